This is an optimization exercise on Yosys and OpenROAD, whose aim is small area and a short achievable clock period, not a production implementation.
RTL that was checked went through simulation tests only; none was proved equivalent to the original.
Order is by start time. A run may have started before the one above it ended, and the first run may already hold edits.
Not every run is shown, and edits may drop behaviour that the tests do not exercise.
The RTL of runs 20, 21, 25, 26 and 30 was laid out without a check of its function.

### design.v
module SegmentDriver( Display, Number);
output[6:0] Display;
input[3:0] Number;
reg[6:0] Display;
always @*
case( Number )
	0: Display = 7'b1000000;
	1: Display = 7'b1111001;
	2: Display = 7'b0100100;
	3: Display = 7'b0110000;
	4: Display = 7'b0011001;
	5: Display = 7'b0010010;
	6: Display = 7'b0000011;
	7: Display = 7'b1111000;
	8: Display = 7'b0000000;
	9: Display = 7'b0011000;
	default: Display = 7'b0000110;
endcase
endmodule
module Keyboard(KeyData, kyClk, kyData, clk, rst);
input kyClk, kyData, clk, rst;
output[7:0] KeyData;
reg[7:0] KeyData;
reg[7:0] tempdata;
reg[31:0] cycles;
reg gotStart;
reg newKbClk;
reg [20:0] countKb;
reg[10:0] element;
reg keyup;
reg oldKbClk;
 always@(posedge clk)
 begin
	oldKbClk = newKbClk;
	if( rst )
	begin
		countKb = 0;
		newKbClk = 0;
		tempdata = 0;
		cycles = 0;
		gotStart = 0;
		element = 0;
		KeyData <= 0;
		keyup = 0;
	end
	else
	begin
	countKb = {countKb[19:0], kyClk};  
	if(countKb == 21'h00000f)  
	begin
		newKbClk = 1;
	end
	else
	if(countKb == 21'h000000)
		newKbClk = 0;
	else
		newKbClk = newKbClk;
	if( oldKbClk == 1 && newKbClk == 0 )
	begin
		if( (kyData == 0) )
		begin 
			 gotStart = 1;
		end
	   if ( (gotStart == 1) && (cycles < 9) && (cycles > 0))
		begin
			tempdata[element] = kyData;
			element = element +1;
		end
		if(cycles >= 10 )
		begin		
			cycles = 0;
			element = 0;
			if( gotStart == 1 )
			begin
				if( tempdata == 8'b11110000 )
				begin
					keyup = 1;
					KeyData <= 8'b11110000;
				end
				else if( keyup == 0 && tempdata != 8'b11110000 )
				begin
					KeyData <= tempdata;
				end
				else
				begin
					KeyData <= 8'b11110000;
					keyup = 0;
				end
			end
			gotStart = 0;
		end
		else
			cycles = cycles + 1;
	end
	end
 end
endmodule
module VGADriver(R, G, B, Vsync, Hsync, sysclk,curnum0, curnum1, curnum2, curnum3, KeyData, rst);
parameter PADDLE_STEP = 30*30*100;
parameter BALL_STEP = 30*30*75;
parameter WIN_TIME = 9000000;
parameter GOAL_STEP = 5;
input sysclk, rst;
input[7:0] KeyData;
output[3:0] curnum0, curnum1, curnum2, curnum3;
reg[3:0] curnum0, curnum1, curnum2, curnum3;
output[3:0] R, G, B;
reg[3:0] R, G, B;
output Vsync, Hsync;
reg Vsync, Hsync;
reg iclk;
reg[31:0] Vcount;
reg[31:0] Hcount;
reg aclk;
reg[31:0] count;
reg[31:0]  dx;
reg[31:0]  dy;
reg[31:0] X_top;
reg[31:0] Y_top;
localparam [31:0] X_width = 30;
localparam [31:0] Y_width = 30;
reg[31:0] A_inc;
reg[31:0] dxb;
reg[31:0] dyb;
reg[31:0] X_topb;
reg[31:0] Y_topb;
localparam [31:0] X_widthb = 30;
localparam [31:0] Y_widthb = 30;
reg[31:0] A_incb;
localparam [31:0] timeb = 75;
localparam [31:0] gravityb = 5;
reg [31:0] X_toplg;
localparam [31:0] X_widthg = 10;
localparam [31:0] Y_widthg = 30;
reg[31:0] X_toprg;
localparam [31:0] Y_topg = 0;
localparam [31:0] X_topc = 220;
localparam [31:0] X_widthc = 200;
localparam [31:0] Y_topc = 180;
localparam [31:0] Y_widthc = 20;
reg win;
reg[31:0] displaycount;
localparam [31:0] displaywin=WIN_TIME;  
always@(posedge sysclk)
begin
	if( rst )
		iclk <= 0;
	else
		iclk <= ~iclk;
end
always@(posedge sysclk)
begin
	if( rst )
	begin
		count = 0;
		aclk = 0;
	end
	else
	if( count > 20000 )
	begin
		aclk = ~aclk;
	end
	else
		count = count +1;
end
always@(posedge sysclk )
begin
	if( rst )
	begin
		Vcount = 0;
		Hcount = 0;
		Vsync = 0;
		Hsync = 0;
		R <= 0;
		G <= 0;
		B <= 0;
		dx = 0;
		dy = 0;
		X_top = 304;
		Y_top = 445;
		A_inc = 0;
		dxb = 1;
		dyb = 0;
		X_topb = 304;
		Y_topb = 300;
		A_incb = 0;
		X_toplg = 0;
		X_toprg = 630;
		win = 0;
		displaycount = 0;
		curnum0 = 0;
		curnum1 = 0;
		curnum2 = 0;
		curnum3 = 0;
	end
	else
	if( iclk == 0 )
	begin
	if( Vcount < 480 && Hcount < 640 )
		begin
		if( win == 0 )
		begin
			if( KeyData == 8'b00011100)  
				dx = -1;
			if( KeyData == 8'b00100011)  
				dx = 1;
			if( KeyData == 8'b00011101)  
				dy = -1;
			if( KeyData == 8'b00011011)  
				dy = 1;
			if( KeyData == 8'b11110000)  
			begin
				dx = 0;
				dy = 0;
			end
			if( ((X_top + X_width + dx) >= 639 || (X_top+dx <= 0)) )  
					dx = 0;
			if( ((Y_top + Y_width + dy) >= 479 || (Y_top+dy <= 0)) )  
					dy = 0;
			if( ((X_topb + X_widthb + dxb) >= 639 || (X_topb+dxb <= 0)) )  
					dxb = dxb*-1;
			if( ((Y_topb + Y_widthb + dyb) >= 479 || (Y_topb+dyb <= 0)) )  
					dyb = dyb*-1;
			if( (Y_topb + Y_widthb +dyb < 5)||(Y_topb +dyb > 475)|| (X_topb + X_widthb +dxb < 5)|| (X_topb+dxb > 635 ) )
			begin
					X_topb = 304;
					Y_topb = 400;
					dxb = -1;
			end
			if( (Y_topb > Y_topg) && (Y_topb < Y_topg+Y_widthg/10))
			begin
				if( (X_topb > X_toplg+X_widthg) && (X_topb+X_widthb < X_toprg) )
				begin
					X_toplg = X_toplg + GOAL_STEP;
					X_toprg = X_toprg - GOAL_STEP;
						X_top = 304;
						Y_top = 445;
						X_topb = 304;
						Y_topb = 300;
						dy = 0;
						dx = 0;
						dyb = 0;
						dxb = -1;
						curnum0 = curnum0 +1;
						if( curnum0 >= 10)	
							begin 
								curnum0 = 0;
								curnum1 = curnum1 +1;
							end
						if(curnum1 >= 10)
							begin
								curnum1 = 0;
								curnum2 = curnum2 +1;
							end
						if( curnum2 >= 10)
							begin
								curnum2 = 0;
								curnum3 = curnum3 + 1;
							end
						if( curnum3 >= 10 )
							begin
								curnum3 = 0;
						end
						if( (X_widthb+10) > ( X_toprg - (X_toplg + X_width)))
						begin
							win = 1;
						end
				end
			end
			if( ((Y_topb +dyb >= Y_top && Y_topb+dyb <= (Y_top+Y_width) )) ||
						((Y_topb+Y_width+dyb) >= Y_top) && ((Y_topb+Y_width +dyb <= Y_top+Y_width)) )  
			begin
					if( ((X_topb+dxb >= X_top && X_topb+dxb <= (X_top+X_width) )) ||
						((X_topb+X_width+dxb) >= X_top) && ((X_topb+X_width+dxb <= X_top+X_width)) )
						begin
							if( dyb == 0)
								dyb = dy;
							else
								dyb = dyb*-1;
								end
			end		
			if( ((X_topb+dxb >= X_top && X_topb+dxb <= (X_top+X_width) )) ||
						((X_topb+X_width+dxb) >= X_top) && ((X_topb+X_width+dxb <= X_top+X_width)) )	 
			begin
					if( ((Y_topb +dyb >= Y_top && Y_topb+dyb <= (Y_top+Y_width) )) ||
						((Y_topb+Y_width+dyb) >= Y_top) && ((Y_topb+Y_width +dyb <= Y_top+Y_width)) )
						begin
							if( dxb == 0)
								dxb = dx;
							else
								dxb = dxb*-1;
						end
			end
			if( ((Y_topb +dyb >= Y_topg && Y_topb+dyb <= (Y_topg+Y_widthg) )) ||
						((Y_topb+Y_width+dyb) >= Y_topg) && ((Y_topb+Y_width +dyb <= Y_topg+Y_widthg)) )  
			begin
					if( ((X_topb+dxb >= X_toplg && X_topb+dxb <= (X_toplg+X_widthg) )) ||
						((X_topb+X_width+dxb) >= X_toplg) && ((X_topb+X_width+dxb <= X_toplg+X_widthg)) )
						begin
							dyb = dyb*-1;
						end
			end
			if( ((X_topb+dxb >= X_toplg && X_topb+dxb <= (X_toplg+X_widthg) )) ||
						((X_topb+X_width+dxb) >= X_toplg) && ((X_topb+X_width+dxb <= X_toplg+X_widthg)) )	 
			begin
					if( ((Y_topb +dyb >= Y_topg && Y_topb+dyb <= (Y_topg+Y_widthg) )) ||
						((Y_topb+Y_width+dyb) >= Y_topg) && ((Y_topb+Y_width +dyb <= Y_topg+Y_widthg)) )
						begin
							dxb = dxb*-1;
						end
			end
			if( ((Y_topb +dyb >= Y_topg && Y_topb+dyb <= (Y_topg+Y_widthg) )) ||
						((Y_topb+Y_width+dyb) >= Y_topg) && ((Y_topb+Y_width +dyb <= Y_topg+Y_widthg)) )  
			begin
					if( ((X_topb+dxb >= X_toprg && X_topb+dxb <= (X_toprg+X_widthg) )) ||
						((X_topb+X_width+dxb) >= X_toprg) && ((X_topb+X_width+dxb <= X_toprg+X_widthg)) )
						begin
							dyb = dyb*-1;
						end
			end
			if( ((X_topb+dxb >= X_toprg && X_topb+dxb <= (X_toprg+X_widthg) )) ||
						((X_topb+X_width+dxb) >= X_toprg) && ((X_topb+X_width+dxb <= X_toprg+X_widthg)) )	 
			begin
					if( ((Y_topb +dyb >= Y_topg && Y_topb+dyb <= (Y_topg+Y_widthg) )) ||
						((Y_topb+Y_width+dyb) >= Y_topg) && ((Y_topb+Y_width +dyb <= Y_topg+Y_widthg)) )
						begin
							dxb = dxb*-1;
						end
			end
			if( ((Y_topb +dyb >= Y_topc && Y_topb+dyb <= (Y_topc+Y_widthc) )) ||
						((Y_topb+Y_width+dyb) >= Y_topc) && ((Y_topb+Y_width +dyb <= Y_topc+Y_widthc)) )  
			begin
					if( ((X_topb+dxb >= X_topc && X_topb+dxb <= (X_topc+X_widthc) )) ||
						((X_topb+X_width+dxb) >= X_topc) && ((X_topb+X_width+dxb <= X_topc+X_widthc)) )
						begin
							dyb = dyb *-1;
							dxb = dxb *-1;
						end
			end		
			if( ((X_topb+dxb >= X_topc && X_topb+dxb <= (X_topc+X_widthc) )) ||
						((X_topb+X_width+dxb) >= X_topc) && ((X_topb+X_width+dxb <= X_topc+X_widthc)) )	 
			begin
					if( ((Y_topb +dyb >= Y_topc && Y_topb+dyb <= (Y_topc+Y_widthc) )) ||
						((Y_topb+Y_width+dyb) >= Y_topc) && ((Y_topb+Y_width +dyb <= Y_topc+Y_widthc)) )
						begin
								dxb = dxb *-1;
								dyb = dyb *-1;
						end
			end
				if( A_inc >= PADDLE_STEP)
					begin
						X_top = X_top + dx;
						Y_top = Y_top + dy;
						A_inc = 0; 
					end
				else	
					A_inc = A_inc + 1;
				if( A_incb >= BALL_STEP)
					begin
						X_topb = X_topb + dxb;
						Y_topb = Y_topb + dyb;
						A_incb = 0; 
					end
				else	
					A_incb = A_incb + 1;
			R <= 4'b1100;
			G <= 4'b1100;
			B <= 4'b1100;
			if(Hcount >= 0 && Hcount < 5)
				begin
						R <= 4'b1001;
						G <= 4'b1100;
						B <= 4'b1111;
				end
			if( Hcount > 635 && Hcount < 640 )
			begin
						R <= 4'b1001;
						G <= 4'b1100;
						B <= 4'b1111;
			end
			if( Vcount >= 0 && Vcount < 5)
				begin
						R <= 4'b1001;
						G <= 4'b1100;
						B <= 4'b1111;
				end
			if( Vcount > 475 && Vcount < 480)
				begin
						R <= 4'b1001;
						G <= 4'b1100;
						B <= 4'b1111;
				end
			if( Hcount > X_toplg && Hcount < X_toplg + X_widthg )
			begin
				if( Vcount > Y_topg && Vcount < Y_topg + Y_widthg )
				begin
						R <= 4'b1111;
						G <= 4'b1111;
						B <= 4'b0000;
				end
			end
				if( Hcount > X_toprg && Hcount < X_toprg + X_widthg )
				begin
					if( Vcount > Y_topg && Vcount < Y_topg + Y_widthg )
					begin
						R <= 4'b1111;
						G <= 4'b1111;
						B <= 4'b0000;
					end
			end
			if( (Vcount > Y_topc && Vcount < (Y_widthc + Y_topc) ) && (Hcount > X_topc && Hcount < (X_widthc + X_topc) ) )
			begin
					R <= 4'b1111;
					G <= 4'b0000;
					B <= 4'b0000;
			end
			if( (Vcount > Y_top && Vcount < (Y_width + Y_top) ) && (Hcount > X_top && Hcount < (X_width + X_top) ) )
				begin
						R <= 4'b1001;
						G <= 4'b1111;
						B <= 4'b1111;
				end
			if( (Vcount > Y_topb && Vcount < (Y_widthb + Y_topb) ) && (Hcount > X_topb && Hcount < (X_widthb + X_topb) ) )
				begin
						R <= 4'b1111;
						G <= 4'b0110;
						B <= 4'b0000;
				end
		end	 
		else  
			begin
				if( displaycount > displaywin)
				begin
						win = 0;
						displaycount =0;
						X_toplg = 0;
						X_toprg = 630;
						X_top = 304;
						Y_top = 445;
						X_topb = 304;
						Y_topb = 300;
						dy = 0;
						dx = 0;
						dyb = 0;
						dxb = 1;
						curnum0 = 4'b0000;
						curnum1 = 4'b0000;
						curnum2 = 4'b0000;
						curnum3 = 4'b0000;
				end
				else
				begin
					displaycount = displaycount +1;
					R <= 4'b1111;
					G <= 4'b1111;
					B <= 4'b1111;
				end
			end  
		end
	else 	 
		begin
			R <= 4'b0000;
			G <= 4'b0000;
			B <= 4'b0000;
		end
	if( Hcount > 655 && Hcount < 752 )
	begin
		 Hsync = 0;
	end
	else
		Hsync = 1;
	if( Hcount >= 800 )
	begin
		Hcount = 0;
		Vcount = Vcount + 1;
	end
	if( Vcount > 490 && Vcount < 492)
	begin
		 Vsync = 0;
	end
	else  
		Vsync = 1;
	if( Vcount >= 525)
	begin
		Vcount = 0;
	end
	Hcount = Hcount + 1;
	end
end
endmodule
module MyMain( R, G, B,Vsync, Hsync,Display0, Display1, Display2, Display3, kyClk, kyData, clk,kd, c0, c1, c2, c3, rst);
output[3:0] R, G, B;
output Vsync, Hsync;
input kyClk, kyData, clk;
input rst;  
output[7:0] kd;
wire[7:0] KeyData;
output[ 6:0 ] Display0, Display1, Display2,Display3;
wire[3:0] curnum0, curnum1, curnum2, curnum3;
output[3:0] c0, c1, c2, c3;
assign kd = KeyData;
assign  c0 = curnum0;
assign c1 = curnum1;
assign c2 = curnum2;
assign c3 = curnum3;
SegmentDriver SegmD0(Display0, curnum0);
SegmentDriver SegmD1(Display1, curnum1);
SegmentDriver SegmD2(Display2, curnum2);
SegmentDriver SegmD3(Display3, curnum3);
Keyboard KBD(KeyData, kyClk, kyData, clk, rst);
VGADriver #(.PADDLE_STEP(63), .BALL_STEP(3), .WIN_TIME(20000), .GOAL_STEP(25))
            VGAD( R, G, B, Vsync, Hsync, clk, curnum0, curnum1, curnum2, curnum3, KeyData, rst);
endmodule
### run.sh
#!/bin/bash
# synth_recipe.tcl (not shown) runs the flow's synth.tcl, then flattens the netlist and writes it again
# the make line also repeats each setting of config.mk as NAME=value (left out here)
make -C /OpenROAD-flow-scripts/flow DESIGN_CONFIG=/design/flow/config.mk WORK_HOME=/design/flow/orfs CLKGATE_MAP_FILE= SYNTH_SCRIPT=/design/flow/synth_recipe.tcl finish
### config.mk
export PLATFORM = sky130hd
export DESIGN_NAME = MyMain
export DESIGN_NICKNAME = MyMain
export VERILOG_FILES = /design/flow/design.v
export SDC_FILE = /design/flow/constraint.sdc
export NUM_CORES = 4
export LEC_CHECK = 0
export CAP_MARGIN = 20
export CORE_MARGIN = 2
export CORE_UTILIZATION = 40
export SLEW_MARGIN = 20
### constraint.sdc
create_clock -name core_clock -period 125.0 [get_ports {clk}]
set_input_delay 25.0000 -clock core_clock [delete_from_list [all_inputs] [get_ports {clk}]]
set_output_delay 25.0000 -clock core_clock [all_outputs]
set_load 0.01 [all_outputs]
==> flow_metrics.py, run 1 <==
metrics = {
    "status": {
        "status": "no timing/DRC/antenna violations",
    },
    "placement": {
        "place_hpwl_mm": 557.3,
        "gp_congestion": 1.108,
        "dp_slack_ns": 32.16,
        "io_buffers": 69,
    },
    "route": {
        "drt_pass1_iterations": 7,
        "viasPerCell": 6.314,
        "ant_nets": 0,
        "wl_per_cell_um": 29.70,
        "routed_wl_mm": 679.5,
        "drt_iter0_drc": 16810,
        "vias": 144500,
        "drcViolationCount": 0,
    },
    "timing": {
        "fmax_mhz": 10.34,
        "maxSlewHeadroom": 0.05241,
        "period_needed_ns": 96.73,
        "worst_slack_ns": 28.27,
        "setup_tns_ns": 0,
        "slew_viol_final": 0,
        "fin_crit_sh": 0.7738,
        "final-hold-violation-count": 0,
        "tightestPinTransition_ns": 1.407,
        "final-setup-viol-count": 0,
        "skew_ns": 0.09113,
        "rsz0062_at_grt": "false",
    },
    "synth": {
        "yosys.cell_types.count": 135,
        "ys_ff_latch": 620,
        "yosys_warnings": 3,
        "yosys.area.top_type": "ha_1",
        "synthFlopType": "dfxtp_1",
        "ys_top_cells_by_count": "2294 x ha_1, 1994 x nor2_1, 1514 x a21oi_1",
        "ys_seq_area_frac": 0.09477,
        "synth.avg_cell_area_um2": 7.161,
        "synthArstFlopShare": 0,
        "yosys.cell_count.top_type": "ha_1",
        "yosysTopAreaCellShare": 0.2192,
        "netlist_top_cells_area": "ha_1 22%, dfxtp_1 9.5%, xnor2_1 6.6%",
        "syn_area_um2": 131000,
        "syn_inst": 18290,
        "synth_edf_count": 0,
    },
    "global_route": {
        "grt_pass1_wl_mm": 955.9,
        "grt_pass1_vias": 133500,
        "grt_max_degree": 109,
        "overflow": 0,
        "antenna_found_initial": 59,
        "grt.total_usage": 0.3928,
    },
    "clocking": {
        "cts_root_buf": "clkbuf_16",
        "post_cts_resized": 0,
        "cts_hold_buf": 0,
        "post_cts_buffers": 0,
        "cts_buffers": 89,
        "h-tree-depth": 3,
        "cts.sinks": 620,
        "clk_latency_ns": 0.87,
        "cts_tree": "done",
        "cts_buffer_depth": 4,
        "path_clk_slew_ns": 0.06,
    },
    "worst_setup_path": {
        "cp_max_fo": 50,
        "end_kind": "flip-flop",
        "r2r_slack_ns": 28.27,
        "start_kind": "flip-flop",
        "required_ns": 125.70,
        "critPathSlowestCell": "dfxtp_1",
        "arrival_ns": 97.43,
        "critPathMaxStageDelay_ns": 1.12,
        "critPathKind": "flip-flop to flip-flop",
        "cpMostUsedCell": "o21ai_0",
    },
    "finish": {
        "nets": 20810,
        "drive_gt1_frac": 0.05732,
        "utilization": 0.4367,
        "areaGrowthSynthToFinish_pct": 8.917,
    },
    "floorplan": {
        "start_util": 0.4010,
        "num_rows": 210,
        "core-area_um2": 326600,
        "io_pins": 70,
        "dieArea_um2": 332000,
        "die_y_um": 576.2,
        "die_width_um": 576.2,
    },
    "job": {
        "maxCapViolCount": 0,
    },
    "hold_path": {
        "holdCritPathClass": "flip-flop to flip-flop",
    },
}
## layout make-up
cell class                 count  area (um2)
antenna                       38       95.09
clock buffer                 122        2532
clock inverter                37       466.7
fill                       33990      184000
inverter                    1224        4594
multi-input combinational  15880      112300
sequential                   620       12410
tap                         4346        5438
timing repair buffer         614        4800
## stage by stage
step           hold slack (ns)  cells  area [um2]
5_1_grt                 0.4699  22840      142600
6_report                0.4641  22880      142600
3_3_place_gp            0.4434  22680      139500
3_5_place_dp            0.4588  22680      139500
4_1_cts                 0.4647  22840      142500
2_1_floorplan           0.4298  18290      131000
## logic make-up (layout without fill, tap and decap cells)
family / Yosys count / count (layout) / synth area share
mux: 142 / 142 / 0.01132
fa+ha+maj: 2382 / 2382 / 0.2325
other cells: 0 / 38 / 0
buf+inv: 1793 / 1997 / 0.05250
simple gates: 6507 / 6507 / 0.2474
compound gates: 5354 / 5354 / 0.2604
flops: 620 / 620 / 0.09477
xor+xnor: 1491 / 1491 / 0.1011
## layout by cell type, fill, tap and decap left out, types with 159 or more instances in the layout
cell      instances
nor4_1          215
ha_1           2294
o21ai_0        1199
o21bai_1        159
nand4_1         359
xnor2_1         966
nor3_1          506
nand2_1        1228
a31oi_1         184
a21oi_1        1511
nor2b_1         348
nand2b_1        343
and3_1          215
a21o_1          573
xor2_1          487
a22oi_1         194
or3_1           168
and2_1          230
buf_4           544
dfxtp_1         619
nand3_1         415
nor2_1         1972
o21a_1          229
inv_1          1217
## routing by layer
| layer | vias to the layer above | routed length (um) | part of all wire | track usage |
|---|---|---|---|---|
| li1 | 66900 | - | - | - |
| met1 | 68230 | 265700 | 0.39 | 0.4747 |
| met2 | 7322 | 286500 | 0.42 | 0.6065 |
| met3 | 1967 | 61310 | 0.090 | 0.07591 |
| met4 | 32 | 65770 | 0.097 | 0.3181 |
| met5 | - | 207 | 0.00030 | 0 |
## worst paths after layout
check	from	end	cells after the start
worst max register to register	VGAD.X_topb[9]	VGAD.G[0]	396
worst min-delay path	KBD.countKb[17]	KBD.countKb[18]	1
worst min register to register	KBD.countKb[17]	KBD.countKb[18]	1
worst max-delay path	VGAD.X_topb[9]	VGAD.G[0]	396
## worst max-delay path, delay by kind of cell, from the launching register on
family / cells / cell delay (ns)
AOI/OAI and AO/OA: 230 / 51.33
xor gates and xnor gates: 13 / 4.04
adders and majority gates: 21 / 7.60
buffers and inverters: 20 / 6.00
DFF: 1 / 1.12
muxes: 4 / 1.19
and+or+nand+nor: 108 / 24.54
Power of run 1 is not shown: the default activity estimate is doubtful for this run.
==> run 2, diff against run 1 <==
==> design.v (replaced) <==
module SegmentDriver( Display, Number);
output[6:0] Display;
input[3:0] Number;
reg[6:0] Display;
always @*
case( Number )
	0: Display = 7'b1000000;
	1: Display = 7'b1111001;
	2: Display = 7'b0100100;
	3: Display = 7'b0110000;
	4: Display = 7'b0011001;
	5: Display = 7'b0010010;
	6: Display = 7'b0000011;
	7: Display = 7'b1111000;
	8: Display = 7'b0000000;
	9: Display = 7'b0011000;
	default: Display = 7'b0000110;
endcase
endmodule
module Keyboard(KeyData, kyClk, kyData, clk, rst);
input kyClk, kyData, clk, rst;
output reg [7:0] KeyData;
reg [4:0] q;
reg       newKbClk;
reg [7:0] tempdata;
reg [3:0] cycles;      
reg [2:0] element;     
reg       gotStart;
reg       keyup;
reg [4:0] qn;
always @* begin
	if (!kyClk)
		qn = (q >= 5'd22) ? 5'd1 : (q == 5'd21) ? 5'd21 : q + 5'd1;
	else if (q < 5'd22)
		qn = (q >= 5'd17) ? 5'd24 : 5'd28;
	else
		qn = (q == 5'd28) ? 5'd28 : q + 5'd1;
end
wire fall = newKbClk && (qn == 5'd21);
wire gs = gotStart || !kyData;
always @(posedge clk) begin
	if (rst) begin
		q <= 5'd21;
		newKbClk <= 1'b0;
		tempdata <= 8'd0;
		cycles <= 4'd0;
		element <= 3'd0;
		gotStart <= 1'b0;
		KeyData <= 8'd0;
		keyup <= 1'b0;
	end else begin
		q <= qn;
		if (qn == 5'd27)
			newKbClk <= 1'b1;
		else if (qn == 5'd21)
			newKbClk <= 1'b0;
		if (fall) begin
			if (gs && cycles != 4'd0 && cycles < 4'd9) begin
				tempdata[element] <= kyData;
				element <= element + 3'd1;
			end
			if (cycles >= 4'd10) begin
				cycles <= 4'd0;
				element <= 3'd0;
				gotStart <= 1'b0;
				if (gs) begin
					if (tempdata == 8'hf0) begin
						keyup <= 1'b1;
						KeyData <= 8'hf0;
					end else if (!keyup)
						KeyData <= tempdata;
					else begin
						KeyData <= 8'hf0;
						keyup <= 1'b0;
					end
				end
			end else begin
				cycles <= cycles + 4'd1;
				gotStart <= gs;
			end
		end
	end
end
endmodule
module VGADriver(R, G, B, Vsync, Hsync, sysclk, curnum0, curnum1, curnum2, curnum3, KeyData, rst);
input sysclk, rst;
input [7:0] KeyData;
output [3:0] curnum0, curnum1, curnum2, curnum3;
output reg [3:0] R, G, B;
output reg Vsync, Hsync;
reg        iclk;
reg [9:0]  Hcount;       
reg [9:0]  Vcount;       
reg [1:0]  dx, dy;       
reg [9:0]  X_top;        
reg [8:0]  Y_top;        
reg [5:0]  A_inc;        
reg [1:0]  A_incb;       
reg [1:0]  dxb, dyb;
reg signed [10:0] X_topb;    
reg signed [9:0]  Y_topb;    
reg [3:0]  n;            
reg [8:0]  lg;           
reg        win;
reg [14:0] displaycount;     
assign curnum0 = (n >= 4'd10) ? n - 4'd10 : n;
assign curnum1 = {3'b000, n >= 4'd10};
assign curnum2 = 4'd0;
assign curnum3 = 4'd0;
function [1:0] neg2;
	input [1:0] d;
	neg2 = 2'b00 - d;
endfunction
function sel;
	input [1:0] d;
	input pm, p0, pp;
	sel = (d == 2'b01) ? pp : (d == 2'b11) ? pm : p0;
endfunction
wire draw = (Vcount < 10'd480) && (Hcount < 10'd640);
wire signed [1:0] sdxb = dxb, sdyb = dyb;
wire signed [11:0] slg = {3'b000, lg};
wire signed [11:0] e1 = X_topb + sdxb;
wire signed [10:0] f1 = Y_topb + sdyb;
wire flipx = (e1 >= 609) || (e1 == 0);
wire flipy = (f1 >= 449) || (f1 == 0);
wire [1:0] dxb1 = flipx ? neg2(dxb) : dxb;
wire [1:0] dyb1 = flipy ? neg2(dyb) : dyb;
wire signed [1:0] sdxb1 = dxb1, sdyb1 = dyb1;
wire signed [11:0] e2 = X_topb + sdxb1;
wire signed [10:0] f2 = Y_topb + sdyb1;
wire pushout = (e2 > 635) || (e2 < 0) || (f2 > 475) || (f2 < 0);
wire signed [10:0] X2 = pushout ? 11'sd304 : X_topb;    
wire signed [9:0]  Y2 = pushout ? 10'sd400 : Y_topb;    
wire [1:0] dxb2 = pushout ? 2'b11 : dxb1;
wire signed [11:0] XmL = X2 - slg;
wire signed [11:0] XpL = X2 + slg;
wire goalhit = (Y2 == 1 || Y2 == 2) && (XmL > 10) && (XpL < 600);
reg [1:0] kdx, kdy;
always @* begin
	kdx = dx;
	kdy = dy;
	if (KeyData == 8'h1c) kdx = 2'b11;
	if (KeyData == 8'h23) kdx = 2'b01;
	if (KeyData == 8'h1d) kdy = 2'b11;
	if (KeyData == 8'h1b) kdy = 2'b01;
	if (KeyData == 8'hf0) begin kdx = 2'b00; kdy = 2'b00; end
	if ((kdx == 2'b01 && X_top == 10'd608) || (kdx == 2'b11 && X_top == 10'd1)) kdx = 2'b00;
	if ((kdy == 2'b01 && Y_top == 9'd448) || (kdy == 2'b11 && Y_top == 9'd1)) kdy = 2'b00;
end
wire signed [10:0] X3 = goalhit ? 11'sd304 : X2;
wire signed [9:0]  Y3 = goalhit ? 10'sd300 : Y2;
wire [9:0] Xp3 = goalhit ? 10'd304 : X_top;
wire [8:0] Yp3 = goalhit ? 9'd445 : Y_top;
wire [8:0] lg3 = goalhit ? lg + 9'd25 : lg;
wire [1:0] dx3 = goalhit ? 2'b00 : kdx;
wire [1:0] dy3 = goalhit ? 2'b00 : kdy;
wire [1:0] dxb3 = goalhit ? 2'b11 : dxb2;
wire [1:0] dyb3 = goalhit ? 2'b00 : dyb1;
wire signed [11:0] sXp3 = {2'b00, Xp3};
wire signed [10:0] sYp3 = {2'b00, Yp3};
wire signed [11:0] slg3 = {3'b000, lg3};
wire signed [11:0] Dpx = X3 - sXp3;
wire signed [10:0] Dpy = Y3 - sYp3;
wire signed [11:0] Dlx = X3 - slg3;
wire signed [11:0] Drx = X3 + slg3 - 12'sd630;
wire px_m = (Dpx >= -29) && (Dpx <= 31);
wire px_0 = (Dpx >= -30) && (Dpx <= 30);
wire px_p = (Dpx >= -31) && (Dpx <= 29);
wire py_m = (Dpy >= -29) && (Dpy <= 31);
wire py_0 = (Dpy >= -30) && (Dpy <= 30);
wire py_p = (Dpy >= -31) && (Dpy <= 29);
wire lx_m = (Dlx >= 1 && Dlx <= 11) || (Dlx >= -29 && Dlx <= -19);
wire lx_0 = (Dlx >= 0 && Dlx <= 10) || (Dlx >= -30 && Dlx <= -20);
wire lx_p = (Dlx >= -1 && Dlx <= 9) || (Dlx >= -31 && Dlx <= -21);
wire rx_m = (Drx >= 1 && Drx <= 11) || (Drx >= -29 && Drx <= -19);
wire rx_0 = (Drx >= 0 && Drx <= 10) || (Drx >= -30 && Drx <= -20);
wire rx_p = (Drx >= -1 && Drx <= 9) || (Drx >= -31 && Drx <= -21);
wire gy_m = (Y3 <= 31);
wire gy_0 = (Y3 <= 30);
wire gy_p = (Y3 <= 29);
wire cx_m = (X3 >= 191) && (X3 <= 421);
wire cx_0 = (X3 >= 190) && (X3 <= 420);
wire cx_p = (X3 >= 189) && (X3 <= 419);
wire cy_m = (Y3 >= 151 && Y3 <= 171) || (Y3 >= 181 && Y3 <= 201);
wire cy_0 = (Y3 >= 150 && Y3 <= 170) || (Y3 >= 180 && Y3 <= 200);
wire cy_p = (Y3 >= 149 && Y3 <= 169) || (Y3 >= 179 && Y3 <= 199);
reg [1:0] cdxb, cdyb;
always @* begin
	cdxb = dxb3;
	cdyb = dyb3;
	if (sel(cdyb, py_m, py_0, py_p) && sel(cdxb, px_m, px_0, px_p))
		cdyb = (cdyb == 2'b00) ? dy3 : neg2(cdyb);
	if (sel(cdxb, px_m, px_0, px_p) && sel(cdyb, py_m, py_0, py_p))
		cdxb = (cdxb == 2'b00) ? dx3 : neg2(cdxb);
	if (sel(cdyb, gy_m, gy_0, gy_p) && sel(cdxb, lx_m, lx_0, lx_p))
		cdyb = neg2(cdyb);
	if (sel(cdxb, lx_m, lx_0, lx_p) && sel(cdyb, gy_m, gy_0, gy_p))
		cdxb = neg2(cdxb);
	if (sel(cdyb, gy_m, gy_0, gy_p) && sel(cdxb, rx_m, rx_0, rx_p))
		cdyb = neg2(cdyb);
	if (sel(cdxb, rx_m, rx_0, rx_p) && sel(cdyb, gy_m, gy_0, gy_p))
		cdxb = neg2(cdxb);
	if (sel(cdyb, cy_m, cy_0, cy_p) && sel(cdxb, cx_m, cx_0, cx_p)) begin
		cdyb = neg2(cdyb);
		cdxb = neg2(cdxb);
	end
	if (sel(cdxb, cx_m, cx_0, cx_p) && sel(cdyb, cy_m, cy_0, cy_p)) begin
		cdxb = neg2(cdxb);
		cdyb = neg2(cdyb);
	end
end
wire pmove = (A_inc == 6'd63);
wire bmove = (A_incb == 2'd3);
wire [9:0] Xp4 = pmove ? Xp3 + {{8{dx3[1]}}, dx3} : Xp3;
wire [8:0] Yp4 = pmove ? Yp3 + {{7{dy3[1]}}, dy3} : Yp3;
wire signed [10:0] X4 = bmove ? X3 + {{9{cdxb[1]}}, cdxb} : X3;
wire signed [9:0]  Y4 = bmove ? Y3 + {{8{cdyb[1]}}, cdyb} : Y3;
wire [9:0] Hc = Hcount;
wire [9:0] Vc = Vcount;
wire signed [11:0] sHc = {2'b00, Hc};
wire signed [10:0] sVc = {1'b0, Vc};
wire signed [11:0] hb = sHc - X4;
wire signed [10:0] vb = sVc - Y4;
wire ball_on = !X4[10] && !Y4[9] && hb >= 1 && hb <= 29 && vb >= 1 && vb <= 29;
wire [10:0] hp = {1'b0, Hc} - {1'b0, Xp4};
wire [9:0]  vp = {1'b0, Vc} - {1'b0, Yp4};
wire player_on = (Hc > Xp4) && (hp <= 29) && (Vc > {1'b0, Yp4}) && (vp <= 29);
wire center_on = (Vc > 180) && (Vc < 200) && (Hc > 220) && (Hc < 420);
wire [10:0] hl = {1'b0, Hc} - {2'b00, lg3};
wire [10:0] hr = {1'b0, Hc} + {2'b00, lg3};
wire post_on = (Vc > 0) && (Vc < 30) &&
	((Hc > lg3 && hl <= 9) || (hr > 630 && hr < 640));
wire border_on = (Hc < 5) || (Hc > 635 && Hc < 640) || (Vc < 5) || (Vc > 475 && Vc < 480);
always @(posedge sysclk) begin
	if (rst)
		iclk <= 1'b0;
	else
		iclk <= ~iclk;
end
always @(posedge sysclk) begin
	if (rst) begin
		Hcount <= 0;
		Vcount <= 0;
		dx <= 0;
		dy <= 0;
		X_top <= 304;
		Y_top <= 445;
		A_inc <= 0;
		A_incb <= 0;
		dxb <= 2'b01;
		dyb <= 0;
		X_topb <= 304;
		Y_topb <= 300;
		n <= 0;
		lg <= 0;
		win <= 0;
		displaycount <= 0;
	end else if (!iclk) begin
		if (draw) begin
			if (!win) begin
				dx <= dx3;
				dy <= dy3;
				dxb <= cdxb;
				dyb <= cdyb;
				X_top <= Xp4;
				Y_top <= Yp4;
				X_topb <= X4;
				Y_topb <= Y4;
				lg <= lg3;
				A_inc <= A_inc + 1'b1;
				A_incb <= A_incb + 1'b1;
				if (goalhit) begin
					n <= n + 1'b1;
					if (n == 4'd11) win <= 1'b1;
				end
			end else if (displaycount > 15'd20000) begin
				win <= 0;
				displaycount <= 0;
				lg <= 0;
				X_top <= 304;
				Y_top <= 445;
				X_topb <= 304;
				Y_topb <= 300;
				dx <= 0;
				dy <= 0;
				dyb <= 0;
				dxb <= 2'b01;
				n <= 0;
			end else
				displaycount <= displaycount + 1'b1;
		end
		if (Hcount >= 10'd800) begin
			Hcount <= 10'd1;
			Vcount <= (Vcount >= 10'd524) ? 10'd0 : Vcount + 1'b1;
		end else
			Hcount <= Hcount + 1'b1;
	end
end
always @(posedge sysclk) begin
	if (rst) begin
		Hsync <= 0; Vsync <= 0;
		R <= 0; G <= 0; B <= 0;
	end else if (!iclk) begin
		Hsync <= !(Hcount > 655 && Hcount < 752);
		Vsync <= !((Hcount >= 10'd800) ? (Vcount == 10'd490) : (Vcount == 10'd491));
		if (!draw) begin
			R <= 4'b0000; G <= 4'b0000; B <= 4'b0000;
		end else if (win) begin
			if (!(displaycount > 15'd20000)) begin
				R <= 4'b1111; G <= 4'b1111; B <= 4'b1111;
			end
		end else if (ball_on) begin
			R <= 4'b1111; G <= 4'b0110; B <= 4'b0000;
		end else if (player_on) begin
			R <= 4'b1001; G <= 4'b1111; B <= 4'b1111;
		end else if (center_on) begin
			R <= 4'b1111; G <= 4'b0000; B <= 4'b0000;
		end else if (post_on) begin
			R <= 4'b1111; G <= 4'b1111; B <= 4'b0000;
		end else if (border_on) begin
			R <= 4'b1001; G <= 4'b1100; B <= 4'b1111;
		end else begin
			R <= 4'b1100; G <= 4'b1100; B <= 4'b1100;
		end
	end
end
endmodule
module MyMain( R, G, B,Vsync, Hsync,Display0, Display1, Display2, Display3, kyClk, kyData, clk,kd, c0, c1, c2, c3, rst);
output[3:0] R, G, B;
output Vsync, Hsync;
input kyClk, kyData, clk;
input rst;  
output[7:0] kd;
wire[7:0] KeyData;
output[ 6:0 ] Display0, Display1, Display2,Display3;
wire[3:0] curnum0, curnum1, curnum2, curnum3;
output[3:0] c0, c1, c2, c3;
assign kd = KeyData;
assign c0 = curnum0;
assign c1 = curnum1;
assign c2 = curnum2;
assign c3 = curnum3;
SegmentDriver SegmD0(Display0, curnum0);
SegmentDriver SegmD1(Display1, curnum1);
SegmentDriver SegmD2(Display2, curnum2);
SegmentDriver SegmD3(Display3, curnum3);
Keyboard KBD(KeyData, kyClk, kyData, clk, rst);
VGADriver VGAD( R, G, B, Vsync, Hsync, clk, curnum0, curnum1, curnum2, curnum3, KeyData, rst);
endmodule
==> run 2 against run 1 <==
Net effect: still clean on timing, DRC and antenna; global-route usage shrank 14 points; first-iteration DRC count shrank 89%; area after synthesis shrank 85%; cell count shrank 85%; maximum frequency grew to 3.4 times the previous value; wire length shrank 90%; utilization shrank 0.34 points; sequential share of layout area grew 5.4 points; critical path type unchanged; critical endpoint is now VGAD.G[3]; largest cell class unchanged.
==> flow_metrics.py, run 2 <==
metrics = {
    "global_route": {
        "antenna_found_initial": 1,
        "grt_max_degree": 87,
        "grt_pass1_vias": 18820,
        "overflow": 0,
        "grt.total_usage": 0.2540,
        "grt_pass1_wl_mm": 103.0,
    },
    "finish": {
        "nets": 2948,
        "top_register": "VGAD.displaycount",
        "areaGrowthSynthToFinish_pct": 7.448,
        "drive_gt1_frac": 0.04728,
        "layout_commonest_cell": "nor2_1",
        "layout_common_cells": "288 x nor2_1, 267 x nand2_1, 232 x ha_1",
        "largest_reg_flops": 15,
        "top_regs": "VGAD.displaycount: 15 flops, VGAD.X_topb: 11 flops",
        "n_antenna_cell": 0,
    },
    "route": {
        "vias": 20140,
        "viasPerCell": 6.050,
        "wl_per_cell_um": 19.61,
        "drt_iter0_drc": 1841,
        "ant_nets": 0,
        "routed_wl_mm": 65.28,
        "drcViolationCount": 0,
        "drt_pass1_iterations": 8,
    },
    "clocking": {
        "clk_latency_ns": 0.46,
        "cts_root_buf": "clkbuf_16",
        "cts.sinks": 149,
        "cts_hold_buf": 0,
        "post_cts_buffers": 0,
        "post_cts_resized": 0,
        "cts_buffer_depth": 2,
        "cts_buffers": 17,
        "path_clk_slew_ns": 0.08,
        "h-tree-depth": 4,
        "cts_tree": "done",
    },
    "floorplan": {
        "start_util": 0.4033,
        "dieArea_um2": 50840,
        "core-area_um2": 48650,
        "die_y_um": 225.5,
        "num_rows": 81,
        "io_pins": 70,
        "die_width_um": 225.5,
    },
    "timing": {
        "setup_tns_ns": 0,
        "tightestPinTransition_ns": 1.088,
        "slew_viol_final": 0,
        "worst_slack_ns": 96.29,
        "rsz0062_at_grt": "false",
        "maxSlewHeadroom": 0.2746,
        "fin_crit_sh": 0.2297,
        "fmax_mhz": 34.83,
        "skew_ns": 0.01297,
        "final-setup-viol-count": 0,
        "final-hold-violation-count": 0,
        "period_needed_ns": 28.71,
    },
    "hold_path": {
        "holdCritPathClass": "flip-flop to flip-flop",
    },
    "placement": {
        "place_hpwl_mm": 49.55,
        "io_buffers": 41,
        "dp_slack_ns": 96.97,
        "gp_congestion": 1.015,
    },
    "synth": {
        "yosys_warnings": 3,
        "synth_compound_area_frac": 0.2576,
        "synth-simple-area-share": 0.2590,
        "ys_seq_area_frac": 0.1520,
        "yosys.area_share.xor_xnor": 0.07678,
        "yosys.cell_count.top_type": "nor2_1",
        "synth_mux_area_frac": 0.01569,
        "ys_ff_latch": 149,
        "syn_area_um2": 19620,
        "synthArstFlopShare": 0,
        "synth_top_family_by_area": "simple AND/OR/NAND/NOR gates",
        "synthFlopType": "dfxtp_1",
        "yosysTopAreaCellShare": 0.1520,
        "synth_edf_count": 0,
        "synth.avg_cell_area_um2": 7.208,
        "ys_top_cells_by_count": "289 x nor2_1, 267 x nand2_1, 232 x ha_1",
        "syn_inst": 2722,
        "yosys.cell_types.count": 104,
        "yosys.area.top_type": "dfxtp_1",
        "netlist_top_cells_area": "dfxtp_1 15%, ha_1 15%, nor2_1 5.5%",
        "synth_fa_ha_area_frac": 0.1700,
    },
    "worst_setup_path": {
        "end_kind": "flip-flop",
        "required_ns": 125.27,
        "start_kind": "flip-flop",
        "cpMostUsedCell": "ha_1",
        "critPathKind": "flip-flop to flip-flop",
        "arrival_ns": 28.99,
        "critPathSlowestCell": "a311oi_1",
        "cp_max_fo": 34,
        "critPathMaxStageDelay_ns": 0.80,
    },
    "job": {
        "maxCapViolCount": 0,
    },
    "status": {
        "status": "no timing/DRC/antenna violations",
    },
}
==> run 2: cells by family after synthesis <==
logic type | after synthesis
buffers and inverters | 322
adders and majority gates | 257
xor gates and xnor gates | 172
and+or+nand+nor | 1044
AOI/OAI and AO/OA | 748
DFF | 149
other | 2
muxes | 28
==> run 2: path summary, 6_finish.rpt <==
| path | start | endpoint | slack, ns | cells after the start |
|---|---|---|---|---|
| max | VGAD.Y_topb[0] | VGAD.G[3] | 96.29 | 124 |
| min | VGAD.A_incb[1] | VGAD.A_incb[1] | 0.47 | 2 |
| min reg2reg | VGAD.A_incb[1] | VGAD.A_incb[1] | 0.47 | 2 |
| max reg2reg | VGAD.Y_topb[0] | VGAD.G[3] | 96.29 | 124 |
==> run 2: worst max-delay path, delay by kind of cell (launching register included) <==
family                   cells  cell delay, ns
AND/OR/NAND/NOR             36            6.78
adder cells (fa/ha/maj)     14            4.46
buffers and inverters       12            2.33
multiplexers                 2            0.57
XOR/XNOR                     3            0.67
flip-flops                   1            0.42
AO/OA/AOI/OAI               57           13.25
==> run 2: cell type report <==
class                   count  area [um2]
repair buffers             67       603.1
clock buffers              18       439.2
fillers                  4970       27560
inverters                 182       683.2
flip-flops and latches    149        2983
multi-input cells        2277       15420
well taps                 622       778.2
clock inverters            14       177.7
==> run 2: through the flow <==
stage	hold slack, ns	instance area, um2	utilization	instances
final	0.4670	21080	0.4334	3329
after global routing	0.4978	21080	0.4334	3329
after CTS	0.4690	21080	0.4333	3329
after detailed placement	0.4577	20460	0.4206	3297
after global placement	0.4454	20460	0.4206	3297
after floorplan	0.4280	19720	-	2748
==> run 2: layer usage <==
metal  GRT usage  routed length (um)  up-vias
met4      0.1019                2462        0
li1            -                   -     9720
met5           0                   0        -
met1      0.3386               28880     9479
met2      0.4152               29380      795
met3     0.03168                4550      145
Power of run 2 is not shown: the default activity estimate is doubtful for this run.
==> run 3, diff against run 2 <==
--- a/design.v
+++ b/design.v
@@ -89,18 +89,18 @@
 output reg [3:0] R, G, B;
 output reg Vsync, Hsync;
 reg        iclk;
-reg [9:0]  Hcount;       
-reg [9:0]  Vcount;       
-reg [1:0]  dx, dy;       
-reg [9:0]  X_top;        
-reg [8:0]  Y_top;        
-reg [5:0]  A_inc;        
-reg [1:0]  A_incb;       
-reg [1:0]  dxb, dyb;
+reg [9:0]  Hcount;           
+reg [9:0]  Vcount;           
+reg [1:0]  dx, dy;           
+reg [9:0]  X_top;            
+reg [8:0]  Y_top;            
+reg [5:0]  A_inc;            
+reg [1:0]  A_incb;           
+reg [1:0]  dxb, dyb;         
 reg signed [10:0] X_topb;    
 reg signed [9:0]  Y_topb;    
-reg [3:0]  n;            
-reg [8:0]  lg;           
+reg [3:0]  n;                
+reg [8:0]  lg;               
 reg        win;
 reg [14:0] displaycount;     
 assign curnum0 = (n >= 4'd10) ? n - 4'd10 : n;
@@ -117,24 +117,19 @@
 	sel = (d == 2'b01) ? pp : (d == 2'b11) ? pm : p0;
 endfunction
 wire draw = (Vcount < 10'd480) && (Hcount < 10'd640);
-wire signed [1:0] sdxb = dxb, sdyb = dyb;
-wire signed [11:0] slg = {3'b000, lg};
-wire signed [11:0] e1 = X_topb + sdxb;
-wire signed [10:0] f1 = Y_topb + sdyb;
-wire flipx = (e1 >= 609) || (e1 == 0);
-wire flipy = (f1 >= 449) || (f1 == 0);
+wire signed [10:0] xb = X_topb;
+wire signed [9:0]  yb = Y_topb;
+wire flipx = sel(dxb, (xb >= 610) || (xb == 1), (xb >= 609) || (xb == 0), (xb >= 608) || (xb == -1));
+wire flipy = sel(dyb, (yb >= 450) || (yb == 1), (yb >= 449) || (yb == 0), (yb >= 448) || (yb == -1));
 wire [1:0] dxb1 = flipx ? neg2(dxb) : dxb;
 wire [1:0] dyb1 = flipy ? neg2(dyb) : dyb;
-wire signed [1:0] sdxb1 = dxb1, sdyb1 = dyb1;
-wire signed [11:0] e2 = X_topb + sdxb1;
-wire signed [10:0] f2 = Y_topb + sdyb1;
-wire pushout = (e2 > 635) || (e2 < 0) || (f2 > 475) || (f2 < 0);
-wire signed [10:0] X2 = pushout ? 11'sd304 : X_topb;    
-wire signed [9:0]  Y2 = pushout ? 10'sd400 : Y_topb;    
-wire [1:0] dxb2 = pushout ? 2'b11 : dxb1;
-wire signed [11:0] XmL = X2 - slg;
-wire signed [11:0] XpL = X2 + slg;
-wire goalhit = (Y2 == 1 || Y2 == 2) && (XmL > 10) && (XpL < 600);
+wire outx = sel(dxb1, (xb < 1) || (xb > 636), (xb < 0) || (xb > 635), (xb < -1) || (xb > 634));
+wire outy = sel(dyb1, (yb < 1) || (yb > 476), (yb < 0) || (yb > 475), (yb < -1) || (yb > 474));
+wire P = outx || outy;       
+wire signed [11:0] slg = {3'b000, lg};
+wire signed [11:0] XmL = xb - slg;       
+wire signed [11:0] XpL = xb + slg;       
+wire Gl = !P && (yb == 1 || yb == 2) && (XmL > 10) && (XpL < 600);
 reg [1:0] kdx, kdy;
 always @* begin
 	kdx = dx;
@@ -147,51 +142,43 @@
 	if ((kdx == 2'b01 && X_top == 10'd608) || (kdx == 2'b11 && X_top == 10'd1)) kdx = 2'b00;
 	if ((kdy == 2'b01 && Y_top == 9'd448) || (kdy == 2'b11 && Y_top == 9'd1)) kdy = 2'b00;
 end
-wire signed [10:0] X3 = goalhit ? 11'sd304 : X2;
-wire signed [9:0]  Y3 = goalhit ? 10'sd300 : Y2;
-wire [9:0] Xp3 = goalhit ? 10'd304 : X_top;
-wire [8:0] Yp3 = goalhit ? 9'd445 : Y_top;
-wire [8:0] lg3 = goalhit ? lg + 9'd25 : lg;
-wire [1:0] dx3 = goalhit ? 2'b00 : kdx;
-wire [1:0] dy3 = goalhit ? 2'b00 : kdy;
-wire [1:0] dxb3 = goalhit ? 2'b11 : dxb2;
-wire [1:0] dyb3 = goalhit ? 2'b00 : dyb1;
-wire signed [11:0] sXp3 = {2'b00, Xp3};
-wire signed [10:0] sYp3 = {2'b00, Yp3};
-wire signed [11:0] slg3 = {3'b000, lg3};
-wire signed [11:0] Dpx = X3 - sXp3;
-wire signed [10:0] Dpy = Y3 - sYp3;
-wire signed [11:0] Dlx = X3 - slg3;
-wire signed [11:0] Drx = X3 + slg3 - 12'sd630;
+wire [1:0] dx3 = Gl ? 2'b00 : kdx;
+wire [1:0] dy3 = Gl ? 2'b00 : kdy;
+wire signed [11:0] sXt = {2'b00, X_top};
+wire signed [10:0] sYt = {2'b00, Y_top};
+wire signed [10:0] xc = P ? 11'sd304 : xb;
+wire signed [9:0]  yc = P ? 10'sd400 : yb;
+wire signed [11:0] Dpx = xc - sXt;
+wire signed [10:0] Dpy = yc - sYt;
 wire px_m = (Dpx >= -29) && (Dpx <= 31);
 wire px_0 = (Dpx >= -30) && (Dpx <= 30);
 wire px_p = (Dpx >= -31) && (Dpx <= 29);
 wire py_m = (Dpy >= -29) && (Dpy <= 31);
 wire py_0 = (Dpy >= -30) && (Dpy <= 30);
 wire py_p = (Dpy >= -31) && (Dpy <= 29);
-wire lx_m = (Dlx >= 1 && Dlx <= 11) || (Dlx >= -29 && Dlx <= -19);
-wire lx_0 = (Dlx >= 0 && Dlx <= 10) || (Dlx >= -30 && Dlx <= -20);
-wire lx_p = (Dlx >= -1 && Dlx <= 9) || (Dlx >= -31 && Dlx <= -21);
-wire rx_m = (Drx >= 1 && Drx <= 11) || (Drx >= -29 && Drx <= -19);
-wire rx_0 = (Drx >= 0 && Drx <= 10) || (Drx >= -30 && Drx <= -20);
-wire rx_p = (Drx >= -1 && Drx <= 9) || (Drx >= -31 && Drx <= -21);
-wire gy_m = (Y3 <= 31);
-wire gy_0 = (Y3 <= 30);
-wire gy_p = (Y3 <= 29);
-wire cx_m = (X3 >= 191) && (X3 <= 421);
-wire cx_0 = (X3 >= 190) && (X3 <= 420);
-wire cx_p = (X3 >= 189) && (X3 <= 419);
-wire cy_m = (Y3 >= 151 && Y3 <= 171) || (Y3 >= 181 && Y3 <= 201);
-wire cy_0 = (Y3 >= 150 && Y3 <= 170) || (Y3 >= 180 && Y3 <= 200);
-wire cy_p = (Y3 >= 149 && Y3 <= 169) || (Y3 >= 179 && Y3 <= 199);
+wire lx_m = (XmL >= 1 && XmL <= 11) || (XmL >= -29 && XmL <= -19);
+wire lx_0 = (XmL >= 0 && XmL <= 10) || (XmL >= -30 && XmL <= -20);
+wire lx_p = (XmL >= -1 && XmL <= 9) || (XmL >= -31 && XmL <= -21);
+wire rx_m = (XpL >= 631 && XpL <= 641) || (XpL >= 601 && XpL <= 611);
+wire rx_0 = (XpL >= 630 && XpL <= 640) || (XpL >= 600 && XpL <= 610);
+wire rx_p = (XpL >= 629 && XpL <= 639) || (XpL >= 599 && XpL <= 609);
+wire gy_m = !P && (yb <= 31);
+wire gy_0 = !P && (yb <= 30);
+wire gy_p = !P && (yb <= 29);
+wire cx_m = (xb >= 191) && (xb <= 421);
+wire cx_0 = (xb >= 190) && (xb <= 420);
+wire cx_p = (xb >= 189) && (xb <= 419);
+wire cy_m = !P && ((yb >= 151 && yb <= 171) || (yb >= 181 && yb <= 201));
+wire cy_0 = !P && ((yb >= 150 && yb <= 170) || (yb >= 180 && yb <= 200));
+wire cy_p = !P && ((yb >= 149 && yb <= 169) || (yb >= 179 && yb <= 199));
 reg [1:0] cdxb, cdyb;
 always @* begin
-	cdxb = dxb3;
-	cdyb = dyb3;
+	cdxb = P ? 2'b11 : dxb1;
+	cdyb = dyb1;
 	if (sel(cdyb, py_m, py_0, py_p) && sel(cdxb, px_m, px_0, px_p))
-		cdyb = (cdyb == 2'b00) ? dy3 : neg2(cdyb);
+		cdyb = (cdyb == 2'b00) ? kdy : neg2(cdyb);
 	if (sel(cdxb, px_m, px_0, px_p) && sel(cdyb, py_m, py_0, py_p))
-		cdxb = (cdxb == 2'b00) ? dx3 : neg2(cdxb);
+		cdxb = (cdxb == 2'b00) ? kdx : neg2(cdxb);
 	if (sel(cdyb, gy_m, gy_0, gy_p) && sel(cdxb, lx_m, lx_0, lx_p))
 		cdyb = neg2(cdyb);
 	if (sel(cdxb, lx_m, lx_0, lx_p) && sel(cdyb, gy_m, gy_0, gy_p))
@@ -208,28 +195,49 @@
 		cdxb = neg2(cdxb);
 		cdyb = neg2(cdyb);
 	end
+	if (Gl) begin
+		cdxb = 2'b11;
+		cdyb = 2'b00;
+	end
 end
 wire pmove = (A_inc == 6'd63);
 wire bmove = (A_incb == 2'd3);
-wire [9:0] Xp4 = pmove ? Xp3 + {{8{dx3[1]}}, dx3} : Xp3;
-wire [8:0] Yp4 = pmove ? Yp3 + {{7{dy3[1]}}, dy3} : Yp3;
-wire signed [10:0] X4 = bmove ? X3 + {{9{cdxb[1]}}, cdxb} : X3;
-wire signed [9:0]  Y4 = bmove ? Y3 + {{8{cdyb[1]}}, cdyb} : Y3;
+wire [1:0] sx = bmove ? cdxb : 2'b00;        
+wire [1:0] sy = bmove ? cdyb : 2'b00;
+wire [1:0] tx = pmove ? dx3 : 2'b00;         
+wire [1:0] ty = pmove ? dy3 : 2'b00;
+wire Rb = P || Gl;                            
+wire [10:0] X3 = Rb ? 11'd304 : X_topb;
+wire [9:0]  Y3 = P ? 10'd400 : Gl ? 10'd300 : Y_topb;
+wire [10:0] X4 = X3 + {{9{sx[1]}}, sx};
+wire [9:0]  Y4 = Y3 + {{8{sy[1]}}, sy};
+wire [9:0]  Xp4 = (Gl ? 10'd304 : X_top) + {{8{tx[1]}}, tx};
+wire [8:0]  Yp4 = (Gl ? 9'd445 : Y_top) + {{7{ty[1]}}, ty};
 wire [9:0] Hc = Hcount;
 wire [9:0] Vc = Vcount;
-wire signed [11:0] sHc = {2'b00, Hc};
-wire signed [10:0] sVc = {1'b0, Vc};
-wire signed [11:0] hb = sHc - X4;
-wire signed [10:0] vb = sVc - Y4;
-wire ball_on = !X4[10] && !Y4[9] && hb >= 1 && hb <= 29 && vb >= 1 && vb <= 29;
-wire [10:0] hp = {1'b0, Hc} - {1'b0, Xp4};
-wire [9:0]  vp = {1'b0, Vc} - {1'b0, Yp4};
-wire player_on = (Hc > Xp4) && (hp <= 29) && (Vc > {1'b0, Yp4}) && (vp <= 29);
+wire signed [11:0] sH = {2'b00, Hc};
+wire signed [10:0] sV = {1'b0, Vc};
+function win30;
+	input [1:0] s;
+	input signed [11:0] D;       
+	win30 = sel(s, (D >= 0) && (D <= 28), (D >= 1) && (D <= 29), (D >= 2) && (D <= 30));
+endfunction
+wire signed [11:0] Hb = sH - xb;
+wire signed [11:0] Vb = sV - yb;
+wire signed [11:0] Hb0 = sH - 12'sd304;
+wire signed [11:0] Vb0 = sV - (P ? 12'sd400 : 12'sd300);
+wire ball_x = Rb ? win30(sx, Hb0) : (win30(sx, Hb) && !(xb == 0 && sx == 2'b11));
+wire ball_y = Rb ? win30(sy, Vb0) : (win30(sy, Vb) && !(yb == 0 && sy == 2'b11));
+wire signed [11:0] Hp = sH - sXt;
+wire signed [11:0] Vp = sV - sYt;
+wire pad_x = Gl ? (Hc > 10'd304 && Hc < 10'd334) : win30(tx, Hp);
+wire pad_y = Gl ? (Vc > 10'd445 && Vc < 10'd475) : win30(ty, Vp);
 wire center_on = (Vc > 180) && (Vc < 200) && (Hc > 220) && (Hc < 420);
-wire [10:0] hl = {1'b0, Hc} - {2'b00, lg3};
-wire [10:0] hr = {1'b0, Hc} + {2'b00, lg3};
-wire post_on = (Vc > 0) && (Vc < 30) &&
-	((Hc > lg3 && hl <= 9) || (hr > 630 && hr < 640));
+wire signed [11:0] Hl = sH - slg;
+wire [10:0] Hr = {1'b0, Hc} + {2'b00, lg};
+wire post_h = Gl ? ((Hl >= 26 && Hl <= 34) || (Hr >= 606 && Hr <= 614))
+                 : ((Hl >= 1 && Hl <= 9) || (Hr >= 631 && Hr <= 639));
+wire post_on = (Vc > 0) && (Vc < 30) && post_h;
 wire border_on = (Hc < 5) || (Hc > 635 && Hc < 640) || (Vc < 5) || (Vc > 475 && Vc < 480);
 always @(posedge sysclk) begin
 	if (rst)
@@ -237,6 +245,7 @@
 	else
 		iclk <= ~iclk;
 end
+wire win_end = displaycount > 15'd20000;
 always @(posedge sysclk) begin
 	if (rst) begin
 		Hcount <= 0;
@@ -266,14 +275,14 @@
 				Y_top <= Yp4;
 				X_topb <= X4;
 				Y_topb <= Y4;
-				lg <= lg3;
 				A_inc <= A_inc + 1'b1;
 				A_incb <= A_incb + 1'b1;
-				if (goalhit) begin
+				if (Gl) begin
 					n <= n + 1'b1;
+					lg <= lg + 9'd25;
 					if (n == 4'd11) win <= 1'b1;
 				end
-			end else if (displaycount > 15'd20000) begin
+			end else if (win_end) begin
 				win <= 0;
 				displaycount <= 0;
 				lg <= 0;
@@ -306,12 +315,12 @@
 		if (!draw) begin
 			R <= 4'b0000; G <= 4'b0000; B <= 4'b0000;
 		end else if (win) begin
-			if (!(displaycount > 15'd20000)) begin
+			if (!win_end) begin
 				R <= 4'b1111; G <= 4'b1111; B <= 4'b1111;
 			end
-		end else if (ball_on) begin
+		end else if (ball_x && ball_y) begin
 			R <= 4'b1111; G <= 4'b0110; B <= 4'b0000;
-		end else if (player_on) begin
+		end else if (pad_x && pad_y) begin
 			R <= 4'b1001; G <= 4'b1111; B <= 4'b1111;
 		end else if (center_on) begin
 			R <= 4'b1111; G <= 4'b0000; B <= 4'b0000;
==> run 3 against run 2 <==
Net effect: critical path type is now flip-flop to output pin; area after synthesis down 9.1%; cell count decreased by 9.2%; highest routed layer unchanged; clock-buffer cell count increased by 2; sequential share of layout area is 1.4 points higher.
==> flow_metrics.py, run 3 <==
metrics = {
    "finish": {
        "areaGrowthSynthToFinish_pct": 7.437,
        "nets": 2637,
        "top_regs": "VGAD.displaycount: 15 flops, VGAD.X_topb: 11 flops",
        "final_cells": 3024,
        "layout_common_cells": "275 x nor2_1, 214 x nand2_1, 199 x ha_1",
        "layout_commonest_cell": "nor2_1",
        "drive_gt1_frac": 0.04317,
        "top_register": "VGAD.displaycount",
        "n_antenna_cell": 0,
        "largest_reg_flops": 15,
        "nFillCells": 4611,
    },
    "route": {
        "routed_wl_mm": 56.22,
        "drt_iter0_drc": 1582,
        "wl_per_cell_um": 18.59,
        "viasPerCell": 6.003,
        "ant_nets": 0,
        "drcViolationCount": 0,
        "vias": 18150,
        "drt_pass1_iterations": 5,
    },
    "floorplan": {
        "io_pins": 70,
        "num_rows": 77,
        "core-area_um2": 44120,
        "dieArea_um2": 46290,
        "die_width_um": 215.2,
        "start_util": 0.4042,
        "die_y_um": 215.2,
    },
    "timing": {
        "skew_ns": 0.01402,
        "worst_slack_ns": 96.94,
        "final-hold-violation-count": 0,
        "rsz0062_at_grt": "false",
        "fin_crit_sh": 0.2244,
        "tightestPinTransition_ns": 1.248,
        "fmax_mhz": 35.64,
        "period_needed_ns": 28.06,
        "slew_viol_final": 0,
        "setup_tns_ns": 0,
        "maxSlewHeadroom": 0.1463,
        "final-setup-viol-count": 0,
    },
    "placement": {
        "gp_congestion": 0.9129,
        "dp_slack_ns": 96.76,
        "io_buffers": 41,
        "place_hpwl_mm": 42.25,
        "placed_cells": 2992,
    },
    "global_route": {
        "grt_pass1_wl_mm": 91.20,
        "antenna_found_initial": 0,
        "grt_pass1_vias": 17290,
        "grt.total_usage": 0.2395,
        "grt_max_degree": 60,
        "overflow": 0,
    },
    "hold_path": {
        "holdCritPathClass": "flip-flop to flip-flop",
        "holdPathEnd": "VGAD.G[2]",
        "hold_depth": 2,
        "hold_start": "VGAD.G[2]",
    },
    "clocking": {
        "post_cts_resized": 0,
        "post_cts_buffers": 0,
        "h-tree-depth": 4,
        "cts_buffer_depth": 2,
        "cts.sinks": 149,
        "cts_root_buf": "clkbuf_16",
        "clk_latency_ns": 0.46,
        "cts_buffers": 17,
        "cts_hold_buf": 0,
        "cts_tree": "done",
        "path_clk_slew_ns": 0.07,
    },
    "worst_setup_path": {
        "critPathMaxStageDelay_ns": 0.56,
        "r2r_slack_ns": 103.88,
        "reg2reg_to": "VGAD.X_topb[10]",
        "start_kind": "flip-flop",
        "end_kind": "output pin",
        "r2r_cells": 100,
        "required_ns": 100.00,
        "path_buf_inv": 3,
        "regToRegStartpoint": "VGAD.Y_topb[6]",
        "critPathKind": "flip-flop to output pin",
        "cp_max_fo": 9,
        "critPathSlowestCell": "clkdlybuf4s50_1",
        "crit_chain": "inv_1 > ha_1 > nor3_1 > nand2b_1 > mux2_2 > inv_1 > ha_1 > o21ai_0 > clkdlybuf4s50_1",
        "cp_top_family": "buffers and inverters",
        "arrival_ns": 3.06,
    },
    "synth": {
        "yosys.area.top_type": "dfxtp_1",
        "ys_seq_area_frac": 0.1673,
        "netlist_top_cells_area": "dfxtp_1 17%, ha_1 14%, nor2_1 5.8%",
        "synth_edf_count": 0,
        "yosys.cell_types.count": 96,
        "yosysTopAreaCellShare": 0.1673,
        "ys_top_cells_by_count": "276 x nor2_1, 215 x nand2_1, 199 x ha_1",
        "syn_inst": 2441,
        "syn_area_um2": 17830,
        "yosys.cell_count.top_type": "nor2_1",
        "synthFlopType": "dfxtp_1",
        "yosys_warnings": 3,
        "synth.avg_cell_area_um2": 7.306,
        "synthArstFlopShare": 0,
        "ys_ff_latch": 149,
    },
    "status": {
        "status": "no timing/DRC/antenna violations",
    },
    "job": {
        "maxCapViolCount": 0,
    },
}
## run 3: final cells by class
type	count	area (um2)	area share
Clock buffer	20	456.7	0.02383
Clock inverter	12	112.6	0.005877
Multi-Input combinational cell	2023	13700	0.7151
Sequential cell	149	2983	0.1557
Tap cell	592	740.7	0.03866
Inverter	172	645.6	0.03369
Timing Repair Buffer	56	520.5	0.02716
## run 3: cell families after synthesis
logic type	count (synthesis)	share of synthesized area
flip-flops	149	0.1673
AO/OA/AOI/OAI	676	0.2622
multiplexers	25	0.01445
adder cells (fa/ha/maj)	214	0.1564
buffers and inverters	295	0.07072
XOR/XNOR	126	0.06188
AND/OR/NAND/NOR	954	0.2666
other	2	0.0004211
## run 3: metal layers
metal / wire (um) / GRT usage / up-vias
met5: 0 / 0 / -
met3: 2872 / 0.03666 / 101
met1: 26500 / 0.3235 / 8760
li1: - / - / 8784
met2: 25240 / 0.3897 / 509
met4: 1600 / 0.07816 / 0
## run 3: how the worst max path moves through the flow
stage	start	end	depth (start not counted)
after global routing	VGAD.n[0]	Display0[4]	11
after global placement	kyClk	KBD.tempdata[2]	11
after floorplan	kyClk	KBD.tempdata[2]	10
after CTS	VGAD.n[0]	Display0[4]	11
final	VGAD.n[0]	Display0[1]	9
after detailed placement	kyClk	KBD.tempdata[2]	11
## run 3: through the flow
step           hold slack (ns)  utilization  instance area [um2]
2_1_floorplan           0.4313            -                17930
3_3_place_gp            0.4369       0.4213                18590
3_5_place_dp            0.4565       0.4213                18590
4_1_cts                 0.4724       0.4342                19160
5_1_grt                 0.4916       0.4342                19160
6_report                0.4626       0.4342                19160
## run 3: worst register-to-register path, delay by kind of cell (launching register included)
kind	cells	cell delay [ns]
and+or+nand+nor	37	6.74
muxes	3	0.69
AOI/OAI and AO/OA	39	8.66
DFF	1	0.46
xor gates and xnor gates	1	0.10
adders and majority gates	11	3.13
buffers and inverters	9	1.27
Power of run 3 is not shown: the default activity estimate is doubtful for this run.
==> run 4, diff against run 3 <==
==> design.v (replaced) <==
module SegmentDriver( Display, Number);
output[6:0] Display;
input[3:0] Number;
reg[6:0] Display;
always @*
case( Number )
	0: Display = 7'b1000000;
	1: Display = 7'b1111001;
	2: Display = 7'b0100100;
	3: Display = 7'b0110000;
	4: Display = 7'b0011001;
	5: Display = 7'b0010010;
	6: Display = 7'b0000011;
	7: Display = 7'b1111000;
	8: Display = 7'b0000000;
	9: Display = 7'b0011000;
	default: Display = 7'b0000110;
endcase
endmodule
module Keyboard(KeyData, kyClk, kyData, clk, rst);
input kyClk, kyData, clk, rst;
output reg [7:0] KeyData;
reg [4:0] q;
reg       newKbClk;
reg [7:0] tempdata;
reg [3:0] cycles;      
reg [2:0] element;     
reg       gotStart;
reg       keyup;
wire [4:0] q0 = (q >= 5'd22) ? 5'd1 : (q == 5'd21) ? 5'd21 : q + 5'd1;
wire [4:0] q1 = (q < 5'd22) ? ((q >= 5'd17) ? 5'd24 : 5'd28) : (q == 5'd28) ? 5'd28 : q + 5'd1;
wire nk0 = newKbClk && !(q == 5'd20 || q == 5'd21);     
wire nk1 = newKbClk || (q == 5'd26);                     
wire pf = newKbClk && (q == 5'd20 || q == 5'd21);
wire mid = (cycles != 4'd0) && (cycles < 4'd9);      
wire last = (cycles >= 4'd10);
wire [7:0] td0 = mid ? (tempdata & ~(8'd1 << element)) : tempdata;
wire [7:0] td1 = (mid && gotStart) ? (tempdata | (8'd1 << element)) : tempdata;
wire [2:0] el0 = last ? 3'd0 : mid ? element + 3'd1 : element;
wire [2:0] el1 = last ? 3'd0 : (mid && gotStart) ? element + 3'd1 : element;
wire [3:0] cy_f = last ? 4'd0 : cycles + 4'd1;
wire gs0 = last ? 1'b0 : 1'b1;
wire gs1 = last ? 1'b0 : gotStart;
wire [7:0] kd_s = (tempdata == 8'hf0) ? 8'hf0 : keyup ? 8'hf0 : tempdata;
wire ku_s = (tempdata == 8'hf0) ? 1'b1 : keyup ? 1'b0 : keyup;
wire [7:0] kd0 = last ? kd_s : KeyData;
wire [7:0] kd1 = (last && gotStart) ? kd_s : KeyData;
wire ku0 = last ? ku_s : keyup;
wire ku1 = (last && gotStart) ? ku_s : keyup;
wire fall = pf && !kyClk;
always @(posedge clk) begin
	if (rst) begin
		q <= 5'd21;
		newKbClk <= 1'b0;
		tempdata <= 8'd0;
		cycles <= 4'd0;
		element <= 3'd0;
		gotStart <= 1'b0;
		KeyData <= 8'd0;
		keyup <= 1'b0;
	end else begin
		q <= kyClk ? q1 : q0;
		newKbClk <= kyClk ? nk1 : nk0;
		if (fall) begin
			tempdata <= kyData ? td1 : td0;
			element <= kyData ? el1 : el0;
			cycles <= cy_f;
			gotStart <= kyData ? gs1 : gs0;
			KeyData <= kyData ? kd1 : kd0;
			keyup <= kyData ? ku1 : ku0;
		end
	end
end
endmodule
module VGADriver(R, G, B, Vsync, Hsync, sysclk, curnum0, curnum1, curnum2, curnum3, Seg0, KeyData, rst);
input sysclk, rst;
input [7:0] KeyData;
output reg [3:0] curnum0;
output [3:0] curnum1, curnum2, curnum3;
output reg [6:0] Seg0;       
output reg [3:0] R, G, B;
output reg Vsync, Hsync;
reg        iclk;
reg [9:0]  HC;
reg [9:0]  VC;
reg [1:0]  dx, dy;           
reg [9:0]  XT;
reg [8:0]  YT;
reg [5:0]  A_inc;            
reg [1:0]  A_incb;           
reg [1:0]  dxb, dyb;         
reg [9:0]  XB;
reg [8:0]  YB;
reg        c1;               
reg [8:0]  LG;
reg        win;
reg [14:0] displaycount;     
assign curnum1 = {3'b000, c1};
assign curnum2 = 4'd0;
assign curnum3 = 4'd0;
function [1:0] neg2;
	input [1:0] d;
	neg2 = 2'b00 - d;
endfunction
function sel;
	input [1:0] d;
	input pm, p0, pp;
	sel = (d == 2'b01) ? pp : (d == 2'b11) ? pm : p0;
endfunction
function [6:0] seg7;
	input [3:0] v;
	case (v)
	0: seg7 = 7'b1000000;
	1: seg7 = 7'b1111001;
	2: seg7 = 7'b0100100;
	3: seg7 = 7'b0110000;
	4: seg7 = 7'b0011001;
	5: seg7 = 7'b0010010;
	6: seg7 = 7'b0000011;
	7: seg7 = 7'b1111000;
	8: seg7 = 7'b0000000;
	9: seg7 = 7'b0011000;
	default: seg7 = 7'b0000110;
	endcase
endfunction
wire draw = (VC < 10'd512) && (HC < 10'd676);
wire flipx = sel(dxb, (XB >= 614) || (XB == 5), (XB >= 613) || (XB == 4), (XB >= 612) || (XB == 3));
wire flipy = sel(dyb, (YB >= 482) || (YB == 33), (YB >= 481) || (YB == 32), (YB >= 480) || (YB == 31));
wire [1:0] dxb1 = flipx ? neg2(dxb) : dxb;
wire [1:0] dyb1 = flipy ? neg2(dyb) : dyb;
wire outx = sel(dxb1, (XB < 5) || (XB > 640), (XB < 4) || (XB > 639), (XB < 3) || (XB > 638));
wire outy = sel(dyb1, (YB < 33) || (YB > 508), (YB < 32) || (YB > 507), (YB < 31) || (YB > 506));
wire P = outx || outy;       
wire [10:0] XmL = {1'b0, XB} - {2'b00, LG};      
wire [9:0]  XpL = XB + {1'b0, LG};               
wire xml_hi = (XmL[10:6] == 5'b11111);           
wire xpl_hi = (XpL[9:6] == 4'b1010);             
wire Gl = !P && (YB == 9'd33 || YB == 9'd34) &&
	(!XmL[10] || XmL >= 11'd2026) && (XpL < 10'd641);
reg [1:0] kdx, kdy;
always @* begin
	kdx = dx;
	kdy = dy;
	if (KeyData == 8'h1c) kdx = 2'b11;
	if (KeyData == 8'h23) kdx = 2'b01;
	if (KeyData == 8'h1d) kdy = 2'b11;
	if (KeyData == 8'h1b) kdy = 2'b01;
	if (KeyData == 8'hf0) begin kdx = 2'b00; kdy = 2'b00; end
	if ((kdx == 2'b01 && XT == 10'd644) || (kdx == 2'b11 && XT == 10'd37)) kdx = 2'b00;
	if ((kdy == 2'b01 && YT == 9'd448) || (kdy == 2'b11 && YT == 9'd1)) kdy = 2'b00;
end
wire [1:0] dx3 = Gl ? 2'b00 : kdx;
wire [1:0] dy3 = Gl ? 2'b00 : kdy;
wire [9:0]  xc = P ? 10'd308 : XB;
wire [8:0]  yc = P ? 9'd432 : YB;
wire [10:0] Dpx = {1'b0, xc} - {1'b0, XT};       
wire [9:0]  Dpy = {1'b0, yc} - {1'b0, YT};       
wire dpx_hi = (Dpx[10:6] == 5'b11111);
wire dpy_hi = (Dpy[9:6] == 4'b0000);
wire px_m = dpx_hi && (Dpx[5:0] >= 3);
wire px_0 = dpx_hi && (Dpx[5:0] >= 2) && (Dpx[5:0] <= 62);
wire px_p = dpx_hi && (Dpx[5:0] >= 1) && (Dpx[5:0] <= 61);
wire py_m = dpy_hi && (Dpy[5:0] >= 3);
wire py_0 = dpy_hi && (Dpy[5:0] >= 2) && (Dpy[5:0] <= 62);
wire py_p = dpy_hi && (Dpy[5:0] >= 1) && (Dpy[5:0] <= 61);
function postwin;
	input [5:0] v;
	input [1:0] d;
	postwin = sel(d, (v >= 32 && v <= 42) || (v >= 2 && v <= 12),
	                 (v >= 31 && v <= 41) || (v >= 1 && v <= 11),
	                 (v >= 30 && v <= 40) || (v <= 10));
endfunction
wire lx_m = xml_hi && postwin(XmL[5:0], 2'b11);
wire lx_0 = xml_hi && postwin(XmL[5:0], 2'b00);
wire lx_p = xml_hi && postwin(XmL[5:0], 2'b01);
wire rx_m = xpl_hi && postwin(XpL[5:0], 2'b11);
wire rx_0 = xpl_hi && postwin(XpL[5:0], 2'b00);
wire rx_p = xpl_hi && postwin(XpL[5:0], 2'b01);
wire gy_m = !P && (YB <= 63);
wire gy_0 = !P && (YB <= 62);
wire gy_p = !P && (YB <= 61);
wire cx_m = (XB >= 195) && (XB <= 425);
wire cx_0 = (XB >= 194) && (XB <= 424);
wire cx_p = (XB >= 193) && (XB <= 423);
wire cy_m = !P && ((YB >= 183 && YB <= 203) || (YB >= 213 && YB <= 233));
wire cy_0 = !P && ((YB >= 182 && YB <= 202) || (YB >= 212 && YB <= 232));
wire cy_p = !P && ((YB >= 181 && YB <= 201) || (YB >= 211 && YB <= 231));
reg [1:0] cdxb, cdyb;
always @* begin
	cdxb = P ? 2'b11 : dxb1;
	cdyb = dyb1;
	if (sel(cdyb, py_m, py_0, py_p) && sel(cdxb, px_m, px_0, px_p))
		cdyb = (cdyb == 2'b00) ? kdy : neg2(cdyb);
	if (sel(cdxb, px_m, px_0, px_p) && sel(cdyb, py_m, py_0, py_p))
		cdxb = (cdxb == 2'b00) ? kdx : neg2(cdxb);
	if (sel(cdyb, gy_m, gy_0, gy_p) && sel(cdxb, lx_m, lx_0, lx_p))
		cdyb = neg2(cdyb);
	if (sel(cdxb, lx_m, lx_0, lx_p) && sel(cdyb, gy_m, gy_0, gy_p))
		cdxb = neg2(cdxb);
	if (sel(cdyb, gy_m, gy_0, gy_p) && sel(cdxb, rx_m, rx_0, rx_p))
		cdyb = neg2(cdyb);
	if (sel(cdxb, rx_m, rx_0, rx_p) && sel(cdyb, gy_m, gy_0, gy_p))
		cdxb = neg2(cdxb);
	if (sel(cdyb, cy_m, cy_0, cy_p) && sel(cdxb, cx_m, cx_0, cx_p)) begin
		cdyb = neg2(cdyb);
		cdxb = neg2(cdxb);
	end
	if (sel(cdxb, cx_m, cx_0, cx_p) && sel(cdyb, cy_m, cy_0, cy_p)) begin
		cdxb = neg2(cdxb);
		cdyb = neg2(cdyb);
	end
	if (Gl) begin
		cdxb = 2'b11;
		cdyb = 2'b00;
	end
end
wire pmove = (A_inc == 6'd63);
wire bmove = (A_incb == 2'd3);
wire [1:0] sx = bmove ? cdxb : 2'b00;        
wire [1:0] sy = bmove ? cdyb : 2'b00;
wire [1:0] tx = pmove ? dx3 : 2'b00;         
wire [1:0] ty = pmove ? dy3 : 2'b00;
wire Rb = P || Gl;                            
wire [9:0] X3 = Rb ? 10'd308 : XB;
wire [8:0] Y3 = P ? 9'd432 : Gl ? 9'd332 : YB;
wire [9:0] X4 = X3 + {{8{sx[1]}}, sx};
wire [8:0] Y4 = Y3 + {{7{sy[1]}}, sy};
wire [9:0] XT4 = (Gl ? 10'd340 : XT) + {{8{tx[1]}}, tx};
wire [8:0] YT4 = (Gl ? 9'd445 : YT) + {{7{ty[1]}}, ty};
function win30;
	input [1:0] s;
	input [4:0] v;       
	win30 = sel(s, (v <= 28), (v >= 1) && (v <= 29), (v >= 2) && (v <= 30));
endfunction
wire [10:0] Hb = {1'b0, HC} - {1'b0, XB};        
wire [9:0]  Vb = VC - {1'b0, YB};                
wire [10:0] Hp = {1'b0, HC} - {1'b0, XT};        
wire [9:0]  Vp = VC - {1'b0, YT};                
wire [9:0] sxw = {{8{sx[1]}}, sx};
wire [9:0] syw = {{8{sy[1]}}, sy};
wire [9:0] bxlo = 10'd341 + sxw, bxhi = 10'd369 + sxw;
wire [9:0] bylo = 10'd433 + syw, byhi = 10'd461 + syw;
wire ball_x = Rb ? ((HC >= bxlo) && (HC <= bxhi))
                 : (Hb[10:5] == 6'b000001 && win30(sx, Hb[4:0]) && !(XB == 10'd4 && sx == 2'b11));
wire ball_y = P  ? ((VC >= bylo) && (VC <= byhi))
            : Gl ? (VC >= 333 && VC <= 361)
                 : (Vb[9:5] == 5'b00000 && win30(sy, Vb[4:0]) && !(YB == 9'd32 && sy == 2'b11));
wire pad_x = Gl ? (HC >= 341 && HC <= 369) : (Hp[10:5] == 6'b000000 && win30(tx, Hp[4:0]));
wire pad_y = Gl ? (VC >= 478 && VC <= 506) : (Vp[9:5] == 5'b00001 && win30(ty, Vp[4:0]));
wire center_on = (VC > 212) && (VC < 232) && (HC > 256) && (HC < 456);
wire [9:0] Hl = HC - {1'b0, LG};                 
wire [9:0] Hr = HC + {1'b0, LG};                 
wire post_h = Gl ? ((Hl[9:6] == 4'b0000 && Hl[5:0] >= 25 && Hl[5:0] <= 33) ||
                    (Hr[9:6] == 4'b1010 && Hr[5:0] >= 39 && Hr[5:0] <= 47))
                 : ((Hl[9:6] == 4'b0000 && Hl[5:0] <= 8) ||
                    (Hr[9:6] == 4'b1011 && Hr[5:0] <= 8));
wire post_on = (VC > 32) && (VC < 62) && post_h;
wire border_on = (HC < 41) || (HC > 671) || (VC < 37) || (VC > 507);
always @(posedge sysclk) begin
	if (rst)
		iclk <= 1'b0;
	else
		iclk <= ~iclk;
end
wire win_end = displaycount > 15'd20000;
always @(posedge sysclk) begin
	if (rst) begin
		HC <= 10'd36;
		VC <= 10'd32;
		dx <= 0;
		dy <= 0;
		XT <= 10'd340;
		YT <= 9'd445;
		A_inc <= 0;
		A_incb <= 0;
		dxb <= 2'b01;
		dyb <= 0;
		XB <= 10'd308;
		YB <= 9'd332;
		curnum0 <= 0;
		c1 <= 0;
		Seg0 <= 7'b1000000;
		LG <= 9'd37;
		win <= 0;
		displaycount <= 0;
	end else if (!iclk) begin
		if (draw) begin
			if (!win) begin
				dx <= dx3;
				dy <= dy3;
				dxb <= cdxb;
				dyb <= cdyb;
				XT <= XT4;
				YT <= YT4;
				XB <= X4;
				YB <= Y4;
				A_inc <= A_inc + 1'b1;
				A_incb <= A_incb + 1'b1;
				if (Gl) begin
					if (curnum0 == 4'd9) begin
						curnum0 <= 4'd0;
						Seg0 <= seg7(4'd0);
						c1 <= 1'b1;
					end else begin
						curnum0 <= curnum0 + 1'b1;
						Seg0 <= seg7(curnum0 + 1'b1);
					end
					LG <= LG + 9'd25;
					if (c1 && curnum0 == 4'd1) win <= 1'b1;
				end
			end else if (win_end) begin
				win <= 0;
				displaycount <= 0;
				LG <= 9'd37;
				XT <= 10'd340;
				YT <= 9'd445;
				XB <= 10'd308;
				YB <= 9'd332;
				dx <= 0;
				dy <= 0;
				dyb <= 0;
				dxb <= 2'b01;
				curnum0 <= 0;
				c1 <= 0;
				Seg0 <= 7'b1000000;
			end else
				displaycount <= displaycount + 1'b1;
		end
		if (HC >= 10'd836) begin
			HC <= 10'd37;
			VC <= (VC >= 10'd556) ? 10'd32 : VC + 1'b1;
		end else
			HC <= HC + 1'b1;
	end
end
always @(posedge sysclk) begin
	if (rst) begin
		Hsync <= 0; Vsync <= 0;
		R <= 0; G <= 0; B <= 0;
	end else if (!iclk) begin
		Hsync <= !(HC > 691 && HC < 788);
		Vsync <= !((HC >= 10'd836) ? (VC == 10'd522) : (VC == 10'd523));
		if (!draw) begin
			R <= 4'b0000; G <= 4'b0000; B <= 4'b0000;
		end else if (win) begin
			if (!win_end) begin
				R <= 4'b1111; G <= 4'b1111; B <= 4'b1111;
			end
		end else if (ball_x && ball_y) begin
			R <= 4'b1111; G <= 4'b0110; B <= 4'b0000;
		end else if (pad_x && pad_y) begin
			R <= 4'b1001; G <= 4'b1111; B <= 4'b1111;
		end else if (center_on) begin
			R <= 4'b1111; G <= 4'b0000; B <= 4'b0000;
		end else if (post_on) begin
			R <= 4'b1111; G <= 4'b1111; B <= 4'b0000;
		end else if (border_on) begin
			R <= 4'b1001; G <= 4'b1100; B <= 4'b1111;
		end else begin
			R <= 4'b1100; G <= 4'b1100; B <= 4'b1100;
		end
	end
end
endmodule
module MyMain( R, G, B,Vsync, Hsync,Display0, Display1, Display2, Display3, kyClk, kyData, clk,kd, c0, c1, c2, c3, rst);
output[3:0] R, G, B;
output Vsync, Hsync;
input kyClk, kyData, clk;
input rst;  
output[7:0] kd;
wire[7:0] KeyData;
output[ 6:0 ] Display0, Display1, Display2,Display3;
wire[3:0] curnum0, curnum1, curnum2, curnum3;
output[3:0] c0, c1, c2, c3;
assign kd = KeyData;
assign c0 = curnum0;
assign c1 = curnum1;
assign c2 = curnum2;
assign c3 = curnum3;
SegmentDriver SegmD1(Display1, curnum1);
SegmentDriver SegmD2(Display2, curnum2);
SegmentDriver SegmD3(Display3, curnum3);
Keyboard KBD(KeyData, kyClk, kyData, clk, rst);
VGADriver VGAD( R, G, B, Vsync, Hsync, clk, curnum0, curnum1, curnum2, curnum3, Display0, KeyData, rst);
endmodule
==> run 4 against run 3 <==
Net effect: worst setup slack better by 0.86 ns; clock skew grew 0.0015 ns; sequential cell count is 7 higher; cell count shrank 10%; area after synthesis is 8.9% lower; critical path type is now input pin to flip-flop; register-to-register slack better by 1.1 ns; global-route usage decreased by 0.56 points; die area is 8.7% lower; still clean on timing, DRC and antenna; maximum frequency is 3.1% higher; wire length is 13% lower; sequential share of layout area rose by 2.2 points; non-clock buffer count down 1.
==> flow_metrics.py, run 4 <==
metrics = {
    "clocking": {
        "path_clk_slew_ns": 0.08,
        "cts_buffers": 17,
        "clk_latency_ns": 0.45,
        "cts_root_buf": "clkbuf_16",
        "cts_tree": "done",
        "post_cts_resized": 0,
        "post_cts_buffers": 0,
        "cts.sinks": 156,
        "h-tree-depth": 4,
        "cts_hold_buf": 0,
        "cts_buffer_depth": 2,
    },
    "synth": {
        "ys_seq_area_frac": 0.1921,
        "yosys.cell_count.top_type": "nor2_1",
        "syn_inst": 2187,
        "yosys.area.top_type": "dfxtp_1",
        "ys_ff_latch": 156,
        "synthArstFlopShare": 0,
        "yosys_warnings": 3,
        "synth.avg_cell_area_um2": 7.432,
        "synth_edf_count": 0,
        "ys_top_cells_by_count": "241 x nor2_1, 200 x ha_1, 173 x a21oi_1",
        "netlist_top_cells_area": "dfxtp_1 19%, ha_1 15%, nor2_1 5.6%",
        "yosys.cell_types.count": 97,
        "syn_area_um2": 16250,
        "yosysTopAreaCellShare": 0.1921,
        "synthFlopType": "dfxtp_1",
    },
    "worst_setup_path": {
        "critPathMaxStageDelay_ns": 0.56,
        "critPathSlowestCell": "nor2_1",
        "cpMostUsedCell": "nand2_1",
        "cp_max_fo": 11,
        "arrival_ns": 27.50,
        "required_ns": 125.29,
        "end_kind": "flip-flop",
        "crit_chain": "clkdlybuf4s50_1 > nor3_1 > and2_0 > o21ai_0 > nor2_1 > and2_1 > nand2_1 > nand2_1 > a21oi_1",
        "start_kind": "input pin",
        "critPathKind": "input pin to flip-flop",
    },
    "finish": {
        "areaGrowthSynthToFinish_pct": 7.998,
        "largest_reg_flops": 15,
        "layout_commonest_cell": "nor2_1",
        "utilization": 0.4398,
        "nets": 2388,
        "layout_common_cells": "241 x nor2_1, 200 x ha_1, 172 x a21oi_1",
        "drive_gt1_frac": 0.04123,
        "n_antenna_cell": 0,
        "top_register": "VGAD.displaycount",
    },
    "timing": {
        "fin_crit_sh": 0.2176,
        "final-setup-viol-count": 0,
        "setup_tns_ns": 0,
        "period_needed_ns": 27.20,
        "tightestPinTransition_ns": 0.9137,
        "skew_ns": 0.01550,
        "maxSlewHeadroom": 0.3894,
        "slew_viol_final": 0,
        "fmax_mhz": 36.76,
        "final-hold-violation-count": 0,
        "rsz0062_at_grt": "false",
    },
    "route": {
        "wl_per_cell_um": 18.05,
        "ant_nets": 0,
        "routed_wl_mm": 48.89,
        "drt_iter0_drc": 1140,
        "drcViolationCount": 0,
        "vias": 15890,
        "drt_pass1_iterations": 8,
        "viasPerCell": 5.866,
    },
    "placement": {
        "io_buffers": 41,
        "gp_congestion": 0.8892,
        "place_hpwl_mm": 36.45,
    },
    "floorplan": {
        "num_rows": 73,
        "die_y_um": 205.6,
        "core-area_um2": 39910,
        "dieArea_um2": 42270,
        "io_pins": 70,
        "die_width_um": 205.6,
        "start_util": 0.4072,
    },
    "global_route": {
        "grt_pass1_vias": 15280,
        "grt_pass1_wl_mm": 79.74,
        "grt.total_usage": 0.2339,
        "antenna_found_initial": 0,
        "grt_max_degree": 70,
        "overflow": 0,
    },
    "status": {
        "status": "no timing/DRC/antenna violations",
    },
    "job": {
        "maxCapViolCount": 0,
    },
    "hold_path": {
        "holdCritPathClass": "flip-flop to flip-flop",
    },
}
==> run 4: kinds of logic (layout without fill, tap and decap cells) <==
| kind of cell | count (synthesis) | in the layout | share of synthesized area |
|---|---|---|---|
| compound gates | 586 | 586 | 0.2345 |
| xor+xnor | 113 | 113 | 0.06089 |
| fa+ha+maj | 215 | 215 | 0.1718 |
| buf+inv | 274 | 244 | 0.07213 |
| flops | 156 | 156 | 0.1921 |
| mux | 30 | 30 | 0.01894 |
| other cells | 2 | 28 | 0.0004620 |
| simple gates | 811 | 811 | 0.2491 |
==> run 4: worst max-delay path: cells and delay by family <==
kind,cells,cell delay (ns)
compound gates,2,0.25
simple gates,6,1.71
buf+inv,1,0.52
==> run 4: worst paths after layout <==
kind / start / to / slack (ns) / cells past startpoint
max: kyClk / flip-flop / 97.80 / 9
min: VGAD.XT[1] / VGAD.XT[1] / 0.45 / 2
max reg2reg: VGAD.YB[8] / VGAD.G[0] / 104.95 / 86
min reg2reg: VGAD.XT[1] / VGAD.XT[1] / 0.45 / 2
==> run 4: through the flow <==
stage | instance area, um2 | hold slack (ns) | worst slack (ns) | std cells
final | 17550 | 0.4538 | 97.80 | 2708
after global routing | 17550 | 0.4830 | 97.53 | 2708
after CTS | 17550 | 0.4553 | 97.83 | 2708
after detailed placement | 16960 | 0.4448 | 97.36 | 2676
after global placement | 16960 | 0.4403 | 97.43 | 2676
after floorplan | 16350 | 0.4319 | 98.49 | 2213
==> run 4: area by class of cell <==
type | count | area, um2
fillers | 4059 | 22360
multi-input cells | 1783 | 12070
flip-flops and latches | 156 | 3123
well taps | 525 | 656.9
inverters | 157 | 589.3
repair buffers | 55 | 513.0
clock buffers | 18 | 439.2
clock inverters | 14 | 160.2
==> run 4: routing by layer <==
metal  track usage  share of wire
met4       0.07246          0.024
met3       0.02582          0.056
met2        0.3923           0.46
met5             0              0
met1        0.3139           0.46
Power of run 4 is not shown: the default activity estimate is doubtful for this run.
==> run 5, diff against run 4 <==
--- a/design.v
+++ b/design.v
@@ -87,25 +87,38 @@
 reg [9:0]  XT;
 reg [8:0]  YT;
 reg [5:0]  A_inc;            
-reg [1:0]  A_incb;           
 reg [1:0]  dxb, dyb;         
 reg [9:0]  XB;
 reg [8:0]  YB;
 reg        c1;               
 reg [8:0]  LG;
-reg        win;
-reg [14:0] displaycount;     
+reg [14:0] dcnt;             
 assign curnum1 = {3'b000, c1};
 assign curnum2 = 4'd0;
 assign curnum3 = 4'd0;
-function [1:0] neg2;
+wire win = c1 & curnum0[1];
+function [14:0] add;
+	input [14:0] x;
+	input [14:0] y;
+	input ci;
+	integer i;
+	reg c;
+	begin
+		c = ci;
+		for (i = 0; i < 15; i = i + 1) begin
+			add[i] = x[i] ^ y[i] ^ c;
+			c = (x[i] & y[i]) | (c & (x[i] ^ y[i]));
+		end
+	end
+endfunction
+function [14:0] step;
 	input [1:0] d;
-	neg2 = 2'b00 - d;
+	step = d[1] ? (d[0] ? 15'h7fff : 15'd1) : 15'd0;
 endfunction
 function sel;
 	input [1:0] d;
 	input pm, p0, pp;
-	sel = (d == 2'b01) ? pp : (d == 2'b11) ? pm : p0;
+	sel = d[1] ? (d[0] ? pm : pp) : p0;
 endfunction
 function [6:0] seg7;
 	input [3:0] v;
@@ -126,13 +139,13 @@
 wire draw = (VC < 10'd512) && (HC < 10'd676);
 wire flipx = sel(dxb, (XB >= 614) || (XB == 5), (XB >= 613) || (XB == 4), (XB >= 612) || (XB == 3));
 wire flipy = sel(dyb, (YB >= 482) || (YB == 33), (YB >= 481) || (YB == 32), (YB >= 480) || (YB == 31));
-wire [1:0] dxb1 = flipx ? neg2(dxb) : dxb;
-wire [1:0] dyb1 = flipy ? neg2(dyb) : dyb;
+wire [1:0] dxb1 = {dxb[1], dxb[0] ^ flipx};
+wire [1:0] dyb1 = {dyb[1], dyb[0] ^ flipy};
 wire outx = sel(dxb1, (XB < 5) || (XB > 640), (XB < 4) || (XB > 639), (XB < 3) || (XB > 638));
 wire outy = sel(dyb1, (YB < 33) || (YB > 508), (YB < 32) || (YB > 507), (YB < 31) || (YB > 506));
 wire P = outx || outy;       
-wire [10:0] XmL = {1'b0, XB} - {2'b00, LG};      
-wire [9:0]  XpL = XB + {1'b0, LG};               
+wire [10:0] XmL = add({5'd0, XB}, ~{6'd0, LG}, 1'b1);   
+wire [9:0]  XpL = add({5'd0, XB}, {6'd0, LG}, 1'b0);    
 wire xml_hi = (XmL[10:6] == 5'b11111);           
 wire xpl_hi = (XpL[9:6] == 4'b1010);             
 wire Gl = !P && (YB == 9'd33 || YB == 9'd34) &&
@@ -142,19 +155,19 @@
 	kdx = dx;
 	kdy = dy;
 	if (KeyData == 8'h1c) kdx = 2'b11;
-	if (KeyData == 8'h23) kdx = 2'b01;
+	if (KeyData == 8'h23) kdx = 2'b10;
 	if (KeyData == 8'h1d) kdy = 2'b11;
-	if (KeyData == 8'h1b) kdy = 2'b01;
+	if (KeyData == 8'h1b) kdy = 2'b10;
 	if (KeyData == 8'hf0) begin kdx = 2'b00; kdy = 2'b00; end
-	if ((kdx == 2'b01 && XT == 10'd644) || (kdx == 2'b11 && XT == 10'd37)) kdx = 2'b00;
-	if ((kdy == 2'b01 && YT == 9'd448) || (kdy == 2'b11 && YT == 9'd1)) kdy = 2'b00;
+	if (kdx[1] && (kdx[0] ? XT == 10'd37 : XT == 10'd644)) kdx = 2'b00;
+	if (kdy[1] && (kdy[0] ? YT == 9'd1 : YT == 9'd448)) kdy = 2'b00;
 end
 wire [1:0] dx3 = Gl ? 2'b00 : kdx;
 wire [1:0] dy3 = Gl ? 2'b00 : kdy;
 wire [9:0]  xc = P ? 10'd308 : XB;
 wire [8:0]  yc = P ? 9'd432 : YB;
-wire [10:0] Dpx = {1'b0, xc} - {1'b0, XT};       
-wire [9:0]  Dpy = {1'b0, yc} - {1'b0, YT};       
+wire [10:0] Dpx = add({5'd0, xc}, ~{5'd0, XT}, 1'b1);   
+wire [9:0]  Dpy = add({6'd0, yc}, ~{6'd0, YT}, 1'b1);   
 wire dpx_hi = (Dpx[10:6] == 5'b11111);
 wire dpy_hi = (Dpy[9:6] == 4'b0000);
 wire px_m = dpx_hi && (Dpx[5:0] >= 3);
@@ -172,10 +185,10 @@
 endfunction
 wire lx_m = xml_hi && postwin(XmL[5:0], 2'b11);
 wire lx_0 = xml_hi && postwin(XmL[5:0], 2'b00);
-wire lx_p = xml_hi && postwin(XmL[5:0], 2'b01);
+wire lx_p = xml_hi && postwin(XmL[5:0], 2'b10);
 wire rx_m = xpl_hi && postwin(XpL[5:0], 2'b11);
 wire rx_0 = xpl_hi && postwin(XpL[5:0], 2'b00);
-wire rx_p = xpl_hi && postwin(XpL[5:0], 2'b01);
+wire rx_p = xpl_hi && postwin(XpL[5:0], 2'b10);
 wire gy_m = !P && (YB <= 63);
 wire gy_0 = !P && (YB <= 62);
 wire gy_p = !P && (YB <= 61);
@@ -186,74 +199,65 @@
 wire cy_0 = !P && ((YB >= 182 && YB <= 202) || (YB >= 212 && YB <= 232));
 wire cy_p = !P && ((YB >= 181 && YB <= 201) || (YB >= 211 && YB <= 231));
 reg [1:0] cdxb, cdyb;
+reg c;
 always @* begin
 	cdxb = P ? 2'b11 : dxb1;
 	cdyb = dyb1;
-	if (sel(cdyb, py_m, py_0, py_p) && sel(cdxb, px_m, px_0, px_p))
-		cdyb = (cdyb == 2'b00) ? kdy : neg2(cdyb);
-	if (sel(cdxb, px_m, px_0, px_p) && sel(cdyb, py_m, py_0, py_p))
-		cdxb = (cdxb == 2'b00) ? kdx : neg2(cdxb);
-	if (sel(cdyb, gy_m, gy_0, gy_p) && sel(cdxb, lx_m, lx_0, lx_p))
-		cdyb = neg2(cdyb);
-	if (sel(cdxb, lx_m, lx_0, lx_p) && sel(cdyb, gy_m, gy_0, gy_p))
-		cdxb = neg2(cdxb);
-	if (sel(cdyb, gy_m, gy_0, gy_p) && sel(cdxb, rx_m, rx_0, rx_p))
-		cdyb = neg2(cdyb);
-	if (sel(cdxb, rx_m, rx_0, rx_p) && sel(cdyb, gy_m, gy_0, gy_p))
-		cdxb = neg2(cdxb);
-	if (sel(cdyb, cy_m, cy_0, cy_p) && sel(cdxb, cx_m, cx_0, cx_p)) begin
-		cdyb = neg2(cdyb);
-		cdxb = neg2(cdxb);
-	end
-	if (sel(cdxb, cx_m, cx_0, cx_p) && sel(cdyb, cy_m, cy_0, cy_p)) begin
-		cdxb = neg2(cdxb);
-		cdyb = neg2(cdyb);
-	end
+	c = sel(cdyb, py_m, py_0, py_p) && sel(cdxb, px_m, px_0, px_p);
+	if (c) cdyb = cdyb[1] ? {1'b1, ~cdyb[0]} : kdy;
+	c = sel(cdxb, px_m, px_0, px_p) && sel(cdyb, py_m, py_0, py_p);
+	if (c) cdxb = cdxb[1] ? {1'b1, ~cdxb[0]} : kdx;
+	c = sel(cdyb, gy_m, gy_0, gy_p) && sel(cdxb, lx_m, lx_0, lx_p);
+	cdyb[0] = cdyb[0] ^ c;
+	c = sel(cdxb, lx_m, lx_0, lx_p) && sel(cdyb, gy_m, gy_0, gy_p);
+	cdxb[0] = cdxb[0] ^ c;
+	c = sel(cdyb, gy_m, gy_0, gy_p) && sel(cdxb, rx_m, rx_0, rx_p);
+	cdyb[0] = cdyb[0] ^ c;
+	c = sel(cdxb, rx_m, rx_0, rx_p) && sel(cdyb, gy_m, gy_0, gy_p);
+	cdxb[0] = cdxb[0] ^ c;
+	c = sel(cdyb, cy_m, cy_0, cy_p) && sel(cdxb, cx_m, cx_0, cx_p);
+	cdyb[0] = cdyb[0] ^ c;
+	cdxb[0] = cdxb[0] ^ c;
+	c = sel(cdxb, cx_m, cx_0, cx_p) && sel(cdyb, cy_m, cy_0, cy_p);
+	cdxb[0] = cdxb[0] ^ c;
+	cdyb[0] = cdyb[0] ^ c;
 	if (Gl) begin
 		cdxb = 2'b11;
 		cdyb = 2'b00;
 	end
 end
 wire pmove = (A_inc == 6'd63);
-wire bmove = (A_incb == 2'd3);
+wire bmove = (A_inc[1:0] == 2'd3);
 wire [1:0] sx = bmove ? cdxb : 2'b00;        
 wire [1:0] sy = bmove ? cdyb : 2'b00;
 wire [1:0] tx = pmove ? dx3 : 2'b00;         
 wire [1:0] ty = pmove ? dy3 : 2'b00;
-wire Rb = P || Gl;                            
-wire [9:0] X3 = Rb ? 10'd308 : XB;
+wire [9:0] X3 = (P || Gl) ? 10'd308 : XB;
 wire [8:0] Y3 = P ? 9'd432 : Gl ? 9'd332 : YB;
-wire [9:0] X4 = X3 + {{8{sx[1]}}, sx};
-wire [8:0] Y4 = Y3 + {{7{sy[1]}}, sy};
-wire [9:0] XT4 = (Gl ? 10'd340 : XT) + {{8{tx[1]}}, tx};
-wire [8:0] YT4 = (Gl ? 9'd445 : YT) + {{7{ty[1]}}, ty};
+wire [9:0] XT3 = Gl ? 10'd340 : XT;
+wire [8:0] YT3 = Gl ? 9'd445 : YT;
+wire [8:0] LG3 = Gl ? add({6'd0, LG}, 15'd25, 1'b0) : LG;
+wire [9:0] X4 = add({5'd0, X3}, step(sx), 1'b0);
+wire [8:0] Y4 = add({6'd0, Y3}, step(sy), 1'b0);
+wire [9:0] XT4 = add({5'd0, XT3}, step(tx), 1'b0);
+wire [8:0] YT4 = add({6'd0, YT3}, step(ty), 1'b0);
 function win30;
 	input [1:0] s;
 	input [4:0] v;       
 	win30 = sel(s, (v <= 28), (v >= 1) && (v <= 29), (v >= 2) && (v <= 30));
 endfunction
-wire [10:0] Hb = {1'b0, HC} - {1'b0, XB};        
-wire [9:0]  Vb = VC - {1'b0, YB};                
-wire [10:0] Hp = {1'b0, HC} - {1'b0, XT};        
-wire [9:0]  Vp = VC - {1'b0, YT};                
-wire [9:0] sxw = {{8{sx[1]}}, sx};
-wire [9:0] syw = {{8{sy[1]}}, sy};
-wire [9:0] bxlo = 10'd341 + sxw, bxhi = 10'd369 + sxw;
-wire [9:0] bylo = 10'd433 + syw, byhi = 10'd461 + syw;
-wire ball_x = Rb ? ((HC >= bxlo) && (HC <= bxhi))
-                 : (Hb[10:5] == 6'b000001 && win30(sx, Hb[4:0]) && !(XB == 10'd4 && sx == 2'b11));
-wire ball_y = P  ? ((VC >= bylo) && (VC <= byhi))
-            : Gl ? (VC >= 333 && VC <= 361)
-                 : (Vb[9:5] == 5'b00000 && win30(sy, Vb[4:0]) && !(YB == 9'd32 && sy == 2'b11));
-wire pad_x = Gl ? (HC >= 341 && HC <= 369) : (Hp[10:5] == 6'b000000 && win30(tx, Hp[4:0]));
-wire pad_y = Gl ? (VC >= 478 && VC <= 506) : (Vp[9:5] == 5'b00001 && win30(ty, Vp[4:0]));
+wire [10:0] Hb = add({5'd0, HC}, ~{5'd0, X3}, 1'b1);    
+wire [9:0]  Vb = add({5'd0, VC}, ~{6'd0, Y3}, 1'b1);    
+wire [10:0] Hp = add({5'd0, HC}, ~{5'd0, XT3}, 1'b1);   
+wire [9:0]  Vp = add({5'd0, VC}, ~{6'd0, YT3}, 1'b1);   
+wire ball_x = (Hb[10:5] == 6'b000001) && win30(sx, Hb[4:0]) && !(X3 == 10'd4 && sx == 2'b11);
+wire ball_y = (Vb[9:5] == 5'b00000) && win30(sy, Vb[4:0]) && !(Y3 == 9'd32 && sy == 2'b11);
+wire pad_x = (Hp[10:5] == 6'b000000) && win30(tx, Hp[4:0]);
+wire pad_y = (Vp[9:5] == 5'b00001) && win30(ty, Vp[4:0]);
 wire center_on = (VC > 212) && (VC < 232) && (HC > 256) && (HC < 456);
-wire [9:0] Hl = HC - {1'b0, LG};                 
-wire [9:0] Hr = HC + {1'b0, LG};                 
-wire post_h = Gl ? ((Hl[9:6] == 4'b0000 && Hl[5:0] >= 25 && Hl[5:0] <= 33) ||
-                    (Hr[9:6] == 4'b1010 && Hr[5:0] >= 39 && Hr[5:0] <= 47))
-                 : ((Hl[9:6] == 4'b0000 && Hl[5:0] <= 8) ||
-                    (Hr[9:6] == 4'b1011 && Hr[5:0] <= 8));
+wire [9:0] Hl = add({5'd0, HC}, ~{6'd0, LG3}, 1'b1);    
+wire [9:0] Hr = add({5'd0, HC}, {6'd0, LG3}, 1'b0);     
+wire post_h = (Hl[9:6] == 4'b0000 && Hl[5:0] <= 8) || (Hr[9:6] == 4'b1011 && Hr[5:0] <= 8);
 wire post_on = (VC > 32) && (VC < 62) && post_h;
 wire border_on = (HC < 41) || (HC > 671) || (VC < 37) || (VC > 507);
 always @(posedge sysclk) begin
@@ -262,7 +266,7 @@
 	else
 		iclk <= ~iclk;
 end
-wire win_end = displaycount > 15'd20000;
+wire win_end = (dcnt == 15'd3020);
 always @(posedge sysclk) begin
 	if (rst) begin
 		HC <= 10'd36;
@@ -272,8 +276,7 @@
 		XT <= 10'd340;
 		YT <= 9'd445;
 		A_inc <= 0;
-		A_incb <= 0;
-		dxb <= 2'b01;
+		dxb <= 2'b10;
 		dyb <= 0;
 		XB <= 10'd308;
 		YB <= 9'd332;
@@ -281,8 +284,7 @@
 		c1 <= 0;
 		Seg0 <= 7'b1000000;
 		LG <= 9'd37;
-		win <= 0;
-		displaycount <= 0;
+		dcnt <= 0;
 	end else if (!iclk) begin
 		if (draw) begin
 			if (!win) begin
@@ -294,23 +296,20 @@
 				YT <= YT4;
 				XB <= X4;
 				YB <= Y4;
-				A_inc <= A_inc + 1'b1;
-				A_incb <= A_incb + 1'b1;
+				LG <= LG3;
+				A_inc <= add({9'd0, A_inc}, 15'd0, 1'b1);
 				if (Gl) begin
 					if (curnum0 == 4'd9) begin
 						curnum0 <= 4'd0;
 						Seg0 <= seg7(4'd0);
 						c1 <= 1'b1;
 					end else begin
-						curnum0 <= curnum0 + 1'b1;
-						Seg0 <= seg7(curnum0 + 1'b1);
+						curnum0 <= add({11'd0, curnum0}, 15'd0, 1'b1);
+						Seg0 <= seg7(add({11'd0, curnum0}, 15'd0, 1'b1));
 					end
-					LG <= LG + 9'd25;
-					if (c1 && curnum0 == 4'd1) win <= 1'b1;
 				end
 			end else if (win_end) begin
-				win <= 0;
-				displaycount <= 0;
+				dcnt <= 0;
 				LG <= 9'd37;
 				XT <= 10'd340;
 				YT <= 9'd445;
@@ -319,18 +318,18 @@
 				dx <= 0;
 				dy <= 0;
 				dyb <= 0;
-				dxb <= 2'b01;
+				dxb <= 2'b10;
 				curnum0 <= 0;
 				c1 <= 0;
 				Seg0 <= 7'b1000000;
 			end else
-				displaycount <= displaycount + 1'b1;
+				dcnt <= {dcnt[13:0], ~(dcnt[14] ^ dcnt[13])};
 		end
 		if (HC >= 10'd836) begin
 			HC <= 10'd37;
-			VC <= (VC >= 10'd556) ? 10'd32 : VC + 1'b1;
+			VC <= (VC >= 10'd556) ? 10'd32 : add({5'd0, VC}, 15'd0, 1'b1);
 		end else
-			HC <= HC + 1'b1;
+			HC <= add({5'd0, HC}, 15'd0, 1'b1);
 	end
 end
 always @(posedge sysclk) begin
==> run 5 against run 4 <==
Net effect: critical path depth unchanged; cell count decreased by 21%; largest cell class unchanged; sequential cell count shrank 3; global-route usage decreased by 2.3 points; sequential share of layout area is 3.0 points higher; area after synthesis decreased by 16%; worst hold slack improved by 0.0098 ns; die area down 16%; still clean; non-clock buffer count is 2 lower; maximum frequency down 0.56%.
==> flow_metrics.py, run 5 <==
metrics = {
    "status": {
        "status": "no timing/DRC/antenna violations",
    },
    "floorplan": {
        "die_width_um": 188.5,
        "io_pins": 70,
        "start_util": 0.4060,
        "core-area_um2": 33530,
        "dieArea_um2": 35530,
        "die_y_um": 188.5,
        "num_rows": 67,
    },
    "clocking": {
        "path_clk_slew_ns": 0.06,
        "cts_hold_buf": 0,
        "cts.sinks": 153,
        "post_cts_resized": 0,
        "post_cts_buffers": 0,
        "cts_buffers": 17,
        "h-tree-depth": 4,
        "cts_root_buf": "clkbuf_16",
        "clk_latency_ns": 0.44,
        "cts_buffer_depth": 2,
        "cts_tree": "done",
    },
    "timing": {
        "final-setup-viol-count": 0,
        "maxSlewHeadroom": 0.3500,
        "rsz0062_at_grt": "false",
        "setup_tns_ns": 0,
        "tightestPinTransition_ns": 0.9750,
        "slew_viol_final": 0,
        "skew_ns": 0.009560,
        "fmax_mhz": 36.56,
        "final-hold-violation-count": 0,
        "fin_crit_sh": 0.2188,
        "period_needed_ns": 27.35,
    },
    "worst_setup_path": {
        "end_kind": "flip-flop",
        "arrival_ns": 27.64,
        "cp_max_fo": 11,
        "start_kind": "input pin",
        "critPathKind": "input pin to flip-flop",
        "required_ns": 125.28,
    },
    "global_route": {
        "overflow": 0,
        "grt_pass1_wl_mm": 60.33,
        "grt_max_degree": 80,
        "grt.total_usage": 0.2105,
        "antenna_found_initial": 0,
        "grt_pass1_vias": 11380,
    },
    "synth": {
        "synth_edf_count": 0,
        "yosys.area.top_type": "dfxtp_1",
        "synthArstFlopShare": 0,
        "yosys.cell_types.count": 99,
        "synthFlopType": "dfxtp_1",
        "ys_ff_latch": 153,
        "synth.avg_cell_area_um2": 8.018,
        "yosys.cell_count.top_type": "nand2_1",
        "syn_inst": 1698,
        "netlist_top_cells_area": "dfxtp_1 22%, fa_1 16%, ha_1 6.1%",
        "yosysTopAreaCellShare": 0.2250,
        "yosys_warnings": 3,
        "ys_seq_area_frac": 0.2250,
        "ys_top_cells_by_count": "191 x nand2_1, 185 x nor2_1, 153 x dfxtp_1",
        "syn_area_um2": 13610,
    },
    "finish": {
        "drive_gt1_frac": 0.05813,
        "postLayoutCellArea_um2": 14750,
        "nets": 1853,
        "n_antenna_cell": 0,
        "layout_commonest_cell": "nand2_1",
        "top_register": "VGAD.dcnt",
        "largest_reg_flops": 15,
        "layout_common_cells": "190 x nand2_1, 183 x nor2_1, 153 x dfxtp_1",
        "areaGrowthSynthToFinish_pct": 8.326,
    },
    "route": {
        "viasPerCell": 5.629,
        "routed_wl_mm": 36.95,
        "ant_nets": 0,
        "wl_per_cell_um": 17.32,
        "drt_pass1_iterations": 5,
        "vias": 12010,
        "drcViolationCount": 0,
        "drt_iter0_drc": 904,
    },
    "job": {
        "maxCapViolCount": 0,
    },
    "placement": {
        "gp_congestion": 0.8878,
        "place_hpwl_mm": 27.59,
        "io_buffers": 41,
        "placed_cell_area_um2": 14170,
    },
    "hold_path": {
        "holdCritPathClass": "flip-flop to flip-flop",
    },
}
run 5: area by class of cell:
| class | count | area, um2 |
|---|---|---|
| tap | 448 | 560.5 |
| clock buffer | 19 | 452.9 |
| sequential | 153 | 3063 |
| timing repair buffer | 53 | 498.0 |
| multi-input combinational | 1318 | 9557 |
| inverter | 131 | 491.7 |
| clock inverter | 12 | 125.1 |
| fill | 3423 | 18780 |
run 5: worst max-delay path: stages:
cell	delay, ns
clkdlybuf4s50_1	0.53
nor4bb_1	0.47
and2_0	0.34
o21ai_0	0.22
nor2_1	0.54
and2_1	0.32
nand2_1	0.08
nand2_1	0.07
a21oi_1	0.06
run 5: final timing paths:
| path | slack, ns | startpoint | endpoint | cells past startpoint |
|---|---|---|---|---|
| worst min-delay path | 0.46 | VGAD.dcnt[3] | VGAD.dcnt[3] | 2 |
| worst max register to register | 111.15 | VGAD.YB[6] | VGAD.XB[9] | 50 |
| worst max-delay path | 97.65 | kyClk | flip-flop | 9 |
| worst min register to register | 0.46 | VGAD.dcnt[3] | VGAD.dcnt[3] | 2 |
run 5: routing by layer:
layer / share of wire / GRT usage
met1: 0.47 / 0.2926
met2: 0.46 / 0.3351
met3: 0.045 / 0.02943
met4: 0.029 / 0.07332
met5: 0 / 0
run 5: cells by family after synthesis:
| logic type | Yosys count | share of synthesized area |
|---|---|---|
| and+or+nand+nor | 692 | 0.2514 |
| AOI/OAI and AO/OA | 373 | 0.1851 |
| buffers and inverters | 253 | 0.08078 |
| adders and majority gates | 176 | 0.2217 |
| DFF | 153 | 0.2250 |
| xor gates and xnor gates | 31 | 0.01994 |
| muxes | 18 | 0.01562 |
| other | 2 | 0.0005516 |
run 5: through the flow:
stage / hold slack (ns) / utilization / setup slack (ns) / cells
2_1_floorplan: 0.4348 / - / 98.35 / 1724
3_3_place_gp: 0.4460 / 0.4226 / 97.28 / 2103
3_5_place_dp: 0.4484 / 0.4226 / 97.20 / 2103
4_1_cts: 0.4659 / 0.4398 / 97.67 / 2134
5_1_grt: 0.4793 / 0.4398 / 97.31 / 2134
6_report: 0.4636 / 0.4398 / 97.65 / 2134
Power of run 5 is not shown: the default activity estimate is doubtful for this run.
==> run 6, diff against run 5 <==
--- a/design.v
+++ b/design.v
@@ -27,28 +27,22 @@
 reg [2:0] element;     
 reg       gotStart;
 reg       keyup;
+reg       fall_r;      
+reg       kyd_r;       
 wire [4:0] q0 = (q >= 5'd22) ? 5'd1 : (q == 5'd21) ? 5'd21 : q + 5'd1;
 wire [4:0] q1 = (q < 5'd22) ? ((q >= 5'd17) ? 5'd24 : 5'd28) : (q == 5'd28) ? 5'd28 : q + 5'd1;
 wire nk0 = newKbClk && !(q == 5'd20 || q == 5'd21);     
 wire nk1 = newKbClk || (q == 5'd26);                     
 wire pf = newKbClk && (q == 5'd20 || q == 5'd21);
-wire mid = (cycles != 4'd0) && (cycles < 4'd9);      
-wire last = (cycles >= 4'd10);
-wire [7:0] td0 = mid ? (tempdata & ~(8'd1 << element)) : tempdata;
-wire [7:0] td1 = (mid && gotStart) ? (tempdata | (8'd1 << element)) : tempdata;
-wire [2:0] el0 = last ? 3'd0 : mid ? element + 3'd1 : element;
-wire [2:0] el1 = last ? 3'd0 : (mid && gotStart) ? element + 3'd1 : element;
-wire [3:0] cy_f = last ? 4'd0 : cycles + 4'd1;
-wire gs0 = last ? 1'b0 : 1'b1;
-wire gs1 = last ? 1'b0 : gotStart;
-wire [7:0] kd_s = (tempdata == 8'hf0) ? 8'hf0 : keyup ? 8'hf0 : tempdata;
-wire ku_s = (tempdata == 8'hf0) ? 1'b1 : keyup ? 1'b0 : keyup;
-wire [7:0] kd0 = last ? kd_s : KeyData;
-wire [7:0] kd1 = (last && gotStart) ? kd_s : KeyData;
-wire ku0 = last ? ku_s : keyup;
-wire ku1 = (last && gotStart) ? ku_s : keyup;
 wire fall = pf && !kyClk;
+wire mid = (cycles != 4'd0) && (cycles < 4'd9);      
+wire last = (cycles >= 4'd10);                       
+wire [7:0] kd_s = (tempdata == 8'hf0 || keyup) ? 8'hf0 : tempdata;
+wire ku_s = (tempdata == 8'hf0);
+wire kd_en = fall && last && (gotStart || !kyData);
+wire gs = gotStart || !kyd_r;
 always @(posedge clk) begin
+	kyd_r <= kyData;
 	if (rst) begin
 		q <= 5'd21;
 		newKbClk <= 1'b0;
@@ -58,16 +52,28 @@
 		gotStart <= 1'b0;
 		KeyData <= 8'd0;
 		keyup <= 1'b0;
+		fall_r <= 1'b0;
 	end else begin
 		q <= kyClk ? q1 : q0;
 		newKbClk <= kyClk ? nk1 : nk0;
-		if (fall) begin
-			tempdata <= kyData ? td1 : td0;
-			element <= kyData ? el1 : el0;
-			cycles <= cy_f;
-			gotStart <= kyData ? gs1 : gs0;
-			KeyData <= kyData ? kd1 : kd0;
-			keyup <= kyData ? ku1 : ku0;
+		fall_r <= fall;
+		if (kd_en)
+			KeyData <= kd_s;
+		if (fall_r) begin
+			if (gs && mid) begin
+				tempdata[element] <= kyd_r;
+				element <= element + 3'd1;
+			end
+			if (last) begin
+				cycles <= 4'd0;
+				element <= 3'd0;
+				gotStart <= 1'b0;
+				if (gs)
+					keyup <= ku_s;
+			end else begin
+				cycles <= cycles + 4'd1;
+				gotStart <= gs;
+			end
 		end
 	end
 end
@@ -78,7 +84,10 @@
 output reg [3:0] curnum0;
 output [3:0] curnum1, curnum2, curnum3;
 output reg [6:0] Seg0;       
-output reg [3:0] R, G, B;
+output reg [3:0] R, G;
+output [3:0] B;
+reg [1:0] Bq;                
+assign B = {Bq[1], Bq[1], Bq[0], Bq[0]};
 output reg Vsync, Hsync;
 reg        iclk;
 reg [9:0]  HC;
@@ -192,11 +201,12 @@
 wire gy_m = !P && (YB <= 63);
 wire gy_0 = !P && (YB <= 62);
 wire gy_p = !P && (YB <= 61);
-wire cx_m = (XB >= 195) && (XB <= 425);
-wire cx_0 = (XB >= 194) && (XB <= 424);
-wire cx_p = (XB >= 193) && (XB <= 423);
-wire cy_m = !P && ((YB >= 183 && YB <= 203) || (YB >= 213 && YB <= 233));
+wire cx_lo = (XB >= 194), cx_hi = (XB <= 424);
+wire cx_0 = cx_lo && cx_hi;
+wire cx_m = cx_lo && (XB != 194) && (cx_hi || XB == 425);
+wire cx_p = (cx_lo || XB == 193) && cx_hi && (XB != 424);
 wire cy_0 = !P && ((YB >= 182 && YB <= 202) || (YB >= 212 && YB <= 232));
+wire cy_m = !P && ((YB >= 183 && YB <= 203) || (YB >= 213 && YB <= 233));
 wire cy_p = !P && ((YB >= 181 && YB <= 201) || (YB >= 211 && YB <= 231));
 reg [1:0] cdxb, cdyb;
 reg c;
@@ -335,28 +345,28 @@
 always @(posedge sysclk) begin
 	if (rst) begin
 		Hsync <= 0; Vsync <= 0;
-		R <= 0; G <= 0; B <= 0;
+		R <= 0; G <= 0; Bq <= 0;
 	end else if (!iclk) begin
 		Hsync <= !(HC > 691 && HC < 788);
 		Vsync <= !((HC >= 10'd836) ? (VC == 10'd522) : (VC == 10'd523));
 		if (!draw) begin
-			R <= 4'b0000; G <= 4'b0000; B <= 4'b0000;
+			R <= 4'b0000; G <= 4'b0000; Bq <= 2'b00;
 		end else if (win) begin
 			if (!win_end) begin
-				R <= 4'b1111; G <= 4'b1111; B <= 4'b1111;
+				R <= 4'b1111; G <= 4'b1111; Bq <= 2'b11;
 			end
 		end else if (ball_x && ball_y) begin
-			R <= 4'b1111; G <= 4'b0110; B <= 4'b0000;
+			R <= 4'b1111; G <= 4'b0110; Bq <= 2'b00;
 		end else if (pad_x && pad_y) begin
-			R <= 4'b1001; G <= 4'b1111; B <= 4'b1111;
+			R <= 4'b1001; G <= 4'b1111; Bq <= 2'b11;
 		end else if (center_on) begin
-			R <= 4'b1111; G <= 4'b0000; B <= 4'b0000;
+			R <= 4'b1111; G <= 4'b0000; Bq <= 2'b00;
 		end else if (post_on) begin
-			R <= 4'b1111; G <= 4'b1111; B <= 4'b0000;
+			R <= 4'b1111; G <= 4'b1111; Bq <= 2'b00;
 		end else if (border_on) begin
-			R <= 4'b1001; G <= 4'b1100; B <= 4'b1111;
+			R <= 4'b1001; G <= 4'b1100; Bq <= 2'b11;
 		end else begin
-			R <= 4'b1100; G <= 4'b1100; B <= 4'b1100;
+			R <= 4'b1100; G <= 4'b1100; Bq <= 2'b10;
 		end
 	end
 end
==> run 6 against run 5 <==
Net effect: critical path type unchanged; register-to-register slack got worse by 1.4 ns; global-route usage increased by 1.9 points; clock-buffer cell count increased by 1; maximum frequency increased by 2.8%; wire length increased by 9.5%; die area increased by 2.1%; sequential cell count increased by 2; sequential share of layout area decreased by 0.28 points; still clean on timing, DRC and antenna; utilization increased by 0.074 points; worst setup slack improved by 0.74 ns; design area increased by 2.7%.
==> flow_metrics.py, run 6 <==
metrics = {
    "worst_setup_path": {
        "required_ns": 125.36,
        "cp-startpoint": "kyClk",
        "end_kind": "flip-flop",
        "reg2reg_to": "VGAD.XB[9]",
        "cp_max_fo": 16,
        "critPathKind": "input pin to flip-flop",
        "regToRegStartpoint": "VGAD.YB[4]",
        "r2r_cells": 52,
        "r2r_slack_ns": 109.78,
        "arrival_ns": 26.97,
        "start_kind": "input pin",
    },
    "placement": {
        "gp_congestion": 0.9006,
        "place_hpwl_mm": 30.22,
        "io_buffers": 41,
    },
    "synth": {
        "ys_ff_latch": 155,
        "syn_inst": 1746,
        "yosys.cell_count.top_type": "nor2_1",
        "synth_mux_area_frac": 0.01098,
        "synth.avg_cell_area_um2": 7.963,
        "synth_fa_ha_area_frac": 0.2174,
        "yosys_warnings": 3,
        "ys_top_cells_by_count": "203 x nor2_1, 182 x nand2_1, 155 x dfxtp_1",
        "synth_top_family_by_area": "simple AND/OR/NAND/NOR gates",
        "yosys.cell_types.count": 97,
        "yosysTopAreaCellShare": 0.2232,
        "yosys.area.top_type": "dfxtp_1",
        "ys_seq_area_frac": 0.2232,
        "synthFlopType": "dfxtp_1",
        "synth-simple-area-share": 0.2404,
        "synth_compound_area_frac": 0.2065,
        "netlist_top_cells_area": "dfxtp_1 22%, fa_1 16%, ha_1 5.8%",
        "syn_area_um2": 13900,
        "synth_edf_count": 0,
        "yosys.area_share.xor_xnor": 0.02196,
        "synthArstFlopShare": 0,
    },
    "timing": {
        "tightestPinTransition_ns": 1.012,
        "final-setup-viol-count": 0,
        "fmax_mhz": 37.58,
        "period_needed_ns": 26.61,
        "slew_viol_final": 0,
        "setup_tns_ns": 0,
        "fin_crit_sh": 0.2129,
        "maxSlewHeadroom": 0.3080,
        "rsz0062_at_grt": "false",
        "final-hold-violation-count": 0,
        "skew_ns": 0.007902,
    },
    "clocking": {
        "cts_buffer_depth": 2,
        "post_cts_buffers": 0,
        "cts.sinks": 155,
        "h-tree-depth": 4,
        "post_cts_resized": 0,
        "cts_root_buf": "clkbuf_16",
        "cts_buffers": 17,
        "cts_tree": "done",
        "cts_hold_buf": 0,
        "path_clk_slew_ns": 0.06,
        "clk_latency_ns": 0.43,
    },
    "route": {
        "drt_pass1_iterations": 8,
        "routed_wl_mm": 40.46,
        "wl_per_cell_um": 18.42,
        "viasPerCell": 5.771,
        "drcViolationCount": 0,
        "ant_nets": 0,
        "vias": 12670,
        "drt_iter0_drc": 1172,
    },
    "global_route": {
        "antenna_found_initial": 1,
        "grt_pass1_wl_mm": 66.16,
        "grt_pass1_vias": 12300,
        "grt.total_usage": 0.2292,
        "overflow": 0,
        "grt_max_degree": 80,
    },
    "finish": {
        "areaGrowthSynthToFinish_pct": 8.918,
        "layout_commonest_cell": "nor2_1",
        "drive_gt1_frac": 0.05402,
        "nets": 1906,
        "largest_reg_flops": 15,
        "layout_common_cells": "201 x nor2_1, 181 x nand2_1, 155 x dfxtp_1",
        "top_register": "VGAD.dcnt",
    },
    "floorplan": {
        "dieArea_um2": 36270,
        "core-area_um2": 34370,
        "num_rows": 68,
        "io_pins": 70,
        "die_y_um": 190.4,
        "die_width_um": 190.4,
        "start_util": 0.4045,
    },
    "job": {
        "maxCapViolCount": 0,
    },
    "status": {
        "status": "no timing/DRC/antenna violations",
    },
    "hold_path": {
        "hold_depth": 2,
        "holdPathEnd": "VGAD.A_inc[1]",
        "holdCritPathClass": "flip-flop to flip-flop",
        "hold_start": "VGAD.A_inc[1]",
    },
}
-- run 6: kinds of logic (layout without fill, tap and decap cells) --
logic type               count (synthesis)  count (layout)
AO/OA/AOI/OAI                          428             428
XOR/XNOR                                34              34
adder cells (fa/ha/maj)                175             175
buffers and inverters                  252             220
flip-flops                             155             155
multiplexers                            15              15
other                                    2              29
AND/OR/NAND/NOR                        685             685
-- run 6: critical path, cell delays in order --
cell and delay (ns):
clkdlybuf4s50_1 0.52, nor3_1 0.30, nand2_1 0.12, nor3_2 0.69, nand3b_1 0.16, a21oi_1 0.17
-- run 6: final cells by class --
class | instances | area, um2
antenna | 1 | 2.502
fill | 3504 | 19230
sequential | 155 | 3103
timing repair buffer | 52 | 490.5
clock buffer | 20 | 446.7
tap | 455 | 569.3
multi-input combinational | 1365 | 9812
clock inverter | 12 | 209.0
inverter | 136 | 510.5
-- run 6: worst max-delay path by stage --
stage | endpoint | cells past startpoint
after global placement | KBD.KeyData[2] | 6
after CTS | kd[0] | 1
after global routing | KBD.KeyData[6] | 6
after floorplan | KBD.KeyData[5] | 6
final | KBD.KeyData[2] | 6
after detailed placement | KBD.KeyData[0] | 6
-- run 6: metal layers --
metal  vias up  GRT usage  wire length (um)
met1      6170     0.3139             18740
li1       6068          -                 -
met4         0    0.07812              1012
met5         -          0                 0
met2       368     0.3650             18640
met3        67    0.03938              2069
-- run 6: stage by stage --
step | cells | utilization | cell area, um2 | hold WS, ns | setup WS, ns
6_report | 2196 | 0.4406 | 15140 | 0.4583 | 98.39
5_1_grt | 2195 | 0.4405 | 15140 | 0.4909 | 98.21
4_1_cts | 2195 | 0.4405 | 15140 | 0.4637 | 98.40
3_5_place_dp | 2163 | 0.4214 | 14490 | 0.4549 | 97.96
3_3_place_gp | 2163 | 0.4213 | 14480 | 0.4486 | 97.65
2_1_floorplan | 1772 | - | 14000 | 0.4335 | 98.68
Power of run 6 is not shown: the default activity estimate is doubtful for this run.
==> run 7, diff against run 6 <==
--- a/config.mk
+++ b/config.mk
@@ -8,4 +8,7 @@
 export CAP_MARGIN = 20
 export CORE_MARGIN = 2
 export CORE_UTILIZATION = 40
+export CTS_BUF_LIST = sky130_fd_sc_hd__clkbuf_8
+export CTS_CLUSTER_DIAMETER = 100
+export CTS_CLUSTER_SIZE = 40
 export SLEW_MARGIN = 20
==> run 7 against run 6 <==
Net effect: still clean on timing, DRC and antenna; wire length increased by 0.14%; sequential share of layout area increased by 0.26 points; cell count unchanged; worst setup slack improved by 0.0030 ns; worst hold slack improved by 0.0029 ns; utilization decreased by 0.56 points; highest routed layer unchanged.
==> flow_metrics.py, run 7 <==
metrics = {
    "status": {
        "status": "no timing/DRC/antenna violations",
    },
    "worst_setup_path": {
        "arrival_ns": 1.61,
        "crit_chain": "clkdlybuf4s50_1",
        "cp_max_fo": 10,
        "required_ns": 100.00,
        "r2r_slack_ns": 109.73,
        "cp_top_family": "buffers and inverters",
        "start_kind": "flip-flop",
        "path_buf_inv": 1,
        "end_kind": "output pin",
        "critPathKind": "flip-flop to output pin",
        "critPathMaxStageDelay_ns": 0.61,
        "critPathSlowestCell": "clkdlybuf4s50_1",
    },
    "clocking": {
        "cts_buffers": 17,
        "cts_buffer_depth": 2,
        "cts.sinks": 155,
        "post_cts_resized": 0,
        "clk_latency_ns": 0.47,
        "post_cts_buffers": 0,
        "h-tree-depth": 4,
        "path_clk_slew_ns": 0.09,
        "cts_tree": "done",
        "cts_hold_buf": 0,
        "cts_root_buf": "clkbuf_8",
    },
    "finish": {
        "ff_latch_area_um2": 3103,
        "layout_commonest_cell": "nor2_1",
        "multi_input_area_um2": 9812,
        "postLayoutCellArea_um2": 14950,
        "layout_common_cells": "201 x nor2_1, 181 x nand2_1, 155 x dfxtp_1",
        "nFillCells": 3529,
        "drive_gt1_frac": 0.05402,
        "largest_reg_flops": 15,
        "top_register": "VGAD.dcnt",
        "utilization": 0.4350,
        "nets": 1906,
        "areaGrowthSynthToFinish_pct": 7.541,
    },
    "synth": {
        "yosys_warnings": 3,
        "yosysTopAreaCellShare": 0.2232,
        "synth_edf_count": 0,
        "syn_area_um2": 13900,
        "synthArstFlopShare": 0,
        "synth.avg_cell_area_um2": 7.963,
        "ys_seq_area_frac": 0.2232,
        "ys_top_cells_by_count": "203 x nor2_1, 182 x nand2_1, 155 x dfxtp_1",
        "syn_inst": 1746,
        "yosys.cell_count.top_type": "nor2_1",
        "netlist_top_cells_area": "dfxtp_1 22%, fa_1 16%, ha_1 5.8%",
        "synthFlopType": "dfxtp_1",
        "yosys.area.top_type": "dfxtp_1",
        "ys_ff_latch": 155,
        "yosys.cell_types.count": 97,
    },
    "floorplan": {
        "core-area_um2": 34370,
        "io_pins": 70,
        "die_width_um": 190.4,
        "dieArea_um2": 36270,
        "die_y_um": 190.4,
        "num_rows": 68,
        "start_util": 0.4045,
    },
    "placement": {
        "placed_cell_area_um2": 14490,
        "gp_congestion": 0.9006,
        "io_buffers": 41,
        "place_hpwl_mm": 30.22,
    },
    "timing": {
        "fmax_mhz": 37.58,
        "tightestPinTransition_ns": 1.017,
        "slew_viol_final": 0,
        "final-hold-violation-count": 0,
        "holdWs_ns": 0.4612,
        "final-setup-viol-count": 0,
        "maxSlewHeadroom": 0.3189,
        "period_needed_ns": 26.61,
        "rsz0062_at_grt": "false",
        "skew_ns": 0.009346,
        "setup_tns_ns": 0,
        "fin_crit_sh": 0.2129,
    },
    "hold_path": {
        "holdCritPathClass": "flip-flop to flip-flop",
    },
    "route": {
        "drcViolationCount": 0,
        "routed_wl_mm": 40.51,
        "drt_pass1_iterations": 8,
        "drt_iter0_drc": 1153,
        "vias": 12770,
        "ant_nets": 0,
        "wl_per_cell_um": 18.45,
        "viasPerCell": 5.815,
    },
    "global_route": {
        "overflow": 0,
        "antenna_found_initial": 1,
        "grt_max_degree": 80,
        "grt_pass1_vias": 12270,
        "grt_pass1_wl_mm": 66.08,
        "grt.total_usage": 0.2283,
    },
    "job": {
        "maxCapViolCount": 0,
    },
}
==> run 7: cell types whose count changed in the layout (fill, tap and decap cells not counted), sizes merged <==
cell / before / now
clkbuf: 20 / 18
inv: 138 / 140
==> run 7: through the flow <==
| stage | cells | setup slack, ns |
|---|---|---|
| 2_1_floorplan | 1772 | 98.68 |
| 3_3_place_gp | 2163 | 97.65 |
| 3_5_place_dp | 2163 | 97.96 |
| 4_1_cts | 2195 | 98.35 |
| 5_1_grt | 2195 | 98.26 |
| 6_report | 2196 | 98.39 |
==> run 7: cell families after synthesis <==
| family | after synthesis | synth area share |
|---|---|---|
| AND/OR/NAND/NOR | 685 | 0.2404 |
| AO/OA/AOI/OAI | 428 | 0.2065 |
| buffers and inverters | 252 | 0.07901 |
| adder cells (fa/ha/maj) | 175 | 0.2174 |
| flip-flops | 155 | 0.2232 |
| XOR/XNOR | 34 | 0.02196 |
| multiplexers | 15 | 0.01098 |
| other | 2 | 0.0005402 |
==> run 7: per-layer routing <==
layer | part of all wire | track usage
met1 | 0.45 | 0.3136
met2 | 0.46 | 0.3655
met3 | 0.063 | 0.03478
met4 | 0.025 | 0.07931
met5 | 0 | 0
==> run 7: area by class of cell <==
type / instances / share of cell area
Multi-Input combinational cell: 1365 / 0.6562
Sequential cell: 155 / 0.2075
Tap cell: 455 / 0.03808
Inverter: 136 / 0.03414
Timing Repair Buffer: 52 / 0.03280
Clock buffer: 18 / 0.01657
Clock inverter: 14 / 0.01448
Antenna cell: 1 / 0.0001674
==> run 7: path summary, 6_finish.rpt <==
check,end,startpoint,cells after the start
max reg2reg,VGAD.XB[9],VGAD.YB[4],53
min,VGAD.A_inc[1],VGAD.A_inc[1],2
min reg2reg,VGAD.A_inc[1],VGAD.A_inc[1],2
max,c0[0],VGAD.curnum0[0],1
==> run 7: tightest hold or removal path, stage by stage, from the launching register on <==
cell and delay (ns):
dfxtp_1 0.32, nand2_1 0.05, a21oi_1 0.05
Power of run 7 is not shown: the default activity estimate is doubtful for this run.
==> run 8, diff against run 7 <==
--- a/config.mk
+++ b/config.mk
@@ -7,8 +7,9 @@
 export LEC_CHECK = 0
 export CAP_MARGIN = 20
 export CORE_MARGIN = 2
-export CORE_UTILIZATION = 40
+export CORE_UTILIZATION = 65
 export CTS_BUF_LIST = sky130_fd_sc_hd__clkbuf_8
 export CTS_CLUSTER_DIAMETER = 100
 export CTS_CLUSTER_SIZE = 40
+export PLACE_DENSITY = 0.8
 export SLEW_MARGIN = 20
==> run 8 against run 7 <==
Net effect: utilization increased by 26 points; clock skew rose by 0.0052 ns; die area decreased by 38%; non-clock buffer count stayed put; clock-buffer cell count unchanged; register-to-register slack better by 0.14 ns; design area decreased by 2.1%; first-iteration DRC count fell by 10%; critical path type unchanged; sequential share of layout area grew 0.45 points; critical path depth did not move; worst setup slack worse by 0.013 ns.
==> flow_metrics.py, run 8 <==
metrics = {
    "synth": {
        "yosys_warnings": 3,
        "syn_inst": 1746,
        "synth.avg_cell_area_um2": 7.963,
        "netlist_top_cells_area": "dfxtp_1 22%, fa_1 16%, ha_1 5.8%",
        "ys_top_cells_by_count": "203 x nor2_1, 182 x nand2_1, 155 x dfxtp_1",
        "ys_ff_latch": 155,
        "yosys.cell_count.top_type": "nor2_1",
        "ys_seq_area_frac": 0.2232,
        "synth_edf_count": 0,
        "synthArstFlopShare": 0,
        "syn_area_um2": 13900,
        "yosys.cell_types.count": 97,
        "synthFlopType": "dfxtp_1",
        "yosysTopAreaCellShare": 0.2232,
        "yosys.area.top_type": "dfxtp_1",
    },
    "finish": {
        "drive_gt1_frac": 0.05402,
        "nets": 1906,
        "areaGrowthSynthToFinish_pct": 5.283,
        "postLayoutCellArea_um2": 14640,
        "layout_commonest_cell": "nor2_1",
        "largest_reg_flops": 15,
        "utilization": 0.6963,
        "n_antenna_cell": 0,
        "layout_common_cells": "201 x nor2_1, 181 x nand2_1, 155 x dfxtp_1",
        "top_register": "VGAD.dcnt",
        "nFillCells": 1744,
    },
    "global_route": {
        "grt_pass1_vias": 12290,
        "met3_usage": 0.07848,
        "grt_max_degree": 80,
        "busiest_layer": "met2",
        "antenna_found_initial": 0,
        "use_met2": 0.5571,
        "grt.total_usage": 0.3460,
        "grt_pass1_wl_mm": 61.82,
        "overflow": 0,
        "groute.layer.met1.usage": 0.4438,
    },
    "timing": {
        "worst_slack_ns": 98.38,
        "setup_tns_ns": 0,
        "final-hold-violation-count": 0,
        "rsz0062_at_grt": "false",
        "tightestPinTransition_ns": 1.169,
        "maxSlewHeadroom": 0.2107,
        "fmax_mhz": 37.56,
        "period_needed_ns": 26.62,
        "fin_crit_sh": 0.2130,
        "slew_viol_final": 0,
        "final-setup-viol-count": 0,
        "skew_ns": 0.01450,
    },
    "placement": {
        "placed_cell_area_um2": 14250,
        "place_hpwl_mm": 28.16,
        "io_buffers": 41,
        "dp_slack_ns": 98.12,
        "gp_congestion": 0.9681,
    },
    "floorplan": {
        "num_rows": 53,
        "io_pins": 70,
        "die_y_um": 150.3,
        "start_util": 0.6614,
        "core-area_um2": 21020,
        "dieArea_um2": 22580,
        "die_width_um": 150.3,
    },
    "route": {
        "ant_nets": 0,
        "drt_pass1_iterations": 5,
        "routed_wl_mm": 37.86,
        "vias": 12880,
        "drcViolationCount": 0,
        "viasPerCell": 6.392,
        "wl_per_cell_um": 18.79,
        "drt_iter0_drc": 1036,
    },
    "hold_path": {
        "holdCritPathClass": "flip-flop to flip-flop",
        "hold_depth": 2,
    },
    "worst_setup_path": {
        "critPathSlowestCell": "clkdlybuf4s50_1",
        "path_buf_inv": 1,
        "critPathKind": "flip-flop to output pin",
        "cp_max_fo": 10,
        "critPathMaxStageDelay_ns": 0.61,
        "crit_cells": 1,
        "r2r_cells": 52,
        "crit_chain": "clkdlybuf4s50_1",
        "arrival_ns": 1.62,
        "required_ns": 100.00,
        "end_kind": "output pin",
        "cp_top_family": "buffers and inverters",
        "start_kind": "flip-flop",
    },
    "status": {
        "status": "no timing/DRC/antenna violations",
    },
    "clocking": {
        "path_clk_slew_ns": 0.09,
        "clk_latency_ns": 0.48,
        "cts_buffer_depth": 2,
        "cts_root_buf": "clkbuf_8",
        "cts_hold_buf": 0,
        "cts.sinks": 155,
        "cts_buffers": 17,
        "post_cts_buffers": 0,
        "post_cts_resized": 0,
        "h-tree-depth": 4,
        "cts_tree": "done",
    },
    "job": {
        "maxCapViolCount": 0,
    },
}
run 8: cell counts after synthesis:
Identical to the previous run, type by type.
run 8: final timing paths:
kind / slack [ns] / endpoint / start
worst max-delay path: 98.38 / c0[0] / VGAD.curnum0[0]
worst min-delay path: 0.47 / KBD.fall_r / KBD.newKbClk
worst min register to register: 0.47 / KBD.fall_r / KBD.newKbClk
worst max register to register: 109.87 / VGAD.XB[9] / VGAD.XB[2]
run 8: layout make-up:
cell class	instances	area [um2]	area share
sequential	155	3103	0.2120
clock buffer	18	247.7	0.01692
inverter	136	510.5	0.03487
timing repair buffer	52	490.5	0.03351
multi-input combinational	1365	9807	0.6700
clock inverter	14	135.1	0.009232
tap	275	344.1	0.02351
run 8: stage by stage:
| step | instances | hold slack (ns) |
|---|---|---|
| after detailed placement | 1983 | 0.4524 |
| after global routing | 2015 | 0.4945 |
| final | 2015 | 0.4652 |
| after global placement | 1983 | 0.4461 |
| after floorplan | 1772 | 0.4335 |
| after CTS | 2015 | 0.4681 |
run 8: kinds of logic (layout without fill, tap and decap cells):
group | count (synthesis) | after routing | share of synthesized area
buffers and inverters | 252 | 220 | 0.07901
multiplexers | 15 | 15 | 0.01098
other | 2 | 28 | 0.0005402
flip-flops | 155 | 155 | 0.2232
adder cells (fa/ha/maj) | 175 | 175 | 0.2174
AND/OR/NAND/NOR | 685 | 685 | 0.2404
AO/OA/AOI/OAI | 428 | 428 | 0.2065
XOR/XNOR | 34 | 34 | 0.02196
run 8: routing by layer:
layer | routed length [um] | part of all wire | up-vias
met4 | 1778 | 0.047 | 0
met5 | 0 | 0 | -
li1 | - | - | 6055
met3 | 3013 | 0.080 | 125
met2 | 17400 | 0.46 | 571
met1 | 15670 | 0.41 | 6129
Power of run 8 is not shown: the default activity estimate is doubtful for this run.
==> run 9, diff against run 8 <==
--- a/config.mk
+++ b/config.mk
@@ -5,6 +5,7 @@
 export SDC_FILE = /design/flow/constraint.sdc
 export NUM_CORES = 4
 export LEC_CHECK = 0
+export ABC_AREA = 1
 export CAP_MARGIN = 20
 export CORE_MARGIN = 2
 export CORE_UTILIZATION = 65
==> run 9 against run 8 <==
Net effect: design area decreased by 1.7%; non-clock buffer count decreased by 3; area after synthesis decreased by 2.3%; wire length decreased by 6.5%; clock skew about the same; highest routed layer unchanged; critical path type is now input pin to flip-flop; critical endpoint is now Display1[4]; via count decreased by 0.71%; worst setup slack got worse by 0.38 ns; largest cell class unchanged; critical path depth increased by 5.
==> flow_metrics.py, run 9 <==
metrics = {
    "status": {
        "status": "no timing/DRC/antenna violations",
    },
    "finish": {
        "layout_common_cells": "323 x nand2_1, 313 x inv_1, 169 x nor2_1",
        "top_register": "VGAD.dcnt",
        "n_antenna_cell": 0,
        "layout_commonest_cell": "nand2_1",
        "largest_reg_flops": 15,
        "areaGrowthSynthToFinish_pct": 5.905,
        "nets": 2074,
        "drive_gt1_frac": 0.05975,
    },
    "worst_setup_path": {
        "end_kind": "flip-flop",
        "arrival_ns": 27.35,
        "cp_top_family": "buffers and inverters",
        "start_kind": "input pin",
        "path_buf_inv": 4,
        "cp_max_fo": 86,
        "critPathKind": "input pin to flip-flop",
        "critPathSlowestCell": "buf_4",
        "crit_chain": "buf_2 > buf_4 > inv_1 > nand2_1 > clkinv_1 > o21a_1",
        "required_ns": 125.35,
        "critPathMaxStageDelay_ns": 0.77,
    },
    "synth": {
        "netlist_top_cells_area": "dfxtp_1 23%, fa_1 16%, nand2_1 8.9%",
        "syn_area_um2": 13580,
        "ys_seq_area_frac": 0.2285,
        "yosys.cell_count.top_type": "nand2_1",
        "yosysTopAreaCellShare": 0.2285,
        "yosys.area.top_type": "dfxtp_1",
        "synth.avg_cell_area_um2": 7.186,
        "synthFlopType": "dfxtp_1",
        "ys_top_cells_by_count": "323 x nand2_1, 314 x inv_1, 171 x nor2_1",
        "yosys.cell_types.count": 60,
        "syn_inst": 1890,
        "yosys_warnings": 3,
        "ys_ff_latch": 155,
        "synth_edf_count": 0,
        "synthArstFlopShare": 0,
    },
    "clocking": {
        "cts.sinks": 155,
        "clk_latency_ns": 0.47,
        "cts_tree": "done",
        "post_cts_buffers": 0,
        "path_clk_slew_ns": 0.09,
        "post_cts_resized": 0,
        "cts_buffer_depth": 2,
        "cts_buffers": 17,
        "cts_hold_buf": 0,
        "h-tree-depth": 4,
        "cts_root_buf": "clkbuf_8",
    },
    "floorplan": {
        "dieArea_um2": 22070,
        "die_width_um": 148.6,
        "core-area_um2": 20360,
        "start_util": 0.6669,
        "io_pins": 70,
        "die_y_um": 148.6,
        "num_rows": 52,
    },
    "global_route": {
        "groute.layer.met1.usage": 0.4253,
        "grt_max_degree": 87,
        "grt_pass1_vias": 12090,
        "grt_pass1_wl_mm": 58.22,
        "overflow": 0,
        "busiest_layer": "met2",
        "grt.total_usage": 0.3286,
        "met3_usage": 0.05736,
        "use_met2": 0.5574,
        "antenna_found_initial": 0,
    },
    "route": {
        "drt_pass1_iterations": 7,
        "vias": 12790,
        "drt_iter0_drc": 1036,
        "ant_nets": 0,
        "viasPerCell": 5.871,
        "wl_per_cell_um": 16.25,
        "routed_wl_mm": 35.39,
        "drcViolationCount": 0,
    },
    "placement": {
        "io_buffers": 41,
        "gp_congestion": 0.9053,
        "place_hpwl_mm": 26.87,
    },
    "timing": {
        "fin_crit_sh": 0.2160,
        "setup_tns_ns": 0,
        "slew_viol_final": 0,
        "tightestPinTransition_ns": 1.193,
        "period_needed_ns": 27.00,
        "maxSlewHeadroom": 0.1840,
        "fmax_mhz": 37.03,
        "final-hold-violation-count": 0,
        "skew_ns": 0.01402,
        "final-setup-viol-count": 0,
        "rsz0062_at_grt": "false",
    },
    "hold_path": {
        "holdCritPathClass": "flip-flop to flip-flop",
    },
    "job": {
        "maxCapViolCount": 0,
    },
}
[run 9: cell types whose count changed after synthesis, sizes merged, moves of 14 or more]
cell	change
nor2	-28
a22oi	-17
o21ai	+49
nand2b	-18
nor2b	-14
nand4	+30
inv	+194
clkbuf	-36
and3	-24
nand3	+57
nand2	+158
[run 9: metal layers]
metal  part of all wire  vias to the layer above
met5                  0                        -
met4              0.030                        0
met3              0.075                       85
met2               0.47                      556
met1               0.42                     6019
li1                   -                     6128
[run 9: layout make-up]
| type | instances | area [um2] |
|---|---|---|
| repair buffers | 49 | 465.4 |
| inverters | 336 | 1264 |
| flip-flops and latches | 155 | 3103 |
| well taps | 270 | 337.8 |
| clock buffers | 18 | 247.7 |
| clock inverters | 14 | 131.4 |
| fillers | 1767 | 5981 |
| multi-input cells | 1336 | 8835 |
[run 9: kinds of logic (layout without fill, tap and decap cells)]
kind of cell / after synthesis / after routing / synth area share
AND/OR/NAND/NOR: 764 / 764 / 0.2584
buffers and inverters: 425 / 417 / 0.1286
AO/OA/AOI/OAI: 352 / 352 / 0.1504
adder cells (fa/ha/maj): 175 / 175 / 0.2226
flip-flops: 155 / 155 / 0.2285
XOR/XNOR: 17 / 17 / 0.01096
other: 2 / 28 / 0.0005529
[run 9: per-stage QoR]
| step | worst slack, ns | hold WS (ns) | cell area (um2) | utilization | std cells |
|---|---|---|---|---|---|
| after global placement | 97.61 | 0.4482 | 14000 | 0.6876 | 2146 |
| after detailed placement | 97.56 | 0.4505 | 14000 | 0.6876 | 2146 |
| after global routing | 97.87 | 0.4879 | 14380 | 0.7063 | 2178 |
| final | 98.00 | 0.4668 | 14380 | 0.7063 | 2178 |
| after CTS | 98.05 | 0.4671 | 14380 | 0.7062 | 2178 |
| after floorplan | 99.08 | 0.4302 | 13680 | - | 1916 |
[run 9: worst paths after layout]
| kind | start | to | slack, ns | cells past startpoint |
|---|---|---|---|---|
| setup / recovery | rst | Display1[4] | 98.00 | 6 |
| hold / removal | VGAD.dx[0] | VGAD.dx[0] | 0.47 | 2 |
| setup reg to reg | VGAD.XB[2] | VGAD.YB[8] | 111.11 | 79 |
| hold reg to reg | VGAD.dx[0] | VGAD.dx[0] | 0.47 | 2 |
[run 9: worst reg2reg max path, delay by kind of cell (launching register included)]
family                   cells  cell delay [ns]
flip-flops                   1             0.67
AND/OR/NAND/NOR             51             5.78
XOR/XNOR                     1             0.13
buffers and inverters        6             0.76
AO/OA/AOI/OAI                4             0.47
adder cells (fa/ha/maj)     17             5.97
Power of run 9 is not shown: the default activity estimate is doubtful for this run.
==> run 10, diff against run 9 <==
==> config.mk (replaced) <==
export PLATFORM = sky130hd
export DESIGN_NAME = MyMain
export DESIGN_NICKNAME = MyMain
export VERILOG_FILES = /design/flow/design.v
export SDC_FILE = /design/flow/constraint.sdc
export NUM_CORES = 4
export LEC_CHECK = 0
export CAP_MARGIN = 20
export CORE_MARGIN = 2
export CORE_UTILIZATION = 78
export CTS_BUF_LIST = sky130_fd_sc_hd__clkbuf_8
export CTS_CLUSTER_DIAMETER = 100
export CTS_CLUSTER_SIZE = 40
export PLACE_DENSITY = 0.9
export SLEW_MARGIN = 20
==> run 10 against run 9 <==
Net effect: non-clock buffer count is 3 higher; first-iteration DRC count is 54% higher; clock skew is 0.00098 ns lower; via count is 6.8% higher; design area is 1.5% higher; cell count is 9.8% lower; highest routed layer unchanged.
==> flow_metrics.py, run 10 <==
metrics = {
    "clocking": {
        "cts.sinks": 155,
        "cts_buffers": 17,
        "post_cts_buffers": 0,
        "cts_hold_buf": 0,
        "clk_latency_ns": 0.49,
        "cts_buffer_depth": 2,
        "cts_root_buf": "clkbuf_8",
        "path_clk_slew_ns": 0.09,
        "h-tree-depth": 4,
        "cts_tree": "done",
        "post_cts_resized": 0,
    },
    "route": {
        "drcViolationCount": 0,
        "drt_pass1_iterations": 8,
        "vias": 13660,
        "drt_iter0_drc": 1593,
        "viasPerCell": 6.956,
        "routed_wl_mm": 40.50,
        "wl_per_cell_um": 20.62,
        "ant_nets": 0,
    },
    "synth": {
        "synth_compound_area_frac": 0.2065,
        "syn_inst": 1746,
        "synth_fa_ha_area_frac": 0.2174,
        "yosys.area_share.xor_xnor": 0.02196,
        "synth-simple-area-share": 0.2404,
        "yosys.area.top_type": "dfxtp_1",
        "yosys.cell_types.count": 97,
        "syn_area_um2": 13900,
        "yosys_warnings": 3,
        "synthFlopType": "dfxtp_1",
        "netlist_top_cells_area": "dfxtp_1 22%, fa_1 16%, ha_1 5.8%",
        "synth_edf_count": 0,
        "synthArstFlopShare": 0,
        "ys_seq_area_frac": 0.2232,
        "yosysTopAreaCellShare": 0.2232,
        "yosys.cell_count.top_type": "nor2_1",
        "synth_top_family_by_area": "simple AND/OR/NAND/NOR gates",
        "synth.avg_cell_area_um2": 7.963,
        "ys_top_cells_by_count": "203 x nor2_1, 182 x nand2_1, 155 x dfxtp_1",
        "synth_mux_area_frac": 0.01098,
        "ys_ff_latch": 155,
    },
    "placement": {
        "placed_cell_area_um2": 14190,
        "place_hpwl_mm": 28.78,
        "gp_congestion": 0.9731,
        "io_buffers": 41,
    },
    "floorplan": {
        "core-area_um2": 17360,
        "die_width_um": 137.5,
        "dieArea_um2": 18910,
        "io_pins": 70,
        "die_y_um": 137.5,
        "num_rows": 48,
        "start_util": 0.8010,
    },
    "hold_path": {
        "holdCritPathClass": "flip-flop to flip-flop",
    },
    "worst_setup_path": {
        "critPathSlowestCell": "clkdlybuf4s50_1",
        "cp_top_family": "buffers and inverters",
        "critPathKind": "flip-flop to output pin",
        "critPathMaxStageDelay_ns": 0.62,
        "cp_max_fo": 10,
        "r2r_slack_ns": 109.39,
        "start_kind": "flip-flop",
        "end_kind": "output pin",
        "required_ns": 100.00,
        "arrival_ns": 1.64,
        "path_buf_inv": 1,
        "crit_chain": "clkdlybuf4s50_1",
    },
    "global_route": {
        "use_met2": 0.7134,
        "groute.layer.met1.usage": 0.5276,
        "grt_pass1_vias": 13070,
        "busiest_layer": "met2",
        "antenna_found_initial": 0,
        "met3_usage": 0.1071,
        "grt_pass1_wl_mm": 64.46,
        "overflow": 0,
        "grt.total_usage": 0.4380,
        "grt_max_degree": 102,
    },
    "finish": {
        "drive_gt1_frac": 0.05348,
        "utilization": 0.8408,
        "largest_reg_flops": 15,
        "n_antenna_cell": 0,
        "top_register": "VGAD.dcnt",
        "nets": 1906,
        "nFillCells": 1098,
        "layout_common_cells": "201 x nor2_1, 181 x nand2_1, 155 x dfxtp_1",
        "layout_commonest_cell": "nor2_1",
        "areaGrowthSynthToFinish_pct": 4.968,
        "postLayoutCellArea_um2": 14590,
    },
    "timing": {
        "holdWs_ns": 0.4674,
        "setup_tns_ns": 0,
        "maxSlewHeadroom": 0.2766,
        "period_needed_ns": 26.64,
        "final-setup-viol-count": 0,
        "tightestPinTransition_ns": 1.085,
        "fin_crit_sh": 0.2131,
        "fmax_mhz": 37.53,
        "skew_ns": 0.01303,
        "final-hold-violation-count": 0,
        "rsz0062_at_grt": "false",
        "slew_viol_final": 0,
    },
    "status": {
        "status": "no timing/DRC/antenna violations",
    },
    "job": {
        "maxCapViolCount": 0,
    },
}
==> run 10: layout make-up <==
| class | count | area [um2] | area share |
|---|---|---|---|
| Clock inverter | 12 | 138.9 | 0.009516 |
| Timing Repair Buffer | 52 | 490.5 | 0.03361 |
| Clock buffer | 19 | 261.5 | 0.01792 |
| Inverter | 136 | 510.5 | 0.03498 |
| Tap cell | 225 | 281.5 | 0.01929 |
| Sequential cell | 155 | 3103 | 0.2126 |
| Multi-Input combinational cell | 1365 | 9808 | 0.6721 |
==> run 10: cells by family after synthesis <==
group | after synthesis
compound gates | 428
fa+ha+maj | 175
mux | 15
xor+xnor | 34
buf+inv | 252
other cells | 2
simple gates | 685
flops | 155
==> run 10: path summary, 6_finish.rpt <==
kind	cells past startpoint	to	from
setup / recovery	1	c0[0]	VGAD.curnum0[0]
hold / removal	2	VGAD.A_inc[1]	VGAD.A_inc[1]
setup reg to reg	53	VGAD.XB[9]	VGAD.YB[4]
hold reg to reg	2	VGAD.A_inc[1]	VGAD.A_inc[1]
==> run 10: stage by stage <==
stage               setup WS [ns]  cells
floorplan                   98.68   1772
global placement            98.25   1933
detailed placement          98.21   1933
CTS                         98.35   1964
global route                98.27   1964
finish                      98.36   1964
==> run 10: worst min-delay path, cell delays in order (launching register included) <==
cell	delay, ns
dfxtp_1	0.32
nand2_1	0.05
a21oi_1	0.05
==> run 10: layer usage <==
metal,routed length (um),vias up
li1,-,6034
met1,14880,6468
met2,19010,920
met3,4021,239
met4,2587,0
met5,0,-
Power of run 10 is not shown: the default activity estimate is doubtful for this run.
==> run 11, diff against run 10 <==
--- a/design.v
+++ b/design.v
@@ -175,9 +175,9 @@
 wire [1:0] dy3 = Gl ? 2'b00 : kdy;
 wire [9:0]  xc = P ? 10'd308 : XB;
 wire [8:0]  yc = P ? 9'd432 : YB;
-wire [10:0] Dpx = add({5'd0, xc}, ~{5'd0, XT}, 1'b1);   
+wire [9:0]  Dpx = add({5'd0, xc}, ~{5'd0, XT}, 1'b1);   
 wire [9:0]  Dpy = add({6'd0, yc}, ~{6'd0, YT}, 1'b1);   
-wire dpx_hi = (Dpx[10:6] == 5'b11111);
+wire dpx_hi = (Dpx[9:6] == 4'b1111);
 wire dpy_hi = (Dpy[9:6] == 4'b0000);
 wire px_m = dpx_hi && (Dpx[5:0] >= 3);
 wire px_0 = dpx_hi && (Dpx[5:0] >= 2) && (Dpx[5:0] <= 62);
@@ -256,13 +256,13 @@
 	input [4:0] v;       
 	win30 = sel(s, (v <= 28), (v >= 1) && (v <= 29), (v >= 2) && (v <= 30));
 endfunction
-wire [10:0] Hb = add({5'd0, HC}, ~{5'd0, X3}, 1'b1);    
+wire [9:0]  Hb = add({5'd0, HC}, ~{5'd0, X3}, 1'b1);    
 wire [9:0]  Vb = add({5'd0, VC}, ~{6'd0, Y3}, 1'b1);    
-wire [10:0] Hp = add({5'd0, HC}, ~{5'd0, XT3}, 1'b1);   
+wire [9:0]  Hp = add({5'd0, HC}, ~{5'd0, XT3}, 1'b1);   
 wire [9:0]  Vp = add({5'd0, VC}, ~{6'd0, YT3}, 1'b1);   
-wire ball_x = (Hb[10:5] == 6'b000001) && win30(sx, Hb[4:0]) && !(X3 == 10'd4 && sx == 2'b11);
+wire ball_x = (Hb[9:5] == 5'b00001) && win30(sx, Hb[4:0]) && !(X3 == 10'd4 && sx == 2'b11);
 wire ball_y = (Vb[9:5] == 5'b00000) && win30(sy, Vb[4:0]) && !(Y3 == 9'd32 && sy == 2'b11);
-wire pad_x = (Hp[10:5] == 6'b000000) && win30(tx, Hp[4:0]);
+wire pad_x = (Hp[9:5] == 5'b00000) && win30(tx, Hp[4:0]);
 wire pad_y = (Vp[9:5] == 5'b00001) && win30(ty, Vp[4:0]);
 wire center_on = (VC > 212) && (VC < 232) && (HC > 256) && (HC < 456);
 wire [9:0] Hl = add({5'd0, HC}, ~{6'd0, LG3}, 1'b1);    
==> flow/run.sh (new file) <==
#!/bin/bash
# The standard layout (standard.sh, unchanged synthesis, floorplan,
# power grid, placement, clock tree and routing), with two settings of its
# own: the ports are buffered with a plain buffer, and timing repair is asked
# for a setup margin, so that it works on the paths from the inputs and to
# the outputs too, which the 125 ns clock leaves with a large slack.
set -o pipefail
export BUFFER_PORTS_ARGS="-buffer_cell sky130_fd_sc_hd__buf_2"
export SETUP_SLACK_MARGIN=99.5
bash standard.sh 2>&1 | tee standard.log
==> standard.sh (new file) <==
#!/bin/bash
# synth_recipe.tcl (not shown) runs the flow's synth.tcl, then flattens the netlist and writes it again
# the make line also repeats each setting of config.mk as NAME=value (left out here)
make -C /OpenROAD-flow-scripts/flow DESIGN_CONFIG=/design/flow/config.mk WORK_HOME=/design/flow/orfs CLKGATE_MAP_FILE= SYNTH_SCRIPT=/design/flow/synth_recipe.tcl "${@:-finish}"
--- a/config.mk
+++ b/config.mk
@@ -7,9 +7,9 @@
 export LEC_CHECK = 0
 export CAP_MARGIN = 20
 export CORE_MARGIN = 2
-export CORE_UTILIZATION = 78
+export CORE_UTILIZATION = 65
 export CTS_BUF_LIST = sky130_fd_sc_hd__clkbuf_8
 export CTS_CLUSTER_DIAMETER = 100
 export CTS_CLUSTER_SIZE = 40
-export PLACE_DENSITY = 0.9
+export PLACE_DENSITY = 0.8
 export SLEW_MARGIN = 20
removed: run.sh
==> run 11 against run 10 <==
Net effect: die area grew 19%; sequential share of layout area shrank 0.32 points; cell count grew 4.0%; non-clock buffer count grew 36; largest cell class unchanged; sequential cell count is the same; clock-buffer cell count grew 1; clock skew grew 0.00071 ns; still clean on timing, DRC and antenna; critical endpoint is now Display1[0]; worst setup slack gained 0.68 ns; global-route usage shrank 8.8 points; utilization shrank 12 points.
==> flow_metrics.py, run 11 <==
metrics = {
    "floorplan": {
        "core-area_um2": 21020,
        "num_rows": 53,
        "dieArea_um2": 22540,
        "die_width_um": 150.1,
        "start_util": 0.6602,
        "io_pins": 70,
        "die_y_um": 150.1,
    },
    "synth": {
        "ys_top_cells_by_count": "201 x nand2_1, 191 x nor2_1, 155 x dfxtp_1",
        "yosys.cell_types.count": 93,
        "syn_inst": 1749,
        "netlist_top_cells_area": "dfxtp_1 22%, fa_1 15%, ha_1 5.9%",
        "yosys_warnings": 3,
        "ys_seq_area_frac": 0.2236,
        "yosys.cell_count.top_type": "nand2_1",
        "ys_ff_latch": 155,
        "yosys.area.top_type": "dfxtp_1",
        "synth.avg_cell_area_um2": 7.935,
        "synthFlopType": "dfxtp_1",
        "syn_area_um2": 13880,
        "yosysTopAreaCellShare": 0.2236,
        "synthArstFlopShare": 0,
        "synth_edf_count": 0,
    },
    "placement": {
        "place_hpwl_mm": 26.65,
        "gp_congestion": 0.9296,
        "io_buffers": 41,
    },
    "worst_setup_path": {
        "critPathCapture": "Display1[0]",
        "critPathSlowestCell": "dfxtp_4",
        "cp_top_family": "flip-flops",
        "crit_chain": "buf_2",
        "path_buf_inv": 1,
        "end_kind": "output pin",
        "start_kind": "flip-flop",
        "r2r_cells": 50,
        "reg2reg_to": "VGAD.XB[9]",
        "critPathMaxStageDelay_ns": 0.36,
        "critPathKind": "flip-flop to output pin",
        "required_ns": 100.00,
        "r2r_slack_ns": 110.24,
        "cp-startpoint": "Display1[4]",
        "arrival_ns": 0.96,
        "crit_cells": 1,
        "cp_max_fo": 4,
        "regToRegStartpoint": "VGAD.YB[6]",
    },
    "clocking": {
        "cts_hold_buf": 0,
        "h-tree-depth": 4,
        "path_clk_slew_ns": 0.08,
        "cts_buffer_depth": 2,
        "cts_root_buf": "clkbuf_8",
        "cts.sinks": 155,
        "clk_latency_ns": 0.47,
        "cts_tree": "done",
        "cts_buffers": 17,
    },
    "finish": {
        "layout_commonest_cell": "nand2_1",
        "areaGrowthSynthToFinish_pct": 9.295,
        "ff_latch_area_um2": 3177,
        "multi_input_area_um2": 9884,
        "nFillCells": 1622,
        "top_register": "VGAD.dcnt",
        "largest_reg_flops": 15,
        "nets": 1933,
        "layout_common_cells": "200 x nand2_1, 187 x nor2_1, 137 x a21oi_1",
        "drive_gt1_frac": 0.1251,
    },
    "timing": {
        "setup_tns_ns": 0,
        "maxSlewHeadroom": 0.3037,
        "period_needed_ns": 25.96,
        "final-setup-viol-count": 0,
        "skew_ns": 0.01374,
        "fin_crit_sh": 0.2077,
        "final-hold-violation-count": 0,
        "slew_viol_final": 0,
        "fmax_mhz": 38.52,
        "rsz0062_at_grt": "true",
        "tightestPinTransition_ns": 1.038,
    },
    "route": {
        "drt_pass1_iterations": 6,
        "wl_per_cell_um": 19.20,
        "drcViolationCount": 0,
        "routed_wl_mm": 39.22,
        "ant_nets": 0,
        "drt_iter0_drc": 1241,
        "viasPerCell": 6.363,
        "vias": 13000,
    },
    "global_route": {
        "antenna_found_initial": 1,
        "grt_pass1_vias": 12510,
        "grt_max_degree": 66,
        "grt.total_usage": 0.3503,
        "grt_pass1_wl_mm": 62.18,
        "overflow": 0,
    },
    "job": {
        "maxCapViolCount": 0,
    },
    "status": {
        "status": "no timing/DRC/antenna violations",
    },
    "hold_path": {
        "holdCritPathClass": "flip-flop to flip-flop",
    },
}
-- run 11: cell count changes after synthesis, sizes merged, moves of 7 or more --
cell | previous run | this run
nand3b | 10 | 21
nand2 | 183 | 201
buf | 43 | 51
nor3b | 3 | 10
or2 | 18 | 11
o211ai | 30 | 21
nand3 | 60 | 45
nor4 | 19 | 26
mux2i | 13 | 21
nor4b | 13 | 4
nor2 | 203 | 192
-- run 11: layer usage --
metal,share of wire,global-route usage,vias to the layer above
met5,0,0,-
met1,0.40,0.4386,6180
met2,0.48,0.5884,641
li1,-,-,6048
met3,0.080,0.06182,130
met4,0.042,0.1670,0
-- run 11: cells by family (layout without fill, tap and decap cells) --
group / Yosys count / count (layout) / share of synthesized area
simple gates: 706 / 706 / 0.2567
flops: 155 / 155 / 0.2236
xor+xnor: 41 / 41 / 0.02587
mux: 28 / 28 / 0.02083
buf+inv: 260 / 251 / 0.08258
other cells: 2 / 29 / 0.0005411
fa+ha+maj: 171 / 171 / 0.2115
compound gates: 386 / 387 / 0.1784
-- run 11: final cells by class --
class,instances,area share
flip-flops and latches,155,0.2094
clock buffers,20,0.01815
repair buffers,88,0.06063
well taps,275,0.02268
multi-input cells,1361,0.6517
clock inverters,8,0.003382
inverters,135,0.03390
diodes,1,0.0001650
-- run 11: how the worst min path moves through the flow --
| stage | start | to | depth (start not counted) |
|---|---|---|---|
| after floorplan | VGAD.dcnt[10] | VGAD.dcnt[11] | 2 |
| after global placement | VGAD.R[3] | VGAD.R[3] | 2 |
| after detailed placement | VGAD.R[3] | VGAD.R[3] | 2 |
| after CTS | VGAD.R[3] | VGAD.R[3] | 2 |
| after global routing | VGAD.dcnt[6] | VGAD.dcnt[6] | 2 |
| final | VGAD.dcnt[0] | VGAD.dcnt[1] | 2 |
-- run 11: metrics by stage --
step             util  setup slack, ns  hold slack, ns  instance area, um2  std cells
2_1_floorplan       -            98.97          0.4399               14190       1775
3_3_place_gp   0.6689            98.19          0.4422               14060       1978
3_5_place_dp   0.6689            98.16          0.4518               14060       1978
4_1_cts        0.7156            99.03          0.4691               15040       2035
5_1_grt        0.7214            99.00          0.4952               15170       2042
6_report       0.7216            99.04          0.4759               15170       2043
-- run 11: repair_timing --
item	in CTS	in global routing
gates cloned	3	1
endpoints found under the hold margin	0	0
buffers inserted	26	6
pin swaps	7	6
endpoints found under the setup margin	153	47
resized for setup	98	11
Power of run 11 is not shown: the default activity estimate is doubtful for this run.
==> run 12, diff against run 11 <==
==> flow/run.sh (replaced) <==
#!/bin/bash
# The standard layout (standard.sh: unchanged synthesis, floorplan,
# power grid, placement, clock tree and routing), with the ports buffered by
# a plain buffer instead of the delay cell the port buffering picks by
# default.
set -o pipefail
export BUFFER_PORTS_ARGS="-buffer_cell sky130_fd_sc_hd__buf_2"
bash standard.sh 2>&1 | tee standard.log
==> run 12 against run 11 <==
Net effect: still clean; worst hold slack lost 0.012 ns; via count decreased by 3.3%; global-route usage down 2.7 points; wire length fell by 8.1%; sequential cell count unchanged; non-clock buffer count decreased by 34; sequential share of layout area is 0.60 points higher; worst setup slack lost 0.51 ns; largest cell class unchanged.
==> flow_metrics.py, run 12 <==
metrics = {
    "synth": {
        "syn_inst": 1749,
        "ys_top_cells_by_count": "201 x nand2_1, 191 x nor2_1, 155 x dfxtp_1",
        "yosys.area.top_type": "dfxtp_1",
        "synthArstFlopShare": 0,
        "yosys_warnings": 3,
        "synth.avg_cell_area_um2": 7.935,
        "synthFlopType": "dfxtp_1",
        "ys_ff_latch": 155,
        "yosys.cell_types.count": 93,
        "syn_area_um2": 13880,
        "yosysTopAreaCellShare": 0.2236,
        "synth_edf_count": 0,
        "yosys.cell_count.top_type": "nand2_1",
        "ys_seq_area_frac": 0.2236,
        "netlist_top_cells_area": "dfxtp_1 22%, fa_1 15%, ha_1 5.9%",
    },
    "clocking": {
        "cts_buffer_depth": 2,
        "cts.sinks": 155,
        "cts_buffers": 17,
        "h-tree-depth": 4,
        "cts_tree": "done",
        "clk_latency_ns": 0.47,
        "post_cts_buffers": 0,
        "cts_root_buf": "clkbuf_8",
        "path_clk_slew_ns": 0.09,
        "post_cts_resized": 0,
        "cts_hold_buf": 0,
    },
    "worst_setup_path": {
        "cp-startpoint": "rst",
        "critPathSlowestCell": "buf_4",
        "crit_cells": 5,
        "start_kind": "input pin",
        "critPathCapture": "VGAD.Bq[0]",
        "reg2reg_to": "VGAD.XB[9]",
        "cp_top_family": "buffers and inverters",
        "cp_max_fo": 77,
        "required_ns": 125.35,
        "end_kind": "flip-flop",
        "r2r_cells": 51,
        "cpMostUsedCell": "buf_4",
        "path_buf_inv": 3,
        "critPathMaxStageDelay_ns": 0.74,
        "critPathKind": "input pin to flip-flop",
        "r2r_slack_ns": 110.93,
        "regToRegStartpoint": "VGAD.YB[6]",
        "arrival_ns": 26.82,
        "crit_chain": "buf_4 > buf_4 > inv_1 > a31oi_1 > o31ai_1",
    },
    "timing": {
        "maxSlewHeadroom": 0.2876,
        "setup_tns_ns": 0,
        "final-hold-violation-count": 0,
        "slew_viol_final": 0,
        "rsz0062_at_grt": "false",
        "fin_crit_sh": 0.2118,
        "skew_ns": 0.009745,
        "tightestPinTransition_ns": 1.057,
        "period_needed_ns": 26.47,
        "final-setup-viol-count": 0,
        "fmax_mhz": 37.78,
    },
    "floorplan": {
        "io_pins": 70,
        "num_rows": 53,
        "die_y_um": 150.1,
        "core-area_um2": 21020,
        "dieArea_um2": 22540,
        "die_width_um": 150.1,
        "start_util": 0.6602,
    },
    "placement": {
        "place_hpwl_mm": 26.69,
        "gp_congestion": 0.9075,
        "io_buffers": 41,
    },
    "route": {
        "ant_nets": 0,
        "viasPerCell": 6.250,
        "routed_wl_mm": 36.05,
        "drt_iter0_drc": 1004,
        "wl_per_cell_um": 17.93,
        "drcViolationCount": 0,
        "vias": 12570,
        "drt_pass1_iterations": 7,
    },
    "finish": {
        "largest_reg_flops": 15,
        "layout_common_cells": "201 x nand2_1, 191 x nor2_1, 155 x dfxtp_1",
        "drive_gt1_frac": 0.07723,
        "nets": 1898,
        "areaGrowthSynthToFinish_pct": 3.804,
        "top_register": "VGAD.dcnt",
        "layout_commonest_cell": "nand2_1",
    },
    "global_route": {
        "antenna_found_initial": 0,
        "grt.total_usage": 0.3230,
        "grt_pass1_wl_mm": 58.00,
        "grt_max_degree": 78,
        "grt_pass1_vias": 11620,
        "overflow": 0,
    },
    "job": {
        "maxCapViolCount": 0,
    },
    "hold_path": {
        "holdCritPathClass": "flip-flop to flip-flop",
    },
    "status": {
        "status": "no timing/DRC/antenna violations",
    },
}
## run 12: cell counts after synthesis
Identical to the previous run, type by type.
## run 12: area by class of cell
cell class                      instances  area (um2)
Sequential cell                       155        3103
Antenna cell                            1       2.502
Clock inverter                         14       161.4
Multi-Input combinational cell       1360        9742
Fill cell                            1804        6615
Timing Repair Buffer                   54       305.3
Inverter                              135       514.2
Tap cell                              275       344.1
Clock buffer                           17       234.0
## run 12: worst min path at each step
| stage | end | cells past startpoint | start | slack [ns] |
|---|---|---|---|---|
| 5_1_grt | VGAD.R[3] | 2 | VGAD.R[3] | 0.49 |
| 3_5_place_dp | VGAD.R[3] | 2 | VGAD.R[3] | 0.45 |
| 6_report | VGAD.R[3] | 2 | VGAD.R[3] | 0.46 |
| 4_1_cts | VGAD.R[3] | 2 | VGAD.R[3] | 0.46 |
| 2_1_floorplan | KBD.fall_r | 2 | KBD.newKbClk | 0.43 |
| 3_3_place_gp | VGAD.R[3] | 2 | VGAD.R[3] | 0.44 |
## run 12: per-layer routing
metal	up-vias	global-route usage	wire length, um
li1	5971	-	-
met3	110	0.04030	2316
met1	5930	0.4255	15350
met2	558	0.5324	16930
met4	0	0.1486	1459
met5	-	0	0
## run 12: per-stage QoR
stage	hold slack (ns)	instance area, um2	setup slack [ns]	utilization	cells
2_1_floorplan	0.4335	13980	98.51	-	1775
3_3_place_gp	0.4445	14010	98.08	0.6664	1979
3_5_place_dp	0.4497	14010	98.05	0.6664	1979
4_1_cts	0.4630	14400	98.54	0.6852	2010
5_1_grt	0.4857	14400	98.39	0.6852	2010
6_report	0.4638	14410	98.53	0.6853	2011
## run 12: kinds of logic (layout without fill, tap and decap cells)
kind of cell	Yosys count	after routing	synth area share
xor+xnor	41	41	0.02587
buf+inv	260	220	0.08258
simple gates	706	706	0.2567
fa+ha+maj	171	171	0.2115
mux	28	28	0.02083
flops	155	155	0.2236
other cells	2	29	0.0005411
compound gates	386	386	0.1784
## run 12: worst reg2reg max path: cells and delay by family (launching register included)
family          cells  cell delay (ns)
fa+ha+maj          17             4.86
mux                 3             1.05
compound gates     11             2.38
flops               1             0.68
simple gates       13             4.34
buf+inv             7             0.65
Power of run 12 is not shown: the default activity estimate is doubtful for this run.
==> run 13, diff against run 12 <==
==> run.sh (new file) <==
#!/bin/bash
# synth_recipe.tcl (not shown) runs the flow's synth.tcl, then flattens the netlist and writes it again
# the make line also repeats each setting of config.mk as NAME=value (left out here)
make -C /OpenROAD-flow-scripts/flow DESIGN_CONFIG=/design/flow/config.mk WORK_HOME=/design/flow/orfs CLKGATE_MAP_FILE= SYNTH_SCRIPT=/design/flow/synth_recipe.tcl finish
--- a/config.mk
+++ b/config.mk
@@ -5,11 +5,11 @@
 export SDC_FILE = /design/flow/constraint.sdc
 export NUM_CORES = 4
 export LEC_CHECK = 0
-export CAP_MARGIN = 20
+export CAP_MARGIN = 0
 export CORE_MARGIN = 2
 export CORE_UTILIZATION = 65
 export CTS_BUF_LIST = sky130_fd_sc_hd__clkbuf_8
 export CTS_CLUSTER_DIAMETER = 100
 export CTS_CLUSTER_SIZE = 40
 export PLACE_DENSITY = 0.8
-export SLEW_MARGIN = 20
+export SLEW_MARGIN = 0
removed: flow/run.sh
removed: standard.sh
==> run 13 against run 12 <==
Net effect: clock skew up 0.0033 ns; worst hold slack better by 0.0058 ns; sequential cell count unchanged; via count up 0.27%; critical path depth down 4; synthesized cell count unchanged; maximum frequency down 0.45%; worst setup slack worse by 0.12 ns; area after synthesis unchanged; wire length down 0.15%; non-clock buffer count up 1.
==> flow_metrics.py, run 13 <==
metrics = {
    "finish": {
        "nets": 1899,
        "layout_common_cells": "201 x nand2_1, 191 x nor2_1, 155 x dfxtp_1",
        "top_register": "VGAD.dcnt",
        "largest_reg_flops": 15,
        "nFillCells": 1764,
        "n_antenna_cell": 0,
        "layout_commonest_cell": "nand2_1",
        "multi_input_area_um2": 9742,
        "drive_gt1_frac": 0.05476,
        "areaGrowthSynthToFinish_pct": 5.057,
        "ff_latch_area_um2": 3103,
        "final_cells": 2010,
    },
    "floorplan": {
        "dieArea_um2": 22540,
        "die_y_um": 150.1,
        "start_util": 0.6602,
        "die_width_um": 150.1,
        "io_pins": 70,
        "num_rows": 53,
        "core-area_um2": 21020,
    },
    "clocking": {
        "cts_tree": "done",
        "path_clk_slew_ns": 0.09,
        "post_cts_resized": 0,
        "cts_buffers": 17,
        "cts.sinks": 155,
        "cts_buffer_depth": 2,
        "clk_latency_ns": 0.48,
        "h-tree-depth": 4,
        "cts_hold_buf": 0,
        "post_cts_buffers": 0,
        "cts_root_buf": "clkbuf_8",
    },
    "synth": {
        "yosys.cell_count.top_type": "nand2_1",
        "yosys.cell_types.count": 93,
        "synth_edf_count": 0,
        "syn_area_um2": 13880,
        "synth.avg_cell_area_um2": 7.935,
        "synthArstFlopShare": 0,
        "yosys.area.top_type": "dfxtp_1",
        "ys_seq_area_frac": 0.2236,
        "syn_inst": 1749,
        "yosys_warnings": 3,
        "ys_top_cells_by_count": "201 x nand2_1, 191 x nor2_1, 155 x dfxtp_1",
        "synthFlopType": "dfxtp_1",
        "yosysTopAreaCellShare": 0.2236,
        "netlist_top_cells_area": "dfxtp_1 22%, fa_1 15%, ha_1 5.9%",
        "ys_ff_latch": 155,
    },
    "worst_setup_path": {
        "path_buf_inv": 1,
        "end_kind": "output pin",
        "cp_max_fo": 9,
        "arrival_ns": 1.59,
        "critPathMaxStageDelay_ns": 0.60,
        "crit_chain": "clkdlybuf4s50_1",
        "critPathSlowestCell": "clkdlybuf4s50_1",
        "critPathKind": "flip-flop to output pin",
        "required_ns": 100.00,
        "cp_top_family": "buffers and inverters",
        "start_kind": "flip-flop",
    },
    "timing": {
        "final-hold-violation-count": 0,
        "fin_crit_sh": 0.2127,
        "fmax_mhz": 37.61,
        "maxSlewHeadroom": 0.2418,
        "period_needed_ns": 26.59,
        "slew_viol_final": 0,
        "setup_tns_ns": 0,
        "final-setup-viol-count": 0,
        "tightestPinTransition_ns": 1.125,
        "skew_ns": 0.01305,
        "rsz0062_at_grt": "false",
    },
    "global_route": {
        "overflow": 0,
        "grt_pass1_wl_mm": 59.93,
        "grt_max_degree": 66,
        "antenna_found_initial": 0,
        "grt_pass1_vias": 11970,
        "grt.total_usage": 0.3325,
    },
    "status": {
        "status": "no timing/DRC/antenna violations",
    },
    "placement": {
        "placed_cells": 1980,
        "gp_congestion": 0.9172,
        "place_hpwl_mm": 26.51,
        "io_buffers": 41,
    },
    "route": {
        "drt_pass1_iterations": 8,
        "viasPerCell": 6.270,
        "drcViolationCount": 0,
        "ant_nets": 0,
        "wl_per_cell_um": 17.91,
        "routed_wl_mm": 36.00,
        "vias": 12600,
        "drt_iter0_drc": 1110,
    },
    "hold_path": {
        "holdCritPathClass": "flip-flop to flip-flop",
    },
    "job": {
        "maxCapViolCount": 0,
    },
}
==> run 13: cell types whose count changed in the layout (fill, tap and decap cells not counted), sizes merged <==
| cell | previous run | this run |
|---|---|---|
| clkdlybuf4s50 | 0 | 40 |
| buf | 54 | 15 |
| clkinv | 2 | 6 |
| inv | 142 | 139 |
| clkinvlp | 3 | 1 |
| bufinv | 2 | 1 |
| clkbuf | 17 | 18 |
| diode | 1 | 0 |
==> run 13: worst paths after layout <==
check	startpoint	to	slack (ns)	cells after the start
worst min-delay path	KBD.newKbClk	KBD.fall_r	0.47	2
worst min register to register	KBD.newKbClk	KBD.fall_r	0.47	2
worst max-delay path	KBD.KeyData[1]	kd[1]	98.41	1
worst max register to register	VGAD.YB[6]	VGAD.XB[9]	110.60	51
==> run 13: cells by family (layout without fill, tap and decap cells) <==
family	after synthesis	in the layout	synth area share
buf+inv	260	220	0.08258
compound gates	386	386	0.1784
mux	28	28	0.02083
xor+xnor	41	41	0.02587
flops	155	155	0.2236
other cells	2	28	0.0005411
fa+ha+maj	171	171	0.2115
simple gates	706	706	0.2567
==> run 13: cell type report <==
type	instances	area share
Clock buffer	18	0.01699
Tap cell	275	0.02360
Multi-Input combinational cell	1360	0.6682
Sequential cell	155	0.2128
Timing Repair Buffer	55	0.03518
Clock inverter	12	0.007981
Inverter	135	0.03527
==> run 13: metrics by stage <==
| step | area, um2 | worst slack [ns] | hold slack (ns) | util |
|---|---|---|---|---|
| finish | 14580 | 98.41 | 0.4697 | 0.6936 |
| global route | 14580 | 98.34 | 0.4843 | 0.6936 |
| CTS | 14580 | 98.41 | 0.4706 | 0.6936 |
| detailed placement | 14220 | 98.01 | 0.4558 | 0.6763 |
| global placement | 14220 | 98.05 | 0.4467 | 0.6763 |
| floorplan | 13980 | 98.51 | 0.4335 | - |
==> run 13: layer usage <==
| metal | global-route usage | wire (um) | share of wire |
|---|---|---|---|
| met1 | 0.4389 | 15170 | 0.42 |
| met2 | 0.5432 | 16990 | 0.47 |
| met3 | 0.05182 | 2339 | 0.065 |
| met4 | 0.1458 | 1501 | 0.042 |
| met5 | 0 | 0 | 0 |
Power of run 13 is not shown: the default activity estimate is doubtful for this run.
==> run 14, diff against run 13 <==
==> flow/run.sh (new file) <==
#!/bin/bash
# The standard layout (standard.sh, unchanged synthesis, floorplan,
# power grid, placement, clock tree and routing), with two settings of its
# own: the ports are buffered with a plain buffer, and timing repair is asked
# for a setup margin, so that it works on the paths from the inputs and to
# the outputs too, which the 125 ns clock leaves with a large slack.
set -o pipefail
export BUFFER_PORTS_ARGS="-buffer_cell sky130_fd_sc_hd__buf_2"
export SETUP_SLACK_MARGIN=98.9
bash standard.sh 2>&1 | tee standard.log
==> standard.sh (new file) <==
#!/bin/bash
# synth_recipe.tcl (not shown) runs the flow's synth.tcl, then flattens the netlist and writes it again
# the make line also repeats each setting of config.mk as NAME=value (left out here)
make -C /OpenROAD-flow-scripts/flow DESIGN_CONFIG=/design/flow/config.mk WORK_HOME=/design/flow/orfs CLKGATE_MAP_FILE= SYNTH_SCRIPT=/design/flow/synth_recipe.tcl "${@:-finish}"
--- a/config.mk
+++ b/config.mk
@@ -5,11 +5,11 @@
 export SDC_FILE = /design/flow/constraint.sdc
 export NUM_CORES = 4
 export LEC_CHECK = 0
-export CAP_MARGIN = 0
+export CAP_MARGIN = 20
 export CORE_MARGIN = 2
 export CORE_UTILIZATION = 65
 export CTS_BUF_LIST = sky130_fd_sc_hd__clkbuf_8
 export CTS_CLUSTER_DIAMETER = 100
 export CTS_CLUSTER_SIZE = 40
 export PLACE_DENSITY = 0.8
-export SLEW_MARGIN = 0
+export SLEW_MARGIN = 20
removed: run.sh
==> run 14 against run 13 <==
Net effect: still clean on timing, DRC and antenna; clock skew decreased by 0.0019 ns; design area decreased by 1.1%; clock-buffer cell count stayed put; area after synthesis stayed put; register-to-register slack got worse by 0.42 ns; utilization down 0.79 points; critical path depth is the same; sequential share of layout area rose by 0.37 points; first-iteration DRC count is 2.2% higher; largest cell class unchanged.
==> flow_metrics.py, run 14 <==
metrics = {
    "placement": {
        "gp_congestion": 0.9652,
        "io_buffers": 41,
        "place_hpwl_mm": 25.87,
    },
    "synth": {
        "synth-simple-area-share": 0.2567,
        "ys_top_cells_by_count": "201 x nand2_1, 191 x nor2_1, 155 x dfxtp_1",
        "yosys.area_share.xor_xnor": 0.02587,
        "syn_inst": 1749,
        "synth_mux_area_frac": 0.02083,
        "yosysTopAreaCellShare": 0.2236,
        "netlist_top_cells_area": "dfxtp_1 22%, fa_1 15%, ha_1 5.9%",
        "synth_edf_count": 0,
        "synth_fa_ha_area_frac": 0.2115,
        "ys_seq_area_frac": 0.2236,
        "synthArstFlopShare": 0,
        "syn_area_um2": 13880,
        "yosys_warnings": 3,
        "synth_top_family_by_area": "simple AND/OR/NAND/NOR gates",
        "yosys.area.top_type": "dfxtp_1",
        "synthFlopType": "dfxtp_1",
        "ys_ff_latch": 155,
        "synth_compound_area_frac": 0.1784,
        "yosys.cell_count.top_type": "nand2_1",
        "synth.avg_cell_area_um2": 7.935,
        "yosys.cell_types.count": 93,
    },
    "timing": {
        "setup_tns_ns": 0,
        "rsz0062_at_grt": "false",
        "slew_viol_final": 0,
        "fmax_mhz": 38.38,
        "tightestPinTransition_ns": 1.060,
        "skew_ns": 0.01112,
        "final-setup-viol-count": 0,
        "maxSlewHeadroom": 0.2886,
        "fin_crit_sh": 0.2084,
        "final-hold-violation-count": 0,
        "period_needed_ns": 26.05,
    },
    "worst_setup_path": {
        "arrival_ns": 1.05,
        "r2r_slack_ns": 110.18,
        "cp-startpoint": "KBD.KeyData[1]",
        "end_kind": "output pin",
        "required_ns": 100.00,
        "path_buf_inv": 1,
        "reg2reg_to": "VGAD.XB[9]",
        "r2r_cells": 50,
        "crit_chain": "buf_2",
        "start_kind": "flip-flop",
        "cp_max_fo": 9,
        "critPathSlowestCell": "dfxtp_4",
        "critPathMaxStageDelay_ns": 0.42,
        "critPathKind": "flip-flop to output pin",
        "cp_top_family": "flip-flops",
        "regToRegStartpoint": "VGAD.YB[6]",
    },
    "finish": {
        "drive_gt1_frac": 0.08478,
        "utilization": 0.6857,
        "nets": 1896,
        "layout_common_cells": "201 x nand2_1, 191 x nor2_1, 144 x dfxtp_1",
        "largest_reg_flops": 15,
        "layout_commonest_cell": "nand2_1",
        "n_antenna_cell": 0,
        "areaGrowthSynthToFinish_pct": 3.868,
        "top_register": "VGAD.dcnt",
    },
    "floorplan": {
        "die_y_um": 150.1,
        "io_pins": 70,
        "num_rows": 53,
        "core-area_um2": 21020,
        "start_util": 0.6602,
        "die_width_um": 150.1,
        "dieArea_um2": 22540,
    },
    "global_route": {
        "grt_pass1_vias": 11720,
        "overflow": 0,
        "grt.total_usage": 0.3234,
        "grt_max_degree": 66,
        "grt_pass1_wl_mm": 58.31,
        "antenna_found_initial": 1,
    },
    "clocking": {
        "cts_buffers": 17,
        "clk_latency_ns": 0.48,
        "h-tree-depth": 4,
        "cts.sinks": 155,
        "cts_buffer_depth": 2,
        "path_clk_slew_ns": 0.09,
        "cts_tree": "done",
        "cts_root_buf": "clkbuf_8",
    },
    "route": {
        "routed_wl_mm": 35.34,
        "drt_pass1_iterations": 6,
        "drt_iter0_drc": 1134,
        "drcViolationCount": 0,
        "vias": 12590,
        "viasPerCell": 6.266,
        "wl_per_cell_um": 17.59,
        "ant_nets": 0,
    },
    "hold_path": {
        "holdCritPathClass": "flip-flop to flip-flop",
        "hold_start": "VGAD.A_inc[1]",
        "hold_depth": 2,
        "holdPathEnd": "VGAD.A_inc[1]",
    },
    "status": {
        "status": "no timing/DRC/antenna violations",
    },
    "job": {
        "maxCapViolCount": 0,
    },
}
## run 14: what timing repair did
item / 4_1_cts / 5_1_grt
pin swaps: 0 / 0
hold buffers: 0 / 0
setup endpoints to repair: 10 / 12
buffers inserted: 0 / 0
resized for setup: 6 / 10
## run 14: cells by family after synthesis
kind of cell             Yosys count
multiplexers                      28
AND/OR/NAND/NOR                  706
adder cells (fa/ha/maj)          171
buffers and inverters            260
flip-flops                       155
AO/OA/AOI/OAI                    386
other                              2
XOR/XNOR                          41
## run 14: routing by layer
layer  global-route usage  part of all wire  vias to the layer above
li1                     -                 -                     5972
met4               0.1259             0.034                        2
met1               0.4459              0.44                     6067
met5                    0           0.00037                        -
met3              0.04788             0.066                       89
met2               0.5158              0.46                      458
## run 14: stage by stage
stage	cell area [um2]	setup slack (ns)	hold WS (ns)	instances
2_1_floorplan	14010	98.91	0.4399	1775
3_3_place_gp	14010	98.26	0.4422	1977
3_5_place_dp	14010	98.22	0.4539	1977
4_1_cts	14400	98.90	0.4666	2009
5_1_grt	14420	98.91	0.4973	2009
6_report	14420	98.95	0.4659	2009
## run 14: worst max-delay path by stage
stage / end / slack (ns) / cells after the start
after floorplan: KBD.KeyData[6] / 98.91 / 7
after global placement: VGAD.Bq[0] / 98.26 / 5
after detailed placement: VGAD.Bq[0] / 98.22 / 5
after CTS: c0[3] / 98.90 / 1
after global routing: c0[1] / 98.91 / 1
final: kd[1] / 98.95 / 1
## run 14: final cells by class
| cell class | count | area (um2) |
|---|---|---|
| clock buffers | 18 | 247.7 |
| clock inverters | 14 | 131.4 |
| fillers | 1756 | 6606 |
| inverters | 135 | 514.2 |
| multi-input cells | 1360 | 9758 |
| flip-flops and latches | 155 | 3122 |
| well taps | 275 | 344.1 |
| repair buffers | 52 | 297.8 |
Power of run 14 is not shown: the default activity estimate is doubtful for this run.
==> run 15, diff against run 14 <==
--- a/flow/run.sh
+++ b/flow/run.sh
@@ -6,5 +6,5 @@
 # the outputs too, which the 125 ns clock leaves with a large slack.
 set -o pipefail
 export BUFFER_PORTS_ARGS="-buffer_cell sky130_fd_sc_hd__buf_2"
-export SETUP_SLACK_MARGIN=98.9
+export SETUP_SLACK_MARGIN=99.3
 bash standard.sh 2>&1 | tee standard.log
==> run 15 against run 14 <==
Net effect: die area is the same; worst setup slack gained 0.076 ns; maximum frequency grew 0.29%; wire length grew 8.0%; synthesized cell count is the same; cell count grew 1.1%; sequential share of layout area shrank 0.47 points; register-to-register slack gained 0.09 ns; via count grew 2.4%; critical path depth is the same.
==> flow_metrics.py, run 15 <==
metrics = {
    "status": {
        "status": "no timing/DRC/antenna violations",
    },
    "route": {
        "drcViolationCount": 0,
        "vias": 12890,
        "wl_met2_mm": 17.98,
        "wl_met1_mm": 15.42,
        "ant_nets": 0,
        "drt_pass1_iterations": 6,
        "met3_length_mm": 2.974,
        "viasPerCell": 6.343,
        "routed_wl_mm": 38.16,
        "drt_iter0_drc": 1142,
        "topRoutingLayerUsed": "met4",
        "wl_per_cell_um": 18.78,
    },
    "timing": {
        "setup_tns_ns": 0,
        "skew_ns": 0.01848,
        "worst_slack_ns": 99.02,
        "tightestPinTransition_ns": 0.9937,
        "final-setup-viol-count": 0,
        "maxSlewHeadroom": 0.3289,
        "period_needed_ns": 25.98,
        "slew_viol_final": 0,
        "rsz0062_at_grt": "true",
        "fmax_mhz": 38.50,
        "final-hold-violation-count": 0,
        "fin_crit_sh": 0.2078,
    },
    "worst_setup_path": {
        "start_kind": "flip-flop",
        "critPathKind": "flip-flop to output pin",
        "required_ns": 100.00,
        "critPathMaxStageDelay_ns": 0.39,
        "cp_max_fo": 3,
        "path_buf_inv": 1,
        "cp_top_family": "flip-flops",
        "critPathSlowestCell": "dfxtp_4",
        "arrival_ns": 0.98,
        "crit_chain": "buf_6",
        "end_kind": "output pin",
    },
    "finish": {
        "n_antenna_cell": 0,
        "top_register": "VGAD.dcnt",
        "nFillCells": 1637,
        "nets": 1920,
        "largest_reg_flops": 15,
        "layout_commonest_cell": "nand2_1",
        "drive_gt1_frac": 0.1116,
        "areaGrowthSynthToFinish_pct": 8.114,
        "layout_common_cells": "200 x nand2_1, 190 x nor2_1, 139 x a21oi_1",
    },
    "synth": {
        "netlist_top_cells_area": "dfxtp_1 22%, fa_1 15%, ha_1 5.9%",
        "ys_ff_latch": 155,
        "ys_seq_area_frac": 0.2236,
        "synthFlopType": "dfxtp_1",
        "synth_edf_count": 0,
        "synthArstFlopShare": 0,
        "yosysTopAreaCellShare": 0.2236,
        "yosys.area.top_type": "dfxtp_1",
        "synth.avg_cell_area_um2": 7.935,
        "yosys_warnings": 3,
        "syn_inst": 1749,
        "ys_top_cells_by_count": "201 x nand2_1, 191 x nor2_1, 155 x dfxtp_1",
        "yosys.cell_types.count": 93,
        "yosys.cell_count.top_type": "nand2_1",
        "syn_area_um2": 13880,
    },
    "clocking": {
        "path_clk_slew_ns": 0.09,
        "cts_root_buf": "clkbuf_8",
        "cts.sinks": 155,
        "cts_buffers": 17,
        "h-tree-depth": 4,
        "cts_buffer_depth": 2,
        "cts_tree": "done",
        "clk_latency_ns": 0.49,
        "cts_hold_buf": 0,
    },
    "global_route": {
        "grt_max_degree": 66,
        "overflow": 0,
        "grt.total_usage": 0.3417,
        "antenna_found_initial": 0,
        "grt_pass1_wl_mm": 60.95,
        "grt_pass1_vias": 12250,
    },
    "floorplan": {
        "dieArea_um2": 22540,
        "core-area_um2": 21020,
        "die_y_um": 150.1,
        "start_util": 0.6602,
        "num_rows": 53,
        "die_width_um": 150.1,
        "io_pins": 70,
    },
    "placement": {
        "io_buffers": 41,
        "place_hpwl_mm": 26.41,
        "gp_congestion": 0.9385,
        "dp_slack_ns": 98.00,
    },
    "hold_path": {
        "holdCritPathClass": "flip-flop to flip-flop",
    },
    "job": {
        "maxCapViolCount": 0,
    },
}
==> run 15: area by class of cell <==
type | instances | area [um2] | share of cell area
clock inverter | 11 | 135.1 | 0.009006
tap | 275 | 344.1 | 0.02293
sequential | 155 | 3179 | 0.2119
multi-input combinational | 1360 | 9779 | 0.6518
clock buffer | 20 | 275.3 | 0.01835
inverter | 135 | 514.2 | 0.03427
timing repair buffer | 76 | 777.0 | 0.05178
==> run 15: cells by family (layout without fill, tap and decap cells) <==
group / after synthesis / after routing / share of synthesized area
fa+ha+maj: 171 / 171 / 0.2115
xor+xnor: 41 / 41 / 0.02587
buf+inv: 260 / 242 / 0.08258
compound gates: 386 / 386 / 0.1784
mux: 28 / 28 / 0.02083
simple gates: 706 / 706 / 0.2567
other cells: 2 / 28 / 0.0005411
flops: 155 / 155 / 0.2236
==> run 15: path summary, 6_finish.rpt <==
path | slack (ns) | from | cells past startpoint | end
max | 99.02 | VGAD.Bq[0] | 1 | B[1]
max reg2reg | 110.27 | VGAD.YB[7] | 50 | VGAD.XB[9]
min | 0.47 | VGAD.dcnt[10] | 2 | VGAD.dcnt[10]
min reg2reg | 0.47 | VGAD.dcnt[10] | 2 | VGAD.dcnt[10]
==> run 15: per-layer routing <==
layer  global-route usage  up-vias
met2               0.5568      621
met5                    0        -
met1               0.4351     6126
met4               0.1736        0
li1                     -     6014
met3              0.06424      127
==> run 15: timing repair <==
| action | CTS | global route |
|---|---|---|
| endpoints found under the setup margin | 111 | 51 |
| setup buffers | 17 | 5 |
| gates resized for setup | 85 | 10 |
| cloned | 0 | 2 |
| pin swaps | 1 | 6 |
==> run 15: stage by stage <==
step | area [um2] | hold slack [ns] | instances | utilization
finish | 15000 | 0.4700 | 2032 | 0.7138
global route | 15000 | 0.4918 | 2032 | 0.7138
CTS | 14880 | 0.4683 | 2025 | 0.7078
detailed placement | 14020 | 0.4511 | 1977 | 0.6669
global placement | 14020 | 0.4453 | 1977 | 0.6669
floorplan | 14050 | 0.4399 | 1775 | -
Power of run 15 is not shown: the default activity estimate is doubtful for this run.
==> run 16, diff against run 15 <==
--- a/flow/run.sh
+++ b/flow/run.sh
@@ -6,5 +6,5 @@
 # the outputs too, which the 125 ns clock leaves with a large slack.
 set -o pipefail
 export BUFFER_PORTS_ARGS="-buffer_cell sky130_fd_sc_hd__buf_2"
-export SETUP_SLACK_MARGIN=99.3
+export SETUP_SLACK_MARGIN=99.1
 bash standard.sh 2>&1 | tee standard.log
==> run 16 against run 15 <==
Net effect: sequential cell count unchanged; register-to-register slack got worse by 0.05 ns; critical path depth unchanged; global-route usage fell by 1.2 points; critical endpoint is now Display1[5].
==> flow_metrics.py, run 16 <==
metrics = {
    "status": {
        "status": "no timing/DRC/antenna violations",
    },
    "synth": {
        "synth_edf_count": 0,
        "synth-simple-area-share": 0.2567,
        "netlist_top_cells_area": "dfxtp_1 22%, fa_1 15%, ha_1 5.9%",
        "synthFlopType": "dfxtp_1",
        "synth.avg_cell_area_um2": 7.935,
        "yosys_warnings": 3,
        "synth_mux_area_frac": 0.02083,
        "ys_seq_area_frac": 0.2236,
        "yosysTopAreaCellShare": 0.2236,
        "ys_ff_latch": 155,
        "yosys.cell_count.top_type": "nand2_1",
        "yosys.cell_types.count": 93,
        "synth_compound_area_frac": 0.1784,
        "synth_top_family_by_area": "simple AND/OR/NAND/NOR gates",
        "syn_inst": 1749,
        "synthArstFlopShare": 0,
        "yosys.area_share.xor_xnor": 0.02587,
        "synth_fa_ha_area_frac": 0.2115,
        "ys_top_cells_by_count": "201 x nand2_1, 191 x nor2_1, 155 x dfxtp_1",
        "syn_area_um2": 13880,
        "yosys.area.top_type": "dfxtp_1",
    },
    "placement": {
        "dp_slack_ns": 98.06,
        "place_hpwl_mm": 25.89,
        "placed_cells": 1976,
        "gp_congestion": 0.9250,
        "io_buffers": 41,
    },
    "clocking": {
        "cts_hold_buf": 0,
        "path_clk_slew_ns": 0.09,
        "cts_buffers": 17,
        "cts_tree": "done",
        "cts_buffer_depth": 2,
        "clk_latency_ns": 0.48,
        "cts_root_buf": "clkbuf_8",
        "cts.sinks": 155,
        "h-tree-depth": 4,
    },
    "floorplan": {
        "core-area_um2": 21020,
        "io_pins": 70,
        "die_width_um": 150.1,
        "dieArea_um2": 22540,
        "die_y_um": 150.1,
        "num_rows": 53,
        "start_util": 0.6602,
    },
    "worst_setup_path": {
        "required_ns": 100.00,
        "critPathSlowestCell": "dfxtp_4",
        "start_kind": "flip-flop",
        "crit_chain": "buf_6",
        "critPathKind": "flip-flop to output pin",
        "critPathMaxStageDelay_ns": 0.39,
        "cp_max_fo": 4,
        "arrival_ns": 0.98,
        "end_kind": "output pin",
        "crit_cells": 1,
        "path_buf_inv": 1,
        "r2r_cells": 50,
        "cp_top_family": "flip-flops",
    },
    "route": {
        "drt_pass1_iterations": 7,
        "routed_wl_mm": 36.75,
        "ant_nets": 0,
        "drt_iter0_drc": 1351,
        "drcViolationCount": 0,
        "vias": 12830,
        "wl_per_cell_um": 18.10,
        "viasPerCell": 6.315,
    },
    "global_route": {
        "grt_pass1_wl_mm": 59.20,
        "grt_pass1_vias": 11930,
        "grt_max_degree": 73,
        "grt.total_usage": 0.3296,
        "overflow": 0,
        "antenna_found_initial": 0,
    },
    "job": {
        "maxCapViolCount": 0,
    },
    "finish": {
        "top_register": "VGAD.dcnt",
        "n_antenna_cell": 0,
        "utilization": 0.7089,
        "areaGrowthSynthToFinish_pct": 7.375,
        "nets": 1919,
        "layout_common_cells": "200 x nand2_1, 191 x nor2_1, 139 x a21oi_1",
        "drive_gt1_frac": 0.1076,
        "layout_commonest_cell": "nand2_1",
        "largest_reg_flops": 15,
        "final_cells": 2031,
    },
    "timing": {
        "period_needed_ns": 25.98,
        "fmax_mhz": 38.49,
        "slew_viol_final": 0,
        "worst_slack_ns": 99.02,
        "setup_tns_ns": 0,
        "rsz0062_at_grt": "true",
        "maxSlewHeadroom": 0.3350,
        "final-setup-viol-count": 0,
        "skew_ns": 0.008315,
        "fin_crit_sh": 0.2078,
        "tightestPinTransition_ns": 0.9900,
        "final-hold-violation-count": 0,
    },
    "hold_path": {
        "holdCritPathClass": "flip-flop to flip-flop",
        "hold_depth": 2,
    },
}
==> run 16: routing by layer <==
metal  part of all wire  global-route usage  routed length [um]
met1               0.42              0.4444               15360
met3              0.074             0.05212                2709
met4              0.044              0.1358                1601
met5                  0                   0                   0
met2               0.46              0.5315               17090
==> run 16: through the flow <==
| stage | hold slack [ns] | area, um2 |
|---|---|---|
| 2_1_floorplan | 0.4399 | 14030 |
| 6_report | 0.4635 | 14900 |
| 3_5_place_dp | 0.4505 | 14010 |
| 3_3_place_gp | 0.4455 | 14010 |
| 4_1_cts | 0.4679 | 14770 |
| 5_1_grt | 0.4814 | 14900 |
==> run 16: cells by family (layout without fill, tap and decap cells) <==
logic type                 Yosys count  count (layout)
and+or+nand+nor                    706             706
other                                2              28
buffers and inverters              260             241
DFF                                155             155
muxes                               28              28
AOI/OAI and AO/OA                  386             386
xor gates and xnor gates            41              41
adders and majority gates          171             171
==> run 16: final timing paths <==
| kind | start | to | slack (ns) |
|---|---|---|---|
| max | Display1[4] | Display1[5] | 99.02 |
| min | VGAD.A_inc[1] | VGAD.A_inc[1] | 0.46 |
| max reg2reg | VGAD.YB[7] | VGAD.XB[9] | 110.22 |
| min reg2reg | VGAD.A_inc[1] | VGAD.A_inc[1] | 0.46 |
==> run 16: layout make-up <==
class / count / area, um2
fillers: 1641 / 6120
clock buffers: 19 / 261.5
multi-input cells: 1360 / 9767
clock inverters: 12 / 101.3
inverters: 135 / 514.2
repair buffers: 75 / 737.0
well taps: 275 / 344.1
flip-flops and latches: 155 / 3177
==> run 16: worst min-delay path, stage by stage, from the launching register on <==
cell     delay (ns)
dfxtp_1        0.32
nand2_1        0.05
a21oi_1        0.05
==> run 16: repair_timing <==
item	in CTS	in global routing
resized for setup	78	11
hold endpoints to repair	0	0
setup buffers	16	8
endpoints found under the setup margin	105	43
pin swaps	0	1
Power of run 16 is not shown: the default activity estimate is doubtful for this run.
==> run 17, diff against run 16 <==
--- a/flow/run.sh
+++ b/flow/run.sh
@@ -6,5 +6,5 @@
 # the outputs too, which the 125 ns clock leaves with a large slack.
 set -o pipefail
 export BUFFER_PORTS_ARGS="-buffer_cell sky130_fd_sc_hd__buf_2"
-export SETUP_SLACK_MARGIN=99.1
+export SETUP_SLACK_MARGIN=98.7
 bash standard.sh 2>&1 | tee standard.log
==> run 17 against run 16 <==
Net effect: still clean on timing, DRC and antenna; sequential share of layout area is 0.16 points higher; maximum frequency shrank 0.87%; utilization down 2.2 points; register-to-register slack improved by 0.19 ns; die area unchanged; via count fell by 2.5%; first-iteration DRC count shrank 28%.
==> flow_metrics.py, run 17 <==
metrics = {
    "timing": {
        "final-hold-violation-count": 0,
        "skew_ns": 0.01391,
        "slew_viol_final": 0,
        "fin_crit_sh": 0.2097,
        "holdWs_ns": 0.4622,
        "rsz0062_at_grt": "false",
        "fmax_mhz": 38.16,
        "worst_slack_ns": 98.79,
        "final-setup-viol-count": 0,
        "period_needed_ns": 26.21,
        "setup_tns_ns": 0,
        "maxSlewHeadroom": 0.3539,
        "tightestPinTransition_ns": 0.9567,
    },
    "synth": {
        "yosysTopAreaCellShare": 0.2236,
        "yosys.area.top_type": "dfxtp_1",
        "synth_edf_count": 0,
        "yosys.cell_types.count": 93,
        "ys_top_cells_by_count": "201 x nand2_1, 191 x nor2_1, 155 x dfxtp_1",
        "yosys.cell_count.top_type": "nand2_1",
        "synthFlopType": "dfxtp_1",
        "netlist_top_cells_area": "dfxtp_1 22%, fa_1 15%, ha_1 5.9%",
        "yosys_warnings": 3,
        "syn_area_um2": 13880,
        "ys_ff_latch": 155,
        "synthArstFlopShare": 0,
        "synth.avg_cell_area_um2": 7.935,
        "ys_seq_area_frac": 0.2236,
        "syn_inst": 1749,
    },
    "route": {
        "drcViolationCount": 0,
        "drt_iter0_drc": 978,
        "viasPerCell": 6.221,
        "wl_per_cell_um": 17.88,
        "vias": 12500,
        "ant_nets": 0,
        "drt_pass1_iterations": 6,
        "routed_wl_mm": 35.92,
    },
    "clocking": {
        "cts_buffer_depth": 2,
        "post_cts_buffers": 0,
        "cts_buffers": 17,
        "cts_tree": "done",
        "cts_root_buf": "clkbuf_8",
        "h-tree-depth": 4,
        "cts.sinks": 155,
        "cts_hold_buf": 0,
        "path_clk_slew_ns": 0.09,
        "clk_latency_ns": 0.47,
    },
    "worst_setup_path": {
        "end_kind": "output pin",
        "r2r_slack_ns": 110.41,
        "regToRegStartpoint": "VGAD.YB[6]",
        "critPathSlowestCell": "dfxtp_1",
        "cp_top_family": "flip-flops",
        "path_buf_inv": 1,
        "cp_max_fo": 9,
        "reg2reg_to": "VGAD.XB[9]",
        "critPathKind": "flip-flop to output pin",
        "required_ns": 100.00,
        "arrival_ns": 1.21,
        "start_kind": "flip-flop",
        "r2r_cells": 50,
        "crit_chain": "buf_2",
        "critPathMaxStageDelay_ns": 0.54,
    },
    "hold_path": {
        "hold_start": "VGAD.R[3]",
        "holdCritPathClass": "flip-flop to flip-flop",
        "holdPathEnd": "VGAD.R[3]",
        "hold_depth": 2,
    },
    "floorplan": {
        "dieArea_um2": 22540,
        "io_pins": 70,
        "start_util": 0.6602,
        "core-area_um2": 21020,
        "num_rows": 53,
        "die_y_um": 150.1,
        "die_width_um": 150.1,
    },
    "global_route": {
        "grt.total_usage": 0.3280,
        "antenna_found_initial": 0,
        "grt_pass1_vias": 11790,
        "grt_max_degree": 82,
        "overflow": 0,
        "grt_pass1_wl_mm": 58.96,
    },
    "finish": {
        "layout_common_cells": "201 x nand2_1, 191 x nor2_1, 155 x dfxtp_1",
        "areaGrowthSynthToFinish_pct": 4.075,
        "drive_gt1_frac": 0.07728,
        "largest_reg_flops": 15,
        "layout_commonest_cell": "nand2_1",
        "n_antenna_cell": 0,
        "nets": 1896,
        "top_register": "VGAD.dcnt",
        "final_cells": 2009,
    },
    "placement": {
        "placed_cells": 1977,
        "io_buffers": 41,
        "gp_congestion": 0.9265,
        "place_hpwl_mm": 26.46,
        "dp_slack_ns": 98.01,
    },
    "status": {
        "status": "no timing/DRC/antenna violations",
    },
    "job": {
        "maxCapViolCount": 0,
    },
}
[run 17: changes by cell type in the layout (fill, tap and decap cells not counted), sizes merged]
cell	delta
buf	-23
bufinv	+2
clkbuf	-1
clkinv	-1
inv	+1
[run 17: cells by family (layout without fill, tap and decap cells)]
group           Yosys count  count (layout)  share of synthesized area
simple gates            706             706                     0.2567
other cells               2              28                  0.0005411
fa+ha+maj               171             171                     0.2115
mux                      28              28                    0.02083
compound gates          386             386                     0.1784
xor+xnor                 41              41                    0.02587
flops                   155             155                     0.2236
buf+inv                 260             219                    0.08258
[run 17: what timing repair did]
action | CTS | global route
endpoints found under the hold margin | 0 | 0
pin swaps | 0 | 0
endpoints found under the setup margin | 6 | 4
cloned | 0 | 0
gates resized for setup | 1 | 2
[run 17: cell type report]
type / count / area [um2]
Clock inverter: 14 / 183.9
Sequential cell: 155 / 3103
Clock buffer: 18 / 247.7
Timing Repair Buffer: 52 / 297.8
Multi-Input combinational cell: 1360 / 9753
Tap cell: 275 / 344.1
Fill cell: 1774 / 6578
Inverter: 135 / 514.2
[run 17: per-stage QoR]
step           cell area (um2)    util
3_5_place_dp             14000  0.6662
3_3_place_gp             14000  0.6662
2_1_floorplan            13990       -
5_1_grt                  14440  0.6871
4_1_cts                  14440  0.6869
6_report                 14440  0.6871
[run 17: worst max path at each step]
stage	end	slack, ns	depth (start not counted)	startpoint
floorplan	KBD.KeyData[6]	98.72	7	kyClk
global placement	VGAD.Bq[0]	98.04	5	rst
detailed placement	VGAD.Bq[0]	98.01	5	rst
CTS	VGAD.Bq[0]	98.76	5	rst
global route	VGAD.Bq[0]	98.71	5	rst
finish	c0[0]	98.79	1	VGAD.curnum0[0]
[run 17: metal layers]
layer  wire [um]  GRT usage
met5           0          0
met1       15270     0.4381
met4        1219     0.1340
met3        2534    0.04212
met2       16890     0.5416
Power of run 17 is not shown: the default activity estimate is doubtful for this run.
==> run 18, diff against run 17 <==
--- a/flow/run.sh
+++ b/flow/run.sh
@@ -6,5 +6,5 @@
 # the outputs too, which the 125 ns clock leaves with a large slack.
 set -o pipefail
 export BUFFER_PORTS_ARGS="-buffer_cell sky130_fd_sc_hd__buf_2"
-export SETUP_SLACK_MARGIN=98.7
+export SETUP_SLACK_MARGIN=98.9
 bash standard.sh 2>&1 | tee standard.log
--- a/config.mk
+++ b/config.mk
@@ -5,6 +5,7 @@
 export SDC_FILE = /design/flow/constraint.sdc
 export NUM_CORES = 4
 export LEC_CHECK = 0
+export ABC_AREA = 1
 export CAP_MARGIN = 20
 export CORE_MARGIN = 2
 export CORE_UTILIZATION = 65
==> run 18 against run 17 <==
Net effect: area after synthesis decreased by 3.0%; register-to-register slack gained 1.0 ns; design area decreased by 2.6%; worst setup slack improved by 0.15 ns; global-route usage grew 0.58 points; critical path depth did not move; non-clock buffer count up 1; worst hold slack better by 0.0066 ns; maximum frequency rose by 0.59%; die area is 3.0% lower.
==> flow_metrics.py, run 18 <==
metrics = {
    "floorplan": {
        "core-area_um2": 20300,
        "die_y_um": 147.9,
        "dieArea_um2": 21870,
        "start_util": 0.6628,
        "num_rows": 52,
        "die_width_um": 147.9,
        "io_pins": 70,
    },
    "global_route": {
        "antenna_found_initial": 0,
        "overflow": 0,
        "grt_pass1_wl_mm": 58.93,
        "grt.total_usage": 0.3338,
        "grt_pass1_vias": 12230,
        "grt_max_degree": 85,
    },
    "synth": {
        "yosys.area.top_type": "dfxtp_1",
        "ys_top_cells_by_count": "321 x nand2_1, 300 x inv_1, 166 x nor2_1",
        "syn_area_um2": 13460,
        "ys_ff_latch": 155,
        "yosys_warnings": 3,
        "ys_seq_area_frac": 0.2306,
        "synthArstFlopShare": 0,
        "yosysTopAreaCellShare": 0.2306,
        "synth.avg_cell_area_um2": 7.192,
        "yosys.cell_count.top_type": "nand2_1",
        "synthFlopType": "dfxtp_1",
        "synth_edf_count": 0,
        "netlist_top_cells_area": "dfxtp_1 23%, fa_1 16%, nand2_1 9.0%",
        "yosys.cell_types.count": 65,
        "syn_inst": 1871,
    },
    "finish": {
        "drive_gt1_frac": 0.08457,
        "postLayoutCellArea_um2": 14070,
        "n_antenna_cell": 0,
        "nets": 2056,
        "largest_reg_flops": 15,
        "top_register": "VGAD.dcnt",
        "layout_commonest_cell": "nand2_1",
        "areaGrowthSynthToFinish_pct": 4.594,
        "layout_common_cells": "321 x nand2_1, 300 x inv_1, 165 x nor2_1",
    },
    "job": {
        "maxCapViolCount": 0,
    },
    "worst_setup_path": {
        "cp_top_family": "flip-flops",
        "critPathSlowestCell": "dfxtp_1",
        "required_ns": 100.00,
        "path_buf_inv": 1,
        "cp_max_fo": 5,
        "crit_chain": "buf_2",
        "critPathKind": "flip-flop to output pin",
        "end_kind": "output pin",
        "arrival_ns": 1.06,
        "start_kind": "flip-flop",
        "r2r_slack_ns": 111.41,
        "critPathMaxStageDelay_ns": 0.42,
    },
    "timing": {
        "fmax_mhz": 38.38,
        "period_needed_ns": 26.06,
        "final-setup-viol-count": 0,
        "fin_crit_sh": 0.2084,
        "tightestPinTransition_ns": 1.109,
        "rsz0062_at_grt": "false",
        "maxSlewHeadroom": 0.2544,
        "setup_tns_ns": 0,
        "slew_viol_final": 0,
        "skew_ns": 0.01612,
        "final-hold-violation-count": 0,
    },
    "clocking": {
        "cts_buffers": 17,
        "path_clk_slew_ns": 0.09,
        "cts_root_buf": "clkbuf_8",
        "clk_latency_ns": 0.47,
        "cts_buffer_depth": 2,
        "h-tree-depth": 4,
        "cts_tree": "done",
        "cts.sinks": 155,
    },
    "route": {
        "drcViolationCount": 0,
        "drt_pass1_iterations": 5,
        "ant_nets": 0,
        "vias": 12610,
        "routed_wl_mm": 35.24,
        "drt_iter0_drc": 1211,
        "wl_per_cell_um": 16.30,
        "viasPerCell": 5.833,
    },
    "placement": {
        "place_hpwl_mm": 27.03,
        "gp_congestion": 0.9582,
        "io_buffers": 41,
        "placed_cell_area_um2": 13710,
    },
    "status": {
        "status": "no timing/DRC/antenna violations",
    },
    "hold_path": {
        "holdCritPathClass": "flip-flop to flip-flop",
    },
}
[run 18: changes by cell type after synthesis, sizes merged, moves of 22 or more]
cell / before / now
inv: 135 / 314
nand2: 201 / 337
nand3: 45 / 116
o21ai: 67 / 110
clkbuf: 74 / 39
nand4: 21 / 46
nor2: 192 / 170
[run 18: logic make-up (layout without fill, tap and decap cells)]
logic type,after synthesis,after routing,synth area share
simple gates,766,766,0.2593
flops,155,155,0.2306
other cells,2,28,0.0005581
buf+inv,411,406,0.1255
compound gates,344,344,0.1510
xor+xnor,22,22,0.01488
fa+ha+maj,171,171,0.2182
[run 18: through the flow]
| step | hold WS [ns] | cells | utilization | worst slack (ns) |
|---|---|---|---|---|
| 6_report | 0.4688 | 2162 | 0.6933 | 98.94 |
| 5_1_grt | 0.4884 | 2162 | 0.6933 | 98.90 |
| 4_1_cts | 0.4684 | 2160 | 0.6919 | 98.90 |
| 3_5_place_dp | 0.4528 | 2129 | 0.6752 | 97.76 |
| 3_3_place_gp | 0.4482 | 2128 | 0.6750 | 97.78 |
| 2_1_floorplan | 0.4299 | 1897 | - | 98.93 |
[run 18: worst paths after layout]
check / depth (start not counted) / endpoint / start
max: 1 / kd[4] / KBD.KeyData[4]
min: 2 / VGAD.R[1] / VGAD.R[1]
max reg2reg: 79 / VGAD.YB[8] / VGAD.XB[9]
min reg2reg: 2 / VGAD.R[1] / VGAD.R[1]
[run 18: layout make-up]
type                            count  area [um2]
Clock buffer                       17       234.0
Fill cell                        1808        6226
Multi-Input combinational cell   1331        8788
Tap cell                          270       337.8
Clock inverter                     13       82.58
Timing Repair inverter              1       5.005
Inverter                          322        1214
Sequential cell                   155        3107
Timing Repair Buffer               53       305.3
[run 18: timing repair]
item	4_1_cts	5_1_grt
cloned	1	0
resized for setup	5	4
pin swaps	0	1
setup endpoints to repair	46	17
buffers inserted	0	2
hold buffers	0	0
[run 18: routing by layer]
layer	up-vias	track usage	wire length (um)
li1	6092	-	-
met2	502	0.5486	16450
met5	-	0	0
met1	5912	0.4387	14910
met4	0	0.1562	1525
met3	105	0.04660	2355
[run 18: worst reg2reg max path: cells and delay by family, from the launching register on]
| family | cells | cell delay (ns) |
|---|---|---|
| compound gates | 6 | 0.81 |
| xor+xnor | 1 | 0.21 |
| fa+ha+maj | 16 | 5.31 |
| buf+inv | 8 | 0.87 |
| flops | 1 | 0.63 |
| simple gates | 48 | 5.69 |
Power of run 18 is not shown: the default activity estimate is doubtful for this run.
==> run 19, diff against run 18 <==
--- a/config.mk
+++ b/config.mk
@@ -6,11 +6,11 @@
 export NUM_CORES = 4
 export LEC_CHECK = 0
 export ABC_AREA = 1
-export CAP_MARGIN = 20
+export CAP_MARGIN = 0
 export CORE_MARGIN = 2
 export CORE_UTILIZATION = 65
 export CTS_BUF_LIST = sky130_fd_sc_hd__clkbuf_8
 export CTS_CLUSTER_DIAMETER = 100
 export CTS_CLUSTER_SIZE = 40
 export PLACE_DENSITY = 0.8
-export SLEW_MARGIN = 20
+export SLEW_MARGIN = 0
==> run 19 against run 18 <==
Net effect: area after synthesis did not move; still clean; non-clock buffer count did not move; register-to-register slack got worse by 0.12 ns.
==> flow_metrics.py, run 19 <==
metrics = {
    "status": {
        "status": "no timing/DRC/antenna violations",
    },
    "floorplan": {
        "io_pins": 70,
        "num_rows": 52,
        "dieArea_um2": 21870,
        "start_util": 0.6628,
        "core-area_um2": 20300,
        "die_y_um": 147.9,
        "die_width_um": 147.9,
    },
    "timing": {
        "period_needed_ns": 26.07,
        "slew_viol_final": 0,
        "skew_ns": 0.01929,
        "tightestPinTransition_ns": 1.131,
        "final-setup-viol-count": 0,
        "fin_crit_sh": 0.2085,
        "rsz0062_at_grt": "false",
        "holdWs_ns": 0.4691,
        "fmax_mhz": 38.36,
        "final-hold-violation-count": 0,
        "setup_tns_ns": 0,
        "maxSlewHeadroom": 0.2381,
    },
    "route": {
        "wl_met1_mm": 15.11,
        "vias": 12700,
        "topRoutingLayerUsed": "met4",
        "drt_pass1_iterations": 6,
        "ant_nets": 0,
        "wl_per_cell_um": 16.40,
        "wl_met2_mm": 16.60,
        "drcViolationCount": 0,
        "viasPerCell": 5.866,
        "routed_wl_mm": 35.48,
        "met3_length_mm": 2.342,
        "drt_iter0_drc": 1212,
    },
    "worst_setup_path": {
        "critPathKind": "flip-flop to output pin",
        "start_kind": "flip-flop",
        "regToRegStartpoint": "VGAD.XB[9]",
        "arrival_ns": 1.07,
        "cp_max_fo": 5,
        "critPathSlowestCell": "dfxtp_1",
        "path_buf_inv": 1,
        "required_ns": 100.00,
        "crit_chain": "buf_2",
        "critPathMaxStageDelay_ns": 0.42,
        "cp-startpoint": "KBD.KeyData[4]",
        "cp_top_family": "flip-flops",
        "end_kind": "output pin",
    },
    "global_route": {
        "overflow": 0,
        "grt_pass1_vias": 12200,
        "antenna_found_initial": 0,
        "grt.total_usage": 0.3343,
        "grt_pass1_wl_mm": 59.06,
        "grt_max_degree": 85,
    },
    "synth": {
        "ys_top_cells_by_count": "321 x nand2_1, 300 x inv_1, 166 x nor2_1",
        "syn_inst": 1871,
        "yosys.area.top_type": "dfxtp_1",
        "ys_seq_area_frac": 0.2306,
        "yosysTopAreaCellShare": 0.2306,
        "yosys_warnings": 3,
        "yosys.cell_count.top_type": "nand2_1",
        "synth_edf_count": 0,
        "syn_area_um2": 13460,
        "netlist_top_cells_area": "dfxtp_1 23%, fa_1 16%, nand2_1 9.0%",
        "yosys.cell_types.count": 65,
        "synthArstFlopShare": 0,
        "ys_ff_latch": 155,
        "synthFlopType": "dfxtp_1",
        "synth.avg_cell_area_um2": 7.192,
    },
    "clocking": {
        "h-tree-depth": 4,
        "clk_latency_ns": 0.48,
        "path_clk_slew_ns": 0.10,
        "cts_root_buf": "clkbuf_8",
        "cts_buffers": 17,
        "cts_hold_buf": 0,
        "cts_buffer_depth": 2,
        "cts.sinks": 155,
        "cts_tree": "done",
    },
    "placement": {
        "gp_congestion": 0.9582,
        "io_buffers": 41,
        "placed_cell_area_um2": 13700,
        "place_hpwl_mm": 26.93,
    },
    "finish": {
        "nets": 2056,
        "drive_gt1_frac": 0.08606,
        "layout_commonest_cell": "nand2_1",
        "areaGrowthSynthToFinish_pct": 5.226,
        "layout_common_cells": "321 x nand2_1, 300 x inv_1, 165 x nor2_1",
        "largest_reg_flops": 15,
        "n_antenna_cell": 0,
        "postLayoutCellArea_um2": 14160,
        "top_register": "VGAD.dcnt",
    },
    "job": {
        "maxCapViolCount": 0,
    },
    "hold_path": {
        "hold_start": "VGAD.R[3]",
        "holdCritPathClass": "flip-flop to flip-flop",
    },
}
## run 19: repair_timing
| item | in CTS | in global routing |
|---|---|---|
| endpoints found under the setup margin | 46 | 17 |
| gates resized for setup | 5 | 5 |
| endpoints found under the hold margin | 0 | 0 |
| buffers inserted | 0 | 3 |
| cloned | 1 | 0 |
| pin swaps | 0 | 1 |
## run 19: per-stage QoR
stage,utilization,setup WS [ns],instances
2_1_floorplan,-,98.93,1897
3_3_place_gp,0.6750,97.78,2128
3_5_place_dp,0.6750,97.76,2128
4_1_cts,0.6957,98.91,2161
5_1_grt,0.6975,98.90,2164
6_report,0.6975,98.93,2164
## run 19: cells by family (layout without fill, tap and decap cells)
family | Yosys count | after routing | synth area share
adders and majority gates | 171 | 171 | 0.2182
xor gates and xnor gates | 22 | 22 | 0.01488
AOI/OAI and AO/OA | 344 | 344 | 0.1510
other | 2 | 28 | 0.0005581
buffers and inverters | 411 | 408 | 0.1255
DFF | 155 | 155 | 0.2306
and+or+nand+nor | 766 | 766 | 0.2593
## run 19: path summary, 6_finish.rpt
check / slack (ns) / depth (start not counted) / end
hold reg to reg: 0.47 / 2 / VGAD.R[3]
setup reg to reg: 111.29 / 81 / VGAD.YB[8]
setup / recovery: 98.93 / 1 / kd[4]
hold / removal: 0.47 / 2 / VGAD.R[3]
## run 19: area by class of cell
type	count	area, um2
fillers	1753	6141
repair inverters	1	5.005
clock inverters	15	163.9
repair buffers	53	307.8
well taps	270	337.8
multi-input cells	1331	8788
inverters	322	1214
flip-flops and latches	155	3108
clock buffers	17	234.0
## run 19: layer usage
metal | track usage | up-vias
li1 | - | 6097
met5 | 0 | -
met2 | 0.5491 | 512
met1 | 0.4432 | 5984
met4 | 0.1500 | 0
met3 | 0.04568 | 102
Power of run 19 is not shown: the default activity estimate is doubtful for this run.
==> run 20, diff against run 19 <==
--- a/design.v
+++ b/design.v
@@ -242,15 +242,36 @@
 wire [1:0] sy = bmove ? cdyb : 2'b00;
 wire [1:0] tx = pmove ? dx3 : 2'b00;         
 wire [1:0] ty = pmove ? dy3 : 2'b00;
-wire [9:0] X3 = (P || Gl) ? 10'd308 : XB;
-wire [8:0] Y3 = P ? 9'd432 : Gl ? 9'd332 : YB;
-wire [9:0] XT3 = Gl ? 10'd340 : XT;
-wire [8:0] YT3 = Gl ? 9'd445 : YT;
-wire [8:0] LG3 = Gl ? add({6'd0, LG}, 15'd25, 1'b0) : LG;
-wire [9:0] X4 = add({5'd0, X3}, step(sx), 1'b0);
-wire [8:0] Y4 = add({6'd0, Y3}, step(sy), 1'b0);
-wire [9:0] XT4 = add({5'd0, XT3}, step(tx), 1'b0);
-wire [8:0] YT4 = add({6'd0, YT3}, step(ty), 1'b0);
+wire win_end = (dcnt == 15'd3020);
+wire tickd = !iclk && draw;
+wire run = tickd && !win;
+wire wend = tickd && win && win_end;
+wire rs = rst || wend;                       
+wire runs = run && !rst;
+wire [9:0] X3 = (rs || run && (P || Gl)) ? 10'd308 : XB;
+wire [8:0] Y3 = (runs && P) ? 9'd432 : (rs || run && Gl) ? 9'd332 : YB;
+wire [9:0] XT3 = (rs || run && Gl) ? 10'd340 : XT;
+wire [8:0] YT3 = (rs || run && Gl) ? 9'd445 : YT;
+wire [8:0] LG3 = (run && Gl) ? add({6'd0, LG}, 15'd25, 1'b0) : LG;
+wire [9:0] X4 = add({5'd0, X3}, step(runs ? sx : 2'b00), 1'b0);
+wire [8:0] Y4 = add({6'd0, Y3}, step(runs ? sy : 2'b00), 1'b0);
+wire [9:0] XT4 = add({5'd0, XT3}, step(runs ? tx : 2'b00), 1'b0);
+wire [8:0] YT4 = add({6'd0, YT3}, step(runs ? ty : 2'b00), 1'b0);
+wire hwrap = !iclk && (HC >= 10'd836);
+wire [9:0] HC4 = (rst || hwrap) ? {9'd18, !rst} : add({5'd0, HC}, 15'd0, !iclk);
+wire [9:0] VC4 = (rst || hwrap && (VC >= 10'd556)) ? 10'd32 : add({5'd0, VC}, 15'd0, hwrap);
+wire [5:0] A4 = rst ? 6'd0 : add({9'd0, A_inc}, 15'd0, run);
+wire [8:0] LG4 = rs ? 9'd37 : LG3;
+always @(posedge sysclk) begin
+	XB <= X4;
+	YB <= Y4;
+	XT <= XT4;
+	YT <= YT4;
+	HC <= HC4;
+	VC <= VC4;
+	A_inc <= A4;
+	LG <= LG4;
+end
 function win30;
 	input [1:0] s;
 	input [4:0] v;       
@@ -276,24 +297,15 @@
 	else
 		iclk <= ~iclk;
 end
-wire win_end = (dcnt == 15'd3020);
 always @(posedge sysclk) begin
 	if (rst) begin
-		HC <= 10'd36;
-		VC <= 10'd32;
 		dx <= 0;
 		dy <= 0;
-		XT <= 10'd340;
-		YT <= 9'd445;
-		A_inc <= 0;
 		dxb <= 2'b10;
 		dyb <= 0;
-		XB <= 10'd308;
-		YB <= 9'd332;
 		curnum0 <= 0;
 		c1 <= 0;
 		Seg0 <= 7'b1000000;
-		LG <= 9'd37;
 		dcnt <= 0;
 	end else if (!iclk) begin
 		if (draw) begin
@@ -302,12 +314,6 @@
 				dy <= dy3;
 				dxb <= cdxb;
 				dyb <= cdyb;
-				XT <= XT4;
-				YT <= YT4;
-				XB <= X4;
-				YB <= Y4;
-				LG <= LG3;
-				A_inc <= add({9'd0, A_inc}, 15'd0, 1'b1);
 				if (Gl) begin
 					if (curnum0 == 4'd9) begin
 						curnum0 <= 4'd0;
@@ -320,11 +326,6 @@
 				end
 			end else if (win_end) begin
 				dcnt <= 0;
-				LG <= 9'd37;
-				XT <= 10'd340;
-				YT <= 9'd445;
-				XB <= 10'd308;
-				YB <= 9'd332;
 				dx <= 0;
 				dy <= 0;
 				dyb <= 0;
@@ -335,11 +336,6 @@
 			end else
 				dcnt <= {dcnt[13:0], ~(dcnt[14] ^ dcnt[13])};
 		end
-		if (HC >= 10'd836) begin
-			HC <= 10'd37;
-			VC <= (VC >= 10'd556) ? 10'd32 : add({5'd0, VC}, 15'd0, 1'b1);
-		end else
-			HC <= add({5'd0, HC}, 15'd0, 1'b1);
 	end
 end
 always @(posedge sysclk) begin
--- a/config.mk
+++ b/config.mk
@@ -6,11 +6,11 @@
 export NUM_CORES = 4
 export LEC_CHECK = 0
 export ABC_AREA = 1
-export CAP_MARGIN = 0
+export CAP_MARGIN = 20
 export CORE_MARGIN = 2
 export CORE_UTILIZATION = 65
 export CTS_BUF_LIST = sky130_fd_sc_hd__clkbuf_8
 export CTS_CLUSTER_DIAMETER = 100
 export CTS_CLUSTER_SIZE = 40
 export PLACE_DENSITY = 0.8
-export SLEW_MARGIN = 0
+export SLEW_MARGIN = 20
==> run 20 against run 19 <==
Net effect: die area shrank 3.7%; global-route usage shrank 0.84 points; cell count shrank 2.4%; wire length shrank 2.2%; sequential cell count is the same; worst setup slack lost 3.8 ns; sequential share of layout area shrank 0.47 points; design area grew 2.3%; non-clock buffer count grew 28; clock-buffer cell count is the same; utilization grew 4.4 points; worst hold slack lost 0.0020 ns; critical endpoint is now VGAD.G[3].
==> flow_metrics.py, run 20 <==
metrics = {
    "hold_path": {
        "hold_start": "VGAD.R[3]",
        "holdCritPathClass": "flip-flop to flip-flop",
    },
    "route": {
        "drt_iter0_drc": 924,
        "viasPerCell": 5.691,
        "ant_nets": 0,
        "drt_pass1_iterations": 6,
        "vias": 12030,
        "routed_wl_mm": 34.68,
        "wl_per_cell_um": 16.41,
        "drcViolationCount": 0,
    },
    "finish": {
        "drive_gt1_frac": 0.1764,
        "multi_input_area_um2": 8670,
        "largest_reg_flops": 15,
        "nets": 2012,
        "ff_latch_area_um2": 3110,
        "top_register": "VGAD.dcnt",
        "areaGrowthSynthToFinish_pct": 11.83,
        "n_antenna_cell": 0,
        "layout_common_cells": "303 x inv_1, 258 x nand2_1, 216 x nor2_1",
        "layout_commonest_cell": "inv_1",
        "nFillCells": 1498,
    },
    "clocking": {
        "cts_buffer_depth": 2,
        "clk_latency_ns": 0.48,
        "path_clk_slew_ns": 0.09,
        "cts_root_buf": "clkbuf_8",
        "h-tree-depth": 4,
        "cts_buffers": 17,
        "cts_hold_buf": 0,
        "cts_tree": "done",
        "cts.sinks": 155,
    },
    "floorplan": {
        "num_rows": 51,
        "io_pins": 70,
        "core-area_um2": 19530,
        "die_y_um": 145.1,
        "die_width_um": 145.1,
        "dieArea_um2": 21070,
        "start_util": 0.6631,
    },
    "global_route": {
        "antenna_found_initial": 0,
        "grt_pass1_wl_mm": 55.79,
        "grt.total_usage": 0.3260,
        "overflow": 0,
        "grt_pass1_vias": 11560,
        "grt_max_degree": 28,
    },
    "timing": {
        "maxSlewHeadroom": 0.4015,
        "fmax_mhz": 33.46,
        "final-hold-violation-count": 0,
        "final-setup-viol-count": 0,
        "tightestPinTransition_ns": 0.8884,
        "rsz0062_at_grt": "true",
        "slew_viol_final": 0,
        "skew_ns": 0.01615,
        "fin_crit_sh": 0.2391,
        "period_needed_ns": 29.89,
        "setup_tns_ns": 0,
    },
    "worst_setup_path": {
        "end_kind": "flip-flop",
        "arrival_ns": 30.30,
        "cp-startpoint": "rst",
        "critPathMaxStageDelay_ns": 0.44,
        "cp_max_fo": 5,
        "cpMostUsedCell": "fa_2",
        "required_ns": 125.41,
        "critPathKind": "input pin to flip-flop",
        "critPathSlowestCell": "fa_1",
        "start_kind": "input pin",
        "regToRegStartpoint": "VGAD.XB[9]",
    },
    "synth": {
        "synthArstFlopShare": 0,
        "synth_compound_area_frac": 0.1102,
        "yosys_warnings": 3,
        "ys_ff_latch": 155,
        "synthFlopType": "dfxtp_1",
        "yosys.area.top_type": "dfxtp_1",
        "ys_seq_area_frac": 0.2396,
        "synth_mux_area_frac": 0,
        "yosys.area_share.xor_xnor": 0.01962,
        "syn_inst": 1775,
        "synth.avg_cell_area_um2": 7.295,
        "synth_top_family_by_area": "simple AND/OR/NAND/NOR gates",
        "yosys.cell_count.top_type": "inv_1",
        "synth-simple-area-share": 0.2660,
        "yosysTopAreaCellShare": 0.2396,
        "netlist_top_cells_area": "dfxtp_1 24%, fa_1 17%, inv_1 9.9%",
        "synth_edf_count": 0,
        "synth_fa_ha_area_frac": 0.2300,
        "ys_top_cells_by_count": "340 x inv_1, 260 x nand2_1, 234 x nor2_1",
        "yosys.cell_types.count": 58,
        "syn_area_um2": 12950,
    },
    "placement": {
        "gp_congestion": 0.9535,
        "place_hpwl_mm": 25.60,
        "io_buffers": 41,
    },
    "status": {
        "status": "no timing/DRC/antenna violations",
    },
    "job": {
        "maxCapViolCount": 0,
    },
}
[run 20: cell types whose count changed after synthesis, moves of 6 or more]
cell,before,now
a21oi_1,125,69
clkbuf_1,39,21
inv_1,300,340
nand2_1,321,260
nand3_2,11,19
nand4_1,46,37
nor2_1,166,234
nor3_1,53,42
o211ai_1,31,14
o21ai_0,106,85
xor2_1,12,18
[run 20: routing by layer]
layer  global-route usage  part of all wire  vias to the layer above
met2               0.5538              0.48                      551
met1               0.4205              0.40                     5652
met4               0.1368             0.037                        0
met5                    0                 0                        -
li1                     -                 -                     5720
met3              0.04371             0.077                      102
[run 20: final timing paths]
path / slack [ns] / to / depth (start not counted)
setup / recovery: 95.11 / VGAD.G[3] / 30
setup reg to reg: 111.40 / VGAD.YB[8] / 80
hold reg to reg: 0.47 / VGAD.R[3] / 2
hold / removal: 0.47 / VGAD.R[3] / 2
[run 20: kinds of logic (layout without fill, tap and decap cells)]
| logic type | count (synthesis) | after routing |
|---|---|---|
| other | 2 | 28 |
| adder cells (fa/ha/maj) | 172 | 172 |
| AND/OR/NAND/NOR | 756 | 756 |
| flip-flops | 155 | 155 |
| buffers and inverters | 422 | 469 |
| XOR/XNOR | 29 | 29 |
| AO/OA/AOI/OAI | 239 | 239 |
[run 20: through the flow]
stage	instance area, um2	utilization	hold WS (ns)	std cells	worst slack, ns
global placement	13300	0.6811	0.4550	2042	93.92
global route	14480	0.7416	0.4942	2113	94.97
CTS	14060	0.7199	0.4699	2090	95.19
detailed placement	13300	0.6811	0.4571	2042	93.73
finish	14480	0.7416	0.4672	2113	95.11
floorplan	13170	-	0.4390	1801	95.22
[run 20: worst max-delay path, delay by kind of cell]
kind / cells / cell delay (ns)
adders and majority gates: 9 / 2.88
buffers and inverters: 11 / 1.01
and+or+nand+nor: 5 / 0.79
AOI/OAI and AO/OA: 5 / 0.61
[run 20: timing repair]
| item | 4_1_cts | 5_1_grt |
|---|---|---|
| setup endpoints to repair | 97 | 51 |
| endpoints found under the hold margin | 0 | 0 |
| pin swaps | 27 | 49 |
| setup buffers | 14 | 23 |
| gates cloned | 3 | 0 |
| gates resized for setup | 71 | 75 |
[run 20: area by class of cell]
| class | instances | area share |
|---|---|---|
| clock buffer | 17 | 0.01616 |
| clock inverter | 14 | 0.009678 |
| inverter | 356 | 0.09419 |
| multi-input combinational | 1224 | 0.5987 |
| sequential | 155 | 0.2148 |
| tap | 265 | 0.02290 |
| timing repair buffer | 81 | 0.04312 |
| timing repair inverter | 1 | 0.0004320 |
Power of run 20 is not shown: the default activity estimate is doubtful for this run.
==> run 21, diff against run 20 <==
--- a/design.v
+++ b/design.v
@@ -41,14 +41,17 @@
 wire ku_s = (tempdata == 8'hf0);
 wire kd_en = fall && last && (gotStart || !kyData);
 wire gs = gotStart || !kyd_r;
+wire clr = rst || (fall_r && last);
+always @(posedge clk) begin
+	cycles <= clr ? 4'd0 : cycles + {3'd0, fall_r};
+	element <= clr ? 3'd0 : element + {2'd0, fall_r && gs && mid};
+end
 always @(posedge clk) begin
 	kyd_r <= kyData;
 	if (rst) begin
 		q <= 5'd21;
 		newKbClk <= 1'b0;
 		tempdata <= 8'd0;
-		cycles <= 4'd0;
-		element <= 3'd0;
 		gotStart <= 1'b0;
 		KeyData <= 8'd0;
 		keyup <= 1'b0;
@@ -60,20 +63,14 @@
 		if (kd_en)
 			KeyData <= kd_s;
 		if (fall_r) begin
-			if (gs && mid) begin
+			if (gs && mid)
 				tempdata[element] <= kyd_r;
-				element <= element + 3'd1;
-			end
 			if (last) begin
-				cycles <= 4'd0;
-				element <= 3'd0;
 				gotStart <= 1'b0;
 				if (gs)
 					keyup <= ku_s;
-			end else begin
-				cycles <= cycles + 4'd1;
+			end else
 				gotStart <= gs;
-			end
 		end
 	end
 end
@@ -262,6 +259,8 @@
 wire [9:0] VC4 = (rst || hwrap && (VC >= 10'd556)) ? 10'd32 : add({5'd0, VC}, 15'd0, hwrap);
 wire [5:0] A4 = rst ? 6'd0 : add({9'd0, A_inc}, 15'd0, run);
 wire [8:0] LG4 = rs ? 9'd37 : LG3;
+wire goal = run && Gl;
+wire [3:0] CN4 = (rs || goal && curnum0 == 4'd9) ? 4'd0 : add({11'd0, curnum0}, 15'd0, goal);
 always @(posedge sysclk) begin
 	XB <= X4;
 	YB <= Y4;
@@ -271,6 +270,7 @@
 	VC <= VC4;
 	A_inc <= A4;
 	LG <= LG4;
+	curnum0 <= CN4;
 end
 function win30;
 	input [1:0] s;
@@ -303,7 +303,6 @@
 		dy <= 0;
 		dxb <= 2'b10;
 		dyb <= 0;
-		curnum0 <= 0;
 		c1 <= 0;
 		Seg0 <= 7'b1000000;
 		dcnt <= 0;
@@ -316,13 +315,10 @@
 				dyb <= cdyb;
 				if (Gl) begin
 					if (curnum0 == 4'd9) begin
-						curnum0 <= 4'd0;
 						Seg0 <= seg7(4'd0);
 						c1 <= 1'b1;
-					end else begin
-						curnum0 <= add({11'd0, curnum0}, 15'd0, 1'b1);
+					end else
 						Seg0 <= seg7(add({11'd0, curnum0}, 15'd0, 1'b1));
-					end
 				end
 			end else if (win_end) begin
 				dcnt <= 0;
@@ -330,7 +326,6 @@
 				dy <= 0;
 				dyb <= 0;
 				dxb <= 2'b10;
-				curnum0 <= 0;
 				c1 <= 0;
 				Seg0 <= 7'b1000000;
 			end else
--- a/config.mk
+++ b/config.mk
@@ -5,7 +5,6 @@
 export SDC_FILE = /design/flow/constraint.sdc
 export NUM_CORES = 4
 export LEC_CHECK = 0
-export ABC_AREA = 1
 export CAP_MARGIN = 20
 export CORE_MARGIN = 2
 export CORE_UTILIZATION = 65
==> run 21 against run 20 <==
Net effect: maximum frequency hardly changed; register-to-register slack worse by 0.09 ns; critical endpoint is now VGAD.Bq[0]; still clean on timing, DRC and antenna; via count down 7.2%; non-clock buffer count fell by 8; global-route usage grew 1.6 points; clock-buffer cell count rose by 2; utilization up 0.13 points; critical path type unchanged; clock skew is essentially flat; die area fell by 2.9%; design area shrank 3.4%.
==> flow_metrics.py, run 21 <==
metrics = {
    "synth": {
        "synth.avg_cell_area_um2": 8.467,
        "ys_ff_latch": 155,
        "yosys_warnings": 3,
        "synthFlopType": "dfxtp_1",
        "synthArstFlopShare": 0,
        "synth_edf_count": 0,
        "yosys.cell_count.top_type": "inv_1",
        "syn_area_um2": 12560,
        "yosys.cell_types.count": 97,
        "ys_top_cells_by_count": "162 x inv_1, 155 x dfxtp_1, 152 x nor2_1",
        "netlist_top_cells_area": "dfxtp_1 25%, fa_1 18%, ha_1 6.5%",
        "syn_inst": 1483,
        "yosys.area.top_type": "dfxtp_1",
        "ys_seq_area_frac": 0.2471,
        "yosysTopAreaCellShare": 0.2471,
    },
    "finish": {
        "nFillCells": 1327,
        "drive_gt1_frac": 0.1660,
        "top_register": "VGAD.dcnt",
        "layout_common_cells": "148 x dfxtp_1, 146 x nor2_1, 140 x inv_1",
        "layout_commonest_cell": "dfxtp_1",
        "areaGrowthSynthToFinish_pct": 11.40,
        "largest_reg_flops": 15,
        "n_antenna_cell": 0,
        "multi_input_area_um2": 8925,
        "nets": 1697,
        "ff_latch_area_um2": 3117,
        "utilization": 0.7429,
        "final_cells": 1790,
    },
    "global_route": {
        "use_met2": 0.5719,
        "busiest_layer": "met2",
        "groute.layer.met1.usage": 0.4475,
        "grt.total_usage": 0.3422,
        "met3_usage": 0.05533,
        "antenna_found_initial": 0,
        "grt_max_degree": 40,
        "grt_pass1_wl_mm": 54.56,
        "grt_pass1_vias": 10680,
        "overflow": 0,
    },
    "route": {
        "drcViolationCount": 0,
        "wl_per_cell_um": 18.90,
        "vias": 11160,
        "routed_wl_mm": 33.84,
        "drt_iter0_drc": 1092,
        "viasPerCell": 6.235,
        "drt_pass1_iterations": 5,
        "ant_nets": 0,
    },
    "hold_path": {
        "holdCritPathClass": "flip-flop to flip-flop",
    },
    "timing": {
        "fin_crit_sh": 0.2391,
        "tightestPinTransition_ns": 0.9453,
        "period_needed_ns": 29.89,
        "rsz0062_at_grt": "true",
        "maxSlewHeadroom": 0.3631,
        "setup_tns_ns": 0,
        "holdWs_ns": 0.4658,
        "final-hold-violation-count": 0,
        "slew_viol_final": 0,
        "fmax_mhz": 33.45,
        "final-setup-viol-count": 0,
        "skew_ns": 0.01660,
    },
    "placement": {
        "gp_congestion": 0.9449,
        "place_hpwl_mm": 23.76,
        "io_buffers": 41,
        "placed_cells": 1730,
    },
    "worst_setup_path": {
        "arrival_ns": 30.26,
        "start_kind": "input pin",
        "required_ns": 125.37,
        "cp_max_fo": 5,
        "critPathMaxStageDelay_ns": 0.45,
        "critPathSlowestCell": "fa_2",
        "critPathKind": "input pin to flip-flop",
        "end_kind": "flip-flop",
        "cpMostUsedCell": "fa_2",
        "r2r_slack_ns": 111.31,
    },
    "clocking": {
        "cts_root_buf": "clkbuf_8",
        "clk_latency_ns": 0.49,
        "cts.sinks": 155,
        "h-tree-depth": 4,
        "cts_tree": "done",
        "cts_hold_buf": 0,
        "cts_buffer_depth": 2,
        "cts_buffers": 17,
        "path_clk_slew_ns": 0.08,
    },
    "floorplan": {
        "die_y_um": 143.0,
        "io_pins": 70,
        "dieArea_um2": 20450,
        "core-area_um2": 18830,
        "start_util": 0.6668,
        "num_rows": 50,
        "die_width_um": 143.0,
    },
    "job": {
        "maxCapViolCount": 0,
    },
    "status": {
        "status": "no timing/DRC/antenna violations",
    },
}
[run 21: final timing paths]
path	from	end	depth (start not counted)
setup / recovery	rst	VGAD.Bq[0]	25
hold / removal	KBD.tempdata[1]	KBD.tempdata[1]	2
hold reg to reg	KBD.tempdata[1]	KBD.tempdata[1]	2
setup reg to reg	VGAD.YB[5]	VGAD.XB[9]	51
[run 21: kinds of logic (layout without fill, tap and decap cells)]
kind of cell,Yosys count,in the layout,share of synthesized area
AO/OA/AOI/OAI,302,303,0.1605
XOR/XNOR,38,38,0.02650
adder cells (fa/ha/maj),176,176,0.2409
buffers and inverters,248,268,0.08529
flip-flops,155,155,0.2471
multiplexers,20,20,0.01684
other,2,28,0.0005981
AND/OR/NAND/NOR,542,542,0.2222
[run 21: per-stage QoR]
| stage | cell area, um2 | setup WS [ns] |
|---|---|---|
| floorplan | 12860 | 94.87 |
| global placement | 12930 | 93.98 |
| detailed placement | 12930 | 93.80 |
| CTS | 13850 | 95.22 |
| global route | 13990 | 94.94 |
| finish | 13990 | 95.11 |
[run 21: layer usage]
layer  share of wire  wire (um)
met5               0          0
met4           0.036       1206
met3           0.079       2679
met2            0.48      16260
met1            0.40      13690
[run 21: cell type report]
type,count,area share
Clock buffer,19,0.01869
Clock inverter,12,0.01154
Inverter,164,0.04436
Multi-Input combinational cell,1107,0.6380
Sequential cell,155,0.2228
Tap cell,260,0.02326
Timing Repair Buffer,73,0.04132
[run 21: worst max-delay path: cells and delay by family]
kind	cells	cell delay, ns
AO/OA/AOI/OAI	4	0.94
adder cells (fa/ha/maj)	8	2.60
buffers and inverters	9	0.87
AND/OR/NAND/NOR	4	0.83
[run 21: repair_timing]
item | CTS | global route
endpoints found under the setup margin | 54 | 51
hold endpoints to repair | 0 | 0
gates resized for setup | 69 | 24
setup buffers | 21 | 4
pin swaps | 26 | 15
gates cloned | 4 | 0
Power of run 21 is not shown: the default activity estimate is doubtful for this run.
==> run 22, diff against run 21 <==
--- a/design.v
+++ b/design.v
@@ -243,48 +243,45 @@
 wire tickd = !iclk && draw;
 wire run = tickd && !win;
 wire wend = tickd && win && win_end;
-wire rs = rst || wend;                       
-wire runs = run && !rst;
-wire [9:0] X3 = (rs || run && (P || Gl)) ? 10'd308 : XB;
-wire [8:0] Y3 = (runs && P) ? 9'd432 : (rs || run && Gl) ? 9'd332 : YB;
-wire [9:0] XT3 = (rs || run && Gl) ? 10'd340 : XT;
-wire [8:0] YT3 = (rs || run && Gl) ? 9'd445 : YT;
+wire [9:0] X3 = (wend || run && (P || Gl)) ? 10'd308 : XB;
+wire [8:0] Y3 = (run && P) ? 9'd432 : (wend || run && Gl) ? 9'd332 : YB;
+wire [9:0] XT3 = (wend || run && Gl) ? 10'd340 : XT;
+wire [8:0] YT3 = (wend || run && Gl) ? 9'd445 : YT;
 wire [8:0] LG3 = (run && Gl) ? add({6'd0, LG}, 15'd25, 1'b0) : LG;
-wire [9:0] X4 = add({5'd0, X3}, step(runs ? sx : 2'b00), 1'b0);
-wire [8:0] Y4 = add({6'd0, Y3}, step(runs ? sy : 2'b00), 1'b0);
-wire [9:0] XT4 = add({5'd0, XT3}, step(runs ? tx : 2'b00), 1'b0);
-wire [8:0] YT4 = add({6'd0, YT3}, step(runs ? ty : 2'b00), 1'b0);
+wire [9:0] X4 = add({5'd0, X3}, step(run ? sx : 2'b00), 1'b0);
+wire [8:0] Y4 = add({6'd0, Y3}, step(run ? sy : 2'b00), 1'b0);
+wire [9:0] XT4 = add({5'd0, XT3}, step(run ? tx : 2'b00), 1'b0);
+wire [8:0] YT4 = add({6'd0, YT3}, step(run ? ty : 2'b00), 1'b0);
 wire hwrap = !iclk && (HC >= 10'd836);
 wire [9:0] HC4 = (rst || hwrap) ? {9'd18, !rst} : add({5'd0, HC}, 15'd0, !iclk);
 wire [9:0] VC4 = (rst || hwrap && (VC >= 10'd556)) ? 10'd32 : add({5'd0, VC}, 15'd0, hwrap);
 wire [5:0] A4 = rst ? 6'd0 : add({9'd0, A_inc}, 15'd0, run);
-wire [8:0] LG4 = rs ? 9'd37 : LG3;
+wire [8:0] LG4 = (rst || wend) ? 9'd37 : LG3;
 wire goal = run && Gl;
-wire [3:0] CN4 = (rs || goal && curnum0 == 4'd9) ? 4'd0 : add({11'd0, curnum0}, 15'd0, goal);
+wire [3:0] CN4 = (rst || wend || goal && curnum0 == 4'd9) ? 4'd0 : add({11'd0, curnum0}, 15'd0, goal);
 always @(posedge sysclk) begin
-	XB <= X4;
-	YB <= Y4;
-	XT <= XT4;
-	YT <= YT4;
+	XB <= rst ? 10'd308 : X4;
+	YB <= rst ? 9'd332 : Y4;
+	XT <= rst ? 10'd340 : XT4;
+	YT <= rst ? 9'd445 : YT4;
 	HC <= HC4;
 	VC <= VC4;
 	A_inc <= A4;
 	LG <= LG4;
 	curnum0 <= CN4;
 end
-function win30;
-	input [1:0] s;
+function win29;
 	input [4:0] v;       
-	win30 = sel(s, (v <= 28), (v >= 1) && (v <= 29), (v >= 2) && (v <= 30));
+	win29 = (v >= 1) && (v <= 29);
 endfunction
-wire [9:0]  Hb = add({5'd0, HC}, ~{5'd0, X3}, 1'b1);    
-wire [9:0]  Vb = add({5'd0, VC}, ~{6'd0, Y3}, 1'b1);    
-wire [9:0]  Hp = add({5'd0, HC}, ~{5'd0, XT3}, 1'b1);   
-wire [9:0]  Vp = add({5'd0, VC}, ~{6'd0, YT3}, 1'b1);   
-wire ball_x = (Hb[9:5] == 5'b00001) && win30(sx, Hb[4:0]) && !(X3 == 10'd4 && sx == 2'b11);
-wire ball_y = (Vb[9:5] == 5'b00000) && win30(sy, Vb[4:0]) && !(Y3 == 9'd32 && sy == 2'b11);
-wire pad_x = (Hp[9:5] == 5'b00000) && win30(tx, Hp[4:0]);
-wire pad_y = (Vp[9:5] == 5'b00001) && win30(ty, Vp[4:0]);
+wire [9:0]  Hb = add({5'd0, HC}, ~{5'd0, X4}, 1'b1);    
+wire [9:0]  Vb = add({5'd0, VC}, ~{6'd0, Y4}, 1'b1);    
+wire [9:0]  Hp = add({5'd0, HC}, ~{5'd0, XT4}, 1'b1);   
+wire [9:0]  Vp = add({5'd0, VC}, ~{6'd0, YT4}, 1'b1);   
+wire ball_x = (Hb[9:5] == 5'b00001) && win29(Hb[4:0]) && (X4 != 10'd3);
+wire ball_y = (Vb[9:5] == 5'b00000) && win29(Vb[4:0]) && (Y4 != 9'd31);
+wire pad_x = (Hp[9:5] == 5'b00000) && win29(Hp[4:0]);
+wire pad_y = (Vp[9:5] == 5'b00001) && win29(Vp[4:0]);
 wire center_on = (VC > 212) && (VC < 232) && (HC > 256) && (HC < 456);
 wire [9:0] Hl = add({5'd0, HC}, ~{6'd0, LG3}, 1'b1);    
 wire [9:0] Hr = add({5'd0, HC}, {6'd0, LG3}, 1'b0);     
--- a/config.mk
+++ b/config.mk
@@ -5,6 +5,7 @@
 export SDC_FILE = /design/flow/constraint.sdc
 export NUM_CORES = 4
 export LEC_CHECK = 0
+export ABC_AREA = 1
 export CAP_MARGIN = 20
 export CORE_MARGIN = 2
 export CORE_UTILIZATION = 65
==> run 22 against run 21 <==
Net effect: still clean; sequential share of layout area increased by 0.98 points; clock-buffer cell count stayed put; synthesized cell count rose by 16%; utilization down 3.5 points; area after synthesis grew 0.40%; via count up 1.5%; critical path depth down 24; first-iteration DRC count increased by 3.8%.
==> flow_metrics.py, run 22 <==
metrics = {
    "floorplan": {
        "start_util": 0.6673,
        "die_width_um": 143.3,
        "dieArea_um2": 20520,
        "num_rows": 50,
        "core-area_um2": 18890,
        "io_pins": 70,
        "die_y_um": 143.3,
    },
    "global_route": {
        "grt_max_degree": 80,
        "overflow": 0,
        "grt_pass1_vias": 10770,
        "grt.total_usage": 0.3177,
        "grt_pass1_wl_mm": 51.73,
        "antenna_found_initial": 0,
    },
    "clocking": {
        "cts_root_buf": "clkbuf_8",
        "h-tree-depth": 4,
        "cts_buffer_depth": 2,
        "cts_buffers": 17,
        "path_clk_slew_ns": 0.10,
        "cts.sinks": 155,
        "cts_tree": "done",
        "clk_latency_ns": 0.46,
    },
    "hold_path": {
        "holdCritPathClass": "flip-flop to flip-flop",
        "hold_start": "VGAD.dx[1]",
    },
    "placement": {
        "io_buffers": 41,
        "dp_slack_ns": 97.70,
        "gp_congestion": 0.9276,
        "place_hpwl_mm": 24.35,
    },
    "timing": {
        "maxSlewHeadroom": 0.4569,
        "slew_viol_final": 0,
        "setup_tns_ns": 0,
        "fmax_mhz": 38.38,
        "worst_slack_ns": 98.95,
        "final-setup-viol-count": 0,
        "skew_ns": 0.01927,
        "final-hold-violation-count": 0,
        "period_needed_ns": 26.05,
        "rsz0062_at_grt": "false",
        "tightestPinTransition_ns": 0.8061,
        "fin_crit_sh": 0.2084,
        "holdWs_ns": 0.4715,
    },
    "route": {
        "vias": 11330,
        "drt_pass1_iterations": 6,
        "routed_wl_mm": 31.29,
        "drcViolationCount": 0,
        "wl_per_cell_um": 15.56,
        "viasPerCell": 5.632,
        "drt_iter0_drc": 1134,
        "ant_nets": 0,
    },
    "worst_setup_path": {
        "required_ns": 100.00,
        "cp_max_fo": 4,
        "end_kind": "output pin",
        "path_buf_inv": 1,
        "cp_top_family": "flip-flops",
        "crit_chain": "buf_2",
        "regToRegStartpoint": "VGAD.YB[2]",
        "critPathMaxStageDelay_ns": 0.42,
        "critPathKind": "flip-flop to output pin",
        "arrival_ns": 1.05,
        "cp-startpoint": "KBD.KeyData[7]",
        "critPathSlowestCell": "dfxtp_1",
        "start_kind": "flip-flop",
    },
    "synth": {
        "yosysTopAreaCellShare": 0.2461,
        "ys_ff_latch": 155,
        "syn_inst": 1713,
        "synthFlopType": "dfxtp_1",
        "yosys.cell_types.count": 56,
        "ys_top_cells_by_count": "292 x inv_1, 283 x nand2_1, 212 x nor2_1",
        "synth.avg_cell_area_um2": 7.360,
        "synthArstFlopShare": 0,
        "ys_seq_area_frac": 0.2461,
        "netlist_top_cells_area": "dfxtp_1 25%, fa_1 17%, inv_1 8.7%",
        "yosys.cell_count.top_type": "inv_1",
        "syn_area_um2": 12610,
        "yosys_warnings": 3,
        "yosys.area.top_type": "dfxtp_1",
        "synth_edf_count": 0,
    },
    "finish": {
        "nFillCells": 1595,
        "drive_gt1_frac": 0.09366,
        "nets": 1916,
        "n_antenna_cell": 0,
        "layout_commonest_cell": "inv_1",
        "ff_latch_area_um2": 3113,
        "layout_common_cells": "291 x inv_1, 282 x nand2_1, 211 x nor2_1",
        "top_register": "VGAD.dcnt",
        "multi_input_area_um2": 8084,
        "largest_reg_flops": 15,
        "areaGrowthSynthToFinish_pct": 6.143,
    },
    "job": {
        "maxCapViolCount": 0,
    },
    "status": {
        "status": "no timing/DRC/antenna violations",
    },
}
-- run 22: cell types whose count changed after synthesis, moves of 17 or more --
cell,change
inv_2,+17
clkbuf_1,-18
nor2_1,+60
nand2_1,+165
inv_1,+130
and2_1,-31
nand3_1,+65
-- run 22: cell families (layout without fill, tap and decap cells) --
kind of cell | Yosys count | in the layout | share of synthesized area
AOI/OAI and AO/OA | 224 | 224 | 0.1045
xor gates and xnor gates | 29 | 29 | 0.02015
adders and majority gates | 174 | 174 | 0.2358
buffers and inverters | 376 | 388 | 0.1240
DFF | 155 | 155 | 0.2461
other | 2 | 28 | 0.0005957
and+or+nand+nor | 753 | 753 | 0.2689
-- run 22: final timing paths --
kind	end	slack [ns]	cells past startpoint
hold reg to reg	VGAD.dx[1]	0.47	2
setup / recovery	kd[7]	98.95	1
setup reg to reg	VGAD.Bq[0]	108.65	89
hold / removal	VGAD.dx[1]	0.47	2
-- run 22: final cells by class --
cell class                      count  share of cell area
Clock buffer                       19             0.01954
Multi-Input combinational cell   1208              0.6041
Tap cell                          260             0.02431
Timing Repair Buffer               46             0.01907
Sequential cell                   155              0.2326
Clock inverter                     13             0.01300
Inverter                          310             0.08733
-- run 22: metrics by stage --
step	instances	utilization	cell area [um2]
2_1_floorplan	1739	-	12750
3_3_place_gp	1979	0.6832	12910
3_5_place_dp	1979	0.6832	12910
4_1_cts	2011	0.7074	13370
5_1_grt	2011	0.7083	13380
6_report	2011	0.7083	13380
-- run 22: routing by layer --
metal / global-route usage / share of wire
met1: 0.4138 / 0.42
met2: 0.5432 / 0.49
met3: 0.04494 / 0.069
met4: 0.1109 / 0.028
met5: 0 / 0
-- run 22: worst min-delay path, delay by kind of cell, from the launching register on --
kind | cells | cell delay [ns]
flip-flops | 1 | 0.32
AND/OR/NAND/NOR | 1 | 0.06
AO/OA/AOI/OAI | 1 | 0.05
-- run 22: repair_timing --
item / 4_1_cts / 5_1_grt
buffers inserted: 0 / 0
resized for setup: 9 / 6
hold buffers: 0 / 0
endpoints found under the setup margin: 64 / 12
Power of run 22 is not shown: the default activity estimate is doubtful for this run.
==> run 23, diff against run 22 <==
--- a/config.mk
+++ b/config.mk
@@ -5,7 +5,6 @@
 export SDC_FILE = /design/flow/constraint.sdc
 export NUM_CORES = 4
 export LEC_CHECK = 0
-export ABC_AREA = 1
 export CAP_MARGIN = 20
 export CORE_MARGIN = 2
 export CORE_UTILIZATION = 65
==> run 23 against run 22 <==
Net effect: critical path depth did not move; maximum frequency barely moved; largest cell class unchanged; utilization fell by 2.2 points; still clean on timing, DRC and antenna; wire length fell by 0.51%; sequential cell count did not move; critical endpoint is now B[2]; first-iteration DRC count fell by 38%; worst hold slack got worse by 0.012 ns; area after synthesis rose by 1.4%; via count fell by 4.7%; register-to-register slack improved by 0.67 ns; highest routed layer unchanged; sequential share of layout area rose by 0.17 points.
==> flow_metrics.py, run 23 <==
metrics = {
    "timing": {
        "final-setup-viol-count": 0,
        "setup_tns_ns": 0,
        "skew_ns": 0.01359,
        "slew_viol_final": 0,
        "tightestPinTransition_ns": 0.9084,
        "fin_crit_sh": 0.2085,
        "fmax_mhz": 38.38,
        "rsz0062_at_grt": "false",
        "maxSlewHeadroom": 0.3922,
        "final-hold-violation-count": 0,
        "period_needed_ns": 26.06,
    },
    "hold_path": {
        "holdCritPathClass": "flip-flop to flip-flop",
    },
    "clocking": {
        "post_cts_buffers": 0,
        "cts_root_buf": "clkbuf_8",
        "cts.sinks": 155,
        "cts_buffer_depth": 2,
        "h-tree-depth": 4,
        "cts_tree": "done",
        "path_clk_slew_ns": 0.09,
        "cts_buffers": 17,
        "clk_latency_ns": 0.49,
    },
    "global_route": {
        "overflow": 0,
        "grt.total_usage": 0.3090,
        "grt_max_degree": 64,
        "antenna_found_initial": 0,
        "grt_pass1_wl_mm": 50.88,
        "grt_pass1_vias": 10420,
    },
    "finish": {
        "drive_gt1_frac": 0.1004,
        "postLayoutCellArea_um2": 13310,
        "final_cells": 1769,
        "layout_commonest_cell": "dfxtp_1",
        "nets": 1670,
        "areaGrowthSynthToFinish_pct": 4.090,
        "largest_reg_flops": 15,
        "n_antenna_cell": 0,
        "top_register": "VGAD.dcnt",
        "layout_common_cells": "146 x dfxtp_1, 138 x inv_1, 137 x nor2_1",
    },
    "worst_setup_path": {
        "cp_max_fo": 3,
        "end_kind": "output pin",
        "critPathCapture": "B[2]",
        "required_ns": 100.00,
        "crit_cells": 1,
        "cp_top_family": "flip-flops",
        "r2r_slack_ns": 109.32,
        "arrival_ns": 1.06,
        "critPathSlowestCell": "dfxtp_1",
        "crit_chain": "buf_2",
        "reg2reg_to": "VGAD.Bq[1]",
        "critPathMaxStageDelay_ns": 0.41,
        "path_buf_inv": 1,
        "cp-startpoint": "VGAD.Bq[1]",
        "critPathKind": "flip-flop to output pin",
        "r2r_cells": 51,
        "start_kind": "flip-flop",
        "regToRegStartpoint": "VGAD.XB[4]",
    },
    "synth": {
        "yosys.area.top_type": "dfxtp_1",
        "yosys_warnings": 3,
        "ys_ff_latch": 155,
        "yosys.cell_types.count": 104,
        "synthArstFlopShare": 0,
        "syn_inst": 1493,
        "ys_top_cells_by_count": "155 x dfxtp_1, 137 x nor2_1, 135 x inv_1",
        "synth.avg_cell_area_um2": 8.564,
        "synthFlopType": "dfxtp_1",
        "synth_edf_count": 0,
        "netlist_top_cells_area": "dfxtp_1 24%, fa_1 17%, ha_1 6.7%",
        "syn_area_um2": 12790,
        "yosys.cell_count.top_type": "dfxtp_1",
        "yosysTopAreaCellShare": 0.2427,
        "ys_seq_area_frac": 0.2427,
    },
    "route": {
        "wl_per_cell_um": 17.60,
        "viasPerCell": 6.101,
        "ant_nets": 0,
        "drt_pass1_iterations": 8,
        "wl_met2_mm": 15.10,
        "wl_met1_mm": 13.14,
        "routed_wl_mm": 31.13,
        "vias": 10790,
        "drcViolationCount": 0,
        "drt_iter0_drc": 705,
        "topRoutingLayerUsed": "met4",
        "met3_length_mm": 2.025,
    },
    "status": {
        "status": "no timing/DRC/antenna violations",
    },
    "floorplan": {
        "core-area_um2": 19400,
        "die_y_um": 144.3,
        "num_rows": 51,
        "dieArea_um2": 20810,
        "die_width_um": 144.3,
        "io_pins": 70,
        "start_util": 0.6591,
    },
    "placement": {
        "placed_cell_area_um2": 12890,
        "place_hpwl_mm": 23.59,
        "placed_cells": 1738,
        "gp_congestion": 0.9105,
        "io_buffers": 41,
    },
    "job": {
        "maxCapViolCount": 0,
    },
}
[run 23: cell count changes after synthesis, sizes merged, moves of 23 or more]
cell,delta
nand2,-169
nand3,-74
nand2b,+23
nor2,-83
inv,-174
and2,+35
[run 23: worst register-to-register path: cells and delay by family (launching register included)]
kind	cells	cell delay [ns]
multiplexers	2	0.57
AND/OR/NAND/NOR	8	2.43
XOR/XNOR	1	0.20
flip-flops	1	0.48
buffers and inverters	5	0.36
AO/OA/AOI/OAI	17	4.85
adder cells (fa/ha/maj)	18	6.66
[run 23: stage by stage]
| step | hold WS (ns) | util | setup WS, ns |
|---|---|---|---|
| 2_1_floorplan | 0.4343 | - | 98.90 |
| 3_3_place_gp | 0.4369 | 0.6644 | 98.16 |
| 3_5_place_dp | 0.4451 | 0.6644 | 98.13 |
| 4_1_cts | 0.4614 | 0.6840 | 98.91 |
| 5_1_grt | 0.4844 | 0.6861 | 98.90 |
| 6_report | 0.4592 | 0.6861 | 98.94 |
[run 23: logic make-up after synthesis]
logic type / share of synthesized area
DFF: 0.2427
AOI/OAI and AO/OA: 0.1528
and+or+nand+nor: 0.2398
adders and majority gates: 0.2325
buffers and inverters: 0.08484
xor gates and xnor gates: 0.02740
muxes: 0.01938
other: 0.0005874
[run 23: cell type report]
class | count | area, um2
clock buffer | 18 | 247.7
clock inverter | 13 | 118.9
fill | 1607 | 6090
inverter | 136 | 510.5
multi-input combinational | 1137 | 8727
sequential | 155 | 3119
tap | 265 | 331.6
timing repair buffer | 45 | 254.0
[run 23: layer usage]
| metal | vias to the layer above | track usage |
|---|---|---|
| li1 | 5087 | - |
| met1 | 5217 | 0.4115 |
| met2 | 414 | 0.5115 |
| met3 | 74 | 0.05563 |
| met4 | 0 | 0.1053 |
| met5 | - | 0 |
[run 23: worst min-delay path by stage]
stage,startpoint,to,cells after the start
floorplan,KBD.newKbClk,KBD.fall_r,2
global placement,VGAD.Seg0[5],VGAD.Seg0[5],2
detailed placement,VGAD.Seg0[6],VGAD.Seg0[6],1
CTS,VGAD.Seg0[5],VGAD.Seg0[5],2
global route,VGAD.dcnt[3],VGAD.dcnt[3],2
finish,VGAD.Seg0[5],VGAD.Seg0[5],2
[run 23: what timing repair did]
action | in CTS | in global routing
gates resized for setup | 7 | 11
cloned | 0 | 0
hold endpoints to repair | 0 | 0
hold buffers | 0 | 0
endpoints found under the setup margin | 26 | 15
Power of run 23 is not shown: the default activity estimate is doubtful for this run.
==> run 24, diff against run 23 <==
==> flow/run.sh (replaced) <==
#!/bin/bash
set -o pipefail
export BUFFER_PORTS_ARGS="-buffer_cell sky130_fd_sc_hd__buf_2"
export SETUP_SLACK_MARGIN=98.9
export CTS_ARGS="-sink_clustering_enable -repair_clock_nets -dont_use_dummy_load -sink_clustering_size 40 -sink_clustering_max_diameter 100 -buf_list sky130_fd_sc_hd__clkbuf_8"
bash standard.sh 2>&1 | tee standard.log
==> run 24 against run 23 <==
Net effect: still clean; critical path depth stayed put; clock skew is 0.020 ns higher; area after synthesis stayed put; global-route usage is 0.21 points lower; cell count is 0.79% lower; register-to-register slack worse by 0.03 ns; maximum frequency hardly changed; synthesized cell count stayed put.
==> flow_metrics.py, run 24 <==
metrics = {
    "finish": {
        "areaGrowthSynthToFinish_pct": 3.034,
        "n_antenna_cell": 0,
        "drive_gt1_frac": 0.09262,
        "utilization": 0.6791,
        "layout_commonest_cell": "dfxtp_1",
        "layout_common_cells": "148 x dfxtp_1, 137 x nor2_1, 135 x inv_1",
        "top_register": "VGAD.dcnt",
        "ff_latch_area_um2": 3117,
        "nFillCells": 1646,
        "largest_reg_flops": 15,
        "nets": 1670,
        "multi_input_area_um2": 8727,
    },
    "global_route": {
        "grt.total_usage": 0.3069,
        "grt_pass1_wl_mm": 50.57,
        "antenna_found_initial": 0,
        "grt_pass1_vias": 10350,
        "grt_max_degree": 64,
        "overflow": 0,
    },
    "hold_path": {
        "hold_start": "VGAD.Seg0[5]",
        "holdPathEnd": "VGAD.Seg0[5]",
        "hold_depth": 2,
        "holdCritPathClass": "flip-flop to flip-flop",
    },
    "worst_setup_path": {
        "r2r_cells": 51,
        "path_buf_inv": 1,
        "regToRegStartpoint": "VGAD.XB[2]",
        "r2r_slack_ns": 109.29,
        "required_ns": 100.00,
        "crit_chain": "buf_2",
        "critPathMaxStageDelay_ns": 0.41,
        "arrival_ns": 1.04,
        "critPathSlowestCell": "dfxtp_1",
        "end_kind": "output pin",
        "start_kind": "flip-flop",
        "crit_cells": 1,
        "cp_max_fo": 5,
        "reg2reg_to": "VGAD.Bq[1]",
        "critPathKind": "flip-flop to output pin",
        "cp_top_family": "flip-flops",
    },
    "clocking": {
        "cts_hold_buf": 0,
        "cts_tree": "done",
        "post_cts_buffers": 0,
        "cts_root_buf": "clkbuf_8",
        "clk_latency_ns": 0.48,
        "path_clk_slew_ns": 0.08,
        "cts_buffer_depth": 2,
        "cts.sinks": 155,
        "h-tree-depth": 4,
        "cts_buffers": 17,
    },
    "floorplan": {
        "die_width_um": 144.3,
        "dieArea_um2": 20810,
        "core-area_um2": 19400,
        "start_util": 0.6591,
        "die_y_um": 144.3,
        "num_rows": 51,
        "io_pins": 70,
    },
    "timing": {
        "fin_crit_sh": 0.2083,
        "final-hold-violation-count": 0,
        "final-setup-viol-count": 0,
        "slew_viol_final": 0,
        "setup_tns_ns": 0,
        "period_needed_ns": 26.04,
        "tightestPinTransition_ns": 0.9090,
        "fmax_mhz": 38.40,
        "skew_ns": 0.03334,
        "maxSlewHeadroom": 0.3918,
        "rsz0062_at_grt": "false",
    },
    "synth": {
        "synth.avg_cell_area_um2": 8.564,
        "ys_seq_area_frac": 0.2427,
        "yosys.area.top_type": "dfxtp_1",
        "synthArstFlopShare": 0,
        "yosysTopAreaCellShare": 0.2427,
        "yosys.cell_types.count": 104,
        "yosys_warnings": 3,
        "ys_top_cells_by_count": "155 x dfxtp_1, 137 x nor2_1, 135 x inv_1",
        "netlist_top_cells_area": "dfxtp_1 24%, fa_1 17%, ha_1 6.7%",
        "syn_area_um2": 12790,
        "syn_inst": 1493,
        "synth_edf_count": 0,
        "synthFlopType": "dfxtp_1",
        "ys_ff_latch": 155,
        "yosys.cell_count.top_type": "dfxtp_1",
    },
    "job": {
        "maxCapViolCount": 0,
    },
    "route": {
        "drcViolationCount": 0,
        "vias": 10700,
        "drt_iter0_drc": 620,
        "wl_per_cell_um": 17.59,
        "routed_wl_mm": 30.88,
        "ant_nets": 0,
        "drt_pass1_iterations": 5,
        "viasPerCell": 6.095,
    },
    "status": {
        "status": "no timing/DRC/antenna violations",
    },
    "placement": {
        "io_buffers": 41,
        "gp_congestion": 0.9105,
        "place_hpwl_mm": 23.59,
    },
}
==> run 24: cells by family after synthesis <==
kind of cell             count (synthesis)  synth area share
buffers and inverters                  227           0.08484
AO/OA/AOI/OAI                          294            0.1528
XOR/XNOR                                40           0.02740
multiplexers                            24           0.01938
flip-flops                             155            0.2427
other                                    2         0.0005874
AND/OR/NAND/NOR                        577            0.2398
adder cells (fa/ha/maj)                174            0.2325
==> run 24: how the worst max path moves through the flow <==
stage,startpoint,slack (ns),end
2_1_floorplan,kyClk,98.90,KBD.KeyData[0]
3_3_place_gp,rst,98.16,VGAD.curnum0[1]
3_5_place_dp,rst,98.13,VGAD.curnum0[2]
4_1_cts,KBD.KeyData[2],98.90,kd[2]
5_1_grt,KBD.KeyData[6],98.90,kd[6]
6_report,KBD.KeyData[6],98.96,kd[6]
==> run 24: tightest hold or removal path, stage by stage (launching register included) <==
cell and delay (ns):
dfxtp_1 0.31, nand2_1 0.06, a21oi_1 0.05
==> run 24: timing repair <==
item / CTS / global route
setup endpoints to repair: 26 / 17
resized for setup: 5 / 11
gates cloned: 0 / 0
==> run 24: metal layers <==
metal / share of wire / global-route usage
met1: 0.43 / 0.4110
met2: 0.48 / 0.5015
met3: 0.063 / 0.05563
met4: 0.030 / 0.1114
met5: 0 / 0
==> run 24: area by class of cell <==
cell class / instances / area share
inverters: 136 / 0.03875
flip-flops and latches: 155 / 0.2366
repair buffers: 45 / 0.01928
multi-input cells: 1137 / 0.6625
well taps: 265 / 0.02517
clock buffers: 17 / 0.01776
==> run 24: stage by stage <==
stage	instances	hold WS, ns	worst slack (ns)	instance area, um2
floorplan	1519	0.4343	98.90	12890
global placement	1738	0.4369	98.16	12890
detailed placement	1738	0.4451	98.13	12890
CTS	1755	0.4610	98.90	13130
global route	1755	0.4845	98.90	13170
finish	1755	0.4597	98.96	13170
Power of run 24 is not shown: the default activity estimate is doubtful for this run.
==> run 25, diff against run 24 <==
--- a/design.v
+++ b/design.v
@@ -98,7 +98,6 @@
 reg [8:0]  YB;
 reg        c1;               
 reg [8:0]  LG;
-reg [14:0] dcnt;             
 assign curnum1 = {3'b000, c1};
 assign curnum2 = 4'd0;
 assign curnum3 = 4'd0;
@@ -239,7 +238,7 @@
 wire [1:0] sy = bmove ? cdyb : 2'b00;
 wire [1:0] tx = pmove ? dx3 : 2'b00;         
 wire [1:0] ty = pmove ? dy3 : 2'b00;
-wire win_end = (dcnt == 15'd3020);
+wire win_end = (YT == 9'd464) && (XT == 10'd885);    
 wire tickd = !iclk && draw;
 wire run = tickd && !win;
 wire wend = tickd && win && win_end;
@@ -250,8 +249,10 @@
 wire [8:0] LG3 = (run && Gl) ? add({6'd0, LG}, 15'd25, 1'b0) : LG;
 wire [9:0] X4 = add({5'd0, X3}, step(run ? sx : 2'b00), 1'b0);
 wire [8:0] Y4 = add({6'd0, Y3}, step(run ? sy : 2'b00), 1'b0);
-wire [9:0] XT4 = add({5'd0, XT3}, step(run ? tx : 2'b00), 1'b0);
-wire [8:0] YT4 = add({6'd0, YT3}, step(run ? ty : 2'b00), 1'b0);
+wire wtick = tickd && win && !win_end;       
+wire xcarry = wtick && (XT == 10'd1023);
+wire [9:0] XT4 = add({5'd0, XT3}, step(run ? tx : {wtick, 1'b0}), 1'b0);
+wire [8:0] YT4 = add({6'd0, YT3}, step(run ? ty : {xcarry, 1'b0}), 1'b0);
 wire hwrap = !iclk && (HC >= 10'd836);
 wire [9:0] HC4 = (rst || hwrap) ? {9'd18, !rst} : add({5'd0, HC}, 15'd0, !iclk);
 wire [9:0] VC4 = (rst || hwrap && (VC >= 10'd556)) ? 10'd32 : add({5'd0, VC}, 15'd0, hwrap);
@@ -302,7 +303,6 @@
 		dyb <= 0;
 		c1 <= 0;
 		Seg0 <= 7'b1000000;
-		dcnt <= 0;
 	end else if (!iclk) begin
 		if (draw) begin
 			if (!win) begin
@@ -318,15 +318,13 @@
 						Seg0 <= seg7(add({11'd0, curnum0}, 15'd0, 1'b1));
 				end
 			end else if (win_end) begin
-				dcnt <= 0;
 				dx <= 0;
 				dy <= 0;
 				dyb <= 0;
 				dxb <= 2'b10;
 				c1 <= 0;
 				Seg0 <= 7'b1000000;
-			end else
-				dcnt <= {dcnt[13:0], ~(dcnt[14] ^ dcnt[13])};
+			end
 		end
 	end
 end
==> run 25 against run 24 <==
Net effect: largest cell class unchanged; critical path depth unchanged; sequential share of layout area decreased by 1.6 points; clock-buffer cell count unchanged; via count shrank 1.2%; utilization up 0.77 points; register-to-register slack lost 1.9 ns; wire length shrank 0.68%.
==> flow_metrics.py, run 25 <==
metrics = {
    "status": {
        "status": "no timing/DRC/antenna violations",
    },
    "worst_setup_path": {
        "start_kind": "flip-flop",
        "crit_cells": 1,
        "critPathMaxStageDelay_ns": 0.44,
        "r2r_cells": 54,
        "end_kind": "output pin",
        "required_ns": 100.00,
        "cp_max_fo": 6,
        "arrival_ns": 1.06,
        "cp_top_family": "flip-flops",
        "critPathKind": "flip-flop to output pin",
        "regToRegStartpoint": "VGAD.YB[6]",
        "reg2reg_to": "VGAD.G[0]",
        "r2r_slack_ns": 107.39,
        "path_buf_inv": 1,
        "crit_chain": "buf_2",
        "critPathSlowestCell": "dfxtp_1",
    },
    "timing": {
        "final-setup-viol-count": 0,
        "period_needed_ns": 26.06,
        "maxSlewHeadroom": 0.2611,
        "tightestPinTransition_ns": 1.098,
        "rsz0062_at_grt": "false",
        "skew_ns": 0.03560,
        "fmax_mhz": 38.38,
        "slew_viol_final": 0,
        "setup_tns_ns": 0,
        "final-hold-violation-count": 0,
        "fin_crit_sh": 0.2085,
        "worst_slack_ns": 98.94,
    },
    "global_route": {
        "grt_max_degree": 67,
        "grt_pass1_vias": 10140,
        "grt_pass1_wl_mm": 50.63,
        "antenna_found_initial": 0,
        "grt.total_usage": 0.3170,
        "overflow": 0,
    },
    "finish": {
        "postLayoutCellArea_um2": 12800,
        "areaGrowthSynthToFinish_pct": 3.920,
        "layout_common_cells": "147 x nor2_1, 131 x dfxtp_1, 123 x inv_1",
        "nets": 1638,
        "layout_commonest_cell": "nor2_1",
        "drive_gt1_frac": 0.08997,
        "final_cells": 1690,
        "n_antenna_cell": 0,
    },
    "placement": {
        "io_buffers": 41,
        "placed_cell_area_um2": 12520,
        "place_hpwl_mm": 24.01,
        "placed_cells": 1673,
        "gp_congestion": 0.9754,
        "dp_slack_ns": 98.32,
    },
    "synth": {
        "yosysTopAreaCellShare": 0.2275,
        "ys_ff_latch": 140,
        "synth-simple-area-share": 0.2374,
        "yosys.cell_types.count": 93,
        "synth_fa_ha_area_frac": 0.2433,
        "synth_mux_area_frac": 0.01919,
        "synthFlopType": "dfxtp_1",
        "syn_area_um2": 12320,
        "yosys.cell_count.top_type": "nor2_1",
        "ys_seq_area_frac": 0.2275,
        "synth.avg_cell_area_um2": 8.515,
        "syn_inst": 1447,
        "ys_top_cells_by_count": "147 x nor2_1, 140 x dfxtp_1, 123 x inv_1",
        "netlist_top_cells_area": "dfxtp_1 23%, fa_1 17%, ha_1 7.1%",
        "synthArstFlopShare": 0,
        "synth_edf_count": 0,
        "yosys.area.top_type": "dfxtp_1",
        "yosys.area_share.xor_xnor": 0.03128,
        "synth_top_family_by_area": "adder cells",
        "yosys_warnings": 3,
        "synth_compound_area_frac": 0.1652,
    },
    "job": {
        "maxCapViolCount": 0,
    },
    "clocking": {
        "cts_root_buf": "clkbuf_8",
        "cts.sinks": 140,
        "path_clk_slew_ns": 0.07,
        "clk_latency_ns": 0.46,
        "cts_tree": "done",
        "cts_buffers": 17,
        "cts_buffer_depth": 2,
        "h-tree-depth": 4,
    },
    "floorplan": {
        "io_pins": 70,
        "num_rows": 50,
        "die_y_um": 141.7,
        "die_width_um": 141.7,
        "core-area_um2": 18640,
        "dieArea_um2": 20070,
        "start_util": 0.6609,
    },
    "route": {
        "viasPerCell": 6.254,
        "routed_wl_mm": 30.67,
        "met3_length_mm": 1.975,
        "ant_nets": 0,
        "wl_met1_mm": 13.55,
        "vias": 10570,
        "wl_per_cell_um": 18.15,
        "wl_met2_mm": 14.04,
        "drt_pass1_iterations": 5,
        "topRoutingLayerUsed": "met4",
        "drt_iter0_drc": 782,
        "drcViolationCount": 0,
    },
    "hold_path": {
        "holdPathEnd": "VGAD.R[3]",
        "hold_depth": 2,
        "holdCritPathClass": "flip-flop to flip-flop",
        "hold_start": "VGAD.R[3]",
    },
}
==> run 25: changes by cell type after synthesis, sizes merged, moves of 6 or more <==
cell,delta
nor2,+10
a211oi,+6
nand3,-17
a21oi,-36
dfxtp,-15
nand2b,+8
nor2b,+6
nand2,-14
inv,-11
mux2i,-8
o21ai,+7
nand4,-8
==> run 25: worst reg2reg max path, delay by kind of cell (launching register included) <==
family                     cells  cell delay [ns]
and+or+nand+nor               12             3.11
DFF                            1             0.69
AOI/OAI and AO/OA             17             5.40
adders and majority gates     18             7.23
buffers and inverters          6             0.88
xor gates and xnor gates       1             0.16
==> run 25: repair_timing <==
| action | 4_1_cts | 5_1_grt |
|---|---|---|
| hold buffers | 0 | 0 |
| endpoints found under the setup margin | 21 | 10 |
| setup buffers | 0 | 0 |
| gates resized for setup | 9 | 7 |
==> run 25: final cells by class <==
class	count	area, um2
Fill cell	1540	5838
Inverter	124	465.4
Sequential cell	140	2819
Clock buffer	17	234.0
Timing Repair Buffer	49	274.0
Tap cell	234	292.8
Multi-Input combinational cell	1126	8720
==> run 25: kinds of logic (layout without fill, tap and decap cells) <==
group,after synthesis,count (layout)
XOR/XNOR,44,44
multiplexers,20,20
flip-flops,140,140
adder cells (fa/ha/maj),176,176
AND/OR/NAND/NOR,563,563
other,2,28
buffers and inverters,207,190
AO/OA/AOI/OAI,295,295
==> run 25: through the flow <==
| stage | hold WS [ns] | util |
|---|---|---|
| floorplan | 0.4227 | - |
| CTS | 0.4582 | 0.6854 |
| detailed placement | 0.4441 | 0.6718 |
| global placement | 0.4404 | 0.6718 |
| global route | 0.4873 | 0.6868 |
| finish | 0.4545 | 0.6868 |
==> run 25: worst max-delay path by stage <==
stage | startpoint | to | slack [ns]
floorplan | kyClk | KBD.KeyData[1] | 98.93
global placement | kyClk | KBD.KeyData[1] | 98.41
detailed placement | kyClk | KBD.KeyData[0] | 98.32
CTS | VGAD.curnum0[0] | c0[0] | 98.92
global route | KBD.KeyData[6] | kd[6] | 98.90
finish | KBD.KeyData[6] | kd[6] | 98.94
==> run 25: metal layers <==
metal / vias to the layer above / GRT usage
li1: 4983 / -
met1: 5058 / 0.4428
met2: 454 / 0.5008
met3: 74 / 0.04117
met4: 0 / 0.1321
met5: - / 0
Power of run 25 is not shown: the default activity estimate is doubtful for this run.
==> run 26, diff against run 25 <==
--- a/config.mk
+++ b/config.mk
@@ -5,6 +5,7 @@
 export SDC_FILE = /design/flow/constraint.sdc
 export NUM_CORES = 4
 export LEC_CHECK = 0
+export ABC_AREA = 1
 export CAP_MARGIN = 20
 export CORE_MARGIN = 2
 export CORE_UTILIZATION = 65
==> run 26 against run 25 <==
Net effect: still clean on timing, DRC and antenna; worst setup slack improved by 0.016 ns; register-to-register slack improved by 2.0 ns; global-route usage rose by 0.19 points; clock-buffer cell count did not move; die area rose by 0.48%; area after synthesis rose by 0.50%; wire length rose by 1.3%; maximum frequency barely moved; utilization rose by 0.41 points; first-iteration DRC count rose by 7.3%; highest routed layer unchanged.
==> flow_metrics.py, run 26 <==
metrics = {
    "status": {
        "status": "no timing/DRC/antenna violations",
    },
    "global_route": {
        "grt_max_degree": 68,
        "antenna_found_initial": 0,
        "grt_pass1_vias": 11030,
        "grt.total_usage": 0.3189,
        "overflow": 0,
        "grt_pass1_wl_mm": 51.62,
    },
    "worst_setup_path": {
        "crit_chain": "buf_2",
        "critPathSlowestCell": "dfxtp_1",
        "arrival_ns": 1.04,
        "cp-startpoint": "KBD.KeyData[0]",
        "path_buf_inv": 1,
        "critPathKind": "flip-flop to output pin",
        "cp_max_fo": 6,
        "cp_top_family": "flip-flops",
        "end_kind": "output pin",
        "required_ns": 100.00,
        "start_kind": "flip-flop",
        "regToRegStartpoint": "VGAD.YB[8]",
        "critPathMaxStageDelay_ns": 0.43,
    },
    "synth": {
        "yosys.area.top_type": "dfxtp_1",
        "ys_seq_area_frac": 0.2263,
        "ys_ff_latch": 140,
        "synth_edf_count": 0,
        "synthFlopType": "dfxtp_1",
        "syn_area_um2": 12380,
        "synth.avg_cell_area_um2": 7.288,
        "yosysTopAreaCellShare": 0.2263,
        "yosys_warnings": 3,
        "yosys.cell_types.count": 59,
        "yosys.cell_count.top_type": "inv_1",
        "synthArstFlopShare": 0,
        "netlist_top_cells_area": "dfxtp_1 23%, fa_1 17%, inv_1 8.9%",
        "ys_top_cells_by_count": "295 x inv_1, 275 x nand2_1, 217 x nor2_1",
        "syn_inst": 1699,
    },
    "floorplan": {
        "die_y_um": 142.0,
        "dieArea_um2": 20170,
        "die_width_um": 142.0,
        "io_pins": 70,
        "core-area_um2": 18710,
        "start_util": 0.6620,
        "num_rows": 50,
    },
    "timing": {
        "fmax_mhz": 38.40,
        "fin_crit_sh": 0.2083,
        "maxSlewHeadroom": 0.4507,
        "slew_viol_final": 0,
        "tightestPinTransition_ns": 0.8154,
        "period_needed_ns": 26.04,
        "skew_ns": 0.03276,
        "final-hold-violation-count": 0,
        "final-setup-viol-count": 0,
        "setup_tns_ns": 0,
        "rsz0062_at_grt": "false",
    },
    "finish": {
        "nets": 1909,
        "drive_gt1_frac": 0.08396,
        "areaGrowthSynthToFinish_pct": 4.365,
        "utilization": 0.6909,
        "n_antenna_cell": 0,
        "layout_common_cells": "295 x inv_1, 275 x nand2_1, 216 x nor2_1",
        "nFillCells": 1561,
        "layout_commonest_cell": "inv_1",
    },
    "route": {
        "drt_iter0_drc": 839,
        "viasPerCell": 5.762,
        "drcViolationCount": 0,
        "drt_pass1_iterations": 6,
        "wl_per_cell_um": 15.85,
        "vias": 11300,
        "routed_wl_mm": 31.08,
        "ant_nets": 0,
    },
    "placement": {
        "place_hpwl_mm": 24.65,
        "gp_congestion": 0.9317,
        "io_buffers": 41,
    },
    "clocking": {
        "clk_latency_ns": 0.45,
        "cts_root_buf": "clkbuf_8",
        "cts_buffers": 17,
        "cts_buffer_depth": 2,
        "cts.sinks": 140,
        "cts_tree": "done",
        "path_clk_slew_ns": 0.07,
        "h-tree-depth": 4,
    },
    "hold_path": {
        "hold_start": "VGAD.dx[0]",
        "holdCritPathClass": "flip-flop to flip-flop",
    },
    "job": {
        "maxCapViolCount": 0,
    },
}
[run 26: changes by cell type in the layout (fill, tap and decap cells not counted), moves of 14 or more]
cell / change
nand2_1: +158
nand3_1: +87
nor2_1: +69
nand2b_1: -31
inv_1: +172
nor2b_1: -26
nand2_2: +14
and2_1: -31
nand3_2: +16
nand4_1: +19
[run 26: timing repair]
item / 4_1_cts / 5_1_grt
hold buffers: 0 / 0
resized for setup: 9 / 6
hold endpoints to repair: 0 / 0
gates cloned: 0 / 0
setup buffers: 0 / 0
setup endpoints to repair: 30 / 18
[run 26: cell families (layout without fill, tap and decap cells)]
group,after synthesis,in the layout,share of synthesized area
other cells,2,28,0.0006065
fa+ha+maj,176,176,0.2421
flops,140,140,0.2263
buf+inv,376,378,0.1272
xor+xnor,30,30,0.02122
compound gates,205,205,0.09922
simple gates,770,770,0.2833
[run 26: worst paths after layout]
check | slack (ns) | depth (start not counted) | to
max | 98.96 | 1 | kd[0]
min | 0.46 | 2 | VGAD.dx[0]
max reg2reg | 109.44 | 83 | VGAD.Bq[0]
min reg2reg | 0.46 | 2 | VGAD.dx[0]
[run 26: worst min-delay path, delay by kind of cell (launching register included)]
kind	cells	cell delay (ns)
DFF	1	0.31
AOI/OAI and AO/OA	1	0.05
and+or+nand+nor	1	0.06
[run 26: layout make-up]
| cell class | count | area (um2) | area share |
|---|---|---|---|
| multi-input cells | 1209 | 8135 | 0.6295 |
| flip-flops and latches | 140 | 2806 | 0.2172 |
| inverters | 314 | 1180 | 0.09130 |
| well taps | 234 | 292.8 | 0.02265 |
| repair buffers | 47 | 275.3 | 0.02130 |
| clock buffers | 17 | 234.0 | 0.01810 |
[run 26: metal layers]
metal  vias to the layer above  global-route usage  share of wire
li1                       5461                   -              -
met1                      5309              0.4026           0.42
met2                       455              0.5451           0.48
met3                        74             0.06494          0.076
met4                         0              0.1126          0.028
met5                         -                   0              0
[run 26: metrics by stage]
step / setup slack [ns] / cells / hold slack (ns) / area, um2
6_report: 98.96 / 1961 / 0.4639 / 12920
5_1_grt: 98.90 / 1961 / 0.4873 / 12920
4_1_cts: 98.93 / 1961 / 0.4644 / 12900
3_5_place_dp: 97.88 / 1944 / 0.4441 / 12640
3_3_place_gp: 97.89 / 1944 / 0.4504 / 12640
2_1_floorplan: 98.93 / 1725 / 0.4422 / 12490
Power of run 26 is not shown: the default activity estimate is doubtful for this run.
==> run 27, diff against run 26 <==
--- a/design.v
+++ b/design.v
@@ -97,7 +97,6 @@
 reg [9:0]  XB;
 reg [8:0]  YB;
 reg        c1;               
-reg [8:0]  LG;
 assign curnum1 = {3'b000, c1};
 assign curnum2 = 4'd0;
 assign curnum3 = 4'd0;
@@ -125,6 +124,26 @@
 	input pm, p0, pp;
 	sel = d[1] ? (d[0] ? pm : pp) : p0;
 endfunction
+function [8:0] lgrom;
+	input c1d;
+	input [3:0] c0d;
+	case ({c1d, c0d})
+	5'h00: lgrom = 9'd37;
+	5'h01: lgrom = 9'd62;
+	5'h02: lgrom = 9'd87;
+	5'h03: lgrom = 9'd112;
+	5'h04: lgrom = 9'd137;
+	5'h05: lgrom = 9'd162;
+	5'h06: lgrom = 9'd187;
+	5'h07: lgrom = 9'd212;
+	5'h08: lgrom = 9'd237;
+	5'h09: lgrom = 9'd262;
+	5'h10: lgrom = 9'd287;
+	5'h11: lgrom = 9'd312;
+	default: lgrom = 9'd337;
+	endcase
+endfunction
+wire [8:0] LG = lgrom(c1, curnum0);
 function [6:0] seg7;
 	input [3:0] v;
 	case (v)
@@ -257,7 +276,6 @@
 wire [9:0] HC4 = (rst || hwrap) ? {9'd18, !rst} : add({5'd0, HC}, 15'd0, !iclk);
 wire [9:0] VC4 = (rst || hwrap && (VC >= 10'd556)) ? 10'd32 : add({5'd0, VC}, 15'd0, hwrap);
 wire [5:0] A4 = rst ? 6'd0 : add({9'd0, A_inc}, 15'd0, run);
-wire [8:0] LG4 = (rst || wend) ? 9'd37 : LG3;
 wire goal = run && Gl;
 wire [3:0] CN4 = (rst || wend || goal && curnum0 == 4'd9) ? 4'd0 : add({11'd0, curnum0}, 15'd0, goal);
 always @(posedge sysclk) begin
@@ -268,7 +286,6 @@
 	HC <= HC4;
 	VC <= VC4;
 	A_inc <= A4;
-	LG <= LG4;
 	curnum0 <= CN4;
 end
 function win29;
--- a/flow/run.sh
+++ b/flow/run.sh
@@ -1,4 +1,15 @@
 #!/bin/bash
+# Layout flow: the standard layout (standard.sh: the standard synthesis,
+# floorplan, power grid, placement, clock tree and routing) with three
+# settings of its own, passed to ORFS through the environment:
+#  - the ports are buffered with a plain buffer (buf_2) instead of the delay
+#    cell that port buffering picks by default;
+#  - timing repair is asked for a setup margin of 98.9 ns, so that it also
+#    works on the paths from the inputs and to the outputs, which the 125 ns
+#    clock otherwise leaves with a large slack;
+#  - the clock tree is built without dummy loads.
+# The whole output of the flow goes to standard.log here, and ORFS writes each
+# step's log under orfs/logs.
 set -o pipefail
 export BUFFER_PORTS_ARGS="-buffer_cell sky130_fd_sc_hd__buf_2"
 export SETUP_SLACK_MARGIN=98.9
--- a/config.mk
+++ b/config.mk
@@ -5,7 +5,6 @@
 export SDC_FILE = /design/flow/constraint.sdc
 export NUM_CORES = 4
 export LEC_CHECK = 0
-export ABC_AREA = 1
 export CAP_MARGIN = 20
 export CORE_MARGIN = 2
 export CORE_UTILIZATION = 65
==> run 27 against run 26 <==
Net effect: non-clock buffer count increased by 4; sequential share of layout area shrank 0.84 points; clock-buffer cell count did not move; design area shrank 2.0%; largest cell class unchanged; worst setup slack worse by 0.032 ns.
==> flow_metrics.py, run 27 <==
metrics = {
    "clocking": {
        "cts_root_buf": "clkbuf_8",
        "clk_latency_ns": 0.46,
        "cts_buffers": 17,
        "path_clk_slew_ns": 0.06,
        "cts_tree": "done",
        "h-tree-depth": 4,
        "cts.sinks": 131,
        "cts_hold_buf": 0,
        "cts_buffer_depth": 2,
    },
    "timing": {
        "fin_crit_sh": 0.2086,
        "final-hold-violation-count": 0,
        "setup_tns_ns": 0,
        "rsz0062_at_grt": "false",
        "slew_viol_final": 0,
        "fmax_mhz": 38.35,
        "maxSlewHeadroom": 0.4230,
        "final-setup-viol-count": 0,
        "skew_ns": 0.02708,
        "tightestPinTransition_ns": 0.8564,
        "period_needed_ns": 26.07,
    },
    "synth": {
        "yosysTopAreaCellShare": 0.2161,
        "synthArstFlopShare": 0,
        "yosys.area.top_type": "dfxtp_1",
        "ys_ff_latch": 131,
        "syn_area_um2": 12130,
        "synth.avg_cell_area_um2": 8.344,
        "synthFlopType": "dfxtp_1",
        "yosys.cell_types.count": 92,
        "ys_top_cells_by_count": "138 x inv_1, 136 x nor2_1, 131 x dfxtp_1",
        "yosys.cell_count.top_type": "inv_1",
        "ys_seq_area_frac": 0.2161,
        "netlist_top_cells_area": "dfxtp_1 22%, fa_1 17%, ha_1 7.3%",
        "syn_inst": 1454,
        "synth_edf_count": 0,
        "yosys_warnings": 3,
    },
    "hold_path": {
        "hold_depth": 2,
        "holdCritPathClass": "flip-flop to flip-flop",
        "hold_start": "VGAD.Seg0[4]",
        "holdPathEnd": "VGAD.Seg0[4]",
    },
    "route": {
        "routed_wl_mm": 31.42,
        "viasPerCell": 6.320,
        "vias": 10680,
        "drt_iter0_drc": 1046,
        "ant_nets": 0,
        "drcViolationCount": 0,
        "wl_per_cell_um": 18.59,
        "drt_pass1_iterations": 7,
    },
    "worst_setup_path": {
        "critPathKind": "input pin to flip-flop",
        "r2r_slack_ns": 108.47,
        "cp_max_fo": 21,
        "end_kind": "flip-flop",
        "reg2reg_to": "VGAD.R[1]",
        "regToRegStartpoint": "VGAD.YB[5]",
        "arrival_ns": 26.41,
        "r2r_cells": 53,
        "required_ns": 125.33,
        "start_kind": "input pin",
    },
    "status": {
        "status": "no timing/DRC/antenna violations",
    },
    "finish": {
        "layout_common_cells": "137 x inv_1, 136 x nor2_1, 128 x nand2_1",
        "multi_input_area_um2": 8640,
        "layout_commonest_cell": "inv_1",
        "nFillCells": 1491,
        "areaGrowthSynthToFinish_pct": 4.393,
        "n_antenna_cell": 0,
        "ff_latch_area_um2": 2644,
        "nets": 1644,
        "drive_gt1_frac": 0.08350,
    },
    "global_route": {
        "overflow": 0,
        "grt_pass1_vias": 10210,
        "antenna_found_initial": 0,
        "grt.total_usage": 0.3182,
        "grt_pass1_wl_mm": 50.58,
        "grt_max_degree": 83,
    },
    "placement": {
        "io_buffers": 41,
        "gp_congestion": 0.9277,
        "place_hpwl_mm": 23.50,
    },
    "floorplan": {
        "start_util": 0.6686,
        "die_y_um": 140.6,
        "dieArea_um2": 19780,
        "die_width_um": 140.6,
        "num_rows": 49,
        "core-area_um2": 18150,
        "io_pins": 70,
    },
    "job": {
        "maxCapViolCount": 0,
    },
}
-- run 27: changes by cell type after synthesis, sizes merged, moves of 13 or more --
cell,before,now
a211oi,1,15
a21o,1,15
and2,2,37
and3,2,15
clkbuf,21,45
inv,308,138
mux2i,0,16
nand2,290,128
nand2b,0,17
nand3,128,28
nand4,39,20
nor2,227,136
nor2b,0,22
or3,0,15
-- run 27: area by class of cell --
class	count	area share
Clock buffer	17	0.01847
Timing Repair inverter	1	0.0003951
Sequential cell	131	0.2087
Timing Repair Buffer	51	0.02647
Inverter	138	0.04119
Tap cell	229	0.02262
Multi-Input combinational cell	1123	0.6821
-- run 27: timing repair --
item | 4_1_cts | 5_1_grt
gates resized for setup | 15 | 5
endpoints found under the setup margin | 46 | 13
buffers inserted | 2 | 1
cloned | 1 | 2
hold endpoints to repair | 0 | 0
-- run 27: how the worst max path moves through the flow --
stage | start | end | slack, ns | cells after the start
final | rst | VGAD.R[1] | 98.93 | 6
after detailed placement | rst | VGAD.R[1] | 97.53 | 6
after global placement | rst | VGAD.R[1] | 97.51 | 6
after global routing | VGAD.curnum0[3] | c0[3] | 98.90 | 1
after floorplan | kyClk | KBD.KeyData[0] | 98.91 | 5
after CTS | rst | VGAD.R[1] | 98.87 | 6
-- run 27: cells by family (layout without fill, tap and decap cells) --
logic type	count (synthesis)	count (layout)	synth area share
simple gates	552	552	0.2353
compound gates	303	303	0.1686
buf+inv	226	207	0.08198
fa+ha+maj	177	177	0.2481
flops	131	131	0.2161
xor+xnor	40	40	0.02887
mux	23	23	0.02031
other cells	2	28	0.0006190
-- run 27: worst max-delay path, stage by stage --
cell,delay [ns]
buf_2,0.25
buf_16,0.22
clkinvlp_4,0.16
and3_1,0.20
or2_2,0.27
o32a_1,0.28
-- run 27: layer usage --
metal / GRT usage / share of wire
met5: 0 / 0
met4: 0.1232 / 0.036
met3: 0.05503 / 0.086
met2: 0.5202 / 0.46
met1: 0.4252 / 0.41
-- run 27: per-stage QoR --
| step | area, um2 | hold WS (ns) | worst slack (ns) | instances | util |
|---|---|---|---|---|---|
| after floorplan | 12230 | 0.4355 | 98.91 | 1480 | - |
| after global placement | 12280 | 0.4440 | 97.51 | 1667 | 0.6768 |
| after detailed placement | 12280 | 0.4505 | 97.53 | 1667 | 0.6768 |
| after CTS | 12580 | 0.4614 | 98.87 | 1687 | 0.6931 |
| after global routing | 12670 | 0.4892 | 98.90 | 1690 | 0.6979 |
| final | 12670 | 0.4586 | 98.93 | 1690 | 0.6979 |
Power of run 27 is not shown: the default activity estimate is doubtful for this run.
==> run 28, diff against run 27 <==
--- a/flow/run.sh
+++ b/flow/run.sh
@@ -13,5 +13,5 @@
 set -o pipefail
 export BUFFER_PORTS_ARGS="-buffer_cell sky130_fd_sc_hd__buf_2"
 export SETUP_SLACK_MARGIN=98.9
-export CTS_ARGS="-sink_clustering_enable -repair_clock_nets -dont_use_dummy_load -sink_clustering_size 40 -sink_clustering_max_diameter 100 -buf_list sky130_fd_sc_hd__clkbuf_8"
+export CTS_ARGS="-sink_clustering_enable -repair_clock_nets -dont_use_dummy_load -sink_clustering_size 35 -sink_clustering_max_diameter 300 -buf_list sky130_fd_sc_hd__clkbuf_16"
 bash standard.sh 2>&1 | tee standard.log
==> run 28 against run 27 <==
Net effect: utilization increased by 1.0 points; global-route usage grew 1.3 points; worst hold slack worse by 0.0014 ns; non-clock buffer count fell by 1; wire length is 2.8% higher; area after synthesis did not move; clock-buffer cell count is the same.
==> flow_metrics.py, run 28 <==
metrics = {
    "synth": {
        "synth-simple-area-share": 0.2353,
        "yosysTopAreaCellShare": 0.2161,
        "synth_mux_area_frac": 0.02032,
        "yosys.cell_types.count": 92,
        "synth_fa_ha_area_frac": 0.2481,
        "synthArstFlopShare": 0,
        "synth.avg_cell_area_um2": 8.344,
        "netlist_top_cells_area": "dfxtp_1 22%, fa_1 17%, ha_1 7.3%",
        "yosys.area_share.xor_xnor": 0.02887,
        "synth_edf_count": 0,
        "synth_compound_area_frac": 0.1686,
        "ys_ff_latch": 131,
        "ys_top_cells_by_count": "138 x inv_1, 136 x nor2_1, 131 x dfxtp_1",
        "yosys.cell_count.top_type": "inv_1",
        "syn_inst": 1454,
        "yosys_warnings": 3,
        "syn_area_um2": 12130,
        "synth_top_family_by_area": "adder cells",
        "synthFlopType": "dfxtp_1",
        "yosys.area.top_type": "dfxtp_1",
        "ys_seq_area_frac": 0.2161,
    },
    "floorplan": {
        "dieArea_um2": 19780,
        "start_util": 0.6686,
        "num_rows": 49,
        "die_y_um": 140.6,
        "io_pins": 70,
        "die_width_um": 140.6,
        "core-area_um2": 18150,
    },
    "route": {
        "drt_pass1_iterations": 6,
        "viasPerCell": 6.364,
        "vias": 10750,
        "drcViolationCount": 0,
        "wl_per_cell_um": 19.12,
        "drt_iter0_drc": 948,
        "ant_nets": 0,
        "routed_wl_mm": 32.29,
    },
    "clocking": {
        "cts_tree": "done",
        "cts_buffers": 17,
        "cts_root_buf": "clkbuf_16",
        "cts_buffer_depth": 2,
        "cts.sinks": 131,
        "clk_latency_ns": 0.43,
        "h-tree-depth": 4,
        "path_clk_slew_ns": 0.05,
    },
    "finish": {
        "n_antenna_cell": 0,
        "layout_commonest_cell": "inv_1",
        "drive_gt1_frac": 0.08219,
        "layout_common_cells": "137 x inv_1, 136 x nor2_1, 128 x nand2_1",
        "areaGrowthSynthToFinish_pct": 5.940,
        "utilization": 0.7083,
        "nets": 1643,
    },
    "worst_setup_path": {
        "critPathMaxStageDelay_ns": 0.28,
        "critPathKind": "input pin to flip-flop",
        "cp_max_fo": 21,
        "path_buf_inv": 3,
        "required_ns": 125.30,
        "end_kind": "flip-flop",
        "crit_cells": 6,
        "cp_top_family": "buffers and inverters",
        "start_kind": "input pin",
        "crit_chain": "buf_2 > buf_16 > clkinvlp_4 > and3_1 > or2_2 > o32a_1",
        "r2r_cells": 53,
        "arrival_ns": 26.39,
        "critPathSlowestCell": "o32a_1",
    },
    "timing": {
        "final-hold-violation-count": 0,
        "final-setup-viol-count": 0,
        "rsz0062_at_grt": "false",
        "maxSlewHeadroom": 0.4376,
        "skew_ns": 0.02286,
        "fin_crit_sh": 0.2087,
        "tightestPinTransition_ns": 0.8348,
        "period_needed_ns": 26.08,
        "slew_viol_final": 0,
        "setup_tns_ns": 0,
        "fmax_mhz": 38.34,
    },
    "placement": {
        "io_buffers": 41,
        "gp_congestion": 0.9277,
        "place_hpwl_mm": 23.50,
    },
    "hold_path": {
        "holdCritPathClass": "flip-flop to flip-flop",
        "hold_depth": 2,
    },
    "job": {
        "maxCapViolCount": 0,
    },
    "global_route": {
        "grt_pass1_vias": 10450,
        "grt.total_usage": 0.3308,
        "grt_max_degree": 42,
        "antenna_found_initial": 0,
        "grt_pass1_wl_mm": 52.32,
        "overflow": 0,
    },
    "status": {
        "status": "no timing/DRC/antenna violations",
    },
}
-- run 28: changes by cell type in the layout (fill, tap and decap cells not counted) --
cell and change:
buf_4 -1, clkbuf_8 -17, bufbuf_16 +1, clkbuf_16 +16
dfxtp_1 +1, dfxtp_4 -1
-- run 28: kinds of logic after synthesis --
family / after synthesis
simple gates: 552
compound gates: 303
buf+inv: 226
fa+ha+maj: 177
flops: 131
xor+xnor: 40
mux: 23
other cells: 2
-- run 28: cell type report --
class	count	area (um2)
multi-input combinational	1123	8640
fill	1445	5294
sequential	131	2640
inverter	138	521.8
clock buffer	17	425.4
timing repair buffer	50	335.3
tap	229	286.5
timing repair inverter	1	5.005
-- run 28: timing repair --
item | in CTS | in global routing
endpoints found under the setup margin | 45 | 10
cloned | 2 | 1
pin swaps | 0 | 0
hold buffers | 0 | 0
setup buffers | 2 | 0
gates resized for setup | 14 | 4
-- run 28: layer usage --
layer  track usage  share of wire  up-vias
met3       0.06692          0.079       86
li1              -              -     4998
met1        0.4327           0.42     5161
met4        0.1311          0.033        0
met2        0.5430           0.47      503
met5             0              0        -
-- run 28: worst reg2reg max path, delay by kind of cell (launching register included) --
| family | cells | cell delay (ns) |
|---|---|---|
| compound gates | 13 | 3.27 |
| flops | 1 | 0.68 |
| xor+xnor | 1 | 0.18 |
| fa+ha+maj | 18 | 6.65 |
| simple gates | 13 | 4.14 |
| buf+inv | 6 | 0.71 |
| mux | 2 | 0.87 |
-- run 28: worst paths after layout --
path	start	endpoint	slack, ns
setup / recovery	rst	VGAD.R[1]	98.92
hold / removal	VGAD.Seg0[4]	VGAD.Seg0[4]	0.46
setup reg to reg	VGAD.YB[5]	VGAD.R[1]	108.43
hold reg to reg	VGAD.Seg0[4]	VGAD.Seg0[4]	0.46
-- run 28: through the flow --
stage	area, um2	cells	setup WS (ns)	hold slack [ns]
2_1_floorplan	12230	1480	98.91	0.4355
3_3_place_gp	12280	1667	97.51	0.4440
3_5_place_dp	12280	1667	97.53	0.4505
4_1_cts	12810	1688	98.91	0.4594
5_1_grt	12850	1689	98.91	0.4872
6_report	12850	1689	98.92	0.4572
Power of run 28 is not shown: the default activity estimate is doubtful for this run.
==> run 29, diff against run 28 <==
--- a/flow/run.sh
+++ b/flow/run.sh
@@ -12,6 +12,6 @@
 # step's log under orfs/logs.
 set -o pipefail
 export BUFFER_PORTS_ARGS="-buffer_cell sky130_fd_sc_hd__buf_2"
-export SETUP_SLACK_MARGIN=98.9
-export CTS_ARGS="-sink_clustering_enable -repair_clock_nets -dont_use_dummy_load -sink_clustering_size 35 -sink_clustering_max_diameter 300 -buf_list sky130_fd_sc_hd__clkbuf_16"
+export SETUP_SLACK_MARGIN=99.05
+export CTS_ARGS="-sink_clustering_enable -repair_clock_nets -dont_use_dummy_load -sink_clustering_size 40 -sink_clustering_max_diameter 100 -buf_list sky130_fd_sc_hd__clkbuf_8"
 bash standard.sh 2>&1 | tee standard.log
--- a/config.mk
+++ b/config.mk
@@ -13,3 +13,4 @@
 export CTS_CLUSTER_SIZE = 40
 export PLACE_DENSITY = 0.8
 export SLEW_MARGIN = 20
+export TNS_END_PERCENT = 5
==> run 29 against run 28 <==
Net effect: worst setup slack improved by 0.046 ns; global-route usage decreased by 1.2 points; wire length fell by 3.3%; die area is the same; still clean; highest routed layer unchanged; sequential share of layout area rose by 0.28 points; register-to-register slack got worse by 0.02 ns; first-iteration DRC count down 8.2%; synthesized cell count did not move; maximum frequency is 0.18% higher; clock skew is 0.0029 ns higher.
==> flow_metrics.py, run 29 <==
metrics = {
    "hold_path": {
        "holdCritPathClass": "flip-flop to flip-flop",
        "hold_start": "VGAD.R[3]",
        "hold_depth": 2,
        "holdPathEnd": "VGAD.R[3]",
    },
    "job": {
        "maxCapViolCount": 0,
    },
    "worst_setup_path": {
        "end_kind": "flip-flop",
        "arrival_ns": 26.36,
        "required_ns": 125.32,
        "start_kind": "input pin",
        "reg2reg_to": "VGAD.R[1]",
        "critPathKind": "input pin to flip-flop",
        "r2r_cells": 53,
        "cp_max_fo": 25,
        "regToRegStartpoint": "VGAD.YB[5]",
        "r2r_slack_ns": 108.41,
    },
    "placement": {
        "gp_congestion": 0.9077,
        "io_buffers": 41,
        "placed_cells": 1668,
        "place_hpwl_mm": 23.24,
        "placed_cell_area_um2": 12310,
    },
    "timing": {
        "final-setup-viol-count": 0,
        "setup_tns_ns": 0,
        "final-hold-violation-count": 0,
        "fin_crit_sh": 0.2083,
        "fmax_mhz": 38.41,
        "rsz0062_at_grt": "true",
        "maxSlewHeadroom": 0.4316,
        "tightestPinTransition_ns": 0.8436,
        "slew_viol_final": 0,
        "period_needed_ns": 26.04,
        "skew_ns": 0.02576,
    },
    "finish": {
        "layout_common_cells": "137 x inv_1, 136 x nor2_1, 128 x nand2_1",
        "layout_commonest_cell": "inv_1",
        "drive_gt1_frac": 0.08538,
        "final_cells": 1693,
        "n_antenna_cell": 0,
        "postLayoutCellArea_um2": 12700,
        "areaGrowthSynthToFinish_pct": 4.661,
        "nets": 1647,
    },
    "global_route": {
        "grt_pass1_vias": 10160,
        "grt.total_usage": 0.3185,
        "overflow": 0,
        "grt_pass1_wl_mm": 50.57,
        "antenna_found_initial": 0,
        "grt_max_degree": 42,
    },
    "floorplan": {
        "die_width_um": 140.6,
        "dieArea_um2": 19780,
        "core-area_um2": 18150,
        "die_y_um": 140.6,
        "io_pins": 70,
        "start_util": 0.6686,
        "num_rows": 49,
    },
    "clocking": {
        "cts_root_buf": "clkbuf_8",
        "clk_latency_ns": 0.45,
        "cts_tree": "done",
        "h-tree-depth": 4,
        "cts_hold_buf": 0,
        "path_clk_slew_ns": 0.07,
        "cts_buffers": 17,
        "cts_buffer_depth": 2,
        "cts.sinks": 131,
    },
    "route": {
        "viasPerCell": 6.267,
        "vias": 10610,
        "drt_iter0_drc": 870,
        "wl_per_cell_um": 18.44,
        "drt_pass1_iterations": 5,
        "drcViolationCount": 0,
        "ant_nets": 0,
        "routed_wl_mm": 31.22,
    },
    "synth": {
        "yosysTopAreaCellShare": 0.2161,
        "syn_inst": 1454,
        "synth.avg_cell_area_um2": 8.344,
        "yosys.cell_count.top_type": "inv_1",
        "synthFlopType": "dfxtp_1",
        "ys_top_cells_by_count": "138 x inv_1, 136 x nor2_1, 131 x dfxtp_1",
        "yosys.cell_types.count": 92,
        "ys_seq_area_frac": 0.2161,
        "syn_area_um2": 12130,
        "yosys.area.top_type": "dfxtp_1",
        "yosys_warnings": 3,
        "ys_ff_latch": 131,
        "synth_edf_count": 0,
        "synthArstFlopShare": 0,
        "netlist_top_cells_area": "dfxtp_1 22%, fa_1 17%, ha_1 7.3%",
    },
    "status": {
        "status": "no timing/DRC/antenna violations",
    },
}
==> run 29: cell counts after synthesis <==
No cell type changed its count.
==> run 29: cell type report <==
class                      instances  area, um2
multi-input combinational       1123       8641
timing repair buffer              55      372.9
fill                            1474       5449
tap                              229      286.5
clock buffer                      17      234.0
sequential                       131       2644
inverter                         138      520.5
==> run 29: per-layer routing <==
| layer | track usage | up-vias | share of wire |
|---|---|---|---|
| met5 | 0 | - | 0 |
| met4 | 0.1205 | 0 | 0.034 |
| met3 | 0.05401 | 92 | 0.084 |
| met2 | 0.5166 | 506 | 0.46 |
| met1 | 0.4311 | 5005 | 0.42 |
| li1 | - | 5007 | - |
==> run 29: worst max-delay path by stage <==
stage / start / end / slack, ns / depth (start not counted)
2_1_floorplan: rst / VGAD.R[1] / 99.04 / 5
3_3_place_gp: rst / VGAD.R[1] / 97.99 / 6
3_5_place_dp: rst / VGAD.R[1] / 98.00 / 6
4_1_cts: VGAD.curnum0[3] / c0[3] / 98.94 / 1
5_1_grt: KBD.KeyData[0] / kd[0] / 98.93 / 1
6_report: rst / VGAD.R[1] / 98.96 / 6
==> run 29: critical path, stage by stage <==
cell	delay, ns
buf_2	0.23
buf_16	0.22
inv_4	0.15
and3_4	0.20
or2_2	0.26
o32a_1	0.28
==> run 29: kinds of logic after synthesis <==
group / after synthesis / share of synthesized area
other cells: 2 / 0.0006190
compound gates: 303 / 0.1686
mux: 23 / 0.02031
buf+inv: 226 / 0.08198
fa+ha+maj: 177 / 0.2481
simple gates: 552 / 0.2353
xor+xnor: 40 / 0.02887
flops: 131 / 0.2161
==> run 29: per-stage QoR <==
step,util,hold slack [ns],worst slack (ns)
4_1_cts,0.6957,0.4587,98.94
6_report,0.6997,0.4571,98.96
2_1_floorplan,-,0.4355,99.04
3_3_place_gp,0.6783,0.4420,97.99
3_5_place_dp,0.6783,0.4477,98.00
5_1_grt,0.6997,0.4828,98.93
==> run 29: timing repair <==
item,4_1_cts,5_1_grt
setup endpoints to repair,37,34
gates resized for setup,16,1
setup buffers,1,5
gates cloned,1,1
Power of run 29 is not shown: the default activity estimate is doubtful for this run.
==> run 30, diff against run 29 <==
--- a/design.v
+++ b/design.v
@@ -75,12 +75,11 @@
 	end
 end
 endmodule
-module VGADriver(R, G, B, Vsync, Hsync, sysclk, curnum0, curnum1, curnum2, curnum3, Seg0, KeyData, rst);
+module VGADriver(R, G, B, Vsync, Hsync, sysclk, curnum0, curnum1, curnum2, curnum3, KeyData, rst);
 input sysclk, rst;
 input [7:0] KeyData;
 output reg [3:0] curnum0;
 output [3:0] curnum1, curnum2, curnum3;
-output reg [6:0] Seg0;       
 output reg [3:0] R, G;
 output [3:0] B;
 reg [1:0] Bq;                
@@ -319,7 +318,6 @@
 		dxb <= 2'b10;
 		dyb <= 0;
 		c1 <= 0;
-		Seg0 <= 7'b1000000;
 	end else if (!iclk) begin
 		if (draw) begin
 			if (!win) begin
@@ -328,11 +326,8 @@
 				dxb <= cdxb;
 				dyb <= cdyb;
 				if (Gl) begin
-					if (curnum0 == 4'd9) begin
-						Seg0 <= seg7(4'd0);
+					if (curnum0 == 4'd9)
 						c1 <= 1'b1;
-					end else
-						Seg0 <= seg7(add({11'd0, curnum0}, 15'd0, 1'b1));
 				end
 			end else if (win_end) begin
 				dx <= 0;
@@ -340,8 +335,7 @@
 				dyb <= 0;
 				dxb <= 2'b10;
 				c1 <= 0;
-				Seg0 <= 7'b1000000;
-			end
+					end
 		end
 	end
 end
@@ -389,9 +383,10 @@
 assign c1 = curnum1;
 assign c2 = curnum2;
 assign c3 = curnum3;
+SegmentDriver SegmD0(Display0, curnum0);
 SegmentDriver SegmD1(Display1, curnum1);
 SegmentDriver SegmD2(Display2, curnum2);
 SegmentDriver SegmD3(Display3, curnum3);
 Keyboard KBD(KeyData, kyClk, kyData, clk, rst);
-VGADriver VGAD( R, G, B, Vsync, Hsync, clk, curnum0, curnum1, curnum2, curnum3, Display0, KeyData, rst);
+VGADriver VGAD( R, G, B, Vsync, Hsync, clk, curnum0, curnum1, curnum2, curnum3, KeyData, rst);
 endmodule
--- a/flow/run.sh
+++ b/flow/run.sh
@@ -12,6 +12,6 @@
 # step's log under orfs/logs.
 set -o pipefail
 export BUFFER_PORTS_ARGS="-buffer_cell sky130_fd_sc_hd__buf_2"
-export SETUP_SLACK_MARGIN=99.05
+export SETUP_SLACK_MARGIN=98.9
 export CTS_ARGS="-sink_clustering_enable -repair_clock_nets -dont_use_dummy_load -sink_clustering_size 40 -sink_clustering_max_diameter 100 -buf_list sky130_fd_sc_hd__clkbuf_8"
 bash standard.sh 2>&1 | tee standard.log
==> run 30 against run 29 <==
Net effect: still clean on timing, DRC and antenna; synthesized cell count decreased by 1.2%; sequential cell count unchanged; register-to-register slack got worse by 0.19 ns; via count decreased by 0.79%; clock skew increased by 0.0035 ns; wire length decreased by 1.1%; clock-buffer cell count unchanged; cell count decreased by 1.1%; non-clock buffer count decreased by 5; sequential share of layout area decreased by 0.11 points; worst hold slack improved by 0.013 ns; utilization about the same; critical path type unchanged.
==> flow_metrics.py, run 30 <==
metrics = {
    "status": {
        "status": "no timing/DRC/antenna violations",
    },
    "worst_setup_path": {
        "r2r_cells": 54,
        "required_ns": 125.40,
        "r2r_slack_ns": 108.22,
        "end_kind": "flip-flop",
        "reg2reg_to": "VGAD.G[3]",
        "critPathSlowestCell": "a31oi_4",
        "critPathKind": "input pin to flip-flop",
        "path_buf_inv": 3,
        "cp_max_fo": 12,
        "crit_chain": "buf_4 > buf_16 > a21o_1 > a31oi_4 > nand2_2 > inv_1 > ha_1 > mux2i_1 > o21ai_0 > and2_1",
        "arrival_ns": 26.58,
        "crit_cells": 10,
        "regToRegStartpoint": "VGAD.XB[9]",
        "cp-startpoint": "rst",
        "cp_top_family": "compound AO/OA/AOI/OAI gates",
        "start_kind": "input pin",
        "critPathCapture": "Display0[4]",
        "critPathMaxStageDelay_ns": 0.27,
    },
    "global_route": {
        "grt_pass1_vias": 9918,
        "grt_max_degree": 96,
        "antenna_found_initial": 0,
        "grt_pass1_wl_mm": 49.55,
        "grt.total_usage": 0.3098,
        "overflow": 0,
    },
    "clocking": {
        "clk_latency_ns": 0.45,
        "h-tree-depth": 4,
        "cts_buffer_depth": 2,
        "path_clk_slew_ns": 0.08,
        "cts_buffers": 17,
        "cts_root_buf": "clkbuf_8",
        "cts_tree": "done",
        "cts.sinks": 131,
    },
    "synth": {
        "synthArstFlopShare": 0,
        "synth.avg_cell_area_um2": 8.453,
        "yosys.cell_types.count": 98,
        "synth_edf_count": 0,
        "netlist_top_cells_area": "dfxtp_1 22%, fa_1 17%, ha_1 7.5%",
        "yosys.area_share.xor_xnor": 0.02886,
        "synth_mux_area_frac": 0.02329,
        "ys_top_cells_by_count": "152 x nor2_1, 131 x dfxtp_1, 131 x inv_1",
        "yosysTopAreaCellShare": 0.2160,
        "synthFlopType": "dfxtp_1",
        "ys_seq_area_frac": 0.2160,
        "syn_inst": 1436,
        "synth_fa_ha_area_frac": 0.2509,
        "syn_area_um2": 12140,
        "yosys.cell_count.top_type": "nor2_1",
        "synth_top_family_by_area": "adder cells",
        "synth_compound_area_frac": 0.1540,
        "yosys.area.top_type": "dfxtp_1",
        "ys_ff_latch": 131,
        "synth-simple-area-share": 0.2472,
        "yosys_warnings": 3,
    },
    "finish": {
        "layout_commonest_cell": "nor2_1",
        "ff_latch_area_um2": 2629,
        "layout_common_cells": "152 x nor2_1, 130 x inv_1, 128 x dfxtp_1",
        "nets": 1630,
        "nFillCells": 1457,
        "n_antenna_cell": 0,
        "utilization": 0.6995,
        "final_cells": 1674,
        "areaGrowthSynthToFinish_pct": 4.566,
        "multi_input_area_um2": 8696,
        "drive_gt1_frac": 0.09343,
        "postLayoutCellArea_um2": 12690,
    },
    "job": {
        "maxCapViolCount": 0,
    },
    "hold_path": {
        "holdCritPathClass": "flip-flop to flip-flop",
    },
    "timing": {
        "tightestPinTransition_ns": 0.9342,
        "maxSlewHeadroom": 0.3611,
        "period_needed_ns": 26.18,
        "final-setup-viol-count": 0,
        "fin_crit_sh": 0.2095,
        "skew_ns": 0.02921,
        "final-hold-violation-count": 0,
        "setup_tns_ns": 0,
        "fmax_mhz": 38.19,
        "slew_viol_final": 0,
        "rsz0062_at_grt": "true",
    },
    "placement": {
        "place_hpwl_mm": 22.89,
        "gp_congestion": 0.9166,
        "io_buffers": 41,
        "placed_cell_area_um2": 12320,
        "placed_cells": 1652,
    },
    "route": {
        "viasPerCell": 6.288,
        "routed_wl_mm": 30.88,
        "ant_nets": 0,
        "drt_pass1_iterations": 5,
        "drcViolationCount": 0,
        "wl_per_cell_um": 18.45,
        "vias": 10530,
        "drt_iter0_drc": 1073,
    },
    "floorplan": {
        "io_pins": 70,
        "dieArea_um2": 19790,
        "die_y_um": 140.7,
        "num_rows": 49,
        "start_util": 0.6689,
        "die_width_um": 140.7,
        "core-area_um2": 18150,
    },
}
## run 30: cell count changes after synthesis, sizes merged, moves of 9 or more
cell    change
nand2      -17
nor2       +16
o31ai      +10
a21oi       -9
a31oi       +9
nand2b      +9
## run 30: area by class of cell
type | instances | area share
Timing Repair Buffer | 50 | 0.02721
Clock buffer | 17 | 0.01843
Multi-Input combinational cell | 1113 | 0.6851
Sequential cell | 131 | 0.2071
Inverter | 134 | 0.03963
Tap cell | 229 | 0.02257
## run 30: cell families (layout without fill, tap and decap cells)
family          after synthesis  in the layout
simple gates                565            565
compound gates              273            273
buf+inv                     218            201
fa+ha+maj                   180            180
flops                       131            131
xor+xnor                     40             40
mux                          27             27
other cells                   2             28
## run 30: repair_timing
action | 4_1_cts | 5_1_grt
cloned | 0 | 3
resized for setup | 5 | 10
setup endpoints to repair | 22 | 23
setup buffers | 0 | 1
hold buffers | 0 | 0
pin swaps | 0 | 2
## run 30: worst min path at each step
| stage | from | to | depth (start not counted) | slack [ns] |
|---|---|---|---|---|
| final | VGAD.R[3] | VGAD.R[3] | 2 | 0.47 |
| after global routing | VGAD.G[0] | VGAD.G[0] | 1 | 0.50 |
| after CTS | VGAD.R[3] | VGAD.R[3] | 2 | 0.47 |
| after detailed placement | VGAD.R[3] | VGAD.R[3] | 2 | 0.45 |
| after global placement | KBD.newKbClk | KBD.fall_r | 2 | 0.44 |
| after floorplan | KBD.newKbClk | KBD.fall_r | 2 | 0.42 |
## run 30: per-layer routing
layer / GRT usage / share of wire
met1: 0.4320 / 0.43
met3: 0.05910 / 0.085
met2: 0.4816 / 0.45
met4: 0.1195 / 0.038
met5: 0 / 0
## run 30: worst register-to-register path, delay by kind of cell (launching register included)
kind	cells	cell delay [ns]
xor+xnor	1	0.30
mux	3	1.04
simple gates	16	4.18
fa+ha+maj	18	7.02
compound gates	11	3.00
flops	1	0.71
buf+inv	5	0.43
## run 30: per-stage QoR
step / hold slack [ns] / setup WS [ns]
final: 0.4698 / 98.82
after global routing: 0.4971 / 98.77
after CTS: 0.4673 / 98.74
after detailed placement: 0.4511 / 97.94
after global placement: 0.4393 / 97.99
after floorplan: 0.4227 / 98.85
Power of run 30 is not shown: the default activity estimate is doubtful for this run.
==> run 31, diff against run 30 <==
--- a/design.v
+++ b/design.v
@@ -75,11 +75,12 @@
 	end
 end
 endmodule
-module VGADriver(R, G, B, Vsync, Hsync, sysclk, curnum0, curnum1, curnum2, curnum3, KeyData, rst);
+module VGADriver(R, G, B, Vsync, Hsync, sysclk, curnum0, curnum1, curnum2, curnum3, Seg0, KeyData, rst);
 input sysclk, rst;
 input [7:0] KeyData;
 output reg [3:0] curnum0;
 output [3:0] curnum1, curnum2, curnum3;
+output reg [6:0] Seg0;       
 output reg [3:0] R, G;
 output [3:0] B;
 reg [1:0] Bq;                
@@ -318,6 +319,7 @@
 		dxb <= 2'b10;
 		dyb <= 0;
 		c1 <= 0;
+		Seg0 <= 7'b1000000;
 	end else if (!iclk) begin
 		if (draw) begin
 			if (!win) begin
@@ -326,8 +328,11 @@
 				dxb <= cdxb;
 				dyb <= cdyb;
 				if (Gl) begin
-					if (curnum0 == 4'd9)
+					if (curnum0 == 4'd9) begin
+						Seg0 <= seg7(4'd0);
 						c1 <= 1'b1;
+					end else
+						Seg0 <= seg7(add({11'd0, curnum0}, 15'd0, 1'b1));
 				end
 			end else if (win_end) begin
 				dx <= 0;
@@ -335,7 +340,8 @@
 				dyb <= 0;
 				dxb <= 2'b10;
 				c1 <= 0;
-					end
+				Seg0 <= 7'b1000000;
+			end
 		end
 	end
 end
@@ -383,10 +389,9 @@
 assign c1 = curnum1;
 assign c2 = curnum2;
 assign c3 = curnum3;
-SegmentDriver SegmD0(Display0, curnum0);
 SegmentDriver SegmD1(Display1, curnum1);
 SegmentDriver SegmD2(Display2, curnum2);
 SegmentDriver SegmD3(Display3, curnum3);
 Keyboard KBD(KeyData, kyClk, kyData, clk, rst);
-VGADriver VGAD( R, G, B, Vsync, Hsync, clk, curnum0, curnum1, curnum2, curnum3, KeyData, rst);
+VGADriver VGAD( R, G, B, Vsync, Hsync, clk, curnum0, curnum1, curnum2, curnum3, Display0, KeyData, rst);
 endmodule
==> run 31 against run 30 <==
Net effect: still clean; design area shrank 0.85%; register-to-register slack improved by 0.35 ns; clock skew down 0.0012 ns; first-iteration DRC count fell by 18%; non-clock buffer count decreased by 2; worst hold slack worse by 0.011 ns; maximum frequency about the same; wire length fell by 0.62%.
==> flow_metrics.py, run 31 <==
metrics = {
    "floorplan": {
        "die_width_um": 140.6,
        "dieArea_um2": 19780,
        "die_y_um": 140.6,
        "num_rows": 49,
        "io_pins": 70,
        "core-area_um2": 18150,
        "start_util": 0.6686,
    },
    "synth": {
        "ys_ff_latch": 131,
        "yosys.area.top_type": "dfxtp_1",
        "syn_area_um2": 12130,
        "synthArstFlopShare": 0,
        "netlist_top_cells_area": "dfxtp_1 22%, fa_1 17%, ha_1 7.3%",
        "synthFlopType": "dfxtp_1",
        "yosys.cell_types.count": 92,
        "ys_top_cells_by_count": "138 x inv_1, 136 x nor2_1, 131 x dfxtp_1",
        "ys_seq_area_frac": 0.2161,
        "yosysTopAreaCellShare": 0.2161,
        "syn_inst": 1454,
        "yosys.cell_count.top_type": "inv_1",
        "yosys_warnings": 3,
        "synth.avg_cell_area_um2": 8.344,
        "synth_edf_count": 0,
    },
    "finish": {
        "nFillCells": 1506,
        "layout_commonest_cell": "inv_1",
        "nets": 1641,
        "n_antenna_cell": 0,
        "layout_common_cells": "137 x inv_1, 136 x nor2_1, 128 x nand2_1",
        "drive_gt1_frac": 0.08025,
        "areaGrowthSynthToFinish_pct": 3.733,
    },
    "global_route": {
        "met3_usage": 0.05503,
        "grt_max_degree": 83,
        "groute.layer.met1.usage": 0.4252,
        "grt.total_usage": 0.3181,
        "use_met2": 0.5196,
        "grt_pass1_wl_mm": 50.57,
        "antenna_found_initial": 0,
        "grt_pass1_vias": 10220,
        "busiest_layer": "met2",
        "overflow": 0,
    },
    "route": {
        "wl_per_cell_um": 18.19,
        "routed_wl_mm": 30.69,
        "ant_nets": 0,
        "viasPerCell": 6.300,
        "drcViolationCount": 0,
        "vias": 10630,
        "drt_iter0_drc": 878,
        "drt_pass1_iterations": 5,
    },
    "clocking": {
        "path_clk_slew_ns": 0.07,
        "cts_root_buf": "clkbuf_8",
        "cts.sinks": 131,
        "clk_latency_ns": 0.46,
        "cts_buffers": 17,
        "cts_hold_buf": 0,
        "cts_tree": "done",
        "cts_buffer_depth": 2,
        "h-tree-depth": 4,
    },
    "timing": {
        "period_needed_ns": 26.17,
        "fmax_mhz": 38.22,
        "fin_crit_sh": 0.2093,
        "final-hold-violation-count": 0,
        "final-setup-viol-count": 0,
        "setup_tns_ns": 0,
        "slew_viol_final": 0,
        "tightestPinTransition_ns": 0.8562,
        "maxSlewHeadroom": 0.4232,
        "skew_ns": 0.02796,
        "rsz0062_at_grt": "true",
    },
    "worst_setup_path": {
        "path_buf_inv": 1,
        "crit_chain": "buf_2",
        "critPathKind": "flip-flop to output pin",
        "cp_max_fo": 19,
        "critPathMaxStageDelay_ns": 0.52,
        "start_kind": "flip-flop",
        "end_kind": "output pin",
        "arrival_ns": 1.17,
        "required_ns": 100.00,
        "critPathSlowestCell": "dfxtp_2",
        "cp_top_family": "flip-flops",
    },
    "placement": {
        "io_buffers": 41,
        "place_hpwl_mm": 23.50,
        "gp_congestion": 0.9277,
    },
    "status": {
        "status": "no timing/DRC/antenna violations",
    },
    "job": {
        "maxCapViolCount": 0,
    },
    "hold_path": {
        "holdCritPathClass": "flip-flop to flip-flop",
    },
}
## run 31: changes by cell type in the layout (fill, tap and decap cells not counted), moves of 8 or more
cell      change
nand2b_1      -9
a21o_1        +8
a21oi_1       +8
o31ai_1      -10
nand2_1      +19
nor2_1       -16
## run 31: layout make-up
cell class	count	area (um2)	share of cell area
repair buffers	48	270.3	0.02147
repair inverters	1	5.005	0.0003977
inverters	138	521.8	0.04146
well taps	229	286.5	0.02277
multi-input cells	1123	8640	0.6865
clock buffers	17	234.0	0.01859
flip-flops and latches	131	2629	0.2089
## run 31: timing repair
action                     in CTS  in global routing
buffers inserted                2                  0
gates resized for setup         7                  5
cloned                          1                  0
setup endpoints to repair      46                 17
## run 31: kinds of logic after synthesis
logic type / count (synthesis) / synth area share
muxes: 23 / 0.02031
and+or+nand+nor: 552 / 0.2353
DFF: 131 / 0.2161
AOI/OAI and AO/OA: 303 / 0.1686
xor gates and xnor gates: 40 / 0.02887
adders and majority gates: 177 / 0.2481
other: 2 / 0.0006190
buffers and inverters: 226 / 0.08198
## run 31: through the flow
stage | cells | setup WS (ns) | cell area (um2) | hold slack (ns) | utilization
2_1_floorplan | 1480 | 98.91 | 12230 | 0.4355 | -
3_3_place_gp | 1667 | 97.51 | 12280 | 0.4440 | 0.6768
3_5_place_dp | 1667 | 97.53 | 12280 | 0.4505 | 0.6768
4_1_cts | 1687 | 98.72 | 12560 | 0.4614 | 0.6922
5_1_grt | 1687 | 98.79 | 12590 | 0.4891 | 0.6935
6_report | 1687 | 98.83 | 12590 | 0.4589 | 0.6935
## run 31: path summary, 6_finish.rpt
kind	startpoint	to	slack, ns	cells after the start
setup / recovery	VGAD.curnum0[2]	c0[2]	98.83	1
hold reg to reg	VGAD.Seg0[4]	VGAD.Seg0[4]	0.46	2
setup reg to reg	VGAD.YB[5]	VGAD.R[1]	108.57	53
hold / removal	VGAD.Seg0[4]	VGAD.Seg0[4]	0.46	2
## run 31: metal layers
metal	vias up	wire, um
met4	0	1034
met3	82	2174
met2	445	14330
met5	-	0
li1	5005	-
met1	5096	13150
Power of run 31 is not shown: the default activity estimate is doubtful for this run.
==> run 32, diff against run 31 <==
--- a/flow/run.sh
+++ b/flow/run.sh
@@ -13,5 +13,5 @@
 set -o pipefail
 export BUFFER_PORTS_ARGS="-buffer_cell sky130_fd_sc_hd__buf_2"
 export SETUP_SLACK_MARGIN=98.9
-export CTS_ARGS="-sink_clustering_enable -repair_clock_nets -dont_use_dummy_load -sink_clustering_size 40 -sink_clustering_max_diameter 100 -buf_list sky130_fd_sc_hd__clkbuf_8"
+export CTS_ARGS="-sink_clustering_enable -repair_clock_nets -dont_use_dummy_load -sink_clustering_size 40 -sink_clustering_max_diameter 100 -buf_list sky130_fd_sc_hd__clkbuf_8 -sink_buffer_max_cap_derate 1.0 -sink_clustering_levels 1"
 bash standard.sh 2>&1 | tee standard.log
==> run 32 against run 31 <==
Net effect: critical path type unchanged; design area unchanged; worst setup slack unchanged; via count unchanged; highest routed layer unchanged; global-route usage unchanged; cell count unchanged.
==> flow_metrics.py, run 32 <==
metrics = {
    "synth": {
        "yosys.area.top_type": "dfxtp_1",
        "ys_ff_latch": 131,
        "ys_top_cells_by_count": "138 x inv_1, 136 x nor2_1, 131 x dfxtp_1",
        "netlist_top_cells_area": "dfxtp_1 22%, fa_1 17%, ha_1 7.3%",
        "yosys.cell_types.count": 92,
        "ys_seq_area_frac": 0.2161,
        "synthArstFlopShare": 0,
        "yosys.cell_count.top_type": "inv_1",
        "yosysTopAreaCellShare": 0.2161,
        "syn_inst": 1454,
        "syn_area_um2": 12130,
        "synth_edf_count": 0,
        "yosys_warnings": 3,
        "synthFlopType": "dfxtp_1",
        "synth.avg_cell_area_um2": 8.344,
    },
    "floorplan": {
        "dieArea_um2": 19780,
        "die_width_um": 140.6,
        "start_util": 0.6686,
        "die_y_um": 140.6,
        "io_pins": 70,
        "core-area_um2": 18150,
        "num_rows": 49,
    },
    "clocking": {
        "cts_buffers": 17,
        "h-tree-depth": 4,
        "cts_tree": "done",
        "cts.sinks": 131,
        "cts_hold_buf": 0,
        "cts_buffer_depth": 2,
        "cts_root_buf": "clkbuf_8",
        "clk_latency_ns": 0.46,
        "path_clk_slew_ns": 0.07,
    },
    "timing": {
        "tightestPinTransition_ns": 0.8562,
        "final-hold-violation-count": 0,
        "slew_viol_final": 0,
        "final-setup-viol-count": 0,
        "period_needed_ns": 26.17,
        "setup_tns_ns": 0,
        "rsz0062_at_grt": "true",
        "maxSlewHeadroom": 0.4232,
        "fmax_mhz": 38.22,
        "fin_crit_sh": 0.2093,
        "skew_ns": 0.02796,
    },
    "worst_setup_path": {
        "start_kind": "flip-flop",
        "cp_top_family": "flip-flops",
        "required_ns": 100.00,
        "critPathMaxStageDelay_ns": 0.52,
        "r2r_cells": 53,
        "end_kind": "output pin",
        "reg2reg_to": "VGAD.R[1]",
        "path_buf_inv": 1,
        "cp-startpoint": "VGAD.curnum0[2]",
        "regToRegStartpoint": "VGAD.YB[5]",
        "arrival_ns": 1.17,
        "r2r_slack_ns": 108.57,
        "critPathKind": "flip-flop to output pin",
        "crit_cells": 1,
        "crit_chain": "buf_2",
        "critPathSlowestCell": "dfxtp_2",
        "cp_max_fo": 19,
    },
    "finish": {
        "layout_common_cells": "137 x inv_1, 136 x nor2_1, 128 x nand2_1",
        "areaGrowthSynthToFinish_pct": 3.733,
        "n_antenna_cell": 0,
        "ff_latch_area_um2": 2629,
        "drive_gt1_frac": 0.08025,
        "nets": 1641,
        "multi_input_area_um2": 8640,
        "nFillCells": 1506,
        "layout_commonest_cell": "inv_1",
    },
    "global_route": {
        "antenna_found_initial": 0,
        "grt_pass1_wl_mm": 50.57,
        "grt_max_degree": 83,
        "grt_pass1_vias": 10220,
        "grt.total_usage": 0.3181,
        "overflow": 0,
    },
    "route": {
        "vias": 10630,
        "viasPerCell": 6.300,
        "drt_pass1_iterations": 5,
        "drt_iter0_drc": 878,
        "wl_per_cell_um": 18.19,
        "ant_nets": 0,
        "routed_wl_mm": 30.69,
        "drcViolationCount": 0,
    },
    "placement": {
        "place_hpwl_mm": 23.50,
        "gp_congestion": 0.9277,
        "io_buffers": 41,
    },
    "hold_path": {
        "hold_start": "VGAD.Seg0[4]",
        "holdPathEnd": "VGAD.Seg0[4]",
        "holdCritPathClass": "flip-flop to flip-flop",
        "hold_depth": 2,
    },
    "job": {
        "maxCapViolCount": 0,
    },
    "status": {
        "status": "no timing/DRC/antenna violations",
    },
}
-- run 32: cell counts after synthesis --
No cell type changed its count.
-- run 32: cell families after synthesis --
family                     share of synthesized area
adders and majority gates                     0.2481
muxes                                        0.02031
other                                      0.0006190
buffers and inverters                        0.08198
AOI/OAI and AO/OA                             0.1686
xor gates and xnor gates                     0.02887
DFF                                           0.2161
and+or+nand+nor                               0.2353
-- run 32: layout make-up --
class | count | area share
clock buffer | 17 | 0.01859
inverter | 138 | 0.04146
multi-input combinational | 1123 | 0.6865
sequential | 131 | 0.2089
tap | 229 | 0.02277
timing repair buffer | 48 | 0.02147
timing repair inverter | 1 | 0.0003977
-- run 32: worst max-delay path by stage --
stage                endpoint  slack [ns]
6_report                c0[2]       98.83
5_1_grt                 c0[2]       98.79
4_1_cts                 c1[0]       98.72
3_5_place_dp        VGAD.R[1]       97.53
3_3_place_gp        VGAD.R[1]       97.51
2_1_floorplan  KBD.KeyData[0]       98.91
-- run 32: per-layer routing --
| metal | global-route usage | wire length [um] | vias to the layer above |
|---|---|---|---|
| met5 | 0 | 0 | - |
| met4 | 0.1232 | 1034 | 0 |
| met3 | 0.05503 | 2174 | 82 |
| met2 | 0.5196 | 14330 | 445 |
| met1 | 0.4252 | 13150 | 5096 |
| li1 | - | - | 5005 |
-- run 32: what timing repair did --
action / CTS / global route
resized for setup: 7 / 5
endpoints found under the setup margin: 46 / 17
hold endpoints to repair: 0 / 0
gates cloned: 1 / 0
buffers inserted: 2 / 0
-- run 32: through the flow --
stage / setup WS, ns / util / instances / hold slack (ns) / instance area (um2)
after floorplan: 98.91 / - / 1480 / 0.4355 / 12230
after global placement: 97.51 / 0.6768 / 1667 / 0.4440 / 12280
after detailed placement: 97.53 / 0.6768 / 1667 / 0.4505 / 12280
after CTS: 98.72 / 0.6922 / 1687 / 0.4614 / 12560
after global routing: 98.79 / 0.6935 / 1687 / 0.4891 / 12590
final: 98.83 / 0.6935 / 1687 / 0.4589 / 12590
Power of run 32 is not shown: the default activity estimate is doubtful for this run.
==> run 33, diff against run 32 <==
--- a/design.v
+++ b/design.v
@@ -277,7 +277,8 @@
 wire [9:0] VC4 = (rst || hwrap && (VC >= 10'd556)) ? 10'd32 : add({5'd0, VC}, 15'd0, hwrap);
 wire [5:0] A4 = rst ? 6'd0 : add({9'd0, A_inc}, 15'd0, run);
 wire goal = run && Gl;
-wire [3:0] CN4 = (rst || wend || goal && curnum0 == 4'd9) ? 4'd0 : add({11'd0, curnum0}, 15'd0, goal);
+wire [3:0] CN3 = (wend || goal && curnum0 == 4'd9) ? 4'd0 : add({11'd0, curnum0}, 15'd0, goal);
+wire [3:0] CN4 = rst ? 4'd0 : CN3;
 always @(posedge sysclk) begin
 	XB <= rst ? 10'd308 : X4;
 	YB <= rst ? 9'd332 : Y4;
@@ -287,6 +288,7 @@
 	VC <= VC4;
 	A_inc <= A4;
 	curnum0 <= CN4;
+	Seg0 <= rst ? 7'b1000000 : seg7(CN3);      
 end
 function win29;
 	input [4:0] v;       
@@ -319,7 +321,6 @@
 		dxb <= 2'b10;
 		dyb <= 0;
 		c1 <= 0;
-		Seg0 <= 7'b1000000;
 	end else if (!iclk) begin
 		if (draw) begin
 			if (!win) begin
@@ -328,11 +329,8 @@
 				dxb <= cdxb;
 				dyb <= cdyb;
 				if (Gl) begin
-					if (curnum0 == 4'd9) begin
-						Seg0 <= seg7(4'd0);
+					if (curnum0 == 4'd9)
 						c1 <= 1'b1;
-					end else
-						Seg0 <= seg7(add({11'd0, curnum0}, 15'd0, 1'b1));
 				end
 			end else if (win_end) begin
 				dx <= 0;
@@ -340,7 +338,6 @@
 				dyb <= 0;
 				dxb <= 2'b10;
 				c1 <= 0;
-				Seg0 <= 7'b1000000;
 			end
 		end
 	end
--- a/flow/run.sh
+++ b/flow/run.sh
@@ -13,5 +13,5 @@
 set -o pipefail
 export BUFFER_PORTS_ARGS="-buffer_cell sky130_fd_sc_hd__buf_2"
 export SETUP_SLACK_MARGIN=98.9
-export CTS_ARGS="-sink_clustering_enable -repair_clock_nets -dont_use_dummy_load -sink_clustering_size 40 -sink_clustering_max_diameter 100 -buf_list sky130_fd_sc_hd__clkbuf_8 -sink_buffer_max_cap_derate 1.0 -sink_clustering_levels 1"
+export CTS_ARGS="-sink_clustering_enable -repair_clock_nets -dont_use_dummy_load -sink_clustering_size 40 -sink_clustering_max_diameter 100 -buf_list sky130_fd_sc_hd__clkbuf_8"
 bash standard.sh 2>&1 | tee standard.log
==> run 33 against run 32 <==
Net effect: area after synthesis down 1.1%; largest cell class unchanged; clock-buffer cell count unchanged; die area decreased by 1.0%; wire length is 4.3% lower; global-route usage decreased by 1.3 points; register-to-register slack better by 0.63 ns; highest routed layer unchanged; critical path depth stayed put; worst hold slack better by 0.021 ns; worst setup slack better by 0.030 ns; via count down 1.4%.
==> flow_metrics.py, run 33 <==
metrics = {
    "floorplan": {
        "die_y_um": 139.9,
        "start_util": 0.6660,
        "io_pins": 70,
        "num_rows": 49,
        "core-area_um2": 18020,
        "die_width_um": 139.9,
        "dieArea_um2": 19570,
    },
    "synth": {
        "synth-simple-area-share": 0.2417,
        "synthFlopType": "dfxtp_1",
        "syn_area_um2": 12000,
        "yosysTopAreaCellShare": 0.2185,
        "ys_ff_latch": 131,
        "syn_inst": 1429,
        "yosys.area.top_type": "dfxtp_1",
        "yosys_warnings": 3,
        "synth_compound_area_frac": 0.1568,
        "ys_top_cells_by_count": "168 x nor2_1, 131 x dfxtp_1, 128 x inv_1",
        "synth_fa_ha_area_frac": 0.2547,
        "yosys.area_share.xor_xnor": 0.03148,
        "synth.avg_cell_area_um2": 8.400,
        "synthArstFlopShare": 0,
        "synth_top_family_by_area": "adder cells",
        "netlist_top_cells_area": "dfxtp_1 22%, fa_1 18%, ha_1 7.7%",
        "synth_mux_area_frac": 0.01689,
        "yosys.cell_types.count": 94,
        "synth_edf_count": 0,
        "yosys.cell_count.top_type": "nor2_1",
        "ys_seq_area_frac": 0.2185,
    },
    "finish": {
        "n_antenna_cell": 0,
        "drive_gt1_frac": 0.08577,
        "layout_common_cells": "168 x nor2_1, 128 x inv_1, 126 x dfxtp_1",
        "nFillCells": 1486,
        "layout_commonest_cell": "nor2_1",
        "areaGrowthSynthToFinish_pct": 3.836,
        "nets": 1620,
    },
    "status": {
        "status": "no timing/DRC/antenna violations",
    },
    "global_route": {
        "antenna_found_initial": 0,
        "grt_max_degree": 105,
        "overflow": 0,
        "grt_pass1_wl_mm": 48.36,
        "grt_pass1_vias": 9921,
        "grt.total_usage": 0.3051,
    },
    "worst_setup_path": {
        "arrival_ns": 1.14,
        "critPathSlowestCell": "dfxtp_2",
        "critPathMaxStageDelay_ns": 0.50,
        "crit_chain": "buf_2",
        "cp_max_fo": 15,
        "start_kind": "flip-flop",
        "required_ns": 100.00,
        "critPathKind": "flip-flop to output pin",
        "path_buf_inv": 1,
        "cp_top_family": "flip-flops",
        "end_kind": "output pin",
    },
    "timing": {
        "fin_crit_sh": 0.2091,
        "final-setup-viol-count": 0,
        "setup_tns_ns": 0,
        "worst_slack_ns": 98.86,
        "final-hold-violation-count": 0,
        "fmax_mhz": 38.26,
        "skew_ns": 0.03447,
        "maxSlewHeadroom": 0.3791,
        "period_needed_ns": 26.14,
        "tightestPinTransition_ns": 0.9228,
        "rsz0062_at_grt": "true",
        "slew_viol_final": 0,
    },
    "route": {
        "viasPerCell": 6.304,
        "routed_wl_mm": 29.38,
        "ant_nets": 0,
        "drt_pass1_iterations": 7,
        "drt_iter0_drc": 719,
        "vias": 10480,
        "wl_per_cell_um": 17.67,
        "drcViolationCount": 0,
    },
    "clocking": {
        "cts.sinks": 131,
        "cts_buffers": 17,
        "h-tree-depth": 4,
        "cts_buffer_depth": 2,
        "cts_tree": "done",
        "cts_root_buf": "clkbuf_8",
        "clk_latency_ns": 0.47,
        "cts_hold_buf": 0,
        "path_clk_slew_ns": 0.07,
    },
    "placement": {
        "io_buffers": 41,
        "place_hpwl_mm": 22.74,
        "gp_congestion": 0.9235,
        "dp_slack_ns": 98.39,
    },
    "hold_path": {
        "holdCritPathClass": "flip-flop to flip-flop",
    },
    "job": {
        "maxCapViolCount": 0,
    },
}
## run 33: changes by cell type in the layout (fill, tap and decap cells not counted), sizes merged, moves of 7 or more
cell / delta
and3: -8
inv: -8
nor2: +33
o21ai: -12
and2: -7
nand2: -35
a31oi: +11
nand2b: +9
## run 33: final timing paths
kind         depth (start not counted)            start  slack (ns)              end
max                                  1          VGAD.c1       98.86            c1[0]
min                                  2  KBD.tempdata[1]        0.48  KBD.tempdata[1]
max reg2reg                         51       VGAD.YB[3]      109.20       VGAD.Bq[1]
min reg2reg                          2  KBD.tempdata[1]        0.48  KBD.tempdata[1]
## run 33: worst register-to-register path, delay by kind of cell (launching register included)
| family | cells | cell delay [ns] |
|---|---|---|
| adders and majority gates | 18 | 6.76 |
| and+or+nand+nor | 11 | 3.40 |
| AOI/OAI and AO/OA | 11 | 3.29 |
| muxes | 3 | 0.68 |
| buffers and inverters | 6 | 0.66 |
| DFF | 1 | 0.49 |
| xor gates and xnor gates | 2 | 0.40 |
## run 33: logic make-up after synthesis
family | count (synthesis)
buf+inv | 216
fa+ha+maj | 181
xor+xnor | 41
simple gates | 554
other cells | 2
mux | 19
flops | 131
compound gates | 285
## run 33: per-stage QoR
step	area [um2]	cells	hold slack, ns	utilization
final	12460	1663	0.4799	0.6915
after global routing	12460	1663	0.5180	0.6915
after CTS	12450	1663	0.4819	0.6910
after detailed placement	12210	1646	0.4688	0.6776
after global placement	12210	1646	0.4477	0.6776
after floorplan	12110	1455	0.4343	-
## run 33: timing repair
action / 4_1_cts / 5_1_grt
gates resized for setup: 5 / 1
pin swaps: 0 / 0
endpoints found under the setup margin: 11 / 31
buffers inserted: 0 / 0
## run 33: routing by layer
| layer | GRT usage | up-vias | share of wire |
|---|---|---|---|
| li1 | - | 4898 | - |
| met1 | 0.4148 | 5090 | 0.43 |
| met2 | 0.4865 | 424 | 0.46 |
| met3 | 0.05607 | 71 | 0.074 |
| met4 | 0.1216 | 0 | 0.031 |
| met5 | 0 | - | 0 |
## run 33: area by class of cell
type	instances	area, um2	area share
Clock buffer	17	234.0	0.01877
Multi-Input combinational cell	1108	8557	0.6865
Tap cell	229	286.5	0.02299
Inverter	129	486.7	0.03905
Timing Repair Buffer	49	271.5	0.02178
Sequential cell	131	2629	0.2109
Power of run 33 is not shown: the default activity estimate is doubtful for this run.
==> run 34, diff against run 33 <==
--- a/config.mk
+++ b/config.mk
@@ -13,4 +13,4 @@
 export CTS_CLUSTER_SIZE = 40
 export PLACE_DENSITY = 0.8
 export SLEW_MARGIN = 20
-export TNS_END_PERCENT = 5
+export TNS_END_PERCENT = 20
==> run 34 against run 33 <==
Net effect: design area up 0.15%; still clean on timing, DRC and antenna; synthesized cell count unchanged; largest cell class unchanged; via count down 0.18%; utilization up 0.10 points; global-route usage about the same; maximum frequency about the same.
==> flow_metrics.py, run 34 <==
metrics = {
    "clocking": {
        "h-tree-depth": 4,
        "cts_buffer_depth": 2,
        "cts_buffers": 17,
        "cts_root_buf": "clkbuf_8",
        "cts.sinks": 131,
        "cts_tree": "done",
        "clk_latency_ns": 0.47,
        "path_clk_slew_ns": 0.07,
    },
    "floorplan": {
        "start_util": 0.6660,
        "dieArea_um2": 19570,
        "die_y_um": 139.9,
        "num_rows": 49,
        "io_pins": 70,
        "die_width_um": 139.9,
        "core-area_um2": 18020,
    },
    "timing": {
        "skew_ns": 0.03424,
        "fin_crit_sh": 0.2091,
        "period_needed_ns": 26.14,
        "rsz0062_at_grt": "true",
        "maxSlewHeadroom": 0.3979,
        "tightestPinTransition_ns": 0.8949,
        "slew_viol_final": 0,
        "holdWs_ns": 0.4817,
        "final-hold-violation-count": 0,
        "fmax_mhz": 38.25,
        "final-setup-viol-count": 0,
        "setup_tns_ns": 0,
    },
    "route": {
        "ant_nets": 0,
        "wl_per_cell_um": 17.71,
        "drt_iter0_drc": 757,
        "routed_wl_mm": 29.45,
        "drt_pass1_iterations": 5,
        "viasPerCell": 6.292,
        "drcViolationCount": 0,
        "vias": 10460,
    },
    "synth": {
        "netlist_top_cells_area": "dfxtp_1 22%, fa_1 18%, ha_1 7.7%",
        "syn_inst": 1429,
        "synthArstFlopShare": 0,
        "yosysTopAreaCellShare": 0.2185,
        "syn_area_um2": 12000,
        "synth.avg_cell_area_um2": 8.400,
        "yosys_warnings": 3,
        "synthFlopType": "dfxtp_1",
        "yosys.area.top_type": "dfxtp_1",
        "synth_edf_count": 0,
        "ys_seq_area_frac": 0.2185,
        "yosys.cell_types.count": 94,
        "yosys.cell_count.top_type": "nor2_1",
        "ys_top_cells_by_count": "168 x nor2_1, 131 x dfxtp_1, 128 x inv_1",
        "ys_ff_latch": 131,
    },
    "worst_setup_path": {
        "r2r_slack_ns": 109.23,
        "start_kind": "flip-flop",
        "critPathSlowestCell": "dfxtp_2",
        "reg2reg_to": "VGAD.Bq[1]",
        "crit_cells": 1,
        "regToRegStartpoint": "VGAD.YB[4]",
        "cp-startpoint": "VGAD.c1",
        "required_ns": 100.00,
        "cp_top_family": "flip-flops",
        "end_kind": "output pin",
        "critPathKind": "flip-flop to output pin",
        "cp_max_fo": 15,
        "r2r_cells": 51,
        "path_buf_inv": 1,
        "arrival_ns": 1.14,
        "critPathMaxStageDelay_ns": 0.50,
        "crit_chain": "buf_2",
        "critPathCapture": "c1[0]",
    },
    "placement": {
        "gp_congestion": 0.9235,
        "place_hpwl_mm": 22.74,
        "io_buffers": 41,
    },
    "finish": {
        "layout_common_cells": "168 x nor2_1, 128 x inv_1, 126 x dfxtp_1",
        "layout_commonest_cell": "nor2_1",
        "n_antenna_cell": 0,
        "areaGrowthSynthToFinish_pct": 3.992,
        "utilization": 0.6926,
        "nets": 1620,
        "drive_gt1_frac": 0.08647,
        "nFillCells": 1481,
    },
    "global_route": {
        "overflow": 0,
        "grt_max_degree": 105,
        "grt_pass1_wl_mm": 48.33,
        "grt.total_usage": 0.3049,
        "antenna_found_initial": 0,
        "grt_pass1_vias": 9922,
    },
    "status": {
        "status": "no timing/DRC/antenna violations",
    },
    "job": {
        "maxCapViolCount": 0,
    },
    "hold_path": {
        "holdCritPathClass": "flip-flop to flip-flop",
    },
}
## run 34: cell families after synthesis
group / count (synthesis) / share of synthesized area
AO/OA/AOI/OAI: 285 / 0.1568
XOR/XNOR: 41 / 0.03148
adder cells (fa/ha/maj): 181 / 0.2547
buffers and inverters: 216 / 0.07932
flip-flops: 131 / 0.2185
multiplexers: 19 / 0.01688
other: 2 / 0.0006256
AND/OR/NAND/NOR: 554 / 0.2417
## run 34: area by class of cell
cell class                 instances  area, um2  area share
clock buffer                      17      234.0     0.01874
inverter                         129      486.7     0.03899
multi-input combinational       1108       8573      0.6868
timing repair buffer              49      271.5     0.02175
tap                              229      286.5     0.02295
sequential                       131       2631      0.2108
## run 34: timing repair
item / in CTS / in global routing
endpoints found under the setup margin: 11 / 30
gates resized for setup: 6 / 3
gates cloned: 0 / 0
hold buffers: 0 / 0
setup buffers: 0 / 0
## run 34: worst min-delay path by stage
| stage | slack (ns) | to | depth (start not counted) | from |
|---|---|---|---|---|
| floorplan | 0.43 | KBD.fall_r | 2 | KBD.newKbClk |
| global placement | 0.45 | KBD.fall_r | 2 | KBD.newKbClk |
| detailed placement | 0.47 | KBD.tempdata[1] | 2 | KBD.tempdata[1] |
| CTS | 0.48 | KBD.tempdata[1] | 2 | KBD.tempdata[1] |
| global route | 0.52 | KBD.tempdata[1] | 2 | KBD.tempdata[1] |
| finish | 0.48 | KBD.tempdata[1] | 2 | KBD.tempdata[1] |
## run 34: layer usage
layer	track usage	up-vias	wire length [um]
met4	0.1216	0	986
met5	0	-	0
met1	0.4143	5076	12740
met3	0.05607	79	2108
li1	-	4902	-
met2	0.4865	407	13610
## run 34: stage by stage
stage               setup WS [ns]  std cells  area [um2]
finish                      98.86       1663       12480
global route                98.82       1663       12480
CTS                         98.84       1663       12460
detailed placement          98.39       1646       12210
global placement            98.41       1646       12210
floorplan                   98.90       1455       12110
Power of run 34 is not shown: the default activity estimate is doubtful for this run.
==> run 35, diff against run 34 <==
--- a/flow/run.sh
+++ b/flow/run.sh
@@ -12,6 +12,6 @@
 # step's log under orfs/logs.
 set -o pipefail
 export BUFFER_PORTS_ARGS="-buffer_cell sky130_fd_sc_hd__buf_2"
-export SETUP_SLACK_MARGIN=98.9
+export SETUP_SLACK_MARGIN=99.0
 export CTS_ARGS="-sink_clustering_enable -repair_clock_nets -dont_use_dummy_load -sink_clustering_size 40 -sink_clustering_max_diameter 100 -buf_list sky130_fd_sc_hd__clkbuf_8"
 bash standard.sh 2>&1 | tee standard.log
--- a/config.mk
+++ b/config.mk
@@ -7,10 +7,10 @@
 export LEC_CHECK = 0
 export CAP_MARGIN = 20
 export CORE_MARGIN = 2
-export CORE_UTILIZATION = 65
+export CORE_UTILIZATION = 70
 export CTS_BUF_LIST = sky130_fd_sc_hd__clkbuf_8
 export CTS_CLUSTER_DIAMETER = 100
 export CTS_CLUSTER_SIZE = 40
-export PLACE_DENSITY = 0.8
+export PLACE_DENSITY = 0.85
 export SLEW_MARGIN = 20
-export TNS_END_PERCENT = 20
+export TNS_END_PERCENT = 5
==> run 35 against run 34 <==
Net effect: register-to-register slack lost 0.23 ns; non-clock buffer count increased by 2; critical path depth is the same; wire length is 2.0% higher; global-route usage is 3.4 points higher; worst hold slack got worse by 0.0045 ns; largest cell class unchanged; first-iteration DRC count rose by 32%; area after synthesis unchanged; still clean on timing, DRC and antenna.
==> flow_metrics.py, run 35 <==
metrics = {
    "timing": {
        "skew_ns": 0.02894,
        "maxSlewHeadroom": 0.4414,
        "period_needed_ns": 26.06,
        "holdWs_ns": 0.4772,
        "final-setup-viol-count": 0,
        "worst_slack_ns": 98.94,
        "tightestPinTransition_ns": 0.8302,
        "final-hold-violation-count": 0,
        "fin_crit_sh": 0.2085,
        "slew_viol_final": 0,
        "fmax_mhz": 38.37,
        "rsz0062_at_grt": "true",
        "setup_tns_ns": 0,
    },
    "clocking": {
        "cts_tree": "done",
        "cts_hold_buf": 0,
        "clk_latency_ns": 0.46,
        "cts.sinks": 131,
        "cts_root_buf": "clkbuf_8",
        "post_cts_buffers": 0,
        "path_clk_slew_ns": 0.07,
        "cts_buffer_depth": 2,
        "cts_buffers": 17,
        "h-tree-depth": 4,
    },
    "synth": {
        "yosys.cell_count.top_type": "nor2_1",
        "yosys.cell_types.count": 94,
        "yosysTopAreaCellShare": 0.2185,
        "synth_edf_count": 0,
        "ys_ff_latch": 131,
        "syn_area_um2": 12000,
        "synthArstFlopShare": 0,
        "ys_seq_area_frac": 0.2185,
        "ys_top_cells_by_count": "168 x nor2_1, 131 x dfxtp_1, 128 x inv_1",
        "synth.avg_cell_area_um2": 8.400,
        "yosys_warnings": 3,
        "yosys.area.top_type": "dfxtp_1",
        "netlist_top_cells_area": "dfxtp_1 22%, fa_1 18%, ha_1 7.7%",
        "syn_inst": 1429,
        "synthFlopType": "dfxtp_1",
    },
    "worst_setup_path": {
        "arrival_ns": 1.06,
        "cp_max_fo": 15,
        "r2r_cells": 51,
        "critPathKind": "flip-flop to output pin",
        "regToRegStartpoint": "VGAD.YB[3]",
        "start_kind": "flip-flop",
        "reg2reg_to": "VGAD.Bq[1]",
        "r2r_slack_ns": 109.00,
        "crit_cells": 1,
        "cp_top_family": "flip-flops",
        "critPathMaxStageDelay_ns": 0.45,
        "crit_chain": "buf_2",
        "required_ns": 100.00,
        "end_kind": "output pin",
        "path_buf_inv": 1,
        "critPathSlowestCell": "dfxtp_4",
    },
    "global_route": {
        "grt_pass1_vias": 9881,
        "grt_max_degree": 105,
        "overflow": 0,
        "antenna_found_initial": 0,
        "grt_pass1_wl_mm": 48.98,
        "grt.total_usage": 0.3394,
        "met3_usage": 0.06381,
        "use_met2": 0.5412,
        "groute.layer.met1.usage": 0.4608,
        "busiest_layer": "met2",
    },
    "floorplan": {
        "io_pins": 70,
        "start_util": 0.7188,
        "die_y_um": 135.0,
        "core-area_um2": 16700,
        "dieArea_um2": 18210,
        "die_width_um": 135.0,
        "num_rows": 47,
    },
    "route": {
        "vias": 10580,
        "ant_nets": 0,
        "routed_wl_mm": 30.04,
        "wl_per_cell_um": 18.14,
        "viasPerCell": 6.391,
        "drt_iter0_drc": 999,
        "drt_pass1_iterations": 5,
        "drcViolationCount": 0,
    },
    "finish": {
        "layout_common_cells": "168 x nor2_1, 128 x inv_1, 121 x dfxtp_1",
        "n_antenna_cell": 0,
        "layout_commonest_cell": "nor2_1",
        "drive_gt1_frac": 0.09192,
        "utilization": 0.7484,
        "areaGrowthSynthToFinish_pct": 4.128,
        "nets": 1622,
    },
    "status": {
        "status": "no timing/DRC/antenna violations",
    },
    "placement": {
        "gp_congestion": 0.9162,
        "io_buffers": 41,
        "dp_slack_ns": 98.30,
        "place_hpwl_mm": 22.76,
    },
    "hold_path": {
        "holdCritPathClass": "flip-flop to flip-flop",
        "hold_start": "KBD.tempdata[4]",
        "hold_depth": 2,
        "holdPathEnd": "KBD.tempdata[4]",
    },
    "job": {
        "maxCapViolCount": 0,
    },
}
==> run 35: cell counts after synthesis <==
No cell type changed its count.
==> run 35: kinds of logic after synthesis <==
kind of cell / synth area share
muxes: 0.01688
buffers and inverters: 0.07932
adders and majority gates: 0.2547
other: 0.0006256
DFF: 0.2185
xor gates and xnor gates: 0.03148
AOI/OAI and AO/OA: 0.1568
and+or+nand+nor: 0.2417
==> run 35: cell type report <==
cell class	count	area, um2
flip-flops and latches	131	2648
well taps	220	275.3
inverters	129	486.7
multi-input cells	1108	8569
fillers	1275	4202
clock buffers	17	234.0
repair buffers	51	286.5
==> run 35: metrics by stage <==
| step | std cells | area (um2) |
|---|---|---|
| global placement | 1639 | 12220 |
| finish | 1656 | 12500 |
| floorplan | 1455 | 12110 |
| CTS | 1656 | 12480 |
| detailed placement | 1639 | 12220 |
| global route | 1656 | 12500 |
==> run 35: how the worst max path moves through the flow <==
stage	end	slack (ns)	start
2_1_floorplan	KBD.KeyData[0]	99.00	kyClk
3_3_place_gp	VGAD.R[0]	98.34	rst
3_5_place_dp	VGAD.R[0]	98.30	rst
4_1_cts	c0[2]	98.94	VGAD.curnum0[2]
5_1_grt	c0[2]	98.91	VGAD.curnum0[2]
6_report	c1[0]	98.94	VGAD.c1
==> run 35: repair_timing <==
action                                  in CTS  in global routing
resized for setup                           14                  5
endpoints found under the setup margin      28                 27
pin swaps                                    0                  0
gates cloned                                 0                  0
==> run 35: layer usage <==
metal | part of all wire | vias up | wire length, um
met5 | 0 | - | 0
met2 | 0.46 | 518 | 13880
li1 | - | 4898 | -
met4 | 0.038 | 0 | 1137
met3 | 0.078 | 93 | 2352
met1 | 0.42 | 5075 | 12670
Power of run 35 is not shown: the default activity estimate is doubtful for this run.

==> port drivers added, routing unchanged <==
The flow's constraints put no driver on any port. The routed layouts listed below were extracted and timed again, unchanged, in two steps.
Step 1 assumes that a clkbuf_16 drives the clock port and a buf_2 every other input.
Step 2 moves the port delays by t, midway between the first and last clock arrival at a register: inputs arrive t later, outputs are due t later. That takes back most of the time a late clock gives input paths.
a / b / c = no drivers / after step 1 / after step 2; a / b = the first two.
run	t (ns)	slack for setup (ns)	worst slew at a driven data input, ns
run 1	0.920	28.271 / 28.271 / 28.271	0.05
run 2	0.504	96.285 / 96.285 / 96.285	0.04
run 3	0.498	96.944 / 96.895 / 96.690	0.03
run 4	0.500	97.799 / 97.831 / 97.331	0.03
run 5	0.481	97.647 / 97.673 / 97.192	0.03
run 6	0.481	98.387 / 98.379 / 97.935	0.04
run 7	0.509	98.390 / 98.348 / 97.937	0.04
run 8	0.517	98.377 / 98.334 / 98.065	0.04
run 9	0.499	97.996 / 98.017 / 97.518	0.04
run 10	0.526	98.357 / 98.317 / 98.154	0.03
run 11	0.503	99.039 / 98.998 / 98.818	0.07
run 12	0.508	98.531 / 98.549 / 98.041	0.03
run 13	0.506	98.411 / 98.374 / 97.996	0.03
run 14	0.512	98.948 / 98.905 / 98.504	0.03
run 15	0.520	99.024 / 98.980 / 98.807	0.08
run 16	0.512	99.020 / 98.980 / 98.580	0.04
run 17	0.504	98.792 / 98.753 / 98.368	0.03
run 18	0.502	98.944 / 98.903 / 98.500	0.03
run 19	0.512	98.935 / 98.893 / 98.538	0.04
run 20	0.511	95.112 / 95.114 / 94.603	0.05
run 21	0.517	95.107 / 95.106 / 94.589	0.05
run 22	0.492	98.947 / 98.908 / 98.607	0.03
run 23	0.520	98.942 / 98.901 / 98.554	0.04
run 24	0.506	98.960 / 98.918 / 98.568	0.04
run 25	0.482	98.941 / 98.902 / 98.654	0.03
run 26	0.470	98.958 / 98.918 / 98.548	0.03
run 27	0.490	98.925 / 98.888 / 98.456	0.03
run 28	0.471	98.919 / 98.904 / 98.474	0.03
run 29	0.478	98.964 / 98.935 / 98.509	0.03
run 30	0.472	98.815 / 98.828 / 98.362	0.03
run 31	0.484	98.832 / 98.790 / 98.386	0.03
run 32	0.484	98.832 / 98.790 / 98.386	0.03
run 33	0.485	98.862 / 98.826 / 98.423	0.04
run 34	0.486	98.859 / 98.822 / 98.582	0.04
run 35	0.487	98.937 / 98.897 / 98.547	0.03
After both steps setup and hold are still met in every run listed. The setup slack of run 21, which loses most, moves by -0.001 ns with the drivers and by -0.518 ns with both steps.
